What follows belongs to an exercise in optimizing a design on an open flow for small area; a production flow would make more cautious choices.
RTL that was checked went through simulation tests only; none was proved equivalent to the original.
Order is by start time. A run may have started before the one above it ended, and the first run may already hold edits.
The series may have gaps, and a smaller design here may also do less where the tests do not look.
Only the layout flow was run in runs 1, 2, 7, 9, 10, 12 and 19; the RTL was not checked for function there.
Power figures rest on the tool's default switching activity, not on a simulated workload.

==> flow/config.mk <==
export PLATFORM = sky130hd
export DESIGN_NAME = chen_unsigned_div
export DESIGN_NICKNAME = chen_unsigned_div
export VERILOG_FILES = /design/flow/design.v
export SDC_FILE = /design/flow/constraint.sdc
export NUM_CORES = 4
export LEC_CHECK = 0
export ABC_AREA = 1
export CAP_MARGIN = 20
export CORE_MARGIN = 2
export CORE_UTILIZATION = 40
export SLEW_MARGIN = 20
==> flow/constraint.sdc <==
create_clock -name core_clock -period 5.0 [get_ports {clk}]
set_input_delay 1.0000 -clock core_clock [delete_from_list [all_inputs] [get_ports {clk}]]
set_output_delay 1.0000 -clock core_clock [all_outputs]
set_load 0.01 [all_outputs]
==> flow/design.v <==
module chen_unsigned_div (clk, rst_n, divide_en, dividend, divisor,
                          divide_error, divide_done, quotient, remainde);
  input         clk;
  input         rst_n;
  input         divide_en;
  input  [31:0] dividend;
  input  [31:0] divisor;
  output        divide_error;
  output        divide_done;
  output [31:0] quotient;
  output [31:0] remainde;
  wire [0:0] t0 = dividend[31];
  wire [0:0] g0_0 = ~t0 & divisor[0:0];
  wire [0:0] p0_0 = ~t0 | divisor[0:0];
  wire [1:0] b0 = {g0_0[0], 1'b0};
  wire [1:0] s0 = {b0[1], divisor[0:0] ^ b0[0:0]};
  wire q0 = ~s0[1] & ~|divisor[31:1];
  wire [0:0] r1 = t0 ^ ({1{q0}} & s0[0:0]);
  wire [31:0] x1 = {dividend[30:0], q0};
  wire [1:0] t1 = {r1, x1[31]};
  wire [1:0] g1_0 = ~t1 & divisor[1:0];
  wire [1:0] p1_0 = ~t1 | divisor[1:0];
  wire g1_1_1 = g1_0[1] | (p1_0[1] & g1_0[0]);
  wire p1_1_1 = p1_0[1] & p1_0[0];
  wire [2:0] b1 = {g1_1_1, g1_0[0], 1'b0};
  wire [2:0] s1 = {b1[2], divisor[1:0] ^ b1[1:0]};
  wire q1 = ~s1[2] & ~|divisor[31:2];
  wire [1:0] r2 = t1 ^ ({2{q1}} & s1[1:0]);
  wire [31:0] x2 = {x1[30:0], q1};
  wire [2:0] t2 = {r2, x2[31]};
  wire [2:0] g2_0 = ~t2 & divisor[2:0];
  wire [2:0] p2_0 = ~t2 | divisor[2:0];
  wire g2_1_1 = g2_0[1] | (p2_0[1] & g2_0[0]);
  wire p2_1_1 = p2_0[1] & p2_0[0];
  wire g2_2_2 = g2_0[2] | (p2_0[2] & g2_1_1);
  wire p2_2_2 = p2_0[2] & p2_1_1;
  wire [3:0] b2 = {g2_2_2, g2_1_1, g2_0[0], 1'b0};
  wire [3:0] s2 = {b2[3], divisor[2:0] ^ b2[2:0]};
  wire q2 = ~s2[3] & ~|divisor[31:3];
  wire [2:0] r3 = t2 ^ ({3{q2}} & s2[2:0]);
  wire [31:0] x3 = {x2[30:0], q2};
  reg        v_0;
  reg [31:0] d_0;
  reg [31:0] x_0;
  reg [2:0] r_0;
  always @(posedge clk) begin
    v_0 <= rst_n & divide_en;
    d_0 <= divisor;
    x_0 <= x3;
    r_0 <= r3;
  end
  wire [3:0] t3 = {r_0, x_0[31]};
  wire [3:0] g3_0 = ~t3 & d_0[3:0];
  wire [3:0] p3_0 = ~t3 | d_0[3:0];
  wire g3_1_1 = g3_0[1] | (p3_0[1] & g3_0[0]);
  wire p3_1_1 = p3_0[1] & p3_0[0];
  wire g3_1_3 = g3_0[3] | (p3_0[3] & g3_0[2]);
  wire p3_1_3 = p3_0[3] & p3_0[2];
  wire g3_2_2 = g3_0[2] | (p3_0[2] & g3_1_1);
  wire p3_2_2 = p3_0[2] & p3_1_1;
  wire g3_2_3 = g3_1_3 | (p3_1_3 & g3_1_1);
  wire p3_2_3 = p3_1_3 & p3_1_1;
  wire [4:0] b3 = {g3_2_3, g3_2_2, g3_1_1, g3_0[0], 1'b0};
  wire [4:0] s3 = {b3[4], d_0[3:0] ^ b3[3:0]};
  wire q3 = ~s3[4] & ~|d_0[31:4];
  wire [3:0] r4 = t3 ^ ({4{q3}} & s3[3:0]);
  wire [31:0] x4 = {x_0[30:0], q3};
  wire [4:0] t4 = {r4, x4[31]};
  wire [4:0] g4_0 = ~t4 & d_0[4:0];
  wire [4:0] p4_0 = ~t4 | d_0[4:0];
  wire g4_1_1 = g4_0[1] | (p4_0[1] & g4_0[0]);
  wire p4_1_1 = p4_0[1] & p4_0[0];
  wire g4_1_3 = g4_0[3] | (p4_0[3] & g4_0[2]);
  wire p4_1_3 = p4_0[3] & p4_0[2];
  wire g4_2_2 = g4_0[2] | (p4_0[2] & g4_1_1);
  wire p4_2_2 = p4_0[2] & p4_1_1;
  wire g4_2_3 = g4_1_3 | (p4_1_3 & g4_1_1);
  wire p4_2_3 = p4_1_3 & p4_1_1;
  wire g4_3_4 = g4_0[4] | (p4_0[4] & g4_2_3);
  wire p4_3_4 = p4_0[4] & p4_2_3;
  wire [5:0] b4 = {g4_3_4, g4_2_3, g4_2_2, g4_1_1, g4_0[0], 1'b0};
  wire [5:0] s4 = {b4[5], d_0[4:0] ^ b4[4:0]};
  wire q4 = ~s4[5] & ~|d_0[31:5];
  wire [4:0] r5 = t4 ^ ({5{q4}} & s4[4:0]);
  wire [31:0] x5 = {x4[30:0], q4};
  wire [5:0] t5 = {r5, x5[31]};
  wire [5:0] g5_0 = ~t5 & d_0[5:0];
  wire [5:0] p5_0 = ~t5 | d_0[5:0];
  wire g5_1_1 = g5_0[1] | (p5_0[1] & g5_0[0]);
  wire p5_1_1 = p5_0[1] & p5_0[0];
  wire g5_1_3 = g5_0[3] | (p5_0[3] & g5_0[2]);
  wire p5_1_3 = p5_0[3] & p5_0[2];
  wire g5_1_5 = g5_0[5] | (p5_0[5] & g5_0[4]);
  wire p5_1_5 = p5_0[5] & p5_0[4];
  wire g5_2_2 = g5_0[2] | (p5_0[2] & g5_1_1);
  wire p5_2_2 = p5_0[2] & p5_1_1;
  wire g5_2_3 = g5_1_3 | (p5_1_3 & g5_1_1);
  wire p5_2_3 = p5_1_3 & p5_1_1;
  wire g5_3_4 = g5_0[4] | (p5_0[4] & g5_2_3);
  wire p5_3_4 = p5_0[4] & p5_2_3;
  wire g5_3_5 = g5_1_5 | (p5_1_5 & g5_2_3);
  wire p5_3_5 = p5_1_5 & p5_2_3;
  wire [6:0] b5 = {g5_3_5, g5_3_4, g5_2_3, g5_2_2, g5_1_1, g5_0[0], 1'b0};
  wire [6:0] s5 = {b5[6], d_0[5:0] ^ b5[5:0]};
  wire q5 = ~s5[6] & ~|d_0[31:6];
  wire [5:0] r6 = t5 ^ ({6{q5}} & s5[5:0]);
  wire [31:0] x6 = {x5[30:0], q5};
  wire [6:0] t6 = {r6, x6[31]};
  wire [6:0] g6_0 = ~t6 & d_0[6:0];
  wire [6:0] p6_0 = ~t6 | d_0[6:0];
  wire g6_1_1 = g6_0[1] | (p6_0[1] & g6_0[0]);
  wire p6_1_1 = p6_0[1] & p6_0[0];
  wire g6_1_3 = g6_0[3] | (p6_0[3] & g6_0[2]);
  wire p6_1_3 = p6_0[3] & p6_0[2];
  wire g6_1_5 = g6_0[5] | (p6_0[5] & g6_0[4]);
  wire p6_1_5 = p6_0[5] & p6_0[4];
  wire g6_2_2 = g6_0[2] | (p6_0[2] & g6_1_1);
  wire p6_2_2 = p6_0[2] & p6_1_1;
  wire g6_2_3 = g6_1_3 | (p6_1_3 & g6_1_1);
  wire p6_2_3 = p6_1_3 & p6_1_1;
  wire g6_2_6 = g6_0[6] | (p6_0[6] & g6_1_5);
  wire p6_2_6 = p6_0[6] & p6_1_5;
  wire g6_3_4 = g6_0[4] | (p6_0[4] & g6_2_3);
  wire p6_3_4 = p6_0[4] & p6_2_3;
  wire g6_3_5 = g6_1_5 | (p6_1_5 & g6_2_3);
  wire p6_3_5 = p6_1_5 & p6_2_3;
  wire g6_3_6 = g6_2_6 | (p6_2_6 & g6_2_3);
  wire p6_3_6 = p6_2_6 & p6_2_3;
  wire [7:0] b6 = {g6_3_6, g6_3_5, g6_3_4, g6_2_3, g6_2_2, g6_1_1, g6_0[0], 1'b0};
  wire [7:0] s6 = {b6[7], d_0[6:0] ^ b6[6:0]};
  wire q6 = ~s6[7] & ~|d_0[31:7];
  wire [6:0] r7 = t6 ^ ({7{q6}} & s6[6:0]);
  wire [31:0] x7 = {x6[30:0], q6};
  wire [7:0] t7 = {r7, x7[31]};
  wire [7:0] g7_0 = ~t7 & d_0[7:0];
  wire [7:0] p7_0 = ~t7 | d_0[7:0];
  wire g7_1_1 = g7_0[1] | (p7_0[1] & g7_0[0]);
  wire p7_1_1 = p7_0[1] & p7_0[0];
  wire g7_1_3 = g7_0[3] | (p7_0[3] & g7_0[2]);
  wire p7_1_3 = p7_0[3] & p7_0[2];
  wire g7_1_5 = g7_0[5] | (p7_0[5] & g7_0[4]);
  wire p7_1_5 = p7_0[5] & p7_0[4];
  wire g7_1_7 = g7_0[7] | (p7_0[7] & g7_0[6]);
  wire p7_1_7 = p7_0[7] & p7_0[6];
  wire g7_2_2 = g7_0[2] | (p7_0[2] & g7_1_1);
  wire p7_2_2 = p7_0[2] & p7_1_1;
  wire g7_2_3 = g7_1_3 | (p7_1_3 & g7_1_1);
  wire p7_2_3 = p7_1_3 & p7_1_1;
  wire g7_2_6 = g7_0[6] | (p7_0[6] & g7_1_5);
  wire p7_2_6 = p7_0[6] & p7_1_5;
  wire g7_2_7 = g7_1_7 | (p7_1_7 & g7_1_5);
  wire p7_2_7 = p7_1_7 & p7_1_5;
  wire g7_3_4 = g7_0[4] | (p7_0[4] & g7_2_3);
  wire p7_3_4 = p7_0[4] & p7_2_3;
  wire g7_3_5 = g7_1_5 | (p7_1_5 & g7_2_3);
  wire p7_3_5 = p7_1_5 & p7_2_3;
  wire g7_3_6 = g7_2_6 | (p7_2_6 & g7_2_3);
  wire p7_3_6 = p7_2_6 & p7_2_3;
  wire g7_3_7 = g7_2_7 | (p7_2_7 & g7_2_3);
  wire p7_3_7 = p7_2_7 & p7_2_3;
  wire [8:0] b7 = {g7_3_7, g7_3_6, g7_3_5, g7_3_4, g7_2_3, g7_2_2, g7_1_1, g7_0[0], 1'b0};
  wire [8:0] s7 = {b7[8], d_0[7:0] ^ b7[7:0]};
  wire q7 = ~s7[8] & ~|d_0[31:8];
  wire [7:0] r8 = t7 ^ ({8{q7}} & s7[7:0]);
  wire [31:0] x8 = {x7[30:0], q7};
  reg        v_1;
  reg [31:0] d_1;
  reg [31:0] x_1;
  reg [7:0] r_1;
  always @(posedge clk) begin
    v_1 <= rst_n & v_0;
    d_1 <= d_0;
    x_1 <= x8;
    r_1 <= r8;
  end
  wire [8:0] t8 = {r_1, x_1[31]};
  wire [8:0] g8_0 = ~t8 & d_1[8:0];
  wire [8:0] p8_0 = ~t8 | d_1[8:0];
  wire g8_1_1 = g8_0[1] | (p8_0[1] & g8_0[0]);
  wire p8_1_1 = p8_0[1] & p8_0[0];
  wire g8_1_3 = g8_0[3] | (p8_0[3] & g8_0[2]);
  wire p8_1_3 = p8_0[3] & p8_0[2];
  wire g8_1_5 = g8_0[5] | (p8_0[5] & g8_0[4]);
  wire p8_1_5 = p8_0[5] & p8_0[4];
  wire g8_1_7 = g8_0[7] | (p8_0[7] & g8_0[6]);
  wire p8_1_7 = p8_0[7] & p8_0[6];
  wire g8_2_2 = g8_0[2] | (p8_0[2] & g8_1_1);
  wire p8_2_2 = p8_0[2] & p8_1_1;
  wire g8_2_3 = g8_1_3 | (p8_1_3 & g8_1_1);
  wire p8_2_3 = p8_1_3 & p8_1_1;
  wire g8_2_6 = g8_0[6] | (p8_0[6] & g8_1_5);
  wire p8_2_6 = p8_0[6] & p8_1_5;
  wire g8_2_7 = g8_1_7 | (p8_1_7 & g8_1_5);
  wire p8_2_7 = p8_1_7 & p8_1_5;
  wire g8_3_4 = g8_0[4] | (p8_0[4] & g8_2_3);
  wire p8_3_4 = p8_0[4] & p8_2_3;
  wire g8_3_5 = g8_1_5 | (p8_1_5 & g8_2_3);
  wire p8_3_5 = p8_1_5 & p8_2_3;
  wire g8_3_6 = g8_2_6 | (p8_2_6 & g8_2_3);
  wire p8_3_6 = p8_2_6 & p8_2_3;
  wire g8_3_7 = g8_2_7 | (p8_2_7 & g8_2_3);
  wire p8_3_7 = p8_2_7 & p8_2_3;
  wire g8_4_8 = g8_0[8] | (p8_0[8] & g8_3_7);
  wire p8_4_8 = p8_0[8] & p8_3_7;
  wire [9:0] b8 = {g8_4_8, g8_3_7, g8_3_6, g8_3_5, g8_3_4, g8_2_3, g8_2_2, g8_1_1, g8_0[0], 1'b0};
  wire [9:0] s8 = {b8[9], d_1[8:0] ^ b8[8:0]};
  wire q8 = ~s8[9] & ~|d_1[31:9];
  wire [8:0] r9 = t8 ^ ({9{q8}} & s8[8:0]);
  wire [31:0] x9 = {x_1[30:0], q8};
  wire [9:0] t9 = {r9, x9[31]};
  wire [9:0] g9_0 = ~t9 & d_1[9:0];
  wire [9:0] p9_0 = ~t9 | d_1[9:0];
  wire g9_1_1 = g9_0[1] | (p9_0[1] & g9_0[0]);
  wire p9_1_1 = p9_0[1] & p9_0[0];
  wire g9_1_3 = g9_0[3] | (p9_0[3] & g9_0[2]);
  wire p9_1_3 = p9_0[3] & p9_0[2];
  wire g9_1_5 = g9_0[5] | (p9_0[5] & g9_0[4]);
  wire p9_1_5 = p9_0[5] & p9_0[4];
  wire g9_1_7 = g9_0[7] | (p9_0[7] & g9_0[6]);
  wire p9_1_7 = p9_0[7] & p9_0[6];
  wire g9_1_9 = g9_0[9] | (p9_0[9] & g9_0[8]);
  wire p9_1_9 = p9_0[9] & p9_0[8];
  wire g9_2_2 = g9_0[2] | (p9_0[2] & g9_1_1);
  wire p9_2_2 = p9_0[2] & p9_1_1;
  wire g9_2_3 = g9_1_3 | (p9_1_3 & g9_1_1);
  wire p9_2_3 = p9_1_3 & p9_1_1;
  wire g9_2_6 = g9_0[6] | (p9_0[6] & g9_1_5);
  wire p9_2_6 = p9_0[6] & p9_1_5;
  wire g9_2_7 = g9_1_7 | (p9_1_7 & g9_1_5);
  wire p9_2_7 = p9_1_7 & p9_1_5;
  wire g9_3_4 = g9_0[4] | (p9_0[4] & g9_2_3);
  wire p9_3_4 = p9_0[4] & p9_2_3;
  wire g9_3_5 = g9_1_5 | (p9_1_5 & g9_2_3);
  wire p9_3_5 = p9_1_5 & p9_2_3;
  wire g9_3_6 = g9_2_6 | (p9_2_6 & g9_2_3);
  wire p9_3_6 = p9_2_6 & p9_2_3;
  wire g9_3_7 = g9_2_7 | (p9_2_7 & g9_2_3);
  wire p9_3_7 = p9_2_7 & p9_2_3;
  wire g9_4_8 = g9_0[8] | (p9_0[8] & g9_3_7);
  wire p9_4_8 = p9_0[8] & p9_3_7;
  wire g9_4_9 = g9_1_9 | (p9_1_9 & g9_3_7);
  wire p9_4_9 = p9_1_9 & p9_3_7;
  wire [10:0] b9 = {g9_4_9, g9_4_8, g9_3_7, g9_3_6, g9_3_5, g9_3_4, g9_2_3, g9_2_2, g9_1_1, g9_0[0], 1'b0};
  wire [10:0] s9 = {b9[10], d_1[9:0] ^ b9[9:0]};
  wire q9 = ~s9[10] & ~|d_1[31:10];
  wire [9:0] r10 = t9 ^ ({10{q9}} & s9[9:0]);
  wire [31:0] x10 = {x9[30:0], q9};
  wire [10:0] t10 = {r10, x10[31]};
  wire [10:0] g10_0 = ~t10 & d_1[10:0];
  wire [10:0] p10_0 = ~t10 | d_1[10:0];
  wire g10_1_1 = g10_0[1] | (p10_0[1] & g10_0[0]);
  wire p10_1_1 = p10_0[1] & p10_0[0];
  wire g10_1_3 = g10_0[3] | (p10_0[3] & g10_0[2]);
  wire p10_1_3 = p10_0[3] & p10_0[2];
  wire g10_1_5 = g10_0[5] | (p10_0[5] & g10_0[4]);
  wire p10_1_5 = p10_0[5] & p10_0[4];
  wire g10_1_7 = g10_0[7] | (p10_0[7] & g10_0[6]);
  wire p10_1_7 = p10_0[7] & p10_0[6];
  wire g10_1_9 = g10_0[9] | (p10_0[9] & g10_0[8]);
  wire p10_1_9 = p10_0[9] & p10_0[8];
  wire g10_2_2 = g10_0[2] | (p10_0[2] & g10_1_1);
  wire p10_2_2 = p10_0[2] & p10_1_1;
  wire g10_2_3 = g10_1_3 | (p10_1_3 & g10_1_1);
  wire p10_2_3 = p10_1_3 & p10_1_1;
  wire g10_2_6 = g10_0[6] | (p10_0[6] & g10_1_5);
  wire p10_2_6 = p10_0[6] & p10_1_5;
  wire g10_2_7 = g10_1_7 | (p10_1_7 & g10_1_5);
  wire p10_2_7 = p10_1_7 & p10_1_5;
  wire g10_2_10 = g10_0[10] | (p10_0[10] & g10_1_9);
  wire p10_2_10 = p10_0[10] & p10_1_9;
  wire g10_3_4 = g10_0[4] | (p10_0[4] & g10_2_3);
  wire p10_3_4 = p10_0[4] & p10_2_3;
  wire g10_3_5 = g10_1_5 | (p10_1_5 & g10_2_3);
  wire p10_3_5 = p10_1_5 & p10_2_3;
  wire g10_3_6 = g10_2_6 | (p10_2_6 & g10_2_3);
  wire p10_3_6 = p10_2_6 & p10_2_3;
  wire g10_3_7 = g10_2_7 | (p10_2_7 & g10_2_3);
  wire p10_3_7 = p10_2_7 & p10_2_3;
  wire g10_4_8 = g10_0[8] | (p10_0[8] & g10_3_7);
  wire p10_4_8 = p10_0[8] & p10_3_7;
  wire g10_4_9 = g10_1_9 | (p10_1_9 & g10_3_7);
  wire p10_4_9 = p10_1_9 & p10_3_7;
  wire g10_4_10 = g10_2_10 | (p10_2_10 & g10_3_7);
  wire p10_4_10 = p10_2_10 & p10_3_7;
  wire [11:0] b10 = {g10_4_10, g10_4_9, g10_4_8, g10_3_7, g10_3_6, g10_3_5, g10_3_4, g10_2_3, g10_2_2, g10_1_1, g10_0[0], 1'b0};
  wire [11:0] s10 = {b10[11], d_1[10:0] ^ b10[10:0]};
  wire q10 = ~s10[11] & ~|d_1[31:11];
  wire [10:0] r11 = t10 ^ ({11{q10}} & s10[10:0]);
  wire [31:0] x11 = {x10[30:0], q10};
  wire [11:0] t11 = {r11, x11[31]};
  wire [11:0] g11_0 = ~t11 & d_1[11:0];
  wire [11:0] p11_0 = ~t11 | d_1[11:0];
  wire g11_1_1 = g11_0[1] | (p11_0[1] & g11_0[0]);
  wire p11_1_1 = p11_0[1] & p11_0[0];
  wire g11_1_3 = g11_0[3] | (p11_0[3] & g11_0[2]);
  wire p11_1_3 = p11_0[3] & p11_0[2];
  wire g11_1_5 = g11_0[5] | (p11_0[5] & g11_0[4]);
  wire p11_1_5 = p11_0[5] & p11_0[4];
  wire g11_1_7 = g11_0[7] | (p11_0[7] & g11_0[6]);
  wire p11_1_7 = p11_0[7] & p11_0[6];
  wire g11_1_9 = g11_0[9] | (p11_0[9] & g11_0[8]);
  wire p11_1_9 = p11_0[9] & p11_0[8];
  wire g11_1_11 = g11_0[11] | (p11_0[11] & g11_0[10]);
  wire p11_1_11 = p11_0[11] & p11_0[10];
  wire g11_2_2 = g11_0[2] | (p11_0[2] & g11_1_1);
  wire p11_2_2 = p11_0[2] & p11_1_1;
  wire g11_2_3 = g11_1_3 | (p11_1_3 & g11_1_1);
  wire p11_2_3 = p11_1_3 & p11_1_1;
  wire g11_2_6 = g11_0[6] | (p11_0[6] & g11_1_5);
  wire p11_2_6 = p11_0[6] & p11_1_5;
  wire g11_2_7 = g11_1_7 | (p11_1_7 & g11_1_5);
  wire p11_2_7 = p11_1_7 & p11_1_5;
  wire g11_2_10 = g11_0[10] | (p11_0[10] & g11_1_9);
  wire p11_2_10 = p11_0[10] & p11_1_9;
  wire g11_2_11 = g11_1_11 | (p11_1_11 & g11_1_9);
  wire p11_2_11 = p11_1_11 & p11_1_9;
  wire g11_3_4 = g11_0[4] | (p11_0[4] & g11_2_3);
  wire p11_3_4 = p11_0[4] & p11_2_3;
  wire g11_3_5 = g11_1_5 | (p11_1_5 & g11_2_3);
  wire p11_3_5 = p11_1_5 & p11_2_3;
  wire g11_3_6 = g11_2_6 | (p11_2_6 & g11_2_3);
  wire p11_3_6 = p11_2_6 & p11_2_3;
  wire g11_3_7 = g11_2_7 | (p11_2_7 & g11_2_3);
  wire p11_3_7 = p11_2_7 & p11_2_3;
  wire g11_4_8 = g11_0[8] | (p11_0[8] & g11_3_7);
  wire p11_4_8 = p11_0[8] & p11_3_7;
  wire g11_4_9 = g11_1_9 | (p11_1_9 & g11_3_7);
  wire p11_4_9 = p11_1_9 & p11_3_7;
  wire g11_4_10 = g11_2_10 | (p11_2_10 & g11_3_7);
  wire p11_4_10 = p11_2_10 & p11_3_7;
  wire g11_4_11 = g11_2_11 | (p11_2_11 & g11_3_7);
  wire p11_4_11 = p11_2_11 & p11_3_7;
  wire [12:0] b11 = {g11_4_11, g11_4_10, g11_4_9, g11_4_8, g11_3_7, g11_3_6, g11_3_5, g11_3_4, g11_2_3, g11_2_2, g11_1_1, g11_0[0], 1'b0};
  wire [12:0] s11 = {b11[12], d_1[11:0] ^ b11[11:0]};
  wire q11 = ~s11[12] & ~|d_1[31:12];
  wire [11:0] r12 = t11 ^ ({12{q11}} & s11[11:0]);
  wire [31:0] x12 = {x11[30:0], q11};
  reg        v_2;
  reg [31:0] d_2;
  reg [31:0] x_2;
  reg [11:0] r_2;
  always @(posedge clk) begin
    v_2 <= rst_n & v_1;
    d_2 <= d_1;
    x_2 <= x12;
    r_2 <= r12;
  end
  wire [12:0] t12 = {r_2, x_2[31]};
  wire [12:0] g12_0 = ~t12 & d_2[12:0];
  wire [12:0] p12_0 = ~t12 | d_2[12:0];
  wire g12_1_1 = g12_0[1] | (p12_0[1] & g12_0[0]);
  wire p12_1_1 = p12_0[1] & p12_0[0];
  wire g12_1_3 = g12_0[3] | (p12_0[3] & g12_0[2]);
  wire p12_1_3 = p12_0[3] & p12_0[2];
  wire g12_1_5 = g12_0[5] | (p12_0[5] & g12_0[4]);
  wire p12_1_5 = p12_0[5] & p12_0[4];
  wire g12_1_7 = g12_0[7] | (p12_0[7] & g12_0[6]);
  wire p12_1_7 = p12_0[7] & p12_0[6];
  wire g12_1_9 = g12_0[9] | (p12_0[9] & g12_0[8]);
  wire p12_1_9 = p12_0[9] & p12_0[8];
  wire g12_1_11 = g12_0[11] | (p12_0[11] & g12_0[10]);
  wire p12_1_11 = p12_0[11] & p12_0[10];
  wire g12_2_2 = g12_0[2] | (p12_0[2] & g12_1_1);
  wire p12_2_2 = p12_0[2] & p12_1_1;
  wire g12_2_3 = g12_1_3 | (p12_1_3 & g12_1_1);
  wire p12_2_3 = p12_1_3 & p12_1_1;
  wire g12_2_6 = g12_0[6] | (p12_0[6] & g12_1_5);
  wire p12_2_6 = p12_0[6] & p12_1_5;
  wire g12_2_7 = g12_1_7 | (p12_1_7 & g12_1_5);
  wire p12_2_7 = p12_1_7 & p12_1_5;
  wire g12_2_10 = g12_0[10] | (p12_0[10] & g12_1_9);
  wire p12_2_10 = p12_0[10] & p12_1_9;
  wire g12_2_11 = g12_1_11 | (p12_1_11 & g12_1_9);
  wire p12_2_11 = p12_1_11 & p12_1_9;
  wire g12_3_4 = g12_0[4] | (p12_0[4] & g12_2_3);
  wire p12_3_4 = p12_0[4] & p12_2_3;
  wire g12_3_5 = g12_1_5 | (p12_1_5 & g12_2_3);
  wire p12_3_5 = p12_1_5 & p12_2_3;
  wire g12_3_6 = g12_2_6 | (p12_2_6 & g12_2_3);
  wire p12_3_6 = p12_2_6 & p12_2_3;
  wire g12_3_7 = g12_2_7 | (p12_2_7 & g12_2_3);
  wire p12_3_7 = p12_2_7 & p12_2_3;
  wire g12_3_12 = g12_0[12] | (p12_0[12] & g12_2_11);
  wire p12_3_12 = p12_0[12] & p12_2_11;
  wire g12_4_8 = g12_0[8] | (p12_0[8] & g12_3_7);
  wire p12_4_8 = p12_0[8] & p12_3_7;
  wire g12_4_9 = g12_1_9 | (p12_1_9 & g12_3_7);
  wire p12_4_9 = p12_1_9 & p12_3_7;
  wire g12_4_10 = g12_2_10 | (p12_2_10 & g12_3_7);
  wire p12_4_10 = p12_2_10 & p12_3_7;
  wire g12_4_11 = g12_2_11 | (p12_2_11 & g12_3_7);
  wire p12_4_11 = p12_2_11 & p12_3_7;
  wire g12_4_12 = g12_3_12 | (p12_3_12 & g12_3_7);
  wire p12_4_12 = p12_3_12 & p12_3_7;
  wire [13:0] b12 = {g12_4_12, g12_4_11, g12_4_10, g12_4_9, g12_4_8, g12_3_7, g12_3_6, g12_3_5, g12_3_4, g12_2_3, g12_2_2, g12_1_1, g12_0[0], 1'b0};
  wire [13:0] s12 = {b12[13], d_2[12:0] ^ b12[12:0]};
  wire q12 = ~s12[13] & ~|d_2[31:13];
  wire [12:0] r13 = t12 ^ ({13{q12}} & s12[12:0]);
  wire [31:0] x13 = {x_2[30:0], q12};
  wire [13:0] t13 = {r13, x13[31]};
  wire [13:0] g13_0 = ~t13 & d_2[13:0];
  wire [13:0] p13_0 = ~t13 | d_2[13:0];
  wire g13_1_1 = g13_0[1] | (p13_0[1] & g13_0[0]);
  wire p13_1_1 = p13_0[1] & p13_0[0];
  wire g13_1_3 = g13_0[3] | (p13_0[3] & g13_0[2]);
  wire p13_1_3 = p13_0[3] & p13_0[2];
  wire g13_1_5 = g13_0[5] | (p13_0[5] & g13_0[4]);
  wire p13_1_5 = p13_0[5] & p13_0[4];
  wire g13_1_7 = g13_0[7] | (p13_0[7] & g13_0[6]);
  wire p13_1_7 = p13_0[7] & p13_0[6];
  wire g13_1_9 = g13_0[9] | (p13_0[9] & g13_0[8]);
  wire p13_1_9 = p13_0[9] & p13_0[8];
  wire g13_1_11 = g13_0[11] | (p13_0[11] & g13_0[10]);
  wire p13_1_11 = p13_0[11] & p13_0[10];
  wire g13_1_13 = g13_0[13] | (p13_0[13] & g13_0[12]);
  wire p13_1_13 = p13_0[13] & p13_0[12];
  wire g13_2_2 = g13_0[2] | (p13_0[2] & g13_1_1);
  wire p13_2_2 = p13_0[2] & p13_1_1;
  wire g13_2_3 = g13_1_3 | (p13_1_3 & g13_1_1);
  wire p13_2_3 = p13_1_3 & p13_1_1;
  wire g13_2_6 = g13_0[6] | (p13_0[6] & g13_1_5);
  wire p13_2_6 = p13_0[6] & p13_1_5;
  wire g13_2_7 = g13_1_7 | (p13_1_7 & g13_1_5);
  wire p13_2_7 = p13_1_7 & p13_1_5;
  wire g13_2_10 = g13_0[10] | (p13_0[10] & g13_1_9);
  wire p13_2_10 = p13_0[10] & p13_1_9;
  wire g13_2_11 = g13_1_11 | (p13_1_11 & g13_1_9);
  wire p13_2_11 = p13_1_11 & p13_1_9;
  wire g13_3_4 = g13_0[4] | (p13_0[4] & g13_2_3);
  wire p13_3_4 = p13_0[4] & p13_2_3;
  wire g13_3_5 = g13_1_5 | (p13_1_5 & g13_2_3);
  wire p13_3_5 = p13_1_5 & p13_2_3;
  wire g13_3_6 = g13_2_6 | (p13_2_6 & g13_2_3);
  wire p13_3_6 = p13_2_6 & p13_2_3;
  wire g13_3_7 = g13_2_7 | (p13_2_7 & g13_2_3);
  wire p13_3_7 = p13_2_7 & p13_2_3;
  wire g13_3_12 = g13_0[12] | (p13_0[12] & g13_2_11);
  wire p13_3_12 = p13_0[12] & p13_2_11;
  wire g13_3_13 = g13_1_13 | (p13_1_13 & g13_2_11);
  wire p13_3_13 = p13_1_13 & p13_2_11;
  wire g13_4_8 = g13_0[8] | (p13_0[8] & g13_3_7);
  wire p13_4_8 = p13_0[8] & p13_3_7;
  wire g13_4_9 = g13_1_9 | (p13_1_9 & g13_3_7);
  wire p13_4_9 = p13_1_9 & p13_3_7;
  wire g13_4_10 = g13_2_10 | (p13_2_10 & g13_3_7);
  wire p13_4_10 = p13_2_10 & p13_3_7;
  wire g13_4_11 = g13_2_11 | (p13_2_11 & g13_3_7);
  wire p13_4_11 = p13_2_11 & p13_3_7;
  wire g13_4_12 = g13_3_12 | (p13_3_12 & g13_3_7);
  wire p13_4_12 = p13_3_12 & p13_3_7;
  wire g13_4_13 = g13_3_13 | (p13_3_13 & g13_3_7);
  wire p13_4_13 = p13_3_13 & p13_3_7;
  wire [14:0] b13 = {g13_4_13, g13_4_12, g13_4_11, g13_4_10, g13_4_9, g13_4_8, g13_3_7, g13_3_6, g13_3_5, g13_3_4, g13_2_3, g13_2_2, g13_1_1, g13_0[0], 1'b0};
  wire [14:0] s13 = {b13[14], d_2[13:0] ^ b13[13:0]};
  wire q13 = ~s13[14] & ~|d_2[31:14];
  wire [13:0] r14 = t13 ^ ({14{q13}} & s13[13:0]);
  wire [31:0] x14 = {x13[30:0], q13};
  wire [14:0] t14 = {r14, x14[31]};
  wire [14:0] g14_0 = ~t14 & d_2[14:0];
  wire [14:0] p14_0 = ~t14 | d_2[14:0];
  wire g14_1_1 = g14_0[1] | (p14_0[1] & g14_0[0]);
  wire p14_1_1 = p14_0[1] & p14_0[0];
  wire g14_1_3 = g14_0[3] | (p14_0[3] & g14_0[2]);
  wire p14_1_3 = p14_0[3] & p14_0[2];
  wire g14_1_5 = g14_0[5] | (p14_0[5] & g14_0[4]);
  wire p14_1_5 = p14_0[5] & p14_0[4];
  wire g14_1_7 = g14_0[7] | (p14_0[7] & g14_0[6]);
  wire p14_1_7 = p14_0[7] & p14_0[6];
  wire g14_1_9 = g14_0[9] | (p14_0[9] & g14_0[8]);
  wire p14_1_9 = p14_0[9] & p14_0[8];
  wire g14_1_11 = g14_0[11] | (p14_0[11] & g14_0[10]);
  wire p14_1_11 = p14_0[11] & p14_0[10];
  wire g14_1_13 = g14_0[13] | (p14_0[13] & g14_0[12]);
  wire p14_1_13 = p14_0[13] & p14_0[12];
  wire g14_2_2 = g14_0[2] | (p14_0[2] & g14_1_1);
  wire p14_2_2 = p14_0[2] & p14_1_1;
  wire g14_2_3 = g14_1_3 | (p14_1_3 & g14_1_1);
  wire p14_2_3 = p14_1_3 & p14_1_1;
  wire g14_2_6 = g14_0[6] | (p14_0[6] & g14_1_5);
  wire p14_2_6 = p14_0[6] & p14_1_5;
  wire g14_2_7 = g14_1_7 | (p14_1_7 & g14_1_5);
  wire p14_2_7 = p14_1_7 & p14_1_5;
  wire g14_2_10 = g14_0[10] | (p14_0[10] & g14_1_9);
  wire p14_2_10 = p14_0[10] & p14_1_9;
  wire g14_2_11 = g14_1_11 | (p14_1_11 & g14_1_9);
  wire p14_2_11 = p14_1_11 & p14_1_9;
  wire g14_2_14 = g14_0[14] | (p14_0[14] & g14_1_13);
  wire p14_2_14 = p14_0[14] & p14_1_13;
  wire g14_3_4 = g14_0[4] | (p14_0[4] & g14_2_3);
  wire p14_3_4 = p14_0[4] & p14_2_3;
  wire g14_3_5 = g14_1_5 | (p14_1_5 & g14_2_3);
  wire p14_3_5 = p14_1_5 & p14_2_3;
  wire g14_3_6 = g14_2_6 | (p14_2_6 & g14_2_3);
  wire p14_3_6 = p14_2_6 & p14_2_3;
  wire g14_3_7 = g14_2_7 | (p14_2_7 & g14_2_3);
  wire p14_3_7 = p14_2_7 & p14_2_3;
  wire g14_3_12 = g14_0[12] | (p14_0[12] & g14_2_11);
  wire p14_3_12 = p14_0[12] & p14_2_11;
  wire g14_3_13 = g14_1_13 | (p14_1_13 & g14_2_11);
  wire p14_3_13 = p14_1_13 & p14_2_11;
  wire g14_3_14 = g14_2_14 | (p14_2_14 & g14_2_11);
  wire p14_3_14 = p14_2_14 & p14_2_11;
  wire g14_4_8 = g14_0[8] | (p14_0[8] & g14_3_7);
  wire p14_4_8 = p14_0[8] & p14_3_7;
  wire g14_4_9 = g14_1_9 | (p14_1_9 & g14_3_7);
  wire p14_4_9 = p14_1_9 & p14_3_7;
  wire g14_4_10 = g14_2_10 | (p14_2_10 & g14_3_7);
  wire p14_4_10 = p14_2_10 & p14_3_7;
  wire g14_4_11 = g14_2_11 | (p14_2_11 & g14_3_7);
  wire p14_4_11 = p14_2_11 & p14_3_7;
  wire g14_4_12 = g14_3_12 | (p14_3_12 & g14_3_7);
  wire p14_4_12 = p14_3_12 & p14_3_7;
  wire g14_4_13 = g14_3_13 | (p14_3_13 & g14_3_7);
  wire p14_4_13 = p14_3_13 & p14_3_7;
  wire g14_4_14 = g14_3_14 | (p14_3_14 & g14_3_7);
  wire p14_4_14 = p14_3_14 & p14_3_7;
  wire [15:0] b14 = {g14_4_14, g14_4_13, g14_4_12, g14_4_11, g14_4_10, g14_4_9, g14_4_8, g14_3_7, g14_3_6, g14_3_5, g14_3_4, g14_2_3, g14_2_2, g14_1_1, g14_0[0], 1'b0};
  wire [15:0] s14 = {b14[15], d_2[14:0] ^ b14[14:0]};
  wire q14 = ~s14[15] & ~|d_2[31:15];
  wire [14:0] r15 = t14 ^ ({15{q14}} & s14[14:0]);
  wire [31:0] x15 = {x14[30:0], q14};
  wire [15:0] t15 = {r15, x15[31]};
  wire [15:0] g15_0 = ~t15 & d_2[15:0];
  wire [15:0] p15_0 = ~t15 | d_2[15:0];
  wire g15_1_1 = g15_0[1] | (p15_0[1] & g15_0[0]);
  wire p15_1_1 = p15_0[1] & p15_0[0];
  wire g15_1_3 = g15_0[3] | (p15_0[3] & g15_0[2]);
  wire p15_1_3 = p15_0[3] & p15_0[2];
  wire g15_1_5 = g15_0[5] | (p15_0[5] & g15_0[4]);
  wire p15_1_5 = p15_0[5] & p15_0[4];
  wire g15_1_7 = g15_0[7] | (p15_0[7] & g15_0[6]);
  wire p15_1_7 = p15_0[7] & p15_0[6];
  wire g15_1_9 = g15_0[9] | (p15_0[9] & g15_0[8]);
  wire p15_1_9 = p15_0[9] & p15_0[8];
  wire g15_1_11 = g15_0[11] | (p15_0[11] & g15_0[10]);
  wire p15_1_11 = p15_0[11] & p15_0[10];
  wire g15_1_13 = g15_0[13] | (p15_0[13] & g15_0[12]);
  wire p15_1_13 = p15_0[13] & p15_0[12];
  wire g15_1_15 = g15_0[15] | (p15_0[15] & g15_0[14]);
  wire p15_1_15 = p15_0[15] & p15_0[14];
  wire g15_2_2 = g15_0[2] | (p15_0[2] & g15_1_1);
  wire p15_2_2 = p15_0[2] & p15_1_1;
  wire g15_2_3 = g15_1_3 | (p15_1_3 & g15_1_1);
  wire p15_2_3 = p15_1_3 & p15_1_1;
  wire g15_2_6 = g15_0[6] | (p15_0[6] & g15_1_5);
  wire p15_2_6 = p15_0[6] & p15_1_5;
  wire g15_2_7 = g15_1_7 | (p15_1_7 & g15_1_5);
  wire p15_2_7 = p15_1_7 & p15_1_5;
  wire g15_2_10 = g15_0[10] | (p15_0[10] & g15_1_9);
  wire p15_2_10 = p15_0[10] & p15_1_9;
  wire g15_2_11 = g15_1_11 | (p15_1_11 & g15_1_9);
  wire p15_2_11 = p15_1_11 & p15_1_9;
  wire g15_2_14 = g15_0[14] | (p15_0[14] & g15_1_13);
  wire p15_2_14 = p15_0[14] & p15_1_13;
  wire g15_2_15 = g15_1_15 | (p15_1_15 & g15_1_13);
  wire p15_2_15 = p15_1_15 & p15_1_13;
  wire g15_3_4 = g15_0[4] | (p15_0[4] & g15_2_3);
  wire p15_3_4 = p15_0[4] & p15_2_3;
  wire g15_3_5 = g15_1_5 | (p15_1_5 & g15_2_3);
  wire p15_3_5 = p15_1_5 & p15_2_3;
  wire g15_3_6 = g15_2_6 | (p15_2_6 & g15_2_3);
  wire p15_3_6 = p15_2_6 & p15_2_3;
  wire g15_3_7 = g15_2_7 | (p15_2_7 & g15_2_3);
  wire p15_3_7 = p15_2_7 & p15_2_3;
  wire g15_3_12 = g15_0[12] | (p15_0[12] & g15_2_11);
  wire p15_3_12 = p15_0[12] & p15_2_11;
  wire g15_3_13 = g15_1_13 | (p15_1_13 & g15_2_11);
  wire p15_3_13 = p15_1_13 & p15_2_11;
  wire g15_3_14 = g15_2_14 | (p15_2_14 & g15_2_11);
  wire p15_3_14 = p15_2_14 & p15_2_11;
  wire g15_3_15 = g15_2_15 | (p15_2_15 & g15_2_11);
  wire p15_3_15 = p15_2_15 & p15_2_11;
  wire g15_4_8 = g15_0[8] | (p15_0[8] & g15_3_7);
  wire p15_4_8 = p15_0[8] & p15_3_7;
  wire g15_4_9 = g15_1_9 | (p15_1_9 & g15_3_7);
  wire p15_4_9 = p15_1_9 & p15_3_7;
  wire g15_4_10 = g15_2_10 | (p15_2_10 & g15_3_7);
  wire p15_4_10 = p15_2_10 & p15_3_7;
  wire g15_4_11 = g15_2_11 | (p15_2_11 & g15_3_7);
  wire p15_4_11 = p15_2_11 & p15_3_7;
  wire g15_4_12 = g15_3_12 | (p15_3_12 & g15_3_7);
  wire p15_4_12 = p15_3_12 & p15_3_7;
  wire g15_4_13 = g15_3_13 | (p15_3_13 & g15_3_7);
  wire p15_4_13 = p15_3_13 & p15_3_7;
  wire g15_4_14 = g15_3_14 | (p15_3_14 & g15_3_7);
  wire p15_4_14 = p15_3_14 & p15_3_7;
  wire g15_4_15 = g15_3_15 | (p15_3_15 & g15_3_7);
  wire p15_4_15 = p15_3_15 & p15_3_7;
  wire [16:0] b15 = {g15_4_15, g15_4_14, g15_4_13, g15_4_12, g15_4_11, g15_4_10, g15_4_9, g15_4_8, g15_3_7, g15_3_6, g15_3_5, g15_3_4, g15_2_3, g15_2_2, g15_1_1, g15_0[0], 1'b0};
  wire [16:0] s15 = {b15[16], d_2[15:0] ^ b15[15:0]};
  wire q15 = ~s15[16] & ~|d_2[31:16];
  wire [15:0] r16 = t15 ^ ({16{q15}} & s15[15:0]);
  wire [31:0] x16 = {x15[30:0], q15};
  reg        v_3;
  reg [31:0] d_3;
  reg [31:0] x_3;
  reg [15:0] r_3;
  always @(posedge clk) begin
    v_3 <= rst_n & v_2;
    d_3 <= d_2;
    x_3 <= x16;
    r_3 <= r16;
  end
  wire [16:0] t16 = {r_3, x_3[31]};
  wire [16:0] g16_0 = ~t16 & d_3[16:0];
  wire [16:0] p16_0 = ~t16 | d_3[16:0];
  wire g16_1_1 = g16_0[1] | (p16_0[1] & g16_0[0]);
  wire p16_1_1 = p16_0[1] & p16_0[0];
  wire g16_1_3 = g16_0[3] | (p16_0[3] & g16_0[2]);
  wire p16_1_3 = p16_0[3] & p16_0[2];
  wire g16_1_5 = g16_0[5] | (p16_0[5] & g16_0[4]);
  wire p16_1_5 = p16_0[5] & p16_0[4];
  wire g16_1_7 = g16_0[7] | (p16_0[7] & g16_0[6]);
  wire p16_1_7 = p16_0[7] & p16_0[6];
  wire g16_1_9 = g16_0[9] | (p16_0[9] & g16_0[8]);
  wire p16_1_9 = p16_0[9] & p16_0[8];
  wire g16_1_11 = g16_0[11] | (p16_0[11] & g16_0[10]);
  wire p16_1_11 = p16_0[11] & p16_0[10];
  wire g16_1_13 = g16_0[13] | (p16_0[13] & g16_0[12]);
  wire p16_1_13 = p16_0[13] & p16_0[12];
  wire g16_1_15 = g16_0[15] | (p16_0[15] & g16_0[14]);
  wire p16_1_15 = p16_0[15] & p16_0[14];
  wire g16_2_2 = g16_0[2] | (p16_0[2] & g16_1_1);
  wire p16_2_2 = p16_0[2] & p16_1_1;
  wire g16_2_3 = g16_1_3 | (p16_1_3 & g16_1_1);
  wire p16_2_3 = p16_1_3 & p16_1_1;
  wire g16_2_6 = g16_0[6] | (p16_0[6] & g16_1_5);
  wire p16_2_6 = p16_0[6] & p16_1_5;
  wire g16_2_7 = g16_1_7 | (p16_1_7 & g16_1_5);
  wire p16_2_7 = p16_1_7 & p16_1_5;
  wire g16_2_10 = g16_0[10] | (p16_0[10] & g16_1_9);
  wire p16_2_10 = p16_0[10] & p16_1_9;
  wire g16_2_11 = g16_1_11 | (p16_1_11 & g16_1_9);
  wire p16_2_11 = p16_1_11 & p16_1_9;
  wire g16_2_14 = g16_0[14] | (p16_0[14] & g16_1_13);
  wire p16_2_14 = p16_0[14] & p16_1_13;
  wire g16_2_15 = g16_1_15 | (p16_1_15 & g16_1_13);
  wire p16_2_15 = p16_1_15 & p16_1_13;
  wire g16_3_4 = g16_0[4] | (p16_0[4] & g16_2_3);
  wire p16_3_4 = p16_0[4] & p16_2_3;
  wire g16_3_5 = g16_1_5 | (p16_1_5 & g16_2_3);
  wire p16_3_5 = p16_1_5 & p16_2_3;
  wire g16_3_6 = g16_2_6 | (p16_2_6 & g16_2_3);
  wire p16_3_6 = p16_2_6 & p16_2_3;
  wire g16_3_7 = g16_2_7 | (p16_2_7 & g16_2_3);
  wire p16_3_7 = p16_2_7 & p16_2_3;
  wire g16_3_12 = g16_0[12] | (p16_0[12] & g16_2_11);
  wire p16_3_12 = p16_0[12] & p16_2_11;
  wire g16_3_13 = g16_1_13 | (p16_1_13 & g16_2_11);
  wire p16_3_13 = p16_1_13 & p16_2_11;
  wire g16_3_14 = g16_2_14 | (p16_2_14 & g16_2_11);
  wire p16_3_14 = p16_2_14 & p16_2_11;
  wire g16_3_15 = g16_2_15 | (p16_2_15 & g16_2_11);
  wire p16_3_15 = p16_2_15 & p16_2_11;
  wire g16_4_8 = g16_0[8] | (p16_0[8] & g16_3_7);
  wire p16_4_8 = p16_0[8] & p16_3_7;
  wire g16_4_9 = g16_1_9 | (p16_1_9 & g16_3_7);
  wire p16_4_9 = p16_1_9 & p16_3_7;
  wire g16_4_10 = g16_2_10 | (p16_2_10 & g16_3_7);
  wire p16_4_10 = p16_2_10 & p16_3_7;
  wire g16_4_11 = g16_2_11 | (p16_2_11 & g16_3_7);
  wire p16_4_11 = p16_2_11 & p16_3_7;
  wire g16_4_12 = g16_3_12 | (p16_3_12 & g16_3_7);
  wire p16_4_12 = p16_3_12 & p16_3_7;
  wire g16_4_13 = g16_3_13 | (p16_3_13 & g16_3_7);
  wire p16_4_13 = p16_3_13 & p16_3_7;
  wire g16_4_14 = g16_3_14 | (p16_3_14 & g16_3_7);
  wire p16_4_14 = p16_3_14 & p16_3_7;
  wire g16_4_15 = g16_3_15 | (p16_3_15 & g16_3_7);
  wire p16_4_15 = p16_3_15 & p16_3_7;
  wire g16_5_16 = g16_0[16] | (p16_0[16] & g16_4_15);
  wire p16_5_16 = p16_0[16] & p16_4_15;
  wire [17:0] b16 = {g16_5_16, g16_4_15, g16_4_14, g16_4_13, g16_4_12, g16_4_11, g16_4_10, g16_4_9, g16_4_8, g16_3_7, g16_3_6, g16_3_5, g16_3_4, g16_2_3, g16_2_2, g16_1_1, g16_0[0], 1'b0};
  wire [17:0] s16 = {b16[17], d_3[16:0] ^ b16[16:0]};
  wire q16 = ~s16[17] & ~|d_3[31:17];
  wire [16:0] r17 = t16 ^ ({17{q16}} & s16[16:0]);
  wire [31:0] x17 = {x_3[30:0], q16};
  wire [17:0] t17 = {r17, x17[31]};
  wire [17:0] g17_0 = ~t17 & d_3[17:0];
  wire [17:0] p17_0 = ~t17 | d_3[17:0];
  wire g17_1_1 = g17_0[1] | (p17_0[1] & g17_0[0]);
  wire p17_1_1 = p17_0[1] & p17_0[0];
  wire g17_1_3 = g17_0[3] | (p17_0[3] & g17_0[2]);
  wire p17_1_3 = p17_0[3] & p17_0[2];
  wire g17_1_5 = g17_0[5] | (p17_0[5] & g17_0[4]);
  wire p17_1_5 = p17_0[5] & p17_0[4];
  wire g17_1_7 = g17_0[7] | (p17_0[7] & g17_0[6]);
  wire p17_1_7 = p17_0[7] & p17_0[6];
  wire g17_1_9 = g17_0[9] | (p17_0[9] & g17_0[8]);
  wire p17_1_9 = p17_0[9] & p17_0[8];
  wire g17_1_11 = g17_0[11] | (p17_0[11] & g17_0[10]);
  wire p17_1_11 = p17_0[11] & p17_0[10];
  wire g17_1_13 = g17_0[13] | (p17_0[13] & g17_0[12]);
  wire p17_1_13 = p17_0[13] & p17_0[12];
  wire g17_1_15 = g17_0[15] | (p17_0[15] & g17_0[14]);
  wire p17_1_15 = p17_0[15] & p17_0[14];
  wire g17_1_17 = g17_0[17] | (p17_0[17] & g17_0[16]);
  wire p17_1_17 = p17_0[17] & p17_0[16];
  wire g17_2_2 = g17_0[2] | (p17_0[2] & g17_1_1);
  wire p17_2_2 = p17_0[2] & p17_1_1;
  wire g17_2_3 = g17_1_3 | (p17_1_3 & g17_1_1);
  wire p17_2_3 = p17_1_3 & p17_1_1;
  wire g17_2_6 = g17_0[6] | (p17_0[6] & g17_1_5);
  wire p17_2_6 = p17_0[6] & p17_1_5;
  wire g17_2_7 = g17_1_7 | (p17_1_7 & g17_1_5);
  wire p17_2_7 = p17_1_7 & p17_1_5;
  wire g17_2_10 = g17_0[10] | (p17_0[10] & g17_1_9);
  wire p17_2_10 = p17_0[10] & p17_1_9;
  wire g17_2_11 = g17_1_11 | (p17_1_11 & g17_1_9);
  wire p17_2_11 = p17_1_11 & p17_1_9;
  wire g17_2_14 = g17_0[14] | (p17_0[14] & g17_1_13);
  wire p17_2_14 = p17_0[14] & p17_1_13;
  wire g17_2_15 = g17_1_15 | (p17_1_15 & g17_1_13);
  wire p17_2_15 = p17_1_15 & p17_1_13;
  wire g17_3_4 = g17_0[4] | (p17_0[4] & g17_2_3);
  wire p17_3_4 = p17_0[4] & p17_2_3;
  wire g17_3_5 = g17_1_5 | (p17_1_5 & g17_2_3);
  wire p17_3_5 = p17_1_5 & p17_2_3;
  wire g17_3_6 = g17_2_6 | (p17_2_6 & g17_2_3);
  wire p17_3_6 = p17_2_6 & p17_2_3;
  wire g17_3_7 = g17_2_7 | (p17_2_7 & g17_2_3);
  wire p17_3_7 = p17_2_7 & p17_2_3;
  wire g17_3_12 = g17_0[12] | (p17_0[12] & g17_2_11);
  wire p17_3_12 = p17_0[12] & p17_2_11;
  wire g17_3_13 = g17_1_13 | (p17_1_13 & g17_2_11);
  wire p17_3_13 = p17_1_13 & p17_2_11;
  wire g17_3_14 = g17_2_14 | (p17_2_14 & g17_2_11);
  wire p17_3_14 = p17_2_14 & p17_2_11;
  wire g17_3_15 = g17_2_15 | (p17_2_15 & g17_2_11);
  wire p17_3_15 = p17_2_15 & p17_2_11;
  wire g17_4_8 = g17_0[8] | (p17_0[8] & g17_3_7);
  wire p17_4_8 = p17_0[8] & p17_3_7;
  wire g17_4_9 = g17_1_9 | (p17_1_9 & g17_3_7);
  wire p17_4_9 = p17_1_9 & p17_3_7;
  wire g17_4_10 = g17_2_10 | (p17_2_10 & g17_3_7);
  wire p17_4_10 = p17_2_10 & p17_3_7;
  wire g17_4_11 = g17_2_11 | (p17_2_11 & g17_3_7);
  wire p17_4_11 = p17_2_11 & p17_3_7;
  wire g17_4_12 = g17_3_12 | (p17_3_12 & g17_3_7);
  wire p17_4_12 = p17_3_12 & p17_3_7;
  wire g17_4_13 = g17_3_13 | (p17_3_13 & g17_3_7);
  wire p17_4_13 = p17_3_13 & p17_3_7;
  wire g17_4_14 = g17_3_14 | (p17_3_14 & g17_3_7);
  wire p17_4_14 = p17_3_14 & p17_3_7;
  wire g17_4_15 = g17_3_15 | (p17_3_15 & g17_3_7);
  wire p17_4_15 = p17_3_15 & p17_3_7;
  wire g17_5_16 = g17_0[16] | (p17_0[16] & g17_4_15);
  wire p17_5_16 = p17_0[16] & p17_4_15;
  wire g17_5_17 = g17_1_17 | (p17_1_17 & g17_4_15);
  wire p17_5_17 = p17_1_17 & p17_4_15;
  wire [18:0] b17 = {g17_5_17, g17_5_16, g17_4_15, g17_4_14, g17_4_13, g17_4_12, g17_4_11, g17_4_10, g17_4_9, g17_4_8, g17_3_7, g17_3_6, g17_3_5, g17_3_4, g17_2_3, g17_2_2, g17_1_1, g17_0[0], 1'b0};
  wire [18:0] s17 = {b17[18], d_3[17:0] ^ b17[17:0]};
  wire q17 = ~s17[18] & ~|d_3[31:18];
  wire [17:0] r18 = t17 ^ ({18{q17}} & s17[17:0]);
  wire [31:0] x18 = {x17[30:0], q17};
  wire [18:0] t18 = {r18, x18[31]};
  wire [18:0] g18_0 = ~t18 & d_3[18:0];
  wire [18:0] p18_0 = ~t18 | d_3[18:0];
  wire g18_1_1 = g18_0[1] | (p18_0[1] & g18_0[0]);
  wire p18_1_1 = p18_0[1] & p18_0[0];
  wire g18_1_3 = g18_0[3] | (p18_0[3] & g18_0[2]);
  wire p18_1_3 = p18_0[3] & p18_0[2];
  wire g18_1_5 = g18_0[5] | (p18_0[5] & g18_0[4]);
  wire p18_1_5 = p18_0[5] & p18_0[4];
  wire g18_1_7 = g18_0[7] | (p18_0[7] & g18_0[6]);
  wire p18_1_7 = p18_0[7] & p18_0[6];
  wire g18_1_9 = g18_0[9] | (p18_0[9] & g18_0[8]);
  wire p18_1_9 = p18_0[9] & p18_0[8];
  wire g18_1_11 = g18_0[11] | (p18_0[11] & g18_0[10]);
  wire p18_1_11 = p18_0[11] & p18_0[10];
  wire g18_1_13 = g18_0[13] | (p18_0[13] & g18_0[12]);
  wire p18_1_13 = p18_0[13] & p18_0[12];
  wire g18_1_15 = g18_0[15] | (p18_0[15] & g18_0[14]);
  wire p18_1_15 = p18_0[15] & p18_0[14];
  wire g18_1_17 = g18_0[17] | (p18_0[17] & g18_0[16]);
  wire p18_1_17 = p18_0[17] & p18_0[16];
  wire g18_2_2 = g18_0[2] | (p18_0[2] & g18_1_1);
  wire p18_2_2 = p18_0[2] & p18_1_1;
  wire g18_2_3 = g18_1_3 | (p18_1_3 & g18_1_1);
  wire p18_2_3 = p18_1_3 & p18_1_1;
  wire g18_2_6 = g18_0[6] | (p18_0[6] & g18_1_5);
  wire p18_2_6 = p18_0[6] & p18_1_5;
  wire g18_2_7 = g18_1_7 | (p18_1_7 & g18_1_5);
  wire p18_2_7 = p18_1_7 & p18_1_5;
  wire g18_2_10 = g18_0[10] | (p18_0[10] & g18_1_9);
  wire p18_2_10 = p18_0[10] & p18_1_9;
  wire g18_2_11 = g18_1_11 | (p18_1_11 & g18_1_9);
  wire p18_2_11 = p18_1_11 & p18_1_9;
  wire g18_2_14 = g18_0[14] | (p18_0[14] & g18_1_13);
  wire p18_2_14 = p18_0[14] & p18_1_13;
  wire g18_2_15 = g18_1_15 | (p18_1_15 & g18_1_13);
  wire p18_2_15 = p18_1_15 & p18_1_13;
  wire g18_2_18 = g18_0[18] | (p18_0[18] & g18_1_17);
  wire p18_2_18 = p18_0[18] & p18_1_17;
  wire g18_3_4 = g18_0[4] | (p18_0[4] & g18_2_3);
  wire p18_3_4 = p18_0[4] & p18_2_3;
  wire g18_3_5 = g18_1_5 | (p18_1_5 & g18_2_3);
  wire p18_3_5 = p18_1_5 & p18_2_3;
  wire g18_3_6 = g18_2_6 | (p18_2_6 & g18_2_3);
  wire p18_3_6 = p18_2_6 & p18_2_3;
  wire g18_3_7 = g18_2_7 | (p18_2_7 & g18_2_3);
  wire p18_3_7 = p18_2_7 & p18_2_3;
  wire g18_3_12 = g18_0[12] | (p18_0[12] & g18_2_11);
  wire p18_3_12 = p18_0[12] & p18_2_11;
  wire g18_3_13 = g18_1_13 | (p18_1_13 & g18_2_11);
  wire p18_3_13 = p18_1_13 & p18_2_11;
  wire g18_3_14 = g18_2_14 | (p18_2_14 & g18_2_11);
  wire p18_3_14 = p18_2_14 & p18_2_11;
  wire g18_3_15 = g18_2_15 | (p18_2_15 & g18_2_11);
  wire p18_3_15 = p18_2_15 & p18_2_11;
  wire g18_4_8 = g18_0[8] | (p18_0[8] & g18_3_7);
  wire p18_4_8 = p18_0[8] & p18_3_7;
  wire g18_4_9 = g18_1_9 | (p18_1_9 & g18_3_7);
  wire p18_4_9 = p18_1_9 & p18_3_7;
  wire g18_4_10 = g18_2_10 | (p18_2_10 & g18_3_7);
  wire p18_4_10 = p18_2_10 & p18_3_7;
  wire g18_4_11 = g18_2_11 | (p18_2_11 & g18_3_7);
  wire p18_4_11 = p18_2_11 & p18_3_7;
  wire g18_4_12 = g18_3_12 | (p18_3_12 & g18_3_7);
  wire p18_4_12 = p18_3_12 & p18_3_7;
  wire g18_4_13 = g18_3_13 | (p18_3_13 & g18_3_7);
  wire p18_4_13 = p18_3_13 & p18_3_7;
  wire g18_4_14 = g18_3_14 | (p18_3_14 & g18_3_7);
  wire p18_4_14 = p18_3_14 & p18_3_7;
  wire g18_4_15 = g18_3_15 | (p18_3_15 & g18_3_7);
  wire p18_4_15 = p18_3_15 & p18_3_7;
  wire g18_5_16 = g18_0[16] | (p18_0[16] & g18_4_15);
  wire p18_5_16 = p18_0[16] & p18_4_15;
  wire g18_5_17 = g18_1_17 | (p18_1_17 & g18_4_15);
  wire p18_5_17 = p18_1_17 & p18_4_15;
  wire g18_5_18 = g18_2_18 | (p18_2_18 & g18_4_15);
  wire p18_5_18 = p18_2_18 & p18_4_15;
  wire [19:0] b18 = {g18_5_18, g18_5_17, g18_5_16, g18_4_15, g18_4_14, g18_4_13, g18_4_12, g18_4_11, g18_4_10, g18_4_9, g18_4_8, g18_3_7, g18_3_6, g18_3_5, g18_3_4, g18_2_3, g18_2_2, g18_1_1, g18_0[0], 1'b0};
  wire [19:0] s18 = {b18[19], d_3[18:0] ^ b18[18:0]};
  wire q18 = ~s18[19] & ~|d_3[31:19];
  wire [18:0] r19 = t18 ^ ({19{q18}} & s18[18:0]);
  wire [31:0] x19 = {x18[30:0], q18};
  reg        v_4;
  reg [31:0] d_4;
  reg [31:0] x_4;
  reg [18:0] r_4;
  always @(posedge clk) begin
    v_4 <= rst_n & v_3;
    d_4 <= d_3;
    x_4 <= x19;
    r_4 <= r19;
  end
  wire [19:0] t19 = {r_4, x_4[31]};
  wire [19:0] g19_0 = ~t19 & d_4[19:0];
  wire [19:0] p19_0 = ~t19 | d_4[19:0];
  wire g19_1_1 = g19_0[1] | (p19_0[1] & g19_0[0]);
  wire p19_1_1 = p19_0[1] & p19_0[0];
  wire g19_1_3 = g19_0[3] | (p19_0[3] & g19_0[2]);
  wire p19_1_3 = p19_0[3] & p19_0[2];
  wire g19_1_5 = g19_0[5] | (p19_0[5] & g19_0[4]);
  wire p19_1_5 = p19_0[5] & p19_0[4];
  wire g19_1_7 = g19_0[7] | (p19_0[7] & g19_0[6]);
  wire p19_1_7 = p19_0[7] & p19_0[6];
  wire g19_1_9 = g19_0[9] | (p19_0[9] & g19_0[8]);
  wire p19_1_9 = p19_0[9] & p19_0[8];
  wire g19_1_11 = g19_0[11] | (p19_0[11] & g19_0[10]);
  wire p19_1_11 = p19_0[11] & p19_0[10];
  wire g19_1_13 = g19_0[13] | (p19_0[13] & g19_0[12]);
  wire p19_1_13 = p19_0[13] & p19_0[12];
  wire g19_1_15 = g19_0[15] | (p19_0[15] & g19_0[14]);
  wire p19_1_15 = p19_0[15] & p19_0[14];
  wire g19_1_17 = g19_0[17] | (p19_0[17] & g19_0[16]);
  wire p19_1_17 = p19_0[17] & p19_0[16];
  wire g19_1_19 = g19_0[19] | (p19_0[19] & g19_0[18]);
  wire p19_1_19 = p19_0[19] & p19_0[18];
  wire g19_2_2 = g19_0[2] | (p19_0[2] & g19_1_1);
  wire p19_2_2 = p19_0[2] & p19_1_1;
  wire g19_2_3 = g19_1_3 | (p19_1_3 & g19_1_1);
  wire p19_2_3 = p19_1_3 & p19_1_1;
  wire g19_2_6 = g19_0[6] | (p19_0[6] & g19_1_5);
  wire p19_2_6 = p19_0[6] & p19_1_5;
  wire g19_2_7 = g19_1_7 | (p19_1_7 & g19_1_5);
  wire p19_2_7 = p19_1_7 & p19_1_5;
  wire g19_2_10 = g19_0[10] | (p19_0[10] & g19_1_9);
  wire p19_2_10 = p19_0[10] & p19_1_9;
  wire g19_2_11 = g19_1_11 | (p19_1_11 & g19_1_9);
  wire p19_2_11 = p19_1_11 & p19_1_9;
  wire g19_2_14 = g19_0[14] | (p19_0[14] & g19_1_13);
  wire p19_2_14 = p19_0[14] & p19_1_13;
  wire g19_2_15 = g19_1_15 | (p19_1_15 & g19_1_13);
  wire p19_2_15 = p19_1_15 & p19_1_13;
  wire g19_2_18 = g19_0[18] | (p19_0[18] & g19_1_17);
  wire p19_2_18 = p19_0[18] & p19_1_17;
  wire g19_2_19 = g19_1_19 | (p19_1_19 & g19_1_17);
  wire p19_2_19 = p19_1_19 & p19_1_17;
  wire g19_3_4 = g19_0[4] | (p19_0[4] & g19_2_3);
  wire p19_3_4 = p19_0[4] & p19_2_3;
  wire g19_3_5 = g19_1_5 | (p19_1_5 & g19_2_3);
  wire p19_3_5 = p19_1_5 & p19_2_3;
  wire g19_3_6 = g19_2_6 | (p19_2_6 & g19_2_3);
  wire p19_3_6 = p19_2_6 & p19_2_3;
  wire g19_3_7 = g19_2_7 | (p19_2_7 & g19_2_3);
  wire p19_3_7 = p19_2_7 & p19_2_3;
  wire g19_3_12 = g19_0[12] | (p19_0[12] & g19_2_11);
  wire p19_3_12 = p19_0[12] & p19_2_11;
  wire g19_3_13 = g19_1_13 | (p19_1_13 & g19_2_11);
  wire p19_3_13 = p19_1_13 & p19_2_11;
  wire g19_3_14 = g19_2_14 | (p19_2_14 & g19_2_11);
  wire p19_3_14 = p19_2_14 & p19_2_11;
  wire g19_3_15 = g19_2_15 | (p19_2_15 & g19_2_11);
  wire p19_3_15 = p19_2_15 & p19_2_11;
  wire g19_4_8 = g19_0[8] | (p19_0[8] & g19_3_7);
  wire p19_4_8 = p19_0[8] & p19_3_7;
  wire g19_4_9 = g19_1_9 | (p19_1_9 & g19_3_7);
  wire p19_4_9 = p19_1_9 & p19_3_7;
  wire g19_4_10 = g19_2_10 | (p19_2_10 & g19_3_7);
  wire p19_4_10 = p19_2_10 & p19_3_7;
  wire g19_4_11 = g19_2_11 | (p19_2_11 & g19_3_7);
  wire p19_4_11 = p19_2_11 & p19_3_7;
  wire g19_4_12 = g19_3_12 | (p19_3_12 & g19_3_7);
  wire p19_4_12 = p19_3_12 & p19_3_7;
  wire g19_4_13 = g19_3_13 | (p19_3_13 & g19_3_7);
  wire p19_4_13 = p19_3_13 & p19_3_7;
  wire g19_4_14 = g19_3_14 | (p19_3_14 & g19_3_7);
  wire p19_4_14 = p19_3_14 & p19_3_7;
  wire g19_4_15 = g19_3_15 | (p19_3_15 & g19_3_7);
  wire p19_4_15 = p19_3_15 & p19_3_7;
  wire g19_5_16 = g19_0[16] | (p19_0[16] & g19_4_15);
  wire p19_5_16 = p19_0[16] & p19_4_15;
  wire g19_5_17 = g19_1_17 | (p19_1_17 & g19_4_15);
  wire p19_5_17 = p19_1_17 & p19_4_15;
  wire g19_5_18 = g19_2_18 | (p19_2_18 & g19_4_15);
  wire p19_5_18 = p19_2_18 & p19_4_15;
  wire g19_5_19 = g19_2_19 | (p19_2_19 & g19_4_15);
  wire p19_5_19 = p19_2_19 & p19_4_15;
  wire [20:0] b19 = {g19_5_19, g19_5_18, g19_5_17, g19_5_16, g19_4_15, g19_4_14, g19_4_13, g19_4_12, g19_4_11, g19_4_10, g19_4_9, g19_4_8, g19_3_7, g19_3_6, g19_3_5, g19_3_4, g19_2_3, g19_2_2, g19_1_1, g19_0[0], 1'b0};
  wire [20:0] s19 = {b19[20], d_4[19:0] ^ b19[19:0]};
  wire q19 = ~s19[20] & ~|d_4[31:20];
  wire [19:0] r20 = t19 ^ ({20{q19}} & s19[19:0]);
  wire [31:0] x20 = {x_4[30:0], q19};
  wire [20:0] t20 = {r20, x20[31]};
  wire [20:0] g20_0 = ~t20 & d_4[20:0];
  wire [20:0] p20_0 = ~t20 | d_4[20:0];
  wire g20_1_1 = g20_0[1] | (p20_0[1] & g20_0[0]);
  wire p20_1_1 = p20_0[1] & p20_0[0];
  wire g20_1_3 = g20_0[3] | (p20_0[3] & g20_0[2]);
  wire p20_1_3 = p20_0[3] & p20_0[2];
  wire g20_1_5 = g20_0[5] | (p20_0[5] & g20_0[4]);
  wire p20_1_5 = p20_0[5] & p20_0[4];
  wire g20_1_7 = g20_0[7] | (p20_0[7] & g20_0[6]);
  wire p20_1_7 = p20_0[7] & p20_0[6];
  wire g20_1_9 = g20_0[9] | (p20_0[9] & g20_0[8]);
  wire p20_1_9 = p20_0[9] & p20_0[8];
  wire g20_1_11 = g20_0[11] | (p20_0[11] & g20_0[10]);
  wire p20_1_11 = p20_0[11] & p20_0[10];
  wire g20_1_13 = g20_0[13] | (p20_0[13] & g20_0[12]);
  wire p20_1_13 = p20_0[13] & p20_0[12];
  wire g20_1_15 = g20_0[15] | (p20_0[15] & g20_0[14]);
  wire p20_1_15 = p20_0[15] & p20_0[14];
  wire g20_1_17 = g20_0[17] | (p20_0[17] & g20_0[16]);
  wire p20_1_17 = p20_0[17] & p20_0[16];
  wire g20_1_19 = g20_0[19] | (p20_0[19] & g20_0[18]);
  wire p20_1_19 = p20_0[19] & p20_0[18];
  wire g20_2_2 = g20_0[2] | (p20_0[2] & g20_1_1);
  wire p20_2_2 = p20_0[2] & p20_1_1;
  wire g20_2_3 = g20_1_3 | (p20_1_3 & g20_1_1);
  wire p20_2_3 = p20_1_3 & p20_1_1;
  wire g20_2_6 = g20_0[6] | (p20_0[6] & g20_1_5);
  wire p20_2_6 = p20_0[6] & p20_1_5;
  wire g20_2_7 = g20_1_7 | (p20_1_7 & g20_1_5);
  wire p20_2_7 = p20_1_7 & p20_1_5;
  wire g20_2_10 = g20_0[10] | (p20_0[10] & g20_1_9);
  wire p20_2_10 = p20_0[10] & p20_1_9;
  wire g20_2_11 = g20_1_11 | (p20_1_11 & g20_1_9);
  wire p20_2_11 = p20_1_11 & p20_1_9;
  wire g20_2_14 = g20_0[14] | (p20_0[14] & g20_1_13);
  wire p20_2_14 = p20_0[14] & p20_1_13;
  wire g20_2_15 = g20_1_15 | (p20_1_15 & g20_1_13);
  wire p20_2_15 = p20_1_15 & p20_1_13;
  wire g20_2_18 = g20_0[18] | (p20_0[18] & g20_1_17);
  wire p20_2_18 = p20_0[18] & p20_1_17;
  wire g20_2_19 = g20_1_19 | (p20_1_19 & g20_1_17);
  wire p20_2_19 = p20_1_19 & p20_1_17;
  wire g20_3_4 = g20_0[4] | (p20_0[4] & g20_2_3);
  wire p20_3_4 = p20_0[4] & p20_2_3;
  wire g20_3_5 = g20_1_5 | (p20_1_5 & g20_2_3);
  wire p20_3_5 = p20_1_5 & p20_2_3;
  wire g20_3_6 = g20_2_6 | (p20_2_6 & g20_2_3);
  wire p20_3_6 = p20_2_6 & p20_2_3;
  wire g20_3_7 = g20_2_7 | (p20_2_7 & g20_2_3);
  wire p20_3_7 = p20_2_7 & p20_2_3;
  wire g20_3_12 = g20_0[12] | (p20_0[12] & g20_2_11);
  wire p20_3_12 = p20_0[12] & p20_2_11;
  wire g20_3_13 = g20_1_13 | (p20_1_13 & g20_2_11);
  wire p20_3_13 = p20_1_13 & p20_2_11;
  wire g20_3_14 = g20_2_14 | (p20_2_14 & g20_2_11);
  wire p20_3_14 = p20_2_14 & p20_2_11;
  wire g20_3_15 = g20_2_15 | (p20_2_15 & g20_2_11);
  wire p20_3_15 = p20_2_15 & p20_2_11;
  wire g20_3_20 = g20_0[20] | (p20_0[20] & g20_2_19);
  wire p20_3_20 = p20_0[20] & p20_2_19;
  wire g20_4_8 = g20_0[8] | (p20_0[8] & g20_3_7);
  wire p20_4_8 = p20_0[8] & p20_3_7;
  wire g20_4_9 = g20_1_9 | (p20_1_9 & g20_3_7);
  wire p20_4_9 = p20_1_9 & p20_3_7;
  wire g20_4_10 = g20_2_10 | (p20_2_10 & g20_3_7);
  wire p20_4_10 = p20_2_10 & p20_3_7;
  wire g20_4_11 = g20_2_11 | (p20_2_11 & g20_3_7);
  wire p20_4_11 = p20_2_11 & p20_3_7;
  wire g20_4_12 = g20_3_12 | (p20_3_12 & g20_3_7);
  wire p20_4_12 = p20_3_12 & p20_3_7;
  wire g20_4_13 = g20_3_13 | (p20_3_13 & g20_3_7);
  wire p20_4_13 = p20_3_13 & p20_3_7;
  wire g20_4_14 = g20_3_14 | (p20_3_14 & g20_3_7);
  wire p20_4_14 = p20_3_14 & p20_3_7;
  wire g20_4_15 = g20_3_15 | (p20_3_15 & g20_3_7);
  wire p20_4_15 = p20_3_15 & p20_3_7;
  wire g20_5_16 = g20_0[16] | (p20_0[16] & g20_4_15);
  wire p20_5_16 = p20_0[16] & p20_4_15;
  wire g20_5_17 = g20_1_17 | (p20_1_17 & g20_4_15);
  wire p20_5_17 = p20_1_17 & p20_4_15;
  wire g20_5_18 = g20_2_18 | (p20_2_18 & g20_4_15);
  wire p20_5_18 = p20_2_18 & p20_4_15;
  wire g20_5_19 = g20_2_19 | (p20_2_19 & g20_4_15);
  wire p20_5_19 = p20_2_19 & p20_4_15;
  wire g20_5_20 = g20_3_20 | (p20_3_20 & g20_4_15);
  wire p20_5_20 = p20_3_20 & p20_4_15;
  wire [21:0] b20 = {g20_5_20, g20_5_19, g20_5_18, g20_5_17, g20_5_16, g20_4_15, g20_4_14, g20_4_13, g20_4_12, g20_4_11, g20_4_10, g20_4_9, g20_4_8, g20_3_7, g20_3_6, g20_3_5, g20_3_4, g20_2_3, g20_2_2, g20_1_1, g20_0[0], 1'b0};
  wire [21:0] s20 = {b20[21], d_4[20:0] ^ b20[20:0]};
  wire q20 = ~s20[21] & ~|d_4[31:21];
  wire [20:0] r21 = t20 ^ ({21{q20}} & s20[20:0]);
  wire [31:0] x21 = {x20[30:0], q20};
  wire [21:0] t21 = {r21, x21[31]};
  wire [21:0] g21_0 = ~t21 & d_4[21:0];
  wire [21:0] p21_0 = ~t21 | d_4[21:0];
  wire g21_1_1 = g21_0[1] | (p21_0[1] & g21_0[0]);
  wire p21_1_1 = p21_0[1] & p21_0[0];
  wire g21_1_3 = g21_0[3] | (p21_0[3] & g21_0[2]);
  wire p21_1_3 = p21_0[3] & p21_0[2];
  wire g21_1_5 = g21_0[5] | (p21_0[5] & g21_0[4]);
  wire p21_1_5 = p21_0[5] & p21_0[4];
  wire g21_1_7 = g21_0[7] | (p21_0[7] & g21_0[6]);
  wire p21_1_7 = p21_0[7] & p21_0[6];
  wire g21_1_9 = g21_0[9] | (p21_0[9] & g21_0[8]);
  wire p21_1_9 = p21_0[9] & p21_0[8];
  wire g21_1_11 = g21_0[11] | (p21_0[11] & g21_0[10]);
  wire p21_1_11 = p21_0[11] & p21_0[10];
  wire g21_1_13 = g21_0[13] | (p21_0[13] & g21_0[12]);
  wire p21_1_13 = p21_0[13] & p21_0[12];
  wire g21_1_15 = g21_0[15] | (p21_0[15] & g21_0[14]);
  wire p21_1_15 = p21_0[15] & p21_0[14];
  wire g21_1_17 = g21_0[17] | (p21_0[17] & g21_0[16]);
  wire p21_1_17 = p21_0[17] & p21_0[16];
  wire g21_1_19 = g21_0[19] | (p21_0[19] & g21_0[18]);
  wire p21_1_19 = p21_0[19] & p21_0[18];
  wire g21_1_21 = g21_0[21] | (p21_0[21] & g21_0[20]);
  wire p21_1_21 = p21_0[21] & p21_0[20];
  wire g21_2_2 = g21_0[2] | (p21_0[2] & g21_1_1);
  wire p21_2_2 = p21_0[2] & p21_1_1;
  wire g21_2_3 = g21_1_3 | (p21_1_3 & g21_1_1);
  wire p21_2_3 = p21_1_3 & p21_1_1;
  wire g21_2_6 = g21_0[6] | (p21_0[6] & g21_1_5);
  wire p21_2_6 = p21_0[6] & p21_1_5;
  wire g21_2_7 = g21_1_7 | (p21_1_7 & g21_1_5);
  wire p21_2_7 = p21_1_7 & p21_1_5;
  wire g21_2_10 = g21_0[10] | (p21_0[10] & g21_1_9);
  wire p21_2_10 = p21_0[10] & p21_1_9;
  wire g21_2_11 = g21_1_11 | (p21_1_11 & g21_1_9);
  wire p21_2_11 = p21_1_11 & p21_1_9;
  wire g21_2_14 = g21_0[14] | (p21_0[14] & g21_1_13);
  wire p21_2_14 = p21_0[14] & p21_1_13;
  wire g21_2_15 = g21_1_15 | (p21_1_15 & g21_1_13);
  wire p21_2_15 = p21_1_15 & p21_1_13;
  wire g21_2_18 = g21_0[18] | (p21_0[18] & g21_1_17);
  wire p21_2_18 = p21_0[18] & p21_1_17;
  wire g21_2_19 = g21_1_19 | (p21_1_19 & g21_1_17);
  wire p21_2_19 = p21_1_19 & p21_1_17;
  wire g21_3_4 = g21_0[4] | (p21_0[4] & g21_2_3);
  wire p21_3_4 = p21_0[4] & p21_2_3;
  wire g21_3_5 = g21_1_5 | (p21_1_5 & g21_2_3);
  wire p21_3_5 = p21_1_5 & p21_2_3;
  wire g21_3_6 = g21_2_6 | (p21_2_6 & g21_2_3);
  wire p21_3_6 = p21_2_6 & p21_2_3;
  wire g21_3_7 = g21_2_7 | (p21_2_7 & g21_2_3);
  wire p21_3_7 = p21_2_7 & p21_2_3;
  wire g21_3_12 = g21_0[12] | (p21_0[12] & g21_2_11);
  wire p21_3_12 = p21_0[12] & p21_2_11;
  wire g21_3_13 = g21_1_13 | (p21_1_13 & g21_2_11);
  wire p21_3_13 = p21_1_13 & p21_2_11;
  wire g21_3_14 = g21_2_14 | (p21_2_14 & g21_2_11);
  wire p21_3_14 = p21_2_14 & p21_2_11;
  wire g21_3_15 = g21_2_15 | (p21_2_15 & g21_2_11);
  wire p21_3_15 = p21_2_15 & p21_2_11;
  wire g21_3_20 = g21_0[20] | (p21_0[20] & g21_2_19);
  wire p21_3_20 = p21_0[20] & p21_2_19;
  wire g21_3_21 = g21_1_21 | (p21_1_21 & g21_2_19);
  wire p21_3_21 = p21_1_21 & p21_2_19;
  wire g21_4_8 = g21_0[8] | (p21_0[8] & g21_3_7);
  wire p21_4_8 = p21_0[8] & p21_3_7;
  wire g21_4_9 = g21_1_9 | (p21_1_9 & g21_3_7);
  wire p21_4_9 = p21_1_9 & p21_3_7;
  wire g21_4_10 = g21_2_10 | (p21_2_10 & g21_3_7);
  wire p21_4_10 = p21_2_10 & p21_3_7;
  wire g21_4_11 = g21_2_11 | (p21_2_11 & g21_3_7);
  wire p21_4_11 = p21_2_11 & p21_3_7;
  wire g21_4_12 = g21_3_12 | (p21_3_12 & g21_3_7);
  wire p21_4_12 = p21_3_12 & p21_3_7;
  wire g21_4_13 = g21_3_13 | (p21_3_13 & g21_3_7);
  wire p21_4_13 = p21_3_13 & p21_3_7;
  wire g21_4_14 = g21_3_14 | (p21_3_14 & g21_3_7);
  wire p21_4_14 = p21_3_14 & p21_3_7;
  wire g21_4_15 = g21_3_15 | (p21_3_15 & g21_3_7);
  wire p21_4_15 = p21_3_15 & p21_3_7;
  wire g21_5_16 = g21_0[16] | (p21_0[16] & g21_4_15);
  wire p21_5_16 = p21_0[16] & p21_4_15;
  wire g21_5_17 = g21_1_17 | (p21_1_17 & g21_4_15);
  wire p21_5_17 = p21_1_17 & p21_4_15;
  wire g21_5_18 = g21_2_18 | (p21_2_18 & g21_4_15);
  wire p21_5_18 = p21_2_18 & p21_4_15;
  wire g21_5_19 = g21_2_19 | (p21_2_19 & g21_4_15);
  wire p21_5_19 = p21_2_19 & p21_4_15;
  wire g21_5_20 = g21_3_20 | (p21_3_20 & g21_4_15);
  wire p21_5_20 = p21_3_20 & p21_4_15;
  wire g21_5_21 = g21_3_21 | (p21_3_21 & g21_4_15);
  wire p21_5_21 = p21_3_21 & p21_4_15;
  wire [22:0] b21 = {g21_5_21, g21_5_20, g21_5_19, g21_5_18, g21_5_17, g21_5_16, g21_4_15, g21_4_14, g21_4_13, g21_4_12, g21_4_11, g21_4_10, g21_4_9, g21_4_8, g21_3_7, g21_3_6, g21_3_5, g21_3_4, g21_2_3, g21_2_2, g21_1_1, g21_0[0], 1'b0};
  wire [22:0] s21 = {b21[22], d_4[21:0] ^ b21[21:0]};
  wire q21 = ~s21[22] & ~|d_4[31:22];
  wire [21:0] r22 = t21 ^ ({22{q21}} & s21[21:0]);
  wire [31:0] x22 = {x21[30:0], q21};
  reg        v_5;
  reg [31:0] d_5;
  reg [31:0] x_5;
  reg [21:0] r_5;
  always @(posedge clk) begin
    v_5 <= rst_n & v_4;
    d_5 <= d_4;
    x_5 <= x22;
    r_5 <= r22;
  end
  wire [22:0] t22 = {r_5, x_5[31]};
  wire [22:0] g22_0 = ~t22 & d_5[22:0];
  wire [22:0] p22_0 = ~t22 | d_5[22:0];
  wire g22_1_1 = g22_0[1] | (p22_0[1] & g22_0[0]);
  wire p22_1_1 = p22_0[1] & p22_0[0];
  wire g22_1_3 = g22_0[3] | (p22_0[3] & g22_0[2]);
  wire p22_1_3 = p22_0[3] & p22_0[2];
  wire g22_1_5 = g22_0[5] | (p22_0[5] & g22_0[4]);
  wire p22_1_5 = p22_0[5] & p22_0[4];
  wire g22_1_7 = g22_0[7] | (p22_0[7] & g22_0[6]);
  wire p22_1_7 = p22_0[7] & p22_0[6];
  wire g22_1_9 = g22_0[9] | (p22_0[9] & g22_0[8]);
  wire p22_1_9 = p22_0[9] & p22_0[8];
  wire g22_1_11 = g22_0[11] | (p22_0[11] & g22_0[10]);
  wire p22_1_11 = p22_0[11] & p22_0[10];
  wire g22_1_13 = g22_0[13] | (p22_0[13] & g22_0[12]);
  wire p22_1_13 = p22_0[13] & p22_0[12];
  wire g22_1_15 = g22_0[15] | (p22_0[15] & g22_0[14]);
  wire p22_1_15 = p22_0[15] & p22_0[14];
  wire g22_1_17 = g22_0[17] | (p22_0[17] & g22_0[16]);
  wire p22_1_17 = p22_0[17] & p22_0[16];
  wire g22_1_19 = g22_0[19] | (p22_0[19] & g22_0[18]);
  wire p22_1_19 = p22_0[19] & p22_0[18];
  wire g22_1_21 = g22_0[21] | (p22_0[21] & g22_0[20]);
  wire p22_1_21 = p22_0[21] & p22_0[20];
  wire g22_2_2 = g22_0[2] | (p22_0[2] & g22_1_1);
  wire p22_2_2 = p22_0[2] & p22_1_1;
  wire g22_2_3 = g22_1_3 | (p22_1_3 & g22_1_1);
  wire p22_2_3 = p22_1_3 & p22_1_1;
  wire g22_2_6 = g22_0[6] | (p22_0[6] & g22_1_5);
  wire p22_2_6 = p22_0[6] & p22_1_5;
  wire g22_2_7 = g22_1_7 | (p22_1_7 & g22_1_5);
  wire p22_2_7 = p22_1_7 & p22_1_5;
  wire g22_2_10 = g22_0[10] | (p22_0[10] & g22_1_9);
  wire p22_2_10 = p22_0[10] & p22_1_9;
  wire g22_2_11 = g22_1_11 | (p22_1_11 & g22_1_9);
  wire p22_2_11 = p22_1_11 & p22_1_9;
  wire g22_2_14 = g22_0[14] | (p22_0[14] & g22_1_13);
  wire p22_2_14 = p22_0[14] & p22_1_13;
  wire g22_2_15 = g22_1_15 | (p22_1_15 & g22_1_13);
  wire p22_2_15 = p22_1_15 & p22_1_13;
  wire g22_2_18 = g22_0[18] | (p22_0[18] & g22_1_17);
  wire p22_2_18 = p22_0[18] & p22_1_17;
  wire g22_2_19 = g22_1_19 | (p22_1_19 & g22_1_17);
  wire p22_2_19 = p22_1_19 & p22_1_17;
  wire g22_2_22 = g22_0[22] | (p22_0[22] & g22_1_21);
  wire p22_2_22 = p22_0[22] & p22_1_21;
  wire g22_3_4 = g22_0[4] | (p22_0[4] & g22_2_3);
  wire p22_3_4 = p22_0[4] & p22_2_3;
  wire g22_3_5 = g22_1_5 | (p22_1_5 & g22_2_3);
  wire p22_3_5 = p22_1_5 & p22_2_3;
  wire g22_3_6 = g22_2_6 | (p22_2_6 & g22_2_3);
  wire p22_3_6 = p22_2_6 & p22_2_3;
  wire g22_3_7 = g22_2_7 | (p22_2_7 & g22_2_3);
  wire p22_3_7 = p22_2_7 & p22_2_3;
  wire g22_3_12 = g22_0[12] | (p22_0[12] & g22_2_11);
  wire p22_3_12 = p22_0[12] & p22_2_11;
  wire g22_3_13 = g22_1_13 | (p22_1_13 & g22_2_11);
  wire p22_3_13 = p22_1_13 & p22_2_11;
  wire g22_3_14 = g22_2_14 | (p22_2_14 & g22_2_11);
  wire p22_3_14 = p22_2_14 & p22_2_11;
  wire g22_3_15 = g22_2_15 | (p22_2_15 & g22_2_11);
  wire p22_3_15 = p22_2_15 & p22_2_11;
  wire g22_3_20 = g22_0[20] | (p22_0[20] & g22_2_19);
  wire p22_3_20 = p22_0[20] & p22_2_19;
  wire g22_3_21 = g22_1_21 | (p22_1_21 & g22_2_19);
  wire p22_3_21 = p22_1_21 & p22_2_19;
  wire g22_3_22 = g22_2_22 | (p22_2_22 & g22_2_19);
  wire p22_3_22 = p22_2_22 & p22_2_19;
  wire g22_4_8 = g22_0[8] | (p22_0[8] & g22_3_7);
  wire p22_4_8 = p22_0[8] & p22_3_7;
  wire g22_4_9 = g22_1_9 | (p22_1_9 & g22_3_7);
  wire p22_4_9 = p22_1_9 & p22_3_7;
  wire g22_4_10 = g22_2_10 | (p22_2_10 & g22_3_7);
  wire p22_4_10 = p22_2_10 & p22_3_7;
  wire g22_4_11 = g22_2_11 | (p22_2_11 & g22_3_7);
  wire p22_4_11 = p22_2_11 & p22_3_7;
  wire g22_4_12 = g22_3_12 | (p22_3_12 & g22_3_7);
  wire p22_4_12 = p22_3_12 & p22_3_7;
  wire g22_4_13 = g22_3_13 | (p22_3_13 & g22_3_7);
  wire p22_4_13 = p22_3_13 & p22_3_7;
  wire g22_4_14 = g22_3_14 | (p22_3_14 & g22_3_7);
  wire p22_4_14 = p22_3_14 & p22_3_7;
  wire g22_4_15 = g22_3_15 | (p22_3_15 & g22_3_7);
  wire p22_4_15 = p22_3_15 & p22_3_7;
  wire g22_5_16 = g22_0[16] | (p22_0[16] & g22_4_15);
  wire p22_5_16 = p22_0[16] & p22_4_15;
  wire g22_5_17 = g22_1_17 | (p22_1_17 & g22_4_15);
  wire p22_5_17 = p22_1_17 & p22_4_15;
  wire g22_5_18 = g22_2_18 | (p22_2_18 & g22_4_15);
  wire p22_5_18 = p22_2_18 & p22_4_15;
  wire g22_5_19 = g22_2_19 | (p22_2_19 & g22_4_15);
  wire p22_5_19 = p22_2_19 & p22_4_15;
  wire g22_5_20 = g22_3_20 | (p22_3_20 & g22_4_15);
  wire p22_5_20 = p22_3_20 & p22_4_15;
  wire g22_5_21 = g22_3_21 | (p22_3_21 & g22_4_15);
  wire p22_5_21 = p22_3_21 & p22_4_15;
  wire g22_5_22 = g22_3_22 | (p22_3_22 & g22_4_15);
  wire p22_5_22 = p22_3_22 & p22_4_15;
  wire [23:0] b22 = {g22_5_22, g22_5_21, g22_5_20, g22_5_19, g22_5_18, g22_5_17, g22_5_16, g22_4_15, g22_4_14, g22_4_13, g22_4_12, g22_4_11, g22_4_10, g22_4_9, g22_4_8, g22_3_7, g22_3_6, g22_3_5, g22_3_4, g22_2_3, g22_2_2, g22_1_1, g22_0[0], 1'b0};
  wire [23:0] s22 = {b22[23], d_5[22:0] ^ b22[22:0]};
  wire q22 = ~s22[23] & ~|d_5[31:23];
  wire [22:0] r23 = t22 ^ ({23{q22}} & s22[22:0]);
  wire [31:0] x23 = {x_5[30:0], q22};
  wire [23:0] t23 = {r23, x23[31]};
  wire [23:0] g23_0 = ~t23 & d_5[23:0];
  wire [23:0] p23_0 = ~t23 | d_5[23:0];
  wire g23_1_1 = g23_0[1] | (p23_0[1] & g23_0[0]);
  wire p23_1_1 = p23_0[1] & p23_0[0];
  wire g23_1_3 = g23_0[3] | (p23_0[3] & g23_0[2]);
  wire p23_1_3 = p23_0[3] & p23_0[2];
  wire g23_1_5 = g23_0[5] | (p23_0[5] & g23_0[4]);
  wire p23_1_5 = p23_0[5] & p23_0[4];
  wire g23_1_7 = g23_0[7] | (p23_0[7] & g23_0[6]);
  wire p23_1_7 = p23_0[7] & p23_0[6];
  wire g23_1_9 = g23_0[9] | (p23_0[9] & g23_0[8]);
  wire p23_1_9 = p23_0[9] & p23_0[8];
  wire g23_1_11 = g23_0[11] | (p23_0[11] & g23_0[10]);
  wire p23_1_11 = p23_0[11] & p23_0[10];
  wire g23_1_13 = g23_0[13] | (p23_0[13] & g23_0[12]);
  wire p23_1_13 = p23_0[13] & p23_0[12];
  wire g23_1_15 = g23_0[15] | (p23_0[15] & g23_0[14]);
  wire p23_1_15 = p23_0[15] & p23_0[14];
  wire g23_1_17 = g23_0[17] | (p23_0[17] & g23_0[16]);
  wire p23_1_17 = p23_0[17] & p23_0[16];
  wire g23_1_19 = g23_0[19] | (p23_0[19] & g23_0[18]);
  wire p23_1_19 = p23_0[19] & p23_0[18];
  wire g23_1_21 = g23_0[21] | (p23_0[21] & g23_0[20]);
  wire p23_1_21 = p23_0[21] & p23_0[20];
  wire g23_1_23 = g23_0[23] | (p23_0[23] & g23_0[22]);
  wire p23_1_23 = p23_0[23] & p23_0[22];
  wire g23_2_2 = g23_0[2] | (p23_0[2] & g23_1_1);
  wire p23_2_2 = p23_0[2] & p23_1_1;
  wire g23_2_3 = g23_1_3 | (p23_1_3 & g23_1_1);
  wire p23_2_3 = p23_1_3 & p23_1_1;
  wire g23_2_6 = g23_0[6] | (p23_0[6] & g23_1_5);
  wire p23_2_6 = p23_0[6] & p23_1_5;
  wire g23_2_7 = g23_1_7 | (p23_1_7 & g23_1_5);
  wire p23_2_7 = p23_1_7 & p23_1_5;
  wire g23_2_10 = g23_0[10] | (p23_0[10] & g23_1_9);
  wire p23_2_10 = p23_0[10] & p23_1_9;
  wire g23_2_11 = g23_1_11 | (p23_1_11 & g23_1_9);
  wire p23_2_11 = p23_1_11 & p23_1_9;
  wire g23_2_14 = g23_0[14] | (p23_0[14] & g23_1_13);
  wire p23_2_14 = p23_0[14] & p23_1_13;
  wire g23_2_15 = g23_1_15 | (p23_1_15 & g23_1_13);
  wire p23_2_15 = p23_1_15 & p23_1_13;
  wire g23_2_18 = g23_0[18] | (p23_0[18] & g23_1_17);
  wire p23_2_18 = p23_0[18] & p23_1_17;
  wire g23_2_19 = g23_1_19 | (p23_1_19 & g23_1_17);
  wire p23_2_19 = p23_1_19 & p23_1_17;
  wire g23_2_22 = g23_0[22] | (p23_0[22] & g23_1_21);
  wire p23_2_22 = p23_0[22] & p23_1_21;
  wire g23_2_23 = g23_1_23 | (p23_1_23 & g23_1_21);
  wire p23_2_23 = p23_1_23 & p23_1_21;
  wire g23_3_4 = g23_0[4] | (p23_0[4] & g23_2_3);
  wire p23_3_4 = p23_0[4] & p23_2_3;
  wire g23_3_5 = g23_1_5 | (p23_1_5 & g23_2_3);
  wire p23_3_5 = p23_1_5 & p23_2_3;
  wire g23_3_6 = g23_2_6 | (p23_2_6 & g23_2_3);
  wire p23_3_6 = p23_2_6 & p23_2_3;
  wire g23_3_7 = g23_2_7 | (p23_2_7 & g23_2_3);
  wire p23_3_7 = p23_2_7 & p23_2_3;
  wire g23_3_12 = g23_0[12] | (p23_0[12] & g23_2_11);
  wire p23_3_12 = p23_0[12] & p23_2_11;
  wire g23_3_13 = g23_1_13 | (p23_1_13 & g23_2_11);
  wire p23_3_13 = p23_1_13 & p23_2_11;
  wire g23_3_14 = g23_2_14 | (p23_2_14 & g23_2_11);
  wire p23_3_14 = p23_2_14 & p23_2_11;
  wire g23_3_15 = g23_2_15 | (p23_2_15 & g23_2_11);
  wire p23_3_15 = p23_2_15 & p23_2_11;
  wire g23_3_20 = g23_0[20] | (p23_0[20] & g23_2_19);
  wire p23_3_20 = p23_0[20] & p23_2_19;
  wire g23_3_21 = g23_1_21 | (p23_1_21 & g23_2_19);
  wire p23_3_21 = p23_1_21 & p23_2_19;
  wire g23_3_22 = g23_2_22 | (p23_2_22 & g23_2_19);
  wire p23_3_22 = p23_2_22 & p23_2_19;
  wire g23_3_23 = g23_2_23 | (p23_2_23 & g23_2_19);
  wire p23_3_23 = p23_2_23 & p23_2_19;
  wire g23_4_8 = g23_0[8] | (p23_0[8] & g23_3_7);
  wire p23_4_8 = p23_0[8] & p23_3_7;
  wire g23_4_9 = g23_1_9 | (p23_1_9 & g23_3_7);
  wire p23_4_9 = p23_1_9 & p23_3_7;
  wire g23_4_10 = g23_2_10 | (p23_2_10 & g23_3_7);
  wire p23_4_10 = p23_2_10 & p23_3_7;
  wire g23_4_11 = g23_2_11 | (p23_2_11 & g23_3_7);
  wire p23_4_11 = p23_2_11 & p23_3_7;
  wire g23_4_12 = g23_3_12 | (p23_3_12 & g23_3_7);
  wire p23_4_12 = p23_3_12 & p23_3_7;
  wire g23_4_13 = g23_3_13 | (p23_3_13 & g23_3_7);
  wire p23_4_13 = p23_3_13 & p23_3_7;
  wire g23_4_14 = g23_3_14 | (p23_3_14 & g23_3_7);
  wire p23_4_14 = p23_3_14 & p23_3_7;
  wire g23_4_15 = g23_3_15 | (p23_3_15 & g23_3_7);
  wire p23_4_15 = p23_3_15 & p23_3_7;
  wire g23_5_16 = g23_0[16] | (p23_0[16] & g23_4_15);
  wire p23_5_16 = p23_0[16] & p23_4_15;
  wire g23_5_17 = g23_1_17 | (p23_1_17 & g23_4_15);
  wire p23_5_17 = p23_1_17 & p23_4_15;
  wire g23_5_18 = g23_2_18 | (p23_2_18 & g23_4_15);
  wire p23_5_18 = p23_2_18 & p23_4_15;
  wire g23_5_19 = g23_2_19 | (p23_2_19 & g23_4_15);
  wire p23_5_19 = p23_2_19 & p23_4_15;
  wire g23_5_20 = g23_3_20 | (p23_3_20 & g23_4_15);
  wire p23_5_20 = p23_3_20 & p23_4_15;
  wire g23_5_21 = g23_3_21 | (p23_3_21 & g23_4_15);
  wire p23_5_21 = p23_3_21 & p23_4_15;
  wire g23_5_22 = g23_3_22 | (p23_3_22 & g23_4_15);
  wire p23_5_22 = p23_3_22 & p23_4_15;
  wire g23_5_23 = g23_3_23 | (p23_3_23 & g23_4_15);
  wire p23_5_23 = p23_3_23 & p23_4_15;
  wire [24:0] b23 = {g23_5_23, g23_5_22, g23_5_21, g23_5_20, g23_5_19, g23_5_18, g23_5_17, g23_5_16, g23_4_15, g23_4_14, g23_4_13, g23_4_12, g23_4_11, g23_4_10, g23_4_9, g23_4_8, g23_3_7, g23_3_6, g23_3_5, g23_3_4, g23_2_3, g23_2_2, g23_1_1, g23_0[0], 1'b0};
  wire [24:0] s23 = {b23[24], d_5[23:0] ^ b23[23:0]};
  wire q23 = ~s23[24] & ~|d_5[31:24];
  wire [23:0] r24 = t23 ^ ({24{q23}} & s23[23:0]);
  wire [31:0] x24 = {x23[30:0], q23};
  wire [24:0] t24 = {r24, x24[31]};
  wire [24:0] g24_0 = ~t24 & d_5[24:0];
  wire [24:0] p24_0 = ~t24 | d_5[24:0];
  wire g24_1_1 = g24_0[1] | (p24_0[1] & g24_0[0]);
  wire p24_1_1 = p24_0[1] & p24_0[0];
  wire g24_1_3 = g24_0[3] | (p24_0[3] & g24_0[2]);
  wire p24_1_3 = p24_0[3] & p24_0[2];
  wire g24_1_5 = g24_0[5] | (p24_0[5] & g24_0[4]);
  wire p24_1_5 = p24_0[5] & p24_0[4];
  wire g24_1_7 = g24_0[7] | (p24_0[7] & g24_0[6]);
  wire p24_1_7 = p24_0[7] & p24_0[6];
  wire g24_1_9 = g24_0[9] | (p24_0[9] & g24_0[8]);
  wire p24_1_9 = p24_0[9] & p24_0[8];
  wire g24_1_11 = g24_0[11] | (p24_0[11] & g24_0[10]);
  wire p24_1_11 = p24_0[11] & p24_0[10];
  wire g24_1_13 = g24_0[13] | (p24_0[13] & g24_0[12]);
  wire p24_1_13 = p24_0[13] & p24_0[12];
  wire g24_1_15 = g24_0[15] | (p24_0[15] & g24_0[14]);
  wire p24_1_15 = p24_0[15] & p24_0[14];
  wire g24_1_17 = g24_0[17] | (p24_0[17] & g24_0[16]);
  wire p24_1_17 = p24_0[17] & p24_0[16];
  wire g24_1_19 = g24_0[19] | (p24_0[19] & g24_0[18]);
  wire p24_1_19 = p24_0[19] & p24_0[18];
  wire g24_1_21 = g24_0[21] | (p24_0[21] & g24_0[20]);
  wire p24_1_21 = p24_0[21] & p24_0[20];
  wire g24_1_23 = g24_0[23] | (p24_0[23] & g24_0[22]);
  wire p24_1_23 = p24_0[23] & p24_0[22];
  wire g24_2_2 = g24_0[2] | (p24_0[2] & g24_1_1);
  wire p24_2_2 = p24_0[2] & p24_1_1;
  wire g24_2_3 = g24_1_3 | (p24_1_3 & g24_1_1);
  wire p24_2_3 = p24_1_3 & p24_1_1;
  wire g24_2_6 = g24_0[6] | (p24_0[6] & g24_1_5);
  wire p24_2_6 = p24_0[6] & p24_1_5;
  wire g24_2_7 = g24_1_7 | (p24_1_7 & g24_1_5);
  wire p24_2_7 = p24_1_7 & p24_1_5;
  wire g24_2_10 = g24_0[10] | (p24_0[10] & g24_1_9);
  wire p24_2_10 = p24_0[10] & p24_1_9;
  wire g24_2_11 = g24_1_11 | (p24_1_11 & g24_1_9);
  wire p24_2_11 = p24_1_11 & p24_1_9;
  wire g24_2_14 = g24_0[14] | (p24_0[14] & g24_1_13);
  wire p24_2_14 = p24_0[14] & p24_1_13;
  wire g24_2_15 = g24_1_15 | (p24_1_15 & g24_1_13);
  wire p24_2_15 = p24_1_15 & p24_1_13;
  wire g24_2_18 = g24_0[18] | (p24_0[18] & g24_1_17);
  wire p24_2_18 = p24_0[18] & p24_1_17;
  wire g24_2_19 = g24_1_19 | (p24_1_19 & g24_1_17);
  wire p24_2_19 = p24_1_19 & p24_1_17;
  wire g24_2_22 = g24_0[22] | (p24_0[22] & g24_1_21);
  wire p24_2_22 = p24_0[22] & p24_1_21;
  wire g24_2_23 = g24_1_23 | (p24_1_23 & g24_1_21);
  wire p24_2_23 = p24_1_23 & p24_1_21;
  wire g24_3_4 = g24_0[4] | (p24_0[4] & g24_2_3);
  wire p24_3_4 = p24_0[4] & p24_2_3;
  wire g24_3_5 = g24_1_5 | (p24_1_5 & g24_2_3);
  wire p24_3_5 = p24_1_5 & p24_2_3;
  wire g24_3_6 = g24_2_6 | (p24_2_6 & g24_2_3);
  wire p24_3_6 = p24_2_6 & p24_2_3;
  wire g24_3_7 = g24_2_7 | (p24_2_7 & g24_2_3);
  wire p24_3_7 = p24_2_7 & p24_2_3;
  wire g24_3_12 = g24_0[12] | (p24_0[12] & g24_2_11);
  wire p24_3_12 = p24_0[12] & p24_2_11;
  wire g24_3_13 = g24_1_13 | (p24_1_13 & g24_2_11);
  wire p24_3_13 = p24_1_13 & p24_2_11;
  wire g24_3_14 = g24_2_14 | (p24_2_14 & g24_2_11);
  wire p24_3_14 = p24_2_14 & p24_2_11;
  wire g24_3_15 = g24_2_15 | (p24_2_15 & g24_2_11);
  wire p24_3_15 = p24_2_15 & p24_2_11;
  wire g24_3_20 = g24_0[20] | (p24_0[20] & g24_2_19);
  wire p24_3_20 = p24_0[20] & p24_2_19;
  wire g24_3_21 = g24_1_21 | (p24_1_21 & g24_2_19);
  wire p24_3_21 = p24_1_21 & p24_2_19;
  wire g24_3_22 = g24_2_22 | (p24_2_22 & g24_2_19);
  wire p24_3_22 = p24_2_22 & p24_2_19;
  wire g24_3_23 = g24_2_23 | (p24_2_23 & g24_2_19);
  wire p24_3_23 = p24_2_23 & p24_2_19;
  wire g24_4_8 = g24_0[8] | (p24_0[8] & g24_3_7);
  wire p24_4_8 = p24_0[8] & p24_3_7;
  wire g24_4_9 = g24_1_9 | (p24_1_9 & g24_3_7);
  wire p24_4_9 = p24_1_9 & p24_3_7;
  wire g24_4_10 = g24_2_10 | (p24_2_10 & g24_3_7);
  wire p24_4_10 = p24_2_10 & p24_3_7;
  wire g24_4_11 = g24_2_11 | (p24_2_11 & g24_3_7);
  wire p24_4_11 = p24_2_11 & p24_3_7;
  wire g24_4_12 = g24_3_12 | (p24_3_12 & g24_3_7);
  wire p24_4_12 = p24_3_12 & p24_3_7;
  wire g24_4_13 = g24_3_13 | (p24_3_13 & g24_3_7);
  wire p24_4_13 = p24_3_13 & p24_3_7;
  wire g24_4_14 = g24_3_14 | (p24_3_14 & g24_3_7);
  wire p24_4_14 = p24_3_14 & p24_3_7;
  wire g24_4_15 = g24_3_15 | (p24_3_15 & g24_3_7);
  wire p24_4_15 = p24_3_15 & p24_3_7;
  wire g24_4_24 = g24_0[24] | (p24_0[24] & g24_3_23);
  wire p24_4_24 = p24_0[24] & p24_3_23;
  wire g24_5_16 = g24_0[16] | (p24_0[16] & g24_4_15);
  wire p24_5_16 = p24_0[16] & p24_4_15;
  wire g24_5_17 = g24_1_17 | (p24_1_17 & g24_4_15);
  wire p24_5_17 = p24_1_17 & p24_4_15;
  wire g24_5_18 = g24_2_18 | (p24_2_18 & g24_4_15);
  wire p24_5_18 = p24_2_18 & p24_4_15;
  wire g24_5_19 = g24_2_19 | (p24_2_19 & g24_4_15);
  wire p24_5_19 = p24_2_19 & p24_4_15;
  wire g24_5_20 = g24_3_20 | (p24_3_20 & g24_4_15);
  wire p24_5_20 = p24_3_20 & p24_4_15;
  wire g24_5_21 = g24_3_21 | (p24_3_21 & g24_4_15);
  wire p24_5_21 = p24_3_21 & p24_4_15;
  wire g24_5_22 = g24_3_22 | (p24_3_22 & g24_4_15);
  wire p24_5_22 = p24_3_22 & p24_4_15;
  wire g24_5_23 = g24_3_23 | (p24_3_23 & g24_4_15);
  wire p24_5_23 = p24_3_23 & p24_4_15;
  wire g24_5_24 = g24_4_24 | (p24_4_24 & g24_4_15);
  wire p24_5_24 = p24_4_24 & p24_4_15;
  wire [25:0] b24 = {g24_5_24, g24_5_23, g24_5_22, g24_5_21, g24_5_20, g24_5_19, g24_5_18, g24_5_17, g24_5_16, g24_4_15, g24_4_14, g24_4_13, g24_4_12, g24_4_11, g24_4_10, g24_4_9, g24_4_8, g24_3_7, g24_3_6, g24_3_5, g24_3_4, g24_2_3, g24_2_2, g24_1_1, g24_0[0], 1'b0};
  wire [25:0] s24 = {b24[25], d_5[24:0] ^ b24[24:0]};
  wire q24 = ~s24[25] & ~|d_5[31:25];
  wire [24:0] r25 = t24 ^ ({25{q24}} & s24[24:0]);
  wire [31:0] x25 = {x24[30:0], q24};
  reg        v_6;
  reg [31:0] d_6;
  reg [31:0] x_6;
  reg [24:0] r_6;
  always @(posedge clk) begin
    v_6 <= rst_n & v_5;
    d_6 <= d_5;
    x_6 <= x25;
    r_6 <= r25;
  end
  wire [25:0] t25 = {r_6, x_6[31]};
  wire [25:0] g25_0 = ~t25 & d_6[25:0];
  wire [25:0] p25_0 = ~t25 | d_6[25:0];
  wire g25_1_1 = g25_0[1] | (p25_0[1] & g25_0[0]);
  wire p25_1_1 = p25_0[1] & p25_0[0];
  wire g25_1_3 = g25_0[3] | (p25_0[3] & g25_0[2]);
  wire p25_1_3 = p25_0[3] & p25_0[2];
  wire g25_1_5 = g25_0[5] | (p25_0[5] & g25_0[4]);
  wire p25_1_5 = p25_0[5] & p25_0[4];
  wire g25_1_7 = g25_0[7] | (p25_0[7] & g25_0[6]);
  wire p25_1_7 = p25_0[7] & p25_0[6];
  wire g25_1_9 = g25_0[9] | (p25_0[9] & g25_0[8]);
  wire p25_1_9 = p25_0[9] & p25_0[8];
  wire g25_1_11 = g25_0[11] | (p25_0[11] & g25_0[10]);
  wire p25_1_11 = p25_0[11] & p25_0[10];
  wire g25_1_13 = g25_0[13] | (p25_0[13] & g25_0[12]);
  wire p25_1_13 = p25_0[13] & p25_0[12];
  wire g25_1_15 = g25_0[15] | (p25_0[15] & g25_0[14]);
  wire p25_1_15 = p25_0[15] & p25_0[14];
  wire g25_1_17 = g25_0[17] | (p25_0[17] & g25_0[16]);
  wire p25_1_17 = p25_0[17] & p25_0[16];
  wire g25_1_19 = g25_0[19] | (p25_0[19] & g25_0[18]);
  wire p25_1_19 = p25_0[19] & p25_0[18];
  wire g25_1_21 = g25_0[21] | (p25_0[21] & g25_0[20]);
  wire p25_1_21 = p25_0[21] & p25_0[20];
  wire g25_1_23 = g25_0[23] | (p25_0[23] & g25_0[22]);
  wire p25_1_23 = p25_0[23] & p25_0[22];
  wire g25_1_25 = g25_0[25] | (p25_0[25] & g25_0[24]);
  wire p25_1_25 = p25_0[25] & p25_0[24];
  wire g25_2_2 = g25_0[2] | (p25_0[2] & g25_1_1);
  wire p25_2_2 = p25_0[2] & p25_1_1;
  wire g25_2_3 = g25_1_3 | (p25_1_3 & g25_1_1);
  wire p25_2_3 = p25_1_3 & p25_1_1;
  wire g25_2_6 = g25_0[6] | (p25_0[6] & g25_1_5);
  wire p25_2_6 = p25_0[6] & p25_1_5;
  wire g25_2_7 = g25_1_7 | (p25_1_7 & g25_1_5);
  wire p25_2_7 = p25_1_7 & p25_1_5;
  wire g25_2_10 = g25_0[10] | (p25_0[10] & g25_1_9);
  wire p25_2_10 = p25_0[10] & p25_1_9;
  wire g25_2_11 = g25_1_11 | (p25_1_11 & g25_1_9);
  wire p25_2_11 = p25_1_11 & p25_1_9;
  wire g25_2_14 = g25_0[14] | (p25_0[14] & g25_1_13);
  wire p25_2_14 = p25_0[14] & p25_1_13;
  wire g25_2_15 = g25_1_15 | (p25_1_15 & g25_1_13);
  wire p25_2_15 = p25_1_15 & p25_1_13;
  wire g25_2_18 = g25_0[18] | (p25_0[18] & g25_1_17);
  wire p25_2_18 = p25_0[18] & p25_1_17;
  wire g25_2_19 = g25_1_19 | (p25_1_19 & g25_1_17);
  wire p25_2_19 = p25_1_19 & p25_1_17;
  wire g25_2_22 = g25_0[22] | (p25_0[22] & g25_1_21);
  wire p25_2_22 = p25_0[22] & p25_1_21;
  wire g25_2_23 = g25_1_23 | (p25_1_23 & g25_1_21);
  wire p25_2_23 = p25_1_23 & p25_1_21;
  wire g25_3_4 = g25_0[4] | (p25_0[4] & g25_2_3);
  wire p25_3_4 = p25_0[4] & p25_2_3;
  wire g25_3_5 = g25_1_5 | (p25_1_5 & g25_2_3);
  wire p25_3_5 = p25_1_5 & p25_2_3;
  wire g25_3_6 = g25_2_6 | (p25_2_6 & g25_2_3);
  wire p25_3_6 = p25_2_6 & p25_2_3;
  wire g25_3_7 = g25_2_7 | (p25_2_7 & g25_2_3);
  wire p25_3_7 = p25_2_7 & p25_2_3;
  wire g25_3_12 = g25_0[12] | (p25_0[12] & g25_2_11);
  wire p25_3_12 = p25_0[12] & p25_2_11;
  wire g25_3_13 = g25_1_13 | (p25_1_13 & g25_2_11);
  wire p25_3_13 = p25_1_13 & p25_2_11;
  wire g25_3_14 = g25_2_14 | (p25_2_14 & g25_2_11);
  wire p25_3_14 = p25_2_14 & p25_2_11;
  wire g25_3_15 = g25_2_15 | (p25_2_15 & g25_2_11);
  wire p25_3_15 = p25_2_15 & p25_2_11;
  wire g25_3_20 = g25_0[20] | (p25_0[20] & g25_2_19);
  wire p25_3_20 = p25_0[20] & p25_2_19;
  wire g25_3_21 = g25_1_21 | (p25_1_21 & g25_2_19);
  wire p25_3_21 = p25_1_21 & p25_2_19;
  wire g25_3_22 = g25_2_22 | (p25_2_22 & g25_2_19);
  wire p25_3_22 = p25_2_22 & p25_2_19;
  wire g25_3_23 = g25_2_23 | (p25_2_23 & g25_2_19);
  wire p25_3_23 = p25_2_23 & p25_2_19;
  wire g25_4_8 = g25_0[8] | (p25_0[8] & g25_3_7);
  wire p25_4_8 = p25_0[8] & p25_3_7;
  wire g25_4_9 = g25_1_9 | (p25_1_9 & g25_3_7);
  wire p25_4_9 = p25_1_9 & p25_3_7;
  wire g25_4_10 = g25_2_10 | (p25_2_10 & g25_3_7);
  wire p25_4_10 = p25_2_10 & p25_3_7;
  wire g25_4_11 = g25_2_11 | (p25_2_11 & g25_3_7);
  wire p25_4_11 = p25_2_11 & p25_3_7;
  wire g25_4_12 = g25_3_12 | (p25_3_12 & g25_3_7);
  wire p25_4_12 = p25_3_12 & p25_3_7;
  wire g25_4_13 = g25_3_13 | (p25_3_13 & g25_3_7);
  wire p25_4_13 = p25_3_13 & p25_3_7;
  wire g25_4_14 = g25_3_14 | (p25_3_14 & g25_3_7);
  wire p25_4_14 = p25_3_14 & p25_3_7;
  wire g25_4_15 = g25_3_15 | (p25_3_15 & g25_3_7);
  wire p25_4_15 = p25_3_15 & p25_3_7;
  wire g25_4_24 = g25_0[24] | (p25_0[24] & g25_3_23);
  wire p25_4_24 = p25_0[24] & p25_3_23;
  wire g25_4_25 = g25_1_25 | (p25_1_25 & g25_3_23);
  wire p25_4_25 = p25_1_25 & p25_3_23;
  wire g25_5_16 = g25_0[16] | (p25_0[16] & g25_4_15);
  wire p25_5_16 = p25_0[16] & p25_4_15;
  wire g25_5_17 = g25_1_17 | (p25_1_17 & g25_4_15);
  wire p25_5_17 = p25_1_17 & p25_4_15;
  wire g25_5_18 = g25_2_18 | (p25_2_18 & g25_4_15);
  wire p25_5_18 = p25_2_18 & p25_4_15;
  wire g25_5_19 = g25_2_19 | (p25_2_19 & g25_4_15);
  wire p25_5_19 = p25_2_19 & p25_4_15;
  wire g25_5_20 = g25_3_20 | (p25_3_20 & g25_4_15);
  wire p25_5_20 = p25_3_20 & p25_4_15;
  wire g25_5_21 = g25_3_21 | (p25_3_21 & g25_4_15);
  wire p25_5_21 = p25_3_21 & p25_4_15;
  wire g25_5_22 = g25_3_22 | (p25_3_22 & g25_4_15);
  wire p25_5_22 = p25_3_22 & p25_4_15;
  wire g25_5_23 = g25_3_23 | (p25_3_23 & g25_4_15);
  wire p25_5_23 = p25_3_23 & p25_4_15;
  wire g25_5_24 = g25_4_24 | (p25_4_24 & g25_4_15);
  wire p25_5_24 = p25_4_24 & p25_4_15;
  wire g25_5_25 = g25_4_25 | (p25_4_25 & g25_4_15);
  wire p25_5_25 = p25_4_25 & p25_4_15;
  wire [26:0] b25 = {g25_5_25, g25_5_24, g25_5_23, g25_5_22, g25_5_21, g25_5_20, g25_5_19, g25_5_18, g25_5_17, g25_5_16, g25_4_15, g25_4_14, g25_4_13, g25_4_12, g25_4_11, g25_4_10, g25_4_9, g25_4_8, g25_3_7, g25_3_6, g25_3_5, g25_3_4, g25_2_3, g25_2_2, g25_1_1, g25_0[0], 1'b0};
  wire [26:0] s25 = {b25[26], d_6[25:0] ^ b25[25:0]};
  wire q25 = ~s25[26] & ~|d_6[31:26];
  wire [25:0] r26 = t25 ^ ({26{q25}} & s25[25:0]);
  wire [31:0] x26 = {x_6[30:0], q25};
  wire [26:0] t26 = {r26, x26[31]};
  wire [26:0] g26_0 = ~t26 & d_6[26:0];
  wire [26:0] p26_0 = ~t26 | d_6[26:0];
  wire g26_1_1 = g26_0[1] | (p26_0[1] & g26_0[0]);
  wire p26_1_1 = p26_0[1] & p26_0[0];
  wire g26_1_3 = g26_0[3] | (p26_0[3] & g26_0[2]);
  wire p26_1_3 = p26_0[3] & p26_0[2];
  wire g26_1_5 = g26_0[5] | (p26_0[5] & g26_0[4]);
  wire p26_1_5 = p26_0[5] & p26_0[4];
  wire g26_1_7 = g26_0[7] | (p26_0[7] & g26_0[6]);
  wire p26_1_7 = p26_0[7] & p26_0[6];
  wire g26_1_9 = g26_0[9] | (p26_0[9] & g26_0[8]);
  wire p26_1_9 = p26_0[9] & p26_0[8];
  wire g26_1_11 = g26_0[11] | (p26_0[11] & g26_0[10]);
  wire p26_1_11 = p26_0[11] & p26_0[10];
  wire g26_1_13 = g26_0[13] | (p26_0[13] & g26_0[12]);
  wire p26_1_13 = p26_0[13] & p26_0[12];
  wire g26_1_15 = g26_0[15] | (p26_0[15] & g26_0[14]);
  wire p26_1_15 = p26_0[15] & p26_0[14];
  wire g26_1_17 = g26_0[17] | (p26_0[17] & g26_0[16]);
  wire p26_1_17 = p26_0[17] & p26_0[16];
  wire g26_1_19 = g26_0[19] | (p26_0[19] & g26_0[18]);
  wire p26_1_19 = p26_0[19] & p26_0[18];
  wire g26_1_21 = g26_0[21] | (p26_0[21] & g26_0[20]);
  wire p26_1_21 = p26_0[21] & p26_0[20];
  wire g26_1_23 = g26_0[23] | (p26_0[23] & g26_0[22]);
  wire p26_1_23 = p26_0[23] & p26_0[22];
  wire g26_1_25 = g26_0[25] | (p26_0[25] & g26_0[24]);
  wire p26_1_25 = p26_0[25] & p26_0[24];
  wire g26_2_2 = g26_0[2] | (p26_0[2] & g26_1_1);
  wire p26_2_2 = p26_0[2] & p26_1_1;
  wire g26_2_3 = g26_1_3 | (p26_1_3 & g26_1_1);
  wire p26_2_3 = p26_1_3 & p26_1_1;
  wire g26_2_6 = g26_0[6] | (p26_0[6] & g26_1_5);
  wire p26_2_6 = p26_0[6] & p26_1_5;
  wire g26_2_7 = g26_1_7 | (p26_1_7 & g26_1_5);
  wire p26_2_7 = p26_1_7 & p26_1_5;
  wire g26_2_10 = g26_0[10] | (p26_0[10] & g26_1_9);
  wire p26_2_10 = p26_0[10] & p26_1_9;
  wire g26_2_11 = g26_1_11 | (p26_1_11 & g26_1_9);
  wire p26_2_11 = p26_1_11 & p26_1_9;
  wire g26_2_14 = g26_0[14] | (p26_0[14] & g26_1_13);
  wire p26_2_14 = p26_0[14] & p26_1_13;
  wire g26_2_15 = g26_1_15 | (p26_1_15 & g26_1_13);
  wire p26_2_15 = p26_1_15 & p26_1_13;
  wire g26_2_18 = g26_0[18] | (p26_0[18] & g26_1_17);
  wire p26_2_18 = p26_0[18] & p26_1_17;
  wire g26_2_19 = g26_1_19 | (p26_1_19 & g26_1_17);
  wire p26_2_19 = p26_1_19 & p26_1_17;
  wire g26_2_22 = g26_0[22] | (p26_0[22] & g26_1_21);
  wire p26_2_22 = p26_0[22] & p26_1_21;
  wire g26_2_23 = g26_1_23 | (p26_1_23 & g26_1_21);
  wire p26_2_23 = p26_1_23 & p26_1_21;
  wire g26_2_26 = g26_0[26] | (p26_0[26] & g26_1_25);
  wire p26_2_26 = p26_0[26] & p26_1_25;
  wire g26_3_4 = g26_0[4] | (p26_0[4] & g26_2_3);
  wire p26_3_4 = p26_0[4] & p26_2_3;
  wire g26_3_5 = g26_1_5 | (p26_1_5 & g26_2_3);
  wire p26_3_5 = p26_1_5 & p26_2_3;
  wire g26_3_6 = g26_2_6 | (p26_2_6 & g26_2_3);
  wire p26_3_6 = p26_2_6 & p26_2_3;
  wire g26_3_7 = g26_2_7 | (p26_2_7 & g26_2_3);
  wire p26_3_7 = p26_2_7 & p26_2_3;
  wire g26_3_12 = g26_0[12] | (p26_0[12] & g26_2_11);
  wire p26_3_12 = p26_0[12] & p26_2_11;
  wire g26_3_13 = g26_1_13 | (p26_1_13 & g26_2_11);
  wire p26_3_13 = p26_1_13 & p26_2_11;
  wire g26_3_14 = g26_2_14 | (p26_2_14 & g26_2_11);
  wire p26_3_14 = p26_2_14 & p26_2_11;
  wire g26_3_15 = g26_2_15 | (p26_2_15 & g26_2_11);
  wire p26_3_15 = p26_2_15 & p26_2_11;
  wire g26_3_20 = g26_0[20] | (p26_0[20] & g26_2_19);
  wire p26_3_20 = p26_0[20] & p26_2_19;
  wire g26_3_21 = g26_1_21 | (p26_1_21 & g26_2_19);
  wire p26_3_21 = p26_1_21 & p26_2_19;
  wire g26_3_22 = g26_2_22 | (p26_2_22 & g26_2_19);
  wire p26_3_22 = p26_2_22 & p26_2_19;
  wire g26_3_23 = g26_2_23 | (p26_2_23 & g26_2_19);
  wire p26_3_23 = p26_2_23 & p26_2_19;
  wire g26_4_8 = g26_0[8] | (p26_0[8] & g26_3_7);
  wire p26_4_8 = p26_0[8] & p26_3_7;
  wire g26_4_9 = g26_1_9 | (p26_1_9 & g26_3_7);
  wire p26_4_9 = p26_1_9 & p26_3_7;
  wire g26_4_10 = g26_2_10 | (p26_2_10 & g26_3_7);
  wire p26_4_10 = p26_2_10 & p26_3_7;
  wire g26_4_11 = g26_2_11 | (p26_2_11 & g26_3_7);
  wire p26_4_11 = p26_2_11 & p26_3_7;
  wire g26_4_12 = g26_3_12 | (p26_3_12 & g26_3_7);
  wire p26_4_12 = p26_3_12 & p26_3_7;
  wire g26_4_13 = g26_3_13 | (p26_3_13 & g26_3_7);
  wire p26_4_13 = p26_3_13 & p26_3_7;
  wire g26_4_14 = g26_3_14 | (p26_3_14 & g26_3_7);
  wire p26_4_14 = p26_3_14 & p26_3_7;
  wire g26_4_15 = g26_3_15 | (p26_3_15 & g26_3_7);
  wire p26_4_15 = p26_3_15 & p26_3_7;
  wire g26_4_24 = g26_0[24] | (p26_0[24] & g26_3_23);
  wire p26_4_24 = p26_0[24] & p26_3_23;
  wire g26_4_25 = g26_1_25 | (p26_1_25 & g26_3_23);
  wire p26_4_25 = p26_1_25 & p26_3_23;
  wire g26_4_26 = g26_2_26 | (p26_2_26 & g26_3_23);
  wire p26_4_26 = p26_2_26 & p26_3_23;
  wire g26_5_16 = g26_0[16] | (p26_0[16] & g26_4_15);
  wire p26_5_16 = p26_0[16] & p26_4_15;
  wire g26_5_17 = g26_1_17 | (p26_1_17 & g26_4_15);
  wire p26_5_17 = p26_1_17 & p26_4_15;
  wire g26_5_18 = g26_2_18 | (p26_2_18 & g26_4_15);
  wire p26_5_18 = p26_2_18 & p26_4_15;
  wire g26_5_19 = g26_2_19 | (p26_2_19 & g26_4_15);
  wire p26_5_19 = p26_2_19 & p26_4_15;
  wire g26_5_20 = g26_3_20 | (p26_3_20 & g26_4_15);
  wire p26_5_20 = p26_3_20 & p26_4_15;
  wire g26_5_21 = g26_3_21 | (p26_3_21 & g26_4_15);
  wire p26_5_21 = p26_3_21 & p26_4_15;
  wire g26_5_22 = g26_3_22 | (p26_3_22 & g26_4_15);
  wire p26_5_22 = p26_3_22 & p26_4_15;
  wire g26_5_23 = g26_3_23 | (p26_3_23 & g26_4_15);
  wire p26_5_23 = p26_3_23 & p26_4_15;
  wire g26_5_24 = g26_4_24 | (p26_4_24 & g26_4_15);
  wire p26_5_24 = p26_4_24 & p26_4_15;
  wire g26_5_25 = g26_4_25 | (p26_4_25 & g26_4_15);
  wire p26_5_25 = p26_4_25 & p26_4_15;
  wire g26_5_26 = g26_4_26 | (p26_4_26 & g26_4_15);
  wire p26_5_26 = p26_4_26 & p26_4_15;
  wire [27:0] b26 = {g26_5_26, g26_5_25, g26_5_24, g26_5_23, g26_5_22, g26_5_21, g26_5_20, g26_5_19, g26_5_18, g26_5_17, g26_5_16, g26_4_15, g26_4_14, g26_4_13, g26_4_12, g26_4_11, g26_4_10, g26_4_9, g26_4_8, g26_3_7, g26_3_6, g26_3_5, g26_3_4, g26_2_3, g26_2_2, g26_1_1, g26_0[0], 1'b0};
  wire [27:0] s26 = {b26[27], d_6[26:0] ^ b26[26:0]};
  wire q26 = ~s26[27] & ~|d_6[31:27];
  wire [26:0] r27 = t26 ^ ({27{q26}} & s26[26:0]);
  wire [31:0] x27 = {x26[30:0], q26};
  wire [27:0] t27 = {r27, x27[31]};
  wire [27:0] g27_0 = ~t27 & d_6[27:0];
  wire [27:0] p27_0 = ~t27 | d_6[27:0];
  wire g27_1_1 = g27_0[1] | (p27_0[1] & g27_0[0]);
  wire p27_1_1 = p27_0[1] & p27_0[0];
  wire g27_1_3 = g27_0[3] | (p27_0[3] & g27_0[2]);
  wire p27_1_3 = p27_0[3] & p27_0[2];
  wire g27_1_5 = g27_0[5] | (p27_0[5] & g27_0[4]);
  wire p27_1_5 = p27_0[5] & p27_0[4];
  wire g27_1_7 = g27_0[7] | (p27_0[7] & g27_0[6]);
  wire p27_1_7 = p27_0[7] & p27_0[6];
  wire g27_1_9 = g27_0[9] | (p27_0[9] & g27_0[8]);
  wire p27_1_9 = p27_0[9] & p27_0[8];
  wire g27_1_11 = g27_0[11] | (p27_0[11] & g27_0[10]);
  wire p27_1_11 = p27_0[11] & p27_0[10];
  wire g27_1_13 = g27_0[13] | (p27_0[13] & g27_0[12]);
  wire p27_1_13 = p27_0[13] & p27_0[12];
  wire g27_1_15 = g27_0[15] | (p27_0[15] & g27_0[14]);
  wire p27_1_15 = p27_0[15] & p27_0[14];
  wire g27_1_17 = g27_0[17] | (p27_0[17] & g27_0[16]);
  wire p27_1_17 = p27_0[17] & p27_0[16];
  wire g27_1_19 = g27_0[19] | (p27_0[19] & g27_0[18]);
  wire p27_1_19 = p27_0[19] & p27_0[18];
  wire g27_1_21 = g27_0[21] | (p27_0[21] & g27_0[20]);
  wire p27_1_21 = p27_0[21] & p27_0[20];
  wire g27_1_23 = g27_0[23] | (p27_0[23] & g27_0[22]);
  wire p27_1_23 = p27_0[23] & p27_0[22];
  wire g27_1_25 = g27_0[25] | (p27_0[25] & g27_0[24]);
  wire p27_1_25 = p27_0[25] & p27_0[24];
  wire g27_1_27 = g27_0[27] | (p27_0[27] & g27_0[26]);
  wire p27_1_27 = p27_0[27] & p27_0[26];
  wire g27_2_2 = g27_0[2] | (p27_0[2] & g27_1_1);
  wire p27_2_2 = p27_0[2] & p27_1_1;
  wire g27_2_3 = g27_1_3 | (p27_1_3 & g27_1_1);
  wire p27_2_3 = p27_1_3 & p27_1_1;
  wire g27_2_6 = g27_0[6] | (p27_0[6] & g27_1_5);
  wire p27_2_6 = p27_0[6] & p27_1_5;
  wire g27_2_7 = g27_1_7 | (p27_1_7 & g27_1_5);
  wire p27_2_7 = p27_1_7 & p27_1_5;
  wire g27_2_10 = g27_0[10] | (p27_0[10] & g27_1_9);
  wire p27_2_10 = p27_0[10] & p27_1_9;
  wire g27_2_11 = g27_1_11 | (p27_1_11 & g27_1_9);
  wire p27_2_11 = p27_1_11 & p27_1_9;
  wire g27_2_14 = g27_0[14] | (p27_0[14] & g27_1_13);
  wire p27_2_14 = p27_0[14] & p27_1_13;
  wire g27_2_15 = g27_1_15 | (p27_1_15 & g27_1_13);
  wire p27_2_15 = p27_1_15 & p27_1_13;
  wire g27_2_18 = g27_0[18] | (p27_0[18] & g27_1_17);
  wire p27_2_18 = p27_0[18] & p27_1_17;
  wire g27_2_19 = g27_1_19 | (p27_1_19 & g27_1_17);
  wire p27_2_19 = p27_1_19 & p27_1_17;
  wire g27_2_22 = g27_0[22] | (p27_0[22] & g27_1_21);
  wire p27_2_22 = p27_0[22] & p27_1_21;
  wire g27_2_23 = g27_1_23 | (p27_1_23 & g27_1_21);
  wire p27_2_23 = p27_1_23 & p27_1_21;
  wire g27_2_26 = g27_0[26] | (p27_0[26] & g27_1_25);
  wire p27_2_26 = p27_0[26] & p27_1_25;
  wire g27_2_27 = g27_1_27 | (p27_1_27 & g27_1_25);
  wire p27_2_27 = p27_1_27 & p27_1_25;
  wire g27_3_4 = g27_0[4] | (p27_0[4] & g27_2_3);
  wire p27_3_4 = p27_0[4] & p27_2_3;
  wire g27_3_5 = g27_1_5 | (p27_1_5 & g27_2_3);
  wire p27_3_5 = p27_1_5 & p27_2_3;
  wire g27_3_6 = g27_2_6 | (p27_2_6 & g27_2_3);
  wire p27_3_6 = p27_2_6 & p27_2_3;
  wire g27_3_7 = g27_2_7 | (p27_2_7 & g27_2_3);
  wire p27_3_7 = p27_2_7 & p27_2_3;
  wire g27_3_12 = g27_0[12] | (p27_0[12] & g27_2_11);
  wire p27_3_12 = p27_0[12] & p27_2_11;
  wire g27_3_13 = g27_1_13 | (p27_1_13 & g27_2_11);
  wire p27_3_13 = p27_1_13 & p27_2_11;
  wire g27_3_14 = g27_2_14 | (p27_2_14 & g27_2_11);
  wire p27_3_14 = p27_2_14 & p27_2_11;
  wire g27_3_15 = g27_2_15 | (p27_2_15 & g27_2_11);
  wire p27_3_15 = p27_2_15 & p27_2_11;
  wire g27_3_20 = g27_0[20] | (p27_0[20] & g27_2_19);
  wire p27_3_20 = p27_0[20] & p27_2_19;
  wire g27_3_21 = g27_1_21 | (p27_1_21 & g27_2_19);
  wire p27_3_21 = p27_1_21 & p27_2_19;
  wire g27_3_22 = g27_2_22 | (p27_2_22 & g27_2_19);
  wire p27_3_22 = p27_2_22 & p27_2_19;
  wire g27_3_23 = g27_2_23 | (p27_2_23 & g27_2_19);
  wire p27_3_23 = p27_2_23 & p27_2_19;
  wire g27_4_8 = g27_0[8] | (p27_0[8] & g27_3_7);
  wire p27_4_8 = p27_0[8] & p27_3_7;
  wire g27_4_9 = g27_1_9 | (p27_1_9 & g27_3_7);
  wire p27_4_9 = p27_1_9 & p27_3_7;
  wire g27_4_10 = g27_2_10 | (p27_2_10 & g27_3_7);
  wire p27_4_10 = p27_2_10 & p27_3_7;
  wire g27_4_11 = g27_2_11 | (p27_2_11 & g27_3_7);
  wire p27_4_11 = p27_2_11 & p27_3_7;
  wire g27_4_12 = g27_3_12 | (p27_3_12 & g27_3_7);
  wire p27_4_12 = p27_3_12 & p27_3_7;
  wire g27_4_13 = g27_3_13 | (p27_3_13 & g27_3_7);
  wire p27_4_13 = p27_3_13 & p27_3_7;
  wire g27_4_14 = g27_3_14 | (p27_3_14 & g27_3_7);
  wire p27_4_14 = p27_3_14 & p27_3_7;
  wire g27_4_15 = g27_3_15 | (p27_3_15 & g27_3_7);
  wire p27_4_15 = p27_3_15 & p27_3_7;
  wire g27_4_24 = g27_0[24] | (p27_0[24] & g27_3_23);
  wire p27_4_24 = p27_0[24] & p27_3_23;
  wire g27_4_25 = g27_1_25 | (p27_1_25 & g27_3_23);
  wire p27_4_25 = p27_1_25 & p27_3_23;
  wire g27_4_26 = g27_2_26 | (p27_2_26 & g27_3_23);
  wire p27_4_26 = p27_2_26 & p27_3_23;
  wire g27_4_27 = g27_2_27 | (p27_2_27 & g27_3_23);
  wire p27_4_27 = p27_2_27 & p27_3_23;
  wire g27_5_16 = g27_0[16] | (p27_0[16] & g27_4_15);
  wire p27_5_16 = p27_0[16] & p27_4_15;
  wire g27_5_17 = g27_1_17 | (p27_1_17 & g27_4_15);
  wire p27_5_17 = p27_1_17 & p27_4_15;
  wire g27_5_18 = g27_2_18 | (p27_2_18 & g27_4_15);
  wire p27_5_18 = p27_2_18 & p27_4_15;
  wire g27_5_19 = g27_2_19 | (p27_2_19 & g27_4_15);
  wire p27_5_19 = p27_2_19 & p27_4_15;
  wire g27_5_20 = g27_3_20 | (p27_3_20 & g27_4_15);
  wire p27_5_20 = p27_3_20 & p27_4_15;
  wire g27_5_21 = g27_3_21 | (p27_3_21 & g27_4_15);
  wire p27_5_21 = p27_3_21 & p27_4_15;
  wire g27_5_22 = g27_3_22 | (p27_3_22 & g27_4_15);
  wire p27_5_22 = p27_3_22 & p27_4_15;
  wire g27_5_23 = g27_3_23 | (p27_3_23 & g27_4_15);
  wire p27_5_23 = p27_3_23 & p27_4_15;
  wire g27_5_24 = g27_4_24 | (p27_4_24 & g27_4_15);
  wire p27_5_24 = p27_4_24 & p27_4_15;
  wire g27_5_25 = g27_4_25 | (p27_4_25 & g27_4_15);
  wire p27_5_25 = p27_4_25 & p27_4_15;
  wire g27_5_26 = g27_4_26 | (p27_4_26 & g27_4_15);
  wire p27_5_26 = p27_4_26 & p27_4_15;
  wire g27_5_27 = g27_4_27 | (p27_4_27 & g27_4_15);
  wire p27_5_27 = p27_4_27 & p27_4_15;
  wire [28:0] b27 = {g27_5_27, g27_5_26, g27_5_25, g27_5_24, g27_5_23, g27_5_22, g27_5_21, g27_5_20, g27_5_19, g27_5_18, g27_5_17, g27_5_16, g27_4_15, g27_4_14, g27_4_13, g27_4_12, g27_4_11, g27_4_10, g27_4_9, g27_4_8, g27_3_7, g27_3_6, g27_3_5, g27_3_4, g27_2_3, g27_2_2, g27_1_1, g27_0[0], 1'b0};
  wire [28:0] s27 = {b27[28], d_6[27:0] ^ b27[27:0]};
  wire q27 = ~s27[28] & ~|d_6[31:28];
  wire [27:0] r28 = t27 ^ ({28{q27}} & s27[27:0]);
  wire [31:0] x28 = {x27[30:0], q27};
  reg        v_7;
  reg [31:0] d_7;
  reg [31:0] x_7;
  reg [27:0] r_7;
  always @(posedge clk) begin
    v_7 <= rst_n & v_6;
    d_7 <= d_6;
    x_7 <= x28;
    r_7 <= r28;
  end
  wire [28:0] t28 = {r_7, x_7[31]};
  wire [28:0] g28_0 = ~t28 & d_7[28:0];
  wire [28:0] p28_0 = ~t28 | d_7[28:0];
  wire g28_1_1 = g28_0[1] | (p28_0[1] & g28_0[0]);
  wire p28_1_1 = p28_0[1] & p28_0[0];
  wire g28_1_3 = g28_0[3] | (p28_0[3] & g28_0[2]);
  wire p28_1_3 = p28_0[3] & p28_0[2];
  wire g28_1_5 = g28_0[5] | (p28_0[5] & g28_0[4]);
  wire p28_1_5 = p28_0[5] & p28_0[4];
  wire g28_1_7 = g28_0[7] | (p28_0[7] & g28_0[6]);
  wire p28_1_7 = p28_0[7] & p28_0[6];
  wire g28_1_9 = g28_0[9] | (p28_0[9] & g28_0[8]);
  wire p28_1_9 = p28_0[9] & p28_0[8];
  wire g28_1_11 = g28_0[11] | (p28_0[11] & g28_0[10]);
  wire p28_1_11 = p28_0[11] & p28_0[10];
  wire g28_1_13 = g28_0[13] | (p28_0[13] & g28_0[12]);
  wire p28_1_13 = p28_0[13] & p28_0[12];
  wire g28_1_15 = g28_0[15] | (p28_0[15] & g28_0[14]);
  wire p28_1_15 = p28_0[15] & p28_0[14];
  wire g28_1_17 = g28_0[17] | (p28_0[17] & g28_0[16]);
  wire p28_1_17 = p28_0[17] & p28_0[16];
  wire g28_1_19 = g28_0[19] | (p28_0[19] & g28_0[18]);
  wire p28_1_19 = p28_0[19] & p28_0[18];
  wire g28_1_21 = g28_0[21] | (p28_0[21] & g28_0[20]);
  wire p28_1_21 = p28_0[21] & p28_0[20];
  wire g28_1_23 = g28_0[23] | (p28_0[23] & g28_0[22]);
  wire p28_1_23 = p28_0[23] & p28_0[22];
  wire g28_1_25 = g28_0[25] | (p28_0[25] & g28_0[24]);
  wire p28_1_25 = p28_0[25] & p28_0[24];
  wire g28_1_27 = g28_0[27] | (p28_0[27] & g28_0[26]);
  wire p28_1_27 = p28_0[27] & p28_0[26];
  wire g28_2_2 = g28_0[2] | (p28_0[2] & g28_1_1);
  wire p28_2_2 = p28_0[2] & p28_1_1;
  wire g28_2_3 = g28_1_3 | (p28_1_3 & g28_1_1);
  wire p28_2_3 = p28_1_3 & p28_1_1;
  wire g28_2_6 = g28_0[6] | (p28_0[6] & g28_1_5);
  wire p28_2_6 = p28_0[6] & p28_1_5;
  wire g28_2_7 = g28_1_7 | (p28_1_7 & g28_1_5);
  wire p28_2_7 = p28_1_7 & p28_1_5;
  wire g28_2_10 = g28_0[10] | (p28_0[10] & g28_1_9);
  wire p28_2_10 = p28_0[10] & p28_1_9;
  wire g28_2_11 = g28_1_11 | (p28_1_11 & g28_1_9);
  wire p28_2_11 = p28_1_11 & p28_1_9;
  wire g28_2_14 = g28_0[14] | (p28_0[14] & g28_1_13);
  wire p28_2_14 = p28_0[14] & p28_1_13;
  wire g28_2_15 = g28_1_15 | (p28_1_15 & g28_1_13);
  wire p28_2_15 = p28_1_15 & p28_1_13;
  wire g28_2_18 = g28_0[18] | (p28_0[18] & g28_1_17);
  wire p28_2_18 = p28_0[18] & p28_1_17;
  wire g28_2_19 = g28_1_19 | (p28_1_19 & g28_1_17);
  wire p28_2_19 = p28_1_19 & p28_1_17;
  wire g28_2_22 = g28_0[22] | (p28_0[22] & g28_1_21);
  wire p28_2_22 = p28_0[22] & p28_1_21;
  wire g28_2_23 = g28_1_23 | (p28_1_23 & g28_1_21);
  wire p28_2_23 = p28_1_23 & p28_1_21;
  wire g28_2_26 = g28_0[26] | (p28_0[26] & g28_1_25);
  wire p28_2_26 = p28_0[26] & p28_1_25;
  wire g28_2_27 = g28_1_27 | (p28_1_27 & g28_1_25);
  wire p28_2_27 = p28_1_27 & p28_1_25;
  wire g28_3_4 = g28_0[4] | (p28_0[4] & g28_2_3);
  wire p28_3_4 = p28_0[4] & p28_2_3;
  wire g28_3_5 = g28_1_5 | (p28_1_5 & g28_2_3);
  wire p28_3_5 = p28_1_5 & p28_2_3;
  wire g28_3_6 = g28_2_6 | (p28_2_6 & g28_2_3);
  wire p28_3_6 = p28_2_6 & p28_2_3;
  wire g28_3_7 = g28_2_7 | (p28_2_7 & g28_2_3);
  wire p28_3_7 = p28_2_7 & p28_2_3;
  wire g28_3_12 = g28_0[12] | (p28_0[12] & g28_2_11);
  wire p28_3_12 = p28_0[12] & p28_2_11;
  wire g28_3_13 = g28_1_13 | (p28_1_13 & g28_2_11);
  wire p28_3_13 = p28_1_13 & p28_2_11;
  wire g28_3_14 = g28_2_14 | (p28_2_14 & g28_2_11);
  wire p28_3_14 = p28_2_14 & p28_2_11;
  wire g28_3_15 = g28_2_15 | (p28_2_15 & g28_2_11);
  wire p28_3_15 = p28_2_15 & p28_2_11;
  wire g28_3_20 = g28_0[20] | (p28_0[20] & g28_2_19);
  wire p28_3_20 = p28_0[20] & p28_2_19;
  wire g28_3_21 = g28_1_21 | (p28_1_21 & g28_2_19);
  wire p28_3_21 = p28_1_21 & p28_2_19;
  wire g28_3_22 = g28_2_22 | (p28_2_22 & g28_2_19);
  wire p28_3_22 = p28_2_22 & p28_2_19;
  wire g28_3_23 = g28_2_23 | (p28_2_23 & g28_2_19);
  wire p28_3_23 = p28_2_23 & p28_2_19;
  wire g28_3_28 = g28_0[28] | (p28_0[28] & g28_2_27);
  wire p28_3_28 = p28_0[28] & p28_2_27;
  wire g28_4_8 = g28_0[8] | (p28_0[8] & g28_3_7);
  wire p28_4_8 = p28_0[8] & p28_3_7;
  wire g28_4_9 = g28_1_9 | (p28_1_9 & g28_3_7);
  wire p28_4_9 = p28_1_9 & p28_3_7;
  wire g28_4_10 = g28_2_10 | (p28_2_10 & g28_3_7);
  wire p28_4_10 = p28_2_10 & p28_3_7;
  wire g28_4_11 = g28_2_11 | (p28_2_11 & g28_3_7);
  wire p28_4_11 = p28_2_11 & p28_3_7;
  wire g28_4_12 = g28_3_12 | (p28_3_12 & g28_3_7);
  wire p28_4_12 = p28_3_12 & p28_3_7;
  wire g28_4_13 = g28_3_13 | (p28_3_13 & g28_3_7);
  wire p28_4_13 = p28_3_13 & p28_3_7;
  wire g28_4_14 = g28_3_14 | (p28_3_14 & g28_3_7);
  wire p28_4_14 = p28_3_14 & p28_3_7;
  wire g28_4_15 = g28_3_15 | (p28_3_15 & g28_3_7);
  wire p28_4_15 = p28_3_15 & p28_3_7;
  wire g28_4_24 = g28_0[24] | (p28_0[24] & g28_3_23);
  wire p28_4_24 = p28_0[24] & p28_3_23;
  wire g28_4_25 = g28_1_25 | (p28_1_25 & g28_3_23);
  wire p28_4_25 = p28_1_25 & p28_3_23;
  wire g28_4_26 = g28_2_26 | (p28_2_26 & g28_3_23);
  wire p28_4_26 = p28_2_26 & p28_3_23;
  wire g28_4_27 = g28_2_27 | (p28_2_27 & g28_3_23);
  wire p28_4_27 = p28_2_27 & p28_3_23;
  wire g28_4_28 = g28_3_28 | (p28_3_28 & g28_3_23);
  wire p28_4_28 = p28_3_28 & p28_3_23;
  wire g28_5_16 = g28_0[16] | (p28_0[16] & g28_4_15);
  wire p28_5_16 = p28_0[16] & p28_4_15;
  wire g28_5_17 = g28_1_17 | (p28_1_17 & g28_4_15);
  wire p28_5_17 = p28_1_17 & p28_4_15;
  wire g28_5_18 = g28_2_18 | (p28_2_18 & g28_4_15);
  wire p28_5_18 = p28_2_18 & p28_4_15;
  wire g28_5_19 = g28_2_19 | (p28_2_19 & g28_4_15);
  wire p28_5_19 = p28_2_19 & p28_4_15;
  wire g28_5_20 = g28_3_20 | (p28_3_20 & g28_4_15);
  wire p28_5_20 = p28_3_20 & p28_4_15;
  wire g28_5_21 = g28_3_21 | (p28_3_21 & g28_4_15);
  wire p28_5_21 = p28_3_21 & p28_4_15;
  wire g28_5_22 = g28_3_22 | (p28_3_22 & g28_4_15);
  wire p28_5_22 = p28_3_22 & p28_4_15;
  wire g28_5_23 = g28_3_23 | (p28_3_23 & g28_4_15);
  wire p28_5_23 = p28_3_23 & p28_4_15;
  wire g28_5_24 = g28_4_24 | (p28_4_24 & g28_4_15);
  wire p28_5_24 = p28_4_24 & p28_4_15;
  wire g28_5_25 = g28_4_25 | (p28_4_25 & g28_4_15);
  wire p28_5_25 = p28_4_25 & p28_4_15;
  wire g28_5_26 = g28_4_26 | (p28_4_26 & g28_4_15);
  wire p28_5_26 = p28_4_26 & p28_4_15;
  wire g28_5_27 = g28_4_27 | (p28_4_27 & g28_4_15);
  wire p28_5_27 = p28_4_27 & p28_4_15;
  wire g28_5_28 = g28_4_28 | (p28_4_28 & g28_4_15);
  wire p28_5_28 = p28_4_28 & p28_4_15;
  wire [29:0] b28 = {g28_5_28, g28_5_27, g28_5_26, g28_5_25, g28_5_24, g28_5_23, g28_5_22, g28_5_21, g28_5_20, g28_5_19, g28_5_18, g28_5_17, g28_5_16, g28_4_15, g28_4_14, g28_4_13, g28_4_12, g28_4_11, g28_4_10, g28_4_9, g28_4_8, g28_3_7, g28_3_6, g28_3_5, g28_3_4, g28_2_3, g28_2_2, g28_1_1, g28_0[0], 1'b0};
  wire [29:0] s28 = {b28[29], d_7[28:0] ^ b28[28:0]};
  wire q28 = ~s28[29] & ~|d_7[31:29];
  wire [28:0] r29 = t28 ^ ({29{q28}} & s28[28:0]);
  wire [31:0] x29 = {x_7[30:0], q28};
  wire [29:0] t29 = {r29, x29[31]};
  wire [29:0] g29_0 = ~t29 & d_7[29:0];
  wire [29:0] p29_0 = ~t29 | d_7[29:0];
  wire g29_1_1 = g29_0[1] | (p29_0[1] & g29_0[0]);
  wire p29_1_1 = p29_0[1] & p29_0[0];
  wire g29_1_3 = g29_0[3] | (p29_0[3] & g29_0[2]);
  wire p29_1_3 = p29_0[3] & p29_0[2];
  wire g29_1_5 = g29_0[5] | (p29_0[5] & g29_0[4]);
  wire p29_1_5 = p29_0[5] & p29_0[4];
  wire g29_1_7 = g29_0[7] | (p29_0[7] & g29_0[6]);
  wire p29_1_7 = p29_0[7] & p29_0[6];
  wire g29_1_9 = g29_0[9] | (p29_0[9] & g29_0[8]);
  wire p29_1_9 = p29_0[9] & p29_0[8];
  wire g29_1_11 = g29_0[11] | (p29_0[11] & g29_0[10]);
  wire p29_1_11 = p29_0[11] & p29_0[10];
  wire g29_1_13 = g29_0[13] | (p29_0[13] & g29_0[12]);
  wire p29_1_13 = p29_0[13] & p29_0[12];
  wire g29_1_15 = g29_0[15] | (p29_0[15] & g29_0[14]);
  wire p29_1_15 = p29_0[15] & p29_0[14];
  wire g29_1_17 = g29_0[17] | (p29_0[17] & g29_0[16]);
  wire p29_1_17 = p29_0[17] & p29_0[16];
  wire g29_1_19 = g29_0[19] | (p29_0[19] & g29_0[18]);
  wire p29_1_19 = p29_0[19] & p29_0[18];
  wire g29_1_21 = g29_0[21] | (p29_0[21] & g29_0[20]);
  wire p29_1_21 = p29_0[21] & p29_0[20];
  wire g29_1_23 = g29_0[23] | (p29_0[23] & g29_0[22]);
  wire p29_1_23 = p29_0[23] & p29_0[22];
  wire g29_1_25 = g29_0[25] | (p29_0[25] & g29_0[24]);
  wire p29_1_25 = p29_0[25] & p29_0[24];
  wire g29_1_27 = g29_0[27] | (p29_0[27] & g29_0[26]);
  wire p29_1_27 = p29_0[27] & p29_0[26];
  wire g29_1_29 = g29_0[29] | (p29_0[29] & g29_0[28]);
  wire p29_1_29 = p29_0[29] & p29_0[28];
  wire g29_2_2 = g29_0[2] | (p29_0[2] & g29_1_1);
  wire p29_2_2 = p29_0[2] & p29_1_1;
  wire g29_2_3 = g29_1_3 | (p29_1_3 & g29_1_1);
  wire p29_2_3 = p29_1_3 & p29_1_1;
  wire g29_2_6 = g29_0[6] | (p29_0[6] & g29_1_5);
  wire p29_2_6 = p29_0[6] & p29_1_5;
  wire g29_2_7 = g29_1_7 | (p29_1_7 & g29_1_5);
  wire p29_2_7 = p29_1_7 & p29_1_5;
  wire g29_2_10 = g29_0[10] | (p29_0[10] & g29_1_9);
  wire p29_2_10 = p29_0[10] & p29_1_9;
  wire g29_2_11 = g29_1_11 | (p29_1_11 & g29_1_9);
  wire p29_2_11 = p29_1_11 & p29_1_9;
  wire g29_2_14 = g29_0[14] | (p29_0[14] & g29_1_13);
  wire p29_2_14 = p29_0[14] & p29_1_13;
  wire g29_2_15 = g29_1_15 | (p29_1_15 & g29_1_13);
  wire p29_2_15 = p29_1_15 & p29_1_13;
  wire g29_2_18 = g29_0[18] | (p29_0[18] & g29_1_17);
  wire p29_2_18 = p29_0[18] & p29_1_17;
  wire g29_2_19 = g29_1_19 | (p29_1_19 & g29_1_17);
  wire p29_2_19 = p29_1_19 & p29_1_17;
  wire g29_2_22 = g29_0[22] | (p29_0[22] & g29_1_21);
  wire p29_2_22 = p29_0[22] & p29_1_21;
  wire g29_2_23 = g29_1_23 | (p29_1_23 & g29_1_21);
  wire p29_2_23 = p29_1_23 & p29_1_21;
  wire g29_2_26 = g29_0[26] | (p29_0[26] & g29_1_25);
  wire p29_2_26 = p29_0[26] & p29_1_25;
  wire g29_2_27 = g29_1_27 | (p29_1_27 & g29_1_25);
  wire p29_2_27 = p29_1_27 & p29_1_25;
  wire g29_3_4 = g29_0[4] | (p29_0[4] & g29_2_3);
  wire p29_3_4 = p29_0[4] & p29_2_3;
  wire g29_3_5 = g29_1_5 | (p29_1_5 & g29_2_3);
  wire p29_3_5 = p29_1_5 & p29_2_3;
  wire g29_3_6 = g29_2_6 | (p29_2_6 & g29_2_3);
  wire p29_3_6 = p29_2_6 & p29_2_3;
  wire g29_3_7 = g29_2_7 | (p29_2_7 & g29_2_3);
  wire p29_3_7 = p29_2_7 & p29_2_3;
  wire g29_3_12 = g29_0[12] | (p29_0[12] & g29_2_11);
  wire p29_3_12 = p29_0[12] & p29_2_11;
  wire g29_3_13 = g29_1_13 | (p29_1_13 & g29_2_11);
  wire p29_3_13 = p29_1_13 & p29_2_11;
  wire g29_3_14 = g29_2_14 | (p29_2_14 & g29_2_11);
  wire p29_3_14 = p29_2_14 & p29_2_11;
  wire g29_3_15 = g29_2_15 | (p29_2_15 & g29_2_11);
  wire p29_3_15 = p29_2_15 & p29_2_11;
  wire g29_3_20 = g29_0[20] | (p29_0[20] & g29_2_19);
  wire p29_3_20 = p29_0[20] & p29_2_19;
  wire g29_3_21 = g29_1_21 | (p29_1_21 & g29_2_19);
  wire p29_3_21 = p29_1_21 & p29_2_19;
  wire g29_3_22 = g29_2_22 | (p29_2_22 & g29_2_19);
  wire p29_3_22 = p29_2_22 & p29_2_19;
  wire g29_3_23 = g29_2_23 | (p29_2_23 & g29_2_19);
  wire p29_3_23 = p29_2_23 & p29_2_19;
  wire g29_3_28 = g29_0[28] | (p29_0[28] & g29_2_27);
  wire p29_3_28 = p29_0[28] & p29_2_27;
  wire g29_3_29 = g29_1_29 | (p29_1_29 & g29_2_27);
  wire p29_3_29 = p29_1_29 & p29_2_27;
  wire g29_4_8 = g29_0[8] | (p29_0[8] & g29_3_7);
  wire p29_4_8 = p29_0[8] & p29_3_7;
  wire g29_4_9 = g29_1_9 | (p29_1_9 & g29_3_7);
  wire p29_4_9 = p29_1_9 & p29_3_7;
  wire g29_4_10 = g29_2_10 | (p29_2_10 & g29_3_7);
  wire p29_4_10 = p29_2_10 & p29_3_7;
  wire g29_4_11 = g29_2_11 | (p29_2_11 & g29_3_7);
  wire p29_4_11 = p29_2_11 & p29_3_7;
  wire g29_4_12 = g29_3_12 | (p29_3_12 & g29_3_7);
  wire p29_4_12 = p29_3_12 & p29_3_7;
  wire g29_4_13 = g29_3_13 | (p29_3_13 & g29_3_7);
  wire p29_4_13 = p29_3_13 & p29_3_7;
  wire g29_4_14 = g29_3_14 | (p29_3_14 & g29_3_7);
  wire p29_4_14 = p29_3_14 & p29_3_7;
  wire g29_4_15 = g29_3_15 | (p29_3_15 & g29_3_7);
  wire p29_4_15 = p29_3_15 & p29_3_7;
  wire g29_4_24 = g29_0[24] | (p29_0[24] & g29_3_23);
  wire p29_4_24 = p29_0[24] & p29_3_23;
  wire g29_4_25 = g29_1_25 | (p29_1_25 & g29_3_23);
  wire p29_4_25 = p29_1_25 & p29_3_23;
  wire g29_4_26 = g29_2_26 | (p29_2_26 & g29_3_23);
  wire p29_4_26 = p29_2_26 & p29_3_23;
  wire g29_4_27 = g29_2_27 | (p29_2_27 & g29_3_23);
  wire p29_4_27 = p29_2_27 & p29_3_23;
  wire g29_4_28 = g29_3_28 | (p29_3_28 & g29_3_23);
  wire p29_4_28 = p29_3_28 & p29_3_23;
  wire g29_4_29 = g29_3_29 | (p29_3_29 & g29_3_23);
  wire p29_4_29 = p29_3_29 & p29_3_23;
  wire g29_5_16 = g29_0[16] | (p29_0[16] & g29_4_15);
  wire p29_5_16 = p29_0[16] & p29_4_15;
  wire g29_5_17 = g29_1_17 | (p29_1_17 & g29_4_15);
  wire p29_5_17 = p29_1_17 & p29_4_15;
  wire g29_5_18 = g29_2_18 | (p29_2_18 & g29_4_15);
  wire p29_5_18 = p29_2_18 & p29_4_15;
  wire g29_5_19 = g29_2_19 | (p29_2_19 & g29_4_15);
  wire p29_5_19 = p29_2_19 & p29_4_15;
  wire g29_5_20 = g29_3_20 | (p29_3_20 & g29_4_15);
  wire p29_5_20 = p29_3_20 & p29_4_15;
  wire g29_5_21 = g29_3_21 | (p29_3_21 & g29_4_15);
  wire p29_5_21 = p29_3_21 & p29_4_15;
  wire g29_5_22 = g29_3_22 | (p29_3_22 & g29_4_15);
  wire p29_5_22 = p29_3_22 & p29_4_15;
  wire g29_5_23 = g29_3_23 | (p29_3_23 & g29_4_15);
  wire p29_5_23 = p29_3_23 & p29_4_15;
  wire g29_5_24 = g29_4_24 | (p29_4_24 & g29_4_15);
  wire p29_5_24 = p29_4_24 & p29_4_15;
  wire g29_5_25 = g29_4_25 | (p29_4_25 & g29_4_15);
  wire p29_5_25 = p29_4_25 & p29_4_15;
  wire g29_5_26 = g29_4_26 | (p29_4_26 & g29_4_15);
  wire p29_5_26 = p29_4_26 & p29_4_15;
  wire g29_5_27 = g29_4_27 | (p29_4_27 & g29_4_15);
  wire p29_5_27 = p29_4_27 & p29_4_15;
  wire g29_5_28 = g29_4_28 | (p29_4_28 & g29_4_15);
  wire p29_5_28 = p29_4_28 & p29_4_15;
  wire g29_5_29 = g29_4_29 | (p29_4_29 & g29_4_15);
  wire p29_5_29 = p29_4_29 & p29_4_15;
  wire [30:0] b29 = {g29_5_29, g29_5_28, g29_5_27, g29_5_26, g29_5_25, g29_5_24, g29_5_23, g29_5_22, g29_5_21, g29_5_20, g29_5_19, g29_5_18, g29_5_17, g29_5_16, g29_4_15, g29_4_14, g29_4_13, g29_4_12, g29_4_11, g29_4_10, g29_4_9, g29_4_8, g29_3_7, g29_3_6, g29_3_5, g29_3_4, g29_2_3, g29_2_2, g29_1_1, g29_0[0], 1'b0};
  wire [30:0] s29 = {b29[30], d_7[29:0] ^ b29[29:0]};
  wire q29 = ~s29[30] & ~|d_7[31:30];
  wire [29:0] r30 = t29 ^ ({30{q29}} & s29[29:0]);
  wire [31:0] x30 = {x29[30:0], q29};
  wire [30:0] t30 = {r30, x30[31]};
  wire [30:0] g30_0 = ~t30 & d_7[30:0];
  wire [30:0] p30_0 = ~t30 | d_7[30:0];
  wire g30_1_1 = g30_0[1] | (p30_0[1] & g30_0[0]);
  wire p30_1_1 = p30_0[1] & p30_0[0];
  wire g30_1_3 = g30_0[3] | (p30_0[3] & g30_0[2]);
  wire p30_1_3 = p30_0[3] & p30_0[2];
  wire g30_1_5 = g30_0[5] | (p30_0[5] & g30_0[4]);
  wire p30_1_5 = p30_0[5] & p30_0[4];
  wire g30_1_7 = g30_0[7] | (p30_0[7] & g30_0[6]);
  wire p30_1_7 = p30_0[7] & p30_0[6];
  wire g30_1_9 = g30_0[9] | (p30_0[9] & g30_0[8]);
  wire p30_1_9 = p30_0[9] & p30_0[8];
  wire g30_1_11 = g30_0[11] | (p30_0[11] & g30_0[10]);
  wire p30_1_11 = p30_0[11] & p30_0[10];
  wire g30_1_13 = g30_0[13] | (p30_0[13] & g30_0[12]);
  wire p30_1_13 = p30_0[13] & p30_0[12];
  wire g30_1_15 = g30_0[15] | (p30_0[15] & g30_0[14]);
  wire p30_1_15 = p30_0[15] & p30_0[14];
  wire g30_1_17 = g30_0[17] | (p30_0[17] & g30_0[16]);
  wire p30_1_17 = p30_0[17] & p30_0[16];
  wire g30_1_19 = g30_0[19] | (p30_0[19] & g30_0[18]);
  wire p30_1_19 = p30_0[19] & p30_0[18];
  wire g30_1_21 = g30_0[21] | (p30_0[21] & g30_0[20]);
  wire p30_1_21 = p30_0[21] & p30_0[20];
  wire g30_1_23 = g30_0[23] | (p30_0[23] & g30_0[22]);
  wire p30_1_23 = p30_0[23] & p30_0[22];
  wire g30_1_25 = g30_0[25] | (p30_0[25] & g30_0[24]);
  wire p30_1_25 = p30_0[25] & p30_0[24];
  wire g30_1_27 = g30_0[27] | (p30_0[27] & g30_0[26]);
  wire p30_1_27 = p30_0[27] & p30_0[26];
  wire g30_1_29 = g30_0[29] | (p30_0[29] & g30_0[28]);
  wire p30_1_29 = p30_0[29] & p30_0[28];
  wire g30_2_2 = g30_0[2] | (p30_0[2] & g30_1_1);
  wire p30_2_2 = p30_0[2] & p30_1_1;
  wire g30_2_3 = g30_1_3 | (p30_1_3 & g30_1_1);
  wire p30_2_3 = p30_1_3 & p30_1_1;
  wire g30_2_6 = g30_0[6] | (p30_0[6] & g30_1_5);
  wire p30_2_6 = p30_0[6] & p30_1_5;
  wire g30_2_7 = g30_1_7 | (p30_1_7 & g30_1_5);
  wire p30_2_7 = p30_1_7 & p30_1_5;
  wire g30_2_10 = g30_0[10] | (p30_0[10] & g30_1_9);
  wire p30_2_10 = p30_0[10] & p30_1_9;
  wire g30_2_11 = g30_1_11 | (p30_1_11 & g30_1_9);
  wire p30_2_11 = p30_1_11 & p30_1_9;
  wire g30_2_14 = g30_0[14] | (p30_0[14] & g30_1_13);
  wire p30_2_14 = p30_0[14] & p30_1_13;
  wire g30_2_15 = g30_1_15 | (p30_1_15 & g30_1_13);
  wire p30_2_15 = p30_1_15 & p30_1_13;
  wire g30_2_18 = g30_0[18] | (p30_0[18] & g30_1_17);
  wire p30_2_18 = p30_0[18] & p30_1_17;
  wire g30_2_19 = g30_1_19 | (p30_1_19 & g30_1_17);
  wire p30_2_19 = p30_1_19 & p30_1_17;
  wire g30_2_22 = g30_0[22] | (p30_0[22] & g30_1_21);
  wire p30_2_22 = p30_0[22] & p30_1_21;
  wire g30_2_23 = g30_1_23 | (p30_1_23 & g30_1_21);
  wire p30_2_23 = p30_1_23 & p30_1_21;
  wire g30_2_26 = g30_0[26] | (p30_0[26] & g30_1_25);
  wire p30_2_26 = p30_0[26] & p30_1_25;
  wire g30_2_27 = g30_1_27 | (p30_1_27 & g30_1_25);
  wire p30_2_27 = p30_1_27 & p30_1_25;
  wire g30_2_30 = g30_0[30] | (p30_0[30] & g30_1_29);
  wire p30_2_30 = p30_0[30] & p30_1_29;
  wire g30_3_4 = g30_0[4] | (p30_0[4] & g30_2_3);
  wire p30_3_4 = p30_0[4] & p30_2_3;
  wire g30_3_5 = g30_1_5 | (p30_1_5 & g30_2_3);
  wire p30_3_5 = p30_1_5 & p30_2_3;
  wire g30_3_6 = g30_2_6 | (p30_2_6 & g30_2_3);
  wire p30_3_6 = p30_2_6 & p30_2_3;
  wire g30_3_7 = g30_2_7 | (p30_2_7 & g30_2_3);
  wire p30_3_7 = p30_2_7 & p30_2_3;
  wire g30_3_12 = g30_0[12] | (p30_0[12] & g30_2_11);
  wire p30_3_12 = p30_0[12] & p30_2_11;
  wire g30_3_13 = g30_1_13 | (p30_1_13 & g30_2_11);
  wire p30_3_13 = p30_1_13 & p30_2_11;
  wire g30_3_14 = g30_2_14 | (p30_2_14 & g30_2_11);
  wire p30_3_14 = p30_2_14 & p30_2_11;
  wire g30_3_15 = g30_2_15 | (p30_2_15 & g30_2_11);
  wire p30_3_15 = p30_2_15 & p30_2_11;
  wire g30_3_20 = g30_0[20] | (p30_0[20] & g30_2_19);
  wire p30_3_20 = p30_0[20] & p30_2_19;
  wire g30_3_21 = g30_1_21 | (p30_1_21 & g30_2_19);
  wire p30_3_21 = p30_1_21 & p30_2_19;
  wire g30_3_22 = g30_2_22 | (p30_2_22 & g30_2_19);
  wire p30_3_22 = p30_2_22 & p30_2_19;
  wire g30_3_23 = g30_2_23 | (p30_2_23 & g30_2_19);
  wire p30_3_23 = p30_2_23 & p30_2_19;
  wire g30_3_28 = g30_0[28] | (p30_0[28] & g30_2_27);
  wire p30_3_28 = p30_0[28] & p30_2_27;
  wire g30_3_29 = g30_1_29 | (p30_1_29 & g30_2_27);
  wire p30_3_29 = p30_1_29 & p30_2_27;
  wire g30_3_30 = g30_2_30 | (p30_2_30 & g30_2_27);
  wire p30_3_30 = p30_2_30 & p30_2_27;
  wire g30_4_8 = g30_0[8] | (p30_0[8] & g30_3_7);
  wire p30_4_8 = p30_0[8] & p30_3_7;
  wire g30_4_9 = g30_1_9 | (p30_1_9 & g30_3_7);
  wire p30_4_9 = p30_1_9 & p30_3_7;
  wire g30_4_10 = g30_2_10 | (p30_2_10 & g30_3_7);
  wire p30_4_10 = p30_2_10 & p30_3_7;
  wire g30_4_11 = g30_2_11 | (p30_2_11 & g30_3_7);
  wire p30_4_11 = p30_2_11 & p30_3_7;
  wire g30_4_12 = g30_3_12 | (p30_3_12 & g30_3_7);
  wire p30_4_12 = p30_3_12 & p30_3_7;
  wire g30_4_13 = g30_3_13 | (p30_3_13 & g30_3_7);
  wire p30_4_13 = p30_3_13 & p30_3_7;
  wire g30_4_14 = g30_3_14 | (p30_3_14 & g30_3_7);
  wire p30_4_14 = p30_3_14 & p30_3_7;
  wire g30_4_15 = g30_3_15 | (p30_3_15 & g30_3_7);
  wire p30_4_15 = p30_3_15 & p30_3_7;
  wire g30_4_24 = g30_0[24] | (p30_0[24] & g30_3_23);
  wire p30_4_24 = p30_0[24] & p30_3_23;
  wire g30_4_25 = g30_1_25 | (p30_1_25 & g30_3_23);
  wire p30_4_25 = p30_1_25 & p30_3_23;
  wire g30_4_26 = g30_2_26 | (p30_2_26 & g30_3_23);
  wire p30_4_26 = p30_2_26 & p30_3_23;
  wire g30_4_27 = g30_2_27 | (p30_2_27 & g30_3_23);
  wire p30_4_27 = p30_2_27 & p30_3_23;
  wire g30_4_28 = g30_3_28 | (p30_3_28 & g30_3_23);
  wire p30_4_28 = p30_3_28 & p30_3_23;
  wire g30_4_29 = g30_3_29 | (p30_3_29 & g30_3_23);
  wire p30_4_29 = p30_3_29 & p30_3_23;
  wire g30_4_30 = g30_3_30 | (p30_3_30 & g30_3_23);
  wire p30_4_30 = p30_3_30 & p30_3_23;
  wire g30_5_16 = g30_0[16] | (p30_0[16] & g30_4_15);
  wire p30_5_16 = p30_0[16] & p30_4_15;
  wire g30_5_17 = g30_1_17 | (p30_1_17 & g30_4_15);
  wire p30_5_17 = p30_1_17 & p30_4_15;
  wire g30_5_18 = g30_2_18 | (p30_2_18 & g30_4_15);
  wire p30_5_18 = p30_2_18 & p30_4_15;
  wire g30_5_19 = g30_2_19 | (p30_2_19 & g30_4_15);
  wire p30_5_19 = p30_2_19 & p30_4_15;
  wire g30_5_20 = g30_3_20 | (p30_3_20 & g30_4_15);
  wire p30_5_20 = p30_3_20 & p30_4_15;
  wire g30_5_21 = g30_3_21 | (p30_3_21 & g30_4_15);
  wire p30_5_21 = p30_3_21 & p30_4_15;
  wire g30_5_22 = g30_3_22 | (p30_3_22 & g30_4_15);
  wire p30_5_22 = p30_3_22 & p30_4_15;
  wire g30_5_23 = g30_3_23 | (p30_3_23 & g30_4_15);
  wire p30_5_23 = p30_3_23 & p30_4_15;
  wire g30_5_24 = g30_4_24 | (p30_4_24 & g30_4_15);
  wire p30_5_24 = p30_4_24 & p30_4_15;
  wire g30_5_25 = g30_4_25 | (p30_4_25 & g30_4_15);
  wire p30_5_25 = p30_4_25 & p30_4_15;
  wire g30_5_26 = g30_4_26 | (p30_4_26 & g30_4_15);
  wire p30_5_26 = p30_4_26 & p30_4_15;
  wire g30_5_27 = g30_4_27 | (p30_4_27 & g30_4_15);
  wire p30_5_27 = p30_4_27 & p30_4_15;
  wire g30_5_28 = g30_4_28 | (p30_4_28 & g30_4_15);
  wire p30_5_28 = p30_4_28 & p30_4_15;
  wire g30_5_29 = g30_4_29 | (p30_4_29 & g30_4_15);
  wire p30_5_29 = p30_4_29 & p30_4_15;
  wire g30_5_30 = g30_4_30 | (p30_4_30 & g30_4_15);
  wire p30_5_30 = p30_4_30 & p30_4_15;
  wire [31:0] b30 = {g30_5_30, g30_5_29, g30_5_28, g30_5_27, g30_5_26, g30_5_25, g30_5_24, g30_5_23, g30_5_22, g30_5_21, g30_5_20, g30_5_19, g30_5_18, g30_5_17, g30_5_16, g30_4_15, g30_4_14, g30_4_13, g30_4_12, g30_4_11, g30_4_10, g30_4_9, g30_4_8, g30_3_7, g30_3_6, g30_3_5, g30_3_4, g30_2_3, g30_2_2, g30_1_1, g30_0[0], 1'b0};
  wire [31:0] s30 = {b30[31], d_7[30:0] ^ b30[30:0]};
  wire q30 = ~s30[31] & ~|d_7[31:31];
  wire [30:0] r31 = t30 ^ ({31{q30}} & s30[30:0]);
  wire [31:0] x31 = {x30[30:0], q30};
  reg        v_8;
  reg [31:0] d_8;
  reg [31:0] x_8;
  reg [30:0] r_8;
  always @(posedge clk) begin
    v_8 <= rst_n & v_7;
    d_8 <= d_7;
    x_8 <= x31;
    r_8 <= r31;
  end
  wire [31:0] t31 = {r_8, x_8[31]};
  wire [31:0] g31_0 = ~t31 & d_8[31:0];
  wire [31:0] p31_0 = ~t31 | d_8[31:0];
  wire g31_1_1 = g31_0[1] | (p31_0[1] & g31_0[0]);
  wire p31_1_1 = p31_0[1] & p31_0[0];
  wire g31_1_3 = g31_0[3] | (p31_0[3] & g31_0[2]);
  wire p31_1_3 = p31_0[3] & p31_0[2];
  wire g31_1_5 = g31_0[5] | (p31_0[5] & g31_0[4]);
  wire p31_1_5 = p31_0[5] & p31_0[4];
  wire g31_1_7 = g31_0[7] | (p31_0[7] & g31_0[6]);
  wire p31_1_7 = p31_0[7] & p31_0[6];
  wire g31_1_9 = g31_0[9] | (p31_0[9] & g31_0[8]);
  wire p31_1_9 = p31_0[9] & p31_0[8];
  wire g31_1_11 = g31_0[11] | (p31_0[11] & g31_0[10]);
  wire p31_1_11 = p31_0[11] & p31_0[10];
  wire g31_1_13 = g31_0[13] | (p31_0[13] & g31_0[12]);
  wire p31_1_13 = p31_0[13] & p31_0[12];
  wire g31_1_15 = g31_0[15] | (p31_0[15] & g31_0[14]);
  wire p31_1_15 = p31_0[15] & p31_0[14];
  wire g31_1_17 = g31_0[17] | (p31_0[17] & g31_0[16]);
  wire p31_1_17 = p31_0[17] & p31_0[16];
  wire g31_1_19 = g31_0[19] | (p31_0[19] & g31_0[18]);
  wire p31_1_19 = p31_0[19] & p31_0[18];
  wire g31_1_21 = g31_0[21] | (p31_0[21] & g31_0[20]);
  wire p31_1_21 = p31_0[21] & p31_0[20];
  wire g31_1_23 = g31_0[23] | (p31_0[23] & g31_0[22]);
  wire p31_1_23 = p31_0[23] & p31_0[22];
  wire g31_1_25 = g31_0[25] | (p31_0[25] & g31_0[24]);
  wire p31_1_25 = p31_0[25] & p31_0[24];
  wire g31_1_27 = g31_0[27] | (p31_0[27] & g31_0[26]);
  wire p31_1_27 = p31_0[27] & p31_0[26];
  wire g31_1_29 = g31_0[29] | (p31_0[29] & g31_0[28]);
  wire p31_1_29 = p31_0[29] & p31_0[28];
  wire g31_1_31 = g31_0[31] | (p31_0[31] & g31_0[30]);
  wire p31_1_31 = p31_0[31] & p31_0[30];
  wire g31_2_2 = g31_0[2] | (p31_0[2] & g31_1_1);
  wire p31_2_2 = p31_0[2] & p31_1_1;
  wire g31_2_3 = g31_1_3 | (p31_1_3 & g31_1_1);
  wire p31_2_3 = p31_1_3 & p31_1_1;
  wire g31_2_6 = g31_0[6] | (p31_0[6] & g31_1_5);
  wire p31_2_6 = p31_0[6] & p31_1_5;
  wire g31_2_7 = g31_1_7 | (p31_1_7 & g31_1_5);
  wire p31_2_7 = p31_1_7 & p31_1_5;
  wire g31_2_10 = g31_0[10] | (p31_0[10] & g31_1_9);
  wire p31_2_10 = p31_0[10] & p31_1_9;
  wire g31_2_11 = g31_1_11 | (p31_1_11 & g31_1_9);
  wire p31_2_11 = p31_1_11 & p31_1_9;
  wire g31_2_14 = g31_0[14] | (p31_0[14] & g31_1_13);
  wire p31_2_14 = p31_0[14] & p31_1_13;
  wire g31_2_15 = g31_1_15 | (p31_1_15 & g31_1_13);
  wire p31_2_15 = p31_1_15 & p31_1_13;
  wire g31_2_18 = g31_0[18] | (p31_0[18] & g31_1_17);
  wire p31_2_18 = p31_0[18] & p31_1_17;
  wire g31_2_19 = g31_1_19 | (p31_1_19 & g31_1_17);
  wire p31_2_19 = p31_1_19 & p31_1_17;
  wire g31_2_22 = g31_0[22] | (p31_0[22] & g31_1_21);
  wire p31_2_22 = p31_0[22] & p31_1_21;
  wire g31_2_23 = g31_1_23 | (p31_1_23 & g31_1_21);
  wire p31_2_23 = p31_1_23 & p31_1_21;
  wire g31_2_26 = g31_0[26] | (p31_0[26] & g31_1_25);
  wire p31_2_26 = p31_0[26] & p31_1_25;
  wire g31_2_27 = g31_1_27 | (p31_1_27 & g31_1_25);
  wire p31_2_27 = p31_1_27 & p31_1_25;
  wire g31_2_30 = g31_0[30] | (p31_0[30] & g31_1_29);
  wire p31_2_30 = p31_0[30] & p31_1_29;
  wire g31_2_31 = g31_1_31 | (p31_1_31 & g31_1_29);
  wire p31_2_31 = p31_1_31 & p31_1_29;
  wire g31_3_4 = g31_0[4] | (p31_0[4] & g31_2_3);
  wire p31_3_4 = p31_0[4] & p31_2_3;
  wire g31_3_5 = g31_1_5 | (p31_1_5 & g31_2_3);
  wire p31_3_5 = p31_1_5 & p31_2_3;
  wire g31_3_6 = g31_2_6 | (p31_2_6 & g31_2_3);
  wire p31_3_6 = p31_2_6 & p31_2_3;
  wire g31_3_7 = g31_2_7 | (p31_2_7 & g31_2_3);
  wire p31_3_7 = p31_2_7 & p31_2_3;
  wire g31_3_12 = g31_0[12] | (p31_0[12] & g31_2_11);
  wire p31_3_12 = p31_0[12] & p31_2_11;
  wire g31_3_13 = g31_1_13 | (p31_1_13 & g31_2_11);
  wire p31_3_13 = p31_1_13 & p31_2_11;
  wire g31_3_14 = g31_2_14 | (p31_2_14 & g31_2_11);
  wire p31_3_14 = p31_2_14 & p31_2_11;
  wire g31_3_15 = g31_2_15 | (p31_2_15 & g31_2_11);
  wire p31_3_15 = p31_2_15 & p31_2_11;
  wire g31_3_20 = g31_0[20] | (p31_0[20] & g31_2_19);
  wire p31_3_20 = p31_0[20] & p31_2_19;
  wire g31_3_21 = g31_1_21 | (p31_1_21 & g31_2_19);
  wire p31_3_21 = p31_1_21 & p31_2_19;
  wire g31_3_22 = g31_2_22 | (p31_2_22 & g31_2_19);
  wire p31_3_22 = p31_2_22 & p31_2_19;
  wire g31_3_23 = g31_2_23 | (p31_2_23 & g31_2_19);
  wire p31_3_23 = p31_2_23 & p31_2_19;
  wire g31_3_28 = g31_0[28] | (p31_0[28] & g31_2_27);
  wire p31_3_28 = p31_0[28] & p31_2_27;
  wire g31_3_29 = g31_1_29 | (p31_1_29 & g31_2_27);
  wire p31_3_29 = p31_1_29 & p31_2_27;
  wire g31_3_30 = g31_2_30 | (p31_2_30 & g31_2_27);
  wire p31_3_30 = p31_2_30 & p31_2_27;
  wire g31_3_31 = g31_2_31 | (p31_2_31 & g31_2_27);
  wire p31_3_31 = p31_2_31 & p31_2_27;
  wire g31_4_8 = g31_0[8] | (p31_0[8] & g31_3_7);
  wire p31_4_8 = p31_0[8] & p31_3_7;
  wire g31_4_9 = g31_1_9 | (p31_1_9 & g31_3_7);
  wire p31_4_9 = p31_1_9 & p31_3_7;
  wire g31_4_10 = g31_2_10 | (p31_2_10 & g31_3_7);
  wire p31_4_10 = p31_2_10 & p31_3_7;
  wire g31_4_11 = g31_2_11 | (p31_2_11 & g31_3_7);
  wire p31_4_11 = p31_2_11 & p31_3_7;
  wire g31_4_12 = g31_3_12 | (p31_3_12 & g31_3_7);
  wire p31_4_12 = p31_3_12 & p31_3_7;
  wire g31_4_13 = g31_3_13 | (p31_3_13 & g31_3_7);
  wire p31_4_13 = p31_3_13 & p31_3_7;
  wire g31_4_14 = g31_3_14 | (p31_3_14 & g31_3_7);
  wire p31_4_14 = p31_3_14 & p31_3_7;
  wire g31_4_15 = g31_3_15 | (p31_3_15 & g31_3_7);
  wire p31_4_15 = p31_3_15 & p31_3_7;
  wire g31_4_24 = g31_0[24] | (p31_0[24] & g31_3_23);
  wire p31_4_24 = p31_0[24] & p31_3_23;
  wire g31_4_25 = g31_1_25 | (p31_1_25 & g31_3_23);
  wire p31_4_25 = p31_1_25 & p31_3_23;
  wire g31_4_26 = g31_2_26 | (p31_2_26 & g31_3_23);
  wire p31_4_26 = p31_2_26 & p31_3_23;
  wire g31_4_27 = g31_2_27 | (p31_2_27 & g31_3_23);
  wire p31_4_27 = p31_2_27 & p31_3_23;
  wire g31_4_28 = g31_3_28 | (p31_3_28 & g31_3_23);
  wire p31_4_28 = p31_3_28 & p31_3_23;
  wire g31_4_29 = g31_3_29 | (p31_3_29 & g31_3_23);
  wire p31_4_29 = p31_3_29 & p31_3_23;
  wire g31_4_30 = g31_3_30 | (p31_3_30 & g31_3_23);
  wire p31_4_30 = p31_3_30 & p31_3_23;
  wire g31_4_31 = g31_3_31 | (p31_3_31 & g31_3_23);
  wire p31_4_31 = p31_3_31 & p31_3_23;
  wire g31_5_16 = g31_0[16] | (p31_0[16] & g31_4_15);
  wire p31_5_16 = p31_0[16] & p31_4_15;
  wire g31_5_17 = g31_1_17 | (p31_1_17 & g31_4_15);
  wire p31_5_17 = p31_1_17 & p31_4_15;
  wire g31_5_18 = g31_2_18 | (p31_2_18 & g31_4_15);
  wire p31_5_18 = p31_2_18 & p31_4_15;
  wire g31_5_19 = g31_2_19 | (p31_2_19 & g31_4_15);
  wire p31_5_19 = p31_2_19 & p31_4_15;
  wire g31_5_20 = g31_3_20 | (p31_3_20 & g31_4_15);
  wire p31_5_20 = p31_3_20 & p31_4_15;
  wire g31_5_21 = g31_3_21 | (p31_3_21 & g31_4_15);
  wire p31_5_21 = p31_3_21 & p31_4_15;
  wire g31_5_22 = g31_3_22 | (p31_3_22 & g31_4_15);
  wire p31_5_22 = p31_3_22 & p31_4_15;
  wire g31_5_23 = g31_3_23 | (p31_3_23 & g31_4_15);
  wire p31_5_23 = p31_3_23 & p31_4_15;
  wire g31_5_24 = g31_4_24 | (p31_4_24 & g31_4_15);
  wire p31_5_24 = p31_4_24 & p31_4_15;
  wire g31_5_25 = g31_4_25 | (p31_4_25 & g31_4_15);
  wire p31_5_25 = p31_4_25 & p31_4_15;
  wire g31_5_26 = g31_4_26 | (p31_4_26 & g31_4_15);
  wire p31_5_26 = p31_4_26 & p31_4_15;
  wire g31_5_27 = g31_4_27 | (p31_4_27 & g31_4_15);
  wire p31_5_27 = p31_4_27 & p31_4_15;
  wire g31_5_28 = g31_4_28 | (p31_4_28 & g31_4_15);
  wire p31_5_28 = p31_4_28 & p31_4_15;
  wire g31_5_29 = g31_4_29 | (p31_4_29 & g31_4_15);
  wire p31_5_29 = p31_4_29 & p31_4_15;
  wire g31_5_30 = g31_4_30 | (p31_4_30 & g31_4_15);
  wire p31_5_30 = p31_4_30 & p31_4_15;
  wire g31_5_31 = g31_4_31 | (p31_4_31 & g31_4_15);
  wire p31_5_31 = p31_4_31 & p31_4_15;
  wire [32:0] b31 = {g31_5_31, g31_5_30, g31_5_29, g31_5_28, g31_5_27, g31_5_26, g31_5_25, g31_5_24, g31_5_23, g31_5_22, g31_5_21, g31_5_20, g31_5_19, g31_5_18, g31_5_17, g31_5_16, g31_4_15, g31_4_14, g31_4_13, g31_4_12, g31_4_11, g31_4_10, g31_4_9, g31_4_8, g31_3_7, g31_3_6, g31_3_5, g31_3_4, g31_2_3, g31_2_2, g31_1_1, g31_0[0], 1'b0};
  wire [32:0] s31 = {b31[32], d_8[31:0] ^ b31[31:0]};
  wire q31 = ~s31[32];
  wire [31:0] r32 = t31 ^ ({32{q31}} & s31[31:0]);
  wire [31:0] x32 = {x_8[30:0], q31};
  assign divide_done  = v_8;
  assign divide_error = v_8 & ~|d_8;
  assign quotient     = x32;
  assign remainde     = r32;
endmodule
==> flow/run.sh <==
#!/bin/bash
# synth_recipe.tcl (not shown) runs the flow's synth.tcl, then flattens the netlist and writes it again
# the make line also repeats each setting of config.mk as NAME=value (left out here)
make -C /OpenROAD-flow-scripts/flow DESIGN_CONFIG=/design/flow/config.mk WORK_HOME=/design/flow/orfs CLKGATE_MAP_FILE= SYNTH_SCRIPT=/design/flow/synth_recipe.tcl finish
==> results of run 1 <==
## worst paths after layout
| check | startpoint | to | slack, ps | cells past startpoint |
|---|---|---|---|---|
| max | d_8[0] | remainde[3] | -960 | 35 |
| min | x_2[5] | x_3[9] | 320 | 0 |
| max reg2reg | r_2[0] | r_3[7] | -90 | 46 |
| min reg2reg | x_2[5] | x_3[9] | 320 | 0 |
## flip-flops by register name, summed over array words and instances (netlist names), 25 cells and up
name	cells
x_1	32
x_3	32
d_2	32
d_1	32
d_7	32
d_5	32
r_7	28
d_6	32
d_3	32
r_8	31
x_4	32
d_0	32
r_6	25
x_6	32
d_8	32
x_5	32
x_2	32
d_4	32
x_7	32
x_0	32
x_8	32
## critical path, delay by kind of cell (launching register included)
kind	cells	cell delay, ps
flops	1	330
buf+inv	27	3240
simple gates	6	430
compound gates	1	170
xor+xnor	1	110
## kinds of logic (layout without fill, tap and decap cells)
group | Yosys count | in the layout | synth area share (%)
AND/OR/NAND/NOR | 5141 | 5152 | 46.40
AO/OA/AOI/OAI | 616 | 616 | 7.727
XOR/XNOR | 247 | 247 | 4.456
flip-flops | 749 | 749 | 30.78
buffers and inverters | 1241 | 2827 | 10.62
adder cells (fa/ha/maj) | 1 | 1 | 0.02055
## cell usage after synthesis (all sizes together), types with 26 or more instances
cell    number  share of area [%]
clkinv      33               0.26
nand3     1090                 12
or2         26               0.33
inv       1093                8.5
nor2       686                5.6
nor4        26               0.35
dfxtp      749                 31
nand2     2982                 24
buf         96                1.7
o21bai      45               0.73
xor2       220                4.0
nand3b      41               0.63
nand4      248                3.3
xnor2       27               0.50
a21oi      194                2.4
a21boi      42               0.68
o21ai      282                3.1
## layer usage
layer  vias up  wire length [um]  share of wire (%)  global-route usage [%]
li1      28500                 -                  -                       -
met1     24907             57750                 38                   22.80
met2       833             81380                 53                   43.30
met3       421              3606                2.4                   2.098
met4         0             10190                6.7                   10.37
met5         -                 0                  0                       0
## cell type report
| cell class | count | area, um2 |
|---|---|---|
| Clock inverter | 54 | 710.7 |
| Multi-Input combinational cell | 6016 | 33390 |
| Timing Repair inverter | 3 | 22.52 |
| Clock buffer | 104 | 2320 |
| Tap cell | 1625 | 2033 |
| Inverter | 1126 | 4334 |
| Timing Repair Buffer | 1540 | 13390 |
| Sequential cell | 749 | 15040 |
| Fill cell | 11375 | 50160 |
## repair_timing
item                       in CTS  in global routing
buffers inserted              129                205
pin swaps                      41                576
gates cloned                   17                 49
hold endpoints to repair        0                  0
setup endpoints to repair     139                203
gates resized for setup       298               1340
## power by group
group          leakage [nW]  total (mW)  internal [mW]  switching [mW]
Combinational          28.9        6.12           2.63            3.49
Sequential             6.25        6.51           6.28           0.229
Clock                  1.48        6.61           3.89            2.72
Total                  36.6        19.2           12.8            6.43
==> impl_metrics.xml, run 1 <==
<?xml version="1.0" encoding="UTF-8"?>
<metrics>
  <group name="floorplanning">
    <metric name="top_level_ports" unit="">133</metric>
    <metric name="core_area" unit="um2">121400</metric>
    <metric name="die-width" unit="um">353</metric>
    <metric name="rows" unit="">128</metric>
    <metric name="die_height" unit="um">353</metric>
    <metric name="design.die.area" unit="um2">124600</metric>
    <metric name="floorplan.initialDensity" unit="%">40.13</metric>
  </group>
  <group name="setup_path">
    <metric name="timing.critical_path.slowest_stage_cell" unit="">dfxtp_2</metric>
    <metric name="path_max_fanout" unit="">2</metric>
    <metric name="worstPathArrival" unit="ps">4960</metric>
    <metric name="timing_worst_setup_path_type" unit="">flip-flop to primary output</metric>
    <metric name="worst_ep_required_time" unit="ps">4000</metric>
    <metric name="timing.critical_path.mode_cell" unit="">buf_4</metric>
    <metric name="worst_setup_path_end_kind" unit="">primary output</metric>
    <metric name="cp-start-kind" unit="">flip-flop</metric>
    <metric name="critical_path.max_stage_delay" unit="ps">330</metric>
  </group>
  <group name="power_and_ir_drop">
    <metric name="static-leakage-power" unit="nW">36.60</metric>
    <metric name="p_total" unit="mW">19.24</metric>
    <metric name="vdd_ir_drop_max" unit="uV">285.8</metric>
    <metric name="p_per_area" unit="nW/um2">270.1</metric>
  </group>
  <group name="timing">
    <metric name="layout_skew" unit="ps">39.47</metric>
    <metric name="final.setup.worst_slack" unit="ps">-960.5</metric>
    <metric name="final_max_slew_viol_count" unit="">0</metric>
    <metric name="final_min_period_over_clock_period" unit="%">119.2</metric>
    <metric name="post-route-min-period" unit="ps">5960</metric>
    <metric name="tns" unit="ps">-23420</metric>
    <metric name="worst_slew_margin_rel" unit="%">52.52</metric>
    <metric name="achievable-frequency" unit="GHz">0.1678</metric>
    <metric name="setup_violations" unit="">56</metric>
    <metric name="hold_viol" unit="">0</metric>
    <metric name="tightest_slew" unit="ps">705.7</metric>
    <metric name="rsz_0062_raised_after_global_routing" unit="">true</metric>
    <metric name="whs" unit="ps">315.7</metric>
  </group>
  <group name="placement">
    <metric name="placed_cell_area" unit="um2">59350</metric>
    <metric name="dp_hpwl" unit="mm">107.9</metric>
    <metric name="detailedPlace.worstSlack" unit="ps">-1055</metric>
    <metric name="place_congestion" unit="">0.8940</metric>
    <metric name="dp_cells" unit="">10681</metric>
    <metric name="total_of_buffers_placed_on_input_and_output_ports" unit="">132</metric>
  </group>
  <group name="cells_and_area">
    <metric name="stdcell_count" unit="">11217</metric>
    <metric name="synthToLayoutAreaGrowth" unit="%">46.22</metric>
    <metric name="layout.cells.most_common_list" unit="">nand2_1 (2394), buf_4 (1226), inv_1 (978)</metric>
    <metric name="commonest_non_fill_non_tap_cell_in_the_layout" unit="">nand2_1</metric>
    <metric name="post_route_cells_drive_above_1_share" unit="%">31.27</metric>
    <metric name="layout.nets" unit="">9589</metric>
    <metric name="design_area" unit="um2">71240</metric>
    <metric name="antenna-diode-count" unit="">0</metric>
    <metric name="final_core_utilization" unit="%">58.68</metric>
  </group>
  <group name="synth">
    <metric name="synth_seq_area_share" unit="%">30.78</metric>
    <metric name="synth_net_count" unit="">8062</metric>
    <metric name="yosys_most_used_dff" unit="">dfxtp_1</metric>
    <metric name="syn_area" unit="um2">48720</metric>
    <metric name="postSynthRegisterBits" unit="">749</metric>
    <metric name="asyncSetResetFlopFracSynth" unit="%">0</metric>
    <metric name="ys.warnings.count" unit="">1</metric>
    <metric name="instance_count_of_the_mapped_netlist" unit="">7995</metric>
    <metric name="synth_edf_count" unit="">0</metric>
    <metric name="synth.avg_cell_area" unit="um2">6.094</metric>
    <metric name="netlist-cell-type-count" unit="">72</metric>
  </group>
  <group name="drt">
    <metric name="route.detailed.wl_per_inst" unit="um">13.63</metric>
    <metric name="drt_pass1_iterations" unit="">6</metric>
    <metric name="initialDrtViolationCount" unit="">2478</metric>
    <metric name="num_vias" unit="">54661</metric>
    <metric name="detail_route.vias_per_cell" unit="">4.873</metric>
    <metric name="route.final.wire_length" unit="mm">152.9</metric>
    <metric name="ant_nets" unit="">0</metric>
    <metric name="drc" unit="">0</metric>
  </group>
  <group name="clock_network">
    <metric name="clockRootBuffer" unit="">clkbuf_16</metric>
    <metric name="cts_tree" unit="">yes</metric>
    <metric name="cts_max_path_bufs" unit="">3</metric>
    <metric name="cts_buffers" unit="">86</metric>
    <metric name="clock_sinks" unit="">749</metric>
    <metric name="cts_clk_pin_slew_worst_paths" unit="ps">60</metric>
    <metric name="htreeDepth" unit="">3</metric>
    <metric name="cts_hold_repair.buffers" unit="">0</metric>
    <metric name="clock_insertion_delay_worst_skew" unit="ps">710</metric>
  </group>
  <group name="grt">
    <metric name="grt_overflow_total" unit="">0</metric>
    <metric name="antenna_found_initial" unit="">0</metric>
    <metric name="grt_pass1_wl" unit="mm">230.2</metric>
    <metric name="grt_max_degree" unit="">42</metric>
    <metric name="vias_in_the_first_global_route" unit="">50108</metric>
    <metric name="grt.total_usage" unit="%">21.86</metric>
  </group>
  <group name="status">
    <metric name="violations" unit="">negative setup slack</metric>
    <metric name="run_status" unit="">failed layout checks</metric>
  </group>
  <group name="min_path">
    <metric name="hold_class" unit="">flip-flop to flip-flop</metric>
  </group>
  <group name="run">
    <metric name="drv.max_cap_violation_count" unit="">0</metric>
  </group>
</metrics>
==> run 2, diff against run 1 <==
--- a/flow/design.v
+++ b/flow/design.v
@@ -39,19 +39,9 @@
   wire q2 = ~s2[3] & ~|divisor[31:3];
   wire [2:0] r3 = t2 ^ ({3{q2}} & s2[2:0]);
   wire [31:0] x3 = {x2[30:0], q2};
-  reg        v_0;
-  reg [31:0] d_0;
-  reg [31:0] x_0;
-  reg [2:0] r_0;
-  always @(posedge clk) begin
-    v_0 <= rst_n & divide_en;
-    d_0 <= divisor;
-    x_0 <= x3;
-    r_0 <= r3;
-  end
-  wire [3:0] t3 = {r_0, x_0[31]};
-  wire [3:0] g3_0 = ~t3 & d_0[3:0];
-  wire [3:0] p3_0 = ~t3 | d_0[3:0];
+  wire [3:0] t3 = {r3, x3[31]};
+  wire [3:0] g3_0 = ~t3 & divisor[3:0];
+  wire [3:0] p3_0 = ~t3 | divisor[3:0];
   wire g3_1_1 = g3_0[1] | (p3_0[1] & g3_0[0]);
   wire p3_1_1 = p3_0[1] & p3_0[0];
   wire g3_1_3 = g3_0[3] | (p3_0[3] & g3_0[2]);
@@ -61,13 +51,13 @@
   wire g3_2_3 = g3_1_3 | (p3_1_3 & g3_1_1);
   wire p3_2_3 = p3_1_3 & p3_1_1;
   wire [4:0] b3 = {g3_2_3, g3_2_2, g3_1_1, g3_0[0], 1'b0};
-  wire [4:0] s3 = {b3[4], d_0[3:0] ^ b3[3:0]};
-  wire q3 = ~s3[4] & ~|d_0[31:4];
+  wire [4:0] s3 = {b3[4], divisor[3:0] ^ b3[3:0]};
+  wire q3 = ~s3[4] & ~|divisor[31:4];
   wire [3:0] r4 = t3 ^ ({4{q3}} & s3[3:0]);
-  wire [31:0] x4 = {x_0[30:0], q3};
+  wire [31:0] x4 = {x3[30:0], q3};
   wire [4:0] t4 = {r4, x4[31]};
-  wire [4:0] g4_0 = ~t4 & d_0[4:0];
-  wire [4:0] p4_0 = ~t4 | d_0[4:0];
+  wire [4:0] g4_0 = ~t4 & divisor[4:0];
+  wire [4:0] p4_0 = ~t4 | divisor[4:0];
   wire g4_1_1 = g4_0[1] | (p4_0[1] & g4_0[0]);
   wire p4_1_1 = p4_0[1] & p4_0[0];
   wire g4_1_3 = g4_0[3] | (p4_0[3] & g4_0[2]);
@@ -79,11 +69,21 @@
   wire g4_3_4 = g4_0[4] | (p4_0[4] & g4_2_3);
   wire p4_3_4 = p4_0[4] & p4_2_3;
   wire [5:0] b4 = {g4_3_4, g4_2_3, g4_2_2, g4_1_1, g4_0[0], 1'b0};
-  wire [5:0] s4 = {b4[5], d_0[4:0] ^ b4[4:0]};
-  wire q4 = ~s4[5] & ~|d_0[31:5];
+  wire [5:0] s4 = {b4[5], divisor[4:0] ^ b4[4:0]};
+  wire q4 = ~s4[5] & ~|divisor[31:5];
   wire [4:0] r5 = t4 ^ ({5{q4}} & s4[4:0]);
   wire [31:0] x5 = {x4[30:0], q4};
-  wire [5:0] t5 = {r5, x5[31]};
+  reg        v_0;
+  reg [31:0] d_0;
+  reg [31:0] x_0;
+  reg [4:0] r_0;
+  always @(posedge clk) begin
+    v_0 <= rst_n & divide_en;
+    d_0 <= divisor;
+    x_0 <= x5;
+    r_0 <= r5;
+  end
+  wire [5:0] t5 = {r_0, x_0[31]};
   wire [5:0] g5_0 = ~t5 & d_0[5:0];
   wire [5:0] p5_0 = ~t5 | d_0[5:0];
   wire g5_1_1 = g5_0[1] | (p5_0[1] & g5_0[0]);
@@ -104,7 +104,7 @@
   wire [6:0] s5 = {b5[6], d_0[5:0] ^ b5[5:0]};
   wire q5 = ~s5[6] & ~|d_0[31:6];
   wire [5:0] r6 = t5 ^ ({6{q5}} & s5[5:0]);
-  wire [31:0] x6 = {x5[30:0], q5};
+  wire [31:0] x6 = {x_0[30:0], q5};
   wire [6:0] t6 = {r6, x6[31]};
   wire [6:0] g6_0 = ~t6 & d_0[6:0];
   wire [6:0] p6_0 = ~t6 | d_0[6:0];
@@ -163,19 +163,9 @@
   wire q7 = ~s7[8] & ~|d_0[31:8];
   wire [7:0] r8 = t7 ^ ({8{q7}} & s7[7:0]);
   wire [31:0] x8 = {x7[30:0], q7};
-  reg        v_1;
-  reg [31:0] d_1;
-  reg [31:0] x_1;
-  reg [7:0] r_1;
-  always @(posedge clk) begin
-    v_1 <= rst_n & v_0;
-    d_1 <= d_0;
-    x_1 <= x8;
-    r_1 <= r8;
-  end
-  wire [8:0] t8 = {r_1, x_1[31]};
-  wire [8:0] g8_0 = ~t8 & d_1[8:0];
-  wire [8:0] p8_0 = ~t8 | d_1[8:0];
+  wire [8:0] t8 = {r8, x8[31]};
+  wire [8:0] g8_0 = ~t8 & d_0[8:0];
+  wire [8:0] p8_0 = ~t8 | d_0[8:0];
   wire g8_1_1 = g8_0[1] | (p8_0[1] & g8_0[0]);
   wire p8_1_1 = p8_0[1] & p8_0[0];
   wire g8_1_3 = g8_0[3] | (p8_0[3] & g8_0[2]);
@@ -203,11 +193,21 @@
   wire g8_4_8 = g8_0[8] | (p8_0[8] & g8_3_7);
   wire p8_4_8 = p8_0[8] & p8_3_7;
   wire [9:0] b8 = {g8_4_8, g8_3_7, g8_3_6, g8_3_5, g8_3_4, g8_2_3, g8_2_2, g8_1_1, g8_0[0], 1'b0};
-  wire [9:0] s8 = {b8[9], d_1[8:0] ^ b8[8:0]};
-  wire q8 = ~s8[9] & ~|d_1[31:9];
+  wire [9:0] s8 = {b8[9], d_0[8:0] ^ b8[8:0]};
+  wire q8 = ~s8[9] & ~|d_0[31:9];
   wire [8:0] r9 = t8 ^ ({9{q8}} & s8[8:0]);
-  wire [31:0] x9 = {x_1[30:0], q8};
-  wire [9:0] t9 = {r9, x9[31]};
+  wire [31:0] x9 = {x8[30:0], q8};
+  reg        v_1;
+  reg [31:0] d_1;
+  reg [31:0] x_1;
+  reg [8:0] r_1;
+  always @(posedge clk) begin
+    v_1 <= rst_n & v_0;
+    d_1 <= d_0;
+    x_1 <= x9;
+    r_1 <= r9;
+  end
+  wire [9:0] t9 = {r_1, x_1[31]};
   wire [9:0] g9_0 = ~t9 & d_1[9:0];
   wire [9:0] p9_0 = ~t9 | d_1[9:0];
   wire g9_1_1 = g9_0[1] | (p9_0[1] & g9_0[0]);
@@ -244,7 +244,7 @@
   wire [10:0] s9 = {b9[10], d_1[9:0] ^ b9[9:0]};
   wire q9 = ~s9[10] & ~|d_1[31:10];
   wire [9:0] r10 = t9 ^ ({10{q9}} & s9[9:0]);
-  wire [31:0] x10 = {x9[30:0], q9};
+  wire [31:0] x10 = {x_1[30:0], q9};
   wire [10:0] t10 = {r10, x10[31]};
   wire [10:0] g10_0 = ~t10 & d_1[10:0];
   wire [10:0] p10_0 = ~t10 | d_1[10:0];
@@ -335,19 +335,9 @@
   wire q11 = ~s11[12] & ~|d_1[31:12];
   wire [11:0] r12 = t11 ^ ({12{q11}} & s11[11:0]);
   wire [31:0] x12 = {x11[30:0], q11};
-  reg        v_2;
-  reg [31:0] d_2;
-  reg [31:0] x_2;
-  reg [11:0] r_2;
-  always @(posedge clk) begin
-    v_2 <= rst_n & v_1;
-    d_2 <= d_1;
-    x_2 <= x12;
-    r_2 <= r12;
-  end
-  wire [12:0] t12 = {r_2, x_2[31]};
-  wire [12:0] g12_0 = ~t12 & d_2[12:0];
-  wire [12:0] p12_0 = ~t12 | d_2[12:0];
+  wire [12:0] t12 = {r12, x12[31]};
+  wire [12:0] g12_0 = ~t12 & d_1[12:0];
+  wire [12:0] p12_0 = ~t12 | d_1[12:0];
   wire g12_1_1 = g12_0[1] | (p12_0[1] & g12_0[0]);
   wire p12_1_1 = p12_0[1] & p12_0[0];
   wire g12_1_3 = g12_0[3] | (p12_0[3] & g12_0[2]);
@@ -393,11 +383,21 @@
   wire g12_4_12 = g12_3_12 | (p12_3_12 & g12_3_7);
   wire p12_4_12 = p12_3_12 & p12_3_7;
   wire [13:0] b12 = {g12_4_12, g12_4_11, g12_4_10, g12_4_9, g12_4_8, g12_3_7, g12_3_6, g12_3_5, g12_3_4, g12_2_3, g12_2_2, g12_1_1, g12_0[0], 1'b0};
-  wire [13:0] s12 = {b12[13], d_2[12:0] ^ b12[12:0]};
-  wire q12 = ~s12[13] & ~|d_2[31:13];
+  wire [13:0] s12 = {b12[13], d_1[12:0] ^ b12[12:0]};
+  wire q12 = ~s12[13] & ~|d_1[31:13];
   wire [12:0] r13 = t12 ^ ({13{q12}} & s12[12:0]);
-  wire [31:0] x13 = {x_2[30:0], q12};
-  wire [13:0] t13 = {r13, x13[31]};
+  wire [31:0] x13 = {x12[30:0], q12};
+  reg        v_2;
+  reg [31:0] d_2;
+  reg [31:0] x_2;
+  reg [12:0] r_2;
+  always @(posedge clk) begin
+    v_2 <= rst_n & v_1;
+    d_2 <= d_1;
+    x_2 <= x13;
+    r_2 <= r13;
+  end
+  wire [13:0] t13 = {r_2, x_2[31]};
   wire [13:0] g13_0 = ~t13 & d_2[13:0];
   wire [13:0] p13_0 = ~t13 | d_2[13:0];
   wire g13_1_1 = g13_0[1] | (p13_0[1] & g13_0[0]);
@@ -454,7 +454,7 @@
   wire [14:0] s13 = {b13[14], d_2[13:0] ^ b13[13:0]};
   wire q13 = ~s13[14] & ~|d_2[31:14];
   wire [13:0] r14 = t13 ^ ({14{q13}} & s13[13:0]);
-  wire [31:0] x14 = {x13[30:0], q13};
+  wire [31:0] x14 = {x_2[30:0], q13};
   wire [14:0] t14 = {r14, x14[31]};
   wire [14:0] g14_0 = ~t14 & d_2[14:0];
   wire [14:0] p14_0 = ~t14 | d_2[14:0];
@@ -591,19 +591,9 @@
   wire q15 = ~s15[16] & ~|d_2[31:16];
   wire [15:0] r16 = t15 ^ ({16{q15}} & s15[15:0]);
   wire [31:0] x16 = {x15[30:0], q15};
-  reg        v_3;
-  reg [31:0] d_3;
-  reg [31:0] x_3;
-  reg [15:0] r_3;
-  always @(posedge clk) begin
-    v_3 <= rst_n & v_2;
-    d_3 <= d_2;
-    x_3 <= x16;
-    r_3 <= r16;
-  end
-  wire [16:0] t16 = {r_3, x_3[31]};
-  wire [16:0] g16_0 = ~t16 & d_3[16:0];
-  wire [16:0] p16_0 = ~t16 | d_3[16:0];
+  wire [16:0] t16 = {r16, x16[31]};
+  wire [16:0] g16_0 = ~t16 & d_2[16:0];
+  wire [16:0] p16_0 = ~t16 | d_2[16:0];
   wire g16_1_1 = g16_0[1] | (p16_0[1] & g16_0[0]);
   wire p16_1_1 = p16_0[1] & p16_0[0];
   wire g16_1_3 = g16_0[3] | (p16_0[3] & g16_0[2]);
@@ -671,11 +661,21 @@
   wire g16_5_16 = g16_0[16] | (p16_0[16] & g16_4_15);
   wire p16_5_16 = p16_0[16] & p16_4_15;
   wire [17:0] b16 = {g16_5_16, g16_4_15, g16_4_14, g16_4_13, g16_4_12, g16_4_11, g16_4_10, g16_4_9, g16_4_8, g16_3_7, g16_3_6, g16_3_5, g16_3_4, g16_2_3, g16_2_2, g16_1_1, g16_0[0], 1'b0};
-  wire [17:0] s16 = {b16[17], d_3[16:0] ^ b16[16:0]};
-  wire q16 = ~s16[17] & ~|d_3[31:17];
+  wire [17:0] s16 = {b16[17], d_2[16:0] ^ b16[16:0]};
+  wire q16 = ~s16[17] & ~|d_2[31:17];
   wire [16:0] r17 = t16 ^ ({17{q16}} & s16[16:0]);
-  wire [31:0] x17 = {x_3[30:0], q16};
-  wire [17:0] t17 = {r17, x17[31]};
+  wire [31:0] x17 = {x16[30:0], q16};
+  reg        v_3;
+  reg [31:0] d_3;
+  reg [31:0] x_3;
+  reg [16:0] r_3;
+  always @(posedge clk) begin
+    v_3 <= rst_n & v_2;
+    d_3 <= d_2;
+    x_3 <= x17;
+    r_3 <= r17;
+  end
+  wire [17:0] t17 = {r_3, x_3[31]};
   wire [17:0] g17_0 = ~t17 & d_3[17:0];
   wire [17:0] p17_0 = ~t17 | d_3[17:0];
   wire g17_1_1 = g17_0[1] | (p17_0[1] & g17_0[0]);
@@ -752,7 +752,7 @@
   wire [18:0] s17 = {b17[18], d_3[17:0] ^ b17[17:0]};
   wire q17 = ~s17[18] & ~|d_3[31:18];
   wire [17:0] r18 = t17 ^ ({18{q17}} & s17[17:0]);
-  wire [31:0] x18 = {x17[30:0], q17};
+  wire [31:0] x18 = {x_3[30:0], q17};
   wire [18:0] t18 = {r18, x18[31]};
   wire [18:0] g18_0 = ~t18 & d_3[18:0];
   wire [18:0] p18_0 = ~t18 | d_3[18:0];
@@ -835,19 +835,9 @@
   wire q18 = ~s18[19] & ~|d_3[31:19];
   wire [18:0] r19 = t18 ^ ({19{q18}} & s18[18:0]);
   wire [31:0] x19 = {x18[30:0], q18};
-  reg        v_4;
-  reg [31:0] d_4;
-  reg [31:0] x_4;
-  reg [18:0] r_4;
-  always @(posedge clk) begin
-    v_4 <= rst_n & v_3;
-    d_4 <= d_3;
-    x_4 <= x19;
-    r_4 <= r19;
-  end
-  wire [19:0] t19 = {r_4, x_4[31]};
-  wire [19:0] g19_0 = ~t19 & d_4[19:0];
-  wire [19:0] p19_0 = ~t19 | d_4[19:0];
+  wire [19:0] t19 = {r19, x19[31]};
+  wire [19:0] g19_0 = ~t19 & d_3[19:0];
+  wire [19:0] p19_0 = ~t19 | d_3[19:0];
   wire g19_1_1 = g19_0[1] | (p19_0[1] & g19_0[0]);
   wire p19_1_1 = p19_0[1] & p19_0[0];
   wire g19_1_3 = g19_0[3] | (p19_0[3] & g19_0[2]);
@@ -929,11 +919,21 @@
   wire g19_5_19 = g19_2_19 | (p19_2_19 & g19_4_15);
   wire p19_5_19 = p19_2_19 & p19_4_15;
   wire [20:0] b19 = {g19_5_19, g19_5_18, g19_5_17, g19_5_16, g19_4_15, g19_4_14, g19_4_13, g19_4_12, g19_4_11, g19_4_10, g19_4_9, g19_4_8, g19_3_7, g19_3_6, g19_3_5, g19_3_4, g19_2_3, g19_2_2, g19_1_1, g19_0[0], 1'b0};
-  wire [20:0] s19 = {b19[20], d_4[19:0] ^ b19[19:0]};
-  wire q19 = ~s19[20] & ~|d_4[31:20];
+  wire [20:0] s19 = {b19[20], d_3[19:0] ^ b19[19:0]};
+  wire q19 = ~s19[20] & ~|d_3[31:20];
   wire [19:0] r20 = t19 ^ ({20{q19}} & s19[19:0]);
-  wire [31:0] x20 = {x_4[30:0], q19};
-  wire [20:0] t20 = {r20, x20[31]};
+  wire [31:0] x20 = {x19[30:0], q19};
+  reg        v_4;
+  reg [31:0] d_4;
+  reg [31:0] x_4;
+  reg [19:0] r_4;
+  always @(posedge clk) begin
+    v_4 <= rst_n & v_3;
+    d_4 <= d_3;
+    x_4 <= x20;
+    r_4 <= r20;
+  end
+  wire [20:0] t20 = {r_4, x_4[31]};
   wire [20:0] g20_0 = ~t20 & d_4[20:0];
   wire [20:0] p20_0 = ~t20 | d_4[20:0];
   wire g20_1_1 = g20_0[1] | (p20_0[1] & g20_0[0]);
@@ -1024,7 +1024,7 @@
   wire [21:0] s20 = {b20[21], d_4[20:0] ^ b20[20:0]};
   wire q20 = ~s20[21] & ~|d_4[31:21];
   wire [20:0] r21 = t20 ^ ({21{q20}} & s20[20:0]);
-  wire [31:0] x21 = {x20[30:0], q20};
+  wire [31:0] x21 = {x_4[30:0], q20};
   wire [21:0] t21 = {r21, x21[31]};
   wire [21:0] g21_0 = ~t21 & d_4[21:0];
   wire [21:0] p21_0 = ~t21 | d_4[21:0];
@@ -1123,19 +1123,9 @@
   wire q21 = ~s21[22] & ~|d_4[31:22];
   wire [21:0] r22 = t21 ^ ({22{q21}} & s21[21:0]);
   wire [31:0] x22 = {x21[30:0], q21};
-  reg        v_5;
-  reg [31:0] d_5;
-  reg [31:0] x_5;
-  reg [21:0] r_5;
-  always @(posedge clk) begin
-    v_5 <= rst_n & v_4;
-    d_5 <= d_4;
-    x_5 <= x22;
-    r_5 <= r22;
-  end
-  wire [22:0] t22 = {r_5, x_5[31]};
-  wire [22:0] g22_0 = ~t22 & d_5[22:0];
-  wire [22:0] p22_0 = ~t22 | d_5[22:0];
+  wire [22:0] t22 = {r22, x22[31]};
+  wire [22:0] g22_0 = ~t22 & d_4[22:0];
+  wire [22:0] p22_0 = ~t22 | d_4[22:0];
   wire g22_1_1 = g22_0[1] | (p22_0[1] & g22_0[0]);
   wire p22_1_1 = p22_0[1] & p22_0[0];
   wire g22_1_3 = g22_0[3] | (p22_0[3] & g22_0[2]);
@@ -1233,11 +1223,21 @@
   wire g22_5_22 = g22_3_22 | (p22_3_22 & g22_4_15);
   wire p22_5_22 = p22_3_22 & p22_4_15;
   wire [23:0] b22 = {g22_5_22, g22_5_21, g22_5_20, g22_5_19, g22_5_18, g22_5_17, g22_5_16, g22_4_15, g22_4_14, g22_4_13, g22_4_12, g22_4_11, g22_4_10, g22_4_9, g22_4_8, g22_3_7, g22_3_6, g22_3_5, g22_3_4, g22_2_3, g22_2_2, g22_1_1, g22_0[0], 1'b0};
-  wire [23:0] s22 = {b22[23], d_5[22:0] ^ b22[22:0]};
-  wire q22 = ~s22[23] & ~|d_5[31:23];
+  wire [23:0] s22 = {b22[23], d_4[22:0] ^ b22[22:0]};
+  wire q22 = ~s22[23] & ~|d_4[31:23];
   wire [22:0] r23 = t22 ^ ({23{q22}} & s22[22:0]);
-  wire [31:0] x23 = {x_5[30:0], q22};
-  wire [23:0] t23 = {r23, x23[31]};
+  wire [31:0] x23 = {x22[30:0], q22};
+  reg        v_5;
+  reg [31:0] d_5;
+  reg [31:0] x_5;
+  reg [22:0] r_5;
+  always @(posedge clk) begin
+    v_5 <= rst_n & v_4;
+    d_5 <= d_4;
+    x_5 <= x23;
+    r_5 <= r23;
+  end
+  wire [23:0] t23 = {r_5, x_5[31]};
   wire [23:0] g23_0 = ~t23 & d_5[23:0];
   wire [23:0] p23_0 = ~t23 | d_5[23:0];
   wire g23_1_1 = g23_0[1] | (p23_0[1] & g23_0[0]);
@@ -1348,7 +1348,7 @@
   wire [24:0] s23 = {b23[24], d_5[23:0] ^ b23[23:0]};
   wire q23 = ~s23[24] & ~|d_5[31:24];
   wire [23:0] r24 = t23 ^ ({24{q23}} & s23[23:0]);
-  wire [31:0] x24 = {x23[30:0], q23};
+  wire [31:0] x24 = {x_5[30:0], q23};
   wire [24:0] t24 = {r24, x24[31]};
   wire [24:0] g24_0 = ~t24 & d_5[24:0];
   wire [24:0] p24_0 = ~t24 | d_5[24:0];
@@ -1465,19 +1465,9 @@
   wire q24 = ~s24[25] & ~|d_5[31:25];
   wire [24:0] r25 = t24 ^ ({25{q24}} & s24[24:0]);
   wire [31:0] x25 = {x24[30:0], q24};
-  reg        v_6;
-  reg [31:0] d_6;
-  reg [31:0] x_6;
-  reg [24:0] r_6;
-  always @(posedge clk) begin
-    v_6 <= rst_n & v_5;
-    d_6 <= d_5;
-    x_6 <= x25;
-    r_6 <= r25;
-  end
-  wire [25:0] t25 = {r_6, x_6[31]};
-  wire [25:0] g25_0 = ~t25 & d_6[25:0];
-  wire [25:0] p25_0 = ~t25 | d_6[25:0];
+  wire [25:0] t25 = {r25, x25[31]};
+  wire [25:0] g25_0 = ~t25 & d_5[25:0];
+  wire [25:0] p25_0 = ~t25 | d_5[25:0];
   wire g25_1_1 = g25_0[1] | (p25_0[1] & g25_0[0]);
   wire p25_1_1 = p25_0[1] & p25_0[0];
   wire g25_1_3 = g25_0[3] | (p25_0[3] & g25_0[2]);
@@ -1593,11 +1583,21 @@
   wire g25_5_25 = g25_4_25 | (p25_4_25 & g25_4_15);
   wire p25_5_25 = p25_4_25 & p25_4_15;
   wire [26:0] b25 = {g25_5_25, g25_5_24, g25_5_23, g25_5_22, g25_5_21, g25_5_20, g25_5_19, g25_5_18, g25_5_17, g25_5_16, g25_4_15, g25_4_14, g25_4_13, g25_4_12, g25_4_11, g25_4_10, g25_4_9, g25_4_8, g25_3_7, g25_3_6, g25_3_5, g25_3_4, g25_2_3, g25_2_2, g25_1_1, g25_0[0], 1'b0};
-  wire [26:0] s25 = {b25[26], d_6[25:0] ^ b25[25:0]};
-  wire q25 = ~s25[26] & ~|d_6[31:26];
+  wire [26:0] s25 = {b25[26], d_5[25:0] ^ b25[25:0]};
+  wire q25 = ~s25[26] & ~|d_5[31:26];
   wire [25:0] r26 = t25 ^ ({26{q25}} & s25[25:0]);
-  wire [31:0] x26 = {x_6[30:0], q25};
-  wire [26:0] t26 = {r26, x26[31]};
+  wire [31:0] x26 = {x25[30:0], q25};
+  reg        v_6;
+  reg [31:0] d_6;
+  reg [31:0] x_6;
+  reg [25:0] r_6;
+  always @(posedge clk) begin
+    v_6 <= rst_n & v_5;
+    d_6 <= d_5;
+    x_6 <= x26;
+    r_6 <= r26;
+  end
+  wire [26:0] t26 = {r_6, x_6[31]};
   wire [26:0] g26_0 = ~t26 & d_6[26:0];
   wire [26:0] p26_0 = ~t26 | d_6[26:0];
   wire g26_1_1 = g26_0[1] | (p26_0[1] & g26_0[0]);
@@ -1724,7 +1724,7 @@
   wire [27:0] s26 = {b26[27], d_6[26:0] ^ b26[26:0]};
   wire q26 = ~s26[27] & ~|d_6[31:27];
   wire [26:0] r27 = t26 ^ ({27{q26}} & s26[26:0]);
-  wire [31:0] x27 = {x26[30:0], q26};
+  wire [31:0] x27 = {x_6[30:0], q26};
   wire [27:0] t27 = {r27, x27[31]};
   wire [27:0] g27_0 = ~t27 & d_6[27:0];
   wire [27:0] p27_0 = ~t27 | d_6[27:0];
@@ -1861,19 +1861,9 @@
   wire q27 = ~s27[28] & ~|d_6[31:28];
   wire [27:0] r28 = t27 ^ ({28{q27}} & s27[27:0]);
   wire [31:0] x28 = {x27[30:0], q27};
-  reg        v_7;
-  reg [31:0] d_7;
-  reg [31:0] x_7;
-  reg [27:0] r_7;
-  always @(posedge clk) begin
-    v_7 <= rst_n & v_6;
-    d_7 <= d_6;
-    x_7 <= x28;
-    r_7 <= r28;
-  end
-  wire [28:0] t28 = {r_7, x_7[31]};
-  wire [28:0] g28_0 = ~t28 & d_7[28:0];
-  wire [28:0] p28_0 = ~t28 | d_7[28:0];
+  wire [28:0] t28 = {r28, x28[31]};
+  wire [28:0] g28_0 = ~t28 & d_6[28:0];
+  wire [28:0] p28_0 = ~t28 | d_6[28:0];
   wire g28_1_1 = g28_0[1] | (p28_0[1] & g28_0[0]);
   wire p28_1_1 = p28_0[1] & p28_0[0];
   wire g28_1_3 = g28_0[3] | (p28_0[3] & g28_0[2]);
@@ -2009,11 +1999,21 @@
   wire g28_5_28 = g28_4_28 | (p28_4_28 & g28_4_15);
   wire p28_5_28 = p28_4_28 & p28_4_15;
   wire [29:0] b28 = {g28_5_28, g28_5_27, g28_5_26, g28_5_25, g28_5_24, g28_5_23, g28_5_22, g28_5_21, g28_5_20, g28_5_19, g28_5_18, g28_5_17, g28_5_16, g28_4_15, g28_4_14, g28_4_13, g28_4_12, g28_4_11, g28_4_10, g28_4_9, g28_4_8, g28_3_7, g28_3_6, g28_3_5, g28_3_4, g28_2_3, g28_2_2, g28_1_1, g28_0[0], 1'b0};
-  wire [29:0] s28 = {b28[29], d_7[28:0] ^ b28[28:0]};
-  wire q28 = ~s28[29] & ~|d_7[31:29];
+  wire [29:0] s28 = {b28[29], d_6[28:0] ^ b28[28:0]};
+  wire q28 = ~s28[29] & ~|d_6[31:29];
   wire [28:0] r29 = t28 ^ ({29{q28}} & s28[28:0]);
-  wire [31:0] x29 = {x_7[30:0], q28};
-  wire [29:0] t29 = {r29, x29[31]};
+  wire [31:0] x29 = {x28[30:0], q28};
+  reg        v_7;
+  reg [31:0] d_7;
+  reg [31:0] x_7;
+  reg [28:0] r_7;
+  always @(posedge clk) begin
+    v_7 <= rst_n & v_6;
+    d_7 <= d_6;
+    x_7 <= x29;
+    r_7 <= r29;
+  end
+  wire [29:0] t29 = {r_7, x_7[31]};
   wire [29:0] g29_0 = ~t29 & d_7[29:0];
   wire [29:0] p29_0 = ~t29 | d_7[29:0];
   wire g29_1_1 = g29_0[1] | (p29_0[1] & g29_0[0]);
@@ -2162,7 +2162,7 @@
   wire [30:0] s29 = {b29[30], d_7[29:0] ^ b29[29:0]};
   wire q29 = ~s29[30] & ~|d_7[31:30];
   wire [29:0] r30 = t29 ^ ({30{q29}} & s29[29:0]);
-  wire [31:0] x30 = {x29[30:0], q29};
+  wire [31:0] x30 = {x_7[30:0], q29};
   wire [30:0] t30 = {r30, x30[31]};
   wire [30:0] g30_0 = ~t30 & d_7[30:0];
   wire [30:0] p30_0 = ~t30 | d_7[30:0];
@@ -2321,19 +2321,9 @@
   wire q30 = ~s30[31] & ~|d_7[31:31];
   wire [30:0] r31 = t30 ^ ({31{q30}} & s30[30:0]);
   wire [31:0] x31 = {x30[30:0], q30};
-  reg        v_8;
-  reg [31:0] d_8;
-  reg [31:0] x_8;
-  reg [30:0] r_8;
-  always @(posedge clk) begin
-    v_8 <= rst_n & v_7;
-    d_8 <= d_7;
-    x_8 <= x31;
-    r_8 <= r31;
-  end
-  wire [31:0] t31 = {r_8, x_8[31]};
-  wire [31:0] g31_0 = ~t31 & d_8[31:0];
-  wire [31:0] p31_0 = ~t31 | d_8[31:0];
+  wire [31:0] t31 = {r31, x31[31]};
+  wire [31:0] g31_0 = ~t31 & d_7[31:0];
+  wire [31:0] p31_0 = ~t31 | d_7[31:0];
   wire g31_1_1 = g31_0[1] | (p31_0[1] & g31_0[0]);
   wire p31_1_1 = p31_0[1] & p31_0[0];
   wire g31_1_3 = g31_0[3] | (p31_0[3] & g31_0[2]);
@@ -2495,12 +2485,22 @@
   wire g31_5_31 = g31_4_31 | (p31_4_31 & g31_4_15);
   wire p31_5_31 = p31_4_31 & p31_4_15;
   wire [32:0] b31 = {g31_5_31, g31_5_30, g31_5_29, g31_5_28, g31_5_27, g31_5_26, g31_5_25, g31_5_24, g31_5_23, g31_5_22, g31_5_21, g31_5_20, g31_5_19, g31_5_18, g31_5_17, g31_5_16, g31_4_15, g31_4_14, g31_4_13, g31_4_12, g31_4_11, g31_4_10, g31_4_9, g31_4_8, g31_3_7, g31_3_6, g31_3_5, g31_3_4, g31_2_3, g31_2_2, g31_1_1, g31_0[0], 1'b0};
-  wire [32:0] s31 = {b31[32], d_8[31:0] ^ b31[31:0]};
+  wire [32:0] s31 = {b31[32], d_7[31:0] ^ b31[31:0]};
   wire q31 = ~s31[32];
   wire [31:0] r32 = t31 ^ ({32{q31}} & s31[31:0]);
-  wire [31:0] x32 = {x_8[30:0], q31};
+  wire [31:0] x32 = {x31[30:0], q31};
+  reg        v_8;
+  reg        e_8;
+  reg [31:0] x_8;
+  reg [31:0] r_8;
+  always @(posedge clk) begin
+    v_8 <= rst_n & v_7;
+    e_8 <= ~|d_7;
+    x_8 <= x32;
+    r_8 <= r32;
+  end
   assign divide_done  = v_8;
-  assign divide_error = v_8 & ~|d_8;
-  assign quotient     = x32;
-  assign remainde     = r32;
+  assign divide_error = v_8 & e_8;
+  assign quotient     = x_8;
+  assign remainde     = r_8;
 endmodule
--- a/flow/config.mk
+++ b/flow/config.mk
@@ -8,5 +8,5 @@
 export ABC_AREA = 1
 export CAP_MARGIN = 20
 export CORE_MARGIN = 2
-export CORE_UTILIZATION = 40
+export CORE_UTILIZATION = 50
 export SLEW_MARGIN = 20
==> run 2 against run 1 <==
Effect of this change:
- still fails the layout checks on negative setup slack
- synthesized cell count is 4.9% higher
- final cell count is 2.1% higher
- count of clock-buffer cells in the layout down 6
- critical path depth up 6
- core utilization grew 15 points
- critical endpoint is now r_6[10]
- highest routed layer unchanged
==> impl_metrics.xml, run 2 <==
<?xml version="1.0" encoding="UTF-8"?>
<metrics>
  <group name="timing">
    <metric name="worst_slew_margin_rel" unit="%">39.69</metric>
    <metric name="post-route-min-period" unit="ps">5150</metric>
    <metric name="achievable-frequency" unit="GHz">0.1942</metric>
    <metric name="rsz_0062_raised_after_global_routing" unit="">true</metric>
    <metric name="final_max_slew_viol_count" unit="">0</metric>
    <metric name="layout_skew" unit="ps">20.83</metric>
    <metric name="tightest_slew" unit="ps">896.3</metric>
    <metric name="final_min_period_over_clock_period" unit="%">103.0</metric>
    <metric name="hold_viol" unit="">0</metric>
    <metric name="final.setup.worst_slack" unit="ps">-149.5</metric>
    <metric name="setup_violations" unit="">70</metric>
    <metric name="whs" unit="ps">315.8</metric>
    <metric name="tns" unit="ps">-4059</metric>
  </group>
  <group name="power_and_ir_drop">
    <metric name="p_total" unit="mW">18.89</metric>
    <metric name="power_report.internal_total" unit="mW">12.45</metric>
    <metric name="power.share.switching" unit="%">34.07</metric>
    <metric name="vdd_ir_drop_max" unit="uV">319.3</metric>
    <metric name="share_seq_of_total_power" unit="%">33.7</metric>
    <metric name="p_per_area" unit="nW/um2">261.6</metric>
    <metric name="clockPowerShare" unit="%">32.9</metric>
    <metric name="static-leakage-power" unit="nW">38.25</metric>
    <metric name="p_comb_share" unit="%">33.5</metric>
    <metric name="power.switching" unit="mW">6.437</metric>
  </group>
  <group name="drt">
    <metric name="drt_pass1_iterations" unit="">5</metric>
    <metric name="drc" unit="">0</metric>
    <metric name="initialDrtViolationCount" unit="">2898</metric>
    <metric name="num_vias" unit="">58205</metric>
    <metric name="detail_route.vias_per_cell" unit="">5.081</metric>
    <metric name="ant_nets" unit="">0</metric>
    <metric name="route.final.wire_length" unit="mm">158.3</metric>
    <metric name="route.detailed.wl_per_inst" unit="um">13.82</metric>
  </group>
  <group name="grt">
    <metric name="grt_pass1_wl" unit="mm">243.2</metric>
    <metric name="antenna_found_initial" unit="">0</metric>
    <metric name="grt_max_degree" unit="">34</metric>
    <metric name="vias_in_the_first_global_route" unit="">53770</metric>
    <metric name="grt.total_usage" unit="%">28.20</metric>
    <metric name="grt_overflow_total" unit="">0</metric>
  </group>
  <group name="min_path">
    <metric name="min_path_cells" unit="">0</metric>
    <metric name="hold_class" unit="">flip-flop to flip-flop</metric>
  </group>
  <group name="synth">
    <metric name="synth.avg_cell_area" unit="um2">5.905</metric>
    <metric name="synth.area.top_cells" unit="">dfxtp_1 (29%), nand2_1 (23%), nand3_1 (12%)</metric>
    <metric name="post_synth_most_frequent_cells" unit="">nand2_1 (3068), nand3_1 (1151), inv_1 (1099), dfxtp_1 (728), nor2_1 (683)</metric>
    <metric name="synth_area_leader_cell" unit="">dfxtp_1</metric>
    <metric name="synth_edf_count" unit="">0</metric>
    <metric name="synth_net_count" unit="">8450</metric>
    <metric name="synthAdderAreaFrac" unit="%">0.06572</metric>
    <metric name="syn_area" unit="um2">49500</metric>
    <metric name="instance_count_of_the_mapped_netlist" unit="">8383</metric>
    <metric name="most_frequently_used_cell_type_in_the_post_synthesis_netlist" unit="">nand2_1</metric>
    <metric name="synth_top_area_share" unit="%">29.44</metric>
    <metric name="asyncSetResetFlopFracSynth" unit="%">0</metric>
    <metric name="synth_top_family_by_area" unit="">simple AND/OR/NAND/NOR gates</metric>
    <metric name="yosys.area_share.simple" unit="%">48.70</metric>
    <metric name="postSynthRegisterBits" unit="">728</metric>
    <metric name="yosys_most_used_dff" unit="">dfxtp_1</metric>
    <metric name="netlist-cell-type-count" unit="">63</metric>
    <metric name="synth_compound_area_share" unit="%">7.404</metric>
    <metric name="synthXorXnorAreaFrac" unit="%">3.238</metric>
    <metric name="ys.warnings.count" unit="">1</metric>
    <metric name="synth_seq_area_share" unit="%">29.44</metric>
    <metric name="share_of_synthesized_area_spent_on_multiplexers" unit="%">0</metric>
  </group>
  <group name="cells_and_area">
    <metric name="synthToLayoutAreaGrowth" unit="%">45.89</metric>
    <metric name="commonest_non_fill_non_tap_cell_in_the_layout" unit="">nand2_1</metric>
    <metric name="layout.nets" unit="">10170</metric>
    <metric name="post_route_cells_drive_above_1_share" unit="%">29.68</metric>
    <metric name="design_area" unit="um2">72220</metric>
    <metric name="regArea" unit="um2">14630</metric>
    <metric name="antenna-diode-count" unit="">0</metric>
    <metric name="fillerInstances" unit="">8239</metric>
    <metric name="multi_input_comb_area" unit="um2">33500</metric>
    <metric name="layout.cells.most_common_list" unit="">nand2_1 (2660), buf_4 (1482), inv_1 (1054)</metric>
  </group>
  <group name="clock_network">
    <metric name="clockRootBuffer" unit="">clkbuf_16</metric>
    <metric name="htreeDepth" unit="">3</metric>
    <metric name="cts_tree" unit="">yes</metric>
    <metric name="clock_insertion_delay_worst_skew" unit="ps">680</metric>
    <metric name="cts_max_path_bufs" unit="">3</metric>
    <metric name="cts_buffers" unit="">80</metric>
    <metric name="cts_clk_pin_slew_worst_paths" unit="ps">60</metric>
    <metric name="clock_sinks" unit="">728</metric>
  </group>
  <group name="placement">
    <metric name="total_of_buffers_placed_on_input_and_output_ports" unit="">132</metric>
    <metric name="dp_hpwl" unit="mm">115.3</metric>
    <metric name="place_congestion" unit="">0.9332</metric>
    <metric name="placed_cell_area" unit="um2">62360</metric>
    <metric name="detailedPlace.worstSlack" unit="ps">-1091</metric>
  </group>
  <group name="setup_path">
    <metric name="critical_path.max_stage_delay" unit="ps">380</metric>
    <metric name="worst_ep_required_time" unit="ps">5620</metric>
    <metric name="timing_worst_setup_path_type" unit="">flip-flop to flip-flop</metric>
    <metric name="worst_setup_path_end_kind" unit="">flip-flop</metric>
    <metric name="timing.critical_path.mode_cell" unit="">nand2_4</metric>
    <metric name="worstRegToRegCells" unit="">41</metric>
    <metric name="timing.critical_path.slowest_stage_cell" unit="">nand3_1</metric>
    <metric name="worstPathArrival" unit="ps">5770</metric>
    <metric name="path_max_fanout" unit="">7</metric>
    <metric name="cp-start-kind" unit="">flip-flop</metric>
  </group>
  <group name="run">
    <metric name="drv.max_cap_violation_count" unit="">0</metric>
  </group>
  <group name="floorplanning">
    <metric name="die-width" unit="um">318.6</metric>
    <metric name="rows" unit="">115</metric>
    <metric name="design.die.area" unit="um2">101500</metric>
    <metric name="core_area" unit="um2">98280</metric>
    <metric name="top_level_ports" unit="">133</metric>
    <metric name="floorplan.initialDensity" unit="%">50.37</metric>
    <metric name="die_height" unit="um">318.6</metric>
  </group>
  <group name="status">
    <metric name="violations" unit="">negative setup slack</metric>
    <metric name="run_status" unit="">failed layout checks</metric>
  </group>
</metrics>
[run 2: final timing paths]
kind                              start  endpoint  slack (ps)
worst max-delay path            x_5[31]   r_6[10]        -150
worst min-delay path            x_4[18]   x_5[21]         320
worst max register to register  x_5[31]   r_6[10]        -150
worst min register to register  x_4[18]   x_5[21]         320
[run 2: power groups by stage]
stage	clock network, mW	registers [mW]	logic (mW)
final	6.21	6.36	6.32
after global routing	6.55	6.39	7.02
after global placement	0	6.47	5.34
after detailed placement	0	6.48	5.46
after CTS	6.36	6.35	5.61
after floorplan	0	6.49	3.26
[run 2: kinds of logic after synthesis]
logic type,after synthesis
XOR/XNOR,183
adder cells (fa/ha/maj),3
AO/OA/AOI/OAI,621
flip-flops,728
buffers and inverters,1336
AND/OR/NAND/NOR,5512
[run 2: metal layers]
layer | global-route usage [%] | part of all wire [%] | up-vias
met2 | 55.28 | 53 | 1101
met1 | 29.28 | 38 | 26431
met3 | 2.849 | 2.8 | 461
li1 | - | - | 30212
met5 | 0 | 0 | -
met4 | 14.71 | 6.6 | 0
[run 2: layout make-up]
class / instances / area share [%]
multi-input combinational: 6330 / 46.40
timing repair buffer: 1762 / 20.77
sequential: 728 / 20.26
inverter: 1197 / 6.400
clock buffer: 98 / 3.004
tap: 1287 / 2.230
clock inverter: 50 / 0.8906
timing repair inverter: 4 / 0.05371
[run 2: per-stage QoR]
step	cells	util (%)
finish	11456	73.48
global route	11456	73.48
CTS	11294	68.09
detailed placement	11062	63.46
global placement	11062	63.46
floorplan	8383	-
[run 2: critical path: cells and delay by family, from the launching register on]
kind	cells	cell delay [ps]
flip-flops	1	320
AND/OR/NAND/NOR	33	3760
AO/OA/AOI/OAI	2	250
buffers and inverters	6	720
[run 2: what timing repair did]
item,CTS,global route
pin swaps,73,440
setup buffers,66,139
resized for setup,247,1103
hold buffers,0,0
endpoints found under the setup margin,129,183
cloned,18,35
==> run 3, diff against run 2 <==
--- a/flow/design.v
+++ b/flow/design.v
@@ -163,9 +163,19 @@
   wire q7 = ~s7[8] & ~|d_0[31:8];
   wire [7:0] r8 = t7 ^ ({8{q7}} & s7[7:0]);
   wire [31:0] x8 = {x7[30:0], q7};
-  wire [8:0] t8 = {r8, x8[31]};
-  wire [8:0] g8_0 = ~t8 & d_0[8:0];
-  wire [8:0] p8_0 = ~t8 | d_0[8:0];
+  reg        v_1;
+  reg [31:0] d_1;
+  reg [31:0] x_1;
+  reg [7:0] r_1;
+  always @(posedge clk) begin
+    v_1 <= rst_n & v_0;
+    d_1 <= d_0;
+    x_1 <= x8;
+    r_1 <= r8;
+  end
+  wire [8:0] t8 = {r_1, x_1[31]};
+  wire [8:0] g8_0 = ~t8 & d_1[8:0];
+  wire [8:0] p8_0 = ~t8 | d_1[8:0];
   wire g8_1_1 = g8_0[1] | (p8_0[1] & g8_0[0]);
   wire p8_1_1 = p8_0[1] & p8_0[0];
   wire g8_1_3 = g8_0[3] | (p8_0[3] & g8_0[2]);
@@ -193,21 +203,11 @@
   wire g8_4_8 = g8_0[8] | (p8_0[8] & g8_3_7);
   wire p8_4_8 = p8_0[8] & p8_3_7;
   wire [9:0] b8 = {g8_4_8, g8_3_7, g8_3_6, g8_3_5, g8_3_4, g8_2_3, g8_2_2, g8_1_1, g8_0[0], 1'b0};
-  wire [9:0] s8 = {b8[9], d_0[8:0] ^ b8[8:0]};
-  wire q8 = ~s8[9] & ~|d_0[31:9];
+  wire [9:0] s8 = {b8[9], d_1[8:0] ^ b8[8:0]};
+  wire q8 = ~s8[9] & ~|d_1[31:9];
   wire [8:0] r9 = t8 ^ ({9{q8}} & s8[8:0]);
-  wire [31:0] x9 = {x8[30:0], q8};
-  reg        v_1;
-  reg [31:0] d_1;
-  reg [31:0] x_1;
-  reg [8:0] r_1;
-  always @(posedge clk) begin
-    v_1 <= rst_n & v_0;
-    d_1 <= d_0;
-    x_1 <= x9;
-    r_1 <= r9;
-  end
-  wire [9:0] t9 = {r_1, x_1[31]};
+  wire [31:0] x9 = {x_1[30:0], q8};
+  wire [9:0] t9 = {r9, x9[31]};
   wire [9:0] g9_0 = ~t9 & d_1[9:0];
   wire [9:0] p9_0 = ~t9 | d_1[9:0];
   wire g9_1_1 = g9_0[1] | (p9_0[1] & g9_0[0]);
@@ -244,7 +244,7 @@
   wire [10:0] s9 = {b9[10], d_1[9:0] ^ b9[9:0]};
   wire q9 = ~s9[10] & ~|d_1[31:10];
   wire [9:0] r10 = t9 ^ ({10{q9}} & s9[9:0]);
-  wire [31:0] x10 = {x_1[30:0], q9};
+  wire [31:0] x10 = {x9[30:0], q9};
   wire [10:0] t10 = {r10, x10[31]};
   wire [10:0] g10_0 = ~t10 & d_1[10:0];
   wire [10:0] p10_0 = ~t10 | d_1[10:0];
@@ -287,9 +287,19 @@
   wire q10 = ~s10[11] & ~|d_1[31:11];
   wire [10:0] r11 = t10 ^ ({11{q10}} & s10[10:0]);
   wire [31:0] x11 = {x10[30:0], q10};
-  wire [11:0] t11 = {r11, x11[31]};
-  wire [11:0] g11_0 = ~t11 & d_1[11:0];
-  wire [11:0] p11_0 = ~t11 | d_1[11:0];
+  reg        v_2;
+  reg [31:0] d_2;
+  reg [31:0] x_2;
+  reg [10:0] r_2;
+  always @(posedge clk) begin
+    v_2 <= rst_n & v_1;
+    d_2 <= d_1;
+    x_2 <= x11;
+    r_2 <= r11;
+  end
+  wire [11:0] t11 = {r_2, x_2[31]};
+  wire [11:0] g11_0 = ~t11 & d_2[11:0];
+  wire [11:0] p11_0 = ~t11 | d_2[11:0];
   wire g11_1_1 = g11_0[1] | (p11_0[1] & g11_0[0]);
   wire p11_1_1 = p11_0[1] & p11_0[0];
   wire g11_1_3 = g11_0[3] | (p11_0[3] & g11_0[2]);
@@ -331,13 +341,13 @@
   wire g11_4_11 = g11_2_11 | (p11_2_11 & g11_3_7);
   wire p11_4_11 = p11_2_11 & p11_3_7;
   wire [12:0] b11 = {g11_4_11, g11_4_10, g11_4_9, g11_4_8, g11_3_7, g11_3_6, g11_3_5, g11_3_4, g11_2_3, g11_2_2, g11_1_1, g11_0[0], 1'b0};
-  wire [12:0] s11 = {b11[12], d_1[11:0] ^ b11[11:0]};
-  wire q11 = ~s11[12] & ~|d_1[31:12];
+  wire [12:0] s11 = {b11[12], d_2[11:0] ^ b11[11:0]};
+  wire q11 = ~s11[12] & ~|d_2[31:12];
   wire [11:0] r12 = t11 ^ ({12{q11}} & s11[11:0]);
-  wire [31:0] x12 = {x11[30:0], q11};
+  wire [31:0] x12 = {x_2[30:0], q11};
   wire [12:0] t12 = {r12, x12[31]};
-  wire [12:0] g12_0 = ~t12 & d_1[12:0];
-  wire [12:0] p12_0 = ~t12 | d_1[12:0];
+  wire [12:0] g12_0 = ~t12 & d_2[12:0];
+  wire [12:0] p12_0 = ~t12 | d_2[12:0];
   wire g12_1_1 = g12_0[1] | (p12_0[1] & g12_0[0]);
   wire p12_1_1 = p12_0[1] & p12_0[0];
   wire g12_1_3 = g12_0[3] | (p12_0[3] & g12_0[2]);
@@ -383,21 +393,11 @@
   wire g12_4_12 = g12_3_12 | (p12_3_12 & g12_3_7);
   wire p12_4_12 = p12_3_12 & p12_3_7;
   wire [13:0] b12 = {g12_4_12, g12_4_11, g12_4_10, g12_4_9, g12_4_8, g12_3_7, g12_3_6, g12_3_5, g12_3_4, g12_2_3, g12_2_2, g12_1_1, g12_0[0], 1'b0};
-  wire [13:0] s12 = {b12[13], d_1[12:0] ^ b12[12:0]};
-  wire q12 = ~s12[13] & ~|d_1[31:13];
+  wire [13:0] s12 = {b12[13], d_2[12:0] ^ b12[12:0]};
+  wire q12 = ~s12[13] & ~|d_2[31:13];
   wire [12:0] r13 = t12 ^ ({13{q12}} & s12[12:0]);
   wire [31:0] x13 = {x12[30:0], q12};
-  reg        v_2;
-  reg [31:0] d_2;
-  reg [31:0] x_2;
-  reg [12:0] r_2;
-  always @(posedge clk) begin
-    v_2 <= rst_n & v_1;
-    d_2 <= d_1;
-    x_2 <= x13;
-    r_2 <= r13;
-  end
-  wire [13:0] t13 = {r_2, x_2[31]};
+  wire [13:0] t13 = {r13, x13[31]};
   wire [13:0] g13_0 = ~t13 & d_2[13:0];
   wire [13:0] p13_0 = ~t13 | d_2[13:0];
   wire g13_1_1 = g13_0[1] | (p13_0[1] & g13_0[0]);
@@ -454,10 +454,20 @@
   wire [14:0] s13 = {b13[14], d_2[13:0] ^ b13[13:0]};
   wire q13 = ~s13[14] & ~|d_2[31:14];
   wire [13:0] r14 = t13 ^ ({14{q13}} & s13[13:0]);
-  wire [31:0] x14 = {x_2[30:0], q13};
-  wire [14:0] t14 = {r14, x14[31]};
-  wire [14:0] g14_0 = ~t14 & d_2[14:0];
-  wire [14:0] p14_0 = ~t14 | d_2[14:0];
+  wire [31:0] x14 = {x13[30:0], q13};
+  reg        v_3;
+  reg [31:0] d_3;
+  reg [31:0] x_3;
+  reg [13:0] r_3;
+  always @(posedge clk) begin
+    v_3 <= rst_n & v_2;
+    d_3 <= d_2;
+    x_3 <= x14;
+    r_3 <= r14;
+  end
+  wire [14:0] t14 = {r_3, x_3[31]};
+  wire [14:0] g14_0 = ~t14 & d_3[14:0];
+  wire [14:0] p14_0 = ~t14 | d_3[14:0];
   wire g14_1_1 = g14_0[1] | (p14_0[1] & g14_0[0]);
   wire p14_1_1 = p14_0[1] & p14_0[0];
   wire g14_1_3 = g14_0[3] | (p14_0[3] & g14_0[2]);
@@ -515,13 +525,13 @@
   wire g14_4_14 = g14_3_14 | (p14_3_14 & g14_3_7);
   wire p14_4_14 = p14_3_14 & p14_3_7;
   wire [15:0] b14 = {g14_4_14, g14_4_13, g14_4_12, g14_4_11, g14_4_10, g14_4_9, g14_4_8, g14_3_7, g14_3_6, g14_3_5, g14_3_4, g14_2_3, g14_2_2, g14_1_1, g14_0[0], 1'b0};
-  wire [15:0] s14 = {b14[15], d_2[14:0] ^ b14[14:0]};
-  wire q14 = ~s14[15] & ~|d_2[31:15];
+  wire [15:0] s14 = {b14[15], d_3[14:0] ^ b14[14:0]};
+  wire q14 = ~s14[15] & ~|d_3[31:15];
   wire [14:0] r15 = t14 ^ ({15{q14}} & s14[14:0]);
-  wire [31:0] x15 = {x14[30:0], q14};
+  wire [31:0] x15 = {x_3[30:0], q14};
   wire [15:0] t15 = {r15, x15[31]};
-  wire [15:0] g15_0 = ~t15 & d_2[15:0];
-  wire [15:0] p15_0 = ~t15 | d_2[15:0];
+  wire [15:0] g15_0 = ~t15 & d_3[15:0];
+  wire [15:0] p15_0 = ~t15 | d_3[15:0];
   wire g15_1_1 = g15_0[1] | (p15_0[1] & g15_0[0]);
   wire p15_1_1 = p15_0[1] & p15_0[0];
   wire g15_1_3 = g15_0[3] | (p15_0[3] & g15_0[2]);
@@ -587,13 +597,13 @@
   wire g15_4_15 = g15_3_15 | (p15_3_15 & g15_3_7);
   wire p15_4_15 = p15_3_15 & p15_3_7;
   wire [16:0] b15 = {g15_4_15, g15_4_14, g15_4_13, g15_4_12, g15_4_11, g15_4_10, g15_4_9, g15_4_8, g15_3_7, g15_3_6, g15_3_5, g15_3_4, g15_2_3, g15_2_2, g15_1_1, g15_0[0], 1'b0};
-  wire [16:0] s15 = {b15[16], d_2[15:0] ^ b15[15:0]};
-  wire q15 = ~s15[16] & ~|d_2[31:16];
+  wire [16:0] s15 = {b15[16], d_3[15:0] ^ b15[15:0]};
+  wire q15 = ~s15[16] & ~|d_3[31:16];
   wire [15:0] r16 = t15 ^ ({16{q15}} & s15[15:0]);
   wire [31:0] x16 = {x15[30:0], q15};
   wire [16:0] t16 = {r16, x16[31]};
-  wire [16:0] g16_0 = ~t16 & d_2[16:0];
-  wire [16:0] p16_0 = ~t16 | d_2[16:0];
+  wire [16:0] g16_0 = ~t16 & d_3[16:0];
+  wire [16:0] p16_0 = ~t16 | d_3[16:0];
   wire g16_1_1 = g16_0[1] | (p16_0[1] & g16_0[0]);
   wire p16_1_1 = p16_0[1] & p16_0[0];
   wire g16_1_3 = g16_0[3] | (p16_0[3] & g16_0[2]);
@@ -661,23 +671,23 @@
   wire g16_5_16 = g16_0[16] | (p16_0[16] & g16_4_15);
   wire p16_5_16 = p16_0[16] & p16_4_15;
   wire [17:0] b16 = {g16_5_16, g16_4_15, g16_4_14, g16_4_13, g16_4_12, g16_4_11, g16_4_10, g16_4_9, g16_4_8, g16_3_7, g16_3_6, g16_3_5, g16_3_4, g16_2_3, g16_2_2, g16_1_1, g16_0[0], 1'b0};
-  wire [17:0] s16 = {b16[17], d_2[16:0] ^ b16[16:0]};
-  wire q16 = ~s16[17] & ~|d_2[31:17];
+  wire [17:0] s16 = {b16[17], d_3[16:0] ^ b16[16:0]};
+  wire q16 = ~s16[17] & ~|d_3[31:17];
   wire [16:0] r17 = t16 ^ ({17{q16}} & s16[16:0]);
   wire [31:0] x17 = {x16[30:0], q16};
-  reg        v_3;
-  reg [31:0] d_3;
-  reg [31:0] x_3;
-  reg [16:0] r_3;
+  reg        v_4;
+  reg [31:0] d_4;
+  reg [31:0] x_4;
+  reg [16:0] r_4;
   always @(posedge clk) begin
-    v_3 <= rst_n & v_2;
-    d_3 <= d_2;
-    x_3 <= x17;
-    r_3 <= r17;
+    v_4 <= rst_n & v_3;
+    d_4 <= d_3;
+    x_4 <= x17;
+    r_4 <= r17;
   end
-  wire [17:0] t17 = {r_3, x_3[31]};
-  wire [17:0] g17_0 = ~t17 & d_3[17:0];
-  wire [17:0] p17_0 = ~t17 | d_3[17:0];
+  wire [17:0] t17 = {r_4, x_4[31]};
+  wire [17:0] g17_0 = ~t17 & d_4[17:0];
+  wire [17:0] p17_0 = ~t17 | d_4[17:0];
   wire g17_1_1 = g17_0[1] | (p17_0[1] & g17_0[0]);
   wire p17_1_1 = p17_0[1] & p17_0[0];
   wire g17_1_3 = g17_0[3] | (p17_0[3] & g17_0[2]);
@@ -749,13 +759,13 @@
   wire g17_5_17 = g17_1_17 | (p17_1_17 & g17_4_15);
   wire p17_5_17 = p17_1_17 & p17_4_15;
   wire [18:0] b17 = {g17_5_17, g17_5_16, g17_4_15, g17_4_14, g17_4_13, g17_4_12, g17_4_11, g17_4_10, g17_4_9, g17_4_8, g17_3_7, g17_3_6, g17_3_5, g17_3_4, g17_2_3, g17_2_2, g17_1_1, g17_0[0], 1'b0};
-  wire [18:0] s17 = {b17[18], d_3[17:0] ^ b17[17:0]};
-  wire q17 = ~s17[18] & ~|d_3[31:18];
+  wire [18:0] s17 = {b17[18], d_4[17:0] ^ b17[17:0]};
+  wire q17 = ~s17[18] & ~|d_4[31:18];
   wire [17:0] r18 = t17 ^ ({18{q17}} & s17[17:0]);
-  wire [31:0] x18 = {x_3[30:0], q17};
+  wire [31:0] x18 = {x_4[30:0], q17};
   wire [18:0] t18 = {r18, x18[31]};
-  wire [18:0] g18_0 = ~t18 & d_3[18:0];
-  wire [18:0] p18_0 = ~t18 | d_3[18:0];
+  wire [18:0] g18_0 = ~t18 & d_4[18:0];
+  wire [18:0] p18_0 = ~t18 | d_4[18:0];
   wire g18_1_1 = g18_0[1] | (p18_0[1] & g18_0[0]);
   wire p18_1_1 = p18_0[1] & p18_0[0];
   wire g18_1_3 = g18_0[3] | (p18_0[3] & g18_0[2]);
@@ -831,13 +841,13 @@
   wire g18_5_18 = g18_2_18 | (p18_2_18 & g18_4_15);
   wire p18_5_18 = p18_2_18 & p18_4_15;
   wire [19:0] b18 = {g18_5_18, g18_5_17, g18_5_16, g18_4_15, g18_4_14, g18_4_13, g18_4_12, g18_4_11, g18_4_10, g18_4_9, g18_4_8, g18_3_7, g18_3_6, g18_3_5, g18_3_4, g18_2_3, g18_2_2, g18_1_1, g18_0[0], 1'b0};
-  wire [19:0] s18 = {b18[19], d_3[18:0] ^ b18[18:0]};
-  wire q18 = ~s18[19] & ~|d_3[31:19];
+  wire [19:0] s18 = {b18[19], d_4[18:0] ^ b18[18:0]};
+  wire q18 = ~s18[19] & ~|d_4[31:19];
   wire [18:0] r19 = t18 ^ ({19{q18}} & s18[18:0]);
   wire [31:0] x19 = {x18[30:0], q18};
   wire [19:0] t19 = {r19, x19[31]};
-  wire [19:0] g19_0 = ~t19 & d_3[19:0];
-  wire [19:0] p19_0 = ~t19 | d_3[19:0];
+  wire [19:0] g19_0 = ~t19 & d_4[19:0];
+  wire [19:0] p19_0 = ~t19 | d_4[19:0];
   wire g19_1_1 = g19_0[1] | (p19_0[1] & g19_0[0]);
   wire p19_1_1 = p19_0[1] & p19_0[0];
   wire g19_1_3 = g19_0[3] | (p19_0[3] & g19_0[2]);
@@ -919,23 +929,23 @@
   wire g19_5_19 = g19_2_19 | (p19_2_19 & g19_4_15);
   wire p19_5_19 = p19_2_19 & p19_4_15;
   wire [20:0] b19 = {g19_5_19, g19_5_18, g19_5_17, g19_5_16, g19_4_15, g19_4_14, g19_4_13, g19_4_12, g19_4_11, g19_4_10, g19_4_9, g19_4_8, g19_3_7, g19_3_6, g19_3_5, g19_3_4, g19_2_3, g19_2_2, g19_1_1, g19_0[0], 1'b0};
-  wire [20:0] s19 = {b19[20], d_3[19:0] ^ b19[19:0]};
-  wire q19 = ~s19[20] & ~|d_3[31:20];
+  wire [20:0] s19 = {b19[20], d_4[19:0] ^ b19[19:0]};
+  wire q19 = ~s19[20] & ~|d_4[31:20];
   wire [19:0] r20 = t19 ^ ({20{q19}} & s19[19:0]);
   wire [31:0] x20 = {x19[30:0], q19};
-  reg        v_4;
-  reg [31:0] d_4;
-  reg [31:0] x_4;
-  reg [19:0] r_4;
+  reg        v_5;
+  reg [31:0] d_5;
+  reg [31:0] x_5;
+  reg [19:0] r_5;
   always @(posedge clk) begin
-    v_4 <= rst_n & v_3;
-    d_4 <= d_3;
-    x_4 <= x20;
-    r_4 <= r20;
+    v_5 <= rst_n & v_4;
+    d_5 <= d_4;
+    x_5 <= x20;
+    r_5 <= r20;
   end
-  wire [20:0] t20 = {r_4, x_4[31]};
-  wire [20:0] g20_0 = ~t20 & d_4[20:0];
-  wire [20:0] p20_0 = ~t20 | d_4[20:0];
+  wire [20:0] t20 = {r_5, x_5[31]};
+  wire [20:0] g20_0 = ~t20 & d_5[20:0];
+  wire [20:0] p20_0 = ~t20 | d_5[20:0];
   wire g20_1_1 = g20_0[1] | (p20_0[1] & g20_0[0]);
   wire p20_1_1 = p20_0[1] & p20_0[0];
   wire g20_1_3 = g20_0[3] | (p20_0[3] & g20_0[2]);
@@ -1021,13 +1031,13 @@
   wire g20_5_20 = g20_3_20 | (p20_3_20 & g20_4_15);
   wire p20_5_20 = p20_3_20 & p20_4_15;
   wire [21:0] b20 = {g20_5_20, g20_5_19, g20_5_18, g20_5_17, g20_5_16, g20_4_15, g20_4_14, g20_4_13, g20_4_12, g20_4_11, g20_4_10, g20_4_9, g20_4_8, g20_3_7, g20_3_6, g20_3_5, g20_3_4, g20_2_3, g20_2_2, g20_1_1, g20_0[0], 1'b0};
-  wire [21:0] s20 = {b20[21], d_4[20:0] ^ b20[20:0]};
-  wire q20 = ~s20[21] & ~|d_4[31:21];
+  wire [21:0] s20 = {b20[21], d_5[20:0] ^ b20[20:0]};
+  wire q20 = ~s20[21] & ~|d_5[31:21];
   wire [20:0] r21 = t20 ^ ({21{q20}} & s20[20:0]);
-  wire [31:0] x21 = {x_4[30:0], q20};
+  wire [31:0] x21 = {x_5[30:0], q20};
   wire [21:0] t21 = {r21, x21[31]};
-  wire [21:0] g21_0 = ~t21 & d_4[21:0];
-  wire [21:0] p21_0 = ~t21 | d_4[21:0];
+  wire [21:0] g21_0 = ~t21 & d_5[21:0];
+  wire [21:0] p21_0 = ~t21 | d_5[21:0];
   wire g21_1_1 = g21_0[1] | (p21_0[1] & g21_0[0]);
   wire p21_1_1 = p21_0[1] & p21_0[0];
   wire g21_1_3 = g21_0[3] | (p21_0[3] & g21_0[2]);
@@ -1119,13 +1129,13 @@
   wire g21_5_21 = g21_3_21 | (p21_3_21 & g21_4_15);
   wire p21_5_21 = p21_3_21 & p21_4_15;
   wire [22:0] b21 = {g21_5_21, g21_5_20, g21_5_19, g21_5_18, g21_5_17, g21_5_16, g21_4_15, g21_4_14, g21_4_13, g21_4_12, g21_4_11, g21_4_10, g21_4_9, g21_4_8, g21_3_7, g21_3_6, g21_3_5, g21_3_4, g21_2_3, g21_2_2, g21_1_1, g21_0[0], 1'b0};
-  wire [22:0] s21 = {b21[22], d_4[21:0] ^ b21[21:0]};
-  wire q21 = ~s21[22] & ~|d_4[31:22];
+  wire [22:0] s21 = {b21[22], d_5[21:0] ^ b21[21:0]};
+  wire q21 = ~s21[22] & ~|d_5[31:22];
   wire [21:0] r22 = t21 ^ ({22{q21}} & s21[21:0]);
   wire [31:0] x22 = {x21[30:0], q21};
   wire [22:0] t22 = {r22, x22[31]};
-  wire [22:0] g22_0 = ~t22 & d_4[22:0];
-  wire [22:0] p22_0 = ~t22 | d_4[22:0];
+  wire [22:0] g22_0 = ~t22 & d_5[22:0];
+  wire [22:0] p22_0 = ~t22 | d_5[22:0];
   wire g22_1_1 = g22_0[1] | (p22_0[1] & g22_0[0]);
   wire p22_1_1 = p22_0[1] & p22_0[0];
   wire g22_1_3 = g22_0[3] | (p22_0[3] & g22_0[2]);
@@ -1223,23 +1233,23 @@
   wire g22_5_22 = g22_3_22 | (p22_3_22 & g22_4_15);
   wire p22_5_22 = p22_3_22 & p22_4_15;
   wire [23:0] b22 = {g22_5_22, g22_5_21, g22_5_20, g22_5_19, g22_5_18, g22_5_17, g22_5_16, g22_4_15, g22_4_14, g22_4_13, g22_4_12, g22_4_11, g22_4_10, g22_4_9, g22_4_8, g22_3_7, g22_3_6, g22_3_5, g22_3_4, g22_2_3, g22_2_2, g22_1_1, g22_0[0], 1'b0};
-  wire [23:0] s22 = {b22[23], d_4[22:0] ^ b22[22:0]};
-  wire q22 = ~s22[23] & ~|d_4[31:23];
+  wire [23:0] s22 = {b22[23], d_5[22:0] ^ b22[22:0]};
+  wire q22 = ~s22[23] & ~|d_5[31:23];
   wire [22:0] r23 = t22 ^ ({23{q22}} & s22[22:0]);
   wire [31:0] x23 = {x22[30:0], q22};
-  reg        v_5;
-  reg [31:0] d_5;
-  reg [31:0] x_5;
-  reg [22:0] r_5;
+  reg        v_6;
+  reg [31:0] d_6;
+  reg [31:0] x_6;
+  reg [22:0] r_6;
   always @(posedge clk) begin
-    v_5 <= rst_n & v_4;
-    d_5 <= d_4;
-    x_5 <= x23;
-    r_5 <= r23;
+    v_6 <= rst_n & v_5;
+    d_6 <= d_5;
+    x_6 <= x23;
+    r_6 <= r23;
   end
-  wire [23:0] t23 = {r_5, x_5[31]};
-  wire [23:0] g23_0 = ~t23 & d_5[23:0];
-  wire [23:0] p23_0 = ~t23 | d_5[23:0];
+  wire [23:0] t23 = {r_6, x_6[31]};
+  wire [23:0] g23_0 = ~t23 & d_6[23:0];
+  wire [23:0] p23_0 = ~t23 | d_6[23:0];
   wire g23_1_1 = g23_0[1] | (p23_0[1] & g23_0[0]);
   wire p23_1_1 = p23_0[1] & p23_0[0];
   wire g23_1_3 = g23_0[3] | (p23_0[3] & g23_0[2]);
@@ -1345,13 +1355,13 @@
   wire g23_5_23 = g23_3_23 | (p23_3_23 & g23_4_15);
   wire p23_5_23 = p23_3_23 & p23_4_15;
   wire [24:0] b23 = {g23_5_23, g23_5_22, g23_5_21, g23_5_20, g23_5_19, g23_5_18, g23_5_17, g23_5_16, g23_4_15, g23_4_14, g23_4_13, g23_4_12, g23_4_11, g23_4_10, g23_4_9, g23_4_8, g23_3_7, g23_3_6, g23_3_5, g23_3_4, g23_2_3, g23_2_2, g23_1_1, g23_0[0], 1'b0};
-  wire [24:0] s23 = {b23[24], d_5[23:0] ^ b23[23:0]};
-  wire q23 = ~s23[24] & ~|d_5[31:24];
+  wire [24:0] s23 = {b23[24], d_6[23:0] ^ b23[23:0]};
+  wire q23 = ~s23[24] & ~|d_6[31:24];
   wire [23:0] r24 = t23 ^ ({24{q23}} & s23[23:0]);
-  wire [31:0] x24 = {x_5[30:0], q23};
+  wire [31:0] x24 = {x_6[30:0], q23};
   wire [24:0] t24 = {r24, x24[31]};
-  wire [24:0] g24_0 = ~t24 & d_5[24:0];
-  wire [24:0] p24_0 = ~t24 | d_5[24:0];
+  wire [24:0] g24_0 = ~t24 & d_6[24:0];
+  wire [24:0] p24_0 = ~t24 | d_6[24:0];
   wire g24_1_1 = g24_0[1] | (p24_0[1] & g24_0[0]);
   wire p24_1_1 = p24_0[1] & p24_0[0];
   wire g24_1_3 = g24_0[3] | (p24_0[3] & g24_0[2]);
@@ -1461,13 +1471,13 @@
   wire g24_5_24 = g24_4_24 | (p24_4_24 & g24_4_15);
   wire p24_5_24 = p24_4_24 & p24_4_15;
   wire [25:0] b24 = {g24_5_24, g24_5_23, g24_5_22, g24_5_21, g24_5_20, g24_5_19, g24_5_18, g24_5_17, g24_5_16, g24_4_15, g24_4_14, g24_4_13, g24_4_12, g24_4_11, g24_4_10, g24_4_9, g24_4_8, g24_3_7, g24_3_6, g24_3_5, g24_3_4, g24_2_3, g24_2_2, g24_1_1, g24_0[0], 1'b0};
-  wire [25:0] s24 = {b24[25], d_5[24:0] ^ b24[24:0]};
-  wire q24 = ~s24[25] & ~|d_5[31:25];
+  wire [25:0] s24 = {b24[25], d_6[24:0] ^ b24[24:0]};
+  wire q24 = ~s24[25] & ~|d_6[31:25];
   wire [24:0] r25 = t24 ^ ({25{q24}} & s24[24:0]);
   wire [31:0] x25 = {x24[30:0], q24};
   wire [25:0] t25 = {r25, x25[31]};
-  wire [25:0] g25_0 = ~t25 & d_5[25:0];
-  wire [25:0] p25_0 = ~t25 | d_5[25:0];
+  wire [25:0] g25_0 = ~t25 & d_6[25:0];
+  wire [25:0] p25_0 = ~t25 | d_6[25:0];
   wire g25_1_1 = g25_0[1] | (p25_0[1] & g25_0[0]);
   wire p25_1_1 = p25_0[1] & p25_0[0];
   wire g25_1_3 = g25_0[3] | (p25_0[3] & g25_0[2]);
@@ -1583,23 +1593,23 @@
   wire g25_5_25 = g25_4_25 | (p25_4_25 & g25_4_15);
   wire p25_5_25 = p25_4_25 & p25_4_15;
   wire [26:0] b25 = {g25_5_25, g25_5_24, g25_5_23, g25_5_22, g25_5_21, g25_5_20, g25_5_19, g25_5_18, g25_5_17, g25_5_16, g25_4_15, g25_4_14, g25_4_13, g25_4_12, g25_4_11, g25_4_10, g25_4_9, g25_4_8, g25_3_7, g25_3_6, g25_3_5, g25_3_4, g25_2_3, g25_2_2, g25_1_1, g25_0[0], 1'b0};
-  wire [26:0] s25 = {b25[26], d_5[25:0] ^ b25[25:0]};
-  wire q25 = ~s25[26] & ~|d_5[31:26];
+  wire [26:0] s25 = {b25[26], d_6[25:0] ^ b25[25:0]};
+  wire q25 = ~s25[26] & ~|d_6[31:26];
   wire [25:0] r26 = t25 ^ ({26{q25}} & s25[25:0]);
   wire [31:0] x26 = {x25[30:0], q25};
-  reg        v_6;
-  reg [31:0] d_6;
-  reg [31:0] x_6;
-  reg [25:0] r_6;
+  reg        v_7;
+  reg [31:0] d_7;
+  reg [31:0] x_7;
+  reg [25:0] r_7;
   always @(posedge clk) begin
-    v_6 <= rst_n & v_5;
-    d_6 <= d_5;
-    x_6 <= x26;
-    r_6 <= r26;
+    v_7 <= rst_n & v_6;
+    d_7 <= d_6;
+    x_7 <= x26;
+    r_7 <= r26;
   end
-  wire [26:0] t26 = {r_6, x_6[31]};
-  wire [26:0] g26_0 = ~t26 & d_6[26:0];
-  wire [26:0] p26_0 = ~t26 | d_6[26:0];
+  wire [26:0] t26 = {r_7, x_7[31]};
+  wire [26:0] g26_0 = ~t26 & d_7[26:0];
+  wire [26:0] p26_0 = ~t26 | d_7[26:0];
   wire g26_1_1 = g26_0[1] | (p26_0[1] & g26_0[0]);
   wire p26_1_1 = p26_0[1] & p26_0[0];
   wire g26_1_3 = g26_0[3] | (p26_0[3] & g26_0[2]);
@@ -1721,13 +1731,13 @@
   wire g26_5_26 = g26_4_26 | (p26_4_26 & g26_4_15);
   wire p26_5_26 = p26_4_26 & p26_4_15;
   wire [27:0] b26 = {g26_5_26, g26_5_25, g26_5_24, g26_5_23, g26_5_22, g26_5_21, g26_5_20, g26_5_19, g26_5_18, g26_5_17, g26_5_16, g26_4_15, g26_4_14, g26_4_13, g26_4_12, g26_4_11, g26_4_10, g26_4_9, g26_4_8, g26_3_7, g26_3_6, g26_3_5, g26_3_4, g26_2_3, g26_2_2, g26_1_1, g26_0[0], 1'b0};
-  wire [27:0] s26 = {b26[27], d_6[26:0] ^ b26[26:0]};
-  wire q26 = ~s26[27] & ~|d_6[31:27];
+  wire [27:0] s26 = {b26[27], d_7[26:0] ^ b26[26:0]};
+  wire q26 = ~s26[27] & ~|d_7[31:27];
   wire [26:0] r27 = t26 ^ ({27{q26}} & s26[26:0]);
-  wire [31:0] x27 = {x_6[30:0], q26};
+  wire [31:0] x27 = {x_7[30:0], q26};
   wire [27:0] t27 = {r27, x27[31]};
-  wire [27:0] g27_0 = ~t27 & d_6[27:0];
-  wire [27:0] p27_0 = ~t27 | d_6[27:0];
+  wire [27:0] g27_0 = ~t27 & d_7[27:0];
+  wire [27:0] p27_0 = ~t27 | d_7[27:0];
   wire g27_1_1 = g27_0[1] | (p27_0[1] & g27_0[0]);
   wire p27_1_1 = p27_0[1] & p27_0[0];
   wire g27_1_3 = g27_0[3] | (p27_0[3] & g27_0[2]);
@@ -1857,13 +1867,13 @@
   wire g27_5_27 = g27_4_27 | (p27_4_27 & g27_4_15);
   wire p27_5_27 = p27_4_27 & p27_4_15;
   wire [28:0] b27 = {g27_5_27, g27_5_26, g27_5_25, g27_5_24, g27_5_23, g27_5_22, g27_5_21, g27_5_20, g27_5_19, g27_5_18, g27_5_17, g27_5_16, g27_4_15, g27_4_14, g27_4_13, g27_4_12, g27_4_11, g27_4_10, g27_4_9, g27_4_8, g27_3_7, g27_3_6, g27_3_5, g27_3_4, g27_2_3, g27_2_2, g27_1_1, g27_0[0], 1'b0};
-  wire [28:0] s27 = {b27[28], d_6[27:0] ^ b27[27:0]};
-  wire q27 = ~s27[28] & ~|d_6[31:28];
+  wire [28:0] s27 = {b27[28], d_7[27:0] ^ b27[27:0]};
+  wire q27 = ~s27[28] & ~|d_7[31:28];
   wire [27:0] r28 = t27 ^ ({28{q27}} & s27[27:0]);
   wire [31:0] x28 = {x27[30:0], q27};
   wire [28:0] t28 = {r28, x28[31]};
-  wire [28:0] g28_0 = ~t28 & d_6[28:0];
-  wire [28:0] p28_0 = ~t28 | d_6[28:0];
+  wire [28:0] g28_0 = ~t28 & d_7[28:0];
+  wire [28:0] p28_0 = ~t28 | d_7[28:0];
   wire g28_1_1 = g28_0[1] | (p28_0[1] & g28_0[0]);
   wire p28_1_1 = p28_0[1] & p28_0[0];
   wire g28_1_3 = g28_0[3] | (p28_0[3] & g28_0[2]);
@@ -1999,23 +2009,23 @@
   wire g28_5_28 = g28_4_28 | (p28_4_28 & g28_4_15);
   wire p28_5_28 = p28_4_28 & p28_4_15;
   wire [29:0] b28 = {g28_5_28, g28_5_27, g28_5_26, g28_5_25, g28_5_24, g28_5_23, g28_5_22, g28_5_21, g28_5_20, g28_5_19, g28_5_18, g28_5_17, g28_5_16, g28_4_15, g28_4_14, g28_4_13, g28_4_12, g28_4_11, g28_4_10, g28_4_9, g28_4_8, g28_3_7, g28_3_6, g28_3_5, g28_3_4, g28_2_3, g28_2_2, g28_1_1, g28_0[0], 1'b0};
-  wire [29:0] s28 = {b28[29], d_6[28:0] ^ b28[28:0]};
-  wire q28 = ~s28[29] & ~|d_6[31:29];
+  wire [29:0] s28 = {b28[29], d_7[28:0] ^ b28[28:0]};
+  wire q28 = ~s28[29] & ~|d_7[31:29];
   wire [28:0] r29 = t28 ^ ({29{q28}} & s28[28:0]);
   wire [31:0] x29 = {x28[30:0], q28};
-  reg        v_7;
-  reg [31:0] d_7;
-  reg [31:0] x_7;
-  reg [28:0] r_7;
+  reg        v_8;
+  reg [31:0] d_8;
+  reg [31:0] x_8;
+  reg [28:0] r_8;
   always @(posedge clk) begin
-    v_7 <= rst_n & v_6;
-    d_7 <= d_6;
-    x_7 <= x29;
-    r_7 <= r29;
+    v_8 <= rst_n & v_7;
+    d_8 <= d_7;
+    x_8 <= x29;
+    r_8 <= r29;
   end
-  wire [29:0] t29 = {r_7, x_7[31]};
-  wire [29:0] g29_0 = ~t29 & d_7[29:0];
-  wire [29:0] p29_0 = ~t29 | d_7[29:0];
+  wire [29:0] t29 = {r_8, x_8[31]};
+  wire [29:0] g29_0 = ~t29 & d_8[29:0];
+  wire [29:0] p29_0 = ~t29 | d_8[29:0];
   wire g29_1_1 = g29_0[1] | (p29_0[1] & g29_0[0]);
   wire p29_1_1 = p29_0[1] & p29_0[0];
   wire g29_1_3 = g29_0[3] | (p29_0[3] & g29_0[2]);
@@ -2159,13 +2169,13 @@
   wire g29_5_29 = g29_4_29 | (p29_4_29 & g29_4_15);
   wire p29_5_29 = p29_4_29 & p29_4_15;
   wire [30:0] b29 = {g29_5_29, g29_5_28, g29_5_27, g29_5_26, g29_5_25, g29_5_24, g29_5_23, g29_5_22, g29_5_21, g29_5_20, g29_5_19, g29_5_18, g29_5_17, g29_5_16, g29_4_15, g29_4_14, g29_4_13, g29_4_12, g29_4_11, g29_4_10, g29_4_9, g29_4_8, g29_3_7, g29_3_6, g29_3_5, g29_3_4, g29_2_3, g29_2_2, g29_1_1, g29_0[0], 1'b0};
-  wire [30:0] s29 = {b29[30], d_7[29:0] ^ b29[29:0]};
-  wire q29 = ~s29[30] & ~|d_7[31:30];
+  wire [30:0] s29 = {b29[30], d_8[29:0] ^ b29[29:0]};
+  wire q29 = ~s29[30] & ~|d_8[31:30];
   wire [29:0] r30 = t29 ^ ({30{q29}} & s29[29:0]);
-  wire [31:0] x30 = {x_7[30:0], q29};
+  wire [31:0] x30 = {x_8[30:0], q29};
   wire [30:0] t30 = {r30, x30[31]};
-  wire [30:0] g30_0 = ~t30 & d_7[30:0];
-  wire [30:0] p30_0 = ~t30 | d_7[30:0];
+  wire [30:0] g30_0 = ~t30 & d_8[30:0];
+  wire [30:0] p30_0 = ~t30 | d_8[30:0];
   wire g30_1_1 = g30_0[1] | (p30_0[1] & g30_0[0]);
   wire p30_1_1 = p30_0[1] & p30_0[0];
   wire g30_1_3 = g30_0[3] | (p30_0[3] & g30_0[2]);
@@ -2317,13 +2327,13 @@
   wire g30_5_30 = g30_4_30 | (p30_4_30 & g30_4_15);
   wire p30_5_30 = p30_4_30 & p30_4_15;
   wire [31:0] b30 = {g30_5_30, g30_5_29, g30_5_28, g30_5_27, g30_5_26, g30_5_25, g30_5_24, g30_5_23, g30_5_22, g30_5_21, g30_5_20, g30_5_19, g30_5_18, g30_5_17, g30_5_16, g30_4_15, g30_4_14, g30_4_13, g30_4_12, g30_4_11, g30_4_10, g30_4_9, g30_4_8, g30_3_7, g30_3_6, g30_3_5, g30_3_4, g30_2_3, g30_2_2, g30_1_1, g30_0[0], 1'b0};
-  wire [31:0] s30 = {b30[31], d_7[30:0] ^ b30[30:0]};
-  wire q30 = ~s30[31] & ~|d_7[31:31];
+  wire [31:0] s30 = {b30[31], d_8[30:0] ^ b30[30:0]};
+  wire q30 = ~s30[31] & ~|d_8[31:31];
   wire [30:0] r31 = t30 ^ ({31{q30}} & s30[30:0]);
   wire [31:0] x31 = {x30[30:0], q30};
   wire [31:0] t31 = {r31, x31[31]};
-  wire [31:0] g31_0 = ~t31 & d_7[31:0];
-  wire [31:0] p31_0 = ~t31 | d_7[31:0];
+  wire [31:0] g31_0 = ~t31 & d_8[31:0];
+  wire [31:0] p31_0 = ~t31 | d_8[31:0];
   wire g31_1_1 = g31_0[1] | (p31_0[1] & g31_0[0]);
   wire p31_1_1 = p31_0[1] & p31_0[0];
   wire g31_1_3 = g31_0[3] | (p31_0[3] & g31_0[2]);
@@ -2485,22 +2495,22 @@
   wire g31_5_31 = g31_4_31 | (p31_4_31 & g31_4_15);
   wire p31_5_31 = p31_4_31 & p31_4_15;
   wire [32:0] b31 = {g31_5_31, g31_5_30, g31_5_29, g31_5_28, g31_5_27, g31_5_26, g31_5_25, g31_5_24, g31_5_23, g31_5_22, g31_5_21, g31_5_20, g31_5_19, g31_5_18, g31_5_17, g31_5_16, g31_4_15, g31_4_14, g31_4_13, g31_4_12, g31_4_11, g31_4_10, g31_4_9, g31_4_8, g31_3_7, g31_3_6, g31_3_5, g31_3_4, g31_2_3, g31_2_2, g31_1_1, g31_0[0], 1'b0};
-  wire [32:0] s31 = {b31[32], d_7[31:0] ^ b31[31:0]};
+  wire [32:0] s31 = {b31[32], d_8[31:0] ^ b31[31:0]};
   wire q31 = ~s31[32];
   wire [31:0] r32 = t31 ^ ({32{q31}} & s31[31:0]);
   wire [31:0] x32 = {x31[30:0], q31};
-  reg        v_8;
-  reg        e_8;
-  reg [31:0] x_8;
-  reg [31:0] r_8;
+  reg        v_9;
+  reg        e_9;
+  reg [31:0] x_9;
+  reg [31:0] r_9;
   always @(posedge clk) begin
-    v_8 <= rst_n & v_7;
-    e_8 <= ~|d_7;
-    x_8 <= x32;
-    r_8 <= r32;
+    v_9 <= rst_n & v_8;
+    e_9 <= ~|d_8;
+    x_9 <= x32;
+    r_9 <= r32;
   end
-  assign divide_done  = v_8;
-  assign divide_error = v_8 & e_8;
-  assign quotient     = x_8;
-  assign remainde     = r_8;
+  assign divide_done  = v_9;
+  assign divide_error = v_9 & e_9;
+  assign quotient     = x_9;
+  assign remainde     = r_9;
 endmodule
==> run 3 against run 2 <==
Effect of this change:
- now clean on timing, DRC and antenna
- non-clock buffer count fell by 642
- clock skew rose by 23 ps
- core utilization fell by 8.5 points
- first-iteration DRC count decreased by 18%
- worst hold slack got worse by 8.7 ps
- global-route usage fell by 2.4 points
- routed wire length down 10%
- synthesized cell count fell by 1.1%
- maximum frequency is 5.5% higher
- final cell count fell by 6.1%
- sequential power up 11%
- count of clock-buffer cells in the layout grew 9
- critical endpoint is now r_9[4]
==> impl_metrics.xml, run 3 <==
<?xml version="1.0" encoding="UTF-8"?>
<metrics>
  <group name="status">
    <metric name="run_status" unit="">timing/DRC/antenna clean</metric>
  </group>
  <group name="synth">
    <metric name="asyncSetResetFlopFracSynth" unit="%">0</metric>
    <metric name="synth.avg_cell_area" unit="um2">6.093</metric>
    <metric name="syn_area" unit="um2">50490</metric>
    <metric name="synth_area_leader_cell" unit="">dfxtp_1</metric>
    <metric name="synth_top_area_share" unit="%">31.88</metric>
    <metric name="postSynthRegisterBits" unit="">804</metric>
    <metric name="instance_count_of_the_mapped_netlist" unit="">8287</metric>
    <metric name="ys.warnings.count" unit="">1</metric>
    <metric name="synth_seq_area_share" unit="%">31.88</metric>
    <metric name="most_frequently_used_cell_type_in_the_post_synthesis_netlist" unit="">nand2_1</metric>
    <metric name="synth_edf_count" unit="">0</metric>
    <metric name="yosys_most_used_dff" unit="">dfxtp_1</metric>
    <metric name="synth.area.top_cells" unit="">dfxtp_1 (32%), nand2_1 (23%), nand3_1 (10%)</metric>
    <metric name="synth_net_count" unit="">8354</metric>
    <metric name="post_synth_most_frequent_cells" unit="">nand2_1 (3072), nand3_1 (1037), inv_1 (1023), dfxtp_1 (804), nor2_1 (612)</metric>
    <metric name="netlist-cell-type-count" unit="">70</metric>
  </group>
  <group name="timing">
    <metric name="post-route-min-period" unit="ps">4879</metric>
    <metric name="setup_violations" unit="">0</metric>
    <metric name="achievable-frequency" unit="GHz">0.2050</metric>
    <metric name="tns" unit="ps">0</metric>
    <metric name="final_min_period_over_clock_period" unit="%">97.58</metric>
    <metric name="worst_slew_margin_rel" unit="%">39.24</metric>
    <metric name="final_max_slew_viol_count" unit="">0</metric>
    <metric name="hold_viol" unit="">0</metric>
    <metric name="layout_skew" unit="ps">43.86</metric>
    <metric name="final.setup.worst_slack" unit="ps">121.0</metric>
    <metric name="tightest_slew" unit="ps">903.0</metric>
  </group>
  <group name="clock_network">
    <metric name="cts_clk_pin_slew_worst_paths" unit="ps">60</metric>
    <metric name="cts_hold_repair.buffers" unit="">0</metric>
    <metric name="clockRootBuffer" unit="">clkbuf_16</metric>
    <metric name="cts_tree" unit="">yes</metric>
    <metric name="cts_buffers" unit="">88</metric>
    <metric name="htreeDepth" unit="">3</metric>
    <metric name="cts_max_path_bufs" unit="">3</metric>
    <metric name="clock_insertion_delay_worst_skew" unit="ps">690</metric>
    <metric name="clock_sinks" unit="">804</metric>
  </group>
  <group name="cells_and_area">
    <metric name="stdcell_count" unit="">10752</metric>
    <metric name="post_route_cells_drive_above_1_share" unit="%">18.82</metric>
    <metric name="fillerInstances" unit="">9220</metric>
    <metric name="commonest_non_fill_non_tap_cell_in_the_layout" unit="">nand2_1</metric>
    <metric name="layout.cells.most_common_list" unit="">nand2_1 (2999), inv_1 (1019), nand3_1 (1015)</metric>
    <metric name="synthToLayoutAreaGrowth" unit="%">28.89</metric>
    <metric name="final_core_utilization" unit="%">64.98</metric>
    <metric name="layout.nets" unit="">9450</metric>
  </group>
  <group name="min_path">
    <metric name="hold_class" unit="">flip-flop to flip-flop</metric>
  </group>
  <group name="grt">
    <metric name="antenna_found_initial" unit="">0</metric>
    <metric name="vias_in_the_first_global_route" unit="">49661</metric>
    <metric name="grt.total_usage" unit="%">25.78</metric>
    <metric name="grt_overflow_total" unit="">0</metric>
    <metric name="grt_max_degree" unit="">45</metric>
    <metric name="grt_pass1_wl" unit="mm">223.7</metric>
  </group>
  <group name="setup_path">
    <metric name="timing_worst_setup_path_type" unit="">flip-flop to flip-flop</metric>
    <metric name="worstPathArrival" unit="ps">5460</metric>
    <metric name="cp-start-kind" unit="">flip-flop</metric>
    <metric name="critical_path_buf_inv_count" unit="">8</metric>
    <metric name="worst_setup_path_end_kind" unit="">flip-flop</metric>
    <metric name="timing.critical_path.max_delay_family" unit="">simple AND/OR/NAND/NOR gates</metric>
    <metric name="critical_path.max_stage_delay" unit="ps">360</metric>
    <metric name="timing.critical_path.slowest_stage_cell" unit="">dfxtp_4</metric>
    <metric name="path_max_fanout" unit="">8</metric>
    <metric name="worst_ep_required_time" unit="ps">5580</metric>
  </group>
  <group name="power_and_ir_drop">
    <metric name="static-leakage-power" unit="nW">34.73</metric>
    <metric name="vdd_ir_drop_max" unit="uV">342.7</metric>
    <metric name="p_per_area" unit="nW/um2">293.5</metric>
    <metric name="clockPowerShare" unit="%">34.3</metric>
    <metric name="power.switching" unit="mW">6.276</metric>
    <metric name="p_comb_share" unit="%">28.7</metric>
    <metric name="power.share.switching" unit="%">32.86</metric>
    <metric name="power_report.internal_total" unit="mW">12.82</metric>
    <metric name="share_seq_of_total_power" unit="%">36.9</metric>
  </group>
  <group name="placement">
    <metric name="dp_cells" unit="">10485</metric>
    <metric name="place_congestion" unit="">0.9060</metric>
    <metric name="dp_hpwl" unit="mm">109.9</metric>
    <metric name="total_of_buffers_placed_on_input_and_output_ports" unit="">132</metric>
    <metric name="detailedPlace.worstSlack" unit="ps">-634.5</metric>
  </group>
  <group name="drt">
    <metric name="route.detailed.wl_per_inst" unit="um">13.20</metric>
    <metric name="drt_pass1_iterations" unit="">6</metric>
    <metric name="initialDrtViolationCount" unit="">2383</metric>
    <metric name="detail_route.vias_per_cell" unit="">4.981</metric>
    <metric name="ant_nets" unit="">0</metric>
    <metric name="num_vias" unit="">53554</metric>
    <metric name="route.final.wire_length" unit="mm">141.9</metric>
    <metric name="drc" unit="">0</metric>
  </group>
  <group name="floorplanning">
    <metric name="top_level_ports" unit="">133</metric>
    <metric name="die_height" unit="um">321.8</metric>
    <metric name="die-width" unit="um">321.8</metric>
    <metric name="rows" unit="">116</metric>
    <metric name="design.die.area" unit="um2">103500</metric>
    <metric name="floorplan.initialDensity" unit="%">50.42</metric>
    <metric name="core_area" unit="um2">100100</metric>
  </group>
  <group name="run">
    <metric name="drv.max_cap_violation_count" unit="">0</metric>
  </group>
</metrics>
## run 3: cell count changes after synthesis, moves of 18 or more
| cell | change |
|---|---|
| nand3_1 | -114 |
| xor2_1 | +34 |
| inv_2 | +28 |
| a21oi_1 | +18 |
| inv_1 | -76 |
| dfxtp_1 | +76 |
| o21ai_0 | +23 |
| nor2_1 | -71 |
## run 3: metrics by stage
stage                     power [mW]  instance area, um2  hold slack (ps)
after floorplan                10.45               50490            309.6
after global placement         12.10               59640            309.8
after detailed placement       12.20               59640            312.1
after CTS                      18.82               62660            314.4
after global routing           20.25               65070            323.9
final                          19.10               65080            307.1
## run 3: cells by family (layout without fill, tap and decap cells)
logic type	count (synthesis)	after routing	synth area share, %
buf+inv	1264	2422	10.45
compound gates	669	670	7.761
simple gates	5332	5339	46.12
other cells	0	1	0
flops	804	804	31.88
fa+ha+maj	1	1	0.01983
xor+xnor	217	217	3.764
## run 3: layout make-up
class | instances | area (um2) | area share [%]
Sequential cell | 804 | 16190 | 24.88
Multi-Input combinational cell | 6227 | 30200 | 46.41
Clock inverter | 53 | 599.3 | 0.9209
Tap cell | 1298 | 1624 | 2.496
Timing Repair Buffer | 1120 | 9698 | 14.90
Timing Repair inverter | 4 | 40.04 | 0.06152
Antenna cell | 1 | 2.502 | 0.003845
Clock buffer | 107 | 2364 | 3.632
Inverter | 1138 | 4358 | 6.697
## run 3: path summary, 6_finish.rpt
path                            startpoint      end  slack [ps]  cells after the start
worst max register to register     d_8[11]   r_9[4]         120                     34
worst min register to register     x_3[20]  x_4[23]         310                      0
worst max-delay path               d_8[11]   r_9[4]         120                     34
worst min-delay path               x_3[20]  x_4[23]         310                      0
## run 3: worst reg2reg max path, delay by kind of cell (launching register included)
kind | cells | cell delay, ps
flip-flops | 1 | 360
buffers and inverters | 8 | 1130
XOR/XNOR | 1 | 140
AO/OA/AOI/OAI | 4 | 920
AND/OR/NAND/NOR | 21 | 2230
## run 3: routing by layer
metal,routed length (um),vias to the layer above,global-route usage [%]
li1,-,28589,-
met1,54460,23780,26.42
met2,74110,831,50.41
met3,3468,354,2.440
met4,9847,0,14.91
met5,0,-,0
## run 3: power groups by stage
| stage | registers, mW | logic [mW] | clock network, mW |
|---|---|---|---|
| final | 7.05 | 5.49 | 6.56 |
| after global routing | 7.09 | 6.19 | 6.97 |
| after CTS | 7.04 | 5.04 | 6.73 |
| after detailed placement | 7.18 | 5.02 | 0 |
| after global placement | 7.18 | 4.92 | 0 |
| after floorplan | 7.17 | 3.28 | 0 |
## run 3: repair_timing
action,4_1_cts,5_1_grt
pin swaps,1,62
resized for setup,5,382
cloned,1,31
setup endpoints to repair,46,194
buffers inserted,1,73
endpoints found under the hold margin,0,0
==> run 4, diff against run 3 <==
--- a/flow/config.mk
+++ b/flow/config.mk
@@ -8,5 +8,6 @@
 export ABC_AREA = 1
 export CAP_MARGIN = 20
 export CORE_MARGIN = 2
-export CORE_UTILIZATION = 50
+export CORE_UTILIZATION = 65
+export PLACE_DENSITY = 0.8
 export SLEW_MARGIN = 20
==> run 4 against run 3 <==
Effect of this change:
- the layout now fails its checks (negative setup slack)
- critical path depth grew 1
- clock power shrank 3%
- total power shrank 0.68%
- worst hold slack gained 14 ps
- non-clock buffer count shrank 149
- synthesized cell count is the same
- sequential share of layout area grew 0.43 points
- critical path type unchanged
- highest routed layer unchanged
==> impl_metrics.xml, run 4 <==
<?xml version="1.0" encoding="UTF-8"?>
<metrics>
  <group name="setup_path">
    <metric name="worst_ep_required_time" unit="ps">5530</metric>
    <metric name="worstRegToRegCells" unit="">35</metric>
    <metric name="critical_path_buf_inv_count" unit="">5</metric>
    <metric name="worst_setup_path_end_kind" unit="">flip-flop</metric>
    <metric name="worstPathArrival" unit="ps">5640</metric>
    <metric name="critical_path.reg2reg.startpoint" unit="">d_6[29]</metric>
    <metric name="launch_point_of_the_worst_path" unit="">d_6[29]</metric>
    <metric name="timing.critical_path.slowest_stage_cell" unit="">dfxtp_2</metric>
    <metric name="cp-start-kind" unit="">flip-flop</metric>
    <metric name="timing_worst_setup_path_type" unit="">flip-flop to flip-flop</metric>
    <metric name="timing.critical_path.max_delay_family" unit="">simple AND/OR/NAND/NOR gates</metric>
    <metric name="path_max_fanout" unit="">8</metric>
    <metric name="critical_path.max_stage_delay" unit="ps">330</metric>
    <metric name="timing.critical_path.depth" unit="">35</metric>
  </group>
  <group name="grt">
    <metric name="grt_max_degree" unit="">50</metric>
    <metric name="grt_overflow_total" unit="">0</metric>
    <metric name="grt.total_usage" unit="%">33.43</metric>
    <metric name="vias_in_the_first_global_route" unit="">52317</metric>
    <metric name="grt_pass1_wl" unit="mm">225.4</metric>
    <metric name="antenna_found_initial" unit="">0</metric>
  </group>
  <group name="cells_and_area">
    <metric name="synthToLayoutAreaGrowth" unit="%">26.79</metric>
    <metric name="final_core_utilization" unit="%">82.91</metric>
    <metric name="layout.nets" unit="">9297</metric>
    <metric name="stdcell_count" unit="">10333</metric>
    <metric name="layout.cells.most_common_list" unit="">nand2_1 (2935), inv_1 (1005), nand3_1 (1001)</metric>
    <metric name="post_route_cells_drive_above_1_share" unit="%">18.81</metric>
    <metric name="commonest_non_fill_non_tap_cell_in_the_layout" unit="">nand2_1</metric>
    <metric name="antenna-diode-count" unit="">0</metric>
  </group>
  <group name="power_and_ir_drop">
    <metric name="power_report.internal_total" unit="mW">12.53</metric>
    <metric name="p_comb_share" unit="%">29.0</metric>
    <metric name="power.switching" unit="mW">6.442</metric>
    <metric name="share_seq_of_total_power" unit="%">37.3</metric>
    <metric name="vdd_ir_drop_max" unit="uV">345.6</metric>
    <metric name="p_per_area" unit="nW/um2">296.3</metric>
    <metric name="static-leakage-power" unit="nW">34.09</metric>
    <metric name="clockPowerShare" unit="%">33.6</metric>
    <metric name="power.share.switching" unit="%">33.96</metric>
  </group>
  <group name="floorplanning">
    <metric name="design.die.area" unit="um2">79920</metric>
    <metric name="top_level_ports" unit="">133</metric>
    <metric name="die-width" unit="um">282.7</metric>
    <metric name="floorplan.initialDensity" unit="%">65.39</metric>
    <metric name="die_height" unit="um">282.7</metric>
    <metric name="core_area" unit="um2">77210</metric>
    <metric name="rows" unit="">102</metric>
  </group>
  <group name="clock_network">
    <metric name="cts_hold_repair.buffers" unit="">0</metric>
    <metric name="htreeDepth" unit="">3</metric>
    <metric name="cts_tree" unit="">yes</metric>
    <metric name="cts_buffers" unit="">84</metric>
    <metric name="cts_max_path_bufs" unit="">3</metric>
    <metric name="clock_insertion_delay_worst_skew" unit="ps">680</metric>
    <metric name="clockRootBuffer" unit="">clkbuf_16</metric>
    <metric name="clock_sinks" unit="">804</metric>
    <metric name="cts_clk_pin_slew_worst_paths" unit="ps">70</metric>
  </group>
  <group name="synth">
    <metric name="netlist-cell-type-count" unit="">70</metric>
    <metric name="synth_edf_count" unit="">0</metric>
    <metric name="synth_top_area_share" unit="%">31.88</metric>
    <metric name="synth_seq_area_share" unit="%">31.88</metric>
    <metric name="syn_area" unit="um2">50490</metric>
    <metric name="yosys_most_used_dff" unit="">dfxtp_1</metric>
    <metric name="most_frequently_used_cell_type_in_the_post_synthesis_netlist" unit="">nand2_1</metric>
    <metric name="synth_net_count" unit="">8354</metric>
    <metric name="synth.area.top_cells" unit="">dfxtp_1 (32%), nand2_1 (23%), nand3_1 (10%)</metric>
    <metric name="ys.warnings.count" unit="">1</metric>
    <metric name="postSynthRegisterBits" unit="">804</metric>
    <metric name="synth.avg_cell_area" unit="um2">6.093</metric>
    <metric name="instance_count_of_the_mapped_netlist" unit="">8287</metric>
    <metric name="post_synth_most_frequent_cells" unit="">nand2_1 (3072), nand3_1 (1037), inv_1 (1023), dfxtp_1 (804), nor2_1 (612)</metric>
    <metric name="asyncSetResetFlopFracSynth" unit="%">0</metric>
    <metric name="synth_area_leader_cell" unit="">dfxtp_1</metric>
  </group>
  <group name="timing">
    <metric name="final.setup.worst_slack" unit="ps">-110.0</metric>
    <metric name="post-route-min-period" unit="ps">5110</metric>
    <metric name="achievable-frequency" unit="GHz">0.1957</metric>
    <metric name="final_min_period_over_clock_period" unit="%">102.2</metric>
    <metric name="hold_viol" unit="">0</metric>
    <metric name="final_max_slew_viol_count" unit="">0</metric>
    <metric name="setup_violations" unit="">16</metric>
    <metric name="worst_slew_margin_rel" unit="%">35.18</metric>
    <metric name="tightest_slew" unit="ps">963.4</metric>
    <metric name="layout_skew" unit="ps">43.04</metric>
  </group>
  <group name="min_path">
    <metric name="min_from" unit="">x_6[8]</metric>
    <metric name="min_path_cells" unit="">0</metric>
    <metric name="hold_class" unit="">flip-flop to flip-flop</metric>
  </group>
  <group name="drt">
    <metric name="drc" unit="">0</metric>
    <metric name="initialDrtViolationCount" unit="">3657</metric>
    <metric name="num_vias" unit="">56859</metric>
    <metric name="detail_route.vias_per_cell" unit="">5.503</metric>
    <metric name="ant_nets" unit="">0</metric>
    <metric name="route.detailed.wl_per_inst" unit="um">14.70</metric>
    <metric name="drt_pass1_iterations" unit="">10</metric>
    <metric name="route.final.wire_length" unit="mm">151.9</metric>
  </group>
  <group name="placement">
    <metric name="dp_cells" unit="">10042</metric>
    <metric name="place_congestion" unit="">0.9594</metric>
    <metric name="total_of_buffers_placed_on_input_and_output_ports" unit="">132</metric>
    <metric name="dp_hpwl" unit="mm">105.1</metric>
  </group>
  <group name="run">
    <metric name="drv.max_cap_violation_count" unit="">0</metric>
  </group>
  <group name="status">
    <metric name="run_status" unit="">failed layout checks</metric>
    <metric name="violations" unit="">negative setup slack</metric>
  </group>
</metrics>
==> run 4: changes by cell type in the layout (fill, tap and decap cells not counted), sizes merged <==
cell | previous run | this run
nand2 | 3218 | 3219
inv | 1129 | 1124
clkinv | 51 | 49
buf | 973 | 820
diode | 1 | 0
bufinv | 6 | 5
==> run 4: worst register-to-register path: cells and delay by family (launching register included) <==
kind,cells,cell delay [ps]
and+or+nand+nor,27,3200
AOI/OAI and AO/OA,3,470
buffers and inverters,5,970
DFF,1,330
==> run 4: layout make-up <==
type                            instances  area (um2)
Multi-Input combinational cell       6228       30740
Sequential cell                       804       16200
Fill cell                            5221       13200
Timing Repair Buffer                  971        8512
Inverter                             1138        4367
Clock buffer                          103        2263
Tap cell                             1040        1301
Clock inverter                         46       593.1
Timing Repair inverter                  3       36.28
==> run 4: layer usage <==
| metal | track usage, % | share of wire (%) | vias to the layer above |
|---|---|---|---|
| met5 | 0 | 0 | - |
| met4 | 25.19 | 10 | 0 |
| met3 | 4.108 | 4.9 | 882 |
| met1 | 32.12 | 35 | 25509 |
| li1 | - | - | 28339 |
| met2 | 64.65 | 50 | 2129 |
==> run 4: power by group through the flow <==
| stage | combinational [mW] | clock (mW) | sequential [mW] |
|---|---|---|---|
| after floorplan | 3.28 | 0 | 7.17 |
| after global placement | 4.72 | 0 | 7.17 |
| after detailed placement | 4.89 | 0 | 7.19 |
| after CTS | 4.94 | 6.43 | 7.06 |
| after global routing | 6.14 | 6.71 | 7.12 |
| final | 5.51 | 6.38 | 7.08 |
==> run 4: what timing repair did <==
| action | 4_1_cts | 5_1_grt |
|---|---|---|
| cloned | 1 | 34 |
| setup endpoints to repair | 67 | 194 |
| hold endpoints to repair | 0 | 0 |
| gates resized for setup | 8 | 573 |
| pin swaps | 2 | 144 |
| buffers inserted | 3 | 106 |
==> run 4: stage by stage <==
step | worst slack [ps] | power (mW) | area [um2] | TNS, ps | hold slack (ps)
2_1_floorplan | 767.7 | 10.45 | 50490 | 0 | 309.6
6_report | -110.0 | 18.97 | 64020 | -651.2 | 321.2
5_1_grt | -304.3 | 19.96 | 64020 | -19080 | 323.9
3_3_place_gp | -179.5 | 11.89 | 57780 | -723.6 | 309.6
3_5_place_dp | -297.0 | 12.08 | 57780 | -1439 | 312.1
4_1_cts | 21.40 | 18.43 | 60730 | 0 | 322.2
==> run 4: worst paths after layout <==
| path | end | slack (ps) |
|---|---|---|
| max | r_7[0] | -110 |
| min | x_7[11] | 320 |
| max reg2reg | r_7[0] | -110 |
| min reg2reg | x_7[11] | 320 |
==> run 4: kinds of logic (layout without fill, tap and decap cells) <==
kind of cell,count (synthesis),count (layout),synth area share [%]
and+or+nand+nor,5332,5340,46.12
buffers and inverters,1264,2261,10.45
DFF,804,804,31.88
AOI/OAI and AO/OA,669,670,7.761
xor gates and xnor gates,217,217,3.764
adders and majority gates,1,1,0.01983
==> run 5, diff against run 4 <==
--- a/flow/design.v
+++ b/flow/design.v
@@ -1133,9 +1133,19 @@
   wire q21 = ~s21[22] & ~|d_5[31:22];
   wire [21:0] r22 = t21 ^ ({22{q21}} & s21[21:0]);
   wire [31:0] x22 = {x21[30:0], q21};
-  wire [22:0] t22 = {r22, x22[31]};
-  wire [22:0] g22_0 = ~t22 & d_5[22:0];
-  wire [22:0] p22_0 = ~t22 | d_5[22:0];
+  reg        v_6;
+  reg [31:0] d_6;
+  reg [31:0] x_6;
+  reg [21:0] r_6;
+  always @(posedge clk) begin
+    v_6 <= rst_n & v_5;
+    d_6 <= d_5;
+    x_6 <= x22;
+    r_6 <= r22;
+  end
+  wire [22:0] t22 = {r_6, x_6[31]};
+  wire [22:0] g22_0 = ~t22 & d_6[22:0];
+  wire [22:0] p22_0 = ~t22 | d_6[22:0];
   wire g22_1_1 = g22_0[1] | (p22_0[1] & g22_0[0]);
   wire p22_1_1 = p22_0[1] & p22_0[0];
   wire g22_1_3 = g22_0[3] | (p22_0[3] & g22_0[2]);
@@ -1233,21 +1243,11 @@
   wire g22_5_22 = g22_3_22 | (p22_3_22 & g22_4_15);
   wire p22_5_22 = p22_3_22 & p22_4_15;
   wire [23:0] b22 = {g22_5_22, g22_5_21, g22_5_20, g22_5_19, g22_5_18, g22_5_17, g22_5_16, g22_4_15, g22_4_14, g22_4_13, g22_4_12, g22_4_11, g22_4_10, g22_4_9, g22_4_8, g22_3_7, g22_3_6, g22_3_5, g22_3_4, g22_2_3, g22_2_2, g22_1_1, g22_0[0], 1'b0};
-  wire [23:0] s22 = {b22[23], d_5[22:0] ^ b22[22:0]};
-  wire q22 = ~s22[23] & ~|d_5[31:23];
+  wire [23:0] s22 = {b22[23], d_6[22:0] ^ b22[22:0]};
+  wire q22 = ~s22[23] & ~|d_6[31:23];
   wire [22:0] r23 = t22 ^ ({23{q22}} & s22[22:0]);
-  wire [31:0] x23 = {x22[30:0], q22};
-  reg        v_6;
-  reg [31:0] d_6;
-  reg [31:0] x_6;
-  reg [22:0] r_6;
-  always @(posedge clk) begin
-    v_6 <= rst_n & v_5;
-    d_6 <= d_5;
-    x_6 <= x23;
-    r_6 <= r23;
-  end
-  wire [23:0] t23 = {r_6, x_6[31]};
+  wire [31:0] x23 = {x_6[30:0], q22};
+  wire [23:0] t23 = {r23, x23[31]};
   wire [23:0] g23_0 = ~t23 & d_6[23:0];
   wire [23:0] p23_0 = ~t23 | d_6[23:0];
   wire g23_1_1 = g23_0[1] | (p23_0[1] & g23_0[0]);
@@ -1358,10 +1358,20 @@
   wire [24:0] s23 = {b23[24], d_6[23:0] ^ b23[23:0]};
   wire q23 = ~s23[24] & ~|d_6[31:24];
   wire [23:0] r24 = t23 ^ ({24{q23}} & s23[23:0]);
-  wire [31:0] x24 = {x_6[30:0], q23};
-  wire [24:0] t24 = {r24, x24[31]};
-  wire [24:0] g24_0 = ~t24 & d_6[24:0];
-  wire [24:0] p24_0 = ~t24 | d_6[24:0];
+  wire [31:0] x24 = {x23[30:0], q23};
+  reg        v_7;
+  reg [31:0] d_7;
+  reg [31:0] x_7;
+  reg [23:0] r_7;
+  always @(posedge clk) begin
+    v_7 <= rst_n & v_6;
+    d_7 <= d_6;
+    x_7 <= x24;
+    r_7 <= r24;
+  end
+  wire [24:0] t24 = {r_7, x_7[31]};
+  wire [24:0] g24_0 = ~t24 & d_7[24:0];
+  wire [24:0] p24_0 = ~t24 | d_7[24:0];
   wire g24_1_1 = g24_0[1] | (p24_0[1] & g24_0[0]);
   wire p24_1_1 = p24_0[1] & p24_0[0];
   wire g24_1_3 = g24_0[3] | (p24_0[3] & g24_0[2]);
@@ -1471,13 +1481,13 @@
   wire g24_5_24 = g24_4_24 | (p24_4_24 & g24_4_15);
   wire p24_5_24 = p24_4_24 & p24_4_15;
   wire [25:0] b24 = {g24_5_24, g24_5_23, g24_5_22, g24_5_21, g24_5_20, g24_5_19, g24_5_18, g24_5_17, g24_5_16, g24_4_15, g24_4_14, g24_4_13, g24_4_12, g24_4_11, g24_4_10, g24_4_9, g24_4_8, g24_3_7, g24_3_6, g24_3_5, g24_3_4, g24_2_3, g24_2_2, g24_1_1, g24_0[0], 1'b0};
-  wire [25:0] s24 = {b24[25], d_6[24:0] ^ b24[24:0]};
-  wire q24 = ~s24[25] & ~|d_6[31:25];
+  wire [25:0] s24 = {b24[25], d_7[24:0] ^ b24[24:0]};
+  wire q24 = ~s24[25] & ~|d_7[31:25];
   wire [24:0] r25 = t24 ^ ({25{q24}} & s24[24:0]);
-  wire [31:0] x25 = {x24[30:0], q24};
+  wire [31:0] x25 = {x_7[30:0], q24};
   wire [25:0] t25 = {r25, x25[31]};
-  wire [25:0] g25_0 = ~t25 & d_6[25:0];
-  wire [25:0] p25_0 = ~t25 | d_6[25:0];
+  wire [25:0] g25_0 = ~t25 & d_7[25:0];
+  wire [25:0] p25_0 = ~t25 | d_7[25:0];
   wire g25_1_1 = g25_0[1] | (p25_0[1] & g25_0[0]);
   wire p25_1_1 = p25_0[1] & p25_0[0];
   wire g25_1_3 = g25_0[3] | (p25_0[3] & g25_0[2]);
@@ -1593,23 +1603,23 @@
   wire g25_5_25 = g25_4_25 | (p25_4_25 & g25_4_15);
   wire p25_5_25 = p25_4_25 & p25_4_15;
   wire [26:0] b25 = {g25_5_25, g25_5_24, g25_5_23, g25_5_22, g25_5_21, g25_5_20, g25_5_19, g25_5_18, g25_5_17, g25_5_16, g25_4_15, g25_4_14, g25_4_13, g25_4_12, g25_4_11, g25_4_10, g25_4_9, g25_4_8, g25_3_7, g25_3_6, g25_3_5, g25_3_4, g25_2_3, g25_2_2, g25_1_1, g25_0[0], 1'b0};
-  wire [26:0] s25 = {b25[26], d_6[25:0] ^ b25[25:0]};
-  wire q25 = ~s25[26] & ~|d_6[31:26];
+  wire [26:0] s25 = {b25[26], d_7[25:0] ^ b25[25:0]};
+  wire q25 = ~s25[26] & ~|d_7[31:26];
   wire [25:0] r26 = t25 ^ ({26{q25}} & s25[25:0]);
   wire [31:0] x26 = {x25[30:0], q25};
-  reg        v_7;
-  reg [31:0] d_7;
-  reg [31:0] x_7;
-  reg [25:0] r_7;
+  reg        v_8;
+  reg [31:0] d_8;
+  reg [31:0] x_8;
+  reg [25:0] r_8;
   always @(posedge clk) begin
-    v_7 <= rst_n & v_6;
-    d_7 <= d_6;
-    x_7 <= x26;
-    r_7 <= r26;
+    v_8 <= rst_n & v_7;
+    d_8 <= d_7;
+    x_8 <= x26;
+    r_8 <= r26;
   end
-  wire [26:0] t26 = {r_7, x_7[31]};
-  wire [26:0] g26_0 = ~t26 & d_7[26:0];
-  wire [26:0] p26_0 = ~t26 | d_7[26:0];
+  wire [26:0] t26 = {r_8, x_8[31]};
+  wire [26:0] g26_0 = ~t26 & d_8[26:0];
+  wire [26:0] p26_0 = ~t26 | d_8[26:0];
   wire g26_1_1 = g26_0[1] | (p26_0[1] & g26_0[0]);
   wire p26_1_1 = p26_0[1] & p26_0[0];
   wire g26_1_3 = g26_0[3] | (p26_0[3] & g26_0[2]);
@@ -1731,13 +1741,13 @@
   wire g26_5_26 = g26_4_26 | (p26_4_26 & g26_4_15);
   wire p26_5_26 = p26_4_26 & p26_4_15;
   wire [27:0] b26 = {g26_5_26, g26_5_25, g26_5_24, g26_5_23, g26_5_22, g26_5_21, g26_5_20, g26_5_19, g26_5_18, g26_5_17, g26_5_16, g26_4_15, g26_4_14, g26_4_13, g26_4_12, g26_4_11, g26_4_10, g26_4_9, g26_4_8, g26_3_7, g26_3_6, g26_3_5, g26_3_4, g26_2_3, g26_2_2, g26_1_1, g26_0[0], 1'b0};
-  wire [27:0] s26 = {b26[27], d_7[26:0] ^ b26[26:0]};
-  wire q26 = ~s26[27] & ~|d_7[31:27];
+  wire [27:0] s26 = {b26[27], d_8[26:0] ^ b26[26:0]};
+  wire q26 = ~s26[27] & ~|d_8[31:27];
   wire [26:0] r27 = t26 ^ ({27{q26}} & s26[26:0]);
-  wire [31:0] x27 = {x_7[30:0], q26};
+  wire [31:0] x27 = {x_8[30:0], q26};
   wire [27:0] t27 = {r27, x27[31]};
-  wire [27:0] g27_0 = ~t27 & d_7[27:0];
-  wire [27:0] p27_0 = ~t27 | d_7[27:0];
+  wire [27:0] g27_0 = ~t27 & d_8[27:0];
+  wire [27:0] p27_0 = ~t27 | d_8[27:0];
   wire g27_1_1 = g27_0[1] | (p27_0[1] & g27_0[0]);
   wire p27_1_1 = p27_0[1] & p27_0[0];
   wire g27_1_3 = g27_0[3] | (p27_0[3] & g27_0[2]);
@@ -1867,13 +1877,23 @@
   wire g27_5_27 = g27_4_27 | (p27_4_27 & g27_4_15);
   wire p27_5_27 = p27_4_27 & p27_4_15;
   wire [28:0] b27 = {g27_5_27, g27_5_26, g27_5_25, g27_5_24, g27_5_23, g27_5_22, g27_5_21, g27_5_20, g27_5_19, g27_5_18, g27_5_17, g27_5_16, g27_4_15, g27_4_14, g27_4_13, g27_4_12, g27_4_11, g27_4_10, g27_4_9, g27_4_8, g27_3_7, g27_3_6, g27_3_5, g27_3_4, g27_2_3, g27_2_2, g27_1_1, g27_0[0], 1'b0};
-  wire [28:0] s27 = {b27[28], d_7[27:0] ^ b27[27:0]};
-  wire q27 = ~s27[28] & ~|d_7[31:28];
+  wire [28:0] s27 = {b27[28], d_8[27:0] ^ b27[27:0]};
+  wire q27 = ~s27[28] & ~|d_8[31:28];
   wire [27:0] r28 = t27 ^ ({28{q27}} & s27[27:0]);
   wire [31:0] x28 = {x27[30:0], q27};
-  wire [28:0] t28 = {r28, x28[31]};
-  wire [28:0] g28_0 = ~t28 & d_7[28:0];
-  wire [28:0] p28_0 = ~t28 | d_7[28:0];
+  reg        v_9;
+  reg [31:0] d_9;
+  reg [31:0] x_9;
+  reg [27:0] r_9;
+  always @(posedge clk) begin
+    v_9 <= rst_n & v_8;
+    d_9 <= d_8;
+    x_9 <= x28;
+    r_9 <= r28;
+  end
+  wire [28:0] t28 = {r_9, x_9[31]};
+  wire [28:0] g28_0 = ~t28 & d_9[28:0];
+  wire [28:0] p28_0 = ~t28 | d_9[28:0];
   wire g28_1_1 = g28_0[1] | (p28_0[1] & g28_0[0]);
   wire p28_1_1 = p28_0[1] & p28_0[0];
   wire g28_1_3 = g28_0[3] | (p28_0[3] & g28_0[2]);
@@ -2009,23 +2029,13 @@
   wire g28_5_28 = g28_4_28 | (p28_4_28 & g28_4_15);
   wire p28_5_28 = p28_4_28 & p28_4_15;
   wire [29:0] b28 = {g28_5_28, g28_5_27, g28_5_26, g28_5_25, g28_5_24, g28_5_23, g28_5_22, g28_5_21, g28_5_20, g28_5_19, g28_5_18, g28_5_17, g28_5_16, g28_4_15, g28_4_14, g28_4_13, g28_4_12, g28_4_11, g28_4_10, g28_4_9, g28_4_8, g28_3_7, g28_3_6, g28_3_5, g28_3_4, g28_2_3, g28_2_2, g28_1_1, g28_0[0], 1'b0};
-  wire [29:0] s28 = {b28[29], d_7[28:0] ^ b28[28:0]};
-  wire q28 = ~s28[29] & ~|d_7[31:29];
+  wire [29:0] s28 = {b28[29], d_9[28:0] ^ b28[28:0]};
+  wire q28 = ~s28[29] & ~|d_9[31:29];
   wire [28:0] r29 = t28 ^ ({29{q28}} & s28[28:0]);
-  wire [31:0] x29 = {x28[30:0], q28};
-  reg        v_8;
-  reg [31:0] d_8;
-  reg [31:0] x_8;
-  reg [28:0] r_8;
-  always @(posedge clk) begin
-    v_8 <= rst_n & v_7;
-    d_8 <= d_7;
-    x_8 <= x29;
-    r_8 <= r29;
-  end
-  wire [29:0] t29 = {r_8, x_8[31]};
-  wire [29:0] g29_0 = ~t29 & d_8[29:0];
-  wire [29:0] p29_0 = ~t29 | d_8[29:0];
+  wire [31:0] x29 = {x_9[30:0], q28};
+  wire [29:0] t29 = {r29, x29[31]};
+  wire [29:0] g29_0 = ~t29 & d_9[29:0];
+  wire [29:0] p29_0 = ~t29 | d_9[29:0];
   wire g29_1_1 = g29_0[1] | (p29_0[1] & g29_0[0]);
   wire p29_1_1 = p29_0[1] & p29_0[0];
   wire g29_1_3 = g29_0[3] | (p29_0[3] & g29_0[2]);
@@ -2169,13 +2179,23 @@
   wire g29_5_29 = g29_4_29 | (p29_4_29 & g29_4_15);
   wire p29_5_29 = p29_4_29 & p29_4_15;
   wire [30:0] b29 = {g29_5_29, g29_5_28, g29_5_27, g29_5_26, g29_5_25, g29_5_24, g29_5_23, g29_5_22, g29_5_21, g29_5_20, g29_5_19, g29_5_18, g29_5_17, g29_5_16, g29_4_15, g29_4_14, g29_4_13, g29_4_12, g29_4_11, g29_4_10, g29_4_9, g29_4_8, g29_3_7, g29_3_6, g29_3_5, g29_3_4, g29_2_3, g29_2_2, g29_1_1, g29_0[0], 1'b0};
-  wire [30:0] s29 = {b29[30], d_8[29:0] ^ b29[29:0]};
-  wire q29 = ~s29[30] & ~|d_8[31:30];
+  wire [30:0] s29 = {b29[30], d_9[29:0] ^ b29[29:0]};
+  wire q29 = ~s29[30] & ~|d_9[31:30];
   wire [29:0] r30 = t29 ^ ({30{q29}} & s29[29:0]);
-  wire [31:0] x30 = {x_8[30:0], q29};
-  wire [30:0] t30 = {r30, x30[31]};
-  wire [30:0] g30_0 = ~t30 & d_8[30:0];
-  wire [30:0] p30_0 = ~t30 | d_8[30:0];
+  wire [31:0] x30 = {x29[30:0], q29};
+  reg        v_10;
+  reg [31:0] d_10;
+  reg [31:0] x_10;
+  reg [29:0] r_10;
+  always @(posedge clk) begin
+    v_10 <= rst_n & v_9;
+    d_10 <= d_9;
+    x_10 <= x30;
+    r_10 <= r30;
+  end
+  wire [30:0] t30 = {r_10, x_10[31]};
+  wire [30:0] g30_0 = ~t30 & d_10[30:0];
+  wire [30:0] p30_0 = ~t30 | d_10[30:0];
   wire g30_1_1 = g30_0[1] | (p30_0[1] & g30_0[0]);
   wire p30_1_1 = p30_0[1] & p30_0[0];
   wire g30_1_3 = g30_0[3] | (p30_0[3] & g30_0[2]);
@@ -2327,13 +2347,13 @@
   wire g30_5_30 = g30_4_30 | (p30_4_30 & g30_4_15);
   wire p30_5_30 = p30_4_30 & p30_4_15;
   wire [31:0] b30 = {g30_5_30, g30_5_29, g30_5_28, g30_5_27, g30_5_26, g30_5_25, g30_5_24, g30_5_23, g30_5_22, g30_5_21, g30_5_20, g30_5_19, g30_5_18, g30_5_17, g30_5_16, g30_4_15, g30_4_14, g30_4_13, g30_4_12, g30_4_11, g30_4_10, g30_4_9, g30_4_8, g30_3_7, g30_3_6, g30_3_5, g30_3_4, g30_2_3, g30_2_2, g30_1_1, g30_0[0], 1'b0};
-  wire [31:0] s30 = {b30[31], d_8[30:0] ^ b30[30:0]};
-  wire q30 = ~s30[31] & ~|d_8[31:31];
+  wire [31:0] s30 = {b30[31], d_10[30:0] ^ b30[30:0]};
+  wire q30 = ~s30[31] & ~|d_10[31:31];
   wire [30:0] r31 = t30 ^ ({31{q30}} & s30[30:0]);
-  wire [31:0] x31 = {x30[30:0], q30};
+  wire [31:0] x31 = {x_10[30:0], q30};
   wire [31:0] t31 = {r31, x31[31]};
-  wire [31:0] g31_0 = ~t31 & d_8[31:0];
-  wire [31:0] p31_0 = ~t31 | d_8[31:0];
+  wire [31:0] g31_0 = ~t31 & d_10[31:0];
+  wire [31:0] p31_0 = ~t31 | d_10[31:0];
   wire g31_1_1 = g31_0[1] | (p31_0[1] & g31_0[0]);
   wire p31_1_1 = p31_0[1] & p31_0[0];
   wire g31_1_3 = g31_0[3] | (p31_0[3] & g31_0[2]);
@@ -2495,22 +2515,22 @@
   wire g31_5_31 = g31_4_31 | (p31_4_31 & g31_4_15);
   wire p31_5_31 = p31_4_31 & p31_4_15;
   wire [32:0] b31 = {g31_5_31, g31_5_30, g31_5_29, g31_5_28, g31_5_27, g31_5_26, g31_5_25, g31_5_24, g31_5_23, g31_5_22, g31_5_21, g31_5_20, g31_5_19, g31_5_18, g31_5_17, g31_5_16, g31_4_15, g31_4_14, g31_4_13, g31_4_12, g31_4_11, g31_4_10, g31_4_9, g31_4_8, g31_3_7, g31_3_6, g31_3_5, g31_3_4, g31_2_3, g31_2_2, g31_1_1, g31_0[0], 1'b0};
-  wire [32:0] s31 = {b31[32], d_8[31:0] ^ b31[31:0]};
+  wire [32:0] s31 = {b31[32], d_10[31:0] ^ b31[31:0]};
   wire q31 = ~s31[32];
   wire [31:0] r32 = t31 ^ ({32{q31}} & s31[31:0]);
   wire [31:0] x32 = {x31[30:0], q31};
-  reg        v_9;
-  reg        e_9;
-  reg [31:0] x_9;
-  reg [31:0] r_9;
+  reg        v_11;
+  reg        e_11;
+  reg [31:0] x_11;
+  reg [31:0] r_11;
   always @(posedge clk) begin
-    v_9 <= rst_n & v_8;
-    e_9 <= ~|d_8;
-    x_9 <= x32;
-    r_9 <= r32;
+    v_11 <= rst_n & v_10;
+    e_11 <= ~|d_10;
+    x_11 <= x32;
+    r_11 <= r32;
   end
-  assign divide_done  = v_9;
-  assign divide_error = v_9 & e_9;
-  assign quotient     = x_9;
-  assign remainde     = r_9;
+  assign divide_done  = v_11;
+  assign divide_error = v_11 & e_11;
+  assign quotient     = x_11;
+  assign remainde     = r_11;
 endmodule
--- a/flow/config.mk
+++ b/flow/config.mk
@@ -8,6 +8,7 @@
 export ABC_AREA = 1
 export CAP_MARGIN = 20
 export CORE_MARGIN = 2
-export CORE_UTILIZATION = 65
-export PLACE_DENSITY = 0.8
+export CORE_UTILIZATION = 50
+export CTS_CLUSTER_DIAMETER = 80
+export CTS_CLUSTER_SIZE = 25
 export SLEW_MARGIN = 20
==> run 5 against run 4 <==
Effect of this change:
- now clean on timing, DRC and antenna
- die area rose by 33%
- worst hold slack improved by 7.8 ps
- setup slack improved by 550 ps
- routed wire length fell by 19%
- largest cell class unchanged
==> impl_metrics.xml, run 5 <==
<?xml version="1.0" encoding="UTF-8"?>
<metrics>
  <group name="status">
    <metric name="run_status" unit="">timing/DRC/antenna clean</metric>
  </group>
  <group name="synth">
    <metric name="most_frequently_used_cell_type_in_the_post_synthesis_netlist" unit="">nand2_1</metric>
    <metric name="synth_area_leader_cell" unit="">dfxtp_1</metric>
    <metric name="synth_top_area_share" unit="%">38.05</metric>
    <metric name="synth_net_count" unit="">8000</metric>
    <metric name="synth.area.top_cells" unit="">dfxtp_1 (38%), nand2_1 (19%), nand3_1 (7.9%)</metric>
    <metric name="asyncSetResetFlopFracSynth" unit="%">0</metric>
    <metric name="postSynthRegisterBits" unit="">986</metric>
    <metric name="syn_area" unit="um2">51870</metric>
    <metric name="synth_edf_count" unit="">0</metric>
    <metric name="post_synth_most_frequent_cells" unit="">nand2_1 (2605), inv_1 (1038), dfxtp_1 (986), nand3_1 (820), nor2_1 (739)</metric>
    <metric name="yosys_most_used_dff" unit="">dfxtp_1</metric>
    <metric name="instance_count_of_the_mapped_netlist" unit="">7933</metric>
    <metric name="synth.avg_cell_area" unit="um2">6.539</metric>
    <metric name="synth_seq_area_share" unit="%">38.05</metric>
    <metric name="netlist-cell-type-count" unit="">70</metric>
    <metric name="ys.warnings.count" unit="">1</metric>
  </group>
  <group name="grt">
    <metric name="grt.total_usage" unit="%">22.82</metric>
    <metric name="gr_layer_usage_met2" unit="%">42.91</metric>
    <metric name="grt_overflow_total" unit="">0</metric>
    <metric name="grt_pass1_wl" unit="mm">204.9</metric>
    <metric name="grt_util_met1" unit="%">26.25</metric>
    <metric name="grt_max_degree" unit="">45</metric>
    <metric name="antenna_found_initial" unit="">1</metric>
    <metric name="grt_most_used_layer" unit="">met2</metric>
    <metric name="vias_in_the_first_global_route" unit="">43466</metric>
    <metric name="grt_use_met3" unit="%">2.430</metric>
  </group>
  <group name="floorplanning">
    <metric name="rows" unit="">118</metric>
    <metric name="core_area" unit="um2">103200</metric>
    <metric name="top_level_ports" unit="">133</metric>
    <metric name="die_height" unit="um">326.1</metric>
    <metric name="die-width" unit="um">326.1</metric>
    <metric name="design.die.area" unit="um2">106300</metric>
    <metric name="floorplan.initialDensity" unit="%">50.26</metric>
  </group>
  <group name="drt">
    <metric name="detail_route.vias_per_cell" unit="">4.896</metric>
    <metric name="num_vias" unit="">47358</metric>
    <metric name="ant_nets" unit="">0</metric>
    <metric name="initialDrtViolationCount" unit="">2442</metric>
    <metric name="route.detailed.wl_per_inst" unit="um">12.76</metric>
    <metric name="route.final.wire_length" unit="mm">123.5</metric>
    <metric name="drt_pass1_iterations" unit="">8</metric>
    <metric name="drc" unit="">0</metric>
  </group>
  <group name="setup_path">
    <metric name="worst_ep_required_time" unit="ps">5570</metric>
    <metric name="cp-start-kind" unit="">flip-flop</metric>
    <metric name="path_max_fanout" unit="">31</metric>
    <metric name="timing_worst_setup_path_type" unit="">flip-flop to flip-flop</metric>
    <metric name="timing.critical_path.slowest_stage_cell" unit="">dfxtp_1</metric>
    <metric name="critical_path.max_stage_delay" unit="ps">360</metric>
    <metric name="critical_path_buf_inv_count" unit="">3</metric>
    <metric name="worst_setup_path_end_kind" unit="">flip-flop</metric>
    <metric name="timing.critical_path.max_delay_family" unit="">simple AND/OR/NAND/NOR gates</metric>
    <metric name="timing.critical_path.mode_cell" unit="">nand2_1</metric>
    <metric name="worstPathArrival" unit="ps">5130</metric>
  </group>
  <group name="power_and_ir_drop">
    <metric name="vdd_ir_drop_max" unit="uV">365.9</metric>
    <metric name="static-leakage-power" unit="nW">30.02</metric>
    <metric name="p_per_area" unit="nW/um2">312.3</metric>
  </group>
  <group name="cells_and_area">
    <metric name="final_core_utilization" unit="%">56.34</metric>
    <metric name="layout.nets" unit="">8323</metric>
    <metric name="design_area" unit="um2">58150</metric>
    <metric name="synthToLayoutAreaGrowth" unit="%">12.10</metric>
    <metric name="multi_input_comb_area" unit="um2">27330</metric>
    <metric name="regArea" unit="um2">19750</metric>
    <metric name="fillerInstances" unit="">10149</metric>
    <metric name="post_route_cells_drive_above_1_share" unit="%">7.562</metric>
    <metric name="layout.cells.most_common_list" unit="">nand2_1 (2602), inv_1 (1037), dfxtp_1 (980)</metric>
    <metric name="commonest_non_fill_non_tap_cell_in_the_layout" unit="">nand2_1</metric>
  </group>
  <group name="min_path">
    <metric name="hold_class" unit="">flip-flop to flip-flop</metric>
  </group>
  <group name="clock_network">
    <metric name="clock_insertion_delay_worst_skew" unit="ps">690</metric>
    <metric name="cts_tree" unit="">yes</metric>
    <metric name="clock_sinks" unit="">986</metric>
    <metric name="htreeDepth" unit="">2</metric>
    <metric name="clockRootBuffer" unit="">clkbuf_16</metric>
    <metric name="cts_max_path_bufs" unit="">3</metric>
    <metric name="cts_clk_pin_slew_worst_paths" unit="ps">90</metric>
    <metric name="cts_buffers" unit="">57</metric>
  </group>
  <group name="timing">
    <metric name="layout_skew" unit="ps">21.56</metric>
    <metric name="final.setup.worst_slack" unit="ps">441.6</metric>
    <metric name="post-route-min-period" unit="ps">4558</metric>
    <metric name="hold_viol" unit="">0</metric>
    <metric name="final_min_period_over_clock_period" unit="%">91.17</metric>
    <metric name="final_max_slew_viol_count" unit="">0</metric>
    <metric name="achievable-frequency" unit="GHz">0.2194</metric>
    <metric name="tightest_slew" unit="ps">736.0</metric>
    <metric name="setup_violations" unit="">0</metric>
    <metric name="worst_slew_margin_rel" unit="%">50.75</metric>
  </group>
  <group name="placement">
    <metric name="detailedPlace.worstSlack" unit="ps">-262.2</metric>
    <metric name="total_of_buffers_placed_on_input_and_output_ports" unit="">132</metric>
    <metric name="dp_hpwl" unit="mm">100.8</metric>
    <metric name="place_congestion" unit="">0.8942</metric>
    <metric name="placed_cell_area" unit="um2">56020</metric>
  </group>
  <group name="run">
    <metric name="drv.max_cap_violation_count" unit="">0</metric>
  </group>
</metrics>
==> run 5: cell types whose count changed in the layout (fill, tap and decap cells not counted), moves of 48 or more <==
cell / before / now
dfxtp_1: 740 / 980
xor2_1: 199 / 291
nor2_1: 556 / 737
nand2_1: 2935 / 2602
o21ai_0: 203 / 302
nand2_2: 213 / 69
nor2_2: 82 / 19
nand3_1: 1001 / 818
dfxtp_2: 54 / 6
buf_4: 756 / 215
nand4_1: 281 / 217
a21oi_1: 164 / 223
==> run 5: cell families after synthesis <==
logic type,share of synthesized area [%]
buffers and inverters,9.470
adder cells (fa/ha/maj),0.1471
AO/OA/AOI/OAI,8.271
flip-flops,38.05
AND/OR/NAND/NOR,38.73
XOR/XNOR,5.328
==> run 5: final timing paths <==
path,from,to,slack [ps],cells after the start
setup / recovery,d_8[0],r_9[3],440,29
hold / removal,x_3[10],x_4[13],330,0
setup reg to reg,d_8[0],r_9[3],440,29
hold reg to reg,x_3[10],x_4[13],330,0
==> run 5: metrics by stage <==
stage / power [mW] / hold WS, ps / std cells / setup TNS (ps)
finish: 18.16 / 329.0 / 9672 / 0
global route: 19.32 / 329.3 / 9672 / -28.31
CTS: 18.35 / 327.0 / 9661 / 0
detailed placement: 13.02 / 312.1 / 9567 / -1327
global placement: 12.95 / 309.5 / 9567 / -689.2
floorplan: 11.77 / 309.6 / 7933 / 0
==> run 5: metal layers <==
layer	vias to the layer above	wire (um)
met2	616	61780
li1	25720	-
met1	20830	53500
met5	-	0
met4	0	4899
met3	192	3274
==> run 5: power breakdown <==
| part | leakage (nW) | internal (mW) | switching [mW] |
|---|---|---|---|
| logic | 20.8 | 1.59 | 2.61 |
| clock network | 0.956 | 2.44 | 2.85 |
| registers | 8.22 | 8.31 | 0.358 |
==> run 5: final cells by class <==
type	count	area share, %
Timing Repair Buffer	360	5.496
Tap cell	1380	2.969
Antenna cell	1	0.004303
Sequential cell	986	33.96
Inverter	1111	7.200
Multi-Input combinational cell	5739	47.00
Clock inverter	31	0.7294
Timing Repair inverter	1	0.01291
Clock buffer	63	2.634
==> run 5: timing repair <==
item                       4_1_cts  5_1_grt
hold buffers                     0        0
setup endpoints to repair        0      111
setup buffers                    0        6
resized for setup                0       31
hold endpoints to repair         0        0
==> run 6, diff against run 5 <==
--- a/flow/config.mk
+++ b/flow/config.mk
@@ -11,4 +11,5 @@
 export CORE_UTILIZATION = 50
 export CTS_CLUSTER_DIAMETER = 80
 export CTS_CLUSTER_SIZE = 25
+export GPL_TIMING_DRIVEN = 0
 export SLEW_MARGIN = 20
==> run 6 against run 5 <==
Effect of this change:
- die area is the same
- combinational power about the same
- global-route usage grew 1.4 points
- critical path type is now input pin to flip-flop
==> impl_metrics.xml, run 6 <==
<?xml version="1.0" encoding="UTF-8"?>
<metrics>
  <group name="status">
    <metric name="run_status" unit="">timing/DRC/antenna clean</metric>
  </group>
  <group name="cells_and_area">
    <metric name="multi_input_comb_area" unit="um2">27820</metric>
    <metric name="final_core_utilization" unit="%">56.39</metric>
    <metric name="design_area" unit="um2">58200</metric>
    <metric name="synthToLayoutAreaGrowth" unit="%">12.19</metric>
    <metric name="fillerInstances" unit="">10184</metric>
    <metric name="post_route_cells_drive_above_1_share" unit="%">8.058</metric>
    <metric name="regArea" unit="um2">19790</metric>
    <metric name="layout.cells.most_common_list" unit="">nand2_1 (2576), inv_1 (1035), dfxtp_1 (959)</metric>
    <metric name="commonest_non_fill_non_tap_cell_in_the_layout" unit="">nand2_1</metric>
    <metric name="stdcell_count" unit="">9600</metric>
    <metric name="layout.nets" unit="">8256</metric>
  </group>
  <group name="drt">
    <metric name="route.detailed.wl_per_inst" unit="um">13.75</metric>
    <metric name="num_vias" unit="">47739</metric>
    <metric name="drt_pass1_iterations" unit="">5</metric>
    <metric name="route.final.wire_length" unit="mm">132.0</metric>
    <metric name="initialDrtViolationCount" unit="">2449</metric>
    <metric name="detail_route.vias_per_cell" unit="">4.973</metric>
    <metric name="drc" unit="">0</metric>
    <metric name="ant_nets" unit="">0</metric>
  </group>
  <group name="synth">
    <metric name="synth_area_leader_cell" unit="">dfxtp_1</metric>
    <metric name="postSynthRegisterBits" unit="">986</metric>
    <metric name="ys.warnings.count" unit="">1</metric>
    <metric name="yosys_most_used_dff" unit="">dfxtp_1</metric>
    <metric name="most_frequently_used_cell_type_in_the_post_synthesis_netlist" unit="">nand2_1</metric>
    <metric name="instance_count_of_the_mapped_netlist" unit="">7933</metric>
    <metric name="asyncSetResetFlopFracSynth" unit="%">0</metric>
    <metric name="synth.area.top_cells" unit="">dfxtp_1 (38%), nand2_1 (19%), nand3_1 (7.9%)</metric>
    <metric name="synth_seq_area_share" unit="%">38.05</metric>
    <metric name="synth_top_area_share" unit="%">38.05</metric>
    <metric name="post_synth_most_frequent_cells" unit="">nand2_1 (2605), inv_1 (1038), dfxtp_1 (986), nand3_1 (820), nor2_1 (739)</metric>
    <metric name="synth_edf_count" unit="">0</metric>
    <metric name="syn_area" unit="um2">51870</metric>
    <metric name="synth.avg_cell_area" unit="um2">6.539</metric>
    <metric name="netlist-cell-type-count" unit="">70</metric>
    <metric name="synth_net_count" unit="">8000</metric>
  </group>
  <group name="power_and_ir_drop">
    <metric name="vdd_ir_drop_max" unit="uV">309.3</metric>
    <metric name="p_per_area" unit="nW/um2">306.9</metric>
    <metric name="p_total" unit="mW">17.86</metric>
    <metric name="static-leakage-power" unit="nW">29.78</metric>
  </group>
  <group name="min_path">
    <metric name="min_path_cells" unit="">0</metric>
    <metric name="hold_class" unit="">flip-flop to flip-flop</metric>
    <metric name="min_from" unit="">x_7[8]</metric>
    <metric name="worstHoldEndpoint" unit="">x_8[10]</metric>
  </group>
  <group name="setup_path">
    <metric name="cp-start-kind" unit="">input pin</metric>
    <metric name="worst_setup_path_end_kind" unit="">flip-flop</metric>
    <metric name="path_max_fanout" unit="">8</metric>
    <metric name="worst_ep_required_time" unit="ps">5570</metric>
    <metric name="worstPathArrival" unit="ps">5250</metric>
    <metric name="crit-reg2reg-capture" unit="">r_4[7]</metric>
    <metric name="critical_path_buf_inv_count" unit="">8</metric>
    <metric name="timing.critical_path.mode_cell" unit="">nand2_1</metric>
    <metric name="critical_path.max_stage_delay" unit="ps">440</metric>
    <metric name="worstRegToRegCells" unit="">37</metric>
    <metric name="timing.critical_path.slowest_stage_cell" unit="">clkdlybuf4s50_1</metric>
    <metric name="timing.critical_path.max_delay_family" unit="">simple AND/OR/NAND/NOR gates</metric>
    <metric name="timing_worst_setup_path_type" unit="">input pin to flip-flop</metric>
    <metric name="critical_path.reg2reg.startpoint" unit="">d_3[6]</metric>
    <metric name="reg2reg_setup_slack" unit="ps">340</metric>
  </group>
  <group name="timing">
    <metric name="final_max_slew_viol_count" unit="">0</metric>
    <metric name="final_min_period_over_clock_period" unit="%">93.56</metric>
    <metric name="post-route-min-period" unit="ps">4678</metric>
    <metric name="rsz_0062_raised_after_global_routing" unit="">true</metric>
    <metric name="layout_skew" unit="ps">33.82</metric>
    <metric name="achievable-frequency" unit="GHz">0.2138</metric>
    <metric name="tightest_slew" unit="ps">804.1</metric>
    <metric name="hold_viol" unit="">0</metric>
    <metric name="worst_slew_margin_rel" unit="%">45.95</metric>
    <metric name="setup_violations" unit="">0</metric>
  </group>
  <group name="floorplanning">
    <metric name="die-width" unit="um">326.1</metric>
    <metric name="floorplan.initialDensity" unit="%">50.26</metric>
    <metric name="top_level_ports" unit="">133</metric>
    <metric name="die_height" unit="um">326.1</metric>
    <metric name="design.die.area" unit="um2">106300</metric>
    <metric name="core_area" unit="um2">103200</metric>
    <metric name="rows" unit="">118</metric>
  </group>
  <group name="grt">
    <metric name="grt_pass1_wl" unit="mm">213.6</metric>
    <metric name="grt_overflow_total" unit="">0</metric>
    <metric name="grt_max_degree" unit="">26</metric>
    <metric name="grt.total_usage" unit="%">24.24</metric>
    <metric name="antenna_found_initial" unit="">3</metric>
    <metric name="vias_in_the_first_global_route" unit="">44138</metric>
  </group>
  <group name="run">
    <metric name="drv.max_cap_violation_count" unit="">0</metric>
  </group>
  <group name="clock_network">
    <metric name="clock_insertion_delay_worst_skew" unit="ps">690</metric>
    <metric name="cts_tree" unit="">yes</metric>
    <metric name="cts_max_path_bufs" unit="">3</metric>
    <metric name="cts_buffers" unit="">55</metric>
    <metric name="clockRootBuffer" unit="">clkbuf_16</metric>
    <metric name="htreeDepth" unit="">2</metric>
    <metric name="cts_clk_pin_slew_worst_paths" unit="ps">90</metric>
    <metric name="clock_sinks" unit="">986</metric>
    <metric name="cts_hold_repair.buffers" unit="">0</metric>
  </group>
  <group name="placement">
    <metric name="placed_cell_area" unit="um2">54930</metric>
    <metric name="dp_cells" unit="">9445</metric>
    <metric name="total_of_buffers_placed_on_input_and_output_ports" unit="">132</metric>
    <metric name="dp_hpwl" unit="mm">107.3</metric>
    <metric name="place_congestion" unit="">0.9134</metric>
  </group>
</metrics>
==> run 6: layer usage <==
| layer | wire length [um] | vias up | global-route usage [%] |
|---|---|---|---|
| li1 | - | 25611 | - |
| met1 | 55320 | 21161 | 27.10 |
| met2 | 64590 | 709 | 44.68 |
| met3 | 3801 | 258 | 2.472 |
| met4 | 8249 | 0 | 13.69 |
| met5 | 0 | - | 0 |
==> run 6: stage by stage <==
step	hold slack [ps]	setup WS [ps]	setup TNS [ps]
final	317.6	321.8	0
after global routing	317.5	-50.55	-191.5
after CTS	320.4	0.1221	0
after detailed placement	312.1	-2234	-40390
after global placement	309.6	-2096	-35900
after floorplan	309.6	800.8	0
==> run 6: timing repair <==
item	CTS	global route
resized for setup	28	246
buffers inserted	7	55
hold endpoints to repair	0	0
endpoints found under the setup margin	137	247
pin swaps	6	39
cloned	0	5
==> run 6: how the worst max path moves through the flow <==
stage	from	end	slack (ps)	cells after the start
2_1_floorplan	divisor[6]	r_0[3]	800	31
4_1_cts	d_10[0]	r_11[21]	0.1	32
5_1_grt	divisor[6]	r_0[0]	-50	37
3_5_place_dp	divisor[6]	r_0[3]	-2230	32
3_3_place_gp	divisor[6]	r_0[2]	-2100	32
6_report	divisor[6]	r_0[0]	320	37
==> run 6: report_power, final <==
part / internal, mW / leakage, nW / switching, mW / total (mW)
Sequential: 8.31 / 8.23 / 0.365 / 8.67
Combinational: 1.52 / 20.7 / 2.66 / 4.18
Clock: 2.23 / 0.855 / 2.77 / 5.00
Total: 12.1 / 29.8 / 5.80 / 17.9
==> run 6: cells by family after synthesis <==
family / Yosys count / synth area share [%]
compound gates: 751 / 8.271
simple gates: 4665 / 38.73
xor+xnor: 313 / 5.328
fa+ha+maj: 7 / 0.1471
buf+inv: 1211 / 9.470
flops: 986 / 38.05
==> run 6: area by class of cell <==
class	count	share of cell area [%]
Antenna cell	5	0.02150
Buffer	100	1.535
Clock buffer	58	2.457
Clock inverter	25	0.6063
Inverter	1111	7.228
Multi-Input combinational cell	5737	47.80
Sequential cell	986	34.00
Tap cell	1380	2.967
Timing Repair Buffer	198	3.384
## Run 7: large edit since run 6, in outline
flow/design.v: 2536 -> 1679 lines; modules unchanged: 0
  chen_unsigned_div: edited, 2536 -> 1679 lines, shown in part
==> module chen_unsigned_div, changes in run 7, first 43 of 3710 lines <==
@@ -20,9 +20,9 @@
   wire [1:0] t1 = {r1, x1[31]};
   wire [1:0] g1_0 = ~t1 & divisor[1:0];
   wire [1:0] p1_0 = ~t1 | divisor[1:0];
-  wire g1_1_1 = g1_0[1] | (p1_0[1] & g1_0[0]);
-  wire p1_1_1 = p1_0[1] & p1_0[0];
-  wire [2:0] b1 = {g1_1_1, g1_0[0], 1'b0};
+  wire g1_u1_1 = g1_0[1] | (p1_0[1] & g1_0[0]);
+  wire p1_u1_1 = p1_0[1] & p1_0[0];
+  wire [2:0] b1 = {g1_u1_1, g1_0[0], 1'b0};
   wire [2:0] s1 = {b1[2], divisor[1:0] ^ b1[1:0]};
   wire q1 = ~s1[2] & ~|divisor[31:2];
   wire [1:0] r2 = t1 ^ ({2{q1}} & s1[1:0]);
@@ -30,11 +30,10 @@
   wire [2:0] t2 = {r2, x2[31]};
   wire [2:0] g2_0 = ~t2 & divisor[2:0];
   wire [2:0] p2_0 = ~t2 | divisor[2:0];
-  wire g2_1_1 = g2_0[1] | (p2_0[1] & g2_0[0]);
-  wire p2_1_1 = p2_0[1] & p2_0[0];
-  wire g2_2_2 = g2_0[2] | (p2_0[2] & g2_1_1);
-  wire p2_2_2 = p2_0[2] & p2_1_1;
-  wire [3:0] b2 = {g2_2_2, g2_1_1, g2_0[0], 1'b0};
+  wire g2_u1_1 = g2_0[1] | (p2_0[1] & g2_0[0]);
+  wire p2_u1_1 = p2_0[1] & p2_0[0];
+  wire g2_d4_2 = g2_0[2] | (p2_0[2] & g2_u1_1);
+  wire [3:0] b2 = {g2_d4_2, g2_u1_1, g2_0[0], 1'b0};
   wire [3:0] s2 = {b2[3], divisor[2:0] ^ b2[2:0]};
   wire q2 = ~s2[3] & ~|divisor[31:3];
   wire [2:0] r3 = t2 ^ ({3{q2}} & s2[2:0]);
@@ -42,15 +41,14 @@
   wire [3:0] t3 = {r3, x3[31]};
   wire [3:0] g3_0 = ~t3 & divisor[3:0];
   wire [3:0] p3_0 = ~t3 | divisor[3:0];
-  wire g3_1_1 = g3_0[1] | (p3_0[1] & g3_0[0]);
-  wire p3_1_1 = p3_0[1] & p3_0[0];
-  wire g3_1_3 = g3_0[3] | (p3_0[3] & g3_0[2]);
-  wire p3_1_3 = p3_0[3] & p3_0[2];
-  wire g3_2_2 = g3_0[2] | (p3_0[2] & g3_1_1);
-  wire p3_2_2 = p3_0[2] & p3_1_1;
-  wire g3_2_3 = g3_1_3 | (p3_1_3 & g3_1_1);
-  wire p3_2_3 = p3_1_3 & p3_1_1;
-  wire [4:0] b3 = {g3_2_3, g3_2_2, g3_1_1, g3_0[0], 1'b0};
+  wire g3_u1_1 = g3_0[1] | (p3_0[1] & g3_0[0]);
--- a/flow/config.mk
+++ b/flow/config.mk
@@ -11,5 +11,4 @@
 export CORE_UTILIZATION = 50
 export CTS_CLUSTER_DIAMETER = 80
 export CTS_CLUSTER_SIZE = 25
-export GPL_TIMING_DRIVEN = 0
 export SLEW_MARGIN = 20
==> run 7 against run 6 <==
Effect of this change:
- global-route usage fell by 0.23 points
- routed wire length fell by 4.2%
- total power rose by 1.4%
- synthesized cell count fell by 8.4%
- non-clock buffer count rose by 322
- critical path depth rose by 5
- count of clock-buffer cells in the layout rose by 1
- worst hold slack got worse by 11 ps
- via count fell by 5.0%
- critical path type is now flip-flop to flip-flop
==> impl_metrics.xml, run 7 <==
<?xml version="1.0" encoding="UTF-8"?>
<metrics>
  <group name="status">
    <metric name="run_status" unit="">timing/DRC/antenna clean</metric>
  </group>
  <group name="synth">
    <metric name="synth_area_leader_cell" unit="">dfxtp_1</metric>
    <metric name="synth_edf_count" unit="">0</metric>
    <metric name="ys.warnings.count" unit="">1</metric>
    <metric name="syn_area" unit="um2">49250</metric>
    <metric name="post_synth_most_frequent_cells" unit="">nand2_1 (2408), dfxtp_1 (986), inv_1 (955), nand3_1 (742), nor2_1 (579)</metric>
    <metric name="synth.avg_cell_area" unit="um2">6.781</metric>
    <metric name="postSynthRegisterBits" unit="">986</metric>
    <metric name="synth_net_count" unit="">7330</metric>
    <metric name="most_frequently_used_cell_type_in_the_post_synthesis_netlist" unit="">nand2_1</metric>
    <metric name="asyncSetResetFlopFracSynth" unit="%">0</metric>
    <metric name="synth_seq_area_share" unit="%">40.08</metric>
    <metric name="netlist-cell-type-count" unit="">64</metric>
    <metric name="instance_count_of_the_mapped_netlist" unit="">7263</metric>
    <metric name="synth.area.top_cells" unit="">dfxtp_1 (40%), nand2_1 (18%), nand3_1 (7.5%)</metric>
    <metric name="synth_top_area_share" unit="%">40.08</metric>
    <metric name="yosys_most_used_dff" unit="">dfxtp_1</metric>
  </group>
  <group name="drt">
    <metric name="drt_pass1_iterations" unit="">5</metric>
    <metric name="initialDrtViolationCount" unit="">1988</metric>
    <metric name="ant_nets" unit="">0</metric>
    <metric name="top_layer_used" unit="">met4</metric>
    <metric name="detail_route.wirelength.met1" unit="mm">51.28</metric>
    <metric name="drc" unit="">0</metric>
    <metric name="route.detailed.wl_per_inst" unit="um">13.78</metric>
    <metric name="route.final.wire_length" unit="mm">126.5</metric>
    <metric name="num_vias" unit="">45359</metric>
    <metric name="dr_wl_met2" unit="mm">65.02</metric>
    <metric name="detailroute.wirelength.met3" unit="mm">3.200</metric>
    <metric name="detail_route.vias_per_cell" unit="">4.943</metric>
  </group>
  <group name="timing">
    <metric name="rsz_0062_raised_after_global_routing" unit="">true</metric>
    <metric name="final_max_slew_viol_count" unit="">0</metric>
    <metric name="tightest_slew" unit="ps">871.4</metric>
    <metric name="hold_viol" unit="">0</metric>
    <metric name="layout_skew" unit="ps">43.03</metric>
    <metric name="worst_slew_margin_rel" unit="%">41.46</metric>
    <metric name="setup_violations" unit="">0</metric>
    <metric name="final.setup.worst_slack" unit="ps">336.4</metric>
    <metric name="final_min_period_over_clock_period" unit="%">93.27</metric>
    <metric name="post-route-min-period" unit="ps">4664</metric>
    <metric name="achievable-frequency" unit="GHz">0.2144</metric>
  </group>
  <group name="floorplanning">
    <metric name="top_level_ports" unit="">133</metric>
    <metric name="die-width" unit="um">317.8</metric>
    <metric name="design.die.area" unit="um2">101000</metric>
    <metric name="core_area" unit="um2">97990</metric>
    <metric name="rows" unit="">115</metric>
    <metric name="floorplan.initialDensity" unit="%">50.26</metric>
    <metric name="die_height" unit="um">317.8</metric>
  </group>
  <group name="placement">
    <metric name="dp_hpwl" unit="mm">100.1</metric>
    <metric name="place_congestion" unit="">0.8967</metric>
    <metric name="dp_cells" unit="">9027</metric>
    <metric name="detailedPlace.worstSlack" unit="ps">-403.1</metric>
    <metric name="total_of_buffers_placed_on_input_and_output_ports" unit="">132</metric>
  </group>
  <group name="grt">
    <metric name="grt_overflow_total" unit="">0</metric>
    <metric name="grt_max_degree" unit="">45</metric>
    <metric name="grt.total_usage" unit="%">24.01</metric>
    <metric name="grt_pass1_wl" unit="mm">201.8</metric>
    <metric name="antenna_found_initial" unit="">1</metric>
    <metric name="vias_in_the_first_global_route" unit="">42305</metric>
  </group>
  <group name="clock_network">
    <metric name="clockRootBuffer" unit="">clkbuf_16</metric>
    <metric name="cts_buffers" unit="">56</metric>
    <metric name="clock_insertion_delay_worst_skew" unit="ps">700</metric>
    <metric name="cts_hold_repair.buffers" unit="">0</metric>
    <metric name="cts_clk_pin_slew_worst_paths" unit="ps">90</metric>
    <metric name="htreeDepth" unit="">2</metric>
    <metric name="cts_max_path_bufs" unit="">3</metric>
    <metric name="cts_tree" unit="">yes</metric>
    <metric name="clock_sinks" unit="">986</metric>
  </group>
  <group name="cells_and_area">
    <metric name="final_core_utilization" unit="%">59.61</metric>
    <metric name="commonest_non_fill_non_tap_cell_in_the_layout" unit="">nand2_1</metric>
    <metric name="synthToLayoutAreaGrowth" unit="%">18.61</metric>
    <metric name="layout.nets" unit="">7925</metric>
    <metric name="post_route_cells_drive_above_1_share" unit="%">12.22</metric>
    <metric name="antenna-diode-count" unit="">0</metric>
    <metric name="fillerInstances" unit="">9270</metric>
    <metric name="layout.cells.most_common_list" unit="">nand2_1 (2349), dfxtp_1 (968), inv_1 (951)</metric>
    <metric name="stdcell_count" unit="">9176</metric>
  </group>
  <group name="setup_path">
    <metric name="worstPathArrival" unit="ps">5230</metric>
    <metric name="timing.critical_path.max_delay_family" unit="">simple AND/OR/NAND/NOR gates</metric>
    <metric name="critical_path.max_stage_delay" unit="ps">380</metric>
    <metric name="path_max_fanout" unit="">15</metric>
    <metric name="timing.critical_path.slowest_stage_cell" unit="">dfxtp_4</metric>
    <metric name="worst_ep_required_time" unit="ps">5560</metric>
    <metric name="timing_worst_setup_path_type" unit="">flip-flop to flip-flop</metric>
    <metric name="cp-start-kind" unit="">flip-flop</metric>
    <metric name="worst_setup_path_end_kind" unit="">flip-flop</metric>
    <metric name="critical_path_buf_inv_count" unit="">6</metric>
    <metric name="timing.critical_path.mode_cell" unit="">nand2_1</metric>
  </group>
  <group name="power_and_ir_drop">
    <metric name="p_total" unit="mW">18.11</metric>
    <metric name="vdd_ir_drop_max" unit="uV">269.5</metric>
    <metric name="static-leakage-power" unit="nW">30.07</metric>
    <metric name="p_per_area" unit="nW/um2">310.0</metric>
  </group>
  <group name="run">
    <metric name="drv.max_cap_violation_count" unit="">0</metric>
  </group>
  <group name="min_path">
    <metric name="hold_class" unit="">flip-flop to flip-flop</metric>
  </group>
</metrics>
-- run 7: timing repair --
action	in CTS	in global routing
endpoints found under the setup margin	9	224
cloned	0	19
pin swaps	0	50
setup buffers	0	41
gates resized for setup	2	219
hold endpoints to repair	0	0
-- run 7: worst paths after layout --
path | from | endpoint | slack (ps) | depth (start not counted)
worst min-delay path | x_7[3] | x_8[5] | 310 | 0
worst min register to register | x_7[3] | x_8[5] | 310 | 0
worst max register to register | d_3[0] | r_4[4] | 340 | 42
worst max-delay path | d_3[0] | r_4[4] | 340 | 42
-- run 7: layout make-up --
type | instances | area (um2) | area share, %
Sequential cell | 986 | 19770 | 33.85
Multi-Input combinational cell | 5184 | 25810 | 44.20
Inverter | 1009 | 3800 | 6.506
Clock buffer | 59 | 1444 | 2.472
Tap cell | 1287 | 1610 | 2.757
Clock inverter | 30 | 429.2 | 0.7347
Timing Repair inverter | 1 | 5.005 | 0.008568
Timing Repair Buffer | 620 | 5535 | 9.477
-- run 7: cells by family after synthesis --
group / synth area share (%)
fa+ha+maj: 0.1524
compound gates: 6.659
buf+inv: 8.948
flops: 40.08
xor+xnor: 7.795
simple gates: 36.36
-- run 7: report_power, final --
part | internal (mW) | switching [mW] | leakage [nW]
sequential | 8.32 | 0.380 | 8.23
clock | 2.27 | 2.85 | 0.899
combinational | 1.77 | 2.51 | 20.9
total | 12.4 | 5.75 | 30.1
-- run 7: layer usage --
| metal | vias to the layer above | global-route usage (%) |
|---|---|---|
| met3 | 299 | 2.477 |
| met2 | 697 | 46.31 |
| met5 | - | 0 |
| li1 | 24028 | - |
| met4 | 0 | 10.94 |
| met1 | 20335 | 26.18 |
-- run 7: metrics by stage --
stage	TNS, ps	cell area (um2)	hold WS, ps
6_report	0	58410	306.9
5_1_grt	-560.4	58410	323.8
4_1_cts	0	57010	292.3
3_5_place_dp	-4448	55130	312.1
3_3_place_gp	-3566	55130	309.8
2_1_floorplan	0	49250	309.6
--- run 8: outline of the changes from run 7 ---
flow/design.v: 1679 -> 1928 lines; modules unchanged: 0
  chen_unsigned_div: edited, 1679 -> 1928 lines, shown in part
==> module chen_unsigned_div, changes in run 8, first 42 of 3102 lines <==
@@ -20,9 +20,9 @@
   wire [1:0] t1 = {r1, x1[31]};
   wire [1:0] g1_0 = ~t1 & divisor[1:0];
   wire [1:0] p1_0 = ~t1 | divisor[1:0];
-  wire g1_u1_1 = g1_0[1] | (p1_0[1] & g1_0[0]);
-  wire p1_u1_1 = p1_0[1] & p1_0[0];
-  wire [2:0] b1 = {g1_u1_1, g1_0[0], 1'b0};
+  wire g1_a_1 = g1_0[1] | (p1_0[1] & g1_0[0]);
+  wire p1_a_1 = p1_0[1] & p1_0[0];
+  wire [2:0] b1 = {g1_a_1, g1_0[0], 1'b0};
   wire [2:0] s1 = {b1[2], divisor[1:0] ^ b1[1:0]};
   wire q1 = ~s1[2] & ~|divisor[31:2];
   wire [1:0] r2 = t1 ^ ({2{q1}} & s1[1:0]);
@@ -30,10 +30,10 @@
   wire [2:0] t2 = {r2, x2[31]};
   wire [2:0] g2_0 = ~t2 & divisor[2:0];
   wire [2:0] p2_0 = ~t2 | divisor[2:0];
-  wire g2_u1_1 = g2_0[1] | (p2_0[1] & g2_0[0]);
-  wire p2_u1_1 = p2_0[1] & p2_0[0];
-  wire g2_d4_2 = g2_0[2] | (p2_0[2] & g2_u1_1);
-  wire [3:0] b2 = {g2_d4_2, g2_u1_1, g2_0[0], 1'b0};
+  wire g2_a_1 = g2_0[1] | (p2_0[1] & g2_0[0]);
+  wire p2_a_1 = p2_0[1] & p2_0[0];
+  wire g2_z_2 = g2_0[2] | (p2_0[2] & g2_a_1);
+  wire [3:0] b2 = {g2_z_2, g2_a_1, g2_0[0], 1'b0};
   wire [3:0] s2 = {b2[3], divisor[2:0] ^ b2[2:0]};
   wire q2 = ~s2[3] & ~|divisor[31:3];
   wire [2:0] r3 = t2 ^ ({3{q2}} & s2[2:0]);
@@ -41,14 +41,14 @@
   wire [3:0] t3 = {r3, x3[31]};
   wire [3:0] g3_0 = ~t3 & divisor[3:0];
   wire [3:0] p3_0 = ~t3 | divisor[3:0];
-  wire g3_u1_1 = g3_0[1] | (p3_0[1] & g3_0[0]);
-  wire p3_u1_1 = p3_0[1] & p3_0[0];
-  wire g3_u1_3 = g3_0[3] | (p3_0[3] & g3_0[2]);
-  wire p3_u1_3 = p3_0[3] & p3_0[2];
-  wire g3_u2_3 = g3_u1_3 | (p3_u1_3 & g3_u1_1);
-  wire p3_u2_3 = p3_u1_3 & p3_u1_1;
-  wire g3_d4_2 = g3_0[2] | (p3_0[2] & g3_u1_1);
-  wire [4:0] b3 = {g3_u2_3, g3_d4_2, g3_u1_1, g3_0[0], 1'b0};
+  wire g3_a_1 = g3_0[1] | (p3_0[1] & g3_0[0]);
+  wire p3_a_1 = p3_0[1] & p3_0[0];
==> run 8 against run 7 <==
Effect of this change:
- area after synthesis rose by 2.2%
- routed wire length fell by 6.1%
- via count decreased by 0.73%
- synthesized cell count up 2.3%
- sequential cell count unchanged
- largest power group unchanged
- setup slack better by 98 ps
- final area decreased by 2.4%
- still clean
==> impl_metrics.xml, run 8 <==
<?xml version="1.0" encoding="UTF-8"?>
<metrics>
  <group name="timing">
    <metric name="final_max_slew_viol_count" unit="">0</metric>
    <metric name="tightest_slew" unit="ps">652.0</metric>
    <metric name="hold_viol" unit="">0</metric>
    <metric name="worst_slew_margin_rel" unit="%">55.41</metric>
    <metric name="post-route-min-period" unit="ps">4566</metric>
    <metric name="final_min_period_over_clock_period" unit="%">91.32</metric>
    <metric name="tns" unit="ps">0</metric>
    <metric name="setup_violations" unit="">0</metric>
    <metric name="whs" unit="ps">321.8</metric>
    <metric name="layout_skew" unit="ps">23.86</metric>
    <metric name="achievable-frequency" unit="GHz">0.2190</metric>
    <metric name="rsz_0062_raised_after_global_routing" unit="">false</metric>
    <metric name="final.setup.worst_slack" unit="ps">434.1</metric>
  </group>
  <group name="drt">
    <metric name="route.final.wire_length" unit="mm">118.8</metric>
    <metric name="drt_pass1_iterations" unit="">5</metric>
    <metric name="ant_nets" unit="">0</metric>
    <metric name="num_vias" unit="">45029</metric>
    <metric name="initialDrtViolationCount" unit="">2350</metric>
    <metric name="drc" unit="">0</metric>
    <metric name="route.detailed.wl_per_inst" unit="um">12.98</metric>
    <metric name="detail_route.vias_per_cell" unit="">4.919</metric>
  </group>
  <group name="cells_and_area">
    <metric name="post_route_cells_drive_above_1_share" unit="%">9.076</metric>
    <metric name="layout.nets" unit="">7894</metric>
    <metric name="regArea" unit="um2">19750</metric>
    <metric name="fillerInstances" unit="">9577</metric>
    <metric name="design_area" unit="um2">57000</metric>
    <metric name="multi_input_comb_area" unit="um2">26180</metric>
    <metric name="commonest_non_fill_non_tap_cell_in_the_layout" unit="">nand2_1</metric>
    <metric name="layout.cells.most_common_list" unit="">nand2_1 (2431), dfxtp_1 (981), inv_1 (970)</metric>
    <metric name="antenna-diode-count" unit="">0</metric>
    <metric name="synthToLayoutAreaGrowth" unit="%">13.22</metric>
  </group>
  <group name="floorplanning">
    <metric name="top_level_ports" unit="">133</metric>
    <metric name="die-width" unit="um">321.3</metric>
    <metric name="design.die.area" unit="um2">103300</metric>
    <metric name="die_height" unit="um">321.3</metric>
    <metric name="rows" unit="">116</metric>
    <metric name="core_area" unit="um2">100000</metric>
    <metric name="floorplan.initialDensity" unit="%">50.35</metric>
  </group>
  <group name="power_and_ir_drop">
    <metric name="vdd_ir_drop_max" unit="uV">318.9</metric>
    <metric name="p_total" unit="mW">17.73</metric>
    <metric name="p_per_area" unit="nW/um2">311.1</metric>
    <metric name="static-leakage-power" unit="nW">29.45</metric>
  </group>
  <group name="synth">
    <metric name="postSynthRegisterBits" unit="">986</metric>
    <metric name="synth_net_count" unit="">7496</metric>
    <metric name="synth.avg_cell_area" unit="um2">6.777</metric>
    <metric name="synth_seq_area_share" unit="%">39.20</metric>
    <metric name="synth.area.top_cells" unit="">dfxtp_1 (39%), nand2_1 (18%), nand3_1 (8.0%)</metric>
    <metric name="syn_area" unit="um2">50350</metric>
    <metric name="synth_edf_count" unit="">0</metric>
    <metric name="synth_top_area_share" unit="%">39.20</metric>
    <metric name="ys.warnings.count" unit="">1</metric>
    <metric name="most_frequently_used_cell_type_in_the_post_synthesis_netlist" unit="">nand2_1</metric>
    <metric name="instance_count_of_the_mapped_netlist" unit="">7429</metric>
    <metric name="asyncSetResetFlopFracSynth" unit="%">0</metric>
    <metric name="post_synth_most_frequent_cells" unit="">nand2_1 (2431), dfxtp_1 (986), inv_1 (971), nand3_1 (801), nor2_1 (594)</metric>
    <metric name="netlist-cell-type-count" unit="">64</metric>
    <metric name="yosys_most_used_dff" unit="">dfxtp_1</metric>
    <metric name="synth_area_leader_cell" unit="">dfxtp_1</metric>
  </group>
  <group name="setup_path">
    <metric name="path_max_fanout" unit="">17</metric>
    <metric name="critical_path.reg2reg.startpoint" unit="">d_3[22]</metric>
    <metric name="worstPathArrival" unit="ps">5140</metric>
    <metric name="critical_path.max_stage_delay" unit="ps">330</metric>
    <metric name="timing.critical_path.max_delay_family" unit="">simple AND/OR/NAND/NOR gates</metric>
    <metric name="worstRegToRegCells" unit="">31</metric>
    <metric name="worst_setup_path_end_kind" unit="">flip-flop</metric>
    <metric name="crit-reg2reg-capture" unit="">r_4[7]</metric>
    <metric name="critical_path_buf_inv_count" unit="">3</metric>
    <metric name="cp-start-kind" unit="">flip-flop</metric>
    <metric name="reg2reg_setup_slack" unit="ps">430</metric>
    <metric name="worst_ep_required_time" unit="ps">5580</metric>
    <metric name="timing.critical_path.mode_cell" unit="">nand2_1</metric>
    <metric name="timing.critical_path.slowest_stage_cell" unit="">dfxtp_1</metric>
    <metric name="timing_worst_setup_path_type" unit="">flip-flop to flip-flop</metric>
  </group>
  <group name="clock_network">
    <metric name="cts_buffers" unit="">56</metric>
    <metric name="cts_clk_pin_slew_worst_paths" unit="ps">90</metric>
    <metric name="clock_insertion_delay_worst_skew" unit="ps">700</metric>
    <metric name="cts_hold_repair.buffers" unit="">0</metric>
    <metric name="cts_tree" unit="">yes</metric>
    <metric name="clock_sinks" unit="">986</metric>
    <metric name="cts_max_path_bufs" unit="">3</metric>
    <metric name="clockRootBuffer" unit="">clkbuf_16</metric>
    <metric name="htreeDepth" unit="">2</metric>
  </group>
  <group name="run">
    <metric name="drv.max_cap_violation_count" unit="">0</metric>
  </group>
  <group name="min_path">
    <metric name="worstHoldEndpoint" unit="">x_8[17]</metric>
    <metric name="min_path_cells" unit="">0</metric>
    <metric name="hold_class" unit="">flip-flop to flip-flop</metric>
    <metric name="min_from" unit="">x_7[15]</metric>
  </group>
  <group name="grt">
    <metric name="grt_max_degree" unit="">41</metric>
    <metric name="grt_pass1_wl" unit="mm">196.0</metric>
    <metric name="grt.total_usage" unit="%">22.81</metric>
    <metric name="grt_overflow_total" unit="">0</metric>
    <metric name="vias_in_the_first_global_route" unit="">40949</metric>
    <metric name="antenna_found_initial" unit="">0</metric>
  </group>
  <group name="placement">
    <metric name="dp_hpwl" unit="mm">97.14</metric>
    <metric name="total_of_buffers_placed_on_input_and_output_ports" unit="">132</metric>
    <metric name="placed_cell_area" unit="um2">55020</metric>
    <metric name="place_congestion" unit="">0.9049</metric>
    <metric name="detailedPlace.worstSlack" unit="ps">-477.9</metric>
  </group>
  <group name="status">
    <metric name="run_status" unit="">timing/DRC/antenna clean</metric>
  </group>
</metrics>
==> run 8: cell count changes after synthesis, sizes merged, moves of 10 or more <==
cell   change
inv       +14
xnor2     +15
nand3     +85
nor2      +38
o21ai     -25
a21oi     +20
nand4     +18
or2       -10
xor2      -38
nand2     +58
==> run 8: report_power, final <==
group          switching [mW]  total, mW  internal (mW)  leakage, nW
Combinational            2.44       3.99           1.55         20.3
Sequential              0.365       8.68           8.31         8.22
Clock                    2.81       5.07           2.25        0.888
Total                    5.62       17.7           12.1         29.4
==> run 8: how the worst max path moves through the flow <==
stage,start,to,slack (ps),depth (start not counted)
after floorplan,divisor[30],r_0[0],810,29
after global placement,divisor[6],r_0[3],-440,35
after detailed placement,divisor[6],r_0[2],-480,37
after CTS,d_4[1],r_5[11],270,37
after global routing,d_3[9],r_4[4],9,33
final,d_3[22],r_4[7],430,31
==> run 8: cells by family after synthesis <==
family	synth area share, %
AO/OA/AOI/OAI	6.518
flip-flops	39.20
adder cells (fa/ha/maj)	0.1342
buffers and inverters	8.999
XOR/XNOR	7.194
AND/OR/NAND/NOR	37.95
==> run 8: layer usage <==
metal  vias to the layer above  part of all wire (%)  global-route usage, %
met2                       630                    50                  42.40
li1                      24202                     -                      -
met4                         0                   3.9                  8.536
met1                     19988                    43                  26.79
met3                       209                   2.9                  2.500
met5                         -                     0                      0
==> run 8: what timing repair did <==
item                                    CTS  global route
gates resized for setup                   0            27
endpoints found under the setup margin    0            73
setup buffers                             0             6
==> run 8: stage by stage <==
| stage | instances | util, % |
|---|---|---|
| 5_1_grt | 9154 | 57.00 |
| 3_3_place_gp | 9060 | 55.02 |
| 4_1_cts | 9147 | 56.85 |
| 3_5_place_dp | 9060 | 55.02 |
| 6_report | 9154 | 57.00 |
| 2_1_floorplan | 7429 | - |
==> run 8: cell type report <==
class	instances	share of cell area (%)
Sequential cell	986	34.64
Timing Repair Buffer	423	6.611
Inverter	1026	6.783
Clock buffer	58	2.509
Tap cell	1298	2.849
Multi-Input combinational cell	5334	45.92
Clock inverter	29	0.6892
==> run 9, diff against run 8 <==
--- a/flow/design.v
+++ b/flow/design.v
@@ -903,19 +903,9 @@
   wire q21 = ~s21[22] & ~|d_5[31:22];
   wire [21:0] r22 = t21 ^ ({22{q21}} & s21[21:0]);
   wire [31:0] x22 = {x21[30:0], q21};
-  reg        v_6;
-  reg [31:0] d_6;
-  reg [31:0] x_6;
-  reg [21:0] r_6;
-  always @(posedge clk) begin
-    v_6 <= rst_n & v_5;
-    d_6 <= d_5;
-    x_6 <= x22;
-    r_6 <= r22;
-  end
-  wire [22:0] t22 = {r_6, x_6[31]};
-  wire [22:0] g22_0 = ~t22 & d_6[22:0];
-  wire [22:0] p22_0 = ~t22 | d_6[22:0];
+  wire [22:0] t22 = {r22, x22[31]};
+  wire [22:0] g22_0 = ~t22 & d_5[22:0];
+  wire [22:0] p22_0 = ~t22 | d_5[22:0];
   wire g22_a_1 = g22_0[1] | (p22_0[1] & g22_0[0]);
   wire p22_a_1 = p22_0[1] & p22_0[0];
   wire g22_a_3 = g22_0[3] | (p22_0[3] & g22_0[2]);
@@ -984,11 +974,21 @@
   wire g22_z_20 = g22_0[20] | (p22_0[20] & g22_5_19);
   wire g22_z_22 = g22_0[22] | (p22_0[22] & g22_5_21);
   wire [23:0] b22 = {g22_z_22, g22_5_21, g22_z_20, g22_5_19, g22_z_18, g22_5_17, g22_z_16, g22_4_15, g22_z_14, g22_4_13, g22_z_12, g22_4_11, g22_z_10, g22_4_9, g22_z_8, g22_3_7, g22_z_6, g22_3_5, g22_z_4, g22_2_3, g22_z_2, g22_a_1, g22_0[0], 1'b0};
-  wire [23:0] s22 = {b22[23], d_6[22:0] ^ b22[22:0]};
-  wire q22 = ~s22[23] & ~|d_6[31:23];
+  wire [23:0] s22 = {b22[23], d_5[22:0] ^ b22[22:0]};
+  wire q22 = ~s22[23] & ~|d_5[31:23];
   wire [22:0] r23 = t22 ^ ({23{q22}} & s22[22:0]);
-  wire [31:0] x23 = {x_6[30:0], q22};
-  wire [23:0] t23 = {r23, x23[31]};
+  wire [31:0] x23 = {x22[30:0], q22};
+  reg        v_6;
+  reg [31:0] d_6;
+  reg [31:0] x_6;
+  reg [22:0] r_6;
+  always @(posedge clk) begin
+    v_6 <= rst_n & v_5;
+    d_6 <= d_5;
+    x_6 <= x23;
+    r_6 <= r23;
+  end
+  wire [23:0] t23 = {r_6, x_6[31]};
   wire [23:0] g23_0 = ~t23 & d_6[23:0];
   wire [23:0] p23_0 = ~t23 | d_6[23:0];
   wire g23_a_1 = g23_0[1] | (p23_0[1] & g23_0[0]);
@@ -1070,20 +1070,10 @@
   wire [24:0] s23 = {b23[24], d_6[23:0] ^ b23[23:0]};
   wire q23 = ~s23[24] & ~|d_6[31:24];
   wire [23:0] r24 = t23 ^ ({24{q23}} & s23[23:0]);
-  wire [31:0] x24 = {x23[30:0], q23};
-  reg        v_7;
-  reg [31:0] d_7;
-  reg [31:0] x_7;
-  reg [23:0] r_7;
-  always @(posedge clk) begin
-    v_7 <= rst_n & v_6;
-    d_7 <= d_6;
-    x_7 <= x24;
-    r_7 <= r24;
-  end
-  wire [24:0] t24 = {r_7, x_7[31]};
-  wire [24:0] g24_0 = ~t24 & d_7[24:0];
-  wire [24:0] p24_0 = ~t24 | d_7[24:0];
+  wire [31:0] x24 = {x_6[30:0], q23};
+  wire [24:0] t24 = {r24, x24[31]};
+  wire [24:0] g24_0 = ~t24 & d_6[24:0];
+  wire [24:0] p24_0 = ~t24 | d_6[24:0];
   wire g24_a_1 = g24_0[1] | (p24_0[1] & g24_0[0]);
   wire p24_a_1 = p24_0[1] & p24_0[0];
   wire g24_a_3 = g24_0[3] | (p24_0[3] & g24_0[2]);
@@ -1161,13 +1151,13 @@
   wire g24_z_22 = g24_0[22] | (p24_0[22] & g24_5_21);
   wire g24_z_24 = g24_0[24] | (p24_0[24] & g24_5_23);
   wire [25:0] b24 = {g24_z_24, g24_5_23, g24_z_22, g24_5_21, g24_z_20, g24_5_19, g24_z_18, g24_5_17, g24_z_16, g24_4_15, g24_z_14, g24_4_13, g24_z_12, g24_4_11, g24_z_10, g24_4_9, g24_z_8, g24_3_7, g24_z_6, g24_3_5, g24_z_4, g24_2_3, g24_z_2, g24_a_1, g24_0[0], 1'b0};
-  wire [25:0] s24 = {b24[25], d_7[24:0] ^ b24[24:0]};
-  wire q24 = ~s24[25] & ~|d_7[31:25];
+  wire [25:0] s24 = {b24[25], d_6[24:0] ^ b24[24:0]};
+  wire q24 = ~s24[25] & ~|d_6[31:25];
   wire [24:0] r25 = t24 ^ ({25{q24}} & s24[24:0]);
-  wire [31:0] x25 = {x_7[30:0], q24};
+  wire [31:0] x25 = {x24[30:0], q24};
   wire [25:0] t25 = {r25, x25[31]};
-  wire [25:0] g25_0 = ~t25 & d_7[25:0];
-  wire [25:0] p25_0 = ~t25 | d_7[25:0];
+  wire [25:0] g25_0 = ~t25 & d_6[25:0];
+  wire [25:0] p25_0 = ~t25 | d_6[25:0];
   wire g25_a_1 = g25_0[1] | (p25_0[1] & g25_0[0]);
   wire p25_a_1 = p25_0[1] & p25_0[0];
   wire g25_a_3 = g25_0[3] | (p25_0[3] & g25_0[2]);
@@ -1251,23 +1241,23 @@
   wire g25_z_22 = g25_0[22] | (p25_0[22] & g25_5_21);
   wire g25_z_24 = g25_0[24] | (p25_0[24] & g25_5_23);
   wire [26:0] b25 = {g25_5_25, g25_z_24, g25_5_23, g25_z_22, g25_5_21, g25_z_20, g25_5_19, g25_z_18, g25_5_17, g25_z_16, g25_4_15, g25_z_14, g25_4_13, g25_z_12, g25_4_11, g25_z_10, g25_4_9, g25_z_8, g25_3_7, g25_z_6, g25_3_5, g25_z_4, g25_2_3, g25_z_2, g25_a_1, g25_0[0], 1'b0};
-  wire [26:0] s25 = {b25[26], d_7[25:0] ^ b25[25:0]};
-  wire q25 = ~s25[26] & ~|d_7[31:26];
+  wire [26:0] s25 = {b25[26], d_6[25:0] ^ b25[25:0]};
+  wire q25 = ~s25[26] & ~|d_6[31:26];
   wire [25:0] r26 = t25 ^ ({26{q25}} & s25[25:0]);
   wire [31:0] x26 = {x25[30:0], q25};
-  reg        v_8;
-  reg [31:0] d_8;
-  reg [31:0] x_8;
-  reg [25:0] r_8;
+  reg        v_7;
+  reg [31:0] d_7;
+  reg [31:0] x_7;
+  reg [25:0] r_7;
   always @(posedge clk) begin
-    v_8 <= rst_n & v_7;
-    d_8 <= d_7;
-    x_8 <= x26;
-    r_8 <= r26;
+    v_7 <= rst_n & v_6;
+    d_7 <= d_6;
+    x_7 <= x26;
+    r_7 <= r26;
   end
-  wire [26:0] t26 = {r_8, x_8[31]};
-  wire [26:0] g26_0 = ~t26 & d_8[26:0];
-  wire [26:0] p26_0 = ~t26 | d_8[26:0];
+  wire [26:0] t26 = {r_7, x_7[31]};
+  wire [26:0] g26_0 = ~t26 & d_7[26:0];
+  wire [26:0] p26_0 = ~t26 | d_7[26:0];
   wire g26_a_1 = g26_0[1] | (p26_0[1] & g26_0[0]);
   wire p26_a_1 = p26_0[1] & p26_0[0];
   wire g26_a_3 = g26_0[3] | (p26_0[3] & g26_0[2]);
@@ -1352,13 +1342,13 @@
   wire g26_z_24 = g26_0[24] | (p26_0[24] & g26_5_23);
   wire g26_z_26 = g26_0[26] | (p26_0[26] & g26_5_25);
   wire [27:0] b26 = {g26_z_26, g26_5_25, g26_z_24, g26_5_23, g26_z_22, g26_5_21, g26_z_20, g26_5_19, g26_z_18, g26_5_17, g26_z_16, g26_4_15, g26_z_14, g26_4_13, g26_z_12, g26_4_11, g26_z_10, g26_4_9, g26_z_8, g26_3_7, g26_z_6, g26_3_5, g26_z_4, g26_2_3, g26_z_2, g26_a_1, g26_0[0], 1'b0};
-  wire [27:0] s26 = {b26[27], d_8[26:0] ^ b26[26:0]};
-  wire q26 = ~s26[27] & ~|d_8[31:27];
+  wire [27:0] s26 = {b26[27], d_7[26:0] ^ b26[26:0]};
+  wire q26 = ~s26[27] & ~|d_7[31:27];
   wire [26:0] r27 = t26 ^ ({27{q26}} & s26[26:0]);
-  wire [31:0] x27 = {x_8[30:0], q26};
+  wire [31:0] x27 = {x_7[30:0], q26};
   wire [27:0] t27 = {r27, x27[31]};
-  wire [27:0] g27_0 = ~t27 & d_8[27:0];
-  wire [27:0] p27_0 = ~t27 | d_8[27:0];
+  wire [27:0] g27_0 = ~t27 & d_7[27:0];
+  wire [27:0] p27_0 = ~t27 | d_7[27:0];
   wire g27_a_1 = g27_0[1] | (p27_0[1] & g27_0[0]);
   wire p27_a_1 = p27_0[1] & p27_0[0];
   wire g27_a_3 = g27_0[3] | (p27_0[3] & g27_0[2]);
@@ -1451,23 +1441,23 @@
   wire g27_z_24 = g27_0[24] | (p27_0[24] & g27_5_23);
   wire g27_z_26 = g27_0[26] | (p27_0[26] & g27_5_25);
   wire [28:0] b27 = {g27_5_27, g27_z_26, g27_5_25, g27_z_24, g27_5_23, g27_z_22, g27_5_21, g27_z_20, g27_5_19, g27_z_18, g27_5_17, g27_z_16, g27_4_15, g27_z_14, g27_4_13, g27_z_12, g27_4_11, g27_z_10, g27_4_9, g27_z_8, g27_3_7, g27_z_6, g27_3_5, g27_z_4, g27_2_3, g27_z_2, g27_a_1, g27_0[0], 1'b0};
-  wire [28:0] s27 = {b27[28], d_8[27:0] ^ b27[27:0]};
-  wire q27 = ~s27[28] & ~|d_8[31:28];
+  wire [28:0] s27 = {b27[28], d_7[27:0] ^ b27[27:0]};
+  wire q27 = ~s27[28] & ~|d_7[31:28];
   wire [27:0] r28 = t27 ^ ({28{q27}} & s27[27:0]);
   wire [31:0] x28 = {x27[30:0], q27};
-  reg        v_9;
-  reg [31:0] d_9;
-  reg [31:0] x_9;
-  reg [27:0] r_9;
+  reg        v_8;
+  reg [31:0] d_8;
+  reg [31:0] x_8;
+  reg [27:0] r_8;
   always @(posedge clk) begin
-    v_9 <= rst_n & v_8;
-    d_9 <= d_8;
-    x_9 <= x28;
-    r_9 <= r28;
+    v_8 <= rst_n & v_7;
+    d_8 <= d_7;
+    x_8 <= x28;
+    r_8 <= r28;
   end
-  wire [28:0] t28 = {r_9, x_9[31]};
-  wire [28:0] g28_0 = ~t28 & d_9[28:0];
-  wire [28:0] p28_0 = ~t28 | d_9[28:0];
+  wire [28:0] t28 = {r_8, x_8[31]};
+  wire [28:0] g28_0 = ~t28 & d_8[28:0];
+  wire [28:0] p28_0 = ~t28 | d_8[28:0];
   wire g28_a_1 = g28_0[1] | (p28_0[1] & g28_0[0]);
   wire p28_a_1 = p28_0[1] & p28_0[0];
   wire g28_a_3 = g28_0[3] | (p28_0[3] & g28_0[2]);
@@ -1561,13 +1551,13 @@
   wire g28_z_26 = g28_0[26] | (p28_0[26] & g28_5_25);
   wire g28_z_28 = g28_0[28] | (p28_0[28] & g28_5_27);
   wire [29:0] b28 = {g28_z_28, g28_5_27, g28_z_26, g28_5_25, g28_z_24, g28_5_23, g28_z_22, g28_5_21, g28_z_20, g28_5_19, g28_z_18, g28_5_17, g28_z_16, g28_4_15, g28_z_14, g28_4_13, g28_z_12, g28_4_11, g28_z_10, g28_4_9, g28_z_8, g28_3_7, g28_z_6, g28_3_5, g28_z_4, g28_2_3, g28_z_2, g28_a_1, g28_0[0], 1'b0};
-  wire [29:0] s28 = {b28[29], d_9[28:0] ^ b28[28:0]};
-  wire q28 = ~s28[29] & ~|d_9[31:29];
+  wire [29:0] s28 = {b28[29], d_8[28:0] ^ b28[28:0]};
+  wire q28 = ~s28[29] & ~|d_8[31:29];
   wire [28:0] r29 = t28 ^ ({29{q28}} & s28[28:0]);
-  wire [31:0] x29 = {x_9[30:0], q28};
+  wire [31:0] x29 = {x_8[30:0], q28};
   wire [29:0] t29 = {r29, x29[31]};
-  wire [29:0] g29_0 = ~t29 & d_9[29:0];
-  wire [29:0] p29_0 = ~t29 | d_9[29:0];
+  wire [29:0] g29_0 = ~t29 & d_8[29:0];
+  wire [29:0] p29_0 = ~t29 | d_8[29:0];
   wire g29_a_1 = g29_0[1] | (p29_0[1] & g29_0[0]);
   wire p29_a_1 = p29_0[1] & p29_0[0];
   wire g29_a_3 = g29_0[3] | (p29_0[3] & g29_0[2]);
@@ -1669,23 +1659,23 @@
   wire g29_z_26 = g29_0[26] | (p29_0[26] & g29_5_25);
   wire g29_z_28 = g29_0[28] | (p29_0[28] & g29_5_27);
   wire [30:0] b29 = {g29_5_29, g29_z_28, g29_5_27, g29_z_26, g29_5_25, g29_z_24, g29_5_23, g29_z_22, g29_5_21, g29_z_20, g29_5_19, g29_z_18, g29_5_17, g29_z_16, g29_4_15, g29_z_14, g29_4_13, g29_z_12, g29_4_11, g29_z_10, g29_4_9, g29_z_8, g29_3_7, g29_z_6, g29_3_5, g29_z_4, g29_2_3, g29_z_2, g29_a_1, g29_0[0], 1'b0};
-  wire [30:0] s29 = {b29[30], d_9[29:0] ^ b29[29:0]};
-  wire q29 = ~s29[30] & ~|d_9[31:30];
+  wire [30:0] s29 = {b29[30], d_8[29:0] ^ b29[29:0]};
+  wire q29 = ~s29[30] & ~|d_8[31:30];
   wire [29:0] r30 = t29 ^ ({30{q29}} & s29[29:0]);
   wire [31:0] x30 = {x29[30:0], q29};
-  reg        v_10;
-  reg [31:0] d_10;
-  reg [31:0] x_10;
-  reg [29:0] r_10;
+  reg        v_9;
+  reg [31:0] d_9;
+  reg [31:0] x_9;
+  reg [29:0] r_9;
   always @(posedge clk) begin
-    v_10 <= rst_n & v_9;
-    d_10 <= d_9;
-    x_10 <= x30;
-    r_10 <= r30;
+    v_9 <= rst_n & v_8;
+    d_9 <= d_8;
+    x_9 <= x30;
+    r_9 <= r30;
   end
-  wire [30:0] t30 = {r_10, x_10[31]};
-  wire [30:0] g30_0 = ~t30 & d_10[30:0];
-  wire [30:0] p30_0 = ~t30 | d_10[30:0];
+  wire [30:0] t30 = {r_9, x_9[31]};
+  wire [30:0] g30_0 = ~t30 & d_9[30:0];
+  wire [30:0] p30_0 = ~t30 | d_9[30:0];
   wire g30_a_1 = g30_0[1] | (p30_0[1] & g30_0[0]);
   wire p30_a_1 = p30_0[1] & p30_0[0];
   wire g30_a_3 = g30_0[3] | (p30_0[3] & g30_0[2]);
@@ -1788,13 +1778,13 @@
   wire g30_z_28 = g30_0[28] | (p30_0[28] & g30_5_27);
   wire g30_z_30 = g30_0[30] | (p30_0[30] & g30_5_29);
   wire [31:0] b30 = {g30_z_30, g30_5_29, g30_z_28, g30_5_27, g30_z_26, g30_5_25, g30_z_24, g30_5_23, g30_z_22, g30_5_21, g30_z_20, g30_5_19, g30_z_18, g30_5_17, g30_z_16, g30_4_15, g30_z_14, g30_4_13, g30_z_12, g30_4_11, g30_z_10, g30_4_9, g30_z_8, g30_3_7, g30_z_6, g30_3_5, g30_z_4, g30_2_3, g30_z_2, g30_a_1, g30_0[0], 1'b0};
-  wire [31:0] s30 = {b30[31], d_10[30:0] ^ b30[30:0]};
-  wire q30 = ~s30[31] & ~|d_10[31:31];
+  wire [31:0] s30 = {b30[31], d_9[30:0] ^ b30[30:0]};
+  wire q30 = ~s30[31] & ~|d_9[31:31];
   wire [30:0] r31 = t30 ^ ({31{q30}} & s30[30:0]);
-  wire [31:0] x31 = {x_10[30:0], q30};
+  wire [31:0] x31 = {x_9[30:0], q30};
   wire [31:0] t31 = {r31, x31[31]};
-  wire [31:0] g31_0 = ~t31 & d_10[31:0];
-  wire [31:0] p31_0 = ~t31 | d_10[31:0];
+  wire [31:0] g31_0 = ~t31 & d_9[31:0];
+  wire [31:0] p31_0 = ~t31 | d_9[31:0];
   wire g31_a_1 = g31_0[1] | (p31_0[1] & g31_0[0]);
   wire p31_a_1 = p31_0[1] & p31_0[0];
   wire g31_a_3 = g31_0[3] | (p31_0[3] & g31_0[2]);
@@ -1907,22 +1897,22 @@
   wire g31_z_28 = g31_0[28] | (p31_0[28] & g31_5_27);
   wire g31_z_30 = g31_0[30] | (p31_0[30] & g31_5_29);
   wire [32:0] b31 = {g31_5_31, g31_z_30, g31_5_29, g31_z_28, g31_5_27, g31_z_26, g31_5_25, g31_z_24, g31_5_23, g31_z_22, g31_5_21, g31_z_20, g31_5_19, g31_z_18, g31_5_17, g31_z_16, g31_4_15, g31_z_14, g31_4_13, g31_z_12, g31_4_11, g31_z_10, g31_4_9, g31_z_8, g31_3_7, g31_z_6, g31_3_5, g31_z_4, g31_2_3, g31_z_2, g31_a_1, g31_0[0], 1'b0};
-  wire [32:0] s31 = {b31[32], d_10[31:0] ^ b31[31:0]};
+  wire [32:0] s31 = {b31[32], d_9[31:0] ^ b31[31:0]};
   wire q31 = ~s31[32];
   wire [31:0] r32 = t31 ^ ({32{q31}} & s31[31:0]);
   wire [31:0] x32 = {x31[30:0], q31};
-  reg        v_11;
-  reg        e_11;
-  reg [31:0] x_11;
-  reg [31:0] r_11;
+  reg        v_10;
+  reg        e_10;
+  reg [31:0] x_10;
+  reg [31:0] r_10;
   always @(posedge clk) begin
-    v_11 <= rst_n & v_10;
-    e_11 <= ~|d_10;
-    x_11 <= x32;
-    r_11 <= r32;
+    v_10 <= rst_n & v_9;
+    e_10 <= ~|d_9;
+    x_10 <= x32;
+    r_10 <= r32;
   end
-  assign divide_done  = v_11;
-  assign divide_error = v_11 & e_11;
-  assign quotient     = x_11;
-  assign remainde     = r_11;
+  assign divide_done  = v_10;
+  assign divide_error = v_10 & e_10;
+  assign quotient     = x_10;
+  assign remainde     = r_10;
 endmodule
--- a/flow/config.mk
+++ b/flow/config.mk
@@ -11,4 +11,5 @@
 export CORE_UTILIZATION = 50
 export CTS_CLUSTER_DIAMETER = 80
 export CTS_CLUSTER_SIZE = 25
+export GPL_TIMING_DRIVEN = 0
 export SLEW_MARGIN = 20
==> run 9 against run 8 <==
Effect of this change:
- critical endpoint is now r_7[19]
- still clean on timing, DRC and antenna
- core utilization rose by 2.0 points
- non-clock buffer count fell by 54
- sequential power down 8.8%
- combinational power rose by 7.0%
- setup slack lost 170 ps
- clock skew shrank 3.7 ps
- largest cell class unchanged
- register-to-register slack got worse by 170 ps
- via count rose by 1.1%
==> impl_metrics.xml, run 9 <==
<?xml version="1.0" encoding="UTF-8"?>
<metrics>
  <group name="setup_path">
    <metric name="timing.critical_path.slowest_stage_cell" unit="">dfxtp_1</metric>
    <metric name="worst_setup_path_end_kind" unit="">flip-flop</metric>
    <metric name="reg2reg_setup_slack" unit="ps">260</metric>
    <metric name="cp-start-kind" unit="">flip-flop</metric>
    <metric name="timing_worst_setup_path_type" unit="">flip-flop to flip-flop</metric>
    <metric name="worst_ep_required_time" unit="ps">5620</metric>
    <metric name="critical_path.max_stage_delay" unit="ps">350</metric>
    <metric name="worstPathArrival" unit="ps">5360</metric>
    <metric name="path_max_fanout" unit="">11</metric>
    <metric name="timing.critical_path.mode_cell" unit="">nand2_1</metric>
  </group>
  <group name="drt">
    <metric name="drt_pass1_iterations" unit="">5</metric>
    <metric name="detail_route.vias_per_cell" unit="">4.998</metric>
    <metric name="initialDrtViolationCount" unit="">2123</metric>
    <metric name="drc" unit="">0</metric>
    <metric name="ant_nets" unit="">0</metric>
    <metric name="route.detailed.wl_per_inst" unit="um">13.76</metric>
    <metric name="num_vias" unit="">45536</metric>
    <metric name="route.final.wire_length" unit="mm">125.3</metric>
  </group>
  <group name="synth">
    <metric name="yosys_most_used_dff" unit="">dfxtp_1</metric>
    <metric name="synth_edf_count" unit="">0</metric>
    <metric name="share_of_synthesized_area_spent_on_multiplexers" unit="%">0</metric>
    <metric name="syn_area" unit="um2">48860</metric>
    <metric name="synthAdderAreaFrac" unit="%">0.1127</metric>
    <metric name="instance_count_of_the_mapped_netlist" unit="">7463</metric>
    <metric name="asyncSetResetFlopFracSynth" unit="%">0</metric>
    <metric name="synth.area.top_cells" unit="">dfxtp_1 (37%), nand2_1 (20%), nand3_1 (8.7%)</metric>
    <metric name="netlist-cell-type-count" unit="">64</metric>
    <metric name="postSynthRegisterBits" unit="">898</metric>
    <metric name="synth_area_leader_cell" unit="">dfxtp_1</metric>
    <metric name="synth_compound_area_share" unit="%">6.387</metric>
    <metric name="post_synth_most_frequent_cells" unit="">nand2_1 (2564), inv_1 (913), dfxtp_1 (898), nand3_1 (845), nor2_1 (551)</metric>
    <metric name="synth_top_family_by_area" unit="">simple AND/OR/NAND/NOR gates</metric>
    <metric name="most_frequently_used_cell_type_in_the_post_synthesis_netlist" unit="">nand2_1</metric>
    <metric name="yosys.area_share.simple" unit="%">40.88</metric>
    <metric name="synth.avg_cell_area" unit="um2">6.547</metric>
    <metric name="synthXorXnorAreaFrac" unit="%">6.518</metric>
    <metric name="synth_top_area_share" unit="%">36.80</metric>
    <metric name="synth_net_count" unit="">7530</metric>
    <metric name="ys.warnings.count" unit="">1</metric>
    <metric name="synth_seq_area_share" unit="%">36.80</metric>
  </group>
  <group name="status">
    <metric name="run_status" unit="">timing/DRC/antenna clean</metric>
  </group>
  <group name="timing">
    <metric name="hold_viol" unit="">0</metric>
    <metric name="achievable-frequency" unit="GHz">0.2110</metric>
    <metric name="worst_slew_margin_rel" unit="%">24.07</metric>
    <metric name="layout_skew" unit="ps">20.12</metric>
    <metric name="final.setup.worst_slack" unit="ps">261.3</metric>
    <metric name="final_max_slew_viol_count" unit="">0</metric>
    <metric name="setup_violations" unit="">0</metric>
    <metric name="post-route-min-period" unit="ps">4739</metric>
    <metric name="tightest_slew" unit="ps">1135</metric>
    <metric name="final_min_period_over_clock_period" unit="%">94.77</metric>
  </group>
  <group name="floorplanning">
    <metric name="design.die.area" unit="um2">100200</metric>
    <metric name="core_area" unit="um2">96710</metric>
    <metric name="floorplan.initialDensity" unit="%">50.52</metric>
    <metric name="top_level_ports" unit="">133</metric>
    <metric name="die_height" unit="um">316.6</metric>
    <metric name="rows" unit="">114</metric>
    <metric name="die-width" unit="um">316.6</metric>
  </group>
  <group name="grt">
    <metric name="gr_layer_usage_met2" unit="%">48.53</metric>
    <metric name="grt_max_degree" unit="">26</metric>
    <metric name="grt_overflow_total" unit="">0</metric>
    <metric name="antenna_found_initial" unit="">1</metric>
    <metric name="grt_most_used_layer" unit="">met2</metric>
    <metric name="vias_in_the_first_global_route" unit="">42162</metric>
    <metric name="grt.total_usage" unit="%">24.30</metric>
    <metric name="grt_util_met1" unit="%">24.48</metric>
    <metric name="grt_pass1_wl" unit="mm">199.6</metric>
    <metric name="grt_use_met3" unit="%">2.525</metric>
  </group>
  <group name="clock_network">
    <metric name="cts_hold_repair.buffers" unit="">0</metric>
    <metric name="cts_buffers" unit="">55</metric>
    <metric name="cts_max_path_bufs" unit="">3</metric>
    <metric name="cts_clk_pin_slew_worst_paths" unit="ps">90</metric>
    <metric name="cts_tree" unit="">yes</metric>
    <metric name="htreeDepth" unit="">2</metric>
    <metric name="clock_sinks" unit="">898</metric>
    <metric name="clockRootBuffer" unit="">clkbuf_16</metric>
    <metric name="clock_insertion_delay_worst_skew" unit="ps">680</metric>
  </group>
  <group name="cells_and_area">
    <metric name="multi_input_comb_area" unit="um2">27830</metric>
    <metric name="regArea" unit="um2">18090</metric>
    <metric name="synthToLayoutAreaGrowth" unit="%">16.74</metric>
    <metric name="fillerInstances" unit="">9253</metric>
    <metric name="commonest_non_fill_non_tap_cell_in_the_layout" unit="">nand2_1</metric>
    <metric name="layout.cells.most_common_list" unit="">nand2_1 (2454), inv_1 (893), dfxtp_1 (837)</metric>
    <metric name="post_route_cells_drive_above_1_share" unit="%">12.95</metric>
    <metric name="layout.nets" unit="">7868</metric>
  </group>
  <group name="min_path">
    <metric name="hold_class" unit="">flip-flop to flip-flop</metric>
  </group>
  <group name="placement">
    <metric name="place_congestion" unit="">0.9244</metric>
    <metric name="total_of_buffers_placed_on_input_and_output_ports" unit="">132</metric>
    <metric name="dp_hpwl" unit="mm">99.99</metric>
    <metric name="detailedPlace.worstSlack" unit="ps">-1543</metric>
  </group>
  <group name="power_and_ir_drop">
    <metric name="static-leakage-power" unit="nW">29.12</metric>
    <metric name="p_total" unit="mW">17.18</metric>
    <metric name="p_per_area" unit="nW/um2">301.2</metric>
    <metric name="vdd_ir_drop_max" unit="uV">323.0</metric>
  </group>
  <group name="run">
    <metric name="drv.max_cap_violation_count" unit="">0</metric>
  </group>
</metrics>
## run 9: changes by cell type after synthesis, moves of 10 or more
cell     previous run  this run
nand4_1           194       247
buf_2              18        28
nand3_2            35        23
dfxtp_1           986       898
inv_2              37        93
inv_1             971       913
nand2_1          2431      2564
xnor2_1            50        28
nor2_1            594       551
nand3_1           801       845
a21oi_2            23        13
buf_6              35        25
xor2_1            358       330
## run 9: cell families (layout without fill, tap and decap cells)
| group | after synthesis | after routing |
|---|---|---|
| AND/OR/NAND/NOR | 4541 | 4545 |
| other | 0 | 3 |
| flip-flops | 898 | 898 |
| buffers and inverters | 1115 | 1480 |
| AO/OA/AOI/OAI | 543 | 543 |
| adder cells (fa/ha/maj) | 5 | 5 |
| XOR/XNOR | 361 | 361 |
## run 9: per-layer routing
layer,wire [um],up-vias
met4,7540,0
met2,66830,601
li1,-,24305
met1,48160,20349
met3,2808,281
met5,0,-
## run 9: through the flow
stage	hold WS (ps)	cells	cell area [um2]	util (%)	setup TNS [ps]
detailed placement	312.1	8872	51790	53.56	-98220
global route	329.2	9110	57030	58.98	-755.3
finish	326.6	9111	57040	58.98	0
global placement	309.7	8871	51770	53.54	-120840
floorplan	309.6	7463	48860	-	0
CTS	328.1	8993	54400	56.25	0
## run 9: critical path: cells and delay by family (launching register included)
family / cells / cell delay, ps
AO/OA/AOI/OAI: 5 / 940
buffers and inverters: 7 / 990
flip-flops: 1 / 350
AND/OR/NAND/NOR: 24 / 2360
## run 9: report_power, final
group	total (mW)	leakage, nW	switching, mW	internal, mW
Clock	4.99	0.903	2.73	2.26
Combinational	4.27	20.7	2.67	1.60
Sequential	7.92	7.50	0.339	7.58
Total	17.2	29.1	5.74	11.4
## run 9: cell type report
type | count | share of cell area [%]
flip-flops and latches | 898 | 31.72
well taps | 1276 | 2.799
inverters | 1023 | 6.943
multi-input cells | 5454 | 48.79
clock buffers | 56 | 2.457
clock inverters | 32 | 0.8248
diodes | 3 | 0.01316
plain buffers | 91 | 1.630
repair buffers | 278 | 4.817
## run 9: what timing repair did
item / 4_1_cts / 5_1_grt
cloned: 1 / 15
gates resized for setup: 117 / 488
setup buffers: 32 / 102
endpoints found under the setup margin: 210 / 224
pin swaps: 17 / 132
## run 9: path summary, 6_finish.rpt
kind	cells after the start	start	to
setup / recovery	36	d_6[12]	r_7[19]
hold / removal	0	x_0[2]	x_1[5]
setup reg to reg	36	d_6[12]	r_7[19]
hold reg to reg	0	x_0[2]	x_1[5]
==> run 10, diff against run 9 <==
--- a/flow/design.v
+++ b/flow/design.v
@@ -69,19 +69,9 @@
   wire q4 = ~s4[5] & ~|divisor[31:5];
   wire [4:0] r5 = t4 ^ ({5{q4}} & s4[4:0]);
   wire [31:0] x5 = {x4[30:0], q4};
-  reg        v_0;
-  reg [31:0] d_0;
-  reg [31:0] x_0;
-  reg [4:0] r_0;
-  always @(posedge clk) begin
-    v_0 <= rst_n & divide_en;
-    d_0 <= divisor;
-    x_0 <= x5;
-    r_0 <= r5;
-  end
-  wire [5:0] t5 = {r_0, x_0[31]};
-  wire [5:0] g5_0 = ~t5 & d_0[5:0];
-  wire [5:0] p5_0 = ~t5 | d_0[5:0];
+  wire [5:0] t5 = {r5, x5[31]};
+  wire [5:0] g5_0 = ~t5 & divisor[5:0];
+  wire [5:0] p5_0 = ~t5 | divisor[5:0];
   wire g5_a_1 = g5_0[1] | (p5_0[1] & g5_0[0]);
   wire p5_a_1 = p5_0[1] & p5_0[0];
   wire g5_a_3 = g5_0[3] | (p5_0[3] & g5_0[2]);
@@ -95,11 +85,21 @@
   wire g5_z_2 = g5_0[2] | (p5_0[2] & g5_a_1);
   wire g5_z_4 = g5_0[4] | (p5_0[4] & g5_2_3);
   wire [6:0] b5 = {g5_3_5, g5_z_4, g5_2_3, g5_z_2, g5_a_1, g5_0[0], 1'b0};
-  wire [6:0] s5 = {b5[6], d_0[5:0] ^ b5[5:0]};
-  wire q5 = ~s5[6] & ~|d_0[31:6];
+  wire [6:0] s5 = {b5[6], divisor[5:0] ^ b5[5:0]};
+  wire q5 = ~s5[6] & ~|divisor[31:6];
   wire [5:0] r6 = t5 ^ ({6{q5}} & s5[5:0]);
-  wire [31:0] x6 = {x_0[30:0], q5};
-  wire [6:0] t6 = {r6, x6[31]};
+  wire [31:0] x6 = {x5[30:0], q5};
+  reg        v_0;
+  reg [31:0] d_0;
+  reg [31:0] x_0;
+  reg [5:0] r_0;
+  always @(posedge clk) begin
+    v_0 <= rst_n & divide_en;
+    d_0 <= divisor;
+    x_0 <= x6;
+    r_0 <= r6;
+  end
+  wire [6:0] t6 = {r_0, x_0[31]};
   wire [6:0] g6_0 = ~t6 & d_0[6:0];
   wire [6:0] p6_0 = ~t6 | d_0[6:0];
   wire g6_a_1 = g6_0[1] | (p6_0[1] & g6_0[0]);
@@ -119,7 +119,7 @@
   wire [7:0] s6 = {b6[7], d_0[6:0] ^ b6[6:0]};
   wire q6 = ~s6[7] & ~|d_0[31:7];
   wire [6:0] r7 = t6 ^ ({7{q6}} & s6[6:0]);
-  wire [31:0] x7 = {x6[30:0], q6};
+  wire [31:0] x7 = {x_0[30:0], q6};
   wire [7:0] t7 = {r7, x7[31]};
   wire [7:0] g7_0 = ~t7 & d_0[7:0];
   wire [7:0] p7_0 = ~t7 | d_0[7:0];
@@ -147,19 +147,9 @@
   wire q7 = ~s7[8] & ~|d_0[31:8];
   wire [7:0] r8 = t7 ^ ({8{q7}} & s7[7:0]);
   wire [31:0] x8 = {x7[30:0], q7};
-  reg        v_1;
-  reg [31:0] d_1;
-  reg [31:0] x_1;
-  reg [7:0] r_1;
-  always @(posedge clk) begin
-    v_1 <= rst_n & v_0;
-    d_1 <= d_0;
-    x_1 <= x8;
-    r_1 <= r8;
-  end
-  wire [8:0] t8 = {r_1, x_1[31]};
-  wire [8:0] g8_0 = ~t8 & d_1[8:0];
-  wire [8:0] p8_0 = ~t8 | d_1[8:0];
+  wire [8:0] t8 = {r8, x8[31]};
+  wire [8:0] g8_0 = ~t8 & d_0[8:0];
+  wire [8:0] p8_0 = ~t8 | d_0[8:0];
   wire g8_a_1 = g8_0[1] | (p8_0[1] & g8_0[0]);
   wire p8_a_1 = p8_0[1] & p8_0[0];
   wire g8_a_3 = g8_0[3] | (p8_0[3] & g8_0[2]);
@@ -181,11 +171,21 @@
   wire g8_z_6 = g8_0[6] | (p8_0[6] & g8_3_5);
   wire g8_z_8 = g8_0[8] | (p8_0[8] & g8_3_7);
   wire [9:0] b8 = {g8_z_8, g8_3_7, g8_z_6, g8_3_5, g8_z_4, g8_2_3, g8_z_2, g8_a_1, g8_0[0], 1'b0};
-  wire [9:0] s8 = {b8[9], d_1[8:0] ^ b8[8:0]};
-  wire q8 = ~s8[9] & ~|d_1[31:9];
+  wire [9:0] s8 = {b8[9], d_0[8:0] ^ b8[8:0]};
+  wire q8 = ~s8[9] & ~|d_0[31:9];
   wire [8:0] r9 = t8 ^ ({9{q8}} & s8[8:0]);
-  wire [31:0] x9 = {x_1[30:0], q8};
-  wire [9:0] t9 = {r9, x9[31]};
+  wire [31:0] x9 = {x8[30:0], q8};
+  reg        v_1;
+  reg [31:0] d_1;
+  reg [31:0] x_1;
+  reg [8:0] r_1;
+  always @(posedge clk) begin
+    v_1 <= rst_n & v_0;
+    d_1 <= d_0;
+    x_1 <= x9;
+    r_1 <= r9;
+  end
+  wire [9:0] t9 = {r_1, x_1[31]};
   wire [9:0] g9_0 = ~t9 & d_1[9:0];
   wire [9:0] p9_0 = ~t9 | d_1[9:0];
   wire g9_a_1 = g9_0[1] | (p9_0[1] & g9_0[0]);
@@ -216,7 +216,7 @@
   wire [10:0] s9 = {b9[10], d_1[9:0] ^ b9[9:0]};
   wire q9 = ~s9[10] & ~|d_1[31:10];
   wire [9:0] r10 = t9 ^ ({10{q9}} & s9[9:0]);
-  wire [31:0] x10 = {x9[30:0], q9};
+  wire [31:0] x10 = {x_1[30:0], q9};
   wire [10:0] t10 = {r10, x10[31]};
   wire [10:0] g10_0 = ~t10 & d_1[10:0];
   wire [10:0] p10_0 = ~t10 | d_1[10:0];
@@ -250,19 +250,9 @@
   wire q10 = ~s10[11] & ~|d_1[31:11];
   wire [10:0] r11 = t10 ^ ({11{q10}} & s10[10:0]);
   wire [31:0] x11 = {x10[30:0], q10};
-  reg        v_2;
-  reg [31:0] d_2;
-  reg [31:0] x_2;
-  reg [10:0] r_2;
-  always @(posedge clk) begin
-    v_2 <= rst_n & v_1;
-    d_2 <= d_1;
-    x_2 <= x11;
-    r_2 <= r11;
-  end
-  wire [11:0] t11 = {r_2, x_2[31]};
-  wire [11:0] g11_0 = ~t11 & d_2[11:0];
-  wire [11:0] p11_0 = ~t11 | d_2[11:0];
+  wire [11:0] t11 = {r11, x11[31]};
+  wire [11:0] g11_0 = ~t11 & d_1[11:0];
+  wire [11:0] p11_0 = ~t11 | d_1[11:0];
   wire g11_a_1 = g11_0[1] | (p11_0[1] & g11_0[0]);
   wire p11_a_1 = p11_0[1] & p11_0[0];
   wire g11_a_3 = g11_0[3] | (p11_0[3] & g11_0[2]);
@@ -295,11 +285,21 @@
   wire g11_z_8 = g11_0[8] | (p11_0[8] & g11_3_7);
   wire g11_z_10 = g11_0[10] | (p11_0[10] & g11_4_9);
   wire [12:0] b11 = {g11_4_11, g11_z_10, g11_4_9, g11_z_8, g11_3_7, g11_z_6, g11_3_5, g11_z_4, g11_2_3, g11_z_2, g11_a_1, g11_0[0], 1'b0};
-  wire [12:0] s11 = {b11[12], d_2[11:0] ^ b11[11:0]};
-  wire q11 = ~s11[12] & ~|d_2[31:12];
+  wire [12:0] s11 = {b11[12], d_1[11:0] ^ b11[11:0]};
+  wire q11 = ~s11[12] & ~|d_1[31:12];
   wire [11:0] r12 = t11 ^ ({12{q11}} & s11[11:0]);
-  wire [31:0] x12 = {x_2[30:0], q11};
-  wire [12:0] t12 = {r12, x12[31]};
+  wire [31:0] x12 = {x11[30:0], q11};
+  reg        v_2;
+  reg [31:0] d_2;
+  reg [31:0] x_2;
+  reg [11:0] r_2;
+  always @(posedge clk) begin
+    v_2 <= rst_n & v_1;
+    d_2 <= d_1;
+    x_2 <= x12;
+    r_2 <= r12;
+  end
+  wire [12:0] t12 = {r_2, x_2[31]};
   wire [12:0] g12_0 = ~t12 & d_2[12:0];
   wire [12:0] p12_0 = ~t12 | d_2[12:0];
   wire g12_a_1 = g12_0[1] | (p12_0[1] & g12_0[0]);
@@ -338,7 +338,7 @@
   wire [13:0] s12 = {b12[13], d_2[12:0] ^ b12[12:0]};
   wire q12 = ~s12[13] & ~|d_2[31:13];
   wire [12:0] r13 = t12 ^ ({13{q12}} & s12[12:0]);
-  wire [31:0] x13 = {x12[30:0], q12};
+  wire [31:0] x13 = {x_2[30:0], q12};
   wire [13:0] t13 = {r13, x13[31]};
   wire [13:0] g13_0 = ~t13 & d_2[13:0];
   wire [13:0] p13_0 = ~t13 | d_2[13:0];
@@ -385,19 +385,9 @@
   wire q13 = ~s13[14] & ~|d_2[31:14];
   wire [13:0] r14 = t13 ^ ({14{q13}} & s13[13:0]);
   wire [31:0] x14 = {x13[30:0], q13};
-  reg        v_3;
-  reg [31:0] d_3;
-  reg [31:0] x_3;
-  reg [13:0] r_3;
-  always @(posedge clk) begin
-    v_3 <= rst_n & v_2;
-    d_3 <= d_2;
-    x_3 <= x14;
-    r_3 <= r14;
-  end
-  wire [14:0] t14 = {r_3, x_3[31]};
-  wire [14:0] g14_0 = ~t14 & d_3[14:0];
-  wire [14:0] p14_0 = ~t14 | d_3[14:0];
+  wire [14:0] t14 = {r14, x14[31]};
+  wire [14:0] g14_0 = ~t14 & d_2[14:0];
+  wire [14:0] p14_0 = ~t14 | d_2[14:0];
   wire g14_a_1 = g14_0[1] | (p14_0[1] & g14_0[0]);
   wire p14_a_1 = p14_0[1] & p14_0[0];
   wire g14_a_3 = g14_0[3] | (p14_0[3] & g14_0[2]);
@@ -438,11 +428,21 @@
   wire g14_z_12 = g14_0[12] | (p14_0[12] & g14_4_11);
   wire g14_z_14 = g14_0[14] | (p14_0[14] & g14_4_13);
   wire [15:0] b14 = {g14_z_14, g14_4_13, g14_z_12, g14_4_11, g14_z_10, g14_4_9, g14_z_8, g14_3_7, g14_z_6, g14_3_5, g14_z_4, g14_2_3, g14_z_2, g14_a_1, g14_0[0], 1'b0};
-  wire [15:0] s14 = {b14[15], d_3[14:0] ^ b14[14:0]};
-  wire q14 = ~s14[15] & ~|d_3[31:15];
+  wire [15:0] s14 = {b14[15], d_2[14:0] ^ b14[14:0]};
+  wire q14 = ~s14[15] & ~|d_2[31:15];
   wire [14:0] r15 = t14 ^ ({15{q14}} & s14[14:0]);
-  wire [31:0] x15 = {x_3[30:0], q14};
-  wire [15:0] t15 = {r15, x15[31]};
+  wire [31:0] x15 = {x14[30:0], q14};
+  reg        v_3;
+  reg [31:0] d_3;
+  reg [31:0] x_3;
+  reg [14:0] r_3;
+  always @(posedge clk) begin
+    v_3 <= rst_n & v_2;
+    d_3 <= d_2;
+    x_3 <= x15;
+    r_3 <= r15;
+  end
+  wire [15:0] t15 = {r_3, x_3[31]};
   wire [15:0] g15_0 = ~t15 & d_3[15:0];
   wire [15:0] p15_0 = ~t15 | d_3[15:0];
   wire g15_a_1 = g15_0[1] | (p15_0[1] & g15_0[0]);
@@ -496,7 +496,7 @@
   wire [16:0] s15 = {b15[16], d_3[15:0] ^ b15[15:0]};
   wire q15 = ~s15[16] & ~|d_3[31:16];
   wire [15:0] r16 = t15 ^ ({16{q15}} & s15[15:0]);
-  wire [31:0] x16 = {x15[30:0], q15};
+  wire [31:0] x16 = {x_3[30:0], q15};
   wire [16:0] t16 = {r16, x16[31]};
   wire [16:0] g16_0 = ~t16 & d_3[16:0];
   wire [16:0] p16_0 = ~t16 | d_3[16:0];
@@ -553,19 +553,9 @@
   wire q16 = ~s16[17] & ~|d_3[31:17];
   wire [16:0] r17 = t16 ^ ({17{q16}} & s16[16:0]);
   wire [31:0] x17 = {x16[30:0], q16};
-  reg        v_4;
-  reg [31:0] d_4;
-  reg [31:0] x_4;
-  reg [16:0] r_4;
-  always @(posedge clk) begin
-    v_4 <= rst_n & v_3;
-    d_4 <= d_3;
-    x_4 <= x17;
-    r_4 <= r17;
-  end
-  wire [17:0] t17 = {r_4, x_4[31]};
-  wire [17:0] g17_0 = ~t17 & d_4[17:0];
-  wire [17:0] p17_0 = ~t17 | d_4[17:0];
+  wire [17:0] t17 = {r17, x17[31]};
+  wire [17:0] g17_0 = ~t17 & d_3[17:0];
+  wire [17:0] p17_0 = ~t17 | d_3[17:0];
   wire g17_a_1 = g17_0[1] | (p17_0[1] & g17_0[0]);
   wire p17_a_1 = p17_0[1] & p17_0[0];
   wire g17_a_3 = g17_0[3] | (p17_0[3] & g17_0[2]);
@@ -619,11 +609,21 @@
   wire g17_z_14 = g17_0[14] | (p17_0[14] & g17_4_13);
   wire g17_z_16 = g17_0[16] | (p17_0[16] & g17_4_15);
   wire [18:0] b17 = {g17_5_17, g17_z_16, g17_4_15, g17_z_14, g17_4_13, g17_z_12, g17_4_11, g17_z_10, g17_4_9, g17_z_8, g17_3_7, g17_z_6, g17_3_5, g17_z_4, g17_2_3, g17_z_2, g17_a_1, g17_0[0], 1'b0};
-  wire [18:0] s17 = {b17[18], d_4[17:0] ^ b17[17:0]};
-  wire q17 = ~s17[18] & ~|d_4[31:18];
+  wire [18:0] s17 = {b17[18], d_3[17:0] ^ b17[17:0]};
+  wire q17 = ~s17[18] & ~|d_3[31:18];
   wire [17:0] r18 = t17 ^ ({18{q17}} & s17[17:0]);
-  wire [31:0] x18 = {x_4[30:0], q17};
-  wire [18:0] t18 = {r18, x18[31]};
+  wire [31:0] x18 = {x17[30:0], q17};
+  reg        v_4;
+  reg [31:0] d_4;
+  reg [31:0] x_4;
+  reg [17:0] r_4;
+  always @(posedge clk) begin
+    v_4 <= rst_n & v_3;
+    d_4 <= d_3;
+    x_4 <= x18;
+    r_4 <= r18;
+  end
+  wire [18:0] t18 = {r_4, x_4[31]};
   wire [18:0] g18_0 = ~t18 & d_4[18:0];
   wire [18:0] p18_0 = ~t18 | d_4[18:0];
   wire g18_a_1 = g18_0[1] | (p18_0[1] & g18_0[0]);
@@ -683,7 +683,7 @@
   wire [19:0] s18 = {b18[19], d_4[18:0] ^ b18[18:0]};
   wire q18 = ~s18[19] & ~|d_4[31:19];
   wire [18:0] r19 = t18 ^ ({19{q18}} & s18[18:0]);
-  wire [31:0] x19 = {x18[30:0], q18};
+  wire [31:0] x19 = {x_4[30:0], q18};
   wire [19:0] t19 = {r19, x19[31]};
   wire [19:0] g19_0 = ~t19 & d_4[19:0];
   wire [19:0] p19_0 = ~t19 | d_4[19:0];
@@ -751,19 +751,9 @@
   wire q19 = ~s19[20] & ~|d_4[31:20];
   wire [19:0] r20 = t19 ^ ({20{q19}} & s19[19:0]);
   wire [31:0] x20 = {x19[30:0], q19};
-  reg        v_5;
-  reg [31:0] d_5;
-  reg [31:0] x_5;
-  reg [19:0] r_5;
-  always @(posedge clk) begin
-    v_5 <= rst_n & v_4;
-    d_5 <= d_4;
-    x_5 <= x20;
-    r_5 <= r20;
-  end
-  wire [20:0] t20 = {r_5, x_5[31]};
-  wire [20:0] g20_0 = ~t20 & d_5[20:0];
-  wire [20:0] p20_0 = ~t20 | d_5[20:0];
+  wire [20:0] t20 = {r20, x20[31]};
+  wire [20:0] g20_0 = ~t20 & d_4[20:0];
+  wire [20:0] p20_0 = ~t20 | d_4[20:0];
   wire g20_a_1 = g20_0[1] | (p20_0[1] & g20_0[0]);
   wire p20_a_1 = p20_0[1] & p20_0[0];
   wire g20_a_3 = g20_0[3] | (p20_0[3] & g20_0[2]);
@@ -825,11 +815,21 @@
   wire g20_z_18 = g20_0[18] | (p20_0[18] & g20_5_17);
   wire g20_z_20 = g20_0[20] | (p20_0[20] & g20_5_19);
   wire [21:0] b20 = {g20_z_20, g20_5_19, g20_z_18, g20_5_17, g20_z_16, g20_4_15, g20_z_14, g20_4_13, g20_z_12, g20_4_11, g20_z_10, g20_4_9, g20_z_8, g20_3_7, g20_z_6, g20_3_5, g20_z_4, g20_2_3, g20_z_2, g20_a_1, g20_0[0], 1'b0};
-  wire [21:0] s20 = {b20[21], d_5[20:0] ^ b20[20:0]};
-  wire q20 = ~s20[21] & ~|d_5[31:21];
+  wire [21:0] s20 = {b20[21], d_4[20:0] ^ b20[20:0]};
+  wire q20 = ~s20[21] & ~|d_4[31:21];
   wire [20:0] r21 = t20 ^ ({21{q20}} & s20[20:0]);
-  wire [31:0] x21 = {x_5[30:0], q20};
-  wire [21:0] t21 = {r21, x21[31]};
+  wire [31:0] x21 = {x20[30:0], q20};
+  reg        v_5;
+  reg [31:0] d_5;
+  reg [31:0] x_5;
+  reg [20:0] r_5;
+  always @(posedge clk) begin
+    v_5 <= rst_n & v_4;
+    d_5 <= d_4;
+    x_5 <= x21;
+    r_5 <= r21;
+  end
+  wire [21:0] t21 = {r_5, x_5[31]};
   wire [21:0] g21_0 = ~t21 & d_5[21:0];
   wire [21:0] p21_0 = ~t21 | d_5[21:0];
   wire g21_a_1 = g21_0[1] | (p21_0[1] & g21_0[0]);
@@ -902,7 +902,7 @@
   wire [22:0] s21 = {b21[22], d_5[21:0] ^ b21[21:0]};
   wire q21 = ~s21[22] & ~|d_5[31:22];
   wire [21:0] r22 = t21 ^ ({22{q21}} & s21[21:0]);
-  wire [31:0] x22 = {x21[30:0], q21};
+  wire [31:0] x22 = {x_5[30:0], q21};
   wire [22:0] t22 = {r22, x22[31]};
   wire [22:0] g22_0 = ~t22 & d_5[22:0];
   wire [22:0] p22_0 = ~t22 | d_5[22:0];
@@ -978,19 +978,9 @@
   wire q22 = ~s22[23] & ~|d_5[31:23];
   wire [22:0] r23 = t22 ^ ({23{q22}} & s22[22:0]);
   wire [31:0] x23 = {x22[30:0], q22};
-  reg        v_6;
-  reg [31:0] d_6;
-  reg [31:0] x_6;
-  reg [22:0] r_6;
-  always @(posedge clk) begin
-    v_6 <= rst_n & v_5;
-    d_6 <= d_5;
-    x_6 <= x23;
-    r_6 <= r23;
-  end
-  wire [23:0] t23 = {r_6, x_6[31]};
-  wire [23:0] g23_0 = ~t23 & d_6[23:0];
-  wire [23:0] p23_0 = ~t23 | d_6[23:0];
+  wire [23:0] t23 = {r23, x23[31]};
+  wire [23:0] g23_0 = ~t23 & d_5[23:0];
+  wire [23:0] p23_0 = ~t23 | d_5[23:0];
   wire g23_a_1 = g23_0[1] | (p23_0[1] & g23_0[0]);
   wire p23_a_1 = p23_0[1] & p23_0[0];
   wire g23_a_3 = g23_0[3] | (p23_0[3] & g23_0[2]);
@@ -1067,11 +1057,21 @@
   wire g23_z_20 = g23_0[20] | (p23_0[20] & g23_5_19);
   wire g23_z_22 = g23_0[22] | (p23_0[22] & g23_5_21);
   wire [24:0] b23 = {g23_5_23, g23_z_22, g23_5_21, g23_z_20, g23_5_19, g23_z_18, g23_5_17, g23_z_16, g23_4_15, g23_z_14, g23_4_13, g23_z_12, g23_4_11, g23_z_10, g23_4_9, g23_z_8, g23_3_7, g23_z_6, g23_3_5, g23_z_4, g23_2_3, g23_z_2, g23_a_1, g23_0[0], 1'b0};
-  wire [24:0] s23 = {b23[24], d_6[23:0] ^ b23[23:0]};
-  wire q23 = ~s23[24] & ~|d_6[31:24];
+  wire [24:0] s23 = {b23[24], d_5[23:0] ^ b23[23:0]};
+  wire q23 = ~s23[24] & ~|d_5[31:24];
   wire [23:0] r24 = t23 ^ ({24{q23}} & s23[23:0]);
-  wire [31:0] x24 = {x_6[30:0], q23};
-  wire [24:0] t24 = {r24, x24[31]};
+  wire [31:0] x24 = {x23[30:0], q23};
+  reg        v_6;
+  reg [31:0] d_6;
+  reg [31:0] x_6;
+  reg [23:0] r_6;
+  always @(posedge clk) begin
+    v_6 <= rst_n & v_5;
+    d_6 <= d_5;
+    x_6 <= x24;
+    r_6 <= r24;
+  end
+  wire [24:0] t24 = {r_6, x_6[31]};
   wire [24:0] g24_0 = ~t24 & d_6[24:0];
   wire [24:0] p24_0 = ~t24 | d_6[24:0];
   wire g24_a_1 = g24_0[1] | (p24_0[1] & g24_0[0]);
@@ -1154,7 +1154,7 @@
   wire [25:0] s24 = {b24[25], d_6[24:0] ^ b24[24:0]};
   wire q24 = ~s24[25] & ~|d_6[31:25];
   wire [24:0] r25 = t24 ^ ({25{q24}} & s24[24:0]);
-  wire [31:0] x25 = {x24[30:0], q24};
+  wire [31:0] x25 = {x_6[30:0], q24};
   wire [25:0] t25 = {r25, x25[31]};
   wire [25:0] g25_0 = ~t25 & d_6[25:0];
   wire [25:0] p25_0 = ~t25 | d_6[25:0];
==> run 10 against run 9 <==
Effect of this change:
- still clean on timing, DRC and antenna
- maximum frequency down 0.26%
- area after synthesis fell by 0.75%
- count of clock-buffer cells in the layout up 1
- clock skew grew 5.6 ps
- worst hold slack got worse by 6.8 ps
- sequential power grew 0.8%
- clock power shrank 1%
- synthesized cell count decreased by 1.8%
- final area down 0.45%
- first-iteration DRC count up 5.9%
- critical path type unchanged
- critical endpoint is now r_9[20]
- largest cell class unchanged
- highest routed layer unchanged
==> impl_metrics.xml, run 10 <==
<?xml version="1.0" encoding="UTF-8"?>
<metrics>
  <group name="timing">
    <metric name="final_min_period_over_clock_period" unit="%">95.02</metric>
    <metric name="rsz_0062_raised_after_global_routing" unit="">true</metric>
    <metric name="setup_violations" unit="">0</metric>
    <metric name="hold_viol" unit="">0</metric>
    <metric name="post-route-min-period" unit="ps">4751</metric>
    <metric name="final.setup.worst_slack" unit="ps">249.1</metric>
    <metric name="final_max_slew_viol_count" unit="">0</metric>
    <metric name="tightest_slew" unit="ps">1021</metric>
    <metric name="achievable-frequency" unit="GHz">0.2105</metric>
    <metric name="layout_skew" unit="ps">25.74</metric>
    <metric name="worst_slew_margin_rel" unit="%">31.43</metric>
  </group>
  <group name="setup_path">
    <metric name="timing.critical_path.slowest_stage_cell" unit="">dfxtp_4</metric>
    <metric name="timing.critical_path.max_delay_family" unit="">simple AND/OR/NAND/NOR gates</metric>
    <metric name="timing.critical_path.mode_cell" unit="">nand2_1</metric>
    <metric name="timing_worst_setup_path_type" unit="">flip-flop to flip-flop</metric>
    <metric name="worstPathArrival" unit="ps">5320</metric>
    <metric name="cp-start-kind" unit="">flip-flop</metric>
    <metric name="path_max_fanout" unit="">10</metric>
    <metric name="critical_path.max_stage_delay" unit="ps">430</metric>
    <metric name="critical_path_buf_inv_count" unit="">5</metric>
    <metric name="worst_ep_required_time" unit="ps">5570</metric>
    <metric name="worst_setup_path_end_kind" unit="">flip-flop</metric>
  </group>
  <group name="grt">
    <metric name="grt_max_degree" unit="">26</metric>
    <metric name="grt.total_usage" unit="%">24.21</metric>
    <metric name="antenna_found_initial" unit="">2</metric>
    <metric name="vias_in_the_first_global_route" unit="">41627</metric>
    <metric name="grt_overflow_total" unit="">0</metric>
    <metric name="grt_pass1_wl" unit="mm">198.0</metric>
  </group>
  <group name="power_and_ir_drop">
    <metric name="power.switching" unit="mW">5.743</metric>
    <metric name="vdd_ir_drop_max" unit="uV">309.0</metric>
    <metric name="power_report.internal_total" unit="mW">11.49</metric>
    <metric name="clockPowerShare" unit="%">28.6</metric>
    <metric name="static-leakage-power" unit="nW">28.84</metric>
    <metric name="p_comb_share" unit="%">25.1</metric>
    <metric name="share_seq_of_total_power" unit="%">46.3</metric>
    <metric name="p_per_area" unit="nW/um2">303.6</metric>
    <metric name="p_total" unit="mW">17.24</metric>
    <metric name="power.share.switching" unit="%">33.32</metric>
  </group>
  <group name="floorplanning">
    <metric name="top_level_ports" unit="">133</metric>
    <metric name="core_area" unit="um2">96420</metric>
    <metric name="die-width" unit="um">315.4</metric>
    <metric name="design.die.area" unit="um2">99490</metric>
    <metric name="floorplan.initialDensity" unit="%">50.29</metric>
    <metric name="die_height" unit="um">315.4</metric>
    <metric name="rows" unit="">114</metric>
  </group>
  <group name="cells_and_area">
    <metric name="post_route_cells_drive_above_1_share" unit="%">12.04</metric>
    <metric name="commonest_non_fill_non_tap_cell_in_the_layout" unit="">nand2_1</metric>
    <metric name="synthToLayoutAreaGrowth" unit="%">17.09</metric>
    <metric name="layout.nets" unit="">7749</metric>
    <metric name="layout.cells.most_common_list" unit="">nand2_1 (2326), inv_1 (901), dfxtp_1 (860)</metric>
    <metric name="stdcell_count" unit="">8996</metric>
  </group>
  <group name="clock_network">
    <metric name="clock_insertion_delay_worst_skew" unit="ps">690</metric>
    <metric name="cts_buffers" unit="">55</metric>
    <metric name="clockRootBuffer" unit="">clkbuf_16</metric>
    <metric name="cts_max_path_bufs" unit="">3</metric>
    <metric name="cts_clk_pin_slew_worst_paths" unit="ps">100</metric>
    <metric name="cts_tree" unit="">yes</metric>
    <metric name="clock_sinks" unit="">905</metric>
    <metric name="cts_hold_repair.buffers" unit="">0</metric>
    <metric name="htreeDepth" unit="">2</metric>
  </group>
  <group name="placement">
    <metric name="total_of_buffers_placed_on_input_and_output_ports" unit="">132</metric>
    <metric name="dp_cells" unit="">8736</metric>
    <metric name="detailedPlace.worstSlack" unit="ps">-1204</metric>
    <metric name="dp_hpwl" unit="mm">98.37</metric>
    <metric name="place_congestion" unit="">0.9138</metric>
  </group>
  <group name="synth">
    <metric name="asyncSetResetFlopFracSynth" unit="%">0</metric>
    <metric name="syn_area" unit="um2">48490</metric>
    <metric name="postSynthRegisterBits" unit="">905</metric>
    <metric name="netlist-cell-type-count" unit="">64</metric>
    <metric name="yosys_most_used_dff" unit="">dfxtp_1</metric>
    <metric name="most_frequently_used_cell_type_in_the_post_synthesis_netlist" unit="">nand2_1</metric>
    <metric name="synth.area.top_cells" unit="">dfxtp_1 (37%), nand2_1 (19%), nand3_1 (8.2%)</metric>
    <metric name="post_synth_most_frequent_cells" unit="">nand2_1 (2417), inv_1 (926), dfxtp_1 (905), nand3_1 (791), nor2_1 (604)</metric>
    <metric name="synth_seq_area_share" unit="%">37.36</metric>
    <metric name="synth_edf_count" unit="">0</metric>
    <metric name="ys.warnings.count" unit="">1</metric>
    <metric name="synth.avg_cell_area" unit="um2">6.618</metric>
    <metric name="instance_count_of_the_mapped_netlist" unit="">7327</metric>
    <metric name="synth_top_area_share" unit="%">37.36</metric>
    <metric name="synth_net_count" unit="">7394</metric>
    <metric name="synth_area_leader_cell" unit="">dfxtp_1</metric>
  </group>
  <group name="drt">
    <metric name="ant_nets" unit="">0</metric>
    <metric name="route.detailed.wl_per_inst" unit="um">13.93</metric>
    <metric name="drc" unit="">0</metric>
    <metric name="drt_pass1_iterations" unit="">8</metric>
    <metric name="initialDrtViolationCount" unit="">2248</metric>
    <metric name="route.final.wire_length" unit="mm">125.3</metric>
    <metric name="num_vias" unit="">45148</metric>
    <metric name="detail_route.vias_per_cell" unit="">5.019</metric>
  </group>
  <group name="run">
    <metric name="drv.max_cap_violation_count" unit="">0</metric>
  </group>
  <group name="min_path">
    <metric name="hold_class" unit="">flip-flop to flip-flop</metric>
  </group>
  <group name="status">
    <metric name="run_status" unit="">timing/DRC/antenna clean</metric>
  </group>
</metrics>
run 10: changes by cell type in the layout (fill, tap and decap cells not counted), moves of 23 or more:
cell and delta:
xor2_1 +28, nor2_1 +55, nand4_1 -33, nand2_1 -128, nand2_2 -28, inv_2 -36, dfxtp_1 +23, o21ai_0 +49
nand3_1 -46
run 10: kinds of logic after synthesis:
group / count (synthesis) / synth area share, %
and+or+nand+nor: 4325 / 39.00
xor gates and xnor gates: 394 / 7.225
adders and majority gates: 6 / 0.1316
AOI/OAI and AO/OA: 616 / 7.374
DFF: 905 / 37.36
buffers and inverters: 1081 / 8.912
run 10: power groups by stage:
stage	clock, mW	combinational (mW)	sequential (mW)
CTS	5.11	4.01	7.98
finish	4.94	4.32	7.98
global placement	0	3.80	8.14
detailed placement	0	3.88	8.15
floorplan	0	2.83	8.10
global route	5.37	4.89	8.04
run 10: worst paths after layout:
kind | from | end | slack [ps] | depth (start not counted)
hold / removal | x_1[26] | x_2[29] | 320 | 0
setup reg to reg | x_8[31] | r_9[20] | 250 | 31
hold reg to reg | x_1[26] | x_2[29] | 320 | 0
setup / recovery | x_8[31] | r_9[20] | 250 | 31
run 10: through the flow:
step	setup TNS (ps)	cell area [um2]	hold slack [ps]	utilization, %
after floorplan	0	48490	309.6	-
after global placement	-138560	51410	309.5	53.32
after detailed placement	-124990	51430	312.1	53.34
after CTS	0	54190	324.6	56.20
after global routing	-957.4	56780	323.3	58.88
final	0	56780	319.8	58.89
run 10: layout make-up:
type,instances,area (um2)
Buffer,89,932.1
Multi-Input combinational cell,5345,27440
Antenna cell,7,17.52
Inverter,992,3817
Tap cell,1276,1597
Fill cell,9265,39640
Clock buffer,57,1405
Timing Repair Buffer,294,2923
Clock inverter,31,442.9
Sequential cell,905,18210
run 10: timing repair:
| item | 4_1_cts | 5_1_grt |
|---|---|---|
| endpoints found under the setup margin | 211 | 231 |
| cloned | 2 | 16 |
| pin swaps | 23 | 113 |
| setup buffers | 42 | 105 |
| resized for setup | 141 | 447 |
run 10: metal layers:
layer / global-route usage, % / vias to the layer above / part of all wire (%)
li1: - / 23947 / -
met1: 24.73 / 20181 / 38
met2: 47.68 / 724 / 53
met3: 2.191 / 296 / 2.5
met4: 13.75 / 0 / 6.6
met5: 0 / - / 0
--- run 11: outline of the changes from run 10 ---
flow/design.v: 1918 -> 8054 lines; modules unchanged: 0
  chen_div_inv: new, 5 lines
  chen_div_nand2: new, 5 lines
  chen_div_nor2: new, 5 lines
  chen_div_aoi21: new, 5 lines, not shown
  chen_div_oai21: new, 5 lines, not shown
  chen_div_xor2: new, 5 lines
  chen_div_xnor2: new, 5 lines
  chen_div_iter_1: new, 18 lines, not shown
  chen_div_iter_2: new, 29 lines, not shown
  chen_div_iter_3: new, 42 lines, not shown
  chen_div_iter_4: new, 57 lines, not shown
  chen_div_iter_5: new, 68 lines, not shown
  chen_div_iter_6: new, 85 lines, not shown
  chen_div_iter_7: new, 96 lines, not shown
  chen_div_iter_8: new, 115 lines, not shown
  chen_div_iter_9: new, 128 lines, not shown
  chen_div_iter_10: new, 143 lines, not shown
  chen_div_iter_11: new, 154 lines, not shown
  chen_div_iter_12: new, 173 lines, not shown
  chen_div_iter_13: new, 186 lines, not shown
  chen_div_iter_14: new, 201 lines, not shown
  chen_div_iter_15: new, 212 lines, not shown
  chen_div_iter_16: new, 235 lines, not shown
  chen_div_iter_17: new, 246 lines, not shown
  chen_div_iter_18: new, 263 lines, not shown
  chen_div_iter_19: new, 274 lines, not shown
  chen_div_iter_20: new, 293 lines, not shown
  chen_div_iter_21: new, 306 lines, not shown
  chen_div_iter_22: new, 321 lines, not shown
  chen_div_iter_23: new, 332 lines, not shown
  and 10 more new or edited modules, 0 of them shown
==> module chen_div_inv as of run 11 <==
module chen_div_inv (a, y);
  input a;
  output y;
  assign y = ~a;
endmodule
==> module chen_div_nand2 as of run 11 <==
module chen_div_nand2 (a, b, y);
  input a, b;
  output y;
  assign y = ~(a & b);
endmodule
==> module chen_div_nor2 as of run 11 <==
module chen_div_nor2 (a, b, y);
  input a, b;
  output y;
  assign y = ~(a | b);
endmodule
==> module chen_div_xor2 as of run 11 <==
module chen_div_xor2 (a, b, y);
  input a, b;
  output y;
  assign y = a ^ b;
endmodule
==> module chen_div_xnor2 as of run 11 <==
module chen_div_xnor2 (a, b, y);
  input a, b;
  output y;
  assign y = ~(a ^ b);
endmodule
--- a/flow/config.mk
+++ b/flow/config.mk
@@ -5,11 +5,10 @@
 export SDC_FILE = /design/flow/constraint.sdc
 export NUM_CORES = 4
 export LEC_CHECK = 0
-export ABC_AREA = 1
 export CAP_MARGIN = 20
 export CORE_MARGIN = 2
 export CORE_UTILIZATION = 50
 export CTS_CLUSTER_DIAMETER = 80
 export CTS_CLUSTER_SIZE = 25
-export GPL_TIMING_DRIVEN = 0
 export SLEW_MARGIN = 20
+export SYNTH_HIERARCHICAL = 1
==> run 11 against run 10 <==
Effect of this change:
- die area shrank 5.2%
- non-clock buffer count grew 199
- sequential power grew about 20%
- core utilization grew 1.5 points
- setup slack lost 140 ps
- area after synthesis shrank 5.3%
- count of clock-buffer cells in the layout grew 5
- critical path type unchanged
- clock skew shrank 4.4 ps
- worst hold slack gained 2.8 ps
- final area shrank 2.8%
==> impl_metrics.xml, run 11 <==
<?xml version="1.0" encoding="UTF-8"?>
<metrics>
  <group name="synth">
    <metric name="ys.warnings.count" unit="">7</metric>
    <metric name="syn_area" unit="um2">45940</metric>
    <metric name="synth_net_count" unit="">5268</metric>
    <metric name="synth.avg_cell_area" unit="um2">8.833</metric>
    <metric name="instance_count_of_the_mapped_netlist" unit="">5201</metric>
  </group>
  <group name="clock_network">
    <metric name="cts_tree" unit="">yes</metric>
    <metric name="cts_hold_repair.buffers" unit="">0</metric>
    <metric name="clock_sinks" unit="">1090</metric>
    <metric name="cts_buffers" unit="">57</metric>
    <metric name="htreeDepth" unit="">2</metric>
    <metric name="clock_insertion_delay_worst_skew" unit="ps">690</metric>
    <metric name="clockRootBuffer" unit="">clkbuf_16</metric>
    <metric name="cts_clk_pin_slew_worst_paths" unit="ps">90</metric>
    <metric name="cts_max_path_bufs" unit="">3</metric>
  </group>
  <group name="cells_and_area">
    <metric name="fillerInstances" unit="">8002</metric>
    <metric name="synthToLayoutAreaGrowth" unit="%">20.19</metric>
    <metric name="regArea" unit="um2">21850</metric>
    <metric name="layout.nets" unit="">5910</metric>
    <metric name="post_route_cells_drive_above_1_share" unit="%">22.43</metric>
    <metric name="antenna-diode-count" unit="">0</metric>
    <metric name="design_area" unit="um2">55220</metric>
    <metric name="commonest_non_fill_non_tap_cell_in_the_layout" unit="">dfxtp_1</metric>
    <metric name="multi_input_comb_area" unit="um2">24210</metric>
    <metric name="layout.cells.most_common_list" unit="">dfxtp_1 (1068), nor2_1 (939), nand2_1 (914)</metric>
  </group>
  <group name="timing">
    <metric name="final.setup.worst_slack" unit="ps">111.8</metric>
    <metric name="worst_slew_margin_rel" unit="%">53.05</metric>
    <metric name="final_min_period_over_clock_period" unit="%">97.76</metric>
    <metric name="achievable-frequency" unit="GHz">0.2046</metric>
    <metric name="post-route-min-period" unit="ps">4888</metric>
    <metric name="tightest_slew" unit="ps">703.2</metric>
    <metric name="tns" unit="ps">0</metric>
    <metric name="layout_skew" unit="ps">21.32</metric>
    <metric name="final_max_slew_viol_count" unit="">0</metric>
    <metric name="hold_viol" unit="">0</metric>
    <metric name="rsz_0062_raised_after_global_routing" unit="">true</metric>
    <metric name="setup_violations" unit="">0</metric>
  </group>
  <group name="placement">
    <metric name="dp_hpwl" unit="mm">62.69</metric>
    <metric name="detailedPlace.worstSlack" unit="ps">-599.9</metric>
    <metric name="place_congestion" unit="">0.8055</metric>
    <metric name="placed_cell_area" unit="um2">52010</metric>
    <metric name="total_of_buffers_placed_on_input_and_output_ports" unit="">132</metric>
  </group>
  <group name="grt">
    <metric name="grt_pass1_wl" unit="mm">135.5</metric>
    <metric name="grt_overflow_total" unit="">0</metric>
    <metric name="vias_in_the_first_global_route" unit="">32125</metric>
    <metric name="antenna_found_initial" unit="">0</metric>
    <metric name="grt.total_usage" unit="%">16.75</metric>
    <metric name="grt_max_degree" unit="">34</metric>
  </group>
  <group name="drt">
    <metric name="route.detailed.wl_per_inst" unit="um">11.47</metric>
    <metric name="drc" unit="">0</metric>
    <metric name="initialDrtViolationCount" unit="">959</metric>
    <metric name="ant_nets" unit="">0</metric>
    <metric name="route.final.wire_length" unit="mm">80.93</metric>
    <metric name="drt_pass1_iterations" unit="">5</metric>
    <metric name="num_vias" unit="">33217</metric>
    <metric name="detail_route.vias_per_cell" unit="">4.706</metric>
  </group>
  <group name="min_path">
    <metric name="hold_class" unit="">flip-flop to flip-flop</metric>
  </group>
  <group name="floorplanning">
    <metric name="floorplan.initialDensity" unit="%">50.27</metric>
    <metric name="rows" unit="">111</metric>
    <metric name="top_level_ports" unit="">133</metric>
    <metric name="core_area" unit="um2">91390</metric>
    <metric name="die_height" unit="um">307.1</metric>
    <metric name="die-width" unit="um">307.1</metric>
    <metric name="design.die.area" unit="um2">94320</metric>
  </group>
  <group name="setup_path">
    <metric name="cp-start-kind" unit="">flip-flop</metric>
    <metric name="timing.critical_path.slowest_stage_cell" unit="">dfxtp_4</metric>
    <metric name="path_max_fanout" unit="">8</metric>
    <metric name="worst_ep_required_time" unit="ps">5580</metric>
    <metric name="worstPathArrival" unit="ps">5460</metric>
    <metric name="timing.critical_path.mode_cell" unit="">a21oi_2</metric>
    <metric name="worst_setup_path_end_kind" unit="">flip-flop</metric>
    <metric name="critical_path.max_stage_delay" unit="ps">360</metric>
    <metric name="timing_worst_setup_path_type" unit="">flip-flop to flip-flop</metric>
  </group>
  <group name="power_and_ir_drop">
    <metric name="vdd_ir_drop_max" unit="uV">293.8</metric>
    <metric name="static-leakage-power" unit="nW">24.25</metric>
    <metric name="p_per_area" unit="nW/um2">339.5</metric>
  </group>
  <group name="status">
    <metric name="run_status" unit="">timing/DRC/antenna clean</metric>
  </group>
  <group name="run">
    <metric name="drv.max_cap_violation_count" unit="">0</metric>
  </group>
</metrics>
## run 11: final cells by class
| class | count | share of cell area (%) |
|---|---|---|
| clock buffers | 62 | 2.690 |
| flip-flops and latches | 1090 | 39.58 |
| multi-input cells | 3898 | 43.84 |
| inverters | 214 | 1.455 |
| clock inverters | 26 | 0.7115 |
| well taps | 1186 | 2.687 |
| repair buffers | 582 | 9.043 |
## run 11: where the power goes
group	internal (mW)	switching, mW
clock network	2.39	2.86
logic	1.86	2.06
registers	9.19	0.386
total	13.4	5.30
## run 11: metrics by stage
stage | instances | util (%) | total power, mW | hold slack [ps]
after global placement | 6910 | 56.91 | 13.52 | 309.7
final | 7058 | 60.42 | 18.74 | 322.6
after detailed placement | 6910 | 56.91 | 13.59 | 312.1
after CTS | 7003 | 59.04 | 18.90 | 317.0
after floorplan | 5201 | - | 12.41 | 309.6
after global routing | 7058 | 60.42 | 19.83 | 322.7
## run 11: per-layer routing
| metal | up-vias | GRT usage, % | routed length [um] |
|---|---|---|---|
| met2 | 205 | 35.57 | 45710 |
| met4 | 0 | 5.207 | 2478 |
| met1 | 15058 | 16.15 | 31110 |
| met3 | 108 | 2.226 | 1621 |
| met5 | - | 0 | 0 |
| li1 | 17846 | - | - |
## run 11: worst max-delay path, delay by kind of cell, from the launching register on
| family | cells | cell delay [ps] |
|---|---|---|
| XOR/XNOR | 3 | 500 |
| flip-flops | 1 | 360 |
| AO/OA/AOI/OAI | 15 | 2090 |
| AND/OR/NAND/NOR | 9 | 1010 |
| buffers and inverters | 6 | 800 |
## run 11: path summary, 6_finish.rpt
path	start	end	slack [ps]	cells after the start
setup / recovery	r_3[4]	r_4[1]	110	33
hold reg to reg	x_0[10]	x_1[13]	320	0
setup reg to reg	r_3[4]	r_4[1]	110	33
hold / removal	x_0[10]	x_1[13]	320	0
## run 11: what timing repair did
item | in CTS | in global routing
endpoints found under the hold margin | 0 | 0
cloned | 0 | 7
setup buffers | 5 | 48
resized for setup | 4 | 200
pin swaps | 5 | 99
setup endpoints to repair | 15 | 96
==> run 12, diff against run 11 <==
--- a/flow/design.v
+++ b/flow/design.v
@@ -7877,6 +7877,8 @@
   always @(posedge clk) hz_4_17 <= &nd_3[31:17];
   reg hz_4_18;
   always @(posedge clk) hz_4_18 <= &nd_3[31:18];
+  reg hz_4_19;
+  always @(posedge clk) hz_4_19 <= &nd_3[31:19];
   wire q16;
   wire [16:0] r17;
   chen_div_iter_17 it16 (.t({r_4, x_4[31]}), .nd(nd_4[16:0]), .hz(hz_4_17), .nhz(~hz_4_17), .q(q16), .r(r17));
@@ -7885,170 +7887,158 @@
   wire [17:0] r18;
   chen_div_iter_18 it17 (.t({r17, x17[31]}), .nd(nd_4[17:0]), .hz(hz_4_18), .nhz(~hz_4_18), .q(q17), .r(r18));
   wire [31:0] x18 = {x17[30:0], q17};
+  wire q18;
+  wire [18:0] r19;
+  chen_div_iter_19 it18 (.t({r18, x18[31]}), .nd(nd_4[18:0]), .hz(hz_4_19), .nhz(~hz_4_19), .q(q18), .r(r19));
+  wire [31:0] x19 = {x18[30:0], q18};
   reg        v_5;
   reg [31:0] nd_5;
   reg [31:0] x_5;
-  reg [17:0] r_5;
+  reg [18:0] r_5;
   always @(posedge clk) begin
     v_5 <= rst_n & v_4;
     nd_5 <= nd_4;
-    x_5 <= x18;
-    r_5 <= r18;
+    x_5 <= x19;
+    r_5 <= r19;
   end
-  reg hz_5_19;
-  always @(posedge clk) hz_5_19 <= &nd_4[31:19];
   reg hz_5_20;
   always @(posedge clk) hz_5_20 <= &nd_4[31:20];
-  wire q18;
-  wire [18:0] r19;
-  chen_div_iter_19 it18 (.t({r_5, x_5[31]}), .nd(nd_5[18:0]), .hz(hz_5_19), .nhz(~hz_5_19), .q(q18), .r(r19));
-  wire [31:0] x19 = {x_5[30:0], q18};
+  reg hz_5_21;
+  always @(posedge clk) hz_5_21 <= &nd_4[31:21];
   wire q19;
   wire [19:0] r20;
-  chen_div_iter_20 it19 (.t({r19, x19[31]}), .nd(nd_5[19:0]), .hz(hz_5_20), .nhz(~hz_5_20), .q(q19), .r(r20));
-  wire [31:0] x20 = {x19[30:0], q19};
+  chen_div_iter_20 it19 (.t({r_5, x_5[31]}), .nd(nd_5[19:0]), .hz(hz_5_20), .nhz(~hz_5_20), .q(q19), .r(r20));
+  wire [31:0] x20 = {x_5[30:0], q19};
+  wire q20;
+  wire [20:0] r21;
+  chen_div_iter_21 it20 (.t({r20, x20[31]}), .nd(nd_5[20:0]), .hz(hz_5_21), .nhz(~hz_5_21), .q(q20), .r(r21));
+  wire [31:0] x21 = {x20[30:0], q20};
   reg        v_6;
   reg [31:0] nd_6;
   reg [31:0] x_6;
-  reg [19:0] r_6;
+  reg [20:0] r_6;
   always @(posedge clk) begin
     v_6 <= rst_n & v_5;
     nd_6 <= nd_5;
-    x_6 <= x20;
-    r_6 <= r20;
+    x_6 <= x21;
+    r_6 <= r21;
   end
-  reg hz_6_21;
-  always @(posedge clk) hz_6_21 <= &nd_5[31:21];
   reg hz_6_22;
   always @(posedge clk) hz_6_22 <= &nd_5[31:22];
-  wire q20;
-  wire [20:0] r21;
-  chen_div_iter_21 it20 (.t({r_6, x_6[31]}), .nd(nd_6[20:0]), .hz(hz_6_21), .nhz(~hz_6_21), .q(q20), .r(r21));
-  wire [31:0] x21 = {x_6[30:0], q20};
+  reg hz_6_23;
+  always @(posedge clk) hz_6_23 <= &nd_5[31:23];
   wire q21;
   wire [21:0] r22;
-  chen_div_iter_22 it21 (.t({r21, x21[31]}), .nd(nd_6[21:0]), .hz(hz_6_22), .nhz(~hz_6_22), .q(q21), .r(r22));
-  wire [31:0] x22 = {x21[30:0], q21};
+  chen_div_iter_22 it21 (.t({r_6, x_6[31]}), .nd(nd_6[21:0]), .hz(hz_6_22), .nhz(~hz_6_22), .q(q21), .r(r22));
+  wire [31:0] x22 = {x_6[30:0], q21};
+  wire q22;
+  wire [22:0] r23;
+  chen_div_iter_23 it22 (.t({r22, x22[31]}), .nd(nd_6[22:0]), .hz(hz_6_23), .nhz(~hz_6_23), .q(q22), .r(r23));
+  wire [31:0] x23 = {x22[30:0], q22};
   reg        v_7;
   reg [31:0] nd_7;
   reg [31:0] x_7;
-  reg [21:0] r_7;
+  reg [22:0] r_7;
   always @(posedge clk) begin
     v_7 <= rst_n & v_6;
     nd_7 <= nd_6;
-    x_7 <= x22;
-    r_7 <= r22;
+    x_7 <= x23;
+    r_7 <= r23;
   end
-  reg hz_7_23;
-  always @(posedge clk) hz_7_23 <= &nd_6[31:23];
   reg hz_7_24;
   always @(posedge clk) hz_7_24 <= &nd_6[31:24];
-  wire q22;
-  wire [22:0] r23;
-  chen_div_iter_23 it22 (.t({r_7, x_7[31]}), .nd(nd_7[22:0]), .hz(hz_7_23), .nhz(~hz_7_23), .q(q22), .r(r23));
-  wire [31:0] x23 = {x_7[30:0], q22};
+  reg hz_7_25;
+  always @(posedge clk) hz_7_25 <= &nd_6[31:25];
   wire q23;
   wire [23:0] r24;
-  chen_div_iter_24 it23 (.t({r23, x23[31]}), .nd(nd_7[23:0]), .hz(hz_7_24), .nhz(~hz_7_24), .q(q23), .r(r24));
-  wire [31:0] x24 = {x23[30:0], q23};
+  chen_div_iter_24 it23 (.t({r_7, x_7[31]}), .nd(nd_7[23:0]), .hz(hz_7_24), .nhz(~hz_7_24), .q(q23), .r(r24));
+  wire [31:0] x24 = {x_7[30:0], q23};
+  wire q24;
+  wire [24:0] r25;
+  chen_div_iter_25 it24 (.t({r24, x24[31]}), .nd(nd_7[24:0]), .hz(hz_7_25), .nhz(~hz_7_25), .q(q24), .r(r25));
+  wire [31:0] x25 = {x24[30:0], q24};
   reg        v_8;
   reg [31:0] nd_8;
   reg [31:0] x_8;
-  reg [23:0] r_8;
+  reg [24:0] r_8;
   always @(posedge clk) begin
     v_8 <= rst_n & v_7;
     nd_8 <= nd_7;
-    x_8 <= x24;
-    r_8 <= r24;
+    x_8 <= x25;
+    r_8 <= r25;
   end
-  reg hz_8_25;
-  always @(posedge clk) hz_8_25 <= &nd_7[31:25];
   reg hz_8_26;
   always @(posedge clk) hz_8_26 <= &nd_7[31:26];
-  wire q24;
-  wire [24:0] r25;
-  chen_div_iter_25 it24 (.t({r_8, x_8[31]}), .nd(nd_8[24:0]), .hz(hz_8_25), .nhz(~hz_8_25), .q(q24), .r(r25));
-  wire [31:0] x25 = {x_8[30:0], q24};
+  reg hz_8_27;
+  always @(posedge clk) hz_8_27 <= &nd_7[31:27];
   wire q25;
   wire [25:0] r26;
-  chen_div_iter_26 it25 (.t({r25, x25[31]}), .nd(nd_8[25:0]), .hz(hz_8_26), .nhz(~hz_8_26), .q(q25), .r(r26));
-  wire [31:0] x26 = {x25[30:0], q25};
+  chen_div_iter_26 it25 (.t({r_8, x_8[31]}), .nd(nd_8[25:0]), .hz(hz_8_26), .nhz(~hz_8_26), .q(q25), .r(r26));
+  wire [31:0] x26 = {x_8[30:0], q25};
+  wire q26;
+  wire [26:0] r27;
+  chen_div_iter_27 it26 (.t({r26, x26[31]}), .nd(nd_8[26:0]), .hz(hz_8_27), .nhz(~hz_8_27), .q(q26), .r(r27));
+  wire [31:0] x27 = {x26[30:0], q26};
   reg        v_9;
   reg [31:0] nd_9;
   reg [31:0] x_9;
-  reg [25:0] r_9;
+  reg [26:0] r_9;
   always @(posedge clk) begin
     v_9 <= rst_n & v_8;
     nd_9 <= nd_8;
-    x_9 <= x26;
-    r_9 <= r26;
+    x_9 <= x27;
+    r_9 <= r27;
   end
-  reg hz_9_27;
-  always @(posedge clk) hz_9_27 <= &nd_8[31:27];
   reg hz_9_28;
   always @(posedge clk) hz_9_28 <= &nd_8[31:28];
-  wire q26;
-  wire [26:0] r27;
-  chen_div_iter_27 it26 (.t({r_9, x_9[31]}), .nd(nd_9[26:0]), .hz(hz_9_27), .nhz(~hz_9_27), .q(q26), .r(r27));
-  wire [31:0] x27 = {x_9[30:0], q26};
+  reg hz_9_29;
+  always @(posedge clk) hz_9_29 <= &nd_8[31:29];
   wire q27;
   wire [27:0] r28;
-  chen_div_iter_28 it27 (.t({r27, x27[31]}), .nd(nd_9[27:0]), .hz(hz_9_28), .nhz(~hz_9_28), .q(q27), .r(r28));
-  wire [31:0] x28 = {x27[30:0], q27};
+  chen_div_iter_28 it27 (.t({r_9, x_9[31]}), .nd(nd_9[27:0]), .hz(hz_9_28), .nhz(~hz_9_28), .q(q27), .r(r28));
+  wire [31:0] x28 = {x_9[30:0], q27};
+  wire q28;
+  wire [28:0] r29;
+  chen_div_iter_29 it28 (.t({r28, x28[31]}), .nd(nd_9[28:0]), .hz(hz_9_29), .nhz(~hz_9_29), .q(q28), .r(r29));
+  wire [31:0] x29 = {x28[30:0], q28};
   reg        v_10;
   reg [31:0] nd_10;
   reg [31:0] x_10;
-  reg [27:0] r_10;
+  reg [28:0] r_10;
   always @(posedge clk) begin
     v_10 <= rst_n & v_9;
     nd_10 <= nd_9;
-    x_10 <= x28;
-    r_10 <= r28;
+    x_10 <= x29;
+    r_10 <= r29;
   end
-  reg hz_10_29;
-  always @(posedge clk) hz_10_29 <= &nd_9[31:29];
   reg hz_10_30;
   always @(posedge clk) hz_10_30 <= &nd_9[31:30];
-  wire q28;
-  wire [28:0] r29;
-  chen_div_iter_29 it28 (.t({r_10, x_10[31]}), .nd(nd_10[28:0]), .hz(hz_10_29), .nhz(~hz_10_29), .q(q28), .r(r29));
-  wire [31:0] x29 = {x_10[30:0], q28};
+  reg hz_10_31;
+  always @(posedge clk) hz_10_31 <= &nd_9[31:31];
   wire q29;
   wire [29:0] r30;
-  chen_div_iter_30 it29 (.t({r29, x29[31]}), .nd(nd_10[29:0]), .hz(hz_10_30), .nhz(~hz_10_30), .q(q29), .r(r30));
-  wire [31:0] x30 = {x29[30:0], q29};
+  chen_div_iter_30 it29 (.t({r_10, x_10[31]}), .nd(nd_10[29:0]), .hz(hz_10_30), .nhz(~hz_10_30), .q(q29), .r(r30));
+  wire [31:0] x30 = {x_10[30:0], q29};
+  wire q30;
+  wire [30:0] r31;
+  chen_div_iter_31 it30 (.t({r30, x30[31]}), .nd(nd_10[30:0]), .hz(hz_10_31), .nhz(~hz_10_31), .q(q30), .r(r31));
+  wire [31:0] x31 = {x30[30:0], q30};
   reg        v_11;
   reg [31:0] nd_11;
   reg [31:0] x_11;
-  reg [29:0] r_11;
+  reg [30:0] r_11;
   always @(posedge clk) begin
     v_11 <= rst_n & v_10;
     nd_11 <= nd_10;
-    x_11 <= x30;
-    r_11 <= r30;
+    x_11 <= x31;
+    r_11 <= r31;
   end
-  reg hz_11_31;
-  always @(posedge clk) hz_11_31 <= &nd_10[31:31];
-  wire q30;
-  wire [30:0] r31;
-  chen_div_iter_31 it30 (.t({r_11, x_11[31]}), .nd(nd_11[30:0]), .hz(hz_11_31), .nhz(~hz_11_31), .q(q30), .r(r31));
-  wire [31:0] x31 = {x_11[30:0], q30};
   wire q31;
   wire [31:0] r32;
-  chen_div_iter_32 it31 (.t({r31, x31[31]}), .nd(nd_11[31:0]), .hz(1'b1), .nhz(~1'b1), .q(q31), .r(r32));
-  wire [31:0] x32 = {x31[30:0], q31};
-  reg        v_12;
-  reg        e_12;
-  reg [31:0] x_12;
-  reg [31:0] r_12;
-  always @(posedge clk) begin
-    v_12 <= rst_n & v_11;
-    e_12 <= &nd_11;
-    x_12 <= x32;
-    r_12 <= r32;
-  end
-  assign divide_done  = v_12;
-  assign divide_error = v_12 & e_12;
-  assign quotient     = x_12;
-  assign remainde     = r_12;
+  chen_div_iter_32 it31 (.t({r_11, x_11[31]}), .nd(nd_11[31:0]), .hz(1'b1), .nhz(~1'b1), .q(q31), .r(r32));
+  wire [31:0] x32 = {x_11[30:0], q31};
+  assign divide_done  = v_11;
+  assign divide_error = v_11 & &nd_11;
+  assign quotient     = x32;
+  assign remainde     = r32;
 endmodule
==> run 12 against run 11 <==
Effect of this change:
- the layout now fails its checks (negative setup slack)
- global-route usage increased by 1.1 points
- sequential cell count decreased by 59
- via count increased by 3.1%
- die area decreased by 2.0%
- critical path depth increased by 1
- synthesized cell count decreased by 0.25%
- non-clock buffer count increased by 260
- final cell count increased by 2.9%
- sequential power decreased by 6.0%
- critical endpoint is now r_4[13]
- largest cell class unchanged
==> impl_metrics.xml, run 12 <==
<?xml version="1.0" encoding="UTF-8"?>
<metrics>
  <group name="grt">
    <metric name="vias_in_the_first_global_route" unit="">33356</metric>
    <metric name="grt.total_usage" unit="%">17.85</metric>
    <metric name="grt_max_degree" unit="">34</metric>
    <metric name="grt_overflow_total" unit="">0</metric>
    <metric name="grt_pass1_wl" unit="mm">142.3</metric>
    <metric name="antenna_found_initial" unit="">0</metric>
  </group>
  <group name="placement">
    <metric name="detailedPlace.worstSlack" unit="ps">-320.6</metric>
    <metric name="placed_cell_area" unit="um2">52640</metric>
    <metric name="dp_hpwl" unit="mm">65.78</metric>
    <metric name="total_of_buffers_placed_on_input_and_output_ports" unit="">132</metric>
    <metric name="place_congestion" unit="">0.8117</metric>
    <metric name="dp_cells" unit="">7094</metric>
  </group>
  <group name="setup_path">
    <metric name="worstPathArrival" unit="ps">5550</metric>
    <metric name="reg2reg_setup_slack" unit="ps">-10</metric>
    <metric name="worst_ep_required_time" unit="ps">5530</metric>
    <metric name="timing.critical_path.slowest_stage_cell" unit="">dfxtp_4</metric>
    <metric name="timing.critical_path.mode_cell" unit="">a21oi_2</metric>
    <metric name="timing_worst_setup_path_type" unit="">flip-flop to flip-flop</metric>
    <metric name="worstRegToRegCells" unit="">34</metric>
    <metric name="critical_path.reg2reg.startpoint" unit="">nd_3[1]</metric>
    <metric name="critical_path.max_stage_delay" unit="ps">360</metric>
    <metric name="worst_setup_path_end_kind" unit="">flip-flop</metric>
    <metric name="cp-start-kind" unit="">flip-flop</metric>
    <metric name="path_max_fanout" unit="">5</metric>
    <metric name="crit-reg2reg-capture" unit="">r_4[13]</metric>
    <metric name="launch_point_of_the_worst_path" unit="">nd_3[1]</metric>
  </group>
  <group name="timing">
    <metric name="final_max_slew_viol_count" unit="">0</metric>
    <metric name="final.setup.worst_slack" unit="ps">-13.74</metric>
    <metric name="setup_violations" unit="">2</metric>
    <metric name="whs" unit="ps">322.1</metric>
    <metric name="tightest_slew" unit="ps">814.9</metric>
    <metric name="final_min_period_over_clock_period" unit="%">100.3</metric>
    <metric name="layout_skew" unit="ps">19.01</metric>
    <metric name="post-route-min-period" unit="ps">5014</metric>
    <metric name="tns" unit="ps">-19.59</metric>
    <metric name="achievable-frequency" unit="GHz">0.1995</metric>
    <metric name="rsz_0062_raised_after_global_routing" unit="">true</metric>
    <metric name="hold_viol" unit="">0</metric>
    <metric name="worst_slew_margin_rel" unit="%">45.60</metric>
  </group>
  <group name="clock_network">
    <metric name="cts_tree" unit="">yes</metric>
    <metric name="cts_max_path_bufs" unit="">3</metric>
    <metric name="clockRootBuffer" unit="">clkbuf_16</metric>
    <metric name="cts_buffers" unit="">55</metric>
    <metric name="htreeDepth" unit="">2</metric>
    <metric name="clock_insertion_delay_worst_skew" unit="ps">640</metric>
    <metric name="cts_clk_pin_slew_worst_paths" unit="ps">90</metric>
    <metric name="clock_sinks" unit="">1031</metric>
  </group>
  <group name="power_and_ir_drop">
    <metric name="static-leakage-power" unit="nW">25.03</metric>
    <metric name="p_per_area" unit="nW/um2">320.5</metric>
    <metric name="clockPowerShare" unit="%">27.0</metric>
    <metric name="p_total" unit="mW">18.05</metric>
    <metric name="power.share.switching" unit="%">28.85</metric>
    <metric name="vdd_ir_drop_max" unit="uV">298.5</metric>
    <metric name="p_comb_share" unit="%">23.1</metric>
    <metric name="power_report.internal_total" unit="mW">12.85</metric>
    <metric name="power.switching" unit="mW">5.208</metric>
    <metric name="share_seq_of_total_power" unit="%">49.9</metric>
  </group>
  <group name="min_path">
    <metric name="hold_class" unit="">flip-flop to flip-flop</metric>
    <metric name="min_path_cells" unit="">0</metric>
    <metric name="min_from" unit="">x_5[29]</metric>
    <metric name="worstHoldEndpoint" unit="">x_6[31]</metric>
  </group>
  <group name="run">
    <metric name="drv.max_cap_violation_count" unit="">0</metric>
  </group>
  <group name="floorplanning">
    <metric name="rows" unit="">110</metric>
    <metric name="die-width" unit="um">304.0</metric>
    <metric name="design.die.area" unit="um2">92420</metric>
    <metric name="core_area" unit="um2">89600</metric>
    <metric name="floorplan.initialDensity" unit="%">50.23</metric>
    <metric name="top_level_ports" unit="">133</metric>
    <metric name="die_height" unit="um">304.0</metric>
  </group>
  <group name="drt">
    <metric name="detail_route.vias_per_cell" unit="">4.714</metric>
    <metric name="drt_pass1_iterations" unit="">7</metric>
    <metric name="drc" unit="">0</metric>
    <metric name="route.final.wire_length" unit="mm">84.40</metric>
    <metric name="route.detailed.wl_per_inst" unit="um">11.62</metric>
    <metric name="ant_nets" unit="">0</metric>
    <metric name="num_vias" unit="">34235</metric>
    <metric name="initialDrtViolationCount" unit="">977</metric>
  </group>
  <group name="cells_and_area">
    <metric name="design_area" unit="um2">56340</metric>
    <metric name="fillerInstances" unit="">7715</metric>
    <metric name="post_route_cells_drive_above_1_share" unit="%">27.08</metric>
    <metric name="synthToLayoutAreaGrowth" unit="%">25.19</metric>
    <metric name="antenna-diode-count" unit="">0</metric>
    <metric name="layout.cells.most_common_list" unit="">dfxtp_1 (996), nand2_1 (923), nor2_1 (915)</metric>
    <metric name="regArea" unit="um2">20690</metric>
    <metric name="multi_input_comb_area" unit="um2">24650</metric>
    <metric name="stdcell_count" unit="">7262</metric>
    <metric name="commonest_non_fill_non_tap_cell_in_the_layout" unit="">dfxtp_1</metric>
    <metric name="final_core_utilization" unit="%">62.88</metric>
    <metric name="layout.nets" unit="">6125</metric>
  </group>
  <group name="status">
    <metric name="run_status" unit="">failed layout checks</metric>
    <metric name="violations" unit="">negative setup slack</metric>
  </group>
  <group name="synth">
    <metric name="synth_net_count" unit="">5255</metric>
    <metric name="synth.avg_cell_area" unit="um2">8.674</metric>
    <metric name="ys.warnings.count" unit="">7</metric>
    <metric name="syn_area" unit="um2">45000</metric>
    <metric name="instance_count_of_the_mapped_netlist" unit="">5188</metric>
  </group>
</metrics>
run 12: worst max-delay path, delay by kind of cell (launching register included):
family	cells	cell delay, ps
compound gates	16	2450
xor+xnor	4	630
buf+inv	6	650
flops	1	360
simple gates	8	790
run 12: cell type report:
cell class	instances	area share (%)
multi-input cells	3912	43.76
flip-flops and latches	1031	36.72
repair buffers	842	12.37
well taps	1176	2.612
clock buffers	60	2.570
inverters	216	1.444
clock inverters	25	0.5241
run 12: repair_timing:
item | in CTS | in global routing
pin swaps | 33 | 152
buffers inserted | 29 | 49
resized for setup | 41 | 252
endpoints found under the setup margin | 79 | 191
gates cloned | 2 | 5
hold buffers | 0 | 0
run 12: worst max path at each step:
stage | endpoint | slack (ps) | cells after the start
after CTS | r_5[8] | -8 | 35
after floorplan | r_3[10] | 8 | 29
after global placement | r_4[15] | -230 | 33
after detailed placement | r_4[15] | -320 | 33
final | r_4[13] | -10 | 34
after global routing | r_4[15] | -300 | 33
run 12: power groups by stage:
stage	clock [mW]	sequential [mW]	combinational (mW)
floorplan	0	9.15	2.69
global placement	0	9.19	3.91
detailed placement	0	9.20	3.99
CTS	5.09	9.00	4.06
global route	5.37	9.08	4.63
finish	4.88	9.00	4.17
run 12: per-layer routing:
layer	wire length, um	GRT usage, %
met5	0	0
met4	2515	4.744
met3	1674	1.950
met2	49290	39.20
met1	30920	16.74
==> run 13, diff against run 12 <==
--- a/flow/design.v
+++ b/flow/design.v
@@ -7761,23 +7761,20 @@
     x_0 <= x4;
     r_0 <= r4;
   end
-  reg hz_0_5;
-  always @(posedge clk) hz_0_5 <= &ndiv[31:5];
-  reg hz_0_6;
-  always @(posedge clk) hz_0_6 <= &ndiv[31:6];
-  reg hz_0_7;
-  always @(posedge clk) hz_0_7 <= &ndiv[31:7];
+  wire hzi_5 = &nd_0[31:5];
   wire q4;
   wire [4:0] r5;
-  chen_div_iter_5 it4 (.t({r_0, x_0[31]}), .nd(nd_0[4:0]), .hz(hz_0_5), .nhz(~hz_0_5), .q(q4), .r(r5));
+  chen_div_iter_5 it4 (.t({r_0, x_0[31]}), .nd(nd_0[4:0]), .hz(hzi_5), .nhz(~hzi_5), .q(q4), .r(r5));
   wire [31:0] x5 = {x_0[30:0], q4};
+  wire hzi_6 = &nd_0[31:6];
   wire q5;
   wire [5:0] r6;
-  chen_div_iter_6 it5 (.t({r5, x5[31]}), .nd(nd_0[5:0]), .hz(hz_0_6), .nhz(~hz_0_6), .q(q5), .r(r6));
+  chen_div_iter_6 it5 (.t({r5, x5[31]}), .nd(nd_0[5:0]), .hz(hzi_6), .nhz(~hzi_6), .q(q5), .r(r6));
   wire [31:0] x6 = {x5[30:0], q5};
+  wire hzi_7 = &nd_0[31:7];
   wire q6;
   wire [6:0] r7;
-  chen_div_iter_7 it6 (.t({r6, x6[31]}), .nd(nd_0[6:0]), .hz(hz_0_7), .nhz(~hz_0_7), .q(q6), .r(r7));
+  chen_div_iter_7 it6 (.t({r6, x6[31]}), .nd(nd_0[6:0]), .hz(hzi_7), .nhz(~hzi_7), .q(q6), .r(r7));
   wire [31:0] x7 = {x6[30:0], q6};
   reg        v_1;
   reg [31:0] nd_1;
@@ -7789,23 +7786,20 @@
     x_1 <= x7;
     r_1 <= r7;
   end
-  reg hz_1_8;
-  always @(posedge clk) hz_1_8 <= &nd_0[31:8];
-  reg hz_1_9;
-  always @(posedge clk) hz_1_9 <= &nd_0[31:9];
-  reg hz_1_10;
-  always @(posedge clk) hz_1_10 <= &nd_0[31:10];
+  wire hzi_8 = &nd_1[31:8];
   wire q7;
   wire [7:0] r8;
-  chen_div_iter_8 it7 (.t({r_1, x_1[31]}), .nd(nd_1[7:0]), .hz(hz_1_8), .nhz(~hz_1_8), .q(q7), .r(r8));
+  chen_div_iter_8 it7 (.t({r_1, x_1[31]}), .nd(nd_1[7:0]), .hz(hzi_8), .nhz(~hzi_8), .q(q7), .r(r8));
   wire [31:0] x8 = {x_1[30:0], q7};
+  wire hzi_9 = &nd_1[31:9];
   wire q8;
   wire [8:0] r9;
-  chen_div_iter_9 it8 (.t({r8, x8[31]}), .nd(nd_1[8:0]), .hz(hz_1_9), .nhz(~hz_1_9), .q(q8), .r(r9));
+  chen_div_iter_9 it8 (.t({r8, x8[31]}), .nd(nd_1[8:0]), .hz(hzi_9), .nhz(~hzi_9), .q(q8), .r(r9));
   wire [31:0] x9 = {x8[30:0], q8};
+  wire hzi_10 = &nd_1[31:10];
   wire q9;
   wire [9:0] r10;
-  chen_div_iter_10 it9 (.t({r9, x9[31]}), .nd(nd_1[9:0]), .hz(hz_1_10), .nhz(~hz_1_10), .q(q9), .r(r10));
+  chen_div_iter_10 it9 (.t({r9, x9[31]}), .nd(nd_1[9:0]), .hz(hzi_10), .nhz(~hzi_10), .q(q9), .r(r10));
   wire [31:0] x10 = {x9[30:0], q9};
   reg        v_2;
   reg [31:0] nd_2;
@@ -7817,23 +7811,20 @@
     x_2 <= x10;
     r_2 <= r10;
   end
-  reg hz_2_11;
-  always @(posedge clk) hz_2_11 <= &nd_1[31:11];
-  reg hz_2_12;
-  always @(posedge clk) hz_2_12 <= &nd_1[31:12];
-  reg hz_2_13;
-  always @(posedge clk) hz_2_13 <= &nd_1[31:13];
+  wire hzi_11 = &nd_2[31:11];
   wire q10;
   wire [10:0] r11;
-  chen_div_iter_11 it10 (.t({r_2, x_2[31]}), .nd(nd_2[10:0]), .hz(hz_2_11), .nhz(~hz_2_11), .q(q10), .r(r11));
+  chen_div_iter_11 it10 (.t({r_2, x_2[31]}), .nd(nd_2[10:0]), .hz(hzi_11), .nhz(~hzi_11), .q(q10), .r(r11));
   wire [31:0] x11 = {x_2[30:0], q10};
+  wire hzi_12 = &nd_2[31:12];
   wire q11;
   wire [11:0] r12;
-  chen_div_iter_12 it11 (.t({r11, x11[31]}), .nd(nd_2[11:0]), .hz(hz_2_12), .nhz(~hz_2_12), .q(q11), .r(r12));
+  chen_div_iter_12 it11 (.t({r11, x11[31]}), .nd(nd_2[11:0]), .hz(hzi_12), .nhz(~hzi_12), .q(q11), .r(r12));
   wire [31:0] x12 = {x11[30:0], q11};
+  wire hzi_13 = &nd_2[31:13];
   wire q12;
   wire [12:0] r13;
-  chen_div_iter_13 it12 (.t({r12, x12[31]}), .nd(nd_2[12:0]), .hz(hz_2_13), .nhz(~hz_2_13), .q(q12), .r(r13));
+  chen_div_iter_13 it12 (.t({r12, x12[31]}), .nd(nd_2[12:0]), .hz(hzi_13), .nhz(~hzi_13), .q(q12), .r(r13));
   wire [31:0] x13 = {x12[30:0], q12};
   reg        v_3;
   reg [31:0] nd_3;
@@ -7845,23 +7836,20 @@
     x_3 <= x13;
     r_3 <= r13;
   end
-  reg hz_3_14;
-  always @(posedge clk) hz_3_14 <= &nd_2[31:14];
-  reg hz_3_15;
-  always @(posedge clk) hz_3_15 <= &nd_2[31:15];
-  reg hz_3_16;
-  always @(posedge clk) hz_3_16 <= &nd_2[31:16];
+  wire hzi_14 = &nd_3[31:14];
   wire q13;
   wire [13:0] r14;
-  chen_div_iter_14 it13 (.t({r_3, x_3[31]}), .nd(nd_3[13:0]), .hz(hz_3_14), .nhz(~hz_3_14), .q(q13), .r(r14));
+  chen_div_iter_14 it13 (.t({r_3, x_3[31]}), .nd(nd_3[13:0]), .hz(hzi_14), .nhz(~hzi_14), .q(q13), .r(r14));
   wire [31:0] x14 = {x_3[30:0], q13};
+  wire hzi_15 = &nd_3[31:15];
   wire q14;
   wire [14:0] r15;
-  chen_div_iter_15 it14 (.t({r14, x14[31]}), .nd(nd_3[14:0]), .hz(hz_3_15), .nhz(~hz_3_15), .q(q14), .r(r15));
+  chen_div_iter_15 it14 (.t({r14, x14[31]}), .nd(nd_3[14:0]), .hz(hzi_15), .nhz(~hzi_15), .q(q14), .r(r15));
   wire [31:0] x15 = {x14[30:0], q14};
+  wire hzi_16 = &nd_3[31:16];
   wire q15;
   wire [15:0] r16;
-  chen_div_iter_16 it15 (.t({r15, x15[31]}), .nd(nd_3[15:0]), .hz(hz_3_16), .nhz(~hz_3_16), .q(q15), .r(r16));
+  chen_div_iter_16 it15 (.t({r15, x15[31]}), .nd(nd_3[15:0]), .hz(hzi_16), .nhz(~hzi_16), .q(q15), .r(r16));
   wire [31:0] x16 = {x15[30:0], q15};
   reg        v_4;
   reg [31:0] nd_4;
@@ -7873,23 +7861,20 @@
     x_4 <= x16;
     r_4 <= r16;
   end
-  reg hz_4_17;
-  always @(posedge clk) hz_4_17 <= &nd_3[31:17];
-  reg hz_4_18;
-  always @(posedge clk) hz_4_18 <= &nd_3[31:18];
-  reg hz_4_19;
-  always @(posedge clk) hz_4_19 <= &nd_3[31:19];
+  wire hzi_17 = &nd_4[31:17];
   wire q16;
   wire [16:0] r17;
-  chen_div_iter_17 it16 (.t({r_4, x_4[31]}), .nd(nd_4[16:0]), .hz(hz_4_17), .nhz(~hz_4_17), .q(q16), .r(r17));
+  chen_div_iter_17 it16 (.t({r_4, x_4[31]}), .nd(nd_4[16:0]), .hz(hzi_17), .nhz(~hzi_17), .q(q16), .r(r17));
   wire [31:0] x17 = {x_4[30:0], q16};
+  wire hzi_18 = &nd_4[31:18];
   wire q17;
   wire [17:0] r18;
-  chen_div_iter_18 it17 (.t({r17, x17[31]}), .nd(nd_4[17:0]), .hz(hz_4_18), .nhz(~hz_4_18), .q(q17), .r(r18));
+  chen_div_iter_18 it17 (.t({r17, x17[31]}), .nd(nd_4[17:0]), .hz(hzi_18), .nhz(~hzi_18), .q(q17), .r(r18));
   wire [31:0] x18 = {x17[30:0], q17};
+  wire hzi_19 = &nd_4[31:19];
   wire q18;
   wire [18:0] r19;
-  chen_div_iter_19 it18 (.t({r18, x18[31]}), .nd(nd_4[18:0]), .hz(hz_4_19), .nhz(~hz_4_19), .q(q18), .r(r19));
+  chen_div_iter_19 it18 (.t({r18, x18[31]}), .nd(nd_4[18:0]), .hz(hzi_19), .nhz(~hzi_19), .q(q18), .r(r19));
   wire [31:0] x19 = {x18[30:0], q18};
   reg        v_5;
   reg [31:0] nd_5;
@@ -7901,17 +7886,15 @@
     x_5 <= x19;
     r_5 <= r19;
   end
-  reg hz_5_20;
-  always @(posedge clk) hz_5_20 <= &nd_4[31:20];
-  reg hz_5_21;
-  always @(posedge clk) hz_5_21 <= &nd_4[31:21];
+  wire hzi_20 = &nd_5[31:20];
   wire q19;
   wire [19:0] r20;
-  chen_div_iter_20 it19 (.t({r_5, x_5[31]}), .nd(nd_5[19:0]), .hz(hz_5_20), .nhz(~hz_5_20), .q(q19), .r(r20));
+  chen_div_iter_20 it19 (.t({r_5, x_5[31]}), .nd(nd_5[19:0]), .hz(hzi_20), .nhz(~hzi_20), .q(q19), .r(r20));
   wire [31:0] x20 = {x_5[30:0], q19};
+  wire hzi_21 = &nd_5[31:21];
   wire q20;
   wire [20:0] r21;
-  chen_div_iter_21 it20 (.t({r20, x20[31]}), .nd(nd_5[20:0]), .hz(hz_5_21), .nhz(~hz_5_21), .q(q20), .r(r21));
+  chen_div_iter_21 it20 (.t({r20, x20[31]}), .nd(nd_5[20:0]), .hz(hzi_21), .nhz(~hzi_21), .q(q20), .r(r21));
   wire [31:0] x21 = {x20[30:0], q20};
   reg        v_6;
   reg [31:0] nd_6;
@@ -7923,17 +7906,15 @@
     x_6 <= x21;
     r_6 <= r21;
   end
-  reg hz_6_22;
-  always @(posedge clk) hz_6_22 <= &nd_5[31:22];
-  reg hz_6_23;
-  always @(posedge clk) hz_6_23 <= &nd_5[31:23];
+  wire hzi_22 = &nd_6[31:22];
   wire q21;
   wire [21:0] r22;
-  chen_div_iter_22 it21 (.t({r_6, x_6[31]}), .nd(nd_6[21:0]), .hz(hz_6_22), .nhz(~hz_6_22), .q(q21), .r(r22));
+  chen_div_iter_22 it21 (.t({r_6, x_6[31]}), .nd(nd_6[21:0]), .hz(hzi_22), .nhz(~hzi_22), .q(q21), .r(r22));
   wire [31:0] x22 = {x_6[30:0], q21};
+  wire hzi_23 = &nd_6[31:23];
   wire q22;
   wire [22:0] r23;
-  chen_div_iter_23 it22 (.t({r22, x22[31]}), .nd(nd_6[22:0]), .hz(hz_6_23), .nhz(~hz_6_23), .q(q22), .r(r23));
+  chen_div_iter_23 it22 (.t({r22, x22[31]}), .nd(nd_6[22:0]), .hz(hzi_23), .nhz(~hzi_23), .q(q22), .r(r23));
   wire [31:0] x23 = {x22[30:0], q22};
   reg        v_7;
   reg [31:0] nd_7;
@@ -7945,17 +7926,15 @@
     x_7 <= x23;
     r_7 <= r23;
   end
-  reg hz_7_24;
-  always @(posedge clk) hz_7_24 <= &nd_6[31:24];
-  reg hz_7_25;
-  always @(posedge clk) hz_7_25 <= &nd_6[31:25];
+  wire hzi_24 = &nd_7[31:24];
   wire q23;
   wire [23:0] r24;
-  chen_div_iter_24 it23 (.t({r_7, x_7[31]}), .nd(nd_7[23:0]), .hz(hz_7_24), .nhz(~hz_7_24), .q(q23), .r(r24));
+  chen_div_iter_24 it23 (.t({r_7, x_7[31]}), .nd(nd_7[23:0]), .hz(hzi_24), .nhz(~hzi_24), .q(q23), .r(r24));
   wire [31:0] x24 = {x_7[30:0], q23};
+  wire hzi_25 = &nd_7[31:25];
   wire q24;
   wire [24:0] r25;
-  chen_div_iter_25 it24 (.t({r24, x24[31]}), .nd(nd_7[24:0]), .hz(hz_7_25), .nhz(~hz_7_25), .q(q24), .r(r25));
+  chen_div_iter_25 it24 (.t({r24, x24[31]}), .nd(nd_7[24:0]), .hz(hzi_25), .nhz(~hzi_25), .q(q24), .r(r25));
   wire [31:0] x25 = {x24[30:0], q24};
   reg        v_8;
   reg [31:0] nd_8;
@@ -7967,17 +7946,15 @@
     x_8 <= x25;
     r_8 <= r25;
   end
-  reg hz_8_26;
-  always @(posedge clk) hz_8_26 <= &nd_7[31:26];
-  reg hz_8_27;
-  always @(posedge clk) hz_8_27 <= &nd_7[31:27];
+  wire hzi_26 = &nd_8[31:26];
   wire q25;
   wire [25:0] r26;
-  chen_div_iter_26 it25 (.t({r_8, x_8[31]}), .nd(nd_8[25:0]), .hz(hz_8_26), .nhz(~hz_8_26), .q(q25), .r(r26));
+  chen_div_iter_26 it25 (.t({r_8, x_8[31]}), .nd(nd_8[25:0]), .hz(hzi_26), .nhz(~hzi_26), .q(q25), .r(r26));
   wire [31:0] x26 = {x_8[30:0], q25};
+  wire hzi_27 = &nd_8[31:27];
   wire q26;
   wire [26:0] r27;
-  chen_div_iter_27 it26 (.t({r26, x26[31]}), .nd(nd_8[26:0]), .hz(hz_8_27), .nhz(~hz_8_27), .q(q26), .r(r27));
+  chen_div_iter_27 it26 (.t({r26, x26[31]}), .nd(nd_8[26:0]), .hz(hzi_27), .nhz(~hzi_27), .q(q26), .r(r27));
   wire [31:0] x27 = {x26[30:0], q26};
   reg        v_9;
   reg [31:0] nd_9;
@@ -7989,17 +7966,15 @@
     x_9 <= x27;
     r_9 <= r27;
   end
-  reg hz_9_28;
-  always @(posedge clk) hz_9_28 <= &nd_8[31:28];
-  reg hz_9_29;
-  always @(posedge clk) hz_9_29 <= &nd_8[31:29];
+  wire hzi_28 = &nd_9[31:28];
   wire q27;
   wire [27:0] r28;
-  chen_div_iter_28 it27 (.t({r_9, x_9[31]}), .nd(nd_9[27:0]), .hz(hz_9_28), .nhz(~hz_9_28), .q(q27), .r(r28));
+  chen_div_iter_28 it27 (.t({r_9, x_9[31]}), .nd(nd_9[27:0]), .hz(hzi_28), .nhz(~hzi_28), .q(q27), .r(r28));
   wire [31:0] x28 = {x_9[30:0], q27};
+  wire hzi_29 = &nd_9[31:29];
   wire q28;
   wire [28:0] r29;
-  chen_div_iter_29 it28 (.t({r28, x28[31]}), .nd(nd_9[28:0]), .hz(hz_9_29), .nhz(~hz_9_29), .q(q28), .r(r29));
+  chen_div_iter_29 it28 (.t({r28, x28[31]}), .nd(nd_9[28:0]), .hz(hzi_29), .nhz(~hzi_29), .q(q28), .r(r29));
   wire [31:0] x29 = {x28[30:0], q28};
   reg        v_10;
   reg [31:0] nd_10;
@@ -8011,17 +7986,15 @@
     x_10 <= x29;
     r_10 <= r29;
   end
-  reg hz_10_30;
-  always @(posedge clk) hz_10_30 <= &nd_9[31:30];
-  reg hz_10_31;
-  always @(posedge clk) hz_10_31 <= &nd_9[31:31];
+  wire hzi_30 = &nd_10[31:30];
   wire q29;
   wire [29:0] r30;
-  chen_div_iter_30 it29 (.t({r_10, x_10[31]}), .nd(nd_10[29:0]), .hz(hz_10_30), .nhz(~hz_10_30), .q(q29), .r(r30));
+  chen_div_iter_30 it29 (.t({r_10, x_10[31]}), .nd(nd_10[29:0]), .hz(hzi_30), .nhz(~hzi_30), .q(q29), .r(r30));
   wire [31:0] x30 = {x_10[30:0], q29};
+  wire hzi_31 = &nd_10[31:31];
   wire q30;
   wire [30:0] r31;
-  chen_div_iter_31 it30 (.t({r30, x30[31]}), .nd(nd_10[30:0]), .hz(hz_10_31), .nhz(~hz_10_31), .q(q30), .r(r31));
+  chen_div_iter_31 it30 (.t({r30, x30[31]}), .nd(nd_10[30:0]), .hz(hzi_31), .nhz(~hzi_31), .q(q30), .r(r31));
   wire [31:0] x31 = {x30[30:0], q30};
   reg        v_11;
   reg [31:0] nd_11;
==> run 13 against run 12 <==
Effect of this change:
- register-to-register slack better by 90 ps
- via count down 3.3%
- maximum frequency up 1.7%
- now clean on timing, DRC and antenna
==> impl_metrics.xml, run 13 <==
<?xml version="1.0" encoding="UTF-8"?>
<metrics>
  <group name="power_and_ir_drop">
    <metric name="power.share.switching" unit="%">28.83</metric>
    <metric name="clockPowerShare" unit="%">27.4</metric>
    <metric name="vdd_ir_drop_max" unit="uV">278.4</metric>
    <metric name="p_comb_share" unit="%">22.7</metric>
    <metric name="share_seq_of_total_power" unit="%">49.9</metric>
    <metric name="p_per_area" unit="nW/um2">325.5</metric>
    <metric name="power_report.internal_total" unit="mW">12.55</metric>
    <metric name="p_total" unit="mW">17.63</metric>
    <metric name="static-leakage-power" unit="nW">23.86</metric>
    <metric name="power.switching" unit="mW">5.081</metric>
  </group>
  <group name="clock_network">
    <metric name="clockRootBuffer" unit="">clkbuf_16</metric>
    <metric name="htreeDepth" unit="">2</metric>
    <metric name="clock_sinks" unit="">1005</metric>
    <metric name="cts_tree" unit="">yes</metric>
    <metric name="cts_clk_pin_slew_worst_paths" unit="ps">90</metric>
    <metric name="cts_max_path_bufs" unit="">3</metric>
    <metric name="clock_insertion_delay_worst_skew" unit="ps">640</metric>
    <metric name="cts_buffers" unit="">53</metric>
  </group>
  <group name="timing">
    <metric name="setup_violations" unit="">0</metric>
    <metric name="post-route-min-period" unit="ps">4928</metric>
    <metric name="worst_slew_margin_rel" unit="%">52.32</metric>
    <metric name="tightest_slew" unit="ps">715.2</metric>
    <metric name="final_min_period_over_clock_period" unit="%">98.57</metric>
    <metric name="layout_skew" unit="ps">25.39</metric>
    <metric name="final_max_slew_viol_count" unit="">0</metric>
    <metric name="hold_viol" unit="">0</metric>
    <metric name="achievable-frequency" unit="GHz">0.2029</metric>
    <metric name="rsz_0062_raised_after_global_routing" unit="">true</metric>
  </group>
  <group name="floorplanning">
    <metric name="floorplan.initialDensity" unit="%">50.37</metric>
    <metric name="core_area" unit="um2">88240</metric>
    <metric name="die-width" unit="um">302.1</metric>
    <metric name="top_level_ports" unit="">133</metric>
    <metric name="design.die.area" unit="um2">91290</metric>
    <metric name="die_height" unit="um">302.1</metric>
    <metric name="rows" unit="">109</metric>
  </group>
  <group name="drt">
    <metric name="num_vias" unit="">33089</metric>
    <metric name="route.final.wire_length" unit="mm">81.61</metric>
    <metric name="ant_nets" unit="">0</metric>
    <metric name="route.detailed.wl_per_inst" unit="um">11.63</metric>
    <metric name="drt_pass1_iterations" unit="">5</metric>
    <metric name="initialDrtViolationCount" unit="">1149</metric>
    <metric name="drc" unit="">0</metric>
    <metric name="detail_route.vias_per_cell" unit="">4.716</metric>
  </group>
  <group name="placement">
    <metric name="total_of_buffers_placed_on_input_and_output_ports" unit="">132</metric>
    <metric name="dp_hpwl" unit="mm">63.31</metric>
    <metric name="place_congestion" unit="">0.8281</metric>
    <metric name="dp_cells" unit="">6861</metric>
  </group>
  <group name="grt">
    <metric name="grt_pass1_wl" unit="mm">136.7</metric>
    <metric name="grt_overflow_total" unit="">0</metric>
    <metric name="vias_in_the_first_global_route" unit="">31805</metric>
    <metric name="antenna_found_initial" unit="">0</metric>
    <metric name="grt_max_degree" unit="">33</metric>
    <metric name="grt.total_usage" unit="%">17.49</metric>
  </group>
  <group name="synth">
    <metric name="instance_count_of_the_mapped_netlist" unit="">5146</metric>
    <metric name="synth.avg_cell_area" unit="um2">8.637</metric>
    <metric name="synth_net_count" unit="">5213</metric>
    <metric name="ys.warnings.count" unit="">7</metric>
    <metric name="syn_area" unit="um2">44440</metric>
  </group>
  <group name="setup_path">
    <metric name="worstPathArrival" unit="ps">5490</metric>
    <metric name="worst_setup_path_end_kind" unit="">flip-flop</metric>
    <metric name="worst_ep_required_time" unit="ps">5560</metric>
    <metric name="cp-start-kind" unit="">flip-flop</metric>
    <metric name="timing_worst_setup_path_type" unit="">flip-flop to flip-flop</metric>
    <metric name="critical_path.max_stage_delay" unit="ps">360</metric>
    <metric name="path_max_fanout" unit="">10</metric>
    <metric name="timing.critical_path.slowest_stage_cell" unit="">dfxtp_2</metric>
  </group>
  <group name="cells_and_area">
    <metric name="commonest_non_fill_non_tap_cell_in_the_layout" unit="">dfxtp_1</metric>
    <metric name="multi_input_comb_area" unit="um2">24540</metric>
    <metric name="antenna-diode-count" unit="">0</metric>
    <metric name="layout.cells.most_common_list" unit="">dfxtp_1 (970), nand2_1 (929), nor2_1 (928)</metric>
    <metric name="stdcell_count" unit="">7017</metric>
    <metric name="post_route_cells_drive_above_1_share" unit="%">24.40</metric>
    <metric name="regArea" unit="um2">20170</metric>
    <metric name="synthToLayoutAreaGrowth" unit="%">21.83</metric>
    <metric name="fillerInstances" unit="">7712</metric>
    <metric name="layout.nets" unit="">5894</metric>
  </group>
  <group name="status">
    <metric name="run_status" unit="">timing/DRC/antenna clean</metric>
  </group>
  <group name="min_path">
    <metric name="hold_class" unit="">flip-flop to flip-flop</metric>
  </group>
  <group name="run">
    <metric name="drv.max_cap_violation_count" unit="">0</metric>
  </group>
</metrics>
-- run 13: cell type report --
type,count,share of cell area (%)
clock inverters,25,0.6632
inverters,207,1.435
well taps,1165,2.692
multi-input cells,3906,45.32
flip-flops and latches,1005,37.24
repair buffers,654,10.12
clock buffers,55,2.521
-- run 13: worst max-delay path, delay by kind of cell (launching register included) --
kind,cells,cell delay (ps)
and+or+nand+nor,9,910
xor gates and xnor gates,3,550
AOI/OAI and AO/OA,15,2170
DFF,1,360
buffers and inverters,6,820
-- run 13: path summary, 6_finish.rpt --
check,slack (ps),to,startpoint,depth (start not counted)
max,70,r_4[1],r_3[0],33
min,320,x_6[31],x_5[29],0
max reg2reg,70,r_4[1],r_3[0],33
min reg2reg,320,x_6[31],x_5[29],0
-- run 13: through the flow --
step	setup slack [ps]	area, um2	util, %	setup TNS (ps)	hold WS (ps)
2_1_floorplan	7.498	44590	-	0	309.6
3_3_place_gp	-403.0	50670	57.43	-7672	309.7
3_5_place_dp	-460.7	50670	57.43	-10870	312.1
4_1_cts	-1.962	52850	59.89	-1.962	318.2
5_1_grt	-344.6	54150	61.36	-10660	328.5
6_report	71.61	54150	61.36	0	316.3
-- run 13: routing by layer --
metal  part of all wire, %  vias up  track usage, %
li1                      -    17729               -
met1                    39    14989           17.31
met2                    56      240           37.09
met3                   2.0      131           1.997
met4                   3.0        0           4.998
met5                     0        -               0
-- run 13: timing repair --
item	CTS	global route
setup endpoints to repair	104	190
pin swaps	35	100
hold buffers	0	0
buffers inserted	33	36
cloned	2	5
resized for setup	38	217
-- run 13: power by group through the flow --
stage	clock (mW)	sequential (mW)	combinational (mW)
finish	4.83	8.80	4.00
global route	5.31	8.87	4.46
CTS	5.03	8.80	3.92
detailed placement	0	8.99	3.86
global placement	0	8.98	3.79
floorplan	0	8.94	2.69
==> run 14, diff against run 13 <==
==> flow/flow/run.sh (new file) <==
#!/bin/bash
# Own layout flow: the standard flow (standard.sh), except that synthesis
# runs with ABC_LOAD_IN_FF=1, so ABC sizes each mapped gate for a 1 fF load
# instead of the platform's 5 fF (the netlist's gate modules are single
# gates, and the larger load made ABC pick double-strength cells).  The
# registers, their names and cell types are those of the standard synthesis.
set -euo pipefail
work="$(pwd)"
sed -e 's#^make -C #make ABC_LOAD_IN_FF=1 -C #' standard.sh > "$work/standard_load1.sh"
grep -q 'ABC_LOAD_IN_FF=1' "$work/standard_load1.sh"
bash "$work/standard_load1.sh" synth > "$work/synth.log" 2>&1
bash standard.sh > "$work/layout.log" 2>&1
==> flow/standard.sh (new file) <==
#!/bin/bash
# synth_recipe.tcl (not shown) runs the flow's synth.tcl, then flattens the netlist and writes it again
# the make line also repeats each setting of config.mk as NAME=value (left out here)
make -C /OpenROAD-flow-scripts/flow DESIGN_CONFIG=/design/flow/config.mk WORK_HOME=/design/flow/orfs CLKGATE_MAP_FILE= SYNTH_SCRIPT=/design/flow/synth_recipe.tcl "${@:-finish}"
removed: flow/run.sh
==> run 14 against run 13 <==
Effect of this change:
- final area is 0.12% higher
- largest power group unchanged
- count of clock-buffer cells in the layout is 3 higher
- routed wire length is 2.5% higher
- now fails the layout checks on negative setup slack
- critical endpoint is now r_4[15]
- worst hold slack worse by 2.8 ps
==> impl_metrics.xml, run 14 <==
<?xml version="1.0" encoding="UTF-8"?>
<metrics>
  <group name="setup_path">
    <metric name="worst_ep_required_time" unit="ps">5530</metric>
    <metric name="timing.critical_path.mode_cell" unit="">a21oi_2</metric>
    <metric name="cp-start-kind" unit="">flip-flop</metric>
    <metric name="timing.critical_path.slowest_stage_cell" unit="">dfxtp_2</metric>
    <metric name="timing_worst_setup_path_type" unit="">flip-flop to flip-flop</metric>
    <metric name="crit-reg2reg-capture" unit="">r_4[15]</metric>
    <metric name="worst_setup_path_end_kind" unit="">flip-flop</metric>
    <metric name="critical_path.max_stage_delay" unit="ps">360</metric>
    <metric name="worstRegToRegCells" unit="">34</metric>
    <metric name="worstPathArrival" unit="ps">5570</metric>
    <metric name="critical_path.reg2reg.startpoint" unit="">r_3[0]</metric>
    <metric name="path_max_fanout" unit="">5</metric>
    <metric name="reg2reg_setup_slack" unit="ps">-40</metric>
  </group>
  <group name="drt">
    <metric name="detail_route.vias_per_cell" unit="">4.747</metric>
    <metric name="initialDrtViolationCount" unit="">963</metric>
    <metric name="drt_pass1_iterations" unit="">5</metric>
    <metric name="route.final.wire_length" unit="mm">83.69</metric>
    <metric name="drc" unit="">0</metric>
    <metric name="route.detailed.wl_per_inst" unit="um">11.73</metric>
    <metric name="ant_nets" unit="">0</metric>
    <metric name="num_vias" unit="">33872</metric>
  </group>
  <group name="power_and_ir_drop">
    <metric name="static-leakage-power" unit="nW">24.66</metric>
    <metric name="p_per_area" unit="nW/um2">321.2</metric>
    <metric name="p_total" unit="mW">17.41</metric>
    <metric name="vdd_ir_drop_max" unit="uV">312.9</metric>
  </group>
  <group name="cells_and_area">
    <metric name="antenna-diode-count" unit="">0</metric>
    <metric name="layout.cells.most_common_list" unit="">dfxtp_1 (959), nand2_1 (898), nor2_1 (884)</metric>
    <metric name="post_route_cells_drive_above_1_share" unit="%">20.13</metric>
    <metric name="multi_input_comb_area" unit="um2">23380</metric>
    <metric name="synthToLayoutAreaGrowth" unit="%">28.24</metric>
    <metric name="fillerInstances" unit="">7035</metric>
    <metric name="layout.nets" unit="">6044</metric>
    <metric name="design_area" unit="um2">54210</metric>
    <metric name="commonest_non_fill_non_tap_cell_in_the_layout" unit="">dfxtp_1</metric>
    <metric name="regArea" unit="um2">20180</metric>
  </group>
  <group name="clock_network">
    <metric name="cts_clk_pin_slew_worst_paths" unit="ps">90</metric>
    <metric name="htreeDepth" unit="">2</metric>
    <metric name="cts_hold_repair.buffers" unit="">0</metric>
    <metric name="clockRootBuffer" unit="">clkbuf_16</metric>
    <metric name="cts_buffers" unit="">51</metric>
    <metric name="cts_max_path_bufs" unit="">3</metric>
    <metric name="clock_insertion_delay_worst_skew" unit="ps">640</metric>
    <metric name="cts_tree" unit="">yes</metric>
    <metric name="clock_sinks" unit="">1005</metric>
  </group>
  <group name="floorplanning">
    <metric name="core_area" unit="um2">83690</metric>
    <metric name="die-width" unit="um">294.8</metric>
    <metric name="top_level_ports" unit="">133</metric>
    <metric name="rows" unit="">106</metric>
    <metric name="floorplan.initialDensity" unit="%">50.51</metric>
    <metric name="design.die.area" unit="um2">86890</metric>
    <metric name="die_height" unit="um">294.8</metric>
  </group>
  <group name="grt">
    <metric name="grt_pass1_wl" unit="mm">134.5</metric>
    <metric name="grt.total_usage" unit="%">18.24</metric>
    <metric name="grt_overflow_total" unit="">0</metric>
    <metric name="grt_max_degree" unit="">33</metric>
    <metric name="vias_in_the_first_global_route" unit="">31890</metric>
    <metric name="antenna_found_initial" unit="">0</metric>
  </group>
  <group name="synth">
    <metric name="synth.avg_cell_area" unit="um2">8.215</metric>
    <metric name="ys.warnings.count" unit="">7</metric>
    <metric name="syn_area" unit="um2">42270</metric>
    <metric name="instance_count_of_the_mapped_netlist" unit="">5146</metric>
    <metric name="synth_net_count" unit="">5213</metric>
  </group>
  <group name="status">
    <metric name="violations" unit="">negative setup slack</metric>
    <metric name="run_status" unit="">failed layout checks</metric>
  </group>
  <group name="run">
    <metric name="drv.max_cap_violation_count" unit="">0</metric>
  </group>
  <group name="timing">
    <metric name="layout_skew" unit="ps">22.57</metric>
    <metric name="hold_viol" unit="">0</metric>
    <metric name="final.setup.worst_slack" unit="ps">-41.52</metric>
    <metric name="setup_violations" unit="">6</metric>
    <metric name="tns" unit="ps">-121.7</metric>
    <metric name="whs" unit="ps">313.5</metric>
    <metric name="final_min_period_over_clock_period" unit="%">100.8</metric>
    <metric name="achievable-frequency" unit="GHz">0.1984</metric>
    <metric name="final_max_slew_viol_count" unit="">0</metric>
    <metric name="post-route-min-period" unit="ps">5042</metric>
    <metric name="worst_slew_margin_rel" unit="%">59.70</metric>
    <metric name="tightest_slew" unit="ps">604.1</metric>
    <metric name="rsz_0062_raised_after_global_routing" unit="">true</metric>
  </group>
  <group name="min_path">
    <metric name="min_path_cells" unit="">0</metric>
    <metric name="worstHoldEndpoint" unit="">x_9[7]</metric>
    <metric name="hold_class" unit="">flip-flop to flip-flop</metric>
    <metric name="min_from" unit="">x_8[5]</metric>
  </group>
  <group name="placement">
    <metric name="place_congestion" unit="">0.8188</metric>
    <metric name="total_of_buffers_placed_on_input_and_output_ports" unit="">132</metric>
    <metric name="placed_cell_area" unit="um2">49310</metric>
    <metric name="dp_hpwl" unit="mm">62.03</metric>
  </group>
</metrics>
==> run 14: through the flow <==
stage | util [%] | setup slack, ps | cells
after floorplan | - | -77.33 | 5146
after global placement | 58.93 | -456.9 | 6931
after detailed placement | 58.93 | -560.2 | 6931
after CTS | 61.77 | -13.45 | 7049
after global routing | 64.78 | -360.0 | 7135
final | 64.78 | -41.52 | 7135
==> run 14: worst max-delay path: cells and delay by family, from the launching register on <==
family	cells	cell delay (ps)
simple gates	8	830
flops	1	360
compound gates	17	2470
buf+inv	5	580
xor+xnor	4	670
==> run 14: final cells by class <==
class / instances / share of cell area (%)
multi-input cells: 3905 / 43.13
flip-flops and latches: 1005 / 37.22
repair buffers: 807 / 12.54
well taps: 1134 / 2.617
clock buffers: 58 / 2.555
inverters: 207 / 1.438
clock inverters: 19 / 0.5031
==> run 14: power breakdown <==
group / switching, mW / internal [mW] / leakage [nW]
registers: 0.367 / 8.43 / 8.39
clock network: 2.53 / 2.19 / 0.813
logic: 1.97 / 1.93 / 15.5
==> run 14: worst max path at each step <==
| stage | end | cells past startpoint | from |
|---|---|---|---|
| global route | r_4[15] | 34 | r_3[0] |
| floorplan | r_4[15] | 32 | nd_3[1] |
| global placement | r_3[11] | 30 | r_2[0] |
| finish | r_4[15] | 34 | r_3[0] |
| CTS | r_4[15] | 33 | nd_3[1] |
| detailed placement | r_3[11] | 30 | r_2[0] |
==> run 14: per-layer routing <==
metal / vias up / global-route usage, % / wire length [um]
li1: 18014 / - / -
met1: 15465 / 17.11 / 31030
met2: 248 / 39.32 / 47930
met3: 145 / 2.157 / 1706
met4: 0 / 6.023 / 3021
met5: - / 0 / 0
==> run 14: what timing repair did <==
action | 4_1_cts | 5_1_grt
pin swaps | 60 | 219
gates resized for setup | 92 | 436
setup endpoints to repair | 138 | 205
cloned | 4 | 8
setup buffers | 37 | 79
==> run 15, diff against run 14 <==
==> flow/run.sh (new file) <==
#!/bin/bash
# synth_recipe.tcl (not shown) runs the flow's synth.tcl, then flattens the netlist and writes it again
# the make line also repeats each setting of config.mk as NAME=value (left out here)
make -C /OpenROAD-flow-scripts/flow DESIGN_CONFIG=/design/flow/config.mk WORK_HOME=/design/flow/orfs CLKGATE_MAP_FILE= SYNTH_SCRIPT=/design/flow/synth_recipe.tcl finish
--- a/flow/config.mk
+++ b/flow/config.mk
@@ -7,8 +7,9 @@
 export LEC_CHECK = 0
 export CAP_MARGIN = 20
 export CORE_MARGIN = 2
-export CORE_UTILIZATION = 50
+export CORE_UTILIZATION = 60
 export CTS_CLUSTER_DIAMETER = 80
 export CTS_CLUSTER_SIZE = 25
+export PLACE_DENSITY = 0.7
 export SLEW_MARGIN = 20
 export SYNTH_HIERARCHICAL = 1
removed: flow/flow/run.sh
removed: flow/standard.sh
==> run 15 against run 14 <==
Effect of this change:
- the layout still fails its checks (negative setup slack)
- core utilization rose by 8.9 points
- combinational power rose by 3%
- worst hold slack improved by 3.4 ps
- first-iteration DRC count rose by 4.7%
- critical path depth fell by 5
- synthesized cell count did not move
- area after synthesis rose by 5.1%
- register-to-register slack got worse by 110 ps
- global-route usage rose by 2.2 points
- largest cell class unchanged
==> impl_metrics.xml, run 15 <==
<?xml version="1.0" encoding="UTF-8"?>
<metrics>
  <group name="min_path">
    <metric name="min_from" unit="">x_2[17]</metric>
    <metric name="hold_class" unit="">flip-flop to flip-flop</metric>
  </group>
  <group name="floorplanning">
    <metric name="floorplan.initialDensity" unit="%">60.71</metric>
    <metric name="top_level_ports" unit="">133</metric>
    <metric name="die-width" unit="um">276.2</metric>
    <metric name="rows" unit="">99</metric>
    <metric name="design.die.area" unit="um2">76270</metric>
    <metric name="core_area" unit="um2">73210</metric>
    <metric name="die_height" unit="um">276.2</metric>
  </group>
  <group name="clock_network">
    <metric name="cts_hold_repair.buffers" unit="">0</metric>
    <metric name="clockRootBuffer" unit="">clkbuf_16</metric>
    <metric name="clock_insertion_delay_worst_skew" unit="ps">640</metric>
    <metric name="cts_tree" unit="">yes</metric>
    <metric name="htreeDepth" unit="">2</metric>
    <metric name="cts_buffers" unit="">51</metric>
    <metric name="clock_sinks" unit="">1005</metric>
    <metric name="cts_clk_pin_slew_worst_paths" unit="ps">90</metric>
    <metric name="cts_max_path_bufs" unit="">3</metric>
  </group>
  <group name="drt">
    <metric name="ant_nets" unit="">0</metric>
    <metric name="initialDrtViolationCount" unit="">1008</metric>
    <metric name="num_vias" unit="">33403</metric>
    <metric name="drc" unit="">0</metric>
    <metric name="route.detailed.wl_per_inst" unit="um">12.19</metric>
    <metric name="drt_pass1_iterations" unit="">5</metric>
    <metric name="route.final.wire_length" unit="mm">82.63</metric>
    <metric name="detail_route.vias_per_cell" unit="">4.929</metric>
  </group>
  <group name="grt">
    <metric name="grt.total_usage" unit="%">20.43</metric>
    <metric name="antenna_found_initial" unit="">0</metric>
    <metric name="grt_overflow_total" unit="">0</metric>
    <metric name="grt_pass1_wl" unit="mm">134.9</metric>
    <metric name="vias_in_the_first_global_route" unit="">32203</metric>
    <metric name="grt_max_degree" unit="">34</metric>
  </group>
  <group name="power_and_ir_drop">
    <metric name="p_total" unit="mW">17.30</metric>
    <metric name="clockPowerShare" unit="%">26.0</metric>
    <metric name="p_comb_share" unit="%">23.1</metric>
    <metric name="share_seq_of_total_power" unit="%">50.9</metric>
    <metric name="vdd_ir_drop_max" unit="uV">292.4</metric>
    <metric name="power.switching" unit="mW">4.992</metric>
    <metric name="power_report.internal_total" unit="mW">12.31</metric>
    <metric name="power.share.switching" unit="%">28.85</metric>
    <metric name="p_per_area" unit="nW/um2">320.7</metric>
    <metric name="static-leakage-power" unit="nW">23.93</metric>
  </group>
  <group name="cells_and_area">
    <metric name="layout.cells.most_common_list" unit="">dfxtp_1 (974), nor2_1 (922), nand2_1 (910)</metric>
    <metric name="fillerInstances" unit="">5405</metric>
    <metric name="final_core_utilization" unit="%">73.69</metric>
    <metric name="layout.nets" unit="">5864</metric>
    <metric name="design_area" unit="um2">53950</metric>
    <metric name="synthToLayoutAreaGrowth" unit="%">21.38</metric>
    <metric name="antenna-diode-count" unit="">0</metric>
    <metric name="commonest_non_fill_non_tap_cell_in_the_layout" unit="">dfxtp_1</metric>
    <metric name="post_route_cells_drive_above_1_share" unit="%">24.63</metric>
  </group>
  <group name="setup_path">
    <metric name="launch_point_of_the_worst_path" unit="">nd_3[23]</metric>
    <metric name="critical_path.reg2reg.startpoint" unit="">nd_3[23]</metric>
    <metric name="worstPathArrival" unit="ps">5690</metric>
    <metric name="timing.critical_path.mode_cell" unit="">a21oi_2</metric>
    <metric name="worst_ep_required_time" unit="ps">5540</metric>
    <metric name="timing.critical_path.max_delay_family" unit="">simple AND/OR/NAND/NOR gates</metric>
    <metric name="cp-start-kind" unit="">flip-flop</metric>
    <metric name="timing.critical_path.slowest_stage_cell" unit="">dfxtp_1</metric>
    <metric name="critical_path.max_stage_delay" unit="ps">360</metric>
    <metric name="reg2reg_setup_slack" unit="ps">-150</metric>
    <metric name="critical_path_buf_inv_count" unit="">5</metric>
    <metric name="timing_worst_setup_path_type" unit="">flip-flop to flip-flop</metric>
    <metric name="worst_setup_path_end_kind" unit="">flip-flop</metric>
    <metric name="path_max_fanout" unit="">8</metric>
  </group>
  <group name="synth">
    <metric name="synth.avg_cell_area" unit="um2">8.637</metric>
    <metric name="ys.warnings.count" unit="">7</metric>
    <metric name="instance_count_of_the_mapped_netlist" unit="">5146</metric>
    <metric name="syn_area" unit="um2">44440</metric>
    <metric name="synth_net_count" unit="">5213</metric>
  </group>
  <group name="placement">
    <metric name="dp_hpwl" unit="mm">61.07</metric>
    <metric name="placed_cell_area" unit="um2">50050</metric>
    <metric name="place_congestion" unit="">0.8425</metric>
    <metric name="detailedPlace.worstSlack" unit="ps">-293.7</metric>
    <metric name="total_of_buffers_placed_on_input_and_output_ports" unit="">132</metric>
  </group>
  <group name="timing">
    <metric name="final.setup.worst_slack" unit="ps">-153.0</metric>
    <metric name="rsz_0062_raised_after_global_routing" unit="">true</metric>
    <metric name="layout_skew" unit="ps">30.26</metric>
    <metric name="hold_viol" unit="">0</metric>
    <metric name="final_min_period_over_clock_period" unit="%">103.1</metric>
    <metric name="tns" unit="ps">-3306</metric>
    <metric name="tightest_slew" unit="ps">852.2</metric>
    <metric name="worst_slew_margin_rel" unit="%">43.19</metric>
    <metric name="setup_violations" unit="">36</metric>
    <metric name="post-route-min-period" unit="ps">5153</metric>
    <metric name="achievable-frequency" unit="GHz">0.1941</metric>
    <metric name="final_max_slew_viol_count" unit="">0</metric>
  </group>
  <group name="run">
    <metric name="drv.max_cap_violation_count" unit="">0</metric>
  </group>
  <group name="status">
    <metric name="violations" unit="">negative setup slack</metric>
    <metric name="run_status" unit="">failed layout checks</metric>
  </group>
</metrics>
==> run 15: layer usage <==
| layer | vias to the layer above | wire, um | track usage, % |
|---|---|---|---|
| met5 | - | 0 | 0 |
| met4 | 0 | 2385 | 6.305 |
| met3 | 141 | 1732 | 2.358 |
| met2 | 314 | 47080 | 43.70 |
| met1 | 15287 | 31430 | 19.78 |
| li1 | 17661 | - | - |
==> run 15: final cells by class <==
| class | count | area, um2 | share of cell area (%) |
|---|---|---|---|
| timing repair buffer | 626 | 5345 | 9.908 |
| inverter | 207 | 777.0 | 1.440 |
| multi-input combinational | 3906 | 24910 | 46.17 |
| clock inverter | 19 | 249.0 | 0.4615 |
| tap | 959 | 1200 | 2.224 |
| sequential | 1005 | 20170 | 37.38 |
| clock buffer | 55 | 1301 | 2.412 |
==> run 15: what timing repair did <==
action	4_1_cts	5_1_grt
setup endpoints to repair	69	177
gates resized for setup	47	282
pin swaps	24	156
setup buffers	27	63
gates cloned	3	6
==> run 15: power groups by stage <==
stage	clock [mW]	sequential [mW]	combinational (mW)
final	4.49	8.81	4.00
after global routing	4.95	8.88	4.43
after CTS	4.67	8.80	3.84
after detailed placement	0	8.99	3.78
after global placement	0	8.98	3.69
after floorplan	0	8.94	2.69
==> run 15: path summary, 6_finish.rpt <==
| kind | end | cells past startpoint |
|---|---|---|
| setup / recovery | r_4[6] | 29 |
| hold / removal | x_3[20] | 0 |
| setup reg to reg | r_4[6] | 29 |
| hold reg to reg | x_3[20] | 0 |
==> run 15: worst register-to-register path, delay by kind of cell, from the launching register on <==
kind	cells	cell delay, ps
buffers and inverters	5	850
AND/OR/NAND/NOR	11	1640
flip-flops	1	360
XOR/XNOR	3	650
AO/OA/AOI/OAI	10	1580
==> run 15: per-stage QoR <==
stage / std cells / hold slack (ps)
6_report: 6777 / 316.9
5_1_grt: 6777 / 327.7
4_1_cts: 6709 / 320.0
3_5_place_dp: 6605 / 312.1
3_3_place_gp: 6605 / 309.8
2_1_floorplan: 5146 / 309.6
==> run 16, diff against run 15 <==
--- a/flow/config.mk
+++ b/flow/config.mk
@@ -7,9 +7,9 @@
 export LEC_CHECK = 0
 export CAP_MARGIN = 20
 export CORE_MARGIN = 2
-export CORE_UTILIZATION = 60
+export CORE_UTILIZATION = 50
 export CTS_CLUSTER_DIAMETER = 80
 export CTS_CLUSTER_SIZE = 25
-export PLACE_DENSITY = 0.7
+export GPL_TIMING_DRIVEN = 0
 export SLEW_MARGIN = 20
 export SYNTH_HIERARCHICAL = 1
==> run 16 against run 15 <==
Effect of this change:
- still fails the layout checks on negative setup slack
- sequential cell count unchanged
- global-route usage shrank 2.9 points
- sequential power hardly changed
- first-iteration DRC count up 8.2%
- total power up 1.3%
- synthesized cell count stayed put
- via count is 2.1% lower
- combinational power about the same
- non-clock buffer count shrank 185
- area after synthesis stayed put
==> impl_metrics.xml, run 16 <==
<?xml version="1.0" encoding="UTF-8"?>
<metrics>
  <group name="drt">
    <metric name="route.final.wire_length" unit="mm">84.68</metric>
    <metric name="route.detailed.wl_per_inst" unit="um">12.43</metric>
    <metric name="num_vias" unit="">32713</metric>
    <metric name="drc" unit="">0</metric>
    <metric name="drt_pass1_iterations" unit="">5</metric>
    <metric name="detail_route.vias_per_cell" unit="">4.802</metric>
    <metric name="ant_nets" unit="">0</metric>
    <metric name="initialDrtViolationCount" unit="">1091</metric>
  </group>
  <group name="setup_path">
    <metric name="worstPathArrival" unit="ps">5730</metric>
    <metric name="path_max_fanout" unit="">8</metric>
    <metric name="critical_path.max_stage_delay" unit="ps">390</metric>
    <metric name="worst_ep_required_time" unit="ps">5540</metric>
    <metric name="worst_setup_path_end_kind" unit="">flip-flop</metric>
    <metric name="timing.critical_path.max_delay_family" unit="">compound AO/OA/AOI/OAI gates</metric>
    <metric name="critical_path_buf_inv_count" unit="">4</metric>
    <metric name="cp-start-kind" unit="">flip-flop</metric>
    <metric name="timing.critical_path.slowest_stage_cell" unit="">dfxtp_4</metric>
    <metric name="timing.critical_path.mode_cell" unit="">a21oi_4</metric>
    <metric name="timing_worst_setup_path_type" unit="">flip-flop to flip-flop</metric>
  </group>
  <group name="timing">
    <metric name="final.setup.worst_slack" unit="ps">-194.9</metric>
    <metric name="hold_viol" unit="">0</metric>
    <metric name="worst_slew_margin_rel" unit="%">26.04</metric>
    <metric name="final_max_slew_viol_count" unit="">0</metric>
    <metric name="final_min_period_over_clock_period" unit="%">103.9</metric>
    <metric name="achievable-frequency" unit="GHz">0.1925</metric>
    <metric name="rsz_0062_raised_after_global_routing" unit="">true</metric>
    <metric name="tightest_slew" unit="ps">1101</metric>
    <metric name="layout_skew" unit="ps">22.14</metric>
    <metric name="setup_violations" unit="">35</metric>
    <metric name="post-route-min-period" unit="ps">5195</metric>
  </group>
  <group name="cells_and_area">
    <metric name="fillerInstances" unit="">7597</metric>
    <metric name="final_core_utilization" unit="%">61.38</metric>
    <metric name="layout.cells.most_common_list" unit="">dfxtp_1 (921), nand2_1 (887), nor2_1 (874)</metric>
    <metric name="design_area" unit="um2">54160</metric>
    <metric name="antenna-diode-count" unit="">0</metric>
    <metric name="post_route_cells_drive_above_1_share" unit="%">25.50</metric>
    <metric name="layout.nets" unit="">5689</metric>
    <metric name="synthToLayoutAreaGrowth" unit="%">21.86</metric>
    <metric name="commonest_non_fill_non_tap_cell_in_the_layout" unit="">dfxtp_1</metric>
  </group>
  <group name="floorplanning">
    <metric name="core_area" unit="um2">88240</metric>
    <metric name="die-width" unit="um">302.1</metric>
    <metric name="rows" unit="">109</metric>
    <metric name="die_height" unit="um">302.1</metric>
    <metric name="floorplan.initialDensity" unit="%">50.37</metric>
    <metric name="top_level_ports" unit="">133</metric>
    <metric name="design.die.area" unit="um2">91290</metric>
  </group>
  <group name="clock_network">
    <metric name="clock_insertion_delay_worst_skew" unit="ps">640</metric>
    <metric name="cts_tree" unit="">yes</metric>
    <metric name="htreeDepth" unit="">2</metric>
    <metric name="clock_sinks" unit="">1005</metric>
    <metric name="cts_buffers" unit="">51</metric>
    <metric name="cts_hold_repair.buffers" unit="">0</metric>
    <metric name="cts_clk_pin_slew_worst_paths" unit="ps">100</metric>
    <metric name="clockRootBuffer" unit="">clkbuf_16</metric>
    <metric name="cts_max_path_bufs" unit="">3</metric>
  </group>
  <group name="synth">
    <metric name="syn_area" unit="um2">44440</metric>
    <metric name="instance_count_of_the_mapped_netlist" unit="">5146</metric>
    <metric name="synth.avg_cell_area" unit="um2">8.637</metric>
    <metric name="synth_net_count" unit="">5213</metric>
    <metric name="ys.warnings.count" unit="">7</metric>
  </group>
  <group name="power_and_ir_drop">
    <metric name="vdd_ir_drop_max" unit="uV">264.6</metric>
    <metric name="p_total" unit="mW">17.53</metric>
    <metric name="share_seq_of_total_power" unit="%">50.4</metric>
    <metric name="clockPowerShare" unit="%">26.6</metric>
    <metric name="power_report.internal_total" unit="mW">12.38</metric>
    <metric name="p_per_area" unit="nW/um2">323.7</metric>
    <metric name="power.switching" unit="mW">5.151</metric>
    <metric name="static-leakage-power" unit="nW">23.27</metric>
    <metric name="p_comb_share" unit="%">23.0</metric>
    <metric name="power.share.switching" unit="%">29.38</metric>
  </group>
  <group name="grt">
    <metric name="grt.total_usage" unit="%">17.50</metric>
    <metric name="grt_pass1_wl" unit="mm">136.0</metric>
    <metric name="vias_in_the_first_global_route" unit="">31166</metric>
    <metric name="antenna_found_initial" unit="">0</metric>
    <metric name="grt_overflow_total" unit="">0</metric>
    <metric name="grt_max_degree" unit="">33</metric>
  </group>
  <group name="min_path">
    <metric name="hold_class" unit="">flip-flop to flip-flop</metric>
  </group>
  <group name="placement">
    <metric name="total_of_buffers_placed_on_input_and_output_ports" unit="">132</metric>
    <metric name="place_congestion" unit="">0.8566</metric>
    <metric name="placed_cell_area" unit="um2">47410</metric>
    <metric name="dp_hpwl" unit="mm">58.10</metric>
  </group>
  <group name="status">
    <metric name="violations" unit="">negative setup slack</metric>
    <metric name="run_status" unit="">failed layout checks</metric>
  </group>
  <group name="run">
    <metric name="drv.max_cap_violation_count" unit="">0</metric>
  </group>
</metrics>
-- run 16: repair_timing --
item / CTS / global route
gates cloned: 10 / 7
setup endpoints to repair: 254 / 238
buffers inserted: 138 / 133
pin swaps: 94 / 185
resized for setup: 279 / 368
-- run 16: per-stage QoR --
stage                     setup WS [ps]  hold slack (ps)  instances  TNS, ps
final                            -194.9            320.5       6813    -3574
after detailed placement          -1740            312.1       6446  -263550
after floorplan                   7.498            309.6       5146        0
after global placement            -1610            309.6       6443  -287810
after global routing             -458.4            323.1       6813   -14490
after CTS                        -152.7            321.0       6673    -2999
-- run 16: power groups by stage --
| stage | Combinational (mW) | Clock, mW | Sequential, mW |
|---|---|---|---|
| floorplan | 2.69 | 0 | 8.94 |
| global placement | 3.33 | 0 | 9.05 |
| detailed placement | 3.40 | 0 | 9.06 |
| CTS | 3.69 | 4.86 | 8.85 |
| global route | 4.46 | 5.16 | 8.92 |
| finish | 4.03 | 4.66 | 8.84 |
-- run 16: routing by layer --
metal / vias to the layer above / wire length [um] / global-route usage (%)
li1: 17318 / - / -
met1: 14970 / 31720 / 17.15
met2: 268 / 47980 / 36.80
met3: 157 / 1710 / 2.040
met4: 0 / 3271 / 5.976
met5: - / 0 / 0
-- run 16: cell type report --
| cell class | count | area, um2 | share of cell area, % |
|---|---|---|---|
| buffer | 33 | 244.0 | 0.4505 |
| clock buffer | 56 | 1315 | 2.428 |
| clock inverter | 23 | 309.0 | 0.5706 |
| inverter | 207 | 777.0 | 1.435 |
| multi-input combinational | 3916 | 26090 | 48.17 |
| sequential | 1005 | 20330 | 37.55 |
| tap | 1165 | 1458 | 2.691 |
| timing repair buffer | 408 | 3635 | 6.711 |
-- run 16: path summary, 6_finish.rpt --
kind,start,end,slack [ps],depth (start not counted)
max,r_3[0],r_4[15],-190,33
max reg2reg,r_3[0],r_4[15],-190,33
min,x_2[1],x_3[4],320,0
min reg2reg,x_2[1],x_3[4],320,0
==> run 17: too many edits to list; what changed since run 16 <==
flow/design.v: 8017 -> 8315 lines; modules unchanged: 28
  chen_div_iter_8: edited, 115 -> 123 lines, not shown
  chen_div_iter_9: edited, 128 -> 136 lines, not shown
  chen_div_iter_10: edited, 143 -> 151 lines, not shown
  chen_div_iter_11: edited, 154 -> 170 lines, not shown
  chen_div_iter_12: edited, 173 -> 189 lines, not shown
  chen_div_iter_13: edited, 186 -> 204 lines, not shown
  chen_div_iter_14: edited, 201 -> 227 lines, not shown
  chen_div_iter_15: edited, 212 -> 250 lines, not shown
  chen_div_iter_16: edited, 235 -> 273 lines, not shown
  chen_div_iter_17: edited, 246 -> 284 lines, not shown
  chen_div_iter_18: edited, 263 -> 301 lines, not shown
  chen_div_iter_19: edited, 274 -> 320 lines, shown in part
==> module chen_div_iter_19, changes in run 17, first 46 of 306 lines <==
@@ -116,159 +116,205 @@
   wire n55;
   chen_div_nand2 u55 (.a(n36), .b(n34), .y(n55));
   wire n56;
-  chen_div_oai21 u56 (.a1(n41), .a2(n39), .b1(n40), .y(n56));
+  chen_div_inv u56 (.a(n39), .y(n56));
   wire n57;
-  chen_div_oai21 u57 (.a1(n45), .a2(n42), .b1(n44), .y(n57));
+  chen_div_aoi21 u57 (.a1(n6), .a2(n56), .b1(n5), .y(n57));
   wire n58;
-  chen_div_nor2 u58 (.a(n45), .b(n43), .y(n58));
+  chen_div_oai21 u58 (.a1(n41), .a2(n39), .b1(n40), .y(n58));
   wire n59;
-  chen_div_oai21 u59 (.a1(n49), .a2(n46), .b1(n48), .y(n59));
+  chen_div_inv u59 (.a(n42), .y(n59));
   wire n60;
-  chen_div_nor2 u60 (.a(n49), .b(n47), .y(n60));
+  chen_div_aoi21 u60 (.a1(n14), .a2(n59), .b1(n13), .y(n60));
   wire n61;
-  chen_div_oai21 u61 (.a1(n53), .a2(n50), .b1(n52), .y(n61));
+  chen_div_inv u61 (.a(n43), .y(n61));
   wire n62;
-  chen_div_nor2 u62 (.a(n53), .b(n51), .y(n62));
+  chen_div_nand2 u62 (.a(n14), .b(n61), .y(n62));
   wire n63;
-  chen_div_aoi21 u63 (.a1(n58), .a2(n56), .b1(n57), .y(n63));
+  chen_div_oai21 u63 (.a1(n45), .a2(n42), .b1(n44), .y(n63));
   wire n64;
-  chen_div_aoi21 u64 (.a1(n62), .a2(n59), .b1(n61), .y(n64));
+  chen_div_nor2 u64 (.a(n45), .b(n43), .y(n64));
   wire n65;
-  chen_div_nand2 u65 (.a(n62), .b(n60), .y(n65));
+  chen_div_inv u65 (.a(n46), .y(n65));
   wire n66;
-  chen_div_oai21 u66 (.a1(n65), .a2(n63), .b1(n64), .y(n66));
+  chen_div_aoi21 u66 (.a1(n22), .a2(n65), .b1(n21), .y(n66));
   wire n67;
-  chen_div_inv u67 (.a(n63), .y(n67));
+  chen_div_inv u67 (.a(n47), .y(n67));
   wire n68;
-  chen_div_aoi21 u68 (.a1(n60), .a2(n67), .b1(n59), .y(n68));
+  chen_div_nand2 u68 (.a(n22), .b(n67), .y(n68));
   wire n69;
-  chen_div_inv u69 (.a(n56), .y(n69));
+  chen_div_oai21 u69 (.a1(n49), .a2(n46), .b1(n48), .y(n69));
   wire n70;
--- a/flow/config.mk
+++ b/flow/config.mk
@@ -10,6 +10,5 @@
 export CORE_UTILIZATION = 50
 export CTS_CLUSTER_DIAMETER = 80
 export CTS_CLUSTER_SIZE = 25
-export GPL_TIMING_DRIVEN = 0
 export SLEW_MARGIN = 20
 export SYNTH_HIERARCHICAL = 1
==> run 17 against run 16 <==
Effect of this change:
- now clean on timing, DRC and antenna
- sequential cell count did not move
- routed wire length fell by 4.3%
- largest cell class unchanged
- area after synthesis rose by 1.5%
==> impl_metrics.xml, run 17 <==
<?xml version="1.0" encoding="UTF-8"?>
<metrics>
  <group name="timing">
    <metric name="setup_violations" unit="">0</metric>
    <metric name="achievable-frequency" unit="GHz">0.2066</metric>
    <metric name="final_max_slew_viol_count" unit="">0</metric>
    <metric name="tns" unit="ps">0</metric>
    <metric name="worst_slew_margin_rel" unit="%">62.05</metric>
    <metric name="tightest_slew" unit="ps">568.7</metric>
    <metric name="post-route-min-period" unit="ps">4840</metric>
    <metric name="hold_viol" unit="">0</metric>
    <metric name="rsz_0062_raised_after_global_routing" unit="">true</metric>
    <metric name="layout_skew" unit="ps">26.14</metric>
    <metric name="final_min_period_over_clock_period" unit="%">96.79</metric>
    <metric name="whs" unit="ps">326.0</metric>
  </group>
  <group name="clock_network">
    <metric name="cts_tree" unit="">yes</metric>
    <metric name="clockRootBuffer" unit="">clkbuf_16</metric>
    <metric name="cts_hold_repair.buffers" unit="">0</metric>
    <metric name="cts_max_path_bufs" unit="">3</metric>
    <metric name="cts_buffers" unit="">52</metric>
    <metric name="cts_clk_pin_slew_worst_paths" unit="ps">90</metric>
    <metric name="htreeDepth" unit="">2</metric>
    <metric name="clock_sinks" unit="">1005</metric>
    <metric name="clock_insertion_delay_worst_skew" unit="ps">640</metric>
  </group>
  <group name="synth">
    <metric name="instance_count_of_the_mapped_netlist" unit="">5295</metric>
    <metric name="synth.avg_cell_area" unit="um2">8.516</metric>
    <metric name="ys.warnings.count" unit="">7</metric>
    <metric name="syn_area" unit="um2">45090</metric>
    <metric name="synth_net_count" unit="">5362</metric>
  </group>
  <group name="cells_and_area">
    <metric name="layout.nets" unit="">5914</metric>
    <metric name="post_route_cells_drive_above_1_share" unit="%">21.40</metric>
    <metric name="synthToLayoutAreaGrowth" unit="%">18.54</metric>
    <metric name="layout.cells.most_common_list" unit="">nand2_1 (1001), dfxtp_1 (980), nor2_1 (936)</metric>
    <metric name="commonest_non_fill_non_tap_cell_in_the_layout" unit="">nand2_1</metric>
    <metric name="antenna-diode-count" unit="">0</metric>
    <metric name="fillerInstances" unit="">7859</metric>
    <metric name="design_area" unit="um2">53450</metric>
    <metric name="stdcell_count" unit="">7046</metric>
    <metric name="final_core_utilization" unit="%">59.57</metric>
  </group>
  <group name="floorplanning">
    <metric name="die_height" unit="um">304.3</metric>
    <metric name="rows" unit="">110</metric>
    <metric name="floorplan.initialDensity" unit="%">50.25</metric>
    <metric name="die-width" unit="um">304.3</metric>
    <metric name="top_level_ports" unit="">133</metric>
    <metric name="design.die.area" unit="um2">92610</metric>
    <metric name="core_area" unit="um2">89740</metric>
  </group>
  <group name="grt">
    <metric name="grt_pass1_wl" unit="mm">137.0</metric>
    <metric name="grt_overflow_total" unit="">0</metric>
    <metric name="grt_max_degree" unit="">33</metric>
    <metric name="antenna_found_initial" unit="">1</metric>
    <metric name="vias_in_the_first_global_route" unit="">32251</metric>
    <metric name="grt.total_usage" unit="%">16.98</metric>
  </group>
  <group name="placement">
    <metric name="place_congestion" unit="">0.8237</metric>
    <metric name="dp_cells" unit="">6893</metric>
    <metric name="dp_hpwl" unit="mm">63.04</metric>
    <metric name="total_of_buffers_placed_on_input_and_output_ports" unit="">132</metric>
    <metric name="placed_cell_area" unit="um2">50350</metric>
  </group>
  <group name="setup_path">
    <metric name="path_max_fanout" unit="">20</metric>
    <metric name="worstPathArrival" unit="ps">5360</metric>
    <metric name="cp-start-kind" unit="">flip-flop</metric>
    <metric name="timing_worst_setup_path_type" unit="">flip-flop to flip-flop</metric>
    <metric name="critical_path.max_stage_delay" unit="ps">350</metric>
    <metric name="timing.critical_path.slowest_stage_cell" unit="">dfxtp_2</metric>
    <metric name="worst_setup_path_end_kind" unit="">flip-flop</metric>
    <metric name="timing.critical_path.mode_cell" unit="">a21oi_2</metric>
    <metric name="worst_ep_required_time" unit="ps">5520</metric>
  </group>
  <group name="power_and_ir_drop">
    <metric name="p_per_area" unit="nW/um2">327.5</metric>
    <metric name="vdd_ir_drop_max" unit="uV">260.5</metric>
    <metric name="static-leakage-power" unit="nW">23.55</metric>
  </group>
  <group name="run">
    <metric name="drv.max_cap_violation_count" unit="">0</metric>
  </group>
  <group name="drt">
    <metric name="drc" unit="">0</metric>
    <metric name="ant_nets" unit="">0</metric>
    <metric name="route.final.wire_length" unit="mm">81.01</metric>
    <metric name="detail_route.vias_per_cell" unit="">4.736</metric>
    <metric name="route.detailed.wl_per_inst" unit="um">11.50</metric>
    <metric name="initialDrtViolationCount" unit="">969</metric>
    <metric name="num_vias" unit="">33370</metric>
    <metric name="drt_pass1_iterations" unit="">5</metric>
  </group>
  <group name="min_path">
    <metric name="hold_class" unit="">flip-flop to flip-flop</metric>
  </group>
  <group name="status">
    <metric name="run_status" unit="">timing/DRC/antenna clean</metric>
  </group>
</metrics>
==> run 17: layer usage <==
layer / global-route usage (%) / wire length, um / vias to the layer above
li1: - / - / 17916
met2: 35.38 / 45100 / 257
met1: 17.25 / 31880 / 15073
met4: 4.893 / 2295 / 0
met3: 2.054 / 1733 / 124
met5: 0 / 0 / -
==> run 17: through the flow <==
step | setup WS, ps | total power, mW
floorplan | 7.935 | 11.69
global placement | -278.1 | 12.76
detailed placement | -365.7 | 12.83
CTS | 0.1359 | 17.64
global route | -156.5 | 18.56
finish | 160.4 | 17.51
==> run 17: layout make-up <==
class | count | area, um2 | area share [%]
multi-input cells | 3994 | 24610 | 46.04
flip-flops and latches | 1005 | 20150 | 37.70
repair buffers | 528 | 4549 | 8.511
well taps | 1176 | 1471 | 2.753
clock buffers | 53 | 1305 | 2.441
inverters | 266 | 1006 | 1.882
clock inverters | 24 | 361.6 | 0.6765
==> run 17: final timing paths <==
check / startpoint / endpoint / slack [ps] / cells past startpoint
worst max-delay path: r_4[0] / r_5[5] / 160 / 35
worst min-delay path: x_1[27] / x_2[30] / 330 / 0
worst max register to register: r_4[0] / r_5[5] / 160 / 35
worst min register to register: x_1[27] / x_2[30] / 330 / 0
==> run 17: report_power, final <==
part	internal, mW	switching, mW
logic	1.88	2.09
clock network	2.17	2.56
registers	8.42	0.382
total	12.5	5.03
==> run 17: what timing repair did <==
item	CTS	global route
endpoints found under the setup margin	43	192
pin swaps	2	98
resized for setup	10	179
buffers inserted	9	62
gates cloned	0	5
==> run 17: worst max-delay path, delay by kind of cell, from the launching register on <==
kind	cells	cell delay, ps
simple gates	9	790
buf+inv	8	1020
flops	1	350
xor+xnor	3	590
compound gates	15	1950
==> run 18, diff against run 17 <==
==> flow/flow/run.sh (new file) <==
#!/bin/bash
# Own layout flow: the standard flow (standard.sh), except that synthesis
# runs with ABC_LOAD_IN_FF=1, so ABC sizes each mapped gate for a 1 fF load
# instead of the platform's 5 fF (the netlist's gate modules are single
# gates, and the larger load made ABC pick double-strength cells).  The
# registers, their names and cell types are those of the standard synthesis.
set -euo pipefail
work="$(pwd)"
sed -e 's#^make -C #make ABC_LOAD_IN_FF=1 -C #' standard.sh > "$work/standard_load1.sh"
grep -q 'ABC_LOAD_IN_FF=1' "$work/standard_load1.sh"
bash "$work/standard_load1.sh" synth > "$work/synth.log" 2>&1
bash standard.sh > "$work/layout.log" 2>&1
==> flow/standard.sh (new file) <==
#!/bin/bash
# synth_recipe.tcl (not shown) runs the flow's synth.tcl, then flattens the netlist and writes it again
# the make line also repeats each setting of config.mk as NAME=value (left out here)
make -C /OpenROAD-flow-scripts/flow DESIGN_CONFIG=/design/flow/config.mk WORK_HOME=/design/flow/orfs CLKGATE_MAP_FILE= SYNTH_SCRIPT=/design/flow/synth_recipe.tcl "${@:-finish}"
removed: flow/run.sh
==> run 18 against run 17 <==
Effect of this change:
- still clean
- maximum frequency increased by 1.9%
- core utilization is 1.5 points higher
- synthesized cell count unchanged
- routed wire length down 1.6%
- non-clock buffer count increased by 122
- worst hold slack lost 8.9 ps
- combinational power is 6.8% lower
- setup slack gained 90 ps
- largest cell class unchanged
- highest routed layer unchanged
==> impl_metrics.xml, run 18 <==
<?xml version="1.0" encoding="UTF-8"?>
<metrics>
  <group name="floorplanning">
    <metric name="die_height" unit="um">296.9</metric>
    <metric name="core_area" unit="um2">85150</metric>
    <metric name="top_level_ports" unit="">133</metric>
    <metric name="design.die.area" unit="um2">88130</metric>
    <metric name="floorplan.initialDensity" unit="%">50.36</metric>
    <metric name="die-width" unit="um">296.9</metric>
    <metric name="rows" unit="">107</metric>
  </group>
  <group name="setup_path">
    <metric name="cp-start-kind" unit="">flip-flop</metric>
    <metric name="critical_path.max_stage_delay" unit="ps">410</metric>
    <metric name="timing.critical_path.slowest_stage_cell" unit="">and4_1</metric>
    <metric name="timing_worst_setup_path_type" unit="">flip-flop to flip-flop</metric>
    <metric name="worst_ep_required_time" unit="ps">5560</metric>
    <metric name="worstPathArrival" unit="ps">5310</metric>
    <metric name="timing.critical_path.mode_cell" unit="">nand2_1</metric>
    <metric name="worst_setup_path_end_kind" unit="">flip-flop</metric>
    <metric name="path_max_fanout" unit="">20</metric>
  </group>
  <group name="grt">
    <metric name="grt_pass1_wl" unit="mm">136.1</metric>
    <metric name="grt_overflow_total" unit="">0</metric>
    <metric name="grt.total_usage" unit="%">17.68</metric>
    <metric name="antenna_found_initial" unit="">0</metric>
    <metric name="vias_in_the_first_global_route" unit="">32371</metric>
    <metric name="grt_max_degree" unit="">34</metric>
  </group>
  <group name="cells_and_area">
    <metric name="post_route_cells_drive_above_1_share" unit="%">13.32</metric>
    <metric name="layout.nets" unit="">6035</metric>
    <metric name="design_area" unit="um2">51990</metric>
    <metric name="stdcell_count" unit="">7133</metric>
    <metric name="synthToLayoutAreaGrowth" unit="%">21.23</metric>
    <metric name="fillerInstances" unit="">7715</metric>
    <metric name="commonest_non_fill_non_tap_cell_in_the_layout" unit="">nand2_1</metric>
    <metric name="layout.cells.most_common_list" unit="">nand2_1 (1008), dfxtp_1 (986), nor2_1 (955)</metric>
    <metric name="antenna-diode-count" unit="">0</metric>
    <metric name="final_core_utilization" unit="%">61.06</metric>
  </group>
  <group name="placement">
    <metric name="placed_cell_area" unit="um2">49290</metric>
    <metric name="dp_hpwl" unit="mm">62.35</metric>
    <metric name="place_congestion" unit="">0.8442</metric>
    <metric name="detailedPlace.worstSlack" unit="ps">-627.4</metric>
    <metric name="dp_cells" unit="">7014</metric>
    <metric name="total_of_buffers_placed_on_input_and_output_ports" unit="">132</metric>
  </group>
  <group name="power_and_ir_drop">
    <metric name="vdd_ir_drop_max" unit="uV">280.0</metric>
    <metric name="static-leakage-power" unit="nW">23.78</metric>
    <metric name="p_total" unit="mW">17.08</metric>
    <metric name="p_per_area" unit="nW/um2">328.6</metric>
  </group>
  <group name="drt">
    <metric name="ant_nets" unit="">0</metric>
    <metric name="detail_route.vias_per_cell" unit="">4.738</metric>
    <metric name="initialDrtViolationCount" unit="">955</metric>
    <metric name="drc" unit="">0</metric>
    <metric name="drt_pass1_iterations" unit="">5</metric>
    <metric name="route.detailed.wl_per_inst" unit="um">11.18</metric>
    <metric name="route.final.wire_length" unit="mm">79.75</metric>
    <metric name="num_vias" unit="">33795</metric>
  </group>
  <group name="run">
    <metric name="drv.max_cap_violation_count" unit="">0</metric>
  </group>
  <group name="timing">
    <metric name="setup_violations" unit="">0</metric>
    <metric name="tns" unit="ps">0</metric>
    <metric name="final_min_period_over_clock_period" unit="%">94.99</metric>
    <metric name="layout_skew" unit="ps">22.85</metric>
    <metric name="achievable-frequency" unit="GHz">0.2105</metric>
    <metric name="final.setup.worst_slack" unit="ps">250.3</metric>
    <metric name="whs" unit="ps">317.1</metric>
    <metric name="hold_viol" unit="">0</metric>
    <metric name="rsz_0062_raised_after_global_routing" unit="">true</metric>
    <metric name="final_max_slew_viol_count" unit="">0</metric>
    <metric name="post-route-min-period" unit="ps">4750</metric>
  </group>
  <group name="clock_network">
    <metric name="clock_sinks" unit="">1005</metric>
    <metric name="cts_hold_repair.buffers" unit="">0</metric>
    <metric name="clock_insertion_delay_worst_skew" unit="ps">650</metric>
    <metric name="clockRootBuffer" unit="">clkbuf_16</metric>
    <metric name="cts_max_path_bufs" unit="">3</metric>
    <metric name="cts_buffers" unit="">51</metric>
    <metric name="htreeDepth" unit="">2</metric>
    <metric name="cts_clk_pin_slew_worst_paths" unit="ps">90</metric>
    <metric name="cts_tree" unit="">yes</metric>
  </group>
  <group name="status">
    <metric name="run_status" unit="">timing/DRC/antenna clean</metric>
  </group>
  <group name="min_path">
    <metric name="hold_class" unit="">flip-flop to flip-flop</metric>
  </group>
  <group name="synth">
    <metric name="synth_net_count" unit="">5362</metric>
    <metric name="ys.warnings.count" unit="">7</metric>
    <metric name="instance_count_of_the_mapped_netlist" unit="">5295</metric>
    <metric name="syn_area" unit="um2">42880</metric>
    <metric name="synth.avg_cell_area" unit="um2">8.099</metric>
  </group>
</metrics>
-- run 18: layer usage --
metal / GRT usage, % / wire [um] / vias up
met3: 1.880 / 1639 / 142
met5: 0 / 0 / -
met4: 4.810 / 2249 / 0
li1: - / - / 18134
met2: 38.02 / 44930 / 263
met1: 17.22 / 30930 / 15256
-- run 18: report_power, final --
part           internal [mW]  leakage (nW)  switching (mW)
Combinational           1.81          14.6            1.89
Sequential              8.42          8.39           0.371
Clock                   2.03         0.761            2.55
Total                   12.3          23.8            4.82
-- run 18: repair_timing --
action                     4_1_cts  5_1_grt
setup endpoints to repair       87      189
pin swaps                       15       71
buffers inserted                11       31
cloned                           2        1
gates resized for setup         22      158
-- run 18: worst paths after layout --
path / slack [ps] / from / cells after the start / to
worst max-delay path: 250 / nd_4[29] / 29 / r_5[14]
worst min-delay path: 320 / x_8[22] / 0 / x_9[24]
worst max register to register: 250 / nd_4[29] / 29 / r_5[14]
worst min register to register: 320 / x_8[22] / 0 / x_9[24]
-- run 18: cell type report --
class,count,area [um2],area share (%)
sequential,1005,20140,38.74
tap,1144,1431,2.753
clock inverter,18,249.0,0.4789
multi-input combinational,3994,22410,43.11
timing repair buffer,650,5418,10.42
inverter,266,1002,1.928
clock buffer,56,1335,2.568
-- run 18: worst max-delay path, delay by kind of cell (launching register included) --
family,cells,cell delay [ps]
buf+inv,5,640
flops,1,340
compound gates,10,1340
simple gates,11,1750
xor+xnor,3,580
==> run 19, diff against run 18 <==
--- a/flow/design.v
+++ b/flow/design.v
@@ -213,13 +213,13 @@
   wire n13;
   chen_div_nand2 u13 (.a(n8), .b(n6), .y(n13));
   wire n14;
-  chen_div_oai21 u14 (.a1(n13), .a2(n11), .b1(n12), .y(n14));
+  chen_div_inv u14 (.a(n11), .y(n14));
   wire n15;
-  chen_div_inv u15 (.a(n11), .y(n15));
+  chen_div_aoi21 u15 (.a1(n6), .a2(n14), .b1(n5), .y(n15));
   wire n16;
-  chen_div_aoi21 u16 (.a1(n6), .a2(n15), .b1(n5), .y(n16));
+  chen_div_oai21 u16 (.a1(n13), .a2(n11), .b1(n12), .y(n16));
   wire n17;
-  chen_div_aoi21 u17 (.a1(n10), .a2(n14), .b1(n9), .y(n17));
+  chen_div_aoi21 u17 (.a1(n10), .a2(n16), .b1(n9), .y(n17));
   wire n18;
   chen_div_nand2 u18 (.a(hz), .b(n17), .y(n18));
   chen_div_inv u19 (.a(n18), .y(q));
@@ -237,12 +237,12 @@
   chen_div_nor2 u26 (.a(n18), .b(n25), .y(n26));
   chen_div_xor2 u27 (.a(t[2]), .b(n26), .y(r[2]));
   wire n28;
-  chen_div_xnor2 u28 (.a(nd[3]), .b(n16), .y(n28));
+  chen_div_xnor2 u28 (.a(nd[3]), .b(n15), .y(n28));
   wire n29;
   chen_div_nor2 u29 (.a(n18), .b(n28), .y(n29));
   chen_div_xor2 u30 (.a(t[3]), .b(n29), .y(r[3]));
   wire n31;
-  chen_div_xor2 u31 (.a(nd[4]), .b(n14), .y(n31));
+  chen_div_xor2 u31 (.a(nd[4]), .b(n16), .y(n31));
   wire n32;
   chen_div_nor2 u32 (.a(n18), .b(n31), .y(n32));
   chen_div_xor2 u33 (.a(t[4]), .b(n32), .y(r[4]));
@@ -289,18 +289,18 @@
   wire n17;
   chen_div_nand2 u17 (.a(n12), .b(n10), .y(n17));
   wire n18;
-  chen_div_oai21 u18 (.a1(n15), .a2(n13), .b1(n14), .y(n18));
+  chen_div_inv u18 (.a(n13), .y(n18));
   wire n19;
-  chen_div_inv u19 (.a(n18), .y(n19));
+  chen_div_aoi21 u19 (.a1(n6), .a2(n18), .b1(n5), .y(n19));
   wire n20;
-  chen_div_oai21 u20 (.a1(n17), .a2(n19), .b1(n16), .y(n20));
+  chen_div_oai21 u20 (.a1(n15), .a2(n13), .b1(n14), .y(n20));
   wire n21;
-  chen_div_inv u21 (.a(n13), .y(n21));
+  chen_div_aoi21 u21 (.a1(n10), .a2(n20), .b1(n9), .y(n21));
   wire n22;
-  chen_div_aoi21 u22 (.a1(n6), .a2(n21), .b1(n5), .y(n22));
+  chen_div_inv u22 (.a(n20), .y(n22));
   wire n23;
-  chen_div_aoi21 u23 (.a1(n10), .a2(n18), .b1(n9), .y(n23));
-  chen_div_nor2 u24 (.a(nhz), .b(n20), .y(q));
+  chen_div_oai21 u23 (.a1(n17), .a2(n22), .b1(n16), .y(n23));
+  chen_div_nor2 u24 (.a(nhz), .b(n23), .y(q));
   wire n25;
   chen_div_inv u25 (.a(nd[0]), .y(n25));
   wire n26;
@@ -317,17 +317,17 @@
   chen_div_nand2 u32 (.a(q), .b(n31), .y(n32));
   chen_div_xnor2 u33 (.a(t[2]), .b(n32), .y(r[2]));
   wire n34;
-  chen_div_xor2 u34 (.a(nd[3]), .b(n22), .y(n34));
+  chen_div_xor2 u34 (.a(nd[3]), .b(n19), .y(n34));
   wire n35;
   chen_div_nand2 u35 (.a(q), .b(n34), .y(n35));
   chen_div_xnor2 u36 (.a(t[3]), .b(n35), .y(r[3]));
   wire n37;
-  chen_div_xnor2 u37 (.a(nd[4]), .b(n18), .y(n37));
+  chen_div_xnor2 u37 (.a(nd[4]), .b(n20), .y(n37));
   wire n38;
   chen_div_nand2 u38 (.a(q), .b(n37), .y(n38));
   chen_div_xnor2 u39 (.a(t[4]), .b(n38), .y(r[4]));
   wire n40;
-  chen_div_xor2 u40 (.a(nd[5]), .b(n23), .y(n40));
+  chen_div_xor2 u40 (.a(nd[5]), .b(n21), .y(n40));
   wire n41;
   chen_div_nand2 u41 (.a(q), .b(n40), .y(n41));
   chen_div_xnor2 u42 (.a(t[5]), .b(n41), .y(r[5]));
@@ -378,55 +378,63 @@
   wire n19;
   chen_div_nand2 u19 (.a(n12), .b(n10), .y(n19));
   wire n20;
-  chen_div_oai21 u20 (.a1(n17), .a2(n15), .b1(n16), .y(n20));
+  chen_div_inv u20 (.a(n15), .y(n20));
   wire n21;
-  chen_div_inv u21 (.a(n20), .y(n21));
+  chen_div_aoi21 u21 (.a1(n6), .a2(n20), .b1(n5), .y(n21));
   wire n22;
-  chen_div_oai21 u22 (.a1(n19), .a2(n21), .b1(n18), .y(n22));
+  chen_div_oai21 u22 (.a1(n17), .a2(n15), .b1(n16), .y(n22));
   wire n23;
-  chen_div_inv u23 (.a(n15), .y(n23));
+  chen_div_inv u23 (.a(n18), .y(n23));
   wire n24;
-  chen_div_aoi21 u24 (.a1(n6), .a2(n23), .b1(n5), .y(n24));
+  chen_div_aoi21 u24 (.a1(n14), .a2(n23), .b1(n13), .y(n24));
   wire n25;
-  chen_div_aoi21 u25 (.a1(n10), .a2(n20), .b1(n9), .y(n25));
+  chen_div_inv u25 (.a(n19), .y(n25));
   wire n26;
-  chen_div_aoi21 u26 (.a1(n14), .a2(n22), .b1(n13), .y(n26));
+  chen_div_nand2 u26 (.a(n14), .b(n25), .y(n26));
   wire n27;
-  chen_div_nand2 u27 (.a(hz), .b(n26), .y(n27));
-  chen_div_inv u28 (.a(n27), .y(q));
+  chen_div_aoi21 u27 (.a1(n10), .a2(n22), .b1(n9), .y(n27));
+  wire n28;
+  chen_div_inv u28 (.a(n22), .y(n28));
   wire n29;
-  chen_div_nor2 u29 (.a(n27), .b(nd[0]), .y(n29));
-  chen_div_xor2 u30 (.a(t[0]), .b(n29), .y(r[0]));
-  wire n31;
-  chen_div_xor2 u31 (.a(nd[1]), .b(n1), .y(n31));
+  chen_div_oai21 u29 (.a1(n19), .a2(n28), .b1(n18), .y(n29));
+  wire n30;
+  chen_div_oai21 u30 (.a1(n26), .a2(n28), .b1(n24), .y(n30));
+  chen_div_nor2 u31 (.a(nhz), .b(n30), .y(q));
   wire n32;
-  chen_div_nor2 u32 (.a(n27), .b(n31), .y(n32));
-  chen_div_xor2 u33 (.a(t[1]), .b(n32), .y(r[1]));
-  wire n34;
-  chen_div_xnor2 u34 (.a(nd[2]), .b(n15), .y(n34));
+  chen_div_inv u32 (.a(nd[0]), .y(n32));
+  wire n33;
+  chen_div_nand2 u33 (.a(q), .b(n32), .y(n33));
+  chen_div_xnor2 u34 (.a(t[0]), .b(n33), .y(r[0]));
   wire n35;
-  chen_div_nor2 u35 (.a(n27), .b(n34), .y(n35));
-  chen_div_xor2 u36 (.a(t[2]), .b(n35), .y(r[2]));
-  wire n37;
-  chen_div_xnor2 u37 (.a(nd[3]), .b(n24), .y(n37));
+  chen_div_xnor2 u35 (.a(nd[1]), .b(n1), .y(n35));
+  wire n36;
+  chen_div_nand2 u36 (.a(q), .b(n35), .y(n36));
+  chen_div_xnor2 u37 (.a(t[1]), .b(n36), .y(r[1]));
   wire n38;
-  chen_div_nor2 u38 (.a(n27), .b(n37), .y(n38));
-  chen_div_xor2 u39 (.a(t[3]), .b(n38), .y(r[3]));
-  wire n40;
-  chen_div_xor2 u40 (.a(nd[4]), .b(n20), .y(n40));
+  chen_div_xor2 u38 (.a(nd[2]), .b(n15), .y(n38));
+  wire n39;
+  chen_div_nand2 u39 (.a(q), .b(n38), .y(n39));
+  chen_div_xnor2 u40 (.a(t[2]), .b(n39), .y(r[2]));
   wire n41;
-  chen_div_nor2 u41 (.a(n27), .b(n40), .y(n41));
-  chen_div_xor2 u42 (.a(t[4]), .b(n41), .y(r[4]));
-  wire n43;
-  chen_div_xnor2 u43 (.a(nd[5]), .b(n25), .y(n43));
+  chen_div_xor2 u41 (.a(nd[3]), .b(n21), .y(n41));
+  wire n42;
+  chen_div_nand2 u42 (.a(q), .b(n41), .y(n42));
+  chen_div_xnor2 u43 (.a(t[3]), .b(n42), .y(r[3]));
   wire n44;
-  chen_div_nor2 u44 (.a(n27), .b(n43), .y(n44));
-  chen_div_xor2 u45 (.a(t[5]), .b(n44), .y(r[5]));
-  wire n46;
-  chen_div_xor2 u46 (.a(nd[6]), .b(n22), .y(n46));
+  chen_div_xnor2 u44 (.a(nd[4]), .b(n22), .y(n44));
+  wire n45;
+  chen_div_nand2 u45 (.a(q), .b(n44), .y(n45));
+  chen_div_xnor2 u46 (.a(t[4]), .b(n45), .y(r[4]));
   wire n47;
-  chen_div_nor2 u47 (.a(n27), .b(n46), .y(n47));
-  chen_div_xor2 u48 (.a(t[6]), .b(n47), .y(r[6]));
+  chen_div_xor2 u47 (.a(nd[5]), .b(n27), .y(n47));
+  wire n48;
+  chen_div_nand2 u48 (.a(q), .b(n47), .y(n48));
+  chen_div_xnor2 u49 (.a(t[5]), .b(n48), .y(r[5]));
+  wire n50;
+  chen_div_xnor2 u50 (.a(nd[6]), .b(n29), .y(n50));
+  wire n51;
+  chen_div_nand2 u51 (.a(q), .b(n50), .y(n51));
+  chen_div_xnor2 u52 (.a(t[6]), .b(n51), .y(r[6]));
 endmodule
 module chen_div_iter_8 (t, nd, hz, nhz, q, r);
   input  [7:0] t;
==> run 19 against run 18 <==
Effect of this change:
- still clean
- clock skew fell by 2.0 ps
- routed wire length rose by 1.6%
- total power rose by 0.67%
- final cell count barely moved
- area after synthesis barely moved
- global-route usage fell by 0.21 points
- sequential share of layout area fell by 0.54 points
- setup slack got worse by 150 ps
- largest cell class unchanged
- highest routed layer unchanged
==> impl_metrics.xml, run 19 <==
<?xml version="1.0" encoding="UTF-8"?>
<metrics>
  <group name="floorplanning">
    <metric name="die_height" unit="um">296.9</metric>
    <metric name="core_area" unit="um2">85150</metric>
    <metric name="die-width" unit="um">296.9</metric>
    <metric name="rows" unit="">107</metric>
    <metric name="top_level_ports" unit="">133</metric>
    <metric name="design.die.area" unit="um2">88150</metric>
    <metric name="floorplan.initialDensity" unit="%">50.38</metric>
  </group>
  <group name="run">
    <metric name="drv.max_cap_violation_count" unit="">0</metric>
  </group>
  <group name="placement">
    <metric name="dp_cells" unit="">6983</metric>
    <metric name="total_of_buffers_placed_on_input_and_output_ports" unit="">132</metric>
    <metric name="dp_hpwl" unit="mm">61.68</metric>
    <metric name="place_congestion" unit="">0.8638</metric>
  </group>
  <group name="power_and_ir_drop">
    <metric name="static-leakage-power" unit="nW">24.03</metric>
    <metric name="p_per_area" unit="nW/um2">325.9</metric>
    <metric name="p_total" unit="mW">17.20</metric>
    <metric name="vdd_ir_drop_max" unit="uV">270.3</metric>
  </group>
  <group name="timing">
    <metric name="setup_violations" unit="">0</metric>
    <metric name="achievable-frequency" unit="GHz">0.2040</metric>
    <metric name="rsz_0062_raised_after_global_routing" unit="">true</metric>
    <metric name="post-route-min-period" unit="ps">4901</metric>
    <metric name="final_max_slew_viol_count" unit="">0</metric>
    <metric name="final_min_period_over_clock_period" unit="%">98.02</metric>
    <metric name="layout_skew" unit="ps">20.85</metric>
    <metric name="hold_viol" unit="">0</metric>
  </group>
  <group name="cells_and_area">
    <metric name="stdcell_count" unit="">7140</metric>
    <metric name="layout.nets" unit="">6037</metric>
    <metric name="multi_input_comb_area" unit="um2">22980</metric>
    <metric name="antenna-diode-count" unit="">0</metric>
    <metric name="post_route_cells_drive_above_1_share" unit="%">15.16</metric>
    <metric name="fillerInstances" unit="">7542</metric>
    <metric name="commonest_non_fill_non_tap_cell_in_the_layout" unit="">nand2_1</metric>
    <metric name="regArea" unit="um2">20160</metric>
    <metric name="layout.cells.most_common_list" unit="">nand2_1 (985), dfxtp_1 (973), nor2_1 (925)</metric>
    <metric name="synthToLayoutAreaGrowth" unit="%">23.03</metric>
  </group>
  <group name="drt">
    <metric name="num_vias" unit="">33960</metric>
    <metric name="detail_route.vias_per_cell" unit="">4.756</metric>
    <metric name="ant_nets" unit="">0</metric>
    <metric name="drt_pass1_iterations" unit="">5</metric>
    <metric name="route.final.wire_length" unit="mm">81.04</metric>
    <metric name="drc" unit="">0</metric>
    <metric name="initialDrtViolationCount" unit="">1059</metric>
    <metric name="route.detailed.wl_per_inst" unit="um">11.35</metric>
  </group>
  <group name="grt">
    <metric name="grt_max_degree" unit="">33</metric>
    <metric name="vias_in_the_first_global_route" unit="">32198</metric>
    <metric name="grt.total_usage" unit="%">17.47</metric>
    <metric name="antenna_found_initial" unit="">0</metric>
    <metric name="grt_pass1_wl" unit="mm">134.7</metric>
    <metric name="grt_overflow_total" unit="">0</metric>
  </group>
  <group name="setup_path">
    <metric name="timing.critical_path.mode_cell" unit="">o21ai_2</metric>
    <metric name="worstPathArrival" unit="ps">5420</metric>
    <metric name="cp-start-kind" unit="">flip-flop</metric>
    <metric name="timing.critical_path.slowest_stage_cell" unit="">dfxtp_2</metric>
    <metric name="worst_ep_required_time" unit="ps">5520</metric>
    <metric name="path_max_fanout" unit="">7</metric>
    <metric name="worstRegToRegCells" unit="">32</metric>
    <metric name="worst_setup_path_end_kind" unit="">flip-flop</metric>
    <metric name="critical_path.max_stage_delay" unit="ps">350</metric>
    <metric name="timing_worst_setup_path_type" unit="">flip-flop to flip-flop</metric>
  </group>
  <group name="clock_network">
    <metric name="cts_clk_pin_slew_worst_paths" unit="ps">90</metric>
    <metric name="clock_insertion_delay_worst_skew" unit="ps">640</metric>
    <metric name="clockRootBuffer" unit="">clkbuf_16</metric>
    <metric name="cts_tree" unit="">yes</metric>
    <metric name="cts_max_path_bufs" unit="">3</metric>
    <metric name="cts_buffers" unit="">52</metric>
    <metric name="clock_sinks" unit="">1005</metric>
    <metric name="htreeDepth" unit="">2</metric>
  </group>
  <group name="synth">
    <metric name="ys.warnings.count" unit="">7</metric>
    <metric name="synth_net_count" unit="">5366</metric>
    <metric name="synth.avg_cell_area" unit="um2">8.095</metric>
    <metric name="instance_count_of_the_mapped_netlist" unit="">5299</metric>
    <metric name="syn_area" unit="um2">42900</metric>
  </group>
  <group name="status">
    <metric name="run_status" unit="">timing/DRC/antenna clean</metric>
  </group>
  <group name="min_path">
    <metric name="min_path_cells" unit="">0</metric>
    <metric name="hold_class" unit="">flip-flop to flip-flop</metric>
  </group>
</metrics>
[run 19: cell type report]
cell class / count / area share [%]
timing repair buffer: 647 / 10.51
clock inverter: 23 / 0.5382
tap: 1144 / 2.712
sequential: 1005 / 38.20
inverter: 268 / 1.906
multi-input combinational: 3996 / 43.55
clock buffer: 57 / 2.579
[run 19: metal layers]
| layer | part of all wire [%] | vias up | track usage [%] |
|---|---|---|---|
| met3 | 2.2 | 166 | 2.048 |
| met1 | 39 | 15372 | 17.43 |
| met5 | 0 | - | 0 |
| met2 | 56 | 293 | 36.44 |
| met4 | 3.2 | 0 | 5.808 |
| li1 | - | 18129 | - |
[run 19: final timing paths]
kind / start / endpoint / slack, ps
worst max register to register: nd_4[1] / r_5[0] / 100
worst max-delay path: nd_4[1] / r_5[0] / 100
worst min-delay path: x_4[26] / x_5[29] / 320
worst min register to register: x_4[26] / x_5[29] / 320
[run 19: power by group]
part	internal, mW	leakage (nW)	switching [mW]
Sequential	8.42	8.39	0.381
Clock	2.09	0.798	2.56
Combinational	1.82	14.8	1.92
Total	12.3	24.0	4.87
[run 19: metrics by stage]
| step | util, % | setup slack (ps) | hold WS (ps) | setup TNS, ps | cell area [um2] |
|---|---|---|---|---|---|
| 2_1_floorplan | - | 1.783 | 309.6 | 0 | 43050 |
| 3_5_place_dp | 57.64 | -476.4 | 312.1 | -10990 | 49080 |
| 5_1_grt | 61.98 | -167.4 | 311.6 | -3685 | 52780 |
| 3_3_place_gp | 57.64 | -391.2 | 310.1 | -6537 | 49080 |
| 4_1_cts | 59.68 | 1.133 | 313.3 | 0 | 50820 |
| 6_report | 61.98 | 98.86 | 324.5 | 0 | 52780 |
[run 19: what timing repair did]
| item | CTS | global route |
|---|---|---|
| endpoints found under the setup margin | 93 | 214 |
| setup buffers | 2 | 65 |
| cloned | 0 | 10 |
| pin swaps | 6 | 142 |
| hold buffers | 0 | 0 |
| resized for setup | 16 | 301 |
[run 19: worst max-delay path: cells and delay by family (launching register included)]
kind / cells / cell delay, ps
xor+xnor: 3 / 470
buf+inv: 5 / 720
compound gates: 15 / 2050
flops: 1 / 350
simple gates: 9 / 1130

[re-timing with driven ports]
How much do the figures lean on ideal ports? The routed layouts below were timed once more, with nothing changed but the port constraints.
Step 1, drivers: a clkbuf_16 drives clk and a buf_2 each remaining input, both assumed.
Step 2 also shifts input and output timing later by t, the mid clock arrival at the registers, as if the neighbouring blocks saw the same clock.
a / b / c = ideal / step 1 / step 2; a / b = the first two.
| run | t (ns) | slack for setup (ns) | latest minus earliest clock arrival (ns) | slew at the worst register clock pin (ns) | worst data-port slew with drivers (ns) |
|---|---|---|---|---|---|
| run 1 | 0.756 | -0.960 / -1.030 / -0.275 | 0.043 / 0.043 | 0.07 / 0.07 | 0.07 |
| run 2 | 0.743 | -0.150 / -0.150 / -0.382 | 0.023 / 0.022 | 0.07 / 0.07 | 0.05 |
| run 3 | 0.736 | 0.121 / 0.121 / 0.026 | 0.044 / 0.043 | 0.07 / 0.07 | 0.04 |
| run 4 | 0.737 | -0.110 / -0.110 / -0.159 | 0.058 / 0.058 | 0.07 / 0.07 | 0.05 |
| run 5 | 0.746 | 0.442 / 0.442 / -0.192 | 0.025 / 0.025 | 0.09 / 0.09 | 0.05 |
| run 6 | 0.743 | 0.322 / 0.335 / -0.369 | 0.034 / 0.034 | 0.10 / 0.10 | 0.07 |
| run 7 | 0.754 | 0.336 / 0.336 / -0.147 | 0.045 / 0.046 | 0.10 / 0.10 | 0.05 |
| run 8 | 0.754 | 0.434 / 0.434 / -0.141 | 0.032 / 0.032 | 0.09 / 0.09 | 0.04 |
| run 9 | 0.741 | 0.261 / 0.261 / -0.384 | 0.025 / 0.024 | 0.09 / 0.09 | 0.05 |
| run 10 | 0.750 | 0.249 / 0.249 / -0.256 | 0.031 / 0.030 | 0.10 / 0.10 | 0.05 |
| run 11 | 0.746 | 0.112 / 0.112 / -0.429 | 0.024 / 0.024 | 0.09 / 0.09 | 0.05 |
| run 12 | 0.700 | -0.014 / -0.014 / -0.129 | 0.023 / 0.023 | 0.09 / 0.09 | 0.05 |
| run 13 | 0.697 | 0.072 / 0.072 / -0.173 | 0.026 / 0.026 | 0.09 / 0.09 | 0.05 |
| run 14 | 0.694 | -0.042 / -0.042 / -0.268 | 0.031 / 0.030 | 0.10 / 0.10 | 0.05 |
| run 15 | 0.693 | -0.153 / -0.153 / -0.157 | 0.031 / 0.030 | 0.09 / 0.09 | 0.05 |
| run 16 | 0.696 | -0.195 / -0.195 / -0.295 | 0.024 / 0.024 | 0.10 / 0.10 | 0.05 |
| run 17 | 0.696 | 0.160 / 0.160 / -0.154 | 0.033 / 0.033 | 0.10 / 0.10 | 0.05 |
| run 18 | 0.702 | 0.250 / 0.247 / -0.199 | 0.029 / 0.030 | 0.10 / 0.10 | 0.05 |
| run 19 | 0.698 | 0.099 / 0.099 / -0.232 | 0.026 / 0.025 | 0.09 / 0.09 | 0.06 |
With both steps, setup timing fails in 11 of these runs, where it was met with ideal ports. The setup slack of run 6, which loses most, moves by +0.013 ns with the drivers and by -0.691 ns with both steps.
